Background: an optimization exercise with open tools, aiming at small area. Do not read the settings as production practice.
Where RTL was checked, it was by simulation tests only, not by an equivalence proof against the original.
The runs stand in the order in which they began. Some may have run side by side, so a run need not build on the results above it, and the first need not be the original design.
The series may have gaps, and a smaller design here may also do less where the tests do not look.
The RTL of runs 1, 2, 6 to 11, 16, 22 to 25, 32 and 33 was laid out without a check of its function.
Power and IR drop assume default switching activity.

[config.mk]
export PLATFORM = sky130hd
export DESIGN_NAME = ALU
export DESIGN_NICKNAME = ALU
export VERILOG_FILES = /design/flow/design.v
export SDC_FILE = /design/flow/constraint.sdc
export NUM_CORES = 4
export LEC_CHECK = 0
export CAP_MARGIN = 20
export CORE_MARGIN = 2
export CORE_UTILIZATION = 40
export SLEW_MARGIN = 20
[constraint.sdc]
create_clock -name core_clock -period 6.0 [get_ports {clk}]
set_input_delay 1.2000 -clock core_clock [delete_from_list [all_inputs] [get_ports {clk}]]
set_output_delay 1.2000 -clock core_clock [all_outputs]
set_load 0.01 [all_outputs]
[design.v]
module ALU #(parameter w = 8) (
    clk, rst, CE, IN_valid, MODE, CMD, OPA, OPB, Cin,
    ERR, RES, OF, COUT, G, L, E);
    input clk;
    input rst;
    input CE;
    input [1:0] IN_valid;
    input MODE;
    input [3:0] CMD;
    input [w-1:0] OPA;
    input [w-1:0] OPB;
    input Cin;
    output reg ERR;
    output reg OF;
    output reg COUT;
    output reg G;
    output reg L;
    output reg E;
    output reg [2*w:0] RES;
reg [1:0] IN_valid_t;
reg [3:0] CMD_t;
reg MODE_t, Cin_t;
reg [w-1:0] OPA_t, OPB_t;
reg ERR_t, OF_t, COUT_t, G_t, L_t, E_t;
reg [2*w:0] RES_t, RES_m;
reg signed [w-1:0] sOPA, sOPB;
reg signed [2*w:0] sRES;
reg [$clog2(w)-1:0] shift_amount;
always @(posedge clk or posedge rst) begin  
    if(rst) begin
        OPA_t <= 0;
        OPB_t <= 0;
        Cin_t <= 0;
        IN_valid_t <= 0;
        MODE_t <= 0;
        CMD_t <= 0; end
     else if(CE) begin
        OPA_t <= OPA;
        OPB_t <= OPB;
        Cin_t <= Cin;
        IN_valid_t <= IN_valid;
        MODE_t <= MODE;
        CMD_t <= CMD; end   
end
always @(*) begin
    ERR_t = 0;    
    sOPA = 0;
    sOPB = 0;
    sRES = 0;
    shift_amount = 0;
    OF_t = 0;
    COUT_t = 0;
    G_t = 0;
    L_t = 0;
    E_t = 0;
    RES_t = 0;
    if(MODE_t) begin
        case(CMD_t)
            4'b0000: begin 
                        if(IN_valid_t == 2'b11) begin
                            RES_t = OPA_t + OPB_t;
                            COUT_t = RES_t[w]; end
                        else ERR_t = 1; end
            4'b0001: begin 
                        if(IN_valid_t == 2'b11) begin
                            RES_t = OPA_t - OPB_t;
                            OF_t = (OPA_t < OPB_t) ? 1 : 0; end
                        else ERR_t = 1; end
            4'b0010: begin 
                        if(IN_valid_t == 2'b11) begin
                            RES_t = OPA_t + OPB_t + Cin_t;
                            COUT_t = RES_t[w]; end
                        else ERR_t = 1; end
            4'b0011: begin 
                        if(IN_valid_t == 2'b11) begin
                            RES_t = OPA_t - OPB_t - Cin_t;
                            OF_t = (OPA_t < (OPB_t + Cin_t)); end
                        else ERR_t = 1; end
            4'b0100: begin 
                        if(IN_valid_t[0] == 1'b1) begin
                            RES_t = OPA_t + 1'b1;
                            COUT_t = RES_t[w]; end
                        else ERR_t = 1; end
            4'b0101: begin 
                        if(IN_valid_t[0] == 1'b1) begin
                            RES_t = OPA_t - 1'b1;
                            OF_t = RES_t[w]; end
                        else ERR_t = 1; end
            4'b0110: begin 
                        if(IN_valid_t[1] == 1'b1) begin
                            RES_t = OPB_t + 1'b1;
                            COUT_t = RES_t[w]; end
                        else ERR_t = 1; end
            4'b0111: begin 
                        if(IN_valid_t[1] == 1'b1) begin
                            RES_t = OPB_t - 1'b1;
                            OF_t = RES_t[w]; end
                        else ERR_t = 1; end
            4'b1000: begin 
                        if(IN_valid_t == 2'b11) begin
                            E_t = (OPA_t == OPB_t) ? 1 : 0;
                            L_t = (OPA_t < OPB_t) ? 1 : 0;
                            G_t = (OPA_t > OPB_t) ? 1 : 0; end
                        else ERR_t = 1; end
            4'b1001: begin 
                        if(IN_valid_t == 2'b11) begin
                            RES_t = (OPA_t + 1) * (OPB_t + 1); end
                        else ERR_t = 1; end
            4'b1010: begin 
                        if(IN_valid_t == 2'b11) begin
                            RES_t = (OPA_t << 1) * OPB_t; end
                        else ERR_t = 1; end
            4'b1011: begin
                        if(IN_valid_t == 2'b11) begin
                            sOPA = $signed(OPA_t);
                            sOPB = $signed(OPB_t);
                            sRES = sOPA + sOPB;
                            RES_t = sRES;
                            OF_t = ((sOPA[w-1] == sOPB[w-1]) && (sRES[w-1] != sOPA[w-1]));
                            E_t = (sOPA == sOPB) ? 1 : 0;
                            L_t = (sOPA < sOPB) ? 1 : 0;
                            G_t = (sOPA > sOPB) ? 1 : 0; end
                        else ERR_t = 1; end
            4'b1100: begin
                        if(IN_valid_t == 2'b11) begin
                            sOPA = $signed(OPA_t);
                            sOPB = $signed(OPB_t);
                            sRES = sOPA - sOPB;
                            RES_t = sRES;
                            OF_t = ((sOPA[w-1] != sOPB[w-1]) && (sRES[w-1] != sOPA[w-1]));
                            E_t = (sOPA == sOPB) ? 1 : 0;
                            L_t = (sOPA < sOPB) ? 1 : 0;
                            G_t = (sOPA > sOPB) ? 1 : 0; end
                        else ERR_t = 1; end
            default: begin
                        RES_t = 0;
                        COUT_t = 1'b0;
                        OF_t = 1'b0;
                        G_t = 1'b0;
                        E_t = 1'b0;
                        L_t = 1'b0;
                        ERR_t = 1'b1; end
             endcase
             end
    else begin 
        case(CMD_t)
          4'b0000: begin
                      if(IN_valid_t == 2'b11) begin
                          RES_t = OPA_t & OPB_t; end
                      else ERR_t = 1; end
          4'b0001: begin
                      if(IN_valid_t == 2'b11) begin
                          RES_t = ~(OPA_t & OPB_t);
                          RES_t[2*w-1 : 8] = 0; end
                      else ERR_t = 1; end
          4'b0010: begin
                      if(IN_valid_t == 2'b11) begin
                          RES_t = OPA_t | OPB_t; end
                      else ERR_t = 1; end
          4'b0011: begin
                      if(IN_valid_t == 2'b11) begin
                          RES_t = ~(OPA_t | OPB_t);
                          RES_t[2*w-1 : 8] = 0; end
                      else ERR_t = 1; end
          4'b0100: begin
                      if(IN_valid_t == 2'b11) begin
                          RES_t = OPA_t ^ OPB_t; end
                      else ERR_t = 1; end
          4'b0101: begin
                      if(IN_valid_t == 2'b11) begin
                          RES_t = ~(OPA_t ^ OPB_t);
                          RES_t[2*w-1 : 8] = 0; end
                      else ERR_t = 1; end
          4'b0110: begin
                      if(IN_valid_t[0] == 1'b1) begin
                          RES_t = ~OPA_t;
                          RES_t[2*w-1 : 8] = 0; end
                      else ERR_t = 1; end
          4'b0111: begin
                      if(IN_valid_t[1] == 1'b1) begin
                          RES_t = ~OPB_t;
                          RES_t[2*w-1 : 8] = 0; end
                      else ERR_t = 1; end
          4'b1000: begin
                      if(IN_valid_t[0] == 1'b1) begin
                          RES_t = OPA_t >> 1; end
                      else ERR_t = 1; end
          4'b1001: begin
                      if(IN_valid_t[0] == 1'b1) begin
                          RES_t = OPA_t << 1; end
                      else ERR_t = 1; end
          4'b1010: begin
                      if(IN_valid_t[1] == 1'b1) begin
                          RES_t = OPB_t >> 1; end
                      else ERR_t = 1; end
          4'b1011: begin
                      if(IN_valid_t[1] == 1'b1) begin
                          RES_t = OPB_t << 1; end
                      else ERR_t = 1; end
          4'b1100: begin 
                      if(IN_valid_t == 2'b11) begin
                          if( |(OPB_t[(w-1) : ($clog2(w)+1)]))
                               ERR_t = 1;
                          else begin
                               shift_amount = OPB_t[$clog2(w)-1:0];
                               RES_t = {1'b0, ((OPA_t << shift_amount) | OPA_t >> (w - shift_amount))}; end end
                      else  ERR_t = 1; end
          4'b1101: begin 
                      if(IN_valid_t == 2'b11) begin
                          if( |(OPB_t[(w-1) : ($clog2(w)+1)]))
                               ERR_t = 1;
                          else begin
                               shift_amount = OPB_t[$clog2(w)-1:0];
                               RES_t = {1'b0, ((OPA_t >> shift_amount) | OPA_t << (w - shift_amount))}; end end
                      else  ERR_t = 1; end
          default: begin
                        RES_t = 0;
                        ERR_t = 1'b1; end
             endcase
             end
end
always @(posedge clk or posedge rst) begin
    if (rst) begin
        RES  <= 0;
        COUT <= 0;
        OF   <= 0;
        G    <= 0;
        L    <= 0;
        E    <= 0;
        ERR  <= 0;
        RES_m <= 0;
    end 
    else if (CE) begin
        if ((CMD_t == 4'b1001 || CMD_t == 4'b1010) && MODE_t == 1) begin
            RES_m <= RES_t;
            RES <= RES_m;
        end
        else
            RES <= RES_t;
            COUT <= COUT_t;
            OF   <= OF_t;
            G    <= G_t;
            L    <= L_t;
            E    <= E_t;
            ERR  <= ERR_t;
  end
end
endmodule
[run.sh]
#!/bin/bash
# synth_recipe.tcl (not shown) runs the flow's synth.tcl, then flattens the netlist and writes it again
# the make line also repeats each setting of config.mk as NAME=value (left out here)
make -C /OpenROAD-flow-scripts/flow DESIGN_CONFIG=/design/flow/config.mk WORK_HOME=/design/flow/orfs CLKGATE_MAP_FILE= SYNTH_SCRIPT=/design/flow/synth_recipe.tcl finish
==> results by group, run 1 <==
Run status
  – Outcome: no timing/DRC/antenna violations

Clock network
  – Htree depth: 3
  – Clk slew on worst S/H paths: 0.07 ns
  – Root Buffer: clkbuf_16
  – CTS Hold Bufs: 0
  – CTS tree: built
  – Inserted Clock Buffers: 9
  – Post-CTS Repair Setup Buffers: 0
  – Deepest clock path buffer count: 2
  – Sink Count: 64
  – Post_cts resized: 0
  – Worst-Skew Late Latency: 0.35 ns

Timing
  – Final setup vio count: 0
  – Max frequency: 175.4 MHz
  – Post-layout minimum cycle time: 5.701 ns
  – Worst hold slack: 0.4796 ns
  – Setup ws final: 0.2995 ns
  – Max-slew violations: 0
  – Setup Skew: 0.01087 ns
  – Period Utilization, post-route: 95.01%
  – Hold Fails Final Rpt: 0
  – Slew HR: 23.70%
  – Worst slew pin tran: 1.129 ns

Floorplanning
  – Die X-Extent: 175.3 um
  – Die ar.: 30740 sq um
  – Die span in y: 175.3 um
  – Starting Density: 40.79%
  – Rows: 62
  – I/O pin cnt: 50
  – Core area: 28780 sq um

Power and ir drop
  – Maximum VDD drop: 0.2133 mV
  – Leak pwr: 0.006056 uW
  – Pwr dens: 298.9 nW/um^2

Worst setup path
  – Worst setup path class: flop to flop
  – Nature of the critical path startpoint: flop
  – Required time of the critical path: 6.23 ns
  – Crit-path max FO: 8
  – Critical Path End Type: flop
  – Arrival time worst endpoint: 5.93 ns

Final layout
  – Commonest non-fill, non-tap cell in the layout: nor2_1
  – Most frequent cells in the layout: nor2_1, nand2_1, inv_1, ha_1
  – ANT cells: 0
  – Multi-input logic area: 9229 sq um
  – Final core occ: 46.50%
  – Reg area: 1602 sq um
  – Syn-to-layout area delta: 13.98%
  – Nets@finish: 1805
  – Finished Layout Cells: 1964
  – Layout cells sized above 1: 9.367%
  – Post-route cell area: 13380 sq um
  – Fillers: 2877

Global route
  – Vias in the first global route: 11608
  – Met1 Resource Use GR: 41.51%
  – First-pass GRT wire length: 71.75 mm
  – GRT Residual Overflow: 0
  – Antenna violations before repair: 0
  – Met2 usage: 46.46%
  – Largest net degree at the start of global routing: 65
  – Top Usage Layer GRT: met2
  – M3 GR Usage: 7.511%
  – All-Layer GR Usage: 30.95%

Synth
  – Seq cells post-synth: 64
  – Yosys cell types: 82
  – Avg Cell Area, Syn: 7.739 sq um
  – Synthesized instance count: 1517
  – Synthesized area: 11740 sq um
  – Number of flops mapped to enable cells by yosys: 0
  – Ys Warns: 1
  – Synth Net Count: 1747
  – Synth area leader: fa_1
  – Primary FF master, synth: dfrtp_1
  – Register area share after synthesis: 13.64%
  – Ys async rst share: 100.0%
  – Synth top area share: 14.84%
  – Most area-consuming cells after synthesis: fa_1, dfrtp_1, ha_1, nor2_1, xnor2_1

Flow run
  – Maxcap violations: 0

Drt
  – Wire per inst: 23.96 um
  – Post-route DRC: 0
  – DRT iter0 DRCs: 1527
  – Total number of vias: 11838
  – Post-DRT Antenna Nets: 0
  – Final wirelength: 47.06 mm
  – DR vias/cell: 6.027
  – Pre-antenna DRT Iters: 6

Place
  – PortBufs: 49
  – DPL Wire Length: 36.91 mm
  – Placed inst area: 13010 sq um
  – GPL Wtd Cong: 1.054
  – Cell count after placement: 1948
  – Pre-CTS setup slack: 0.2115 ns

Min path
  – Hold crit path type: flop to flop
-- per-layer routing --
layer  vias up  wire length [um]
li1       5386                 -
met1      5794             20070
met2       549             20020
met3       109              4267
met4         0              2709
met5         -                 0
-- final timing paths --
| kind | startpoint | end | slack (ns) | depth (start not counted) |
|---|---|---|---|---|
| max | OPB_t[0] | RES[14] | 0.30 | 20 |
| min | RES_m[3] | RES_m[3] | 0.48 | 2 |
| max reg2reg | OPB_t[0] | RES[14] | 0.30 | 20 |
| min reg2reg | RES_m[3] | RES_m[3] | 0.48 | 2 |
| max in group asynchronous | rst | OPA_t[4] | 3.98 | 3 |
| min in group asynchronous | rst | RES[1] | 1.44 | 3 |
-- cells in the mapped netlist (29+ instances only) --
cell type and instances:
nor2_1 169, nand2_1 150, inv_1 146, ha_1 116
o21ai_0 89, fa_1 87, clkbuf_1 66, xnor2_1 66
a21oi_1 64, dfrtp_1 64, nand3_1 43, nor3_1 37
a22oi_1 30, nand2b_1 29
-- power breakdown --
group	leakage (uW)	total (uW)	switching, uW	internal, uW
registers	0.000829	528	47.5	480
clock network	0.000169	663	243	420
logic	0.00506	2810	1760	1050
total	0.00606	4000	2050	1950
-- cell type report --
cell class / count / share of cell area, %
Clock buffer: 10 / 1.786
Timing Repair Buffer: 134 / 8.396
Tap cell: 384 / 3.590
Sequential cell: 64 / 11.97
Clock inverter: 6 / 0.8602
Multi-Input combinational cell: 1208 / 68.97
Inverter: 158 / 4.432
-- state kept, by name, indices dropped and copies added (netlist names), 2 cells and up --
| register | count |
|---|---|
| OPB_t | 8 |
| IN_valid_t | 2 |
| RES | 17 |
| RES_m | 17 |
| OPA_t | 8 |
| CMD_t | 4 |
-- cells by family after synthesis --
kind of cell	Yosys count	synth area share (%)
AOI/OAI and AO/OA	357	20.35
xor gates and xnor gates	83	6.309
adders and majority gates	203	27.20
buffers and inverters	245	7.993
DFF	64	13.64
muxes	33	3.133
and+or+nand+nor	532	21.38
-- stage by stage --
step,total power [uW],setup TNS [ns]
3_5_place_dp,3281,0
4_1_cts,3955,0
5_1_grt,4307,-0.003780
3_3_place_gp,3254,0
6_report,4000,0
2_1_floorplan,2291,0
-- critical path, cell delays in order (launching register included) --
cell      delay (ns)
dfrtp_1         0.47
ha_1            0.21
nand3_1         0.10
xnor2_1         0.39
buf_4           0.25
nor2_1          0.07
fa_1            0.53
fa_1            0.44
fa_1            0.55
inv_1           0.06
fa_1            0.55
inv_1           0.05
ha_1            0.34
and3_1          0.18
a22o_1          0.28
nor2_1          0.15
xnor2_1         0.12
a22oi_1         0.15
o221ai_1        0.18
and2_1          0.26
a221o_1         0.26
==> inputs of run 2 (changes only) <==
==> design.v (replaced) <==
module ALU #(parameter w = 8) (
    clk, rst, CE, IN_valid, MODE, CMD, OPA, OPB, Cin,
    ERR, RES, OF, COUT, G, L, E);
    input clk;
    input rst;
    input CE;
    input [1:0] IN_valid;
    input MODE;
    input [3:0] CMD;
    input [7:0] OPA;
    input [7:0] OPB;
    input Cin;
    output reg ERR;
    output reg OF;
    output reg COUT;
    output reg G;
    output reg L;
    output reg E;
    output reg [16:0] RES;
reg need_a, need_b, bad_cmd;
always @(*) begin
    need_a = 1'b1; need_b = 1'b1; bad_cmd = 1'b0;
    if (MODE) begin
        case (CMD)
            4'b0100, 4'b0101: need_b = 1'b0;
            4'b0110, 4'b0111: need_a = 1'b0;
            4'b1101, 4'b1110, 4'b1111: bad_cmd = 1'b1;
            default: ;
        endcase
    end else begin
        case (CMD)
            4'b0110, 4'b1000, 4'b1001: need_b = 1'b0;
            4'b0111, 4'b1010, 4'b1011: need_a = 1'b0;
            4'b1100, 4'b1101: bad_cmd = |OPB[7:4];
            4'b1110, 4'b1111: bad_cmd = 1'b1;
            default: ;
        endcase
    end
end
wire err_in = bad_cmd | (need_a & ~IN_valid[0]) | (need_b & ~IN_valid[1]);
reg [7:0] A, B;
reg Cin_t, MODE_t;
reg [3:0] CMD_t;
reg err_t;
always @(posedge clk) begin
    if (CE) begin
        A <= OPA;
        B <= OPB;
        Cin_t <= Cin;
        MODE_t <= MODE;
        CMD_t <= CMD;
    end
end
always @(posedge clk or posedge rst) begin
    if (rst)
        err_t <= 1'b1;
    else if (CE)
        err_t <= err_in;
end
wire ok = ~err_t;
wire m1 = MODE_t & ok;
wire m0 = ~MODE_t & ok;
wire [15:0] c1 = m1 ? (16'd1 << CMD_t) : 16'd0;
wire [15:0] c0 = m0 ? (16'd1 << CMD_t) : 16'd0;
wire op_add  = c1[0];
wire op_sub  = c1[1];
wire op_addc = c1[2];
wire op_subc = c1[3];
wire op_inca = c1[4];
wire op_deca = c1[5];
wire op_incb = c1[6];
wire op_decb = c1[7];
wire op_cmp  = c1[8];
wire op_mul1 = c1[9];
wire op_mul2 = c1[10];
wire op_sadd = c1[11];
wire op_ssub = c1[12];
wire op_shra = c0[8];
wire op_shla = c0[9];
wire op_shrb = c0[10];
wire op_shlb = c0[11];
wire op_rotl = c0[12];
wire op_rotr = c0[13];
wire mulop = MODE_t & (CMD_t == 4'b1001 || CMD_t == 4'b1010);
wire arith = op_add | op_sub | op_addc | op_subc | op_inca | op_deca |
             op_incb | op_decb | op_sadd | op_ssub;
wire sgn = op_sadd | op_ssub;
wire [2:0] rs = op_rotr ? (3'd0 - B[2:0]) : B[2:0];
wire [2:0] sa = op_shla ? 3'd1 : op_shra ? 3'd7 : rs;
wire dec_en = op_rotl | op_rotr | op_shla | op_shra;
wire [7:0] onehot = dec_en ? (8'd1 << sa) : 8'd0;
wire selA = op_mul1 | dec_en;
wire [8:0] Aq = ({9{selA}} & {1'b0, A}) | ({9{op_mul2}} & {A, 1'b0}) |
                {1'b0, op_shrb, 5'b0, op_shlb, 1'b0};
wire [7:0] Bq = ({8{op_mul1 | op_mul2 | op_shrb | op_shlb}} & B) | onehot;
wire xa = op_add | op_sub | op_addc | op_subc | op_inca | op_deca | op_mul1 | sgn;
wire [7:0] X = ({8{xa}} & A) | {8{op_decb}};
wire yb  = op_add | op_addc | op_incb | op_decb | op_mul1 | op_sadd;
wire ynb = op_sub | op_subc | op_ssub;
wire [7:0] Y = ({8{yb}} & B) | ({8{ynb}} & ~B) | {8{op_deca}};
wire ci = op_sub | op_ssub | op_inca | op_incb | op_mul1 |
          (op_addc & Cin_t) | (op_subc & ~Cin_t);
wire [7:0] pp [0:8];
genvar gi;
generate for (gi = 0; gi < 9; gi = gi + 1) begin : g_pp
    assign pp[gi] = {8{Aq[gi]}} & Bq;
end endgenerate
wire [16:0] P;
wire s1;
wire c2;
assign s1 = pp[0][7] ^ pp[1][6];
assign c2 = pp[0][7] & pp[1][6];
wire s3;
wire c4;
assign s3 = pp[0][4] ^ pp[1][3];
assign c4 = pp[0][4] & pp[1][3];
wire s5;
wire c6;
assign s5 = pp[0][5] ^ pp[1][4] ^ pp[2][3];
assign c6 = (pp[0][5] & pp[1][4]) | (pp[0][5] & pp[2][3]) | (pp[1][4] & pp[2][3]);
wire s7;
wire c8;
assign s7 = pp[3][2] ^ pp[4][1];
assign c8 = pp[3][2] & pp[4][1];
wire s9;
wire c10;
assign s9 = pp[0][6] ^ pp[1][5] ^ pp[2][4];
assign c10 = (pp[0][6] & pp[1][5]) | (pp[0][6] & pp[2][4]) | (pp[1][5] & pp[2][4]);
wire s11;
wire c12;
assign s11 = pp[3][3] ^ pp[4][2] ^ pp[5][1];
assign c12 = (pp[3][3] & pp[4][2]) | (pp[3][3] & pp[5][1]) | (pp[4][2] & pp[5][1]);
wire s13;
wire c14;
assign s13 = pp[6][0] ^ X[6];
assign c14 = pp[6][0] & X[6];
wire s15;
wire c16;
assign s15 = pp[2][5] ^ pp[3][4] ^ pp[4][3];
assign c16 = (pp[2][5] & pp[3][4]) | (pp[2][5] & pp[4][3]) | (pp[3][4] & pp[4][3]);
wire s17;
wire c18;
assign s17 = pp[5][2] ^ pp[6][1] ^ pp[7][0];
assign c18 = (pp[5][2] & pp[6][1]) | (pp[5][2] & pp[7][0]) | (pp[6][1] & pp[7][0]);
wire s19;
wire c20;
assign s19 = X[7] ^ Y[7] ^ s1;
assign c20 = (X[7] & Y[7]) | (X[7] & s1) | (Y[7] & s1);
wire s21;
wire c22;
assign s21 = pp[1][7] ^ pp[2][6] ^ pp[3][5];
assign c22 = (pp[1][7] & pp[2][6]) | (pp[1][7] & pp[3][5]) | (pp[2][6] & pp[3][5]);
wire s23;
wire c24;
assign s23 = pp[4][4] ^ pp[5][3] ^ pp[6][2];
assign c24 = (pp[4][4] & pp[5][3]) | (pp[4][4] & pp[6][2]) | (pp[5][3] & pp[6][2]);
wire s25;
wire c26;
assign s25 = pp[7][1] ^ pp[8][0] ^ c2;
assign c26 = (pp[7][1] & pp[8][0]) | (pp[7][1] & c2) | (pp[8][0] & c2);
wire s27;
wire c28;
assign s27 = pp[2][7] ^ pp[3][6] ^ pp[4][5];
assign c28 = (pp[2][7] & pp[3][6]) | (pp[2][7] & pp[4][5]) | (pp[3][6] & pp[4][5]);
wire s29;
wire c30;
assign s29 = pp[5][4] ^ pp[6][3] ^ pp[7][2];
assign c30 = (pp[5][4] & pp[6][3]) | (pp[5][4] & pp[7][2]) | (pp[6][3] & pp[7][2]);
wire s31;
wire c32;
assign s31 = pp[3][7] ^ pp[4][6] ^ pp[5][5];
assign c32 = (pp[3][7] & pp[4][6]) | (pp[3][7] & pp[5][5]) | (pp[4][6] & pp[5][5]);
wire s33;
wire c34;
assign s33 = pp[0][2] ^ pp[1][1];
assign c34 = pp[0][2] & pp[1][1];
wire s35;
wire c36;
assign s35 = pp[0][3] ^ pp[1][2] ^ pp[2][1];
assign c36 = (pp[0][3] & pp[1][2]) | (pp[0][3] & pp[2][1]) | (pp[1][2] & pp[2][1]);
wire s37;
wire c38;
assign s37 = pp[3][0] ^ X[3];
assign c38 = pp[3][0] & X[3];
wire s39;
wire c40;
assign s39 = pp[2][2] ^ pp[3][1] ^ pp[4][0];
assign c40 = (pp[2][2] & pp[3][1]) | (pp[2][2] & pp[4][0]) | (pp[3][1] & pp[4][0]);
wire s41;
wire c42;
assign s41 = X[4] ^ Y[4] ^ s3;
assign c42 = (X[4] & Y[4]) | (X[4] & s3) | (Y[4] & s3);
wire s43;
wire c44;
assign s43 = pp[5][0] ^ X[5] ^ Y[5];
assign c44 = (pp[5][0] & X[5]) | (pp[5][0] & Y[5]) | (X[5] & Y[5]);
wire s45;
wire c46;
assign s45 = s5 ^ s7 ^ c4;
assign c46 = (s5 & s7) | (s5 & c4) | (s7 & c4);
wire s47;
wire c48;
assign s47 = Y[6] ^ s9 ^ s11;
assign c48 = (Y[6] & s9) | (Y[6] & s11) | (s9 & s11);
wire s49;
wire c50;
assign s49 = s13 ^ c6 ^ c8;
assign c50 = (s13 & c6) | (s13 & c8) | (c6 & c8);
wire s51;
wire c52;
assign s51 = s15 ^ s17 ^ s19;
assign c52 = (s15 & s17) | (s15 & s19) | (s17 & s19);
wire s53;
wire c54;
assign s53 = c10 ^ c12 ^ c14;
assign c54 = (c10 & c12) | (c10 & c14) | (c12 & c14);
wire s55;
wire c56;
assign s55 = s21 ^ s23 ^ s25;
assign c56 = (s21 & s23) | (s21 & s25) | (s23 & s25);
wire s57;
wire c58;
assign s57 = c16 ^ c18 ^ c20;
assign c58 = (c16 & c18) | (c16 & c20) | (c18 & c20);
wire s59;
wire c60;
assign s59 = pp[8][1] ^ s27 ^ s29;
assign c60 = (pp[8][1] & s27) | (pp[8][1] & s29) | (s27 & s29);
wire s61;
wire c62;
assign s61 = c22 ^ c24 ^ c26;
assign c62 = (c22 & c24) | (c22 & c26) | (c24 & c26);
wire s63;
wire c64;
assign s63 = pp[6][4] ^ pp[7][3] ^ pp[8][2];
assign c64 = (pp[6][4] & pp[7][3]) | (pp[6][4] & pp[8][2]) | (pp[7][3] & pp[8][2]);
wire s65;
wire c66;
assign s65 = s31 ^ c28 ^ c30;
assign c66 = (s31 & c28) | (s31 & c30) | (c28 & c30);
wire s67;
wire c68;
assign s67 = pp[4][7] ^ pp[5][6] ^ pp[6][5];
assign c68 = (pp[4][7] & pp[5][6]) | (pp[4][7] & pp[6][5]) | (pp[5][6] & pp[6][5]);
wire s69;
wire c70;
assign s69 = pp[7][4] ^ pp[8][3] ^ c32;
assign c70 = (pp[7][4] & pp[8][3]) | (pp[7][4] & c32) | (pp[8][3] & c32);
wire s71;
wire c72;
assign s71 = pp[5][7] ^ pp[6][6] ^ pp[7][5];
assign c72 = (pp[5][7] & pp[6][6]) | (pp[5][7] & pp[7][5]) | (pp[6][6] & pp[7][5]);
wire s73;
wire c74;
assign s73 = pp[0][0] ^ X[0];
assign c74 = pp[0][0] & X[0];
wire s75;
wire c76;
assign s75 = pp[0][1] ^ pp[1][0] ^ X[1];
assign c76 = (pp[0][1] & pp[1][0]) | (pp[0][1] & X[1]) | (pp[1][0] & X[1]);
wire s77;
wire c78;
assign s77 = pp[2][0] ^ X[2] ^ Y[2];
assign c78 = (pp[2][0] & X[2]) | (pp[2][0] & Y[2]) | (X[2] & Y[2]);
wire s79;
wire c80;
assign s79 = Y[3] ^ s35 ^ s37;
assign c80 = (Y[3] & s35) | (Y[3] & s37) | (s35 & s37);
wire s81;
wire c82;
assign s81 = s39 ^ s41 ^ c36;
assign c82 = (s39 & s41) | (s39 & c36) | (s41 & c36);
wire s83;
wire c84;
assign s83 = s43 ^ s45 ^ c40;
assign c84 = (s43 & s45) | (s43 & c40) | (s45 & c40);
wire s85;
wire c86;
assign s85 = s47 ^ s49 ^ c44;
assign c86 = (s47 & s49) | (s47 & c44) | (s49 & c44);
wire s87;
wire c88;
assign s87 = s51 ^ s53 ^ c48;
assign c88 = (s51 & s53) | (s51 & c48) | (s53 & c48);
wire s89;
wire c90;
assign s89 = s55 ^ s57 ^ c52;
assign c90 = (s55 & s57) | (s55 & c52) | (s57 & c52);
wire s91;
wire c92;
assign s91 = s59 ^ s61 ^ c56;
assign c92 = (s59 & s61) | (s59 & c56) | (s61 & c56);
wire s93;
wire c94;
assign s93 = s63 ^ s65 ^ c60;
assign c94 = (s63 & s65) | (s63 & c60) | (s65 & c60);
wire s95;
wire c96;
assign s95 = s67 ^ s69 ^ c64;
assign c96 = (s67 & s69) | (s67 & c64) | (s69 & c64);
wire s97;
wire c98;
assign s97 = pp[8][4] ^ s71 ^ c68;
assign c98 = (pp[8][4] & s71) | (pp[8][4] & c68) | (s71 & c68);
wire s99;
wire c100;
assign s99 = pp[6][7] ^ pp[7][6] ^ pp[8][5];
assign c100 = (pp[6][7] & pp[7][6]) | (pp[6][7] & pp[8][5]) | (pp[7][6] & pp[8][5]);
wire s101;
wire c102;
assign s101 = Y[0] ^ ci;
assign c102 = Y[0] & ci;
wire s103;
wire c104;
assign s103 = Y[1] ^ s75 ^ c74;
assign c104 = (Y[1] & s75) | (Y[1] & c74) | (s75 & c74);
wire s105;
wire c106;
assign s105 = s33 ^ s77 ^ c76;
assign c106 = (s33 & s77) | (s33 & c76) | (s77 & c76);
wire s107;
wire c108;
assign s107 = c34 ^ s79 ^ c78;
assign c108 = (c34 & s79) | (c34 & c78) | (s79 & c78);
wire s109;
wire c110;
assign s109 = c38 ^ s81 ^ c80;
assign c110 = (c38 & s81) | (c38 & c80) | (s81 & c80);
wire s111;
wire c112;
assign s111 = c42 ^ s83 ^ c82;
assign c112 = (c42 & s83) | (c42 & c82) | (s83 & c82);
wire s113;
wire c114;
assign s113 = c46 ^ s85 ^ c84;
assign c114 = (c46 & s85) | (c46 & c84) | (s85 & c84);
wire s115;
wire c116;
assign s115 = c50 ^ s87 ^ c86;
assign c116 = (c50 & s87) | (c50 & c86) | (s87 & c86);
wire s117;
wire c118;
assign s117 = c54 ^ s89 ^ c88;
assign c118 = (c54 & s89) | (c54 & c88) | (s89 & c88);
wire s119;
wire c120;
assign s119 = c58 ^ s91 ^ c90;
assign c120 = (c58 & s91) | (c58 & c90) | (s91 & c90);
wire s121;
wire c122;
assign s121 = c62 ^ s93 ^ c92;
assign c122 = (c62 & s93) | (c62 & c92) | (s93 & c92);
wire s123;
wire c124;
assign s123 = c66 ^ s95 ^ c94;
assign c124 = (c66 & s95) | (c66 & c94) | (s95 & c94);
wire s125;
wire c126;
assign s125 = c70 ^ s97 ^ c96;
assign c126 = (c70 & s97) | (c70 & c96) | (s97 & c96);
wire s127;
wire c128;
assign s127 = c72 ^ s99 ^ c98;
assign c128 = (c72 & s99) | (c72 & c98) | (s99 & c98);
wire s129;
wire c130;
assign s129 = pp[7][7] ^ pp[8][6] ^ c100;
assign c130 = (pp[7][7] & pp[8][6]) | (pp[7][7] & c100) | (pp[8][6] & c100);
wire s131;
wire c132;
assign s131 = s73 ^ s101;
assign c132 = s73 & s101;
wire s133;
wire c134;
assign s133 = s103 ^ c102 ^ c132;
assign c134 = (s103 & c102) | (s103 & c132) | (c102 & c132);
wire s135;
wire c136;
assign s135 = s105 ^ c104 ^ c134;
assign c136 = (s105 & c104) | (s105 & c134) | (c104 & c134);
wire s137;
wire c138;
assign s137 = s107 ^ c106 ^ c136;
assign c138 = (s107 & c106) | (s107 & c136) | (c106 & c136);
wire s139;
wire c140;
assign s139 = s109 ^ c108 ^ c138;
assign c140 = (s109 & c108) | (s109 & c138) | (c108 & c138);
wire s141;
wire c142;
assign s141 = s111 ^ c110 ^ c140;
assign c142 = (s111 & c110) | (s111 & c140) | (c110 & c140);
wire s143;
wire c144;
assign s143 = s113 ^ c112 ^ c142;
assign c144 = (s113 & c112) | (s113 & c142) | (c112 & c142);
wire s145;
wire c146;
assign s145 = s115 ^ c114 ^ c144;
assign c146 = (s115 & c114) | (s115 & c144) | (c114 & c144);
wire s147;
wire c148;
assign s147 = s117 ^ c116 ^ c146;
assign c148 = (s117 & c116) | (s117 & c146) | (c116 & c146);
wire s149;
wire c150;
assign s149 = s119 ^ c118 ^ c148;
assign c150 = (s119 & c118) | (s119 & c148) | (c118 & c148);
wire s151;
wire c152;
assign s151 = s121 ^ c120 ^ c150;
assign c152 = (s121 & c120) | (s121 & c150) | (c120 & c150);
wire s153;
wire c154;
assign s153 = s123 ^ c122 ^ c152;
assign c154 = (s123 & c122) | (s123 & c152) | (c122 & c152);
wire s155;
wire c156;
assign s155 = s125 ^ c124 ^ c154;
assign c156 = (s125 & c124) | (s125 & c154) | (c124 & c154);
wire s157;
wire c158;
assign s157 = s127 ^ c126 ^ c156;
assign c158 = (s127 & c126) | (s127 & c156) | (c126 & c156);
wire s159;
wire c160;
assign s159 = s129 ^ c128 ^ c158;
assign c160 = (s129 & c128) | (s129 & c158) | (c128 & c158);
wire s161;
wire c162;
assign s161 = pp[8][7] ^ c130 ^ c160;
assign c162 = (pp[8][7] & c130) | (pp[8][7] & c160) | (c130 & c160);
assign P = {c162, s161, s159, s157, s155, s153, s151, s149, s147, s145, s143, s141, s139, s137, s135, s133, s131};
reg [3:0] tt;
always @(*) begin
    tt = 4'b0000;
    if (m0)
        case (CMD_t)
            4'b0000: tt = 4'b1000;
            4'b0001: tt = 4'b0111;
            4'b0010: tt = 4'b1110;
            4'b0011: tt = 4'b0001;
            4'b0100: tt = 4'b0110;
            4'b0101: tt = 4'b1001;
            4'b0110: tt = 4'b0011;
            4'b0111: tt = 4'b0101;
            default: tt = 4'b0000;
        endcase
end
wire inv16 = m0 & (CMD_t == 4'b0001 || CMD_t == 4'b0011 || CMD_t == 4'b0101 ||
                   CMD_t == 4'b0110 || CMD_t == 4'b0111);
wire lo_en = arith | op_shla | op_shlb | op_rotl | op_rotr;
wire hi_en = op_shra | op_shrb | op_rotl | op_rotr;
wire en8   = arith | op_shla | op_shlb;
wire subk  = op_sub | op_subc | op_deca | op_decb;
wire k8    = subk | (op_sadd & (A[7] ^ B[7])) | (op_ssub & ~(A[7] ^ B[7]));
reg [7:0] lo;
integer i;
always @(*)
    for (i = 0; i < 8; i = i + 1)
        lo[i] = (lo_en & P[i]) | (hi_en & P[i+8]) | tt[{A[i], B[i]}];
wire r8 = (en8 & P[8]) ^ k8;
wire U  = arith & (k8 ? ~P[8] : (sgn & A[7]));
wire [16:0] R = {U | inv16, {7{U}}, r8, lo};
wire y7 = op_ssub ? ~B[7] : B[7];
wire cout_n = (op_add | op_addc | op_inca | op_incb) & P[8];
wire of_n = ((op_sub | op_deca | op_decb) & ~P[8]) |
            (op_subc & ~P[8] & ~(Cin_t & (&B))) |
            (sgn & (A[7] == y7) & (P[7] != A[7]));
wire cmp_en = op_cmp | sgn;
wire [7:0] ca = {A[7] ^ sgn, A[6:0]};
wire [7:0] cb = {B[7] ^ sgn, B[6:0]};
wire e_n = cmp_en & (ca == cb);
wire l_n = cmp_en & (ca < cb);
wire g_n = cmp_en & (ca > cb);
reg [16:0] RES_m;
always @(posedge clk or posedge rst) begin
    if (rst) begin
        RES <= 0; RES_m <= 0;
        COUT <= 0; OF <= 0; G <= 0; L <= 0; E <= 0; ERR <= 0;
    end else if (CE) begin
        if (mulop) begin
            RES_m <= P;
            RES <= RES_m;
        end else
            RES <= R;
        COUT <= cout_n;
        OF <= of_n;
        G <= g_n;
        L <= l_n;
        E <= e_n;
        ERR <= err_t;
    end
end
endmodule
==> run 2 against run 1 <==
  * Highest routed layer unchanged
  * Via count decreased by 51%
  * Largest cell class unchanged
  * Non-clock buffer count increased by 46
  * Die area decreased by 44%
  * Final area decreased by 35%
  * Final cell count decreased by 45%
  * Critical endpoint is now RES[7]
  * Now fails the layout checks on negative setup slack
  * Global-route usage decreased by 6.4 points
  * Clock power decreased by 16%
  * Critical path depth increased by 8
  * First-iteration DRC count decreased by 74%
  * Utilization increased by 8.1 points
==> results by group, run 2 <==
Timing
  – Max-slew violations: 0 (unchanged)
  – Final setup vio count: 28 (was 0)
  – RSZ-0062 raised after global routing: yes
  – Setup ws final: -2.362 ns (was 0.2995 ns)
  – Hold Fails Final Rpt: 0 (unchanged)
  – Post-layout minimum cycle time: 8.362 ns (was 5.701 ns)
  – Max frequency: 119.6 MHz (was 175.4 MHz)
  – Setup Skew: 0.007024 ns (was 0.01087 ns)
  – Period Utilization, post-route: 139.4% (was 95.01%)
  – Worst slew pin tran: 0.9291 ns (was 1.129 ns)
  – Slew HR: 36.46% (was 23.70%)

Drt
  – Pre-antenna DRT Iters: 5 (was 6)
  – Total number of vias: 5781 (was 11838)
  – Post-route DRC: 0 (unchanged)
  – DRT iter0 DRCs: 395 (was 1527)
  – Post-DRT Antenna Nets: 0 (unchanged)
  – Wire per inst: 19.02 um (was 23.96 um)
  – Final wirelength: 20.41 mm (was 47.06 mm)
  – DR vias/cell: 5.388 (was 6.027)

Synth
  – Combinational family with the most area after synthesis: adder cells (unchanged)
  – Synth area leader: fa_1 (unchanged)
  – Synthesized area: 6528 sq um (was 11740 sq um)
  – Synth Net Count: 822 (was 1747)
  – Post-Synth Simple-Gate Area: 17.10% (was 21.38%)
  – Yosys cell types: 65 (was 82)
  – Synthesized instance count: 701 (was 1517)
  – Compound-Gate Fraction of Synth Area: 17.44% (was 20.35%)
  – Most area-consuming cells after synthesis: fa_1, dfrtp_1, edfxtp_1, inv_1, nand2_1 (was fa_1, dfrtp_1, ha_1, nor2_1, xnor2_1)
  – Most frequent cell after synthesis: inv_1 (was nor2_1)
  – Primary FF master, synth: dfrtp_1 (unchanged)
  – Number of flops mapped to enable cells by yosys: 22 (was 0)
  – Synth Area in XOR/XNOR: 0.4025% (was 6.309%)
  – Synth top area share: 22.08% (was 14.84%)
  – Ys async rst share: 61.19% (was 100.0%)
  – Register area share after synthesis: 27.08% (was 13.64%)
  – Avg Cell Area, Syn: 9.312 sq um (was 7.739 sq um)
  – Top cells by count, synth: inv_1, nand2_1, fa_1 (was nor2_1, nand2_1, inv_1)
  – Seq cells post-synth: 67 (was 64)
  – Multiplexer area fraction after synthesis: 3.776% (was 3.133%)
  – Adder-Cell Fraction of Synth Area: 26.30% (was 27.20%)
  – Ys Warns: 1 (unchanged)

Power and ir drop
  – Internal: 1052 uW (was 1949 uW)
  – Pwr dens: 173.5 nW/um^2 (was 298.9 nW/um^2)
  – Maximum VDD drop: 0.2983 mV (was 0.2133 mV)
  – Switching share of power: 30.36% (was 51.29%)
  – Clock group share of total power: 36.8% (was 16.6%)
  – Combinational power share: 27.0% (was 70.2%)
  – Power consumption: 1510 uW (was 4000 uW)
  – Psw: 458.5 uW (was 2052 uW)
  – Leak pwr: 0.003694 uW (was 0.006056 uW)
  – Sequential Power Share: 36.2% (was 13.2%)

Final layout
  – ANT cells: 0 (unchanged)
  – Commonest non-fill, non-tap cell in the layout: buf_4 (was nor2_1)
  – Layout cells sized above 1: 26.49% (was 9.367%)
  – Regs by FF count: RES: 17 flops, RES_m: 17 flops (unchanged)
  – Most frequent cells in the layout: buf_4, inv_1, nand2_1, nor2_1, fa_1 (was nor2_1, nand2_1, inv_1, ha_1)
  – Final core occ: 54.61% (was 46.50%)
  – Multi-input logic area: 4504 sq um (was 9229 sq um)
  – Nets@finish: 973 (was 1805)
  – Syn-to-layout area delta: 33.39% (was 13.98%)
  – Fillers: 1440 (was 2877)
  – Reg area: 1768 sq um (was 1602 sq um)

Clock network
  – Root Buffer: clkbuf_16 (unchanged)
  – Worst-Skew Late Latency: 0.34 ns (was 0.35 ns)
  – Sink Count: 67 (was 64)
  – Inserted Clock Buffers: 9 (unchanged)
  – Clk slew on worst S/H paths: 0.06 ns (was 0.07 ns)
  – CTS tree: built (unchanged)
  – CTS Hold Bufs: 0 (unchanged)
  – Deepest clock path buffer count: 2 (unchanged)
  – Htree depth: 3 (unchanged)

Floorplanning
  – Starting Density: 40.94% (was 40.79%)
  – Core area: 15940 sq um (was 28780 sq um)
  – I/O pin cnt: 50 (unchanged)
  – Rows: 46 (was 62)
  – Die ar.: 17360 sq um (was 30740 sq um)
  – Die span in y: 131.7 um (was 175.3 um)
  – Die X-Extent: 131.7 um (was 175.3 um)

Worst setup path
  – Largest stage delay, worst path: 0.56 ns (was 0.55 ns)
  – Arrival time worst endpoint: 8.58 ns (was 5.93 ns)
  – Critical Path End Type: flop (unchanged)
  – Reg2Reg Depth: 28 (was 20)
  – Nature of the critical path startpoint: flop (unchanged)
  – Worst setup path class: flop to flop (unchanged)
  – Crit-path max FO: 6 (was 8)
  – Crit path top cell by count: fa_2 (was fa_1)
  – Required time of the critical path: 6.22 ns (was 6.23 ns)
  – Slowest stage cell, crit path: or4_4 (was fa_1)

Global route
  – Antenna violations before repair: 0 (unchanged)
  – Largest net degree at the start of global routing: 42 (was 65)
  – All-Layer GR Usage: 24.50% (was 30.95%)
  – GRT Residual Overflow: 0 (unchanged)
  – Vias in the first global route: 6003 (was 11608)
  – First-pass GRT wire length: 32.92 mm (was 71.75 mm)

Run status
  – Failing Checks: negative setup slack
  – Outcome: failed layout checks (was no timing/DRC/antenna violations)

Min path
  – Cells on Worst Hold Path: 2 (unchanged)
  – Hold crit path type: flop to flop (unchanged)

Place
  – GPL Wtd Cong: 0.9562 (was 1.054)
  – DPL Wire Length: 16.23 mm (was 36.91 mm)
  – PortBufs: 49 (unchanged)

Flow run
  – Maxcap violations: 0 (unchanged)
-- run 2: cell types whose count changed in the layout (fill, tap and decap cells not counted), moves of 23 or more --
cell and change:
buf_4 +40, fa_1 -30, nor2_1 -107, a22oi_1 -23, nor3_1 -29, a21oi_1 -32, inv_1 -61, nand3_1 -37
dfrtp_1 -24, nand2_1 -76, xnor2_1 -65, ha_1 -94, o21ai_0 -65
-- run 2: path summary, 6_finish.rpt --
kind	startpoint	endpoint	slack (ns)
setup / recovery	MODE_t	RES[7]	-2.36
hold / removal	RES_m[2]	RES_m[2]	0.48
setup reg to reg	MODE_t	RES[7]	-2.36
hold reg to reg	RES_m[2]	RES_m[2]	0.48
max in group asynchronous	rst	err_t	4.33
min in group asynchronous	rst	RES_m[9]	1.29
-- run 2: cell type report --
| cell class | instances | area share, % |
|---|---|---|
| Tap cell | 216 | 3.104 |
| Multi-Input combinational cell | 502 | 51.73 |
| Clock buffer | 10 | 2.874 |
| Inverter | 92 | 4.009 |
| Timing Repair Buffer | 180 | 17.17 |
| Sequential cell | 67 | 20.30 |
| Clock inverter | 6 | 0.8047 |
-- run 2: what timing repair did --
| action | CTS | global route |
|---|---|---|
| setup endpoints to repair | 28 | 29 |
| buffers inserted | 4 | 8 |
| gates resized for setup | 14 | 25 |
| pin swaps | 14 | 24 |
| cloned | 0 | 0 |
-- run 2: cell families after synthesis --
kind of cell	Yosys count
simple gates	235
fa+ha+maj	94
buf+inv	132
xor+xnor	3
compound gates	156
flops	67
mux	14
-- run 2: power groups by stage --
stage	clock network [uW]	logic, uW	registers [uW]
2_1_floorplan	0	211	551
3_3_place_gp	0	381	553
3_5_place_dp	0	387	555
4_1_cts	570	395	547
5_1_grt	593	443	552
6_report	556	407	547
-- run 2: layer usage --
layer  wire, um  track usage [%]  vias to the layer above  share of wire [%]
met1       9246            33.85                     2840                 45
met4        515            7.548                        0                2.5
met3       1164            4.037                       34                5.7
met2       9485            39.76                      200                 46
li1           -                -                     2707                  -
met5          0                0                        -                  0
-- run 2: per-stage QoR --
stage,setup slack (ns),hold slack [ns],std cells,area [sq um],TNS [ns]
2_1_floorplan,-2.418,0.4463,701,6664,-21.02
3_3_place_gp,-2.375,0.4626,1046,8129,-22.57
3_5_place_dp,-2.492,0.4654,1047,8149,-24.55
4_1_cts,-2.346,0.4803,1067,8552,-23.18
5_1_grt,-2.593,0.5052,1073,8707,-29.37
6_report,-2.362,0.4755,1073,8707,-24.15
-- run 2: worst max-delay path: cells and delay by family, from the launching register on --
family                     cells  cell delay (ns)
adders and majority gates     17             5.94
and+or+nand+nor                3             0.91
AOI/OAI and AO/OA              4             0.76
DFF                            1             0.41
buffers and inverters          4             0.22
==> inputs of run 3 (changes only) <==
==> design.v (replaced) <==
module ALU #(parameter w = 8) (
    clk, rst, CE, IN_valid, MODE, CMD, OPA, OPB, Cin,
    ERR, RES, OF, COUT, G, L, E);
    input clk;
    input rst;
    input CE;
    input [1:0] IN_valid;
    input MODE;
    input [3:0] CMD;
    input [7:0] OPA;
    input [7:0] OPB;
    input Cin;
    output reg ERR;
    output reg OF;
    output reg COUT;
    output reg G;
    output reg L;
    output reg E;
    output reg [16:0] RES;
wire sgn_in = (CMD[3:2] == 2'b11) | (CMD[1:0] == 2'b11);   
wire [7:0] ca = {OPA[7] ^ sgn_in, OPA[6:0]};
wire [7:0] cb = {OPB[7] ^ sgn_in, OPB[6:0]};
wire [1:0] cmp_code = (ca == cb) ? 2'b11 : (ca < cb) ? 2'b01 : 2'b10;
wire [2:0] rot_amt = CMD[0] ? (3'd0 - OPB[2:0]) : OPB[2:0];
reg need_a, need_b, bad;
reg rows_i, aq1_i, aq2_i, ci_i, swap;
reg [3:0] s_i;
reg [1:0] bsel;        
reg [7:0] bconst;
reg azero;
always @(*) begin
    need_a = 1'b1; need_b = 1'b1; bad = 1'b0;
    rows_i = 1'b0; aq1_i = 1'b0; aq2_i = 1'b0; ci_i = 1'b0;
    s_i = 4'b0000; swap = 1'b0; bsel = 2'd0; bconst = 8'h00; azero = 1'b0;
    if (MODE) begin
        case (CMD)
            4'b0000: begin rows_i = 1'b1; end
            4'b0001: begin rows_i = 1'b1; ci_i = 1'b1; s_i = 4'b1000; bsel = 2'd1; end
            4'b0010: begin rows_i = 1'b1; ci_i = Cin; end
            4'b0011: begin rows_i = 1'b1; ci_i = ~Cin; bsel = 2'd1;
                           s_i = {3'b100, Cin & (&OPB)}; end
            4'b0100: begin rows_i = 1'b1; ci_i = 1'b1; bsel = 2'd3; need_b = 1'b0; end
            4'b0101: begin rows_i = 1'b1; s_i = 4'b1000; bsel = 2'd2; bconst = 8'hFF;
                           need_b = 1'b0; end
            4'b0110: begin rows_i = 1'b1; ci_i = 1'b1; bsel = 2'd3; swap = 1'b1;
                           need_a = 1'b0; end
            4'b0111: begin rows_i = 1'b1; s_i = 4'b1000; bsel = 2'd2; bconst = 8'hFF;
                           swap = 1'b1; need_a = 1'b0; end
            4'b1000: begin rows_i = 1'b1; s_i = {2'b01, cmp_code}; bsel = 2'd3;
                           azero = 1'b1; end
            4'b1001: begin rows_i = 1'b1; aq1_i = 1'b1; ci_i = 1'b1; end
            4'b1010: begin aq2_i = 1'b1; end
            4'b1011: begin rows_i = 1'b1; s_i = {2'b01, cmp_code}; end
            4'b1100: begin rows_i = 1'b1; ci_i = 1'b1; s_i = {2'b01, cmp_code};
                           bsel = 2'd1; end
            default: bad = 1'b1;
        endcase
    end else begin
        case (CMD)
            4'b0000: s_i = 4'b1000;
            4'b0001: s_i = 4'b0111;
            4'b0010: s_i = 4'b1110;
            4'b0011: s_i = 4'b0001;
            4'b0100: s_i = 4'b0110;
            4'b0101: s_i = 4'b1001;
            4'b0110: begin s_i = 4'b0011; need_b = 1'b0; end
            4'b0111: begin s_i = 4'b0011; swap = 1'b1; need_a = 1'b0; end
            4'b1000: begin aq1_i = 1'b1; s_i = 4'b0001; bsel = 2'd2; bconst = 8'h80;
                           need_b = 1'b0; end
            4'b1001: begin aq1_i = 1'b1; s_i = 4'b0110; bsel = 2'd2; bconst = 8'h02;
                           need_b = 1'b0; end
            4'b1010: begin aq1_i = 1'b1; s_i = 4'b0001; bsel = 2'd2; bconst = 8'h80;
                           swap = 1'b1; need_a = 1'b0; end
            4'b1011: begin aq1_i = 1'b1; s_i = 4'b0110; bsel = 2'd2; bconst = 8'h02;
                           swap = 1'b1; need_a = 1'b0; end
            4'b1100, 4'b1101: begin
                           aq1_i = 1'b1; s_i = 4'b0011; bsel = 2'd2;
                           bconst = 8'd1 << rot_amt; bad = |OPB[7:4]; end
            default: bad = 1'b1;
        endcase
    end
end
wire err_in = bad | (need_a & ~IN_valid[0]) | (need_b & ~IN_valid[1]);
wire mul_in = MODE & (CMD == 4'b1001 || CMD == 4'b1010);
wire [7:0] a_in = (err_in | azero) ? 8'h00 : swap ? OPB : OPA;
wire [7:0] b_in = bsel == 2'd0 ? OPB : bsel == 2'd1 ? ~OPB :
                  bsel == 2'd2 ? bconst : 8'h00;
wire [7:0] code_in = err_in ? {2'b00, mul_in, 1'b0, mul_in, 3'b000} :
                     {rows_i, aq1_i, aq2_i, ci_i, s_i};
reg [7:0] A, B;
reg rows, aq1, aq2, ci;
reg [3:0] s;
always @(posedge clk) begin
    if (CE) begin
        A <= a_in;
        B <= b_in;
    end
end
always @(posedge clk or posedge rst) begin
    if (rst)
        {rows, aq1, aq2, ci, s} <= 8'h00;
    else if (CE)
        {rows, aq1, aq2, ci, s} <= code_in;
end
wire [8:0] Aq = ({9{aq1}} & {1'b0, A}) | ({9{aq2}} & {A, 1'b0});
wire [7:0] X = {8{rows}} & A;
wire [7:0] Y = {8{rows}} & B;
wire [7:0] pp [0:8];
genvar gi;
generate for (gi = 0; gi < 9; gi = gi + 1) begin : g_pp
    assign pp[gi] = {8{Aq[gi]}} & B;
end endgenerate
wire [16:0] P;
wire s1;
wire c2;
alu_ha us1 (pp[0][7], pp[1][6], s1, c2);
wire s3;
wire c4;
alu_ha us3 (pp[0][4], pp[1][3], s3, c4);
wire s5;
wire c6;
alu_fa us5 (pp[0][5], pp[1][4], pp[2][3], s5, c6);
wire s7;
wire c8;
alu_ha us7 (pp[3][2], pp[4][1], s7, c8);
wire s9;
wire c10;
alu_fa us9 (pp[0][6], pp[1][5], pp[2][4], s9, c10);
wire s11;
wire c12;
alu_fa us11 (pp[3][3], pp[4][2], pp[5][1], s11, c12);
wire s13;
wire c14;
alu_ha us13 (pp[6][0], X[6], s13, c14);
wire s15;
wire c16;
alu_fa us15 (pp[2][5], pp[3][4], pp[4][3], s15, c16);
wire s17;
wire c18;
alu_fa us17 (pp[5][2], pp[6][1], pp[7][0], s17, c18);
wire s19;
wire c20;
alu_fa us19 (X[7], Y[7], s1, s19, c20);
wire s21;
wire c22;
alu_fa us21 (pp[1][7], pp[2][6], pp[3][5], s21, c22);
wire s23;
wire c24;
alu_fa us23 (pp[4][4], pp[5][3], pp[6][2], s23, c24);
wire s25;
wire c26;
alu_fa us25 (pp[7][1], pp[8][0], c2, s25, c26);
wire s27;
wire c28;
alu_fa us27 (pp[2][7], pp[3][6], pp[4][5], s27, c28);
wire s29;
wire c30;
alu_fa us29 (pp[5][4], pp[6][3], pp[7][2], s29, c30);
wire s31;
wire c32;
alu_fa us31 (pp[3][7], pp[4][6], pp[5][5], s31, c32);
wire s33;
wire c34;
alu_ha us33 (pp[0][2], pp[1][1], s33, c34);
wire s35;
wire c36;
alu_fa us35 (pp[0][3], pp[1][2], pp[2][1], s35, c36);
wire s37;
wire c38;
alu_ha us37 (pp[3][0], X[3], s37, c38);
wire s39;
wire c40;
alu_fa us39 (pp[2][2], pp[3][1], pp[4][0], s39, c40);
wire s41;
wire c42;
alu_fa us41 (X[4], Y[4], s3, s41, c42);
wire s43;
wire c44;
alu_fa us43 (pp[5][0], X[5], Y[5], s43, c44);
wire s45;
wire c46;
alu_fa us45 (s5, s7, c4, s45, c46);
wire s47;
wire c48;
alu_fa us47 (Y[6], s9, s11, s47, c48);
wire s49;
wire c50;
alu_fa us49 (s13, c6, c8, s49, c50);
wire s51;
wire c52;
alu_fa us51 (s15, s17, s19, s51, c52);
wire s53;
wire c54;
alu_fa us53 (c10, c12, c14, s53, c54);
wire s55;
wire c56;
alu_fa us55 (s21, s23, s25, s55, c56);
wire s57;
wire c58;
alu_fa us57 (c16, c18, c20, s57, c58);
wire s59;
wire c60;
alu_fa us59 (pp[8][1], s27, s29, s59, c60);
wire s61;
wire c62;
alu_fa us61 (c22, c24, c26, s61, c62);
wire s63;
wire c64;
alu_fa us63 (pp[6][4], pp[7][3], pp[8][2], s63, c64);
wire s65;
wire c66;
alu_fa us65 (s31, c28, c30, s65, c66);
wire s67;
wire c68;
alu_fa us67 (pp[4][7], pp[5][6], pp[6][5], s67, c68);
wire s69;
wire c70;
alu_fa us69 (pp[7][4], pp[8][3], c32, s69, c70);
wire s71;
wire c72;
alu_fa us71 (pp[5][7], pp[6][6], pp[7][5], s71, c72);
wire s73;
wire c74;
alu_ha us73 (pp[0][0], X[0], s73, c74);
wire s75;
wire c76;
alu_fa us75 (pp[0][1], pp[1][0], X[1], s75, c76);
wire s77;
wire c78;
alu_fa us77 (pp[2][0], X[2], Y[2], s77, c78);
wire s79;
wire c80;
alu_fa us79 (Y[3], s35, s37, s79, c80);
wire s81;
wire c82;
alu_fa us81 (s39, s41, c36, s81, c82);
wire s83;
wire c84;
alu_fa us83 (s43, s45, c40, s83, c84);
wire s85;
wire c86;
alu_fa us85 (s47, s49, c44, s85, c86);
wire s87;
wire c88;
alu_fa us87 (s51, s53, c48, s87, c88);
wire s89;
wire c90;
alu_fa us89 (s55, s57, c52, s89, c90);
wire s91;
wire c92;
alu_fa us91 (s59, s61, c56, s91, c92);
wire s93;
wire c94;
alu_fa us93 (s63, s65, c60, s93, c94);
wire s95;
wire c96;
alu_fa us95 (s67, s69, c64, s95, c96);
wire s97;
wire c98;
alu_fa us97 (pp[8][4], s71, c68, s97, c98);
wire s99;
wire c100;
alu_fa us99 (pp[6][7], pp[7][6], pp[8][5], s99, c100);
wire s101;
wire c102;
alu_ha us101 (Y[0], ci, s101, c102);
wire s103;
wire c104;
alu_fa us103 (Y[1], s75, c74, s103, c104);
wire s105;
wire c106;
alu_fa us105 (s33, s77, c76, s105, c106);
wire s107;
wire c108;
alu_fa us107 (c34, s79, c78, s107, c108);
wire s109;
wire c110;
alu_fa us109 (c38, s81, c80, s109, c110);
wire s111;
wire c112;
alu_fa us111 (c42, s83, c82, s111, c112);
wire s113;
wire c114;
alu_fa us113 (c46, s85, c84, s113, c114);
wire s115;
wire c116;
alu_fa us115 (c50, s87, c86, s115, c116);
wire s117;
wire c118;
alu_fa us117 (c54, s89, c88, s117, c118);
wire s119;
wire c120;
alu_fa us119 (c58, s91, c90, s119, c120);
wire s121;
wire c122;
alu_fa us121 (c62, s93, c92, s121, c122);
wire s123;
wire c124;
alu_fa us123 (c66, s95, c94, s123, c124);
wire s125;
wire c126;
alu_fa us125 (c70, s97, c96, s125, c126);
wire s127;
wire c128;
alu_fa us127 (c72, s99, c98, s127, c128);
wire s129;
wire c130;
alu_fa us129 (pp[7][7], pp[8][6], c100, s129, c130);
wire [16:0] row0 = {1'b0, pp[8][7], s129, s127, s125, s123, s121, s119, s117, s115, s113, s111, s109, s107, s105, s103, s73};
wire [16:0] row1 = {1'b0, c130, c128, c126, c124, c122, c120, c118, c116, c114, c112, c110, c108, c106, c104, c102, s101};
wire [16:0] psum = row0 + row1;
assign P = {psum[16], psum[15], psum[14], psum[13], psum[12], psum[11], psum[10], psum[9], psum[8], psum[7], psum[6], psum[5], psum[4], psum[3], psum[2], psum[1], psum[0]};
wire arith = rows & ~aq1;
wire shrot = aq1 & ~rows;
wire lgc   = ~rows & ~aq1 & ~aq2;
wire mulop = aq2 | (rows & aq1);
wire lo_en = arith | (shrot & s[1]);
wire hi_en = shrot & s[0];
wire en8   = arith | (shrot & s[2]);
wire [3:0] tt = {4{lgc}} & s;
wire inv16 = lgc & s[0];
wire k8 = arith & (s[3] | (s[2] & (A[7] ^ B[7])));
wire U  = arith & (k8 ? ~P[8] : (s[2] & A[7]));
reg [7:0] lo;
integer i;
always @(*)
    for (i = 0; i < 8; i = i + 1)
        lo[i] = (lo_en & P[i]) | (hi_en & P[i+8]) | tt[{A[i], B[i]}];
wire r8 = (en8 & P[8]) ^ k8;
wire [16:0] R = {U | inv16, {7{U}}, r8, lo};
wire cout_n = arith & ~s[3] & ~s[2] & P[8];
wire of_n = arith & ((s[3] & ~s[0] & ~P[8]) |
                     (s[2] & (A[7] == B[7]) & (P[7] != A[7])));
wire cmp = arith & s[2];
wire e_n = cmp & s[1] & s[0];
wire l_n = cmp & ~s[1] & s[0];
wire g_n = cmp & s[1] & ~s[0];
wire err_n = (lgc & (s == 4'b0000)) | (aq2 & s[3]);
reg [16:0] RES_m;
always @(posedge clk or posedge rst) begin
    if (rst) begin
        RES <= 0; RES_m <= 0;
        COUT <= 0; OF <= 0; G <= 0; L <= 0; E <= 0; ERR <= 0;
    end else if (CE) begin
        if (mulop) begin
            RES_m <= P;
            RES <= RES_m;
        end else
            RES <= R;
        COUT <= cout_n;
        OF <= of_n;
        G <= g_n;
        L <= l_n;
        E <= e_n;
        ERR <= err_n;
    end
end
endmodule
module alu_fa (a, b, c, s, co);
    input a, b, c;
    output s, co;
    assign s = a ^ b ^ c;
    assign co = (a & b) | (a & c) | (b & c);
endmodule
module alu_ha (a, b, s, co);
    input a, b;
    output s, co;
    assign s = a ^ b;
    assign co = a & b;
endmodule
--- a/config.mk
+++ b/config.mk
@@ -5,7 +5,9 @@
 export SDC_FILE = /design/flow/constraint.sdc
 export NUM_CORES = 4
 export LEC_CHECK = 0
+export ABC_AREA = 1
 export CAP_MARGIN = 20
 export CORE_MARGIN = 2
 export CORE_UTILIZATION = 40
 export SLEW_MARGIN = 20
+export SYNTH_HIERARCHICAL = 1
==> run 3 against run 2 <==
  * Worst hold slack gained 0.0012 ns
  * Clock power increased by 4.0%
  * Largest power group is now combinational logic
  * Now clean on timing, DRC and antenna
  * Largest cell class unchanged
  * Final area shrank 8.9%
  * Sequential share of layout area grew 0.89 points
  * Critical endpoint is now RES[11]
  * Clock skew up 0.0077 ns
==> results by group, run 3 <==
Timing
  – Hold Fails Final Rpt: 0 (unchanged)
  – Final setup vio count: 0 (was 28)
  – Setup ws final: 0.9870 ns (was -2.362 ns)
  – RSZ-0062 raised after global routing: no (was yes)
  – Max frequency: 199.5 MHz (was 119.6 MHz)
  – Post-layout minimum cycle time: 5.013 ns (was 8.362 ns)
  – Worst slew pin tran: 0.8264 ns (was 0.9291 ns)
  – Max-slew violations: 0 (unchanged)
  – Setup Skew: 0.01477 ns (was 0.007024 ns)
  – Slew HR: 44.91% (was 36.46%)
  – Period Utilization, post-route: 83.55% (was 139.4%)
  – Worst hold slack: 0.4768 ns (was 0.4755 ns)
  – Fin Setup TNS: 0 ns (was -24.15 ns)

Clock network
  – Worst-Skew Late Latency: 0.35 ns (was 0.34 ns)
  – CTS tree: built (unchanged)
  – Htree depth: 3 (unchanged)
  – Post_cts resized: 0 (was 14)
  – Deepest clock path buffer count: 2 (unchanged)
  – Post-CTS Repair Setup Buffers: 0 (was 4)
  – Sink Count: 64 (was 67)
  – Inserted Clock Buffers: 9 (unchanged)
  – Clk slew on worst S/H paths: 0.06 ns (about the same)
  – CTS Hold Bufs: 0 (unchanged)
  – Root Buffer: clkbuf_16 (unchanged)

Worst setup path
  – Arrival time worst endpoint: 5.23 ns (was 8.58 ns)
  – Nature of the critical path startpoint: flop (unchanged)
  – Crit-path max FO: 13 (was 6)
  – Largest stage delay, worst path: 0.59 ns (was 0.56 ns)
  – Worst-path cell chain: inv_1, o21ai_0, inv_1, nor2_1, ha_1, fa_1, fa_1, fa_1, fa_1, ha_1, nand2_1, nor2_1, nand2_1, nand2_1, nand2_1, nand3b_1, nand2_1, nand3_1, nand2_1
  – Reg2Reg Depth: 19 (was 28)
  – Crit path top cell by count: nand2_1 (was fa_2)
  – Worst setup path class: flop to flop (unchanged)
  – Slowest stage cell, crit path: fa_1 (was or4_4)
  – Required time of the critical path: 6.22 ns (about the same)
  – Critical Path End Type: flop (unchanged)

Drt
  – DRT iter0 DRCs: 456 (was 395)
  – Final wirelength: 19.30 mm (was 20.41 mm)
  – Total number of vias: 6385 (was 5781)
  – DR vias/cell: 5.080 (was 5.388)
  – Wire per inst: 15.35 um (was 19.02 um)
  – Post-route DRC: 0 (unchanged)
  – Post-DRT Antenna Nets: 0 (unchanged)
  – Pre-antenna DRT Iters: 7 (was 5)

Synth
  – Avg Cell Area, Syn: 6.998 sq um (was 9.312 sq um)
  – Synth Net Count: 1112 (was 822)
  – Yosys cell types: 42 (was 65)
  – Ys Warns: 7 (was 1)
  – Primary FF master, synth: dfrtp_1 (unchanged)
  – Seq cells post-synth: 64 (was 67)
  – Top cells by count, synth: nand2_1, inv_1, nor2_1 (was inv_1, nand2_1, fa_1)
  – Synth area leader: dfrtp_1 (was fa_1)
  – Number of flops mapped to enable cells by yosys: 16 (was 22)
  – Most area-consuming cells after synthesis: dfrtp_1, fa_1, nand2_1, inv_1, nor2_1 (was fa_1, dfrtp_1, edfxtp_1, inv_1, nand2_1)
  – Synthesized area: 6942 sq um (was 6528 sq um)
  – Register area share after synthesis: 24.22% (was 27.08%)
  – Synthesized instance count: 992 (was 701)
  – Ys async rst share: 75.00% (was 61.19%)
  – Synth top area share: 17.30% (was 22.08%)
  – Most frequent cell after synthesis: nand2_1 (was inv_1)

Place
  – Pre-CTS setup slack: 1.002 ns (was -2.492 ns)
  – PortBufs: 49 (unchanged)
  – GPL Wtd Cong: 0.9305 (was 0.9562)
  – DPL Wire Length: 15.19 mm (was 16.23 mm)

Flow run
  – Maxcap violations: 0 (unchanged)

Final layout
  – ANT cells: 0 (unchanged)
  – Syn-to-layout area delta: 14.31% (was 33.39%)
  – Regs by FF count: RES: 17 flops, RES_m: 17 flops (unchanged)
  – Layout cells sized above 1: 4.651% (was 26.49%)
  – Commonest non-fill, non-tap cell in the layout: nand2_1 (was buf_4)
  – Most frequent cells in the layout: nand2_1, inv_1, nor2_1, nand3_1, fa_1 (was buf_4, inv_1, nand2_1, nor2_1, fa_1)
  – Nets@finish: 1147 (was 973)
  – Final core occ: 46.36% (was 54.61%)
  – Fillers: 1778 (was 1440)

Floorplanning
  – Core area: 17120 sq um (was 15940 sq um)
  – I/O pin cnt: 50 (unchanged)
  – Rows: 48 (was 46)
  – Die X-Extent: 135.7 um (was 131.7 um)
  – Die span in y: 135.7 um (was 131.7 um)
  – Starting Density: 40.56% (was 40.94%)
  – Die ar.: 18420 sq um (was 17360 sq um)

Power and ir drop
  – Leak pwr: 0.004223 uW (was 0.003694 uW)
  – Power consumption: 2110 uW (was 1510 uW)
  – Maximum VDD drop: 0.1572 mV (was 0.2983 mV)
  – Pwr dens: 265.9 nW/um^2 (was 173.5 nW/um^2)

Global route
  – GRT Residual Overflow: 0 (unchanged)
  – Antenna violations before repair: 0 (unchanged)
  – First-pass GRT wire length: 32.02 mm (was 32.92 mm)
  – All-Layer GR Usage: 22.35% (was 24.50%)
  – Vias in the first global route: 6317 (was 6003)
  – Largest net degree at the start of global routing: 49 (was 42)

Min path
  – Cells on Worst Hold Path: 2 (unchanged)
  – Hold crit path type: flop to flop (unchanged)

Run status
  – Outcome: no timing/DRC/antenna violations (was failed layout checks)
==> run 3: changes by cell type in the layout (fill, tap and decap cells not counted), moves of 9 or more <==
cell and change:
nand2_1 +230, buf_4 -123, nor2_1 +73, nand3_1 +61, inv_1 +50, o21ai_0 +23, nand2b_1 -17, a221oi_1 -16
fa_2 -15, o211ai_1 +15, ha_1 +14, or2_1 -10, a21o_1 -9
==> run 3: worst max-delay path: cells and delay by family, from the launching register on <==
| family | cells | cell delay, ns |
|---|---|---|
| AOI/OAI and AO/OA | 1 | 0.16 |
| buffers and inverters | 2 | 0.54 |
| and+or+nand+nor | 10 | 1.16 |
| DFF | 1 | 0.39 |
| adders and majority gates | 6 | 2.66 |
==> run 3: cells by family (layout without fill, tap and decap cells) <==
family	count (synthesis)	after routing	share of synthesized area [%]
adder cells (fa/ha/maj)	93	93	23.04
multiplexers	1	1	0.1442
XOR/XNOR	3	3	0.3786
AO/OA/AOI/OAI	111	111	9.607
AND/OR/NAND/NOR	550	550	33.13
flip-flops	64	64	24.22
buffers and inverters	170	210	9.481
==> run 3: area by class of cell <==
| type | instances | area (sq um) | share of cell area, % |
|---|---|---|---|
| well taps | 225 | 281.5 | 3.548 |
| clock buffers | 9 | 225.2 | 2.838 |
| flip-flops and latches | 64 | 1682 | 21.19 |
| clock inverters | 7 | 101.3 | 1.277 |
| multi-input cells | 758 | 4602 | 57.99 |
| inverters | 143 | 538.0 | 6.780 |
| repair buffers | 51 | 505.5 | 6.370 |
==> run 3: final timing paths <==
path / slack (ns) / startpoint / to
worst max-delay path: 0.99 / aq1 / RES[11]
worst min-delay path: 0.48 / RES[1] / RES[1]
worst max register to register: 0.99 / aq1 / RES[11]
worst min register to register: 0.48 / RES[1] / RES[1]
max in group asynchronous: 4.20 / rst / RES_m[7]
min in group asynchronous: 1.31 / rst / RES[6]
==> run 3: layer usage <==
metal  track usage [%]  wire (um)  vias to the layer above
li1                  -          -                     3199
met1             29.31       8526                     2966
met2             38.10       9304                      190
met3             3.143       1017                       30
met4             7.234        450                        0
met5                 0          0                        -
==> run 3: power breakdown <==
part / internal [uW] / switching, uW
sequential: 533 / 50.5
combinational: 352 / 596
clock: 368 / 210
total: 1250 / 857
==> run 3: modules after synthesis (local to each module, per instance) <==
module  cells  area, sq um  times used
alu_fa      1        20.02          57
alu_ha      1        12.51           8
ALU       927         5700           1
==> run 3: per-stage QoR <==
step,instance area (sq um),instances
floorplan,6942,992
global placement,7607,1241
detailed placement,7607,1241
CTS,7934,1257
global route,7935,1257
finish,7935,1257
==> inputs of run 4 (changes only) <==
--- a/config.mk
+++ b/config.mk
@@ -5,7 +5,6 @@
 export SDC_FILE = /design/flow/constraint.sdc
 export NUM_CORES = 4
 export LEC_CHECK = 0
-export ABC_AREA = 1
 export CAP_MARGIN = 20
 export CORE_MARGIN = 2
 export CORE_UTILIZATION = 40
==> run 4 against run 3 <==
  * Wire length shrank 6.4%
  * Power down 4.9%
  * Global-route usage decreased by 1.4 points
  * Largest cell class unchanged
  * Largest power group unchanged
  * Synthesized area down 3.6%
  * Setup slack got worse by 0.57 ns
  * Critical path type unchanged
  * Combinational power shrank 13%
  * Via count decreased by 15%
  * Synthesized cell count down 29%
  * Worst hold slack improved by 0.0073 ns
  * Clock skew shrank 0.0089 ns
  * Flip-flop and latch count is the same
  * Critical endpoint is now RES[8]
  * Still clean
==> results by group, run 4 <==
Synth
  – Yosys cell types: 73 (was 42)
  – Synth Net Count: 823 (was 1112)
  – Synth area leader: dfrtp_1 (unchanged)
  – Synthesized instance count: 703 (was 992)
  – Compound-Gate Fraction of Synth Area: 20.71% (was 9.607%)
  – Avg Cell Area, Syn: 9.524 sq um (was 6.998 sq um)
  – Seq cells post-synth: 64 (unchanged)
  – Most frequent cell after synthesis: nor2b_1 (was nand2_1)
  – Ys async rst share: 75.00% (unchanged)
  – Ys Warns: 7 (unchanged)
  – Synthesized area: 6695 sq um (was 6942 sq um)
  – Combinational family with the most area after synthesis: adder cells (was simple AND/OR/NAND/NOR gates)
  – Multiplexer area fraction after synthesis: 4.709% (was 0.1442%)
  – Primary FF master, synth: dfrtp_1 (unchanged)
  – Register area share after synthesis: 25.12% (was 24.22%)
  – Synth Area in XOR/XNOR: 3.140% (was 0.3785%)
  – Adder-Cell Fraction of Synth Area: 23.88% (was 23.04%)
  – Top cells by count, synth: nor2b_1, a21oi_1, fa_1 (was nand2_1, inv_1, nor2_1)
  – Post-Synth Simple-Gate Area: 18.54% (was 33.13%)
  – Synth top area share: 17.94% (was 17.30%)
  – Number of flops mapped to enable cells by yosys: 16 (unchanged)
  – Most area-consuming cells after synthesis: dfrtp_1, fa_1, edfxtp_1, ha_1, nor2b_1 (was dfrtp_1, fa_1, nand2_1, inv_1, nor2_1)

Global route
  – Largest net degree at the start of global routing: 49 (unchanged)
  – All-Layer GR Usage: 20.95% (was 22.35%)
  – GRT Residual Overflow: 0 (unchanged)
  – First-pass GRT wire length: 29.73 mm (was 32.02 mm)
  – Vias in the first global route: 5615 (was 6317)
  – Antenna violations before repair: 0 (unchanged)

Timing
  – Worst hold slack: 0.4841 ns (was 0.4768 ns)
  – Slew HR: 32.83% (was 44.91%)
  – Max frequency: 179.0 MHz (was 199.5 MHz)
  – Final setup vio count: 0 (unchanged)
  – Hold Fails Final Rpt: 0 (unchanged)
  – Period Utilization, post-route: 93.09% (was 83.55%)
  – Max-slew violations: 0 (unchanged)
  – Setup Skew: 0.005920 ns (was 0.01477 ns)
  – Worst slew pin tran: 1.004 ns (was 0.8264 ns)
  – Fin Setup TNS: 0 ns (unchanged)
  – Post-layout minimum cycle time: 5.585 ns (was 5.013 ns)
  – RSZ-0062 raised after global routing: no (unchanged)

Final layout
  – Final core occ: 46.49% (was 46.36%)
  – Commonest non-fill, non-tap cell in the layout: nor2b_1 (was nand2_1)
  – Most frequent cells in the layout: nor2b_1, a21oi_1, fa_1, nor2_1 (was nand2_1, inv_1, nor2_1, nand3_1, fa_1)
  – Layout cells sized above 1: 9.078% (was 4.651%)
  – Reg area: 1682 sq um (unchanged)
  – Multi-input logic area: 4772 sq um (was 4602 sq um)
  – Finished Layout Cells: 947 (was 1257)
  – ANT cells: 0 (unchanged)
  – Syn-to-layout area delta: 14.33% (was 14.31%)
  – Fillers: 1597 (was 1778)
  – Regs by FF count: RES: 17 flops, RES_m: 17 flops (unchanged)
  – Nets@finish: 842 (was 1147)

Place
  – PortBufs: 49 (unchanged)
  – GPL Wtd Cong: 0.8992 (was 0.9305)
  – Cell count after placement: 931 (was 1241)
  – DPL Wire Length: 14.09 mm (was 15.19 mm)

Clock network
  – Clk slew on worst S/H paths: 0.05 ns (was 0.06 ns)
  – Worst-Skew Late Latency: 0.33 ns (was 0.35 ns)
  – Post-CTS Repair Setup Buffers: 0 (unchanged)
  – Deepest clock path buffer count: 2 (unchanged)
  – Sink Count: 64 (unchanged)
  – Inserted Clock Buffers: 9 (unchanged)
  – CTS tree: built (unchanged)
  – Htree depth: 3 (unchanged)
  – Root Buffer: clkbuf_16 (unchanged)

Drt
  – Final wirelength: 18.07 mm (was 19.30 mm)
  – DRT iter0 DRCs: 286 (was 456)
  – DR vias/cell: 5.713 (was 5.080)
  – Pre-antenna DRT Iters: 6 (was 7)
  – Wire per inst: 19.08 um (was 15.35 um)
  – Post-route DRC: 0 (unchanged)
  – Post-DRT Antenna Nets: 0 (unchanged)
  – Total number of vias: 5410 (was 6385)

Floorplanning
  – I/O pin cnt: 50 (unchanged)
  – Die ar.: 17790 sq um (was 18420 sq um)
  – Rows: 47 (was 48)
  – Core area: 16470 sq um (was 17120 sq um)
  – Starting Density: 40.66% (was 40.56%)
  – Die X-Extent: 133.4 um (was 135.7 um)
  – Die span in y: 133.4 um (was 135.7 um)

Power and ir drop
  – Pwr dens: 262.2 nW/um^2 (was 265.9 nW/um^2)
  – Leak pwr: 0.003298 uW (was 0.004223 uW)
  – Maximum VDD drop: 0.1671 mV (was 0.1572 mV)

Worst setup path
  – Required time of the critical path: 6.27 ns (was 6.22 ns)
  – Arrival time worst endpoint: 5.86 ns (was 5.23 ns)
  – Nature of the critical path startpoint: flop (unchanged)
  – Crit-path max FO: 20 (was 13)
  – Worst setup path class: flop to flop (unchanged)
  – Critical Path End Type: flop (unchanged)

Run status
  – Outcome: no timing/DRC/antenna violations (unchanged)

Min path
  – Hold crit path type: flop to flop (unchanged)

Flow run
  – Maxcap violations: 0 (unchanged)
run 4: critical path: stages (launching register included):
cell and delay (ns):
dfrtp_1 0.66, a22oi_1 0.76, nor2b_1 0.13, fa_1 0.56, fa_1 0.45, fa_1 0.59
fa_1 0.42, ha_1 0.52, o21ai_0 0.22, a22oi_1 0.48, nand3_1 0.14, mux2_4 0.28
o2111ai_1 0.10, o221a_2 0.20
run 4: timing repair:
| item | 4_1_cts | 5_1_grt |
|---|---|---|
| endpoints found under the hold margin | 0 | 0 |
| setup endpoints to repair | 0 | 3 |
| resized for setup | 0 | 4 |
| hold buffers | 0 | 0 |
run 4: area by class of cell:
cell class              count  share of cell area (%)
repair buffers             55                   6.930
clock inverters             6                   1.193
clock buffers              10                   3.122
inverters                  17                  0.8500
flip-flops and latches     64                   21.97
multi-input cells         575                   62.34
well taps                 220                   3.596
run 4: path summary, 6_finish.rpt:
kind                       cells past startpoint      from  slack, ns   endpoint
setup / recovery                              13       aq2       0.41     RES[8]
hold / removal                                 2  RES_m[9]       0.48   RES_m[9]
setup reg to reg                              13       aq2       0.41     RES[8]
hold reg to reg                                2  RES_m[9]       0.48   RES_m[9]
max in group asynchronous                      2       rst       4.20  RES_m[15]
min in group asynchronous                      2       rst       1.32       s[1]
run 4: per-stage QoR:
step	power [uW]	setup slack (ns)	cell area (sq um)
finish	2007	0.4147	7655
global route	2145	0.02985	7655
CTS	2027	0.3574	7634
detailed placement	1454	0.3705	7303
global placement	1430	0.4488	7303
floorplan	1186	1.099	6695
run 4: cells by family after synthesis:
| kind of cell | Yosys count |
|---|---|
| and+or+nand+nor | 235 |
| AOI/OAI and AO/OA | 203 |
| adders and majority gates | 93 |
| buffers and inverters | 64 |
| DFF | 64 |
| xor gates and xnor gates | 24 |
| muxes | 20 |
run 4: modules after synthesis (local to each module, per instance):
module | area [sq um] | flip-flops and latches
alu_ha | 12.51 | 0
alu_fa | 20.02 | 0
ALU | 5454 | 64
run 4: metal layers:
metal	vias up	wire [um]	track usage (%)
met1	2648	8039	27.49
met5	-	0	0
li1	2581	-	-
met3	26	684	2.740
met2	155	8975	36.43
met4	0	367	5.910
run 4: where the power goes:
part / internal [uW] / switching [uW]
Sequential: 532 / 87.2
Clock: 376 / 189
Combinational: 355 / 467
==> inputs of run 5 (changes only) <==
--- a/config.mk
+++ b/config.mk
@@ -7,6 +7,7 @@
 export LEC_CHECK = 0
 export CAP_MARGIN = 20
 export CORE_MARGIN = 2
-export CORE_UTILIZATION = 40
+export CORE_UTILIZATION = 60
+export CTS_BUF_LIST = sky130_fd_sc_hd__clkbuf_4
 export SLEW_MARGIN = 20
 export SYNTH_HIERARCHICAL = 1
==> run 5 against run 4 <==
  * Critical path depth did not move
  * Clock power shrank 49%
  * First-iteration DRC count increased by 54%
  * Final area is 4.3% lower
  * Synthesized area stayed put
  * Wire length fell by 4.7%
  * Count of clock-buffer cells in the layout decreased by 1
==> results by group, run 5 <==
Worst setup path
  – R2r startpoint: aq2 (unchanged)
  – Reg2Reg Depth: 13 (unchanged)
  – Crit-path max FO: 20 (unchanged)
  – End point of the critical path: RES[8] (unchanged)
  – CP Depth: 13 (unchanged)
  – R2R Path End: RES[8] (unchanged)
  – Arrival time worst endpoint: 6.10 ns (was 5.86 ns)
  – Crit path top cell by count: fa_1 (unchanged)
  – Critical Path End Type: flop (unchanged)
  – Required time of the critical path: 6.37 ns (was 6.27 ns)
  – Crit path buf inv count: 0 (unchanged)
  – Nature of the critical path startpoint: flop (unchanged)
  – R2R setup slack: 0.27 ns (was 0.41 ns)
  – CP startpoint: aq2 (unchanged)
  – Largest stage delay, worst path: 0.82 ns (was 0.76 ns)
  – Worst-path cell chain: a22oi_1, nor2b_1, fa_1, fa_1, fa_1, fa_1, ha_1, o21ai_0, a22oi_1, nand3_1, mux2_4, o2111ai_1, o221a_2 (unchanged)
  – Worst setup path class: flop to flop (unchanged)
  – Slowest stage cell, crit path: a22oi_1 (unchanged)
  – Crit-path leading delay family: adder cells (unchanged)

Final layout
  – Layout cells sized above 1: 8.138% (was 9.078%)
  – Final core occ: 67.58% (was 46.49%)
  – Nets@finish: 840 (was 842)
  – Syn-to-layout area delta: 9.419% (was 14.33%)
  – ANT cells: 0 (unchanged)
  – Most frequent cells in the layout: nor2b_1, a21oi_1, fa_1, nor2_1 (unchanged)
  – Regs by FF count: RES: 17 flops, RES_m: 17 flops (unchanged)
  – Commonest non-fill, non-tap cell in the layout: nor2b_1 (unchanged)
  – Fillers: 896 (was 1597)

Synth
  – Primary FF master, synth: dfrtp_1 (unchanged)
  – Adder-Cell Fraction of Synth Area: 23.88% (unchanged)
  – Most area-consuming cells after synthesis: dfrtp_1, fa_1, edfxtp_1, ha_1, nor2b_1 (unchanged)
  – Avg Cell Area, Syn: 9.524 sq um (unchanged)
  – Synth Area in XOR/XNOR: 3.140% (unchanged)
  – Ys Warns: 7 (unchanged)
  – Synthesized instance count: 703 (unchanged)
  – Combinational family with the most area after synthesis: adder cells (unchanged)
  – Synth area leader: dfrtp_1 (unchanged)
  – Multiplexer area fraction after synthesis: 4.709% (unchanged)
  – Synth Net Count: 823 (unchanged)
  – Most frequent cell after synthesis: nor2b_1 (unchanged)
  – Register area share after synthesis: 25.12% (unchanged)
  – Post-Synth Simple-Gate Area: 18.54% (unchanged)
  – Yosys cell types: 73 (unchanged)
  – Ys async rst share: 75.00% (unchanged)
  – Compound-Gate Fraction of Synth Area: 20.71% (unchanged)
  – Synth top area share: 17.94% (unchanged)
  – Seq cells post-synth: 64 (unchanged)
  – Synthesized area: 6695 sq um (unchanged)
  – Top cells by count, synth: nor2b_1, a21oi_1, fa_1 (unchanged)
  – Number of flops mapped to enable cells by yosys: 16 (unchanged)

Global route
  – Largest net degree at the start of global routing: 49 (unchanged)
  – First-pass GRT wire length: 28.17 mm (was 29.73 mm)
  – GRT Residual Overflow: 0 (unchanged)
  – All-Layer GR Usage: 30.74% (was 20.95%)
  – Vias in the first global route: 5579 (was 5615)
  – Antenna violations before repair: 0 (unchanged)

Timing
  – Setup Skew: 0.01624 ns (was 0.005920 ns)
  – Worst hold slack: 0.4931 ns (was 0.4841 ns)
  – Hold Fails Final Rpt: 0 (unchanged)
  – Period Utilization, post-route: 95.53% (was 93.09%)
  – Fin Setup TNS: 0 ns (unchanged)
  – Final setup vio count: 0 (unchanged)
  – Worst slew pin tran: 0.9317 ns (was 1.004 ns)
  – Max frequency: 174.5 MHz (was 179.0 MHz)
  – Setup ws final: 0.2682 ns (was 0.4147 ns)
  – Slew HR: 37.79% (was 32.83%)
  – Post-layout minimum cycle time: 5.732 ns (was 5.585 ns)
  – RSZ-0062 raised after global routing: no (unchanged)
  – Max-slew violations: 0 (unchanged)

Clock network
  – Post_cts resized: 0 (unchanged)
  – CTS tree: built (unchanged)
  – Deepest clock path buffer count: 2 (unchanged)
  – CTS Hold Bufs: 0 (unchanged)
  – Post-CTS Repair Setup Buffers: 0 (unchanged)
  – Inserted Clock Buffers: 9 (unchanged)
  – Root Buffer: clkbuf_4 (was clkbuf_16)
  – Clk slew on worst S/H paths: 0.11 ns (was 0.05 ns)
  – Worst-Skew Late Latency: 0.43 ns (was 0.33 ns)
  – Sink Count: 64 (unchanged)
  – Htree depth: 3 (unchanged)

Power and ir drop
  – Maximum VDD drop: 0.1320 mV (was 0.1671 mV)
  – Switching share of power: 41.60% (was 37.04%)
  – Sequential Power Share: 35.8% (was 30.8%)
  – Internal: 1010 uW (was 1264 uW)
  – Power consumption: 1730 uW (was 2007 uW)
  – Leak pwr: 0.003198 uW (was 0.003298 uW)
  – Psw: 719.6 uW (was 743.6 uW)
  – Pwr dens: 236.1 nW/um^2 (was 262.2 nW/um^2)
  – Clock group share of total power: 16.8% (was 28.2%)
  – Combinational power share: 47.4% (was 41.0%)

Run status
  – Outcome: no timing/DRC/antenna violations (unchanged)

Floorplanning
  – I/O pin cnt: 50 (unchanged)
  – Core area: 10840 sq um (was 16470 sq um)
  – Die X-Extent: 109.6 um (was 133.4 um)
  – Die span in y: 109.6 um (was 133.4 um)
  – Rows: 38 (was 47)
  – Starting Density: 61.76% (was 40.66%)
  – Die ar.: 12020 sq um (was 17790 sq um)

Flow run
  – Maxcap violations: 0 (unchanged)

Place
  – Pre-CTS setup slack: 0.4043 ns (was 0.3705 ns)
  – PortBufs: 49 (unchanged)
  – GPL Wtd Cong: 0.9313 (was 0.8992)
  – DPL Wire Length: 13.20 mm (was 14.09 mm)

Drt
  – DRT iter0 DRCs: 440 (was 286)
  – Post-DRT Antenna Nets: 0 (unchanged)
  – Final wirelength: 17.22 mm (was 18.07 mm)
  – DR vias/cell: 6.401 (was 5.713)
  – Wire per inst: 19.91 um (was 19.08 um)
  – Post-route DRC: 0 (unchanged)
  – Pre-antenna DRT Iters: 5 (was 6)
  – Total number of vias: 5537 (was 5410)

Min path
  – Hold crit path type: flop to flop (unchanged)
[run 5: logic make-up (layout without fill, tap and decap cells)]
group	Yosys count	count (layout)
fa+ha+maj	93	93
simple gates	235	235
mux	20	20
xor+xnor	24	24
compound gates	203	203
buf+inv	64	86
flops	64	64
[run 5: tightest hold or removal path, stage by stage, from the launching register on]
cell and delay (ns):
dfrtp_1 0.36, nand2_1 0.05, o21ai_0 0.06
[run 5: how the worst min path moves through the flow]
stage,cells after the start,startpoint,slack [ns],end
finish,2,RES_m[3],0.49,RES_m[3]
global route,1,RES[0],0.52,RES[0]
CTS,2,RES_m[3],0.50,RES_m[3]
detailed placement,2,RES_m[3],0.47,RES_m[3]
global placement,2,RES_m[5],0.47,RES_m[5]
floorplan,2,RES_m[5],0.44,RES_m[5]
[run 5: final cells by class]
class	count	area [sq um]	share of cell area, %
sequential	64	1682	22.95
tap	140	175.2	2.391
clock inverter	7	70.07	0.9564
timing repair buffer	53	515.5	7.037
inverter	17	63.81	0.8710
clock buffer	9	67.56	0.9223
multi-input combinational	575	4752	64.87
[run 5: metal layers]
metal	vias up	share of wire, %	global-route usage, %
li1	2581	-	-
met2	203	49	51.85
met1	2715	43	39.78
met5	-	0	0
met4	0	2.9	11.57
met3	38	5.2	5.157
[run 5: through the flow]
step / cell area (sq um) / std cells
finish: 7326 / 865
global placement: 7188 / 849
global route: 7326 / 865
floorplan: 6695 / 703
CTS: 7326 / 865
detailed placement: 7188 / 849
[run 5: per-module statistics from Yosys, one instance, submodules excluded]
module,copies in the design,flip-flops and latches
ALU,1,64
alu_fa,57,0
alu_ha,8,0
[run 5: power by group through the flow]
stage               clock network, uW  logic [uW]  registers (uW)
floorplan                           0         597             588
global placement                    0         795             622
detailed placement                  0         814             627
CTS                               297         816             617
global route                      318         907             629
finish                            290         821             619
==> inputs of run 6 (changes only) <==
--- a/design.v
+++ b/design.v
@@ -306,10 +306,124 @@
 wire s129;
 wire c130;
 alu_fa us129 (pp[7][7], pp[8][6], c100, s129, c130);
-wire [16:0] row0 = {1'b0, pp[8][7], s129, s127, s125, s123, s121, s119, s117, s115, s113, s111, s109, s107, s105, s103, s73};
-wire [16:0] row1 = {1'b0, c130, c128, c126, c124, c122, c120, c118, c116, c114, c112, c110, c108, c106, c104, c102, s101};
-wire [16:0] psum = row0 + row1;
-assign P = {psum[16], psum[15], psum[14], psum[13], psum[12], psum[11], psum[10], psum[9], psum[8], psum[7], psum[6], psum[5], psum[4], psum[3], psum[2], psum[1], psum[0]};
+wire s131;
+wire c132;
+alu_ha us131 (s73, s101, s131, c132);
+wire s133;
+wire c134;
+wire p135;
+wire g136;
+alu_ha up135 (s103, c102, p135, g136);
+alu_aoi uc134 (p135, c132, g136, c134);
+alu_xr us133 (p135, c132, s133);
+wire s137;
+wire c138;
+wire p139;
+wire g140;
+alu_xn up139 (s105, c104, p139);
+alu_nd ug140 (s105, c104, g140);
+alu_oai uc138 (p139, c134, g140, c138);
+alu_xr us137 (p139, c134, s137);
+wire s141;
+wire c142;
+wire p143;
+wire g144;
+alu_ha up143 (s107, c106, p143, g144);
+alu_aoi uc142 (p143, c138, g144, c142);
+alu_xr us141 (p143, c138, s141);
+wire s145;
+wire c146;
+wire p147;
+wire g148;
+alu_xn up147 (s109, c108, p147);
+alu_nd ug148 (s109, c108, g148);
+alu_oai uc146 (p147, c142, g148, c146);
+alu_xr us145 (p147, c142, s145);
+wire s149;
+wire c150;
+wire p151;
+wire g152;
+alu_ha up151 (s111, c110, p151, g152);
+alu_aoi uc150 (p151, c146, g152, c150);
+alu_xr us149 (p151, c146, s149);
+wire s153;
+wire c154;
+wire p155;
+wire g156;
+alu_xn up155 (s113, c112, p155);
+alu_nd ug156 (s113, c112, g156);
+alu_oai uc154 (p155, c150, g156, c154);
+alu_xr us153 (p155, c150, s153);
+wire s157;
+wire c158;
+wire p159;
+wire g160;
+alu_ha up159 (s115, c114, p159, g160);
+alu_aoi uc158 (p159, c154, g160, c158);
+alu_xr us157 (p159, c154, s157);
+wire s161;
+wire c162;
+wire p163;
+wire g164;
+alu_xn up163 (s117, c116, p163);
+alu_nd ug164 (s117, c116, g164);
+alu_oai uc162 (p163, c158, g164, c162);
+alu_xr us161 (p163, c158, s161);
+wire s165;
+wire c166;
+wire p167;
+wire g168;
+alu_ha up167 (s119, c118, p167, g168);
+alu_aoi uc166 (p167, c162, g168, c166);
+alu_xr us165 (p167, c162, s165);
+wire s169;
+wire c170;
+wire p171;
+wire g172;
+alu_xn up171 (s121, c120, p171);
+alu_nd ug172 (s121, c120, g172);
+alu_oai uc170 (p171, c166, g172, c170);
+alu_xr us169 (p171, c166, s169);
+wire s173;
+wire c174;
+wire p175;
+wire g176;
+alu_ha up175 (s123, c122, p175, g176);
+alu_aoi uc174 (p175, c170, g176, c174);
+alu_xr us173 (p175, c170, s173);
+wire s177;
+wire c178;
+wire p179;
+wire g180;
+alu_xn up179 (s125, c124, p179);
+alu_nd ug180 (s125, c124, g180);
+alu_oai uc178 (p179, c174, g180, c178);
+alu_xr us177 (p179, c174, s177);
+wire s181;
+wire c182;
+wire p183;
+wire g184;
+alu_ha up183 (s127, c126, p183, g184);
+alu_aoi uc182 (p183, c178, g184, c182);
+alu_xr us181 (p183, c178, s181);
+wire s185;
+wire c186;
+wire p187;
+wire g188;
+alu_xn up187 (s129, c128, p187);
+alu_nd ug188 (s129, c128, g188);
+alu_oai uc186 (p187, c182, g188, c186);
+alu_xr us185 (p187, c182, s185);
+wire s189;
+wire c190;
+wire p191;
+wire g192;
+alu_ha up191 (pp[8][7], c130, p191, g192);
+alu_aoi uc190 (p191, c186, g192, c190);
+alu_xr us189 (p191, c186, s189);
+wire s193;
+assign s193 = ~c190;
+assign P = {s193, s189, s185, s181, s177, s173, s169, s165, s161, s157, s153, s149, s145, s141, s137, s133, s131};
 wire arith = rows & ~aq1;
 wire shrot = aq1 & ~rows;
 wire lgc   = ~rows & ~aq1 & ~aq2;
@@ -368,3 +482,33 @@
     assign s = a ^ b;
     assign co = a & b;
 endmodule
+module alu_nd (a, b, y);
+    input a, b;
+    output y;
+    assign y = ~(a & b);
+endmodule
+module alu_xn (a, b, y);
+    input a, b;
+    output y;
+    assign y = ~(a ^ b);
+endmodule
+module alu_xr (a, b, y);
+    input a, b;
+    output y;
+    assign y = a ^ b;
+endmodule
+module alu_anb (a, bn, y);
+    input a, bn;
+    output y;
+    assign y = a & ~bn;
+endmodule
+module alu_aoi (p, c, g, y);
+    input p, c, g;
+    output y;
+    assign y = ~((p & c) | g);
+endmodule
+module alu_oai (pn, cn, gn, y);
+    input pn, cn, gn;
+    output y;
+    assign y = ~((pn | cn) & gn);
+endmodule
--- a/config.mk
+++ b/config.mk
@@ -8,6 +8,6 @@
 export CAP_MARGIN = 20
 export CORE_MARGIN = 2
 export CORE_UTILIZATION = 60
-export CTS_BUF_LIST = sky130_fd_sc_hd__clkbuf_4
+export CTS_BUF_LIST = sky130_fd_sc_hd__clkbuf_4 sky130_fd_sc_hd__clkbuf_8
 export SLEW_MARGIN = 20
 export SYNTH_HIERARCHICAL = 1
==> run 6 against run 5 <==
  * Still clean
  * Clock power is 26% higher
  * Non-clock buffer count grew 21
  * Global-route usage rose by 1.6 points
  * Combinational power down 38%
  * Clock skew down 0.0022 ns
  * Flip-flop and latch count unchanged
  * Synthesized area fell by 5.2%
  * Final cell count is 1.6% lower
  * Power fell by 15%
  * Fmax is essentially flat
  * Die area shrank 5.0%
  * Setup slack got worse by 0.0018 ns
==> results by group, run 6 <==
Run status
  – Outcome: no timing/DRC/antenna violations (unchanged)

Worst setup path
  – Critical Path End Type: flop (unchanged)
  – Worst-path cell chain: a22oi_2, buf_4, nor2b_1, ha_1, fa_1, fa_1, fa_1, fa_1, ha_1, a21oi_2, o21ai_1, a21oi_2, o21ai_2, a21oi_2, o21ai_2, a21oi_2, o21ai_2, xor2_1, a21oi_1, o21ai_0, a21o_1, o221ai_1, o21ai_0 (was a22oi_1, nor2b_1, fa_1, fa_1, fa_1, fa_1, ha_1, o21ai_0, a22oi_1, nand3_1, mux2_4, o2111ai_1, o221a_2)
  – Largest stage delay, worst path: 0.57 ns (was 0.82 ns)
  – Crit path buf inv count: 1 (was 0)
  – Crit-path max FO: 7 (was 20)
  – Slowest stage cell, crit path: fa_1 (was a22oi_1)
  – Nature of the critical path startpoint: flop (unchanged)
  – R2r startpoint: A[0] (was aq2)
  – Reg2Reg Depth: 23 (was 13)
  – Worst setup path class: flop to flop (unchanged)
  – Required time of the critical path: 6.21 ns (was 6.37 ns)
  – CP Depth: 23 (was 13)
  – Arrival time worst endpoint: 5.95 ns (was 6.10 ns)
  – Crit-path leading delay family: adder cells (unchanged)
  – R2R Path End: RES[7] (was RES[8])
  – R2R setup slack: 0.27 ns (about the same)

Clock network
  – CTS tree: built (unchanged)
  – Root Buffer: clkbuf_8 (was clkbuf_4)
  – CTS Hold Bufs: 0 (unchanged)
  – Worst-Skew Late Latency: 0.35 ns (was 0.43 ns)
  – Deepest clock path buffer count: 2 (unchanged)
  – Sink Count: 64 (unchanged)
  – Clk slew on worst S/H paths: 0.08 ns (was 0.11 ns)
  – Inserted Clock Buffers: 9 (unchanged)
  – Htree depth: 3 (unchanged)

Power and ir drop
  – Power consumption: 1470 uW (was 1730 uW)
  – Sequential Power Share: 40.6% (was 35.8%)
  – Leak pwr: 0.003192 uW (was 0.003198 uW)
  – Switching share of power: 36.20% (was 41.60%)
  – Combinational power share: 34.7% (was 47.4%)
  – Maximum VDD drop: 0.1280 mV (was 0.1320 mV)
  – Internal: 937.6 uW (was 1010 uW)
  – Pwr dens: 203.2 nW/um^2 (was 236.1 nW/um^2)
  – Psw: 532.0 uW (was 719.6 uW)
  – Clock group share of total power: 24.8% (was 16.8%)

Drt
  – Total number of vias: 5304 (was 5537)
  – Final wirelength: 17.41 mm (was 17.22 mm)
  – DR vias/cell: 6.233 (was 6.401)
  – Post-route DRC: 0 (unchanged)
  – Post-DRT Antenna Nets: 0 (unchanged)
  – Pre-antenna DRT Iters: 5 (unchanged)
  – Wire per inst: 20.46 um (was 19.91 um)
  – DRT iter0 DRCs: 312 (was 440)

Timing
  – Post-layout minimum cycle time: 5.734 ns (was 5.732 ns)
  – Slew HR: 34.20% (was 37.79%)
  – Final setup vio count: 0 (unchanged)
  – Setup ws final: 0.2664 ns (was 0.2682 ns)
  – Max frequency: 174.4 MHz (was 174.5 MHz)
  – Worst slew pin tran: 0.9870 ns (was 0.9317 ns)
  – Hold Fails Final Rpt: 0 (unchanged)
  – Max-slew violations: 0 (unchanged)
  – Worst hold slack: 0.5115 ns (was 0.4931 ns)
  – Setup Skew: 0.01403 ns (was 0.01624 ns)
  – Period Utilization, post-route: 95.56% (was 95.53%)
  – Fin Setup TNS: 0 ns (unchanged)

Final layout
  – Most frequent cells in the layout: nor2b_1, nor2_1, fa_1, a21oi_1, clkdlybuf4s50_1 (was nor2b_1, a21oi_1, fa_1, nor2_1)
  – Regs by FF count: RES: 17 flops, RES_m: 17 flops (unchanged)
  – Layout cells sized above 1: 12.31% (was 8.138%)
  – ANT cells: 0 (unchanged)
  – Commonest non-fill, non-tap cell in the layout: nor2b_1 (unchanged)
  – Syn-to-layout area delta: 13.98% (was 9.419%)
  – Nets@finish: 820 (was 840)
  – Finished Layout Cells: 851 (was 865)
  – Fillers: 828 (was 896)

Global route
  – First-pass GRT wire length: 28.19 mm (was 28.17 mm)
  – Top Usage Layer GRT: met2 (unchanged)
  – All-Layer GR Usage: 32.32% (was 30.74%)
  – Met1 Resource Use GR: 43.72% (was 39.78%)
  – Met2 usage: 52.78% (was 51.85%)
  – GRT Residual Overflow: 0 (unchanged)
  – Antenna violations before repair: 0 (unchanged)
  – Largest net degree at the start of global routing: 52 (was 49)
  – M3 GR Usage: 6.201% (was 5.157%)
  – Vias in the first global route: 5415 (was 5579)

Floorplanning
  – Starting Density: 61.74% (was 61.76%)
  – Core area: 10280 sq um (was 10840 sq um)
  – I/O pin cnt: 50 (unchanged)
  – Die ar.: 11410 sq um (was 12020 sq um)
  – Die X-Extent: 106.8 um (was 109.6 um)
  – Rows: 37 (was 38)
  – Die span in y: 106.8 um (was 109.6 um)

Synth
  – Number of flops mapped to enable cells by yosys: 16 (unchanged)
  – Seq cells post-synth: 64 (unchanged)
  – Synth area leader: dfrtp_1 (unchanged)
  – Primary FF master, synth: dfrtp_1 (unchanged)
  – Register area share after synthesis: 26.50% (was 25.12%)
  – Yosys cell types: 58 (was 73)
  – Avg Cell Area, Syn: 9.470 sq um (was 9.524 sq um)
  – Synthesized instance count: 670 (was 703)
  – Top cells by count, synth: nor2b_1, fa_1, nor2_1 (was nor2b_1, a21oi_1, fa_1)
  – Synth Net Count: 780 (was 823)
  – Ys Warns: 7 (unchanged)
  – Most area-consuming cells after synthesis: dfrtp_1, fa_1, edfxtp_1, nor2b_1, ha_1 (was dfrtp_1, fa_1, edfxtp_1, ha_1, nor2b_1)
  – Most frequent cell after synthesis: nor2b_1 (unchanged)
  – Synth top area share: 18.93% (was 17.94%)
  – Ys async rst share: 75.00% (unchanged)
  – Synthesized area: 6345 sq um (was 6695 sq um)

Min path
  – Worst Hold End: RES_m[16] (was RES_m[3])
  – Hold Path Origin: RES_m[16] (was RES_m[3])
  – Hold crit path type: flop to flop (unchanged)
  – Cells on Worst Hold Path: 2 (unchanged)

Place
  – PortBufs: 49 (unchanged)
  – GPL Wtd Cong: 0.9730 (was 0.9313)
  – Cell count after placement: 831 (was 849)
  – DPL Wire Length: 13.16 mm (was 13.20 mm)
  – Pre-CTS setup slack: 0.08437 ns (was 0.4043 ns)

Flow run
  – Maxcap violations: 0 (unchanged)
[run 6: worst reg2reg max path: cells and delay by family, from the launching register on]
family	cells	cell delay, ns
fa+ha+maj	6	2.56
compound gates	14	2.10
flops	1	0.50
buf+inv	1	0.19
xor+xnor	1	0.19
simple gates	1	0.06
[run 6: what timing repair did]
action,in CTS,in global routing
setup endpoints to repair,0,2
setup buffers,0,4
gates resized for setup,0,9
[run 6: worst max-delay path by stage]
stage | start | endpoint | slack [ns]
after floorplan | aq1 | RES[7] | 0.31
after global placement | aq1 | RES[7] | 0.20
after detailed placement | aq1 | RES[7] | 0.08
after CTS | aq1 | RES[7] | 0.04
after global routing | A[0] | RES[7] | -0.05
final | A[0] | RES[7] | 0.27
[run 6: layer usage]
| metal | wire (um) | vias to the layer above |
|---|---|---|
| met2 | 8545 | 193 |
| met3 | 1061 | 38 |
| met5 | 0 | - |
| met1 | 7337 | 2628 |
| li1 | - | 2445 |
| met4 | 467 | 0 |
[run 6: power by group through the flow]
stage                     Combinational [uW]  Clock (uW)  Sequential (uW)
after CTS                                499         369              593
final                                    509         364              596
after floorplan                          334           0              575
after global routing                     556         389              604
after global placement                   479           0              599
after detailed placement                 497           0              601
[run 6: cell families (layout without fill, tap and decap cells)]
| kind of cell | count (synthesis) | count (layout) | share of synthesized area [%] |
|---|---|---|---|
| buffers and inverters | 68 | 113 | 4.398 |
| AO/OA/AOI/OAI | 170 | 170 | 17.27 |
| XOR/XNOR | 26 | 26 | 3.589 |
| multiplexers | 27 | 27 | 6.172 |
| flip-flops | 64 | 64 | 26.50 |
| adder cells (fa/ha/maj) | 83 | 83 | 23.11 |
| AND/OR/NAND/NOR | 232 | 232 | 18.95 |
[run 6: layout make-up]
type,instances,area (sq um),share of cell area [%]
clock buffers,11,151.4,2.093
clock inverters,5,38.79,0.5363
inverters,23,87.58,1.211
multi-input cells,538,4428,61.23
flip-flops and latches,64,1683,23.27
well taps,136,170.2,2.353
repair buffers,74,673.1,9.308
[run 6: metrics by stage]
step	util [%]	instance area, sq um
floorplan	-	6345
global placement	67.77	6965
detailed placement	67.77	6965
CTS	69.63	7156
global route	70.37	7232
finish	70.37	7232
[run 6: per-module statistics from Yosys (local to each module, per instance)]
module	times used	cell area, sq um	cells	flip-flops and latches
alu_aoi	8	8.758	1	0
ALU	1	4667	552	64
alu_nd	7	3.754	1	0
alu_xn	7	8.758	1	0
alu_ha	17	12.51	1	0
alu_fa	57	20.02	1	0
alu_oai	7	5.005	1	0
alu_xr	15	8.758	1	0
==> inputs of run 7 (changes only) <==
--- a/design.v
+++ b/design.v
@@ -451,14 +451,19 @@
 wire g_n = cmp & s[1] & ~s[0];
 wire err_n = (lgc & (s == 4'b0000)) | (aq2 & s[3]);
 reg [16:0] RES_m;
+reg m_ok;
+always @(posedge clk) begin
+    if (CE & mulop)
+        RES_m <= P;
+end
 always @(posedge clk or posedge rst) begin
     if (rst) begin
-        RES <= 0; RES_m <= 0;
+        RES <= 0; m_ok <= 0;
         COUT <= 0; OF <= 0; G <= 0; L <= 0; E <= 0; ERR <= 0;
     end else if (CE) begin
         if (mulop) begin
-            RES_m <= P;
-            RES <= RES_m;
+            RES <= m_ok ? RES_m : 17'd0;
+            m_ok <= 1'b1;
         end else
             RES <= R;
         COUT <= cout_n;
==> run 7 against run 6 <==
  * Setup slack improved by 0.068 ns
  * Non-clock buffer count rose by 3
  * Combinational power rose by 38%
  * Power rose by 14%
  * Synthesized area rose by 0.97%
  * Via count fell by 1.5%
  * First-iteration DRC count rose by 21%
  * Wire length fell by 1.9%
  * Final cell count fell by 4.2%
  * Critical path type unchanged
  * Highest routed layer unchanged
==> results by group, run 7 <==
Synth
  – Synthesized area: 6406 sq um (was 6345 sq um)
  – Avg Cell Area, Syn: 10.09 sq um (was 9.470 sq um)
  – Seq cells post-synth: 65 (was 64)
  – Most area-consuming cells after synthesis: fa_1, edfxtp_1, dfrtp_1, nor2b_1, ha_1 (was dfrtp_1, fa_1, edfxtp_1, nor2b_1, ha_1)
  – Synth Net Count: 745 (was 780)
  – Ys async rst share: 49.23% (was 75.00%)
  – Primary FF master, synth: edfxtp_1 (was dfrtp_1)
  – Ys Warns: 7 (unchanged)
  – Synth area leader: fa_1 (was dfrtp_1)
  – Synth top area share: 17.81% (was 18.93%)
  – Most frequent cell after synthesis: nor2b_1 (unchanged)
  – Register area share after synthesis: 27.97% (was 26.50%)
  – Number of flops mapped to enable cells by yosys: 33 (was 16)
  – Top cells by count, synth: nor2b_1, fa_1, a21oi_1 (was nor2b_1, fa_1, nor2_1)
  – Synthesized instance count: 635 (was 670)
  – Yosys cell types: 69 (was 58)

Worst setup path
  – Crit path buf inv count: 1 (unchanged)
  – Reg2Reg Depth: 22 (was 23)
  – Required time of the critical path: 6.26 ns (was 6.21 ns)
  – Slowest stage cell, crit path: fa_1 (unchanged)
  – R2r startpoint: A[1] (was A[0])
  – Arrival time worst endpoint: 5.92 ns (was 5.95 ns)
  – R2R Path End: RES[7] (unchanged)
  – Critical Path End Type: flop (unchanged)
  – R2R setup slack: 0.33 ns (was 0.27 ns)
  – Crit-path leading delay family: adder cells (unchanged)
  – Nature of the critical path startpoint: flop (unchanged)
  – Worst setup path class: flop to flop (unchanged)
  – Largest stage delay, worst path: 0.58 ns (was 0.57 ns)
  – Worst-path cell chain: a22oi_2, buf_4, nor2b_1, ha_1, fa_1, fa_1, fa_1, fa_1, ha_1, a21oi_2, o21ai_1, a21oi_2, o21ai_2, a21oi_2, o21ai_2, a21oi_2, o21ai_2, xor2_1, a21oi_1, o2111ai_1, a21oi_1, a211oi_1 (was a22oi_2, buf_4, nor2b_1, ha_1, fa_1, fa_1, fa_1, fa_1, ha_1, a21oi_2, o21ai_1, a21oi_2, o21ai_2, a21oi_2, o21ai_2, a21oi_2, o21ai_2, xor2_1, a21oi_1, o21ai_0, a21o_1, o221ai_1, o21ai_0)
  – Crit-path max FO: 7 (unchanged)

Drt
  – Post-DRT Antenna Nets: 0 (unchanged)
  – Top Metal Used: met4 (unchanged)
  – DRT iter0 DRCs: 376 (was 312)
  – DR vias/cell: 6.407 (was 6.233)
  – Post-route DRC: 0 (unchanged)
  – Metal-1 WL: 7.002 mm (was 7.337 mm)
  – WL met3: 1.176 mm (was 1.061 mm)
  – DR WL met2: 8.505 mm (was 8.545 mm)
  – Final wirelength: 17.08 mm (was 17.41 mm)
  – Total number of vias: 5222 (was 5304)
  – Pre-antenna DRT Iters: 5 (unchanged)
  – Wire per inst: 20.95 um (was 20.46 um)

Place
  – GPL Wtd Cong: 0.9219 (was 0.9730)
  – DPL Wire Length: 13.02 mm (was 13.16 mm)
  – PortBufs: 49 (unchanged)
  – Cell count after placement: 798 (was 831)

Flow run
  – Maxcap violations: 0 (unchanged)

Floorplanning
  – Starting Density: 62.05% (was 61.74%)
  – Die X-Extent: 107.3 um (was 106.8 um)
  – Die span in y: 107.3 um (was 106.8 um)
  – Die ar.: 11520 sq um (was 11410 sq um)
  – Core area: 10320 sq um (was 10280 sq um)
  – I/O pin cnt: 50 (unchanged)
  – Rows: 37 (unchanged)

Timing
  – Period Utilization, post-route: 94.43% (was 95.56%)
  – Slew HR: 27.96% (was 34.20%)
  – Worst slew pin tran: 1.078 ns (was 0.9870 ns)
  – Fin Setup TNS: 0 ns (unchanged)
  – Post-layout minimum cycle time: 5.666 ns (was 5.734 ns)
  – Setup Skew: 0.01410 ns (was 0.01403 ns)
  – Final setup vio count: 0 (unchanged)
  – Worst hold slack: 0.4910 ns (was 0.5115 ns)
  – Max frequency: 176.5 MHz (was 174.4 MHz)
  – Hold Fails Final Rpt: 0 (unchanged)
  – Max-slew violations: 0 (unchanged)

Final layout
  – Finished Layout Cells: 815 (was 851)
  – Layout cells sized above 1: 12.37% (was 12.31%)
  – Syn-to-layout area delta: 13.48% (was 13.98%)
  – ANT cells: 0 (unchanged)
  – Regs by FF count: RES: 17 flops, RES_m: 17 flops (unchanged)
  – Fillers: 787 (was 828)
  – Nets@finish: 784 (was 820)
  – Commonest non-fill, non-tap cell in the layout: nor2b_1 (unchanged)
  – Most frequent cells in the layout: nor2b_1, fa_1, a21oi_1, clkdlybuf4s50_1, nand2_1 (was nor2b_1, nor2_1, fa_1, a21oi_1, clkdlybuf4s50_1)

Clock network
  – Deepest clock path buffer count: 2 (unchanged)
  – Htree depth: 3 (unchanged)
  – Worst-Skew Late Latency: 0.35 ns (about the same)
  – Sink Count: 65 (was 64)
  – Inserted Clock Buffers: 9 (unchanged)
  – Root Buffer: clkbuf_8 (unchanged)
  – CTS tree: built (unchanged)
  – Clk slew on worst S/H paths: 0.09 ns (was 0.08 ns)
  – CTS Hold Bufs: 0 (unchanged)

Min path
  – Hold crit path type: flop to flop (unchanged)
  – Cells on Worst Hold Path: 2 (unchanged)
  – Worst Hold End: G (was RES_m[16])
  – Hold Path Origin: G (was RES_m[16])

Power and ir drop
  – Maximum VDD drop: 0.1245 mV (was 0.1280 mV)
  – Leak pwr: 0.003089 uW (was 0.003192 uW)
  – Pwr dens: 229.8 nW/um^2 (was 203.2 nW/um^2)

Global route
  – GRT Residual Overflow: 0 (unchanged)
  – First-pass GRT wire length: 27.43 mm (was 28.19 mm)
  – Antenna violations before repair: 0 (unchanged)
  – Largest net degree at the start of global routing: 54 (was 52)
  – Vias in the first global route: 5151 (was 5415)
  – All-Layer GR Usage: 31.17% (was 32.32%)

Run status
  – Outcome: no timing/DRC/antenna violations (unchanged)
-- run 7: cell count changes in the layout (fill, tap and decap cells not counted), sizes merged, moves of 5 or more --
cell | before | now
o211ai | 2 | 7
o21a | 10 | 0
mux2 | 17 | 1
o21ai | 33 | 19
a21oi | 63 | 57
a221o | 0 | 7
nor2 | 57 | 33
dfrtp | 48 | 32
a211oi | 11 | 3
nand2b | 3 | 8
edfxtp | 16 | 33
-- run 7: repair_timing --
action	CTS	global route
endpoints found under the setup margin	0	1
buffers inserted	0	1
gates resized for setup	0	6
-- run 7: how the worst max path moves through the flow --
stage               startpoint  endpoint  slack (ns)  cells after the start
finish                    A[1]    RES[7]        0.33                     22
global route               aq2    RES[7]      -0.001                     24
CTS                        aq2    RES[7]        0.15                     23
detailed placement         aq2    RES[7]        0.18                     23
global placement           aq2    RES[7]        0.32                     23
floorplan                  aq1    RES[7]        0.33                     24
-- run 7: cell type report --
cell class,instances,area (sq um),share of cell area [%]
sequential,65,1792,24.65
clock buffer,9,123.9,1.704
multi-input combinational,501,4333,59.60
tap,136,170.2,2.341
inverter,20,75.07,1.033
clock inverter,7,80.08,1.102
timing repair buffer,77,695.7,9.570
-- run 7: power breakdown --
group	switching, uW	internal (uW)
registers	45.6	531
clock network	192	199
logic	409	293
total	647	1020
-- run 7: cell families (layout without fill, tap and decap cells) --
kind of cell	Yosys count	after routing	synth area share [%]
simple gates	222	222	18.91
fa+ha+maj	83	83	22.89
mux	10	10	3.144
buf+inv	69	113	4.785
xor+xnor	30	30	4.102
compound gates	156	156	18.20
flops	65	65	27.97
-- run 7: through the flow --
step	area (sq um)	total power, uW	setup slack (ns)	utilization, %
CTS	7237	1663	0.1510	70.10
floorplan	6406	1029	0.3331	-
global placement	7033	1251	0.3176	68.13
global route	7269	1756	-0.001354	70.42
finish	7269	1670	0.3341	70.42
detailed placement	7033	1273	0.1837	68.13
-- run 7: worst min-delay path, delay by kind of cell (launching register included) --
| family | cells | cell delay (ns) |
|---|---|---|
| flops | 1 | 0.36 |
| simple gates | 1 | 0.05 |
| compound gates | 1 | 0.05 |
-- run 7: Yosys stat by module (local to each module, per instance) --
module   flip-flops and latches  cells inside  copies in the design  cell area, sq um
ALU                          65           517                     1              4728
alu_aoi                       0             1                     8             8.758
alu_fa                        0             1                    57             20.02
alu_ha                        0             1                    17             12.51
alu_nd                        0             1                     7             3.754
alu_oai                       0             1                     7             5.005
alu_xn                        0             1                     7             8.758
alu_xr                        0             1                    15             8.758
-- run 7: routing by layer --
metal  track usage, %  up-vias
li1                 -     2364
met1            42.00     2584
met2            53.21      246
met3            4.298       28
met4            8.700        0
met5                0        -
==> inputs of run 8 (changes only) <==
--- a/design.v
+++ b/design.v
@@ -451,19 +451,14 @@
 wire g_n = cmp & s[1] & ~s[0];
 wire err_n = (lgc & (s == 4'b0000)) | (aq2 & s[3]);
 reg [16:0] RES_m;
-reg m_ok;
-always @(posedge clk) begin
-    if (CE & mulop)
-        RES_m <= P;
-end
 always @(posedge clk or posedge rst) begin
     if (rst) begin
-        RES <= 0; m_ok <= 0;
+        RES <= 0; RES_m <= 0;
         COUT <= 0; OF <= 0; G <= 0; L <= 0; E <= 0; ERR <= 0;
     end else if (CE) begin
         if (mulop) begin
-            RES <= m_ok ? RES_m : 17'd0;
-            m_ok <= 1'b1;
+            RES_m <= P;
+            RES <= RES_m;
         end else
             RES <= R;
         COUT <= cout_n;
--- a/config.mk
+++ b/config.mk
@@ -9,5 +9,6 @@
 export CORE_MARGIN = 2
 export CORE_UTILIZATION = 60
 export CTS_BUF_LIST = sky130_fd_sc_hd__clkbuf_4 sky130_fd_sc_hd__clkbuf_8
+export GPL_TIMING_DRIVEN = 0
 export SLEW_MARGIN = 20
 export SYNTH_HIERARCHICAL = 1
==> run 8 against run 7 <==
  * Still clean on timing, DRC and antenna
  * Clock power down 3%
  * Synthesized cell count up 5.5%
  * Count of clock-buffer cells in the layout up 1
  * Critical path depth up 1
  * Wire length up 2.9%
  * Fmax down 2.6%
  * Final cell count up 8.8%
  * Sequential share of layout area down 2.1 points
  * Highest routed layer unchanged
==> results by group, run 8 <==
Clock network
  – Htree depth: 3 (unchanged)
  – Deepest clock path buffer count: 2 (unchanged)
  – CTS Hold Bufs: 0 (unchanged)
  – Worst-Skew Late Latency: 0.36 ns (was 0.35 ns)
  – Sink Count: 64 (was 65)
  – Root Buffer: clkbuf_8 (unchanged)
  – Inserted Clock Buffers: 9 (unchanged)
  – Clk slew on worst S/H paths: 0.07 ns (was 0.09 ns)
  – CTS tree: built (unchanged)

Drt
  – Wire per inst: 19.81 um (was 20.95 um)
  – DRT iter0 DRCs: 479 (was 376)
  – Pre-antenna DRT Iters: 5 (unchanged)
  – Final wirelength: 17.57 mm (was 17.08 mm)
  – Metal-1 WL: 7.378 mm (was 7.002 mm)
  – DR WL met2: 8.603 mm (was 8.505 mm)
  – DR vias/cell: 6.283 (was 6.407)
  – Total number of vias: 5573 (was 5222)
  – Post-DRT Antenna Nets: 0 (unchanged)
  – Top Metal Used: met4 (unchanged)
  – Post-route DRC: 0 (unchanged)
  – WL met3: 1.063 mm (was 1.176 mm)

Timing
  – Max frequency: 171.9 MHz (was 176.5 MHz)
  – Setup Skew: 0.01651 ns (was 0.01410 ns)
  – Period Utilization, post-route: 96.96% (was 94.43%)
  – Post-layout minimum cycle time: 5.818 ns (was 5.666 ns)
  – Worst hold slack: 0.5055 ns (was 0.4910 ns)
  – Slew HR: 44.80% (was 27.96%)
  – Max-slew violations: 0 (unchanged)
  – Worst slew pin tran: 0.8280 ns (was 1.078 ns)
  – Hold Fails Final Rpt: 0 (unchanged)
  – Final setup vio count: 0 (unchanged)

Worst setup path
  – Crit-path max FO: 7 (unchanged)
  – Required time of the critical path: 6.22 ns (was 6.26 ns)
  – R2r startpoint: aq1 (was A[1])
  – Arrival time worst endpoint: 6.03 ns (was 5.92 ns)
  – Nature of the critical path startpoint: flop (unchanged)
  – Worst setup path class: flop to flop (unchanged)
  – CP startpoint: aq1 (was A[1])
  – Critical Path End Type: flop (unchanged)

Global route
  – Antenna violations before repair: 0 (unchanged)
  – All-Layer GR Usage: 32.75% (was 31.17%)
  – Largest net degree at the start of global routing: 33 (was 54)
  – GRT Residual Overflow: 0 (unchanged)
  – Vias in the first global route: 5675 (was 5151)
  – First-pass GRT wire length: 29.17 mm (was 27.43 mm)

Final layout
  – Post-route cell area: 7465 sq um (was 7269 sq um)
  – Layout cells sized above 1: 14.11% (was 12.37%)
  – Commonest non-fill, non-tap cell in the layout: nor2b_1 (unchanged)
  – Nets@finish: 856 (was 784)
  – ANT cells: 0 (unchanged)
  – Syn-to-layout area delta: 17.65% (was 13.48%)
  – Most frequent cells in the layout: nor2b_1, nor2_1, fa_1, a21oi_1, clkdlybuf4s50_1 (was nor2b_1, fa_1, a21oi_1, clkdlybuf4s50_1, nand2_1)
  – Fillers: 793 (was 787)
  – Regs by FF count: RES: 17 flops, RES_m: 17 flops (unchanged)

Flow run
  – Maxcap violations: 0 (unchanged)

Synth
  – Seq cells post-synth: 64 (was 65)
  – Most area-consuming cells after synthesis: dfrtp_1, fa_1, edfxtp_1, nor2b_1, ha_1 (was fa_1, edfxtp_1, dfrtp_1, nor2b_1, ha_1)
  – Yosys cell types: 58 (was 69)
  – Most frequent cell after synthesis: nor2b_1 (unchanged)
  – Synth Net Count: 780 (was 745)
  – Synth top area share: 18.93% (was 17.81%)
  – Number of flops mapped to enable cells by yosys: 16 (was 33)
  – Avg Cell Area, Syn: 9.470 sq um (was 10.09 sq um)
  – Primary FF master, synth: dfrtp_1 (was edfxtp_1)
  – Synthesized instance count: 670 (was 635)
  – Top cells by count, synth: nor2b_1, fa_1, nor2_1 (was nor2b_1, fa_1, a21oi_1)
  – Register area share after synthesis: 26.50% (was 27.97%)
  – Synthesized area: 6345 sq um (was 6406 sq um)
  – Ys async rst share: 75.00% (was 49.23%)
  – Ys Warns: 7 (unchanged)
  – Synth area leader: dfrtp_1 (was fa_1)

Min path
  – Hold Path Origin: RES_m[16] (was G)
  – Hold crit path type: flop to flop (unchanged)

Floorplanning
  – Core area: 10280 sq um (was 10320 sq um)
  – I/O pin cnt: 50 (unchanged)
  – Die ar.: 11410 sq um (was 11520 sq um)
  – Die X-Extent: 106.8 um (was 107.3 um)
  – Starting Density: 61.74% (was 62.05%)
  – Rows: 37 (unchanged)
  – Die span in y: 106.8 um (was 107.3 um)

Place
  – PortBufs: 47 (was 49)
  – Placed inst area: 7005 sq um (was 7033 sq um)
  – GPL Wtd Cong: 0.9745 (was 0.9219)
  – DPL Wire Length: 13.24 mm (was 13.02 mm)

Power and ir drop
  – Leak pwr: 0.003273 uW (was 0.003089 uW)
  – Pwr dens: 201.3 nW/um^2 (was 229.8 nW/um^2)
  – Maximum VDD drop: 0.1872 mV (was 0.1245 mV)

Run status
  – Outcome: no timing/DRC/antenna violations (unchanged)
[run 8: changes by cell type after synthesis, sizes merged, moves of 6 or more]
cell,delta
a221o,-7
edfxtp,-17
dfrtp,+16
nor2,+24
a21oi,+6
o21a,+10
mux2,+16
o21ai,+14
a211oi,+8
[run 8: layout make-up]
| type | instances | area (sq um) | share of cell area [%] |
|---|---|---|---|
| inverter | 23 | 86.33 | 1.157 |
| timing repair buffer | 75 | 693.2 | 9.286 |
| clock inverter | 6 | 66.31 | 0.8884 |
| tap | 136 | 170.2 | 2.280 |
| clock buffer | 10 | 137.6 | 1.844 |
| sequential | 64 | 1684 | 22.56 |
| multi-input combinational | 538 | 4468 | 59.86 |
| buffer | 35 | 158.9 | 2.129 |
[run 8: final timing paths]
kind                              to  slack [ns]  cells after the start
setup / recovery              RES[7]        0.18                     23
hold / removal             RES_m[16]        0.51                      2
setup reg to reg              RES[7]        0.18                     23
hold reg to reg            RES_m[16]        0.51                      2
max in group asynchronous     RES[4]        4.37                      3
min in group asynchronous     RES[9]        1.14                      2
[run 8: critical path, cell delays in order, from the launching register on]
cell	delay [ns]
dfrtp_2	0.48
a22oi_2	0.28
buf_4	0.18
nor2b_1	0.05
ha_1	0.29
fa_1	0.47
fa_1	0.53
fa_1	0.57
fa_1	0.47
ha_4	0.28
a21oi_2	0.17
o21ai_2	0.11
a21oi_2	0.20
o21ai_2	0.11
a21oi_2	0.21
o21ai_2	0.11
a21oi_2	0.19
o21ai_2	0.11
xor2_2	0.17
a21oi_1	0.13
o21ai_0	0.12
a21o_1	0.19
o221ai_2	0.15
o21ai_0	0.12
[run 8: power breakdown]
group	total, uW	internal, uW	switching (uW)	leakage, uW
clock	382	205	178	0.000103
sequential	593	525	68.4	0.000774
combinational	528	245	283	0.00240
total	1500	974	529	0.00327
[run 8: per-module statistics from Yosys, one instance, submodules excluded]
module,times used,flops+latches,cells
alu_xn,7,0,1
alu_fa,57,0,1
ALU,1,64,552
alu_xr,15,0,1
alu_oai,7,0,1
alu_ha,17,0,1
alu_aoi,8,0,1
alu_nd,7,0,1
[run 8: metal layers]
layer | up-vias | global-route usage, %
li1 | 2518 | -
met1 | 2756 | 44.02
met2 | 252 | 54.37
met3 | 47 | 4.620
met4 | 0 | 12.06
met5 | - | 0
[run 8: kinds of logic (layout without fill, tap and decap cells)]
family / after synthesis / in the layout / synth area share (%)
multiplexers: 27 / 27 / 6.172
AND/OR/NAND/NOR: 232 / 232 / 18.95
AO/OA/AOI/OAI: 170 / 170 / 17.27
XOR/XNOR: 26 / 26 / 3.589
adder cells (fa/ha/maj): 83 / 83 / 23.11
buffers and inverters: 68 / 149 / 4.398
flip-flops: 64 / 64 / 26.50
[run 8: what timing repair did]
item / 4_1_cts / 5_1_grt
pin swaps: 4 / 15
endpoints found under the setup margin: 15 / 1
gates resized for setup: 12 / 10
setup buffers: 14 / 13
[run 8: stage by stage]
step	setup WS [ns]	utilization, %	power, uW	setup TNS [ns]	std cells
floorplan	0.3134	-	909.0	0	670
global placement	-0.6285	67.97	1076	-1.136	853
detailed placement	-0.6859	68.16	1093	-1.703	854
CTS	0.02830	71.44	1485	0	879
global route	-0.07211	72.63	1579	-0.07211	887
finish	0.1823	72.63	1503	0	887
==> inputs of run 9 (changes only) <==
==> config.mk (replaced) <==
export PLATFORM = sky130hd
export DESIGN_NAME = ALU
export DESIGN_NICKNAME = ALU
export VERILOG_FILES = /design/flow/design.v
export SDC_FILE = /design/flow/constraint.sdc
export NUM_CORES = 4
export LEC_CHECK = 0
export CAP_MARGIN = 0
export CORE_MARGIN = 2
export CORE_UTILIZATION = 70
export CTS_BUF_LIST = sky130_fd_sc_hd__clkbuf_4 sky130_fd_sc_hd__clkbuf_8
export SLEW_MARGIN = 0
export SYNTH_HIERARCHICAL = 1
==> run 9 against run 8 <==
  * Combinational power down 2%
  * Non-clock buffer count down 35
  * Clock skew up 0.0031 ns
  * Utilization up 9.7 points
  * Flip-flop and latch count unchanged
  * Worst hold slack better by 0.0088 ns
  * Synthesized area unchanged
  * Fmax up 1.4%
  * Count of clock-buffer cells in the layout unchanged
  * Critical path type unchanged
  * Largest power group unchanged
==> results by group, run 9 <==
Worst setup path
  – Arrival time worst endpoint: 5.95 ns (was 6.03 ns)
  – Crit-path max FO: 9 (was 7)
  – R2R Path End: RES[7] (unchanged)
  – CP startpoint: aq1 (unchanged)
  – End point of the critical path: RES[7] (unchanged)
  – Critical Path End Type: flop (unchanged)
  – R2R setup slack: 0.27 ns (was 0.18 ns)
  – Nature of the critical path startpoint: flop (unchanged)
  – Reg2Reg Depth: 23 (unchanged)
  – R2r startpoint: aq1 (unchanged)
  – Worst setup path class: flop to flop (unchanged)
  – Required time of the critical path: 6.21 ns (was 6.22 ns)

Drt
  – Post-DRT Antenna Nets: 0 (unchanged)
  – Pre-antenna DRT Iters: 5 (unchanged)
  – DRT iter0 DRCs: 389 (was 479)
  – DR vias/cell: 6.666 (was 6.283)
  – Post-route DRC: 0 (unchanged)
  – Total number of vias: 5493 (was 5573)
  – Final wirelength: 17.80 mm (was 17.57 mm)
  – Wire per inst: 21.61 um (was 19.81 um)

Timing
  – Hold Fails Final Rpt: 0 (unchanged)
  – Max frequency: 174.4 MHz (was 171.9 MHz)
  – Post-layout minimum cycle time: 5.735 ns (was 5.818 ns)
  – Worst slew pin tran: 1.160 ns (was 0.8280 ns)
  – Fin Setup TNS: 0 ns (unchanged)
  – Max-slew violations: 0 (unchanged)
  – RSZ-0062 raised after global routing: no
  – Final setup vio count: 0 (unchanged)
  – Period Utilization, post-route: 95.58% (was 96.96%)
  – Slew HR: 22.43% (was 44.80%)
  – Setup Skew: 0.01956 ns (was 0.01651 ns)

Clock network
  – Worst-Skew Late Latency: 0.36 ns (about the same)
  – CTS Hold Bufs: 0 (unchanged)
  – Deepest clock path buffer count: 2 (unchanged)
  – Sink Count: 64 (unchanged)
  – Clk slew on worst S/H paths: 0.08 ns (was 0.07 ns)
  – CTS tree: built (unchanged)
  – Root Buffer: clkbuf_8 (unchanged)
  – Inserted Clock Buffers: 9 (unchanged)
  – Htree depth: 3 (unchanged)

Power and ir drop
  – Power consumption: 1504 uW (was 1503 uW)
  – Pwr dens: 208.5 nW/um^2 (was 201.3 nW/um^2)
  – Leak pwr: 0.003203 uW (was 0.003273 uW)
  – Maximum VDD drop: 0.1419 mV (was 0.1872 mV)

Synth
  – Synthesized area: 6345 sq um (unchanged)
  – Primary FF master, synth: dfrtp_1 (unchanged)
  – Number of flops mapped to enable cells by yosys: 16 (unchanged)
  – Top cells by count, synth: nor2b_1, fa_1, nor2_1 (unchanged)
  – Ys async rst share: 75.00% (unchanged)
  – Yosys cell types: 58 (unchanged)
  – Seq cells post-synth: 64 (unchanged)
  – Synthesized instance count: 670 (unchanged)
  – Synth top area share: 18.93% (unchanged)
  – Most area-consuming cells after synthesis: dfrtp_1, fa_1, edfxtp_1, nor2b_1, ha_1 (unchanged)
  – Ys Warns: 7 (unchanged)
  – Most frequent cell after synthesis: nor2b_1 (unchanged)
  – Synth Net Count: 780 (unchanged)
  – Synth area leader: dfrtp_1 (unchanged)
  – Register area share after synthesis: 26.50% (unchanged)
  – Avg Cell Area, Syn: 9.470 sq um (unchanged)

Final layout
  – Regs by FF count: RES: 17 flops, RES_m: 17 flops (unchanged)
  – Nets@finish: 821 (was 856)
  – ANT cells: 0 (unchanged)
  – Multi-input logic area: 4428 sq um (was 4468 sq um)
  – Fillers: 539 (was 793)
  – Commonest non-fill, non-tap cell in the layout: nor2b_1 (unchanged)
  – Reg area: 1683 sq um (was 1684 sq um)
  – Finished Layout Cells: 824 (was 887)
  – Most frequent cells in the layout: nor2b_1, nor2_1, fa_1, a21oi_1, clkdlybuf4s50_1 (unchanged)
  – Layout cells sized above 1: 12.57% (was 14.11%)
  – Syn-to-layout area delta: 13.74% (was 17.65%)

Run status
  – Outcome: no timing/DRC/antenna violations (unchanged)

Place
  – Cell count after placement: 803 (was 854)
  – DPL Wire Length: 13.19 mm (was 13.24 mm)
  – GPL Wtd Cong: 0.9149 (was 0.9745)
  – PortBufs: 49 (was 47)

Floorplanning
  – Die X-Extent: 99.21 um (was 106.8 um)
  – Starting Density: 72.40% (was 61.74%)
  – Die ar.: 9842 sq um (was 11410 sq um)
  – Rows: 34 (was 37)
  – I/O pin cnt: 50 (unchanged)
  – Core area: 8763 sq um (was 10280 sq um)
  – Die span in y: 99.21 um (was 106.8 um)

Global route
  – First-pass GRT wire length: 29.24 mm (was 29.17 mm)
  – Antenna violations before repair: 0 (unchanged)
  – Largest net degree at the start of global routing: 49 (was 33)
  – All-Layer GR Usage: 38.06% (was 32.75%)
  – Vias in the first global route: 5669 (was 5675)
  – GRT Residual Overflow: 0 (unchanged)

Min path
  – Cells on Worst Hold Path: 1 (was 2)
  – Hold crit path type: flop to flop (unchanged)

Flow run
  – Maxcap violations: 0 (unchanged)
## run 9: cell counts after synthesis
Identical to the previous run, type by type.
## run 9: worst min path at each step
stage	startpoint	to	slack, ns
6_report	RES_m[8]	RES_m[8]	0.51
5_1_grt	RES_m[8]	RES_m[8]	0.53
4_1_cts	RES_m[8]	RES_m[8]	0.52
3_5_place_dp	RES_m[8]	RES_m[8]	0.50
3_3_place_gp	L	L	0.48
2_1_floorplan	RES_m[16]	RES_m[16]	0.45
## run 9: metrics by stage
stage               hold slack [ns]  utilization (%)  worst slack [ns]  area [sq um]
global placement             0.4801            79.08            0.2236          6930
CTS                          0.5155            81.50           0.07390          7142
global route                 0.5343            82.35          0.006301          7217
finish                       0.5143            82.35            0.2654          7217
detailed placement           0.4976            79.08         -0.005447          6930
floorplan                    0.4504                -            0.3134          6345
## run 9: cell families (layout without fill, tap and decap cells)
kind of cell    count (synthesis)  in the layout  synth area share (%)
simple gates                  232            232                 18.95
fa+ha+maj                      83             83                 23.11
mux                            27             27                 6.172
compound gates                170            170                 17.27
flops                          64             64                 26.50
buf+inv                        68            114                 4.398
xor+xnor                       26             26                 3.589
## run 9: area by class of cell
class                           instances  share of cell area [%]
Clock buffer                           10                   1.907
Clock inverter                          6                  0.9189
Inverter                               23                   1.196
Multi-Input combinational cell        538                   61.36
Sequential cell                        64                   23.32
Tap cell                              108                   1.872
Timing Repair Buffer                   75                   9.431
## run 9: critical path, cell delays in order (launching register included)
cell and delay (ns):
dfrtp_2 0.49, a22oi_2 0.28, nor2b_1 0.10, fa_1 0.50, fa_1 0.60, fa_1 0.45, fa_1 0.49, ha_1 0.35
a21oi_2 0.08, o21ai_2 0.22, a21oi_2 0.10, o21ai_2 0.21, a21oi_2 0.10, o21ai_2 0.24, a21oi_2 0.11, o21ai_2 0.20
a21oi_2 0.09, o21ai_1 0.26, xor2_1 0.13, a21oi_1 0.13, o21ai_0 0.09, a21o_1 0.17, o221ai_1 0.12, o21ai_0 0.10
## run 9: modules after synthesis (local to each module, per instance), a selection
module / cell area (sq um) / copies in the design / flip-flops and latches
alu_aoi: 8.758 / 8 / 0
alu_ha: 12.51 / 17 / 0
ALU: 4667 / 1 / 64
alu_xr: 8.758 / 15 / 0
alu_nd: 3.754 / 7 / 0
alu_fa: 20.02 / 57 / 0
alu_oai: 5.005 / 7 / 0
## run 9: what timing repair did
item                                    in CTS  in global routing
setup buffers                                0                  5
hold endpoints to repair                     0                  0
pin swaps                                    0                  4
gates resized for setup                      2                  9
endpoints found under the setup margin       1                  2
## run 9: report_power, final
part / internal, uW / switching (uW) / leakage, uW / total (uW)
logic: 237 / 282 / 0.00232 / 519
registers: 524 / 69.8 / 0.000775 / 594
clock network: 205 / 186 / 0.000107 / 391
## run 9: layer usage
metal,GRT usage (%),vias up,share of wire [%]
met5,0,-,0
met4,18.44,0,5.0
li1,-,2447,-
met3,6.817,81,7.4
met2,62.68,287,49
met1,49.07,2678,39
==> inputs of run 10 (changes only) <==
--- a/design.v
+++ b/design.v
@@ -106,83 +106,94 @@
 wire [7:0] X = {8{rows}} & A;
 wire [7:0] Y = {8{rows}} & B;
 wire [7:0] pp [0:8];
+wire [7:0] ppn [0:8];
 genvar gi;
 generate for (gi = 0; gi < 9; gi = gi + 1) begin : g_pp
     assign pp[gi] = {8{Aq[gi]}} & B;
+    assign ppn[gi] = ~({8{Aq[gi]}} & B);
 end endgenerate
+wire [7:0] Xn = ~X;
+wire [7:0] Yn = ~Y;
+wire cin = ~ci;
 wire [16:0] P;
 wire s1;
 wire c2;
-alu_ha us1 (pp[0][7], pp[1][6], s1, c2);
+alu_xn us1 (ppn[0][7], ppn[1][6], s1);
+alu_or uc2 (ppn[0][7], ppn[1][6], c2);
 wire s3;
 wire c4;
-alu_ha us3 (pp[0][4], pp[1][3], s3, c4);
+alu_xn us3 (ppn[0][4], ppn[1][3], s3);
+alu_or uc4 (ppn[0][4], ppn[1][3], c4);
 wire s5;
 wire c6;
-alu_fa us5 (pp[0][5], pp[1][4], pp[2][3], s5, c6);
+alu_fa us5 (ppn[0][5], ppn[1][4], ppn[2][3], s5, c6);
 wire s7;
 wire c8;
-alu_ha us7 (pp[3][2], pp[4][1], s7, c8);
+alu_xn us7 (ppn[3][2], ppn[4][1], s7);
+alu_or uc8 (ppn[3][2], ppn[4][1], c8);
 wire s9;
 wire c10;
-alu_fa us9 (pp[0][6], pp[1][5], pp[2][4], s9, c10);
+alu_fa us9 (ppn[0][6], ppn[1][5], ppn[2][4], s9, c10);
 wire s11;
 wire c12;
-alu_fa us11 (pp[3][3], pp[4][2], pp[5][1], s11, c12);
+alu_fa us11 (ppn[3][3], ppn[4][2], ppn[5][1], s11, c12);
 wire s13;
 wire c14;
-alu_ha us13 (pp[6][0], X[6], s13, c14);
+alu_xn us13 (ppn[6][0], Xn[6], s13);
+alu_or uc14 (ppn[6][0], Xn[6], c14);
 wire s15;
 wire c16;
-alu_fa us15 (pp[2][5], pp[3][4], pp[4][3], s15, c16);
+alu_fa us15 (ppn[2][5], ppn[3][4], ppn[4][3], s15, c16);
 wire s17;
 wire c18;
-alu_fa us17 (pp[5][2], pp[6][1], pp[7][0], s17, c18);
+alu_fa us17 (ppn[5][2], ppn[6][1], ppn[7][0], s17, c18);
 wire s19;
 wire c20;
-alu_fa us19 (X[7], Y[7], s1, s19, c20);
+alu_fa us19 (Xn[7], Yn[7], s1, s19, c20);
 wire s21;
 wire c22;
-alu_fa us21 (pp[1][7], pp[2][6], pp[3][5], s21, c22);
+alu_fa us21 (ppn[1][7], ppn[2][6], ppn[3][5], s21, c22);
 wire s23;
 wire c24;
-alu_fa us23 (pp[4][4], pp[5][3], pp[6][2], s23, c24);
+alu_fa us23 (ppn[4][4], ppn[5][3], ppn[6][2], s23, c24);
 wire s25;
 wire c26;
-alu_fa us25 (pp[7][1], pp[8][0], c2, s25, c26);
+alu_fa us25 (ppn[7][1], ppn[8][0], c2, s25, c26);
 wire s27;
 wire c28;
-alu_fa us27 (pp[2][7], pp[3][6], pp[4][5], s27, c28);
+alu_fa us27 (ppn[2][7], ppn[3][6], ppn[4][5], s27, c28);
 wire s29;
 wire c30;
-alu_fa us29 (pp[5][4], pp[6][3], pp[7][2], s29, c30);
+alu_fa us29 (ppn[5][4], ppn[6][3], ppn[7][2], s29, c30);
 wire s31;
 wire c32;
-alu_fa us31 (pp[3][7], pp[4][6], pp[5][5], s31, c32);
+alu_fa us31 (ppn[3][7], ppn[4][6], ppn[5][5], s31, c32);
 wire s33;
 wire c34;
-alu_ha us33 (pp[0][2], pp[1][1], s33, c34);
+alu_xn us33 (ppn[0][2], ppn[1][1], s33);
+alu_or uc34 (ppn[0][2], ppn[1][1], c34);
 wire s35;
 wire c36;
-alu_fa us35 (pp[0][3], pp[1][2], pp[2][1], s35, c36);
+alu_fa us35 (ppn[0][3], ppn[1][2], ppn[2][1], s35, c36);
 wire s37;
 wire c38;
-alu_ha us37 (pp[3][0], X[3], s37, c38);
+alu_xn us37 (ppn[3][0], Xn[3], s37);
+alu_or uc38 (ppn[3][0], Xn[3], c38);
 wire s39;
 wire c40;
-alu_fa us39 (pp[2][2], pp[3][1], pp[4][0], s39, c40);
+alu_fa us39 (ppn[2][2], ppn[3][1], ppn[4][0], s39, c40);
 wire s41;
 wire c42;
-alu_fa us41 (X[4], Y[4], s3, s41, c42);
+alu_fa us41 (Xn[4], Yn[4], s3, s41, c42);
 wire s43;
 wire c44;
-alu_fa us43 (pp[5][0], X[5], Y[5], s43, c44);
+alu_fa us43 (ppn[5][0], Xn[5], Yn[5], s43, c44);
 wire s45;
 wire c46;
 alu_fa us45 (s5, s7, c4, s45, c46);
 wire s47;
 wire c48;
-alu_fa us47 (Y[6], s9, s11, s47, c48);
+alu_fa us47 (Yn[6], s9, s11, s47, c48);
 wire s49;
 wire c50;
 alu_fa us49 (s13, c6, c8, s49, c50);
@@ -200,37 +211,38 @@
 alu_fa us57 (c16, c18, c20, s57, c58);
 wire s59;
 wire c60;
-alu_fa us59 (pp[8][1], s27, s29, s59, c60);
+alu_fa us59 (ppn[8][1], s27, s29, s59, c60);
 wire s61;
 wire c62;
 alu_fa us61 (c22, c24, c26, s61, c62);
 wire s63;
 wire c64;
-alu_fa us63 (pp[6][4], pp[7][3], pp[8][2], s63, c64);
+alu_fa us63 (ppn[6][4], ppn[7][3], ppn[8][2], s63, c64);
 wire s65;
 wire c66;
 alu_fa us65 (s31, c28, c30, s65, c66);
 wire s67;
 wire c68;
-alu_fa us67 (pp[4][7], pp[5][6], pp[6][5], s67, c68);
+alu_fa us67 (ppn[4][7], ppn[5][6], ppn[6][5], s67, c68);
 wire s69;
 wire c70;
-alu_fa us69 (pp[7][4], pp[8][3], c32, s69, c70);
+alu_fa us69 (ppn[7][4], ppn[8][3], c32, s69, c70);
 wire s71;
 wire c72;
-alu_fa us71 (pp[5][7], pp[6][6], pp[7][5], s71, c72);
+alu_fa us71 (ppn[5][7], ppn[6][6], ppn[7][5], s71, c72);
 wire s73;
 wire c74;
-alu_ha us73 (pp[0][0], X[0], s73, c74);
+alu_xn us73 (ppn[0][0], Xn[0], s73);
+alu_or uc74 (ppn[0][0], Xn[0], c74);
 wire s75;
 wire c76;
-alu_fa us75 (pp[0][1], pp[1][0], X[1], s75, c76);
+alu_fa us75 (ppn[0][1], ppn[1][0], Xn[1], s75, c76);
 wire s77;
 wire c78;
-alu_fa us77 (pp[2][0], X[2], Y[2], s77, c78);
+alu_fa us77 (ppn[2][0], Xn[2], Yn[2], s77, c78);
 wire s79;
 wire c80;
-alu_fa us79 (Y[3], s35, s37, s79, c80);
+alu_fa us79 (Yn[3], s35, s37, s79, c80);
 wire s81;
 wire c82;
 alu_fa us81 (s39, s41, c36, s81, c82);
@@ -257,16 +269,17 @@
 alu_fa us95 (s67, s69, c64, s95, c96);
 wire s97;
 wire c98;
-alu_fa us97 (pp[8][4], s71, c68, s97, c98);
+alu_fa us97 (ppn[8][4], s71, c68, s97, c98);
 wire s99;
 wire c100;
-alu_fa us99 (pp[6][7], pp[7][6], pp[8][5], s99, c100);
+alu_fa us99 (ppn[6][7], ppn[7][6], ppn[8][5], s99, c100);
 wire s101;
 wire c102;
-alu_ha us101 (Y[0], ci, s101, c102);
+alu_xn us101 (Yn[0], cin, s101);
+alu_or uc102 (Yn[0], cin, c102);
 wire s103;
 wire c104;
-alu_fa us103 (Y[1], s75, c74, s103, c104);
+alu_fa us103 (Yn[1], s75, c74, s103, c104);
 wire s105;
 wire c106;
 alu_fa us105 (s33, s77, c76, s105, c106);
@@ -305,30 +318,33 @@
 alu_fa us127 (c72, s99, c98, s127, c128);
 wire s129;
 wire c130;
-alu_fa us129 (pp[7][7], pp[8][6], c100, s129, c130);
+alu_fa us129 (ppn[7][7], ppn[8][6], c100, s129, c130);
 wire s131;
-wire c132;
-alu_ha us131 (s73, s101, s131, c132);
+wire g132;
+alu_xr us131 (s73, s101, s131);
+alu_nr ug132 (s73, s101, g132);
 wire s133;
 wire c134;
 wire p135;
 wire g136;
-alu_ha up135 (s103, c102, p135, g136);
-alu_aoi uc134 (p135, c132, g136, c134);
-alu_xr us133 (p135, c132, s133);
+alu_xr up135 (s103, c102, p135);
+alu_nr ug136 (s103, c102, g136);
+alu_aoi uc134 (p135, g132, g136, c134);
+alu_xr us133 (p135, g132, s133);
 wire s137;
 wire c138;
 wire p139;
 wire g140;
 alu_xn up139 (s105, c104, p139);
-alu_nd ug140 (s105, c104, g140);
+alu_or ug140 (s105, c104, g140);
 alu_oai uc138 (p139, c134, g140, c138);
 alu_xr us137 (p139, c134, s137);
 wire s141;
 wire c142;
 wire p143;
 wire g144;
-alu_ha up143 (s107, c106, p143, g144);
+alu_xr up143 (s107, c106, p143);
+alu_nr ug144 (s107, c106, g144);
 alu_aoi uc142 (p143, c138, g144, c142);
 alu_xr us141 (p143, c138, s141);
 wire s145;
@@ -336,14 +352,15 @@
 wire p147;
 wire g148;
 alu_xn up147 (s109, c108, p147);
-alu_nd ug148 (s109, c108, g148);
+alu_or ug148 (s109, c108, g148);
 alu_oai uc146 (p147, c142, g148, c146);
 alu_xr us145 (p147, c142, s145);
 wire s149;
 wire c150;
 wire p151;
 wire g152;
-alu_ha up151 (s111, c110, p151, g152);
+alu_xr up151 (s111, c110, p151);
+alu_nr ug152 (s111, c110, g152);
 alu_aoi uc150 (p151, c146, g152, c150);
 alu_xr us149 (p151, c146, s149);
 wire s153;
@@ -351,14 +368,15 @@
 wire p155;
 wire g156;
 alu_xn up155 (s113, c112, p155);
-alu_nd ug156 (s113, c112, g156);
+alu_or ug156 (s113, c112, g156);
 alu_oai uc154 (p155, c150, g156, c154);
 alu_xr us153 (p155, c150, s153);
 wire s157;
 wire c158;
 wire p159;
 wire g160;
-alu_ha up159 (s115, c114, p159, g160);
+alu_xr up159 (s115, c114, p159);
+alu_nr ug160 (s115, c114, g160);
 alu_aoi uc158 (p159, c154, g160, c158);
 alu_xr us157 (p159, c154, s157);
 wire s161;
@@ -366,14 +384,15 @@
 wire p163;
 wire g164;
 alu_xn up163 (s117, c116, p163);
-alu_nd ug164 (s117, c116, g164);
+alu_or ug164 (s117, c116, g164);
 alu_oai uc162 (p163, c158, g164, c162);
 alu_xr us161 (p163, c158, s161);
 wire s165;
 wire c166;
 wire p167;
 wire g168;
-alu_ha up167 (s119, c118, p167, g168);
+alu_xr up167 (s119, c118, p167);
+alu_nr ug168 (s119, c118, g168);
 alu_aoi uc166 (p167, c162, g168, c166);
 alu_xr us165 (p167, c162, s165);
 wire s169;
@@ -381,14 +400,15 @@
 wire p171;
 wire g172;
 alu_xn up171 (s121, c120, p171);
-alu_nd ug172 (s121, c120, g172);
+alu_or ug172 (s121, c120, g172);
 alu_oai uc170 (p171, c166, g172, c170);
 alu_xr us169 (p171, c166, s169);
 wire s173;
 wire c174;
 wire p175;
 wire g176;
-alu_ha up175 (s123, c122, p175, g176);
+alu_xr up175 (s123, c122, p175);
+alu_nr ug176 (s123, c122, g176);
 alu_aoi uc174 (p175, c170, g176, c174);
 alu_xr us173 (p175, c170, s173);
 wire s177;
@@ -396,14 +416,15 @@
 wire p179;
 wire g180;
 alu_xn up179 (s125, c124, p179);
-alu_nd ug180 (s125, c124, g180);
+alu_or ug180 (s125, c124, g180);
 alu_oai uc178 (p179, c174, g180, c178);
 alu_xr us177 (p179, c174, s177);
 wire s181;
 wire c182;
 wire p183;
 wire g184;
-alu_ha up183 (s127, c126, p183, g184);
+alu_xr up183 (s127, c126, p183);
+alu_nr ug184 (s127, c126, g184);
 alu_aoi uc182 (p183, c178, g184, c182);
 alu_xr us181 (p183, c178, s181);
 wire s185;
@@ -411,14 +432,15 @@
 wire p187;
 wire g188;
 alu_xn up187 (s129, c128, p187);
-alu_nd ug188 (s129, c128, g188);
+alu_or ug188 (s129, c128, g188);
 alu_oai uc186 (p187, c182, g188, c186);
 alu_xr us185 (p187, c182, s185);
 wire s189;
 wire c190;
 wire p191;
 wire g192;
-alu_ha up191 (pp[8][7], c130, p191, g192);
+alu_xr up191 (ppn[8][7], c130, p191);
+alu_nr ug192 (ppn[8][7], c130, g192);
 alu_aoi uc190 (p191, c186, g192, c190);
 alu_xr us189 (p191, c186, s189);
 wire s193;
@@ -502,6 +524,21 @@
     output y;
     assign y = a & ~bn;
 endmodule
+module alu_nr (a, b, y);
+    input a, b;
+    output y;
+    assign y = ~(a | b);
+endmodule
+module alu_or (a, b, y);
+    input a, b;
+    output y;
+    assign y = a | b;
+endmodule
+module alu_onb (a, bn, y);
+    input a, bn;
+    output y;
+    assign y = a | ~bn;
+endmodule
 module alu_aoi (p, c, g, y);
     input p, c, g;
     output y;
==> config.mk (replaced) <==
export PLATFORM = sky130hd
export DESIGN_NAME = ALU
export DESIGN_NICKNAME = ALU
export VERILOG_FILES = /design/flow/design.v
export SDC_FILE = /design/flow/constraint.sdc
export NUM_CORES = 4
export LEC_CHECK = 0
export ABC_AREA = 1
export CAP_MARGIN = 20
export CORE_MARGIN = 2
export CORE_UTILIZATION = 60
export CTS_BUF_LIST = sky130_fd_sc_hd__clkbuf_4 sky130_fd_sc_hd__clkbuf_8
export SLEW_MARGIN = 20
export SYNTH_HIERARCHICAL = 1
==> run 10 against run 9 <==
  * Still clean on timing, DRC and antenna
  * First-iteration DRC count is 25% higher
  * Clock skew is 0.0049 ns lower
  * Global-route usage is 8.0 points lower
  * Critical path depth is 6 higher
  * Sequential power is 3% lower
  * Die area is 23% higher
  * Final area is 6.5% higher
  * Fmax is 2.4% higher
  * Final cell count is 46% higher
  * Combinational power is 13% higher
  * Synthesized area is 5.9% higher
  * Highest routed layer unchanged
==> results by group, run 10 <==
Floorplanning
  – I/O pin cnt: 50 (unchanged)
  – Die ar.: 12060 sq um (was 9842 sq um)
  – Starting Density: 61.69% (was 72.40%)
  – Die span in y: 109.8 um (was 99.21 um)
  – Core area: 10890 sq um (was 8763 sq um)
  – Die X-Extent: 109.8 um (was 99.21 um)
  – Rows: 38 (was 34)

Clock network
  – Root Buffer: clkbuf_8 (unchanged)
  – Deepest clock path buffer count: 2 (unchanged)
  – Inserted Clock Buffers: 9 (unchanged)
  – Worst-Skew Late Latency: 0.36 ns (about the same)
  – Htree depth: 3 (unchanged)
  – Clk slew on worst S/H paths: 0.09 ns (was 0.08 ns)
  – Sink Count: 64 (unchanged)
  – CTS tree: built (unchanged)
  – CTS Hold Bufs: 0 (unchanged)

Synth
  – Synth Net Count: 1102 (was 780)
  – Primary FF master, synth: dfrtp_1 (unchanged)
  – Ys Warns: 7 (unchanged)
  – Seq cells post-synth: 64 (unchanged)
  – Avg Cell Area, Syn: 6.657 sq um (was 9.470 sq um)
  – Top cells by count, synth: nand2_1, inv_1, nand3_1 (was nor2b_1, fa_1, nor2_1)
  – Register area share after synthesis: 25.04% (was 26.50%)
  – Synth top area share: 21.80% (was 18.93%)
  – Yosys cell types: 39 (was 58)
  – Synthesized area: 6716 sq um (was 6345 sq um)
  – Synth area leader: nand2_1 (was dfrtp_1)
  – Synthesized instance count: 1009 (was 670)
  – Ys async rst share: 75.00% (unchanged)
  – Most frequent cell after synthesis: nand2_1 (was nor2b_1)
  – Number of flops mapped to enable cells by yosys: 16 (unchanged)
  – Most area-consuming cells after synthesis: nand2_1, dfrtp_1, fa_1, inv_1, edfxtp_1 (was dfrtp_1, fa_1, edfxtp_1, nor2b_1, ha_1)

Global route
  – All-Layer GR Usage: 30.11% (was 38.06%)
  – GRT Residual Overflow: 0 (unchanged)
  – First-pass GRT wire length: 28.27 mm (was 29.24 mm)
  – Vias in the first global route: 5933 (was 5669)
  – Largest net degree at the start of global routing: 49 (unchanged)
  – Antenna violations before repair: 0 (unchanged)

Timing
  – Worst hold slack: 0.4839 ns (was 0.5143 ns)
  – Setup ws final: 0.4004 ns (was 0.2654 ns)
  – Fin Setup TNS: 0 ns (unchanged)
  – Period Utilization, post-route: 93.33% (was 95.58%)
  – Max frequency: 178.6 MHz (was 174.4 MHz)
  – Slew HR: 38.42% (was 22.43%)
  – Hold Fails Final Rpt: 0 (unchanged)
  – Final setup vio count: 0 (unchanged)
  – Setup Skew: 0.01467 ns (was 0.01956 ns)
  – Worst slew pin tran: 0.9215 ns (was 1.160 ns)
  – Max-slew violations: 0 (unchanged)
  – RSZ-0062 raised after global routing: no (unchanged)
  – Post-layout minimum cycle time: 5.600 ns (was 5.735 ns)

Final layout
  – Commonest non-fill, non-tap cell in the layout: nand2_1 (was nor2b_1)
  – ANT cells: 0 (unchanged)
  – Layout cells sized above 1: 7.613% (was 12.57%)
  – Regs by FF count: RES: 17 flops, RES_m: 17 flops (unchanged)
  – Most frequent cells in the layout: nand2_1, inv_1, nand3_1, fa_1, nor2_1 (was nor2b_1, nor2_1, fa_1, a21oi_1, clkdlybuf4s50_1)
  – Finished Layout Cells: 1204 (was 824)
  – Nets@finish: 1152 (was 821)
  – Syn-to-layout area delta: 14.40% (was 13.74%)

Drt
  – Post-DRT Antenna Nets: 0 (unchanged)
  – DR vias/cell: 5.365 (was 6.666)
  – Top Metal Used: met4 (unchanged)
  – Total number of vias: 6460 (was 5493)
  – Final wirelength: 16.83 mm (was 17.80 mm)
  – Metal-1 WL: 7.358 mm (was 6.947 mm)
  – DRT iter0 DRCs: 487 (was 389)
  – Post-route DRC: 0 (unchanged)
  – DR WL met2: 7.885 mm (was 8.651 mm)
  – WL met3: 1.265 mm (was 1.320 mm)
  – Wire per inst: 13.98 um (was 21.61 um)
  – Pre-antenna DRT Iters: 7 (was 5)

Place
  – PortBufs: 49 (unchanged)
  – GPL Wtd Cong: 0.9621 (was 0.9149)
  – DPL Wire Length: 13.55 mm (was 13.19 mm)
  – Pre-CTS setup slack: 0.06234 ns (was -0.005447 ns)
  – Cell count after placement: 1186 (was 803)

Worst setup path
  – Arrival time worst endpoint: 5.84 ns (was 5.95 ns)
  – Slowest stage cell, crit path: fa_1 (unchanged)
  – Largest stage delay, worst path: 0.61 ns (was 0.60 ns)
  – Critical Path End Type: flop (unchanged)
  – Nature of the critical path startpoint: flop (unchanged)
  – Crit-path max FO: 10 (was 9)
  – Required time of the critical path: 6.24 ns (was 6.21 ns)
  – Worst setup path class: flop to flop (unchanged)
  – Crit path top cell by count: nand2_1 (was a21oi_2)

Power and ir drop
  – Maximum VDD drop: 0.1612 mV (was 0.1419 mV)
  – Combinational power share: 36.8% (was 34.5%)
  – Psw: 604.3 uW (was 538.0 uW)
  – Leak pwr: 0.003943 uW (was 0.003203 uW)
  – Internal: 981.7 uW (was 966.5 uW)
  – Power consumption: 1586 uW (was 1504 uW)
  – Pwr dens: 206.4 nW/um^2 (was 208.5 nW/um^2)
  – Clock group share of total power: 26.7% (was 26.0%)
  – Sequential Power Share: 36.5% (was 39.5%)
  – Switching share of power: 38.10% (was 35.76%)

Min path
  – Hold crit path type: flop to flop (unchanged)

Flow run
  – Maxcap violations: 0 (unchanged)

Run status
  – Outcome: no timing/DRC/antenna violations (unchanged)
[run 10: cell count changes in the layout (fill, tap and decap cells not counted), moves of 30 or more]
| cell | change |
|---|---|
| nand2_1 | +348 |
| inv_1 | +157 |
| nor2b_1 | -62 |
| a21oi_1 | -31 |
| o21ai_0 | +30 |
| nand3_1 | +51 |
[run 10: power groups by stage]
stage	logic, uW	clock network [uW]	registers (uW)
final	584	424	579
after CTS	577	427	578
after global routing	671	445	589
after detailed placement	575	0	586
after floorplan	396	0	570
after global placement	562	0	585
[run 10: area by class of cell]
type / instances / area [sq um]
inverter: 186 / 699.4
multi-input combinational: 730 / 4269
fill: 972 / 3204
clock inverter: 7 / 100.1
timing repair buffer: 68 / 633.1
tap: 140 / 175.2
clock buffer: 9 / 123.9
sequential: 64 / 1683
[run 10: kinds of logic after synthesis]
group | count (synthesis) | share of synthesized area, %
simple gates | 535 | 32.36
buf+inv | 215 | 12.28
compound gates | 121 | 10.36
fa+ha+maj | 66 | 18.67
flops | 64 | 25.04
mux | 7 | 1.174
xor+xnor | 1 | 0.1304
[run 10: final timing paths]
path | start | to | slack [ns] | cells past startpoint
min in group asynchronous | rst | RES[10] | 1.30 | 2
setup / recovery | aq1 | RES[7] | 0.40 | 29
setup reg to reg | aq1 | RES[7] | 0.40 | 29
hold reg to reg | RES[0] | RES[0] | 0.48 | 2
max in group asynchronous | rst | aq2 | 4.17 | 2
hold / removal | RES[0] | RES[0] | 0.48 | 2
[run 10: routing by layer]
layer,global-route usage (%),vias to the layer above
li1,-,3208
met2,49.96,272
met5,0,-
met1,41.34,2950
met3,4.801,30
met4,7.324,0
[run 10: repair_timing]
item	CTS	global route
endpoints found under the setup margin	0	6
setup buffers	0	2
gates resized for setup	0	13
[run 10: per-module statistics from Yosys, one instance, submodules excluded, a selection]
module   copies in the design  cells  flip-flops and latches  area [sq um]
alu_nr                      9      1                       0         3.754
alu_oai                     7      1                       0         5.005
alu_aoi                     8      1                       0         8.758
alu_xr                     24      5                       0         18.77
alu_xn                     15      5                       0         18.77
ALU                         1    688                      64          4536
alu_fa                     57      1                       0         20.02
[run 10: critical path: cells and delay by family (launching register included)]
| kind | cells | cell delay (ns) |
|---|---|---|
| buffers and inverters | 5 | 0.47 |
| AO/OA/AOI/OAI | 11 | 1.82 |
| adder cells (fa/ha/maj) | 4 | 2.12 |
| flip-flops | 1 | 0.41 |
| AND/OR/NAND/NOR | 9 | 0.66 |
[run 10: stage by stage]
step,utilization [%],cell area [sq um]
floorplan,-,6716
global placement,67.81,7383
detailed placement,67.81,7383
CTS,69.87,7607
global route,70.57,7684
finish,70.57,7684
==> inputs of run 11 (changes only) <==
--- a/config.mk
+++ b/config.mk
@@ -5,7 +5,6 @@
 export SDC_FILE = /design/flow/constraint.sdc
 export NUM_CORES = 4
 export LEC_CHECK = 0
-export ABC_AREA = 1
 export CAP_MARGIN = 20
 export CORE_MARGIN = 2
 export CORE_UTILIZATION = 60
==> run 11 against run 10 <==
  * Synthesized cell count shrank 34%
  * Die area decreased by 5.9%
  * Clock power increased by 6.4%
  * Clock skew down 0.0040 ns
  * Largest cell class unchanged
  * Largest power group unchanged
  * Fmax fell by 0.34%
  * Critical endpoint unchanged
==> results by group, run 11 <==
Drt
  – DR vias/cell: 6.325 (was 5.365)
  – DR WL met2: 8.062 mm (was 7.885 mm)
  – Wire per inst: 19.86 um (was 13.98 um)
  – Metal-1 WL: 6.486 mm (was 7.358 mm)
  – Pre-antenna DRT Iters: 7 (unchanged)
  – WL met3: 1.216 mm (was 1.265 mm)
  – Total number of vias: 5288 (was 6460)
  – Post-DRT Antenna Nets: 0 (unchanged)
  – DRT iter0 DRCs: 435 (was 487)
  – Post-route DRC: 0 (unchanged)
  – Final wirelength: 16.61 mm (was 16.83 mm)
  – Top Metal Used: met4 (unchanged)

Clock network
  – Inserted Clock Buffers: 9 (unchanged)
  – Post-CTS Repair Setup Buffers: 0 (unchanged)
  – Htree depth: 3 (unchanged)
  – Deepest clock path buffer count: 2 (unchanged)
  – Post_cts resized: 0 (unchanged)
  – Root Buffer: clkbuf_8 (unchanged)
  – Clk slew on worst S/H paths: 0.07 ns (was 0.09 ns)
  – CTS tree: built (unchanged)
  – Worst-Skew Late Latency: 0.35 ns (was 0.36 ns)
  – Sink Count: 64 (unchanged)
  – CTS Hold Bufs: 0 (unchanged)

Final layout
  – Commonest non-fill, non-tap cell in the layout: nand2_1 (unchanged)
  – Most frequent cells in the layout: nand2_1, fa_1, clkdlybuf4s50_1, dfrtp_1, nor2_1 (was nand2_1, inv_1, nand3_1, fa_1, nor2_1)
  – Syn-to-layout area delta: 12.93% (was 14.40%)
  – Layout cells sized above 1: 11.14% (was 7.613%)
  – Final core occ: 69.31% (was 70.57%)
  – ANT cells: 0 (unchanged)
  – Multi-input logic area: 4334 sq um (was 4269 sq um)
  – Reg area: 1683 sq um (unchanged)
  – Regs by FF count: RES: 17 flops, RES_m: 17 flops (unchanged)
  – Nets@finish: 788 (was 1152)
  – Fillers: 831 (was 972)

Min path
  – Hold crit path type: flop to flop (unchanged)

Place
  – PortBufs: 49 (unchanged)
  – GPL Wtd Cong: 0.9520 (was 0.9621)
  – DPL Wire Length: 12.73 mm (was 13.55 mm)

Worst setup path
  – Required time of the critical path: 6.24 ns (about the same)
  – Worst setup path class: flop to flop (unchanged)
  – Arrival time worst endpoint: 5.85 ns (was 5.84 ns)
  – Crit-path max FO: 4 (was 10)
  – Nature of the critical path startpoint: flop (unchanged)
  – Critical Path End Type: flop (unchanged)
  – R2R setup slack: 0.38 ns (was 0.40 ns)

Power and ir drop
  – Maximum VDD drop: 0.1183 mV (was 0.1612 mV)
  – Pwr dens: 254.4 nW/um^2 (was 206.4 nW/um^2)
  – Leak pwr: 0.002492 uW (was 0.003943 uW)

Floorplanning
  – Die X-Extent: 106.5 um (was 109.8 um)
  – Die ar.: 11350 sq um (was 12060 sq um)
  – Core area: 10280 sq um (was 10890 sq um)
  – I/O pin cnt: 50 (unchanged)
  – Starting Density: 61.37% (was 61.69%)
  – Rows: 37 (was 38)
  – Die span in y: 106.5 um (was 109.8 um)

Synth
  – Seq cells post-synth: 64 (unchanged)
  – Synthesized instance count: 664 (was 1009)
  – Ys Warns: 7 (unchanged)
  – Primary FF master, synth: dfrtp_1 (unchanged)
  – Register area share after synthesis: 26.66% (was 25.04%)
  – Most area-consuming cells after synthesis: dfrtp_1, fa_1, edfxtp_1, nand2_1, xor2_1 (was nand2_1, dfrtp_1, fa_1, inv_1, edfxtp_1)
  – Yosys cell types: 72 (was 39)
  – Synth Net Count: 757 (was 1102)
  – Avg Cell Area, Syn: 9.499 sq um (was 6.657 sq um)
  – Synth top area share: 19.04% (was 21.80%)
  – Ys async rst share: 75.00% (unchanged)
  – Number of flops mapped to enable cells by yosys: 16 (unchanged)
  – Most frequent cell after synthesis: nand2_1 (unchanged)
  – Top cells by count, synth: nand2_1, fa_1, dfrtp_1 (was nand2_1, inv_1, nand3_1)
  – Synthesized area: 6307 sq um (was 6716 sq um)
  – Synth area leader: dfrtp_1 (was nand2_1)

Timing
  – RSZ-0062 raised after global routing: no (unchanged)
  – Max-slew violations: 0 (unchanged)
  – Setup Skew: 0.01063 ns (was 0.01467 ns)
  – Hold Fails Final Rpt: 0 (unchanged)
  – Slew HR: 44.32% (was 38.42%)
  – Fin Setup TNS: 0 ns (unchanged)
  – Period Utilization, post-route: 93.64% (was 93.33%)
  – Max frequency: 178.0 MHz (was 178.6 MHz)
  – Post-layout minimum cycle time: 5.618 ns (was 5.600 ns)
  – Worst slew pin tran: 0.8326 ns (was 0.9215 ns)
  – Final setup vio count: 0 (unchanged)

Global route
  – Vias in the first global route: 5338 (was 5933)
  – All-Layer GR Usage: 31.26% (was 30.11%)
  – Largest net degree at the start of global routing: 49 (unchanged)
  – Antenna violations before repair: 0 (unchanged)
  – First-pass GRT wire length: 27.21 mm (was 28.27 mm)
  – GRT Residual Overflow: 0 (unchanged)

Flow run
  – Maxcap violations: 0 (unchanged)

Run status
  – Outcome: no timing/DRC/antenna violations (unchanged)
run 11: cell count changes after synthesis, moves of 16 or more:
cell,change
xnor2_1,+17
xor2_1,+26
mux2i_1,+16
nand3_1,-54
nand2_1,-269
o21ai_0,-40
inv_1,-163
run 11: cells by family (layout without fill, tap and decap cells):
family	after synthesis	after routing	synth area share (%)
buffers and inverters	67	103	4.622
flip-flops	64	64	26.66
multiplexers	41	41	8.431
AND/OR/NAND/NOR	227	227	16.60
adder cells (fa/ha/maj)	66	66	19.88
XOR/XNOR	44	44	6.110
AO/OA/AOI/OAI	155	155	17.70
run 11: worst paths after layout:
kind / startpoint / to / depth (start not counted)
max: A[1] / RES[7] / 22
min: RES_m[7] / RES_m[7] / 1
max reg2reg: A[1] / RES[7] / 22
min reg2reg: RES_m[7] / RES_m[7] / 1
max in group asynchronous: rst / aq1 / 2
min in group asynchronous: rst / RES[15] / 2
run 11: critical path, stage by stage (launching register included):
cell and delay [ns]:
edfxtp_1 0.50, a22o_1 0.28, nand2_1 0.09, fa_1 0.44, fa_1 0.57, fa_1 0.44, fa_1 0.56, xor2_1 0.26
a21oi_2 0.11, o21ai_1 0.23, a21oi_2 0.10, o21ai_1 0.25, a21oi_2 0.12, o21ai_1 0.25, a21oi_2 0.11, o21ai_1 0.26
a21oi_2 0.10, o21ai_1 0.24, xor2_1 0.12, a22oi_1 0.15, nand2_1 0.07, a21oi_1 0.15, o2bb2ai_1 0.08
run 11: through the flow:
step | cell area (sq um) | setup slack (ns) | instances | power (uW) | hold slack (ns)
2_1_floorplan | 6307 | 0.4113 | 664 | 1094 | 0.4423
3_3_place_gp | 6878 | 0.4879 | 820 | 1328 | 0.4669
3_5_place_dp | 6878 | 0.3725 | 820 | 1357 | 0.4763
4_1_cts | 7121 | 0.3334 | 836 | 1807 | 0.4919
5_1_grt | 7123 | 0.02273 | 836 | 1911 | 0.5056
6_report | 7123 | 0.3815 | 836 | 1812 | 0.4878
run 11: per-module statistics from Yosys, one instance, submodules excluded:
module	cells inside	flip-flops and latches
ALU	529	64
alu_or	1	0
alu_aoi	1	0
alu_fa	1	0
alu_xr	1	0
alu_oai	1	0
alu_nr	1	0
alu_xn	1	0
run 11: power by group:
group / total, uW / internal [uW] / switching, uW
logic: 757 / 324 / 433
registers: 604 / 530 / 74.4
clock network: 451 / 277 / 175
run 11: final cells by class:
cell class,instances,share of cell area [%]
Multi-Input combinational cell,533,60.85
Sequential cell,64,23.63
Inverter,21,1.124
Clock inverter,7,1.669
Clock buffer,9,1.739
Timing Repair Buffer,66,8.607
Tap cell,136,2.389
run 11: per-layer routing:
metal / up-vias / global-route usage (%)
li1: 2385 / -
met3: 65 / 4.537
met2: 280 / 49.95
met5: - / 0
met1: 2558 / 41.75
met4: 0 / 16.05
==> inputs of run 12 (changes only) <==
--- a/design.v
+++ b/design.v
@@ -22,37 +22,36 @@
 wire [7:0] cb = {OPB[7] ^ sgn_in, OPB[6:0]};
 wire [1:0] cmp_code = (ca == cb) ? 2'b11 : (ca < cb) ? 2'b01 : 2'b10;
 wire [2:0] rot_amt = CMD[0] ? (3'd0 - OPB[2:0]) : OPB[2:0];
+wire [7:0] rot_hot = 8'd1 << rot_amt;
 reg need_a, need_b, bad;
-reg rows_i, aq1_i, aq2_i, ci_i, swap;
+reg rows_i, aq1_i, aq2_i, ci_i;
 reg [3:0] s_i;
-reg [1:0] bsel;        
-reg [7:0] bconst;
-reg azero;
+reg sela, selb, invb, rot;
+reg [7:0] ka, kb;
 always @(*) begin
     need_a = 1'b1; need_b = 1'b1; bad = 1'b0;
-    rows_i = 1'b0; aq1_i = 1'b0; aq2_i = 1'b0; ci_i = 1'b0;
-    s_i = 4'b0000; swap = 1'b0; bsel = 2'd0; bconst = 8'h00; azero = 1'b0;
+    rows_i = 1'b0; aq1_i = 1'b0; aq2_i = 1'b0; ci_i = 1'b0; s_i = 4'b0000;
+    sela = 1'b1; selb = 1'b1; invb = 1'b0; rot = 1'b0; ka = 8'h00; kb = 8'h00;
     if (MODE) begin
         case (CMD)
-            4'b0000: begin rows_i = 1'b1; end
-            4'b0001: begin rows_i = 1'b1; ci_i = 1'b1; s_i = 4'b1000; bsel = 2'd1; end
+            4'b0000: rows_i = 1'b1;
+            4'b0001: begin rows_i = 1'b1; ci_i = 1'b1; s_i = 4'b1000; invb = 1'b1; end
             4'b0010: begin rows_i = 1'b1; ci_i = Cin; end
-            4'b0011: begin rows_i = 1'b1; ci_i = ~Cin; bsel = 2'd1;
+            4'b0011: begin rows_i = 1'b1; ci_i = ~Cin; invb = 1'b1;
                            s_i = {3'b100, Cin & (&OPB)}; end
-            4'b0100: begin rows_i = 1'b1; ci_i = 1'b1; bsel = 2'd3; need_b = 1'b0; end
-            4'b0101: begin rows_i = 1'b1; s_i = 4'b1000; bsel = 2'd2; bconst = 8'hFF;
+            4'b0100: begin rows_i = 1'b1; ci_i = 1'b1; selb = 1'b0; need_b = 1'b0; end
+            4'b0101: begin rows_i = 1'b1; s_i = 4'b1000; selb = 1'b0; kb = 8'hFF;
                            need_b = 1'b0; end
-            4'b0110: begin rows_i = 1'b1; ci_i = 1'b1; bsel = 2'd3; swap = 1'b1;
+            4'b0110: begin rows_i = 1'b1; ci_i = 1'b1; sela = 1'b0; need_a = 1'b0; end
+            4'b0111: begin rows_i = 1'b1; s_i = 4'b1000; sela = 1'b0; ka = 8'hFF;
                            need_a = 1'b0; end
-            4'b0111: begin rows_i = 1'b1; s_i = 4'b1000; bsel = 2'd2; bconst = 8'hFF;
-                           swap = 1'b1; need_a = 1'b0; end
-            4'b1000: begin rows_i = 1'b1; s_i = {2'b01, cmp_code}; bsel = 2'd3;
-                           azero = 1'b1; end
+            4'b1000: begin rows_i = 1'b1; s_i = {2'b01, cmp_code}; sela = 1'b0;
+                           selb = 1'b0; end
             4'b1001: begin rows_i = 1'b1; aq1_i = 1'b1; ci_i = 1'b1; end
-            4'b1010: begin aq2_i = 1'b1; end
+            4'b1010: aq2_i = 1'b1;
             4'b1011: begin rows_i = 1'b1; s_i = {2'b01, cmp_code}; end
             4'b1100: begin rows_i = 1'b1; ci_i = 1'b1; s_i = {2'b01, cmp_code};
-                           bsel = 2'd1; end
+                           invb = 1'b1; end
             default: bad = 1'b1;
         endcase
     end else begin
@@ -64,27 +63,26 @@
             4'b0100: s_i = 4'b0110;
             4'b0101: s_i = 4'b1001;
             4'b0110: begin s_i = 4'b0011; need_b = 1'b0; end
-            4'b0111: begin s_i = 4'b0011; swap = 1'b1; need_a = 1'b0; end
-            4'b1000: begin aq1_i = 1'b1; s_i = 4'b0001; bsel = 2'd2; bconst = 8'h80;
+            4'b0111: begin s_i = 4'b0101; need_a = 1'b0; end
+            4'b1000: begin aq1_i = 1'b1; s_i = 4'b0001; selb = 1'b0; kb = 8'h80;
                            need_b = 1'b0; end
-            4'b1001: begin aq1_i = 1'b1; s_i = 4'b0110; bsel = 2'd2; bconst = 8'h02;
+            4'b1001: begin aq1_i = 1'b1; s_i = 4'b0110; selb = 1'b0; kb = 8'h02;
                            need_b = 1'b0; end
-            4'b1010: begin aq1_i = 1'b1; s_i = 4'b0001; bsel = 2'd2; bconst = 8'h80;
-                           swap = 1'b1; need_a = 1'b0; end
-            4'b1011: begin aq1_i = 1'b1; s_i = 4'b0110; bsel = 2'd2; bconst = 8'h02;
-                           swap = 1'b1; need_a = 1'b0; end
+            4'b1010: begin aq1_i = 1'b1; s_i = 4'b0001; sela = 1'b0; ka = 8'h80;
+                           need_a = 1'b0; end
+            4'b1011: begin aq1_i = 1'b1; s_i = 4'b0110; sela = 1'b0; ka = 8'h02;
+                           need_a = 1'b0; end
             4'b1100, 4'b1101: begin
-                           aq1_i = 1'b1; s_i = 4'b0011; bsel = 2'd2;
-                           bconst = 8'd1 << rot_amt; bad = |OPB[7:4]; end
+                           aq1_i = 1'b1; s_i = 4'b0011; selb = 1'b0; rot = 1'b1;
+                           bad = |OPB[7:4]; end
             default: bad = 1'b1;
         endcase
     end
 end
 wire err_in = bad | (need_a & ~IN_valid[0]) | (need_b & ~IN_valid[1]);
 wire mul_in = MODE & (CMD == 4'b1001 || CMD == 4'b1010);
-wire [7:0] a_in = (err_in | azero) ? 8'h00 : swap ? OPB : OPA;
-wire [7:0] b_in = bsel == 2'd0 ? OPB : bsel == 2'd1 ? ~OPB :
-                  bsel == 2'd2 ? bconst : 8'h00;
+wire [7:0] a_in = err_in ? 8'h00 : ({8{sela}} & OPA) | ka;
+wire [7:0] b_in = ({8{selb}} & (OPB ^ {8{invb}})) | kb | ({8{rot}} & rot_hot);
 wire [7:0] code_in = err_in ? {2'b00, mul_in, 1'b0, mul_in, 3'b000} :
                      {rows_i, aq1_i, aq2_i, ci_i, s_i};
 reg [7:0] A, B;
==> run 12 against run 11 <==
  * Sequential power shrank 4.0%
  * Final cell count grew 1.6%
  * Sequential share of layout area grew 0.66 points
  * Via count shrank 0.17%
  * Setup slack lost 0.018 ns
  * Register-to-register slack lost 0.02 ns
  * Wire length shrank 2.5%
  * Largest power group is now sequential cells
  * Highest routed layer unchanged
  * Power shrank 24%
==> results by group, run 12 <==
Place
  – Pre-CTS setup slack: 0.2240 ns (was 0.3725 ns)
  – PortBufs: 49 (unchanged)
  – GPL Wtd Cong: 0.9742 (was 0.9520)
  – DPL Wire Length: 12.50 mm (was 12.73 mm)

Min path
  – Hold Path Origin: RES_m[4] (was RES_m[7])
  – Hold crit path type: flop to flop (unchanged)
  – Worst Hold End: RES_m[4] (was RES_m[7])
  – Cells on Worst Hold Path: 2 (was 1)

Final layout
  – Regs by FF count: RES: 17 flops, RES_m: 17 flops (unchanged)
  – Nets@finish: 804 (was 788)
  – Most frequent cells in the layout: nand2_1, fa_1, clkdlybuf4s50_1, dfrtp_1, nor2_1 (unchanged)
  – Commonest non-fill, non-tap cell in the layout: nand2_1 (unchanged)
  – Layout cells sized above 1: 9.218% (was 11.14%)
  – Final core occ: 70.58% (was 69.31%)
  – ANT cells: 0 (unchanged)
  – Syn-to-layout area delta: 13.36% (was 12.93%)

Power and ir drop
  – Maximum VDD drop: 0.1023 mV (was 0.1183 mV)
  – Switching share of power: 36.61% (was 37.64%)
  – Psw: 503.9 uW (was 682.1 uW)
  – Leak pwr: 0.002320 uW (was 0.002492 uW)
  – Clock group share of total power: 24.9% (about the same)
  – Combinational power share: 32.9% (was 41.7%)
  – Sequential Power Share: 42.1% (was 33.3%)
  – Internal: 872.5 uW (was 1130 uW)
  – Pwr dens: 198.6 nW/um^2 (was 254.4 nW/um^2)

Synth
  – Avg Cell Area, Syn: 9.003 sq um (was 9.499 sq um)
  – Post-Synth Simple-Gate Area: 18.97% (was 16.60%)
  – Multiplexer area fraction after synthesis: 3.131% (was 8.431%)
  – Synthesized instance count: 679 (was 664)
  – Synth Area in XOR/XNOR: 7.307% (was 6.110%)
  – Top cells by count, synth: nand2_1, fa_1, dfrtp_1 (unchanged)
  – Synthesized area: 6113 sq um (was 6307 sq um)
  – Ys Warns: 7 (unchanged)
  – Synth area leader: dfrtp_1 (unchanged)
  – Synth top area share: 19.65% (was 19.04%)
  – Ys async rst share: 75.00% (unchanged)
  – Register area share after synthesis: 27.51% (was 26.66%)
  – Seq cells post-synth: 64 (unchanged)
  – Number of flops mapped to enable cells by yosys: 16 (unchanged)
  – Primary FF master, synth: dfrtp_1 (unchanged)
  – Yosys cell types: 62 (was 72)
  – Compound-Gate Fraction of Synth Area: 18.19% (was 17.69%)
  – Adder-Cell Fraction of Synth Area: 20.51% (was 19.88%)
  – Most frequent cell after synthesis: nand2_1 (unchanged)
  – Most area-consuming cells after synthesis: dfrtp_1, fa_1, nand2_1, edfxtp_1, xor2_1 (was dfrtp_1, fa_1, edfxtp_1, nand2_1, xor2_1)
  – Combinational family with the most area after synthesis: adder cells (unchanged)
  – Synth Net Count: 772 (was 757)

Drt
  – DRT iter0 DRCs: 362 (was 435)
  – Post-route DRC: 0 (unchanged)
  – Total number of vias: 5279 (was 5288)
  – Post-DRT Antenna Nets: 0 (unchanged)
  – Pre-antenna DRT Iters: 5 (was 7)
  – Final wirelength: 16.19 mm (was 16.61 mm)
  – DR vias/cell: 6.218 (was 6.325)
  – Wire per inst: 19.07 um (was 19.86 um)

Clock network
  – Worst-Skew Late Latency: 0.36 ns (was 0.35 ns)
  – Deepest clock path buffer count: 2 (unchanged)
  – CTS Hold Bufs: 0 (unchanged)
  – Inserted Clock Buffers: 9 (unchanged)
  – CTS tree: built (unchanged)
  – Clk slew on worst S/H paths: 0.07 ns (about the same)
  – Root Buffer: clkbuf_8 (unchanged)
  – Sink Count: 64 (unchanged)
  – Htree depth: 3 (unchanged)

Timing
  – Hold Fails Final Rpt: 0 (unchanged)
  – Period Utilization, post-route: 93.94% (was 93.64%)
  – Fin Setup TNS: 0 ns (unchanged)
  – Slew HR: 27.27% (was 44.32%)
  – Setup Skew: 0.007446 ns (was 0.01063 ns)
  – Setup ws final: 0.3637 ns (was 0.3815 ns)
  – Max frequency: 177.4 MHz (was 178.0 MHz)
  – Final setup vio count: 0 (unchanged)
  – Worst slew pin tran: 1.081 ns (was 0.8326 ns)
  – RSZ-0062 raised after global routing: no (unchanged)
  – Post-layout minimum cycle time: 5.636 ns (was 5.618 ns)
  – Max-slew violations: 0 (unchanged)

Global route
  – First-pass GRT wire length: 26.09 mm (was 27.21 mm)
  – Antenna violations before repair: 0 (unchanged)
  – Vias in the first global route: 5297 (was 5338)
  – All-Layer GR Usage: 30.37% (was 31.26%)
  – GRT Residual Overflow: 0 (unchanged)
  – Largest net degree at the start of global routing: 49 (unchanged)

Worst setup path
  – R2R Path End: RES[7] (unchanged)
  – Crit-path max FO: 12 (was 4)
  – Nature of the critical path startpoint: flop (unchanged)
  – Critical Path End Type: flop (unchanged)
  – R2r startpoint: aq2 (was A[1])
  – Worst setup path class: flop to flop (unchanged)
  – Arrival time worst endpoint: 5.92 ns (was 5.85 ns)
  – Reg2Reg Depth: 22 (unchanged)
  – Required time of the critical path: 6.28 ns (was 6.24 ns)
  – R2R setup slack: 0.36 ns (was 0.38 ns)

Floorplanning
  – Rows: 36 (was 37)
  – I/O pin cnt: 50 (unchanged)
  – Core area: 9819 sq um (was 10280 sq um)
  – Starting Density: 62.26% (was 61.37%)
  – Die X-Extent: 104.9 um (was 106.5 um)
  – Die ar.: 11010 sq um (was 11350 sq um)
  – Die span in y: 104.9 um (was 106.5 um)

Flow run
  – Maxcap violations: 0 (unchanged)

Run status
  – Outcome: no timing/DRC/antenna violations (unchanged)
-- run 12: timing repair --
action | in CTS | in global routing
endpoints found under the setup margin | 0 | 2
setup buffers | 0 | 0
resized for setup | 0 | 3
-- run 12: routing by layer --
layer  routed length, um  global-route usage, %
met1                6260                  37.06
met2                8129                  51.67
met3                1192                  5.989
met4                 608                  14.57
met5                   0                      0
-- run 12: worst max-delay path by stage --
stage	slack, ns	cells past startpoint	end	start
after floorplan	0.41	24	RES[7]	aq1
after global placement	0.38	22	RES[7]	aq2
after detailed placement	0.22	22	RES[7]	aq2
after CTS	0.16	22	RES[7]	aq2
after global routing	0.007	22	RES[7]	aq2
final	0.36	22	RES[7]	aq2
-- run 12: per-stage QoR --
stage                     hold WS, ns  cell area (sq um)  cells  power, uW
after floorplan                0.4468               6113    679      871.2
after global placement         0.4598               6716    832       1016
after detailed placement       0.4634               6716    832       1036
after CTS                      0.4810               6897    848       1374
after global routing           0.5126               6930    849       1457
final                          0.4793               6930    849       1376
-- run 12: modules after synthesis (local to each module, per instance) --
module | flip-flops and latches | copies in the design | cells inside
ALU | 64 | 1 | 544
alu_aoi | 0 | 8 | 1
alu_fa | 0 | 57 | 1
alu_nr | 0 | 9 | 1
alu_oai | 0 | 7 | 1
alu_or | 0 | 15 | 1
alu_xn | 0 | 15 | 1
alu_xr | 0 | 24 | 1
-- run 12: cell type report --
class                   instances  area [sq um]
clock buffers                  10         137.6
clock inverters                 6         42.54
fillers                       822          2889
inverters                      19         71.32
multi-input cells             548          4177
flip-flops and latches         64          1683
well taps                     133         166.4
repair buffers                 69         653.1
-- run 12: power groups by stage --
stage	sequential (uW)	combinational [uW]	clock, uW
after floorplan	565	306	0
after global placement	585	432	0
after detailed placement	587	448	0
after CTS	578	450	346
after global routing	590	501	367
final	580	453	343
-- run 12: worst max-delay path: stages (launching register included) --
cell and delay (ns):
dfrtp_2 0.49, a22o_1 0.24, nand2_1 0.09, fa_1 0.46, fa_1 0.58, fa_1 0.46
fa_1 0.56, xor2_1 0.26, a21oi_2 0.11, o21ai_1 0.26, a21oi_2 0.12, o21ai_2 0.21
a21oi_2 0.10, o21ai_2 0.22, a21oi_2 0.10, o21ai_1 0.24, a21oi_2 0.10, o21ai_1 0.24
xor2_1 0.22, a22oi_1 0.10, o211ai_1 0.21, a21oi_1 0.07, nor2_1 0.14
-- run 12: logic make-up after synthesis --
group	after synthesis
xor gates and xnor gates	51
adders and majority gates	66
DFF	64
AOI/OAI and AO/OA	161
muxes	9
and+or+nand+nor	261
buffers and inverters	67
==> inputs of run 13 (changes only) <==
==> flow/run.sh (new file) <==
#!/bin/bash
# Layout flow: the standard layout (standard.sh, all ORFS steps from
# synthesis to finish) with one change: the buffers that the flow puts on
# every input and output port are buf_1 cells, not the resizer's default
# choice. The full output of the run goes to standard.log in this folder;
# ORFS keeps each step's own log under orfs/logs/.
set -euo pipefail
bash standard.sh "BUFFER_PORTS_ARGS=-buffer_cell sky130_fd_sc_hd__buf_1" finish > standard.log 2>&1
==> standard.sh (new file) <==
#!/bin/bash
# synth_recipe.tcl (not shown) runs the flow's synth.tcl, then flattens the netlist and writes it again
# the make line also repeats each setting of config.mk as NAME=value (left out here)
make -C /OpenROAD-flow-scripts/flow DESIGN_CONFIG=/design/flow/config.mk WORK_HOME=/design/flow/orfs CLKGATE_MAP_FILE= SYNTH_SCRIPT=/design/flow/synth_recipe.tcl "${@:-finish}"
removed: run.sh
==> run 13 against run 12 <==
  * Still clean on timing, DRC and antenna
  * Wire length decreased by 0.23%
  * Final cell count increased by 0.35%
  * Utilization decreased by 2.1 points
  * Clock power increased by 39%
  * Setup slack got worse by 0.0026 ns
  * Critical path type unchanged
  * Largest cell class unchanged
==> results by group, run 13 <==
Run status
  – Outcome: no timing/DRC/antenna violations (unchanged)

Worst setup path
  – Worst-path cell chain: a22o_1, nand2_1, fa_1, fa_1, fa_1, fa_1, xor2_2, a21oi_2, o21ai_1, a21oi_2, o21ai_1, a21oi_2, o21ai_2, a21oi_2, o21ai_1, a21oi_2, o21ai_1, xor2_1, a22oi_1, o211ai_1, a21oi_1, nor2_1 (was a22o_1, nand2_1, fa_1, fa_1, fa_1, fa_1, xor2_1, a21oi_2, o21ai_1, a21oi_2, o21ai_2, a21oi_2, o21ai_2, a21oi_2, o21ai_1, a21oi_2, o21ai_1, xor2_1, a22oi_1, o211ai_1, a21oi_1, nor2_1)
  – Required time of the critical path: 6.28 ns (about the same)
  – Crit path top cell by count: a21oi_2 (unchanged)
  – Largest stage delay, worst path: 0.59 ns (was 0.58 ns)
  – Nature of the critical path startpoint: flop (unchanged)
  – Critical Path End Type: flop (unchanged)
  – Crit-path max FO: 12 (unchanged)
  – Arrival time worst endpoint: 5.92 ns (about the same)
  – Slowest stage cell, crit path: fa_1 (unchanged)
  – Worst setup path class: flop to flop (unchanged)

Floorplanning
  – I/O pin cnt: 50 (unchanged)
  – Rows: 36 (unchanged)
  – Die X-Extent: 104.9 um (unchanged)
  – Die ar.: 11010 sq um (unchanged)
  – Core area: 9819 sq um (unchanged)
  – Die span in y: 104.9 um (unchanged)
  – Starting Density: 62.26% (unchanged)

Flow run
  – Maxcap violations: 0 (unchanged)

Global route
  – Vias in the first global route: 5235 (was 5297)
  – Antenna violations before repair: 0 (unchanged)
  – First-pass GRT wire length: 26.66 mm (was 26.09 mm)
  – All-Layer GR Usage: 30.83% (was 30.37%)
  – GRT Residual Overflow: 0 (unchanged)
  – Largest net degree at the start of global routing: 49 (unchanged)

Timing
  – Hold Fails Final Rpt: 0 (unchanged)
  – Fin Setup TNS: 0 ns (unchanged)
  – Max-slew violations: 0 (unchanged)
  – Final setup vio count: 0 (unchanged)
  – Period Utilization, post-route: 93.98% (was 93.94%)
  – Setup Skew: 0.01177 ns (was 0.007446 ns)
  – Max frequency: 177.3 MHz (was 177.4 MHz)
  – Post-layout minimum cycle time: 5.639 ns (was 5.636 ns)
  – Worst hold slack: 0.4829 ns (was 0.4793 ns)
  – Worst slew pin tran: 1.213 ns (was 1.081 ns)
  – Slew HR: 18.51% (was 27.27%)

Synth
  – Number of flops mapped to enable cells by yosys: 16 (unchanged)
  – Synthesized area: 6113 sq um (unchanged)
  – Most area-consuming cells after synthesis: dfrtp_1, fa_1, nand2_1, edfxtp_1, xor2_1 (unchanged)
  – Seq cells post-synth: 64 (unchanged)
  – Synth Net Count: 772 (unchanged)
  – Most frequent cell after synthesis: nand2_1 (unchanged)
  – Synth top area share: 19.65% (unchanged)
  – Primary FF master, synth: dfrtp_1 (unchanged)
  – Ys async rst share: 75.00% (unchanged)
  – Top cells by count, synth: nand2_1, fa_1, dfrtp_1 (unchanged)
  – Synth area leader: dfrtp_1 (unchanged)
  – Yosys cell types: 62 (unchanged)
  – Register area share after synthesis: 27.51% (unchanged)
  – Synthesized instance count: 679 (unchanged)
  – Avg Cell Area, Syn: 9.003 sq um (unchanged)
  – Ys Warns: 7 (unchanged)

Min path
  – Hold crit path type: flop to flop (unchanged)

Place
  – PortBufs: 49 (unchanged)
  – GPL Wtd Cong: 0.9368 (was 0.9742)
  – DPL Wire Length: 12.15 mm (was 12.50 mm)

Clock network
  – CTS tree: built (unchanged)
  – Root Buffer: clkbuf_8 (unchanged)
  – Htree depth: 3 (unchanged)
  – Sink Count: 64 (unchanged)
  – Inserted Clock Buffers: 9 (unchanged)
  – CTS Hold Bufs: 0 (unchanged)
  – Deepest clock path buffer count: 2 (unchanged)
  – Clk slew on worst S/H paths: 0.07 ns (about the same)
  – Worst-Skew Late Latency: 0.35 ns (was 0.36 ns)

Final layout
  – Fillers: 819 (was 822)
  – Syn-to-layout area delta: 9.947% (was 13.36%)
  – Nets@finish: 807 (was 804)
  – Commonest non-fill, non-tap cell in the layout: nand2_1 (unchanged)
  – Reg area: 1683 sq um (unchanged)
  – Most frequent cells in the layout: nand2_1, fa_1, buf_1, dfrtp_1, nor2_1 (was nand2_1, fa_1, clkdlybuf4s50_1, dfrtp_1, nor2_1)
  – ANT cells: 0 (unchanged)
  – Multi-input logic area: 4188 sq um (was 4177 sq um)
  – Layout cells sized above 1: 10.01% (was 9.218%)
  – Regs by FF count: RES: 17 flops, RES_m: 17 flops (unchanged)

Drt
  – Final wirelength: 16.15 mm (was 16.19 mm)
  – Wire per inst: 18.96 um (was 19.07 um)
  – DR vias/cell: 6.170 (was 6.218)
  – Post-route DRC: 0 (unchanged)
  – DRT iter0 DRCs: 414 (was 362)
  – Total number of vias: 5257 (was 5279)
  – Pre-antenna DRT Iters: 5 (unchanged)
  – Post-DRT Antenna Nets: 0 (unchanged)

Power and ir drop
  – Pwr dens: 220.4 nW/um^2 (was 198.6 nW/um^2)
  – Maximum VDD drop: 0.1381 mV (was 0.1023 mV)
  – Leak pwr: 0.002240 uW (was 0.002320 uW)
run 13: cell counts after synthesis:
No cell type changed its count.
run 13: through the flow:
| stage | power (uW) | cells | util, % | worst slack [ns] | instance area (sq um) |
|---|---|---|---|---|---|
| after global placement | 982.7 | 830 | 65.14 | 0.3880 | 6396 |
| after global routing | 1557 | 852 | 68.45 | -0.008156 | 6721 |
| final | 1481 | 852 | 68.45 | 0.3611 | 6721 |
| after detailed placement | 999.2 | 830 | 65.14 | 0.1912 | 6396 |
| after floorplan | 871.2 | 679 | - | 0.4144 | 6113 |
| after CTS | 1472 | 846 | 67.72 | 0.1598 | 6650 |
run 13: report_power, final:
| group | switching, uW | leakage, uW | internal (uW) |
|---|---|---|---|
| Combinational | 256 | 0.00133 | 164 |
| Sequential | 65.6 | 0.000787 | 518 |
| Clock | 180 | 0.000126 | 298 |
| Total | 501 | 0.00224 | 980 |
run 13: worst paths after layout:
kind / start / end / slack, ns / cells past startpoint
max: aq2 / RES[7] / 0.36 / 22
min: RES_m[5] / RES_m[5] / 0.48 / 2
max reg2reg: aq2 / RES[7] / 0.36 / 22
min reg2reg: RES_m[5] / RES_m[5] / 0.48 / 2
max in group asynchronous: rst / aq2 / 4.50 / 2
min in group asynchronous: rst / RES[13] / 0.95 / 2
run 13: cells by family after synthesis:
group	synth area share (%)
simple gates	18.97
fa+ha+maj	20.51
flops	27.51
xor+xnor	7.307
compound gates	18.20
mux	3.131
buf+inv	4.380
run 13: critical path: cells and delay by family (launching register included):
kind | cells | cell delay [ns]
xor gates and xnor gates | 2 | 0.42
and+or+nand+nor | 2 | 0.23
adders and majority gates | 4 | 2.08
AOI/OAI and AO/OA | 14 | 2.32
DFF | 1 | 0.50
run 13: what timing repair did:
action,in CTS,in global routing
hold endpoints to repair,0,0
setup endpoints to repair,0,3
setup buffers,0,6
resized for setup,0,6
run 13: per-layer routing:
metal	vias up	share of wire [%]	track usage (%)
li1	2422	-	-
met1	2546	41	40.35
met2	252	49	50.79
met3	37	6.6	4.616
met4	0	3.9	14.00
met5	-	0	0
run 13: per-module statistics from Yosys, one instance, submodules excluded:
module	flops+latches	cell area (sq um)	cells	copies in the design
alu_xn	0	8.758	1	15
alu_xr	0	8.758	1	24
alu_fa	0	20.02	1	57
ALU	64	4398	544	1
alu_nr	0	3.754	1	9
alu_aoi	0	8.758	1	8
alu_or	0	6.256	1	15
alu_oai	0	5.005	1	7
run 13: cell type report:
type	count	area share (%)
timing repair buffer	72	5.324
tap	133	2.476
clock inverter	5	1.526
sequential	64	25.04
clock buffer	11	2.252
inverter	19	1.080
multi-input combinational	548	62.30
==> inputs of run 14 (changes only) <==
==> flow/run.sh (replaced) <==
#!/bin/bash
# Layout flow: the standard layout (standard.sh, all ORFS steps from
# synthesis to finish) with two changes: the buffers that the flow puts on
# every input and output port are buf_1 cells, not the resizer's default
# choice, clock tree synthesis adds no dummy loads to balance the tree, and after
# global routing the resizer downsizes cells on paths with slack to spare
# (RECOVER_POWER).
# The full output of the run goes to standard.log in this folder; ORFS keeps
# each step's own log under orfs/logs/.
set -euo pipefail
bash standard.sh \
  "BUFFER_PORTS_ARGS=-buffer_cell sky130_fd_sc_hd__buf_1" \
  "CTS_ARGS=-sink_clustering_enable -repair_clock_nets -buf_list {sky130_fd_sc_hd__clkbuf_4 sky130_fd_sc_hd__clkbuf_8} -dont_use_dummy_load" \
  "RECOVER_POWER=100" \
  finish > standard.log 2>&1
==> run 14 against run 13 <==
  * The layout now fails its checks (max-capacitance violations, max-slew violations)
  * Die area stayed put
  * Worst hold slack worse by 0.0056 ns
  * Global-route usage is 0.27 points lower
  * First-iteration DRC count is 9.7% lower
  * Register-to-register slack hardly changed
  * Critical path depth is 1 lower
==> results by group, run 14 <==
Global route
  – GRT Residual Overflow: 0 (unchanged)
  – All-Layer GR Usage: 30.55% (was 30.83%)
  – First-pass GRT wire length: 26.44 mm (was 26.66 mm)
  – Vias in the first global route: 5198 (was 5235)
  – Antenna violations before repair: 0 (unchanged)
  – Largest net degree at the start of global routing: 49 (unchanged)

Worst setup path
  – Required time of the critical path: 6.27 ns (was 6.28 ns)
  – Crit-path max FO: 8 (was 12)
  – Arrival time worst endpoint: 5.91 ns (was 5.92 ns)
  – R2R setup slack: 0.35 ns (was 0.36 ns)
  – Nature of the critical path startpoint: flop (unchanged)
  – Worst setup path class: flop to flop (unchanged)
  – Reg2Reg Depth: 21 (was 22)
  – R2r startpoint: A[4] (was aq2)
  – R2R Path End: RES[7] (unchanged)
  – Critical Path End Type: flop (unchanged)

Floorplanning
  – Rows: 36 (unchanged)
  – Starting Density: 62.26% (unchanged)
  – Core area: 9819 sq um (unchanged)
  – Die span in y: 104.9 um (unchanged)
  – I/O pin cnt: 50 (unchanged)
  – Die X-Extent: 104.9 um (unchanged)
  – Die ar.: 11010 sq um (unchanged)

Power and ir drop
  – Psw: 471.3 uW (was 501.2 uW)
  – Combinational power share: 32.6% (was 28.3%)
  – Internal: 815.6 uW (was 980.0 uW)
  – Maximum VDD drop: 0.09217 mV (was 0.1381 mV)
  – Clock group share of total power: 22.0% (was 32.3%)
  – Leak pwr: 0.002170 uW (was 0.002240 uW)
  – Power consumption: 1287 uW (was 1481 uW)
  – Switching share of power: 36.63% (was 33.84%)
  – Pwr dens: 195.5 nW/um^2 (was 220.4 nW/um^2)
  – Sequential Power Share: 45.4% (was 39.4%)

Final layout
  – Regs by FF count: RES: 17 flops, RES_m: 17 flops (unchanged)
  – Most frequent cells in the layout: nand2_1, fa_1, buf_1, dfrtp_1, nor2_1 (unchanged)
  – Post-route cell area: 6584 sq um (was 6721 sq um)
  – Finished Layout Cells: 844 (was 852)
  – Nets@finish: 806 (was 807)
  – ANT cells: 0 (unchanged)
  – Syn-to-layout area delta: 7.695% (was 9.947%)
  – Commonest non-fill, non-tap cell in the layout: nand2_1 (unchanged)
  – Layout cells sized above 1: 9.001% (was 10.01%)

Place
  – PortBufs: 49 (unchanged)
  – Pre-CTS setup slack: 0.1912 ns (unchanged)
  – DPL Wire Length: 12.15 mm (unchanged)
  – Cell count after placement: 830 (unchanged)
  – Placed inst area: 6396 sq um (unchanged)
  – GPL Wtd Cong: 0.9368 (unchanged)

Synth
  – Register area share after synthesis: 27.51% (unchanged)
  – Ys async rst share: 75.00% (unchanged)
  – Primary FF master, synth: dfrtp_1 (unchanged)
  – Yosys cell types: 62 (unchanged)
  – Most area-consuming cells after synthesis: dfrtp_1, fa_1, nand2_1, edfxtp_1, xor2_1 (unchanged)
  – Most frequent cell after synthesis: nand2_1 (unchanged)
  – Top cells by count, synth: nand2_1, fa_1, dfrtp_1 (unchanged)
  – Synth top area share: 19.65% (unchanged)
  – Synthesized instance count: 679 (unchanged)
  – Ys Warns: 7 (unchanged)
  – Synth area leader: dfrtp_1 (unchanged)
  – Avg Cell Area, Syn: 9.003 sq um (unchanged)
  – Synthesized area: 6113 sq um (unchanged)
  – Synth Net Count: 772 (unchanged)
  – Seq cells post-synth: 64 (unchanged)
  – Number of flops mapped to enable cells by yosys: 16 (unchanged)

Clock network
  – Inserted Clock Buffers: 9 (unchanged)
  – Htree depth: 3 (unchanged)
  – Worst-Skew Late Latency: 0.35 ns (about the same)
  – CTS tree: built (unchanged)
  – Root Buffer: clkbuf_8 (unchanged)
  – Clk slew on worst S/H paths: 0.06 ns (was 0.07 ns)
  – Sink Count: 64 (unchanged)
  – CTS Hold Bufs: 0 (unchanged)
  – Deepest clock path buffer count: 2 (unchanged)

Timing
  – Max-slew violations: 49 (was 0)
  – Setup ws final: 0.3539 ns (was 0.3611 ns)
  – Post-layout minimum cycle time: 5.646 ns (was 5.639 ns)
  – Max frequency: 177.1 MHz (was 177.3 MHz)
  – Period Utilization, post-route: 94.10% (was 93.98%)
  – Setup Skew: 0.01789 ns (was 0.01177 ns)
  – Hold Fails Final Rpt: 0 (unchanged)
  – Final setup vio count: 0 (unchanged)
  – Slew HR: -38.82% (was 18.51%)
  – Worst slew pin tran: 2.071 ns (was 1.213 ns)

Run status
  – Failing Checks: max-capacitance violations, max-slew violations
  – Outcome: failed layout checks (was no timing/DRC/antenna violations)

Drt
  – DRT iter0 DRCs: 374 (was 414)
  – DR vias/cell: 6.187 (was 6.170)
  – Total number of vias: 5222 (was 5257)
  – Pre-antenna DRT Iters: 5 (unchanged)
  – Final wirelength: 16.03 mm (was 16.15 mm)
  – Wire per inst: 18.99 um (was 18.96 um)
  – Post-DRT Antenna Nets: 0 (unchanged)
  – Post-route DRC: 0 (unchanged)

Flow run
  – Maxcap violations: 1 (was 0)

Min path
  – Cells on Worst Hold Path: 2 (unchanged)
  – Hold crit path type: flop to flop (unchanged)
  – Worst Hold End: RES_m[9] (was RES_m[5])
  – Hold Path Origin: RES_m[9] (was RES_m[5])
run 14: cell types whose count changed in the layout (fill, tap and decap cells not counted):
cell | previous run | this run
bufinv_16 | 3 | 0
clkbuf_8 | 11 | 9
clkinv_2 | 2 | 0
buf_4 | 23 | 22
clkinvlp_2 | 0 | 1
clkinvlp_4 | 1 | 0
run 14: timing repair:
action,CTS,global route
endpoints found under the setup margin,0,3
buffers inserted,0,5
gates resized for setup,0,6
run 14: cells by family (layout without fill, tap and decap cells):
family,count (synthesis),after routing,synth area share [%]
AOI/OAI and AO/OA,161,161,18.20
xor gates and xnor gates,51,51,7.307
adders and majority gates,66,66,20.51
buffers and inverters,67,99,4.380
DFF,64,64,27.51
muxes,9,9,3.131
and+or+nand+nor,261,261,18.97
run 14: metrics by stage:
stage	hold slack, ns	setup TNS (ns)	util (%)
after detailed placement	0.4641	0	65.14
after floorplan	0.4468	0	-
after global routing	0.5028	-0.01998	67.05
final	0.4773	0	67.05
after global placement	0.4598	0	65.14
after CTS	0.4786	0	66.40
run 14: metal layers:
metal / GRT usage [%] / share of wire [%] / vias up / wire, um
li1: - / - / 2411 / -
met1: 39.84 / 41 / 2532 / 6573
met4: 13.62 / 3.9 / 0 / 621
met5: 0 / 0 / - / 0
met2: 50.23 / 49 / 238 / 7879
met3: 5.115 / 5.9 / 41 / 952
run 14: cell type report:
cell class,instances,area (sq um)
timing repair buffer,71,350.3
clock buffer,9,123.9
fill,840,3236
inverter,19,72.57
tap,133,166.4
multi-input combinational,548,4188
sequential,64,1683
run 14: worst max path at each step:
| stage | start | to | slack (ns) | depth (start not counted) |
|---|---|---|---|---|
| after global routing | aq2 | RES[7] | -0.02 | 22 |
| after CTS | aq2 | RES[7] | 0.16 | 24 |
| after detailed placement | aq2 | RES[7] | 0.19 | 24 |
| final | A[4] | RES[7] | 0.35 | 21 |
| after floorplan | aq1 | RES[7] | 0.41 | 24 |
| after global placement | aq2 | RES[7] | 0.39 | 22 |
run 14: critical path, stage by stage, from the launching register on:
cell and delay, ns:
edfxtp_1 0.49, a22o_1 0.39, nand2_1 0.13, fa_1 0.55
fa_1 0.44, fa_1 0.59, fa_1 0.46, xnor2_1 0.17
o21ai_1 0.25, a21oi_2 0.12, o21ai_1 0.24, a21oi_2 0.11
o21ai_2 0.22, a21oi_2 0.09, o21ai_1 0.24, a21oi_2 0.10
o21ai_1 0.25, xor2_1 0.22, a22oi_1 0.09, o211ai_1 0.23
a21oi_1 0.06, nor2_1 0.14
run 14: power by group through the flow:
stage | registers [uW] | clock network (uW) | logic, uW
after global routing | 594 | 302 | 468
after global placement | 589 | 0 | 394
after detailed placement | 593 | 0 | 406
final | 585 | 283 | 419
after floorplan | 565 | 0 | 306
after CTS | 585 | 286 | 408
run 14: modules after synthesis (local to each module, per instance):
module	flops+latches	area [sq um]	copies in the design	cells
alu_fa	0	20.02	57	1
alu_oai	0	5.005	7	1
alu_xr	0	8.758	24	1
alu_aoi	0	8.758	8	1
alu_or	0	6.256	15	1
ALU	64	4398	1	544
alu_xn	0	8.758	15	1
alu_nr	0	3.754	9	1
==> inputs of run 15 (changes only) <==
==> flow/run.sh (replaced) <==
#!/bin/bash
# Layout flow: the standard layout (standard.sh, all ORFS steps from
# synthesis to finish) with two changes: the buffers that the flow puts on
# every input and output port are buf_1 cells, not the resizer's default
# choice, and clock tree synthesis adds no dummy loads to balance the tree.
# The full output of the run goes to standard.log in this folder; ORFS keeps
# each step's own log under orfs/logs/.
set -euo pipefail
bash standard.sh \
  "BUFFER_PORTS_ARGS=-buffer_cell sky130_fd_sc_hd__buf_1" \
  "CTS_ARGS=-sink_clustering_enable -repair_clock_nets -buf_list {sky130_fd_sc_hd__clkbuf_4 sky130_fd_sc_hd__clkbuf_8} -dont_use_dummy_load" \
  finish > standard.log 2>&1
==> run 15 against run 14 <==
  * Synthesized area stayed put
  * Count of clock-buffer cells in the layout unchanged
  * Wire length is essentially flat
  * Clock skew is essentially flat
  * Fmax barely moved
  * Sequential power about the same
  * Via count grew 0.17%
  * Setup slack about the same
  * Utilization stayed put
  * Power barely moved
  * Non-clock buffer count unchanged
  * Global-route usage stayed put
  * Now clean on timing, DRC and antenna
==> results by group, run 15 <==
Floorplanning
  – Die X-Extent: 104.9 um (unchanged)
  – I/O pin cnt: 50 (unchanged)
  – Die span in y: 104.9 um (unchanged)
  – Core area: 9819 sq um (unchanged)
  – Rows: 36 (unchanged)
  – Die ar.: 11010 sq um (unchanged)
  – Starting Density: 62.26% (unchanged)

Synth
  – Synth area leader: dfrtp_1 (unchanged)
  – Number of flops mapped to enable cells by yosys: 16 (unchanged)
  – Ys Warns: 7 (unchanged)
  – Synthesized instance count: 679 (unchanged)
  – Most frequent cell after synthesis: nand2_1 (unchanged)
  – Avg Cell Area, Syn: 9.003 sq um (unchanged)
  – Top cells by count, synth: nand2_1, fa_1, dfrtp_1 (unchanged)
  – Synth Net Count: 772 (unchanged)
  – Yosys cell types: 62 (unchanged)
  – Most area-consuming cells after synthesis: dfrtp_1, fa_1, nand2_1, edfxtp_1, xor2_1 (unchanged)
  – Primary FF master, synth: dfrtp_1 (unchanged)
  – Register area share after synthesis: 27.51% (unchanged)
  – Seq cells post-synth: 64 (unchanged)
  – Synth top area share: 19.65% (unchanged)
  – Synthesized area: 6113 sq um (unchanged)
  – Ys async rst share: 75.00% (unchanged)

Worst setup path
  – Slowest stage cell, crit path: fa_1 (unchanged)
  – Worst setup path class: flop to flop (unchanged)
  – CP startpoint: A[4] (unchanged)
  – Crit-path max FO: 8 (unchanged)
  – R2R setup slack: 0.35 ns (about the same)
  – Critical Path End Type: flop (unchanged)
  – Arrival time worst endpoint: 5.91 ns (about the same)
  – R2R Path End: RES[7] (unchanged)
  – Largest stage delay, worst path: 0.59 ns (about the same)
  – Worst-path cell chain: a22o_1, nand2_1, fa_1, fa_1, fa_1, fa_1, xnor2_1, o21ai_1, a21oi_2, o21ai_1, a21oi_2, o21ai_2, a21oi_2, o21ai_1, a21oi_2, o21ai_1, xor2_1, a22oi_1, o211ai_1, a21oi_1, nor2_1 (unchanged)
  – R2r startpoint: A[4] (unchanged)
  – Required time of the critical path: 6.27 ns (about the same)
  – Reg2Reg Depth: 21 (unchanged)
  – Nature of the critical path startpoint: flop (unchanged)

Min path
  – Worst Hold End: RES_m[9] (unchanged)
  – Hold crit path type: flop to flop (unchanged)
  – Cells on Worst Hold Path: 2 (unchanged)
  – Hold Path Origin: RES_m[9] (unchanged)

Global route
  – Met1 Resource Use GR: 39.84% (unchanged)
  – M3 GR Usage: 5.115% (unchanged)
  – Vias in the first global route: 5198 (unchanged)
  – All-Layer GR Usage: 30.55% (unchanged)
  – Top Usage Layer GRT: met2 (unchanged)
  – Largest net degree at the start of global routing: 49 (unchanged)
  – Met2 usage: 50.23% (unchanged)
  – GRT Residual Overflow: 0 (unchanged)
  – Antenna violations before repair: 0 (unchanged)
  – First-pass GRT wire length: 26.44 mm (unchanged)

Drt
  – Final wirelength: 16.04 mm (was 16.03 mm)
  – Pre-antenna DRT Iters: 5 (unchanged)
  – Total number of vias: 5231 (was 5222)
  – DR vias/cell: 6.198 (was 6.187)
  – DRT iter0 DRCs: 374 (unchanged)
  – Post-DRT Antenna Nets: 0 (unchanged)
  – Wire per inst: 19.01 um (was 18.99 um)
  – Post-route DRC: 0 (unchanged)

Clock network
  – Htree depth: 3 (unchanged)
  – CTS Hold Bufs: 0 (unchanged)
  – CTS tree: built (unchanged)
  – Root Buffer: clkbuf_8 (unchanged)
  – Clk slew on worst S/H paths: 0.06 ns (about the same)
  – Sink Count: 64 (unchanged)
  – Deepest clock path buffer count: 2 (unchanged)
  – Inserted Clock Buffers: 9 (unchanged)
  – Worst-Skew Late Latency: 0.35 ns (about the same)

Timing
  – Max frequency: 177.1 MHz (about the same)
  – Worst slew pin tran: 1.163 ns (was 2.071 ns)
  – Max-slew violations: 0 (was 49)
  – Setup Skew: 0.01789 ns (about the same)
  – Fin Setup TNS: 0 ns (unchanged)
  – Worst hold slack: 0.4773 ns (unchanged)
  – Period Utilization, post-route: 94.10% (about the same)
  – Slew HR: 21.84% (was -38.82%)
  – Post-layout minimum cycle time: 5.646 ns (about the same)
  – Setup ws final: 0.3540 ns (was 0.3539 ns)
  – Final setup vio count: 0 (unchanged)
  – Hold Fails Final Rpt: 0 (unchanged)

Final layout
  – Regs by FF count: RES: 17 flops, RES_m: 17 flops (unchanged)
  – Layout cells sized above 1: 9.001% (unchanged)
  – ANT cells: 0 (unchanged)
  – Finished Layout Cells: 844 (unchanged)
  – Fillers: 840 (unchanged)
  – Most frequent cells in the layout: nand2_1, fa_1, buf_1, dfrtp_1, nor2_1 (unchanged)
  – Commonest non-fill, non-tap cell in the layout: nand2_1 (unchanged)
  – Reg area: 1683 sq um (unchanged)
  – Nets@finish: 806 (unchanged)
  – Multi-input logic area: 4188 sq um (unchanged)
  – Syn-to-layout area delta: 7.695% (unchanged)

Power and ir drop
  – Maximum VDD drop: 0.09213 mV (was 0.09217 mV)
  – Leak pwr: 0.002174 uW (was 0.002170 uW)
  – Pwr dens: 195.5 nW/um^2 (about the same)

Place
  – GPL Wtd Cong: 0.9368 (unchanged)
  – PortBufs: 49 (unchanged)
  – DPL Wire Length: 12.15 mm (unchanged)
  – Cell count after placement: 830 (unchanged)
  – Pre-CTS setup slack: 0.1912 ns (unchanged)

Flow run
  – Maxcap violations: 0 (was 1)

Run status
  – Outcome: no timing/DRC/antenna violations (was failed layout checks)
run 15: cell counts after synthesis:
No cell type changed its count.
run 15: repair_timing:
action | 4_1_cts | 5_1_grt
resized for setup | 0 | 6
endpoints found under the setup margin | 0 | 3
setup buffers | 0 | 5
run 15: Yosys stat by module (local to each module, per instance):
| module | times used | cells | flip-flops and latches | area, sq um |
|---|---|---|---|---|
| alu_xr | 24 | 1 | 0 | 8.758 |
| ALU | 1 | 544 | 64 | 4398 |
| alu_or | 15 | 1 | 0 | 6.256 |
| alu_fa | 57 | 1 | 0 | 20.02 |
| alu_oai | 7 | 1 | 0 | 5.005 |
| alu_xn | 15 | 1 | 0 | 8.758 |
| alu_aoi | 8 | 1 | 0 | 8.758 |
| alu_nr | 9 | 1 | 0 | 3.754 |
run 15: worst max-delay path by stage:
stage	slack, ns	end	cells past startpoint
3_3_place_gp	0.39	RES[7]	22
2_1_floorplan	0.41	RES[7]	24
3_5_place_dp	0.19	RES[7]	24
4_1_cts	0.16	RES[7]	24
5_1_grt	-0.02	RES[7]	22
6_report	0.35	RES[7]	21
run 15: where the power goes:
part / internal (uW) / switching, uW / leakage [uW]
registers: 519 / 65.9 / 0.000787
logic: 163 / 256 / 0.00132
clock network: 134 / 149 / 0.0000647
run 15: kinds of logic after synthesis:
kind of cell,synth area share (%)
flops,27.51
compound gates,18.20
fa+ha+maj,20.51
buf+inv,4.380
simple gates,18.97
xor+xnor,7.307
mux,3.131
run 15: layer usage:
layer,vias up,wire (um)
li1,2411,-
met1,2538,6604
met2,241,7868
met3,41,949
met4,0,620
met5,-,0
run 15: critical path: cells and delay by family, from the launching register on:
| kind | cells | cell delay, ns |
|---|---|---|
| compound gates | 13 | 2.39 |
| xor+xnor | 2 | 0.39 |
| flops | 1 | 0.49 |
| fa+ha+maj | 4 | 2.04 |
| simple gates | 2 | 0.27 |
run 15: layout make-up:
class                           count  share of cell area, %
Inverter                           19                  1.102
Sequential cell                    64                  25.56
Clock buffer                        9                  1.881
Multi-Input combinational cell    548                  63.61
Timing Repair Buffer               71                  5.321
Tap cell                          133                  2.528
run 15: stage by stage:
stage	utilization (%)	instance area [sq um]	total power, uW
3_3_place_gp	65.14	6396	982.7
2_1_floorplan	-	6113	871.2
5_1_grt	67.05	6584	1364
3_5_place_dp	65.14	6396	999.2
4_1_cts	66.40	6520	1279
6_report	67.05	6584	1287
==> inputs of run 16 (changes only) <==
--- a/design.v
+++ b/design.v
@@ -471,14 +471,19 @@
 wire g_n = cmp & s[1] & ~s[0];
 wire err_n = (lgc & (s == 4'b0000)) | (aq2 & s[3]);
 reg [16:0] RES_m;
+reg m_ok;
+always @(posedge clk) begin
+    if (CE & mulop)
+        RES_m <= P;
+end
 always @(posedge clk or posedge rst) begin
     if (rst) begin
-        RES <= 0; RES_m <= 0;
+        RES <= 0; m_ok <= 0;
         COUT <= 0; OF <= 0; G <= 0; L <= 0; E <= 0; ERR <= 0;
     end else if (CE) begin
         if (mulop) begin
-            RES_m <= P;
-            RES <= RES_m;
+            RES <= m_ok ? RES_m : 17'd0;
+            m_ok <= 1'b1;
         end else
             RES <= R;
         COUT <= cout_n;
==> run 16 against run 15 <==
  * Synthesized area increased by 2.0%
  * Clock power down 2%
  * Utilization decreased by 1.1 points
  * Largest power group unchanged
==> results by group, run 16 <==
Worst setup path
  – Required time of the critical path: 6.18 ns (was 6.27 ns)
  – Worst-path cell chain: a22o_1, buf_4, nand2_1, xnor2_1, fa_1, fa_1, fa_1, fa_1, xor2_1, a21oi_2, o21ai_2, a21oi_2, o21ai_2, a21oi_2, o21ai_1, a21oi_2, xor2_1, a22oi_1, nor3_1, a221oi_1, a2bb2oi_1, a21oi_1 (was a22o_1, nand2_1, fa_1, fa_1, fa_1, fa_1, xnor2_1, o21ai_1, a21oi_2, o21ai_1, a21oi_2, o21ai_2, a21oi_2, o21ai_1, a21oi_2, o21ai_1, xor2_1, a22oi_1, o211ai_1, a21oi_1, nor2_1)
  – Nature of the critical path startpoint: flop (unchanged)
  – R2R Path End: RES[6] (was RES[7])
  – Arrival time worst endpoint: 5.76 ns (was 5.91 ns)
  – Critical Path End Type: flop (unchanged)
  – Worst setup path class: flop to flop (unchanged)
  – Slowest stage cell, crit path: fa_1 (unchanged)
  – R2r startpoint: A[1] (was A[4])
  – Crit-path max FO: 7 (was 8)
  – Reg2Reg Depth: 22 (was 21)
  – R2R setup slack: 0.42 ns (was 0.35 ns)
  – Largest stage delay, worst path: 0.56 ns (was 0.59 ns)

Synth
  – Yosys cell types: 68 (was 62)
  – Synth Net Count: 752 (was 772)
  – Avg Cell Area, Syn: 9.461 sq um (was 9.003 sq um)
  – Top cells by count, synth: nand2_1, fa_1, nor2_1 (was nand2_1, fa_1, dfrtp_1)
  – Synthesized area: 6235 sq um (was 6113 sq um)
  – Ys async rst share: 49.23% (was 75.00%)
  – Synth area leader: fa_1 (was dfrtp_1)
  – Most frequent cell after synthesis: nand2_1 (unchanged)
  – Synth top area share: 18.30% (was 19.65%)
  – Seq cells post-synth: 65 (was 64)
  – Synthesized instance count: 659 (was 679)
  – Ys Warns: 7 (unchanged)
  – Most area-consuming cells after synthesis: fa_1, edfxtp_1, dfrtp_1, nand2_1, xor2_1 (was dfrtp_1, fa_1, nand2_1, edfxtp_1, xor2_1)
  – Number of flops mapped to enable cells by yosys: 33 (was 16)
  – Register area share after synthesis: 28.74% (was 27.51%)
  – Primary FF master, synth: edfxtp_1 (was dfrtp_1)

Global route
  – GRT Residual Overflow: 0 (unchanged)
  – Largest net degree at the start of global routing: 69 (was 49)
  – M3 GR Usage: 5.702% (was 5.115%)
  – Met2 usage: 50.88% (was 50.23%)
  – Met1 Resource Use GR: 41.50% (was 39.84%)
  – All-Layer GR Usage: 30.54% (was 30.55%)
  – Top Usage Layer GRT: met2 (unchanged)
  – Antenna violations before repair: 0 (unchanged)
  – Vias in the first global route: 5098 (was 5198)
  – First-pass GRT wire length: 26.60 mm (was 26.44 mm)

Floorplanning
  – Rows: 37 (was 36)
  – Core area: 10180 sq um (was 9819 sq um)
  – Die span in y: 105.9 um (was 104.9 um)
  – Die ar.: 11220 sq um (was 11010 sq um)
  – Starting Density: 61.22% (was 62.26%)
  – Die X-Extent: 105.9 um (was 104.9 um)
  – I/O pin cnt: 50 (unchanged)

Timing
  – Max-slew violations: 0 (unchanged)
  – Hold Fails Final Rpt: 0 (unchanged)
  – Fin Setup TNS: 0 ns (unchanged)
  – RSZ-0062 raised after global routing: no
  – Worst slew pin tran: 1.006 ns (was 1.163 ns)
  – Final setup vio count: 0 (unchanged)
  – Period Utilization, post-route: 93.03% (was 94.10%)
  – Setup Skew: 0.02720 ns (was 0.01789 ns)
  – Max frequency: 179.1 MHz (was 177.1 MHz)
  – Post-layout minimum cycle time: 5.582 ns (was 5.646 ns)
  – Slew HR: 32.93% (was 21.84%)

Clock network
  – Worst-Skew Late Latency: 0.34 ns (was 0.35 ns)
  – Deepest clock path buffer count: 2 (unchanged)
  – CTS tree: built (unchanged)
  – Root Buffer: clkbuf_8 (unchanged)
  – Inserted Clock Buffers: 9 (unchanged)
  – Sink Count: 65 (was 64)
  – Htree depth: 3 (unchanged)
  – Clk slew on worst S/H paths: 0.08 ns (was 0.06 ns)

Final layout
  – Finished Layout Cells: 833 (was 844)
  – Most frequent cells in the layout: nand2_1, fa_1, buf_1, nor2_1, a21oi_1 (was nand2_1, fa_1, buf_1, dfrtp_1, nor2_1)
  – Syn-to-layout area delta: 7.807% (was 7.695%)
  – ANT cells: 0 (unchanged)
  – Nets@finish: 792 (was 806)
  – Reg area: 1793 sq um (was 1683 sq um)
  – Layout cells sized above 1: 10.04% (was 9.001%)
  – Commonest non-fill, non-tap cell in the layout: nand2_1 (unchanged)
  – Fillers: 896 (was 840)
  – Regs by FF count: RES: 17 flops, RES_m: 17 flops (unchanged)
  – Multi-input logic area: 4160 sq um (was 4188 sq um)

Drt
  – Post-DRT Antenna Nets: 0 (unchanged)
  – Final wirelength: 16.00 mm (was 16.04 mm)
  – Post-route DRC: 0 (unchanged)
  – DR vias/cell: 6.194 (was 6.198)
  – Wire per inst: 19.20 um (was 19.01 um)
  – DRT iter0 DRCs: 453 (was 374)
  – Pre-antenna DRT Iters: 8 (was 5)
  – Total number of vias: 5160 (was 5231)

Min path
  – Hold crit path type: flop to flop (unchanged)
  – Hold Path Origin: RES_m[9] (unchanged)
  – Worst Hold End: RES[9] (was RES_m[9])
  – Cells on Worst Hold Path: 2 (unchanged)

Run status
  – Outcome: no timing/DRC/antenna violations (unchanged)

Power and ir drop
  – Leak pwr: 0.002091 uW (was 0.002174 uW)
  – Pwr dens: 184.9 nW/um^2 (was 195.5 nW/um^2)
  – Maximum VDD drop: 0.08895 mV (was 0.09213 mV)

Flow run
  – Maxcap violations: 0 (unchanged)

Place
  – Cell count after placement: 824 (was 830)
  – GPL Wtd Cong: 0.9380 (was 0.9368)
  – DPL Wire Length: 12.35 mm (was 12.15 mm)
  – PortBufs: 49 (unchanged)
## run 16: timing repair
item | CTS | global route
gates resized for setup | 0 | 7
setup endpoints to repair | 0 | 3
buffers inserted | 0 | 0
hold buffers | 0 | 0
## run 16: critical path: cells and delay by family (launching register included)
| kind | cells | cell delay, ns |
|---|---|---|
| AO/OA/AOI/OAI | 12 | 2.06 |
| adder cells (fa/ha/maj) | 4 | 2.01 |
| XOR/XNOR | 3 | 0.60 |
| flip-flops | 1 | 0.45 |
| buffers and inverters | 1 | 0.17 |
| AND/OR/NAND/NOR | 2 | 0.16 |
## run 16: how the worst max path moves through the flow
| stage | startpoint | to | slack [ns] | cells past startpoint |
|---|---|---|---|---|
| finish | A[1] | RES[6] | 0.42 | 22 |
| CTS | A[1] | RES[6] | 0.17 | 22 |
| global route | A[1] | RES[6] | 0.01 | 22 |
| detailed placement | A[1] | RES[6] | 0.18 | 22 |
| floorplan | aq1 | RES[7] | 0.31 | 24 |
| global placement | A[1] | RES[6] | 0.43 | 22 |
## run 16: per-stage QoR
stage / setup WS (ns) / hold WS [ns] / cell area [sq um] / util, % / total power, uW
after floorplan: 0.3101 / 0.4695 / 6235 / - / 845.5
after global placement: 0.4287 / 0.4928 / 6568 / 64.48 / 958.8
after detailed placement: 0.1837 / 0.4989 / 6568 / 64.48 / 969.3
after CTS: 0.1720 / 0.4791 / 6691 / 65.70 / 1247
after global routing: 0.009691 / 0.5278 / 6721 / 66.00 / 1319
final: 0.4180 / 0.4819 / 6721 / 66.00 / 1243
## run 16: modules after synthesis, one instance, submodules excluded
module	cell area [sq um]	flops+latches
ALU	4519	65
alu_fa	20.02	0
alu_aoi	8.758	0
alu_xn	8.758	0
alu_xr	8.758	0
alu_or	6.256	0
alu_oai	5.005	0
alu_nr	3.754	0
## run 16: per-layer routing
metal / vias up / wire length (um)
met2: 197 / 7962
met4: 0 / 291
met5: - / 0
li1: 2388 / -
met1: 2554 / 6689
met3: 21 / 1054
## run 16: kinds of logic (layout without fill, tap and decap cells)
logic type               Yosys count  in the layout  synth area share, %
AND/OR/NAND/NOR                  238            238                17.90
multiplexers                      12             12                3.592
XOR/XNOR                          52             52                7.305
AO/OA/AOI/OAI                    155            155                17.36
buffers and inverters             71            109                4.997
adder cells (fa/ha/maj)           66             66                20.11
flip-flops                        65             65                28.74
## run 16: area by class of cell
type	instances	area share (%)
Inverter	25	1.396
Timing Repair Buffer	75	5.659
Multi-Input combinational cell	523	61.89
Clock buffer	9	1.843
Sequential cell	65	26.68
Tap cell	136	2.532
## run 16: power breakdown
part	internal, uW	total (uW)	switching (uW)
combinational	161	415	254
sequential	512	551	39.6
clock	133	276	143
==> inputs of run 17 (changes only) <==
--- a/design.v
+++ b/design.v
@@ -471,19 +471,14 @@
 wire g_n = cmp & s[1] & ~s[0];
 wire err_n = (lgc & (s == 4'b0000)) | (aq2 & s[3]);
 reg [16:0] RES_m;
-reg m_ok;
-always @(posedge clk) begin
-    if (CE & mulop)
-        RES_m <= P;
-end
 always @(posedge clk or posedge rst) begin
     if (rst) begin
-        RES <= 0; m_ok <= 0;
+        RES <= 0; RES_m <= 0;
         COUT <= 0; OF <= 0; G <= 0; L <= 0; E <= 0; ERR <= 0;
     end else if (CE) begin
         if (mulop) begin
-            RES <= m_ok ? RES_m : 17'd0;
-            m_ok <= 1'b1;
+            RES_m <= P;
+            RES <= RES_m;
         end else
             RES <= R;
         COUT <= cout_n;
--- a/config.mk
+++ b/config.mk
@@ -7,7 +7,7 @@
 export LEC_CHECK = 0
 export CAP_MARGIN = 20
 export CORE_MARGIN = 2
-export CORE_UTILIZATION = 60
+export CORE_UTILIZATION = 75
 export CTS_BUF_LIST = sky130_fd_sc_hd__clkbuf_4 sky130_fd_sc_hd__clkbuf_8
 export SLEW_MARGIN = 20
 export SYNTH_HIERARCHICAL = 1
==> run 17 against run 16 <==
  * Still clean on timing, DRC and antenna
  * Setup slack got worse by 0.035 ns
  * Final cell count fell by 3.1%
  * Clock power rose by 2%
  * Sequential share of layout area fell by 0.74 points
  * Global-route usage rose by 8.9 points
  * Power rose by 3.7%
  * Largest power group unchanged
==> results by group, run 17 <==
Worst setup path
  – Worst setup path class: flop to flop (unchanged)
  – Largest stage delay, worst path: 0.59 ns (was 0.56 ns)
  – End point of the critical path: RES[7] (was RES[6])
  – Slowest stage cell, crit path: fa_1 (unchanged)
  – R2R setup slack: 0.38 ns (was 0.42 ns)
  – Crit-path max FO: 9 (was 7)
  – Arrival time worst endpoint: 5.87 ns (was 5.76 ns)
  – Critical Path End Type: flop (unchanged)
  – Nature of the critical path startpoint: flop (unchanged)
  – Crit path top cell by count: a21oi_2
  – Reg2Reg Depth: 24 (was 22)
  – CP startpoint: aq1 (was A[1])
  – Worst-path cell chain: and2_1, buf_4, nand2_1, fa_1, fa_1, fa_1, xor2_1, a21oi_2, o21ai_1, a21oi_2, o21ai_2, a21oi_2, o21ai_2, a21oi_2, o21ai_2, a21oi_2, o21ai_1, a21oi_2, o21ai_1, xor2_1, a22oi_1, o211ai_1, a21oi_1, nor2_1 (was a22o_1, buf_4, nand2_1, xnor2_1, fa_1, fa_1, fa_1, fa_1, xor2_1, a21oi_2, o21ai_2, a21oi_2, o21ai_2, a21oi_2, o21ai_1, a21oi_2, xor2_1, a22oi_1, nor3_1, a221oi_1, a2bb2oi_1, a21oi_1)
  – R2R Path End: RES[7] (was RES[6])
  – Required time of the critical path: 6.26 ns (was 6.18 ns)
  – R2r startpoint: aq1 (was A[1])

Synth
  – Combinational family with the most area after synthesis: adder cells (unchanged)
  – Multiplexer area fraction after synthesis: 3.131% (was 3.592%)
  – Yosys cell types: 62 (was 68)
  – Top cells by count, synth: nand2_1, fa_1, dfrtp_1 (was nand2_1, fa_1, nor2_1)
  – Ys Warns: 7 (unchanged)
  – Synth area leader: dfrtp_1 (was fa_1)
  – Primary FF master, synth: dfrtp_1 (was edfxtp_1)
  – Number of flops mapped to enable cells by yosys: 16 (was 33)
  – Most area-consuming cells after synthesis: dfrtp_1, fa_1, nand2_1, edfxtp_1, xor2_1 (was fa_1, edfxtp_1, dfrtp_1, nand2_1, xor2_1)
  – Synth Area in XOR/XNOR: 7.307% (was 7.305%)
  – Ys async rst share: 75.00% (was 49.23%)
  – Most frequent cell after synthesis: nand2_1 (unchanged)
  – Seq cells post-synth: 64 (was 65)
  – Synthesized instance count: 679 (was 659)
  – Synth top area share: 19.65% (was 18.30%)
  – Avg Cell Area, Syn: 9.003 sq um (was 9.461 sq um)
  – Compound-Gate Fraction of Synth Area: 18.19% (was 17.36%)
  – Adder-Cell Fraction of Synth Area: 20.51% (was 20.11%)
  – Synth Net Count: 772 (was 752)
  – Register area share after synthesis: 27.51% (was 28.74%)
  – Post-Synth Simple-Gate Area: 18.97% (was 17.90%)
  – Synthesized area: 6113 sq um (was 6235 sq um)

Place
  – PortBufs: 49 (unchanged)
  – DPL Wire Length: 12.39 mm (was 12.35 mm)
  – GPL Wtd Cong: 0.9248 (was 0.9380)

Clock network
  – Inserted Clock Buffers: 9 (unchanged)
  – Worst-Skew Late Latency: 0.34 ns (about the same)
  – CTS Hold Bufs: 0 (unchanged)
  – Htree depth: 3 (unchanged)
  – Clk slew on worst S/H paths: 0.08 ns (about the same)
  – Root Buffer: clkbuf_8 (unchanged)
  – Sink Count: 64 (was 65)
  – CTS tree: built (unchanged)
  – Deepest clock path buffer count: 2 (unchanged)
  – Post-CTS Repair Setup Buffers: 0 (unchanged)

Timing
  – Setup Skew: 0.01721 ns (was 0.02720 ns)
  – Max frequency: 178.0 MHz (was 179.1 MHz)
  – RSZ-0062 raised after global routing: no (unchanged)
  – Max-slew violations: 0 (unchanged)
  – Period Utilization, post-route: 93.61% (was 93.03%)
  – Post-layout minimum cycle time: 5.617 ns (was 5.582 ns)
  – Slew HR: 29.30% (was 32.93%)
  – Hold Fails Final Rpt: 0 (unchanged)
  – Worst slew pin tran: 1.052 ns (was 1.006 ns)
  – Fin Setup TNS: 0 ns (unchanged)
  – Final setup vio count: 0 (unchanged)
  – Worst hold slack: 0.4866 ns (was 0.4819 ns)

Global route
  – Antenna violations before repair: 0 (unchanged)
  – Vias in the first global route: 5365 (was 5098)
  – GRT Residual Overflow: 0 (unchanged)
  – Largest net degree at the start of global routing: 49 (was 69)
  – All-Layer GR Usage: 39.47% (was 30.54%)
  – First-pass GRT wire length: 26.63 mm (was 26.60 mm)

Floorplanning
  – Die ar.: 8890 sq um (was 11220 sq um)
  – Rows: 32 (was 37)
  – Starting Density: 78.30% (was 61.22%)
  – Die span in y: 94.29 um (was 105.9 um)
  – Core area: 7807 sq um (was 10180 sq um)
  – I/O pin cnt: 50 (unchanged)
  – Die X-Extent: 94.29 um (was 105.9 um)

Final layout
  – Layout cells sized above 1: 7.943% (was 10.04%)
  – Commonest non-fill, non-tap cell in the layout: nand2_1 (unchanged)
  – Syn-to-layout area delta: 6.119% (was 7.807%)
  – Reg area: 1683 sq um (was 1793 sq um)
  – Multi-input logic area: 4175 sq um (was 4160 sq um)
  – Regs by FF count: RES: 17 flops, RES_m: 17 flops (unchanged)
  – ANT cells: 0 (unchanged)
  – Most frequent cells in the layout: nand2_1, fa_1, buf_1, dfrtp_1, nor2_1 (was nand2_1, fa_1, buf_1, nor2_1, a21oi_1)
  – Fillers: 476 (was 896)
  – Nets@finish: 800 (was 792)

Drt
  – Total number of vias: 5498 (was 5160)
  – DR WL met2: 7.969 mm (was 7.962 mm)
  – DR vias/cell: 6.813 (was 6.194)
  – Metal-1 WL: 6.031 mm (was 6.689 mm)
  – Pre-antenna DRT Iters: 5 (was 8)
  – Final wirelength: 16.51 mm (was 16.00 mm)
  – DRT iter0 DRCs: 564 (was 453)
  – WL met3: 1.840 mm (was 1.054 mm)
  – Wire per inst: 20.46 um (was 19.20 um)
  – Post-route DRC: 0 (unchanged)
  – Post-DRT Antenna Nets: 0 (unchanged)
  – Top Metal Used: met4 (unchanged)

Power and ir drop
  – Maximum VDD drop: 0.1254 mV (was 0.08895 mV)
  – Leak pwr: 0.002141 uW (was 0.002091 uW)
  – Pwr dens: 198.7 nW/um^2 (was 184.9 nW/um^2)

Run status
  – Outcome: no timing/DRC/antenna violations (unchanged)

Flow run
  – Maxcap violations: 0 (unchanged)

Min path
  – Hold crit path type: flop to flop (unchanged)
[run 17: metrics by stage]
stage	power, uW	setup slack [ns]	utilization (%)	area, sq um	std cells
3_3_place_gp	970.8	0.4622	81.33	6350	798
4_1_cts	1276	0.1500	82.92	6474	807
5_1_grt	1359	0.05593	83.09	6487	807
3_5_place_dp	1001	0.1855	81.33	6350	798
2_1_floorplan	871.2	0.4144	-	6113	679
6_report	1289	0.3833	83.09	6487	807
[run 17: logic make-up after synthesis]
group | after synthesis
AND/OR/NAND/NOR | 261
AO/OA/AOI/OAI | 161
buffers and inverters | 67
adder cells (fa/ha/maj) | 66
flip-flops | 64
XOR/XNOR | 51
multiplexers | 9
[run 17: worst min path at each step]
stage / start / endpoint / slack [ns] / depth (start not counted)
3_5_place_dp: RES_m[12] / RES_m[12] / 0.47 / 2
6_report: L / L / 0.49 / 2
5_1_grt: RES_m[7] / RES_m[7] / 0.51 / 2
4_1_cts: RES_m[12] / RES_m[12] / 0.48 / 2
2_1_floorplan: RES_m[0] / RES_m[0] / 0.45 / 2
3_3_place_gp: RES_m[6] / RES_m[6] / 0.46 / 2
[run 17: critical path, delay by kind of cell, from the launching register on]
kind | cells | cell delay, ns
AO/OA/AOI/OAI | 15 | 2.39
buffers and inverters | 1 | 0.17
flip-flops | 1 | 0.47
adder cells (fa/ha/maj) | 3 | 1.59
AND/OR/NAND/NOR | 3 | 0.41
XOR/XNOR | 2 | 0.48
[run 17: layer usage]
metal	GRT usage [%]	vias to the layer above
met5	0	-
met4	16.30	0
met3	10.75	77
met2	64.58	427
met1	49.73	2585
li1	-	2409
[run 17: final cells by class]
class,count,share of cell area [%]
Tap cell,102,1.967
Sequential cell,64,25.94
Inverter,19,1.119
Multi-Input combinational cell,548,64.36
Timing Repair Buffer,65,4.706
Clock buffer,9,1.909
[run 17: what timing repair did]
action / in CTS / in global routing
setup endpoints to repair: 0 / 3
hold endpoints to repair: 0 / 0
gates resized for setup: 0 / 4
[run 17: power by group]
part / switching [uW] / internal [uW]
Sequential: 66.3 / 519
Clock: 147 / 134
Combinational: 265 / 159
[run 17: per-module statistics from Yosys, one instance, submodules excluded]
module,cells inside,flip-flops and latches,copies in the design,cell area (sq um)
ALU,544,64,1,4398
alu_fa,1,0,57,20.02
alu_aoi,1,0,8,8.758
alu_xn,1,0,15,8.758
alu_xr,1,0,24,8.758
alu_or,1,0,15,6.256
alu_oai,1,0,7,5.005
alu_nr,1,0,9,3.754
==> inputs of run 18 (changes only) <==
==> flow/run.sh (replaced) <==
#!/bin/bash
# Layout flow: the standard layout (standard.sh: ORFS from synthesis to
# finish) with these changes:
#  - synthesis maps the logic with an area-oriented ABC script (deepsyn, then
#    area mapping) instead of ORFS's delay-oriented one. Only the final abc
#    call of ORFS's synthesis is changed: its -script argument is replaced.
#    Everything else, registers included, is the standard synthesis
#    (synth_recipe.tcl).
#  - the buffers that the flow puts on every input and output port are buf_1
#    cells, not the resizer's default choice;
#  - clock tree synthesis adds no dummy loads to balance the tree.
# The full output of the run goes to standard.log in this folder; ORFS keeps
# each step's own log under orfs/logs/.
set -euo pipefail
W=$(pwd)
printf '%s\n' '&get -n' '&st' '&deepsyn -T 10' '&put' 'dch' 'map -a' 'topo' 'stime -c' > "$W/abc_area_deep.script"
cat > "$W/own_synth.tcl" <<EOT
proc abc {args} {
  set i [lsearch -exact \$args -script]
  if {\$i >= 0} { lset args [expr {\$i + 1}] {$W/abc_area_deep.script} }
  yosys abc {*}\$args
}
source {$W/synth_recipe.tcl}
EOT
bash standard.sh \
  "SYNTH_SCRIPT=$W/own_synth.tcl" \
  "BUFFER_PORTS_ARGS=-buffer_cell sky130_fd_sc_hd__buf_1" \
  "CTS_ARGS=-sink_clustering_enable -repair_clock_nets -buf_list {sky130_fd_sc_hd__clkbuf_4 sky130_fd_sc_hd__clkbuf_8} -dont_use_dummy_load" \
  finish > standard.log 2>&1
--- a/config.mk
+++ b/config.mk
@@ -7,7 +7,7 @@
 export LEC_CHECK = 0
 export CAP_MARGIN = 20
 export CORE_MARGIN = 2
-export CORE_UTILIZATION = 75
+export CORE_UTILIZATION = 60
 export CTS_BUF_LIST = sky130_fd_sc_hd__clkbuf_4 sky130_fd_sc_hd__clkbuf_8
 export SLEW_MARGIN = 20
 export SYNTH_HIERARCHICAL = 1
==> run 18 against run 17 <==
  * Still clean
  * Synthesized area is 8.0% lower
  * Clock power is 4% lower
  * Power is 45% higher
  * Global-route usage is 6.4 points lower
  * Final cell count is 7.8% higher
  * First-iteration DRC count is 43% lower
  * Flip-flop and latch count stayed put
  * Final area is 2.1% lower
  * Worst hold slack worse by 0.0078 ns
  * Wire length is 4.9% lower
  * Die area is 14% higher
  * Critical path type unchanged
  * Critical endpoint is now RES[6]
  * Highest routed layer unchanged
==> results by group, run 18 <==
Timing
  – Hold Fails Final Rpt: 0 (unchanged)
  – Final setup vio count: 0 (unchanged)
  – Period Utilization, post-route: 94.14% (was 93.61%)
  – Fin Setup TNS: 0 ns (unchanged)
  – Worst slew pin tran: 0.9799 ns (was 1.052 ns)
  – Post-layout minimum cycle time: 5.648 ns (was 5.617 ns)
  – Max frequency: 177.0 MHz (was 178.0 MHz)
  – RSZ-0062 raised after global routing: no (unchanged)
  – Setup Skew: 0.03475 ns (was 0.01721 ns)
  – Slew HR: 34.58% (was 29.30%)
  – Max-slew violations: 0 (unchanged)

Drt
  – DRT iter0 DRCs: 321 (was 564)
  – Post-DRT Antenna Nets: 0 (unchanged)
  – Final wirelength: 15.71 mm (was 16.51 mm)
  – Pre-antenna DRT Iters: 5 (unchanged)
  – DR vias/cell: 6.094 (was 6.813)
  – Wire per inst: 18.06 um (was 20.46 um)
  – Total number of vias: 5302 (was 5498)
  – Post-route DRC: 0 (unchanged)

Floorplanning
  – I/O pin cnt: 50 (unchanged)
  – Core area: 9153 sq um (was 7807 sq um)
  – Rows: 35 (was 32)
  – Die span in y: 100.8 um (was 94.29 um)
  – Starting Density: 61.48% (was 78.30%)
  – Die X-Extent: 100.8 um (was 94.29 um)
  – Die ar.: 10170 sq um (was 8890 sq um)

Clock network
  – Htree depth: 3 (unchanged)
  – Root Buffer: clkbuf_8 (unchanged)
  – CTS tree: built (unchanged)
  – Sink Count: 64 (unchanged)
  – Post_cts resized: 3 (was 0)
  – Deepest clock path buffer count: 2 (unchanged)
  – Inserted Clock Buffers: 9 (unchanged)
  – CTS Hold Bufs: 0 (unchanged)
  – Clk slew on worst S/H paths: 0.06 ns (was 0.08 ns)
  – Worst-Skew Late Latency: 0.34 ns (about the same)
  – Post-CTS Repair Setup Buffers: 0 (unchanged)

Place
  – DPL Wire Length: 12.73 mm (was 12.39 mm)
  – PortBufs: 49 (unchanged)
  – GPL Wtd Cong: 1.069 (was 0.9248)

Synth
  – Primary FF master, synth: dfrtp_1 (unchanged)
  – Avg Cell Area, Syn: 8.385 sq um (was 9.003 sq um)
  – Synth Net Count: 764 (was 772)
  – Synthesized area: 5627 sq um (was 6113 sq um)
  – Synth top area share: 21.35% (was 19.65%)
  – Register area share after synthesis: 29.89% (was 27.51%)
  – Most frequent cell after synthesis: nand2_1 (unchanged)
  – Yosys cell types: 32 (was 62)
  – Synthesized instance count: 671 (was 679)
  – Synth area leader: dfrtp_1 (unchanged)
  – Ys async rst share: 75.00% (unchanged)
  – Number of flops mapped to enable cells by yosys: 16 (unchanged)
  – Ys Warns: 7 (unchanged)
  – Top cells by count, synth: nand2_1, nor2_1, clkinv_1 (was nand2_1, fa_1, dfrtp_1)
  – Seq cells post-synth: 64 (unchanged)
  – Most area-consuming cells after synthesis: dfrtp_1, fa_1, nand2_1, edfxtp_1, nor2_1 (was dfrtp_1, fa_1, nand2_1, edfxtp_1, xor2_1)

Run status
  – Outcome: no timing/DRC/antenna violations (unchanged)

Worst setup path
  – Worst setup path class: flop to flop (unchanged)
  – Crit-path max FO: 6 (was 9)
  – Arrival time worst endpoint: 5.91 ns (was 5.87 ns)
  – Nature of the critical path startpoint: flop (unchanged)
  – Critical Path End Type: flop (unchanged)
  – Required time of the critical path: 6.26 ns (about the same)

Final layout
  – Commonest non-fill, non-tap cell in the layout: nand2_1 (unchanged)
  – Regs by FF count: RES: 17 flops, RES_m: 17 flops (unchanged)
  – Syn-to-layout area delta: 12.88% (was 6.119%)
  – ANT cells: 0 (unchanged)
  – Most frequent cells in the layout: nand2_1, nor2_1, clkinv_1, fa_1, a21oi_1 (was nand2_1, fa_1, buf_1, dfrtp_1, nor2_1)
  – Nets@finish: 854 (was 800)
  – Layout cells sized above 1: 8.827% (was 7.943%)
  – Fillers: 738 (was 476)

Power and ir drop
  – Clock group share of total power: 14.4% (was 21.8%)
  – Combinational power share: 52.3% (was 32.9%)
  – Switching share of power: 44.32% (was 37.06%)
  – Internal: 1044 uW (was 811.5 uW)
  – Pwr dens: 295.2 nW/um^2 (was 198.7 nW/um^2)
  – Power consumption: 1875 uW (was 1289 uW)
  – Maximum VDD drop: 0.1723 mV (was 0.1254 mV)
  – Sequential Power Share: 33.3% (was 45.4%)
  – Leak pwr: 0.002213 uW (was 0.002141 uW)
  – Psw: 831.1 uW (was 477.8 uW)

Global route
  – First-pass GRT wire length: 26.10 mm (was 26.63 mm)
  – GRT Residual Overflow: 0 (unchanged)
  – Antenna violations before repair: 0 (unchanged)
  – All-Layer GR Usage: 33.11% (was 39.47%)
  – Vias in the first global route: 5319 (was 5365)
  – Largest net degree at the start of global routing: 49 (unchanged)

Min path
  – Hold crit path type: flop to flop (unchanged)

Flow run
  – Maxcap violations: 0 (unchanged)
[run 18: changes by cell type in the layout (fill, tap and decap cells not counted), sizes merged, moves of 9 or more]
cell    change
a21oi      +12
nor2       +38
xnor2       -9
o22ai       +9
buf        +15
inv        -16
clkinv     +60
o21ai      +10
nand3      +14
[run 18: kinds of logic after synthesis]
family	after synthesis	synth area share (%)
XOR/XNOR	40	6.226
multiplexers	1	0.1779
adder cells (fa/ha/maj)	66	22.28
buffers and inverters	64	4.270
flip-flops	64	29.89
AO/OA/AOI/OAI	161	17.19
AND/OR/NAND/NOR	275	19.97
[run 18: worst paths after layout]
path	startpoint	to	slack, ns	cells after the start
setup / recovery	aq2	RES[6]	0.35	22
hold / removal	E	E	0.48	2
setup reg to reg	aq2	RES[6]	0.35	22
hold reg to reg	E	E	0.48	2
max in group asynchronous	rst	aq2	4.30	2
min in group asynchronous	rst	RES[14]	1.06	2
[run 18: through the flow]
| stage | area (sq um) | hold slack (ns) | setup WS, ns | util [%] | std cells |
|---|---|---|---|---|---|
| after floorplan | 5643 | 0.4427 | 0.09197 | - | 671 |
| after global placement | 6193 | 0.4595 | 0.09326 | 67.67 | 861 |
| after detailed placement | 6193 | 0.4635 | -0.1028 | 67.67 | 861 |
| after CTS | 6324 | 0.4835 | 0.03725 | 69.09 | 870 |
| after global routing | 6351 | 0.4892 | 0.01380 | 69.39 | 870 |
| final | 6351 | 0.4787 | 0.3517 | 69.39 | 870 |
[run 18: modules after synthesis (local to each module, per instance)]
module	copies in the design	flops+latches	area, sq um
alu_xn	15	0	8.758
alu_oai	7	0	5.005
alu_xr	24	0	8.758
alu_or	15	0	6.256
alu_aoi	8	0	5.005
alu_fa	57	0	20.02
ALU	1	64	3941
alu_nr	9	0	3.754
[run 18: power by group through the flow]
stage          Sequential [uW]  Combinational (uW)  Clock, uW
2_1_floorplan              638                 622          0
3_3_place_gp               625                 927          0
3_5_place_dp               631                 963          0
4_1_cts                    622                 968        272
5_1_grt                    636                1090        289
6_report                   624                 981        270
[run 18: worst max-delay path, cell delays in order (launching register included)]
cell        delay [ns]
dfrtp_1           0.42
clkinvlp_4        0.21
o22ai_2           0.20
nand2_1           0.11
fa_1              0.51
fa_1              0.58
fa_1              0.45
fa_1              0.50
xor2_1            0.17
a21oi_1           0.22
o21ai_1           0.14
a21oi_1           0.21
o21ai_1           0.13
a21oi_1           0.21
o21ai_1           0.14
a21oi_2           0.19
o21ai_1           0.13
a21oi_1           0.21
xor2_1            0.44
a31oi_1           0.14
o21ai_0           0.10
a21oi_1           0.08
nor2_1            0.09
[run 18: cell type report]
type / count / area (sq um) / share of cell area, %
clock buffers: 9 / 123.9 / 1.950
inverters: 64 / 245.2 / 3.861
multi-input cells: 543 / 3752 / 59.08
flip-flops and latches: 64 / 1682 / 26.48
well taps: 111 / 138.9 / 2.187
repair buffers: 79 / 409.1 / 6.442
[run 18: routing by layer]
| layer | wire, um | global-route usage, % | vias up |
|---|---|---|---|
| met5 | 0 | 0 | - |
| met4 | 549 | 12.33 | 0 |
| met3 | 1236 | 6.449 | 50 |
| met2 | 7514 | 54.31 | 260 |
| met1 | 6411 | 43.86 | 2528 |
| li1 | - | - | 2464 |
==> inputs of run 19 (changes only) <==
--- a/config.mk
+++ b/config.mk
@@ -9,5 +9,6 @@
 export CORE_MARGIN = 2
 export CORE_UTILIZATION = 60
 export CTS_BUF_LIST = sky130_fd_sc_hd__clkbuf_4 sky130_fd_sc_hd__clkbuf_8
+export GPL_TIMING_DRIVEN = 0
 export SLEW_MARGIN = 20
 export SYNTH_HIERARCHICAL = 1
==> run 19 against run 18 <==
  * Final cell count down 2.0%
  * Die area stayed put
  * Setup slack lost 0.10 ns
  * Clock skew down 0.0094 ns
  * Worst hold slack barely moved
  * First-iteration DRC count grew 2.5%
  * Wire length shrank 1.5%
  * Sequential share of layout area increased by 0.056 points
  * Synthesized area stayed put
  * Critical path depth is the same
  * Critical path type unchanged
  * Critical endpoint is now RES[7]
  * Highest routed layer unchanged
==> results by group, run 19 <==
Min path
  – Hold crit path type: flop to flop (unchanged)
  – Worst Hold End: RES_m[14] (was E)
  – Hold Path Origin: RES_m[14] (was E)
  – Cells on Worst Hold Path: 2 (unchanged)

Global route
  – M3 GR Usage: 8.252% (was 6.449%)
  – Met2 usage: 50.00% (was 54.31%)
  – Vias in the first global route: 5056 (was 5319)
  – Met1 Resource Use GR: 40.91% (was 43.86%)
  – Top Usage Layer GRT: met2 (unchanged)
  – All-Layer GR Usage: 31.35% (was 33.11%)
  – GRT Residual Overflow: 0 (unchanged)
  – First-pass GRT wire length: 24.61 mm (was 26.10 mm)
  – Largest net degree at the start of global routing: 37 (was 49)
  – Antenna violations before repair: 0 (unchanged)

Floorplanning
  – Starting Density: 61.48% (unchanged)
  – Die ar.: 10170 sq um (unchanged)
  – Core area: 9153 sq um (unchanged)
  – Rows: 35 (unchanged)
  – I/O pin cnt: 50 (unchanged)
  – Die span in y: 100.8 um (unchanged)
  – Die X-Extent: 100.8 um (unchanged)

Clock network
  – CTS tree: built (unchanged)
  – Root Buffer: clkbuf_8 (unchanged)
  – Inserted Clock Buffers: 9 (unchanged)
  – Worst-Skew Late Latency: 0.34 ns (about the same)
  – Clk slew on worst S/H paths: 0.07 ns (was 0.06 ns)
  – Deepest clock path buffer count: 2 (unchanged)
  – Sink Count: 64 (unchanged)
  – CTS Hold Bufs: 0 (unchanged)
  – Htree depth: 3 (unchanged)

Drt
  – DRT iter0 DRCs: 329 (was 321)
  – Pre-antenna DRT Iters: 5 (unchanged)
  – Post-DRT Antenna Nets: 0 (unchanged)
  – Wire per inst: 18.14 um (was 18.06 um)
  – DR vias/cell: 6.216 (was 6.094)
  – Total number of vias: 5302 (unchanged)
  – Final wirelength: 15.47 mm (was 15.71 mm)
  – Post-route DRC: 0 (unchanged)

Synth
  – Synth Net Count: 764 (unchanged)
  – Register area share after synthesis: 29.89% (unchanged)
  – Most area-consuming cells after synthesis: dfrtp_1, fa_1, nand2_1, edfxtp_1, nor2_1 (unchanged)
  – Primary FF master, synth: dfrtp_1 (unchanged)
  – Avg Cell Area, Syn: 8.385 sq um (unchanged)
  – Synth top area share: 21.35% (unchanged)
  – Synth area leader: dfrtp_1 (unchanged)
  – Most frequent cell after synthesis: nand2_1 (unchanged)
  – Number of flops mapped to enable cells by yosys: 16 (unchanged)
  – Synthesized instance count: 671 (unchanged)
  – Seq cells post-synth: 64 (unchanged)
  – Synthesized area: 5627 sq um (unchanged)
  – Ys Warns: 7 (unchanged)
  – Top cells by count, synth: nand2_1, nor2_1, clkinv_1 (unchanged)
  – Yosys cell types: 32 (unchanged)
  – Ys async rst share: 75.00% (unchanged)

Power and ir drop
  – Switching share of power: 44.95% (was 44.32%)
  – Clock group share of total power: 14.4% (about the same)
  – Power consumption: 1878 uW (was 1875 uW)
  – Internal: 1034 uW (was 1044 uW)
  – Leak pwr: 0.002163 uW (was 0.002213 uW)
  – Maximum VDD drop: 0.1488 mV (was 0.1723 mV)
  – Combinational power share: 51.5% (was 52.3%)
  – Pwr dens: 296.1 nW/um^2 (was 295.2 nW/um^2)
  – Psw: 844.1 uW (was 831.1 uW)
  – Sequential Power Share: 34.1% (was 33.3%)

Timing
  – Max-slew violations: 0 (unchanged)
  – Period Utilization, post-route: 95.85% (was 94.14%)
  – Worst slew pin tran: 0.8152 ns (was 0.9799 ns)
  – Fin Setup TNS: 0 ns (unchanged)
  – Slew HR: 45.65% (was 34.58%)
  – Setup Skew: 0.02532 ns (was 0.03475 ns)
  – Final setup vio count: 0 (unchanged)
  – Post-layout minimum cycle time: 5.751 ns (was 5.648 ns)
  – Hold Fails Final Rpt: 0 (unchanged)
  – Setup ws final: 0.2492 ns (was 0.3517 ns)
  – Max frequency: 173.9 MHz (was 177.0 MHz)

Final layout
  – Layout cells sized above 1: 8.491% (was 8.827%)
  – Syn-to-layout area delta: 12.72% (was 12.88%)
  – Regs by FF count: RES: 17 flops, RES_m: 17 flops (unchanged)
  – ANT cells: 0 (unchanged)
  – Nets@finish: 837 (was 854)
  – Most frequent cells in the layout: nand2_1, nor2_1, clkinv_1, fa_1, a21oi_1 (unchanged)
  – Commonest non-fill, non-tap cell in the layout: nand2_1 (unchanged)

Worst setup path
  – Arrival time worst endpoint: 5.98 ns (was 5.91 ns)
  – R2r startpoint: A[3] (was aq2)
  – Required time of the critical path: 6.23 ns (was 6.26 ns)
  – Worst setup path class: flop to flop (unchanged)
  – Reg2Reg Depth: 22 (unchanged)
  – Crit-path max FO: 4 (was 6)
  – R2R setup slack: 0.25 ns (was 0.35 ns)
  – Critical Path End Type: flop (unchanged)
  – Nature of the critical path startpoint: flop (unchanged)
  – R2R Path End: RES[7] (was RES[6])

Place
  – GPL Wtd Cong: 0.9804 (was 1.069)
  – PortBufs: 49 (unchanged)
  – DPL Wire Length: 11.68 mm (was 12.73 mm)
  – Pre-CTS setup slack: -0.9190 ns (was -0.1028 ns)

Run status
  – Outcome: no timing/DRC/antenna violations (unchanged)

Flow run
  – Maxcap violations: 0 (unchanged)
-- run 19: cell types whose count changed in the layout (fill, tap and decap cells not counted), sizes merged --
cell / change
buf: -17
clkinvlp: -1
inv: +1
-- run 19: logic make-up after synthesis --
kind of cell	share of synthesized area, %
buffers and inverters	4.270
flip-flops	29.89
AND/OR/NAND/NOR	19.97
XOR/XNOR	6.226
multiplexers	0.1779
AO/OA/AOI/OAI	17.19
adder cells (fa/ha/maj)	22.28
-- run 19: power by group through the flow --
stage | combinational [uW] | clock [uW] | sequential [uW]
floorplan | 622 | 0 | 638
global placement | 855 | 0 | 642
detailed placement | 887 | 0 | 648
CTS | 907 | 273 | 639
global route | 1060 | 291 | 653
finish | 967 | 271 | 640
-- run 19: metal layers --
metal | part of all wire (%) | wire (um)
met5 | 0 | 0
met4 | 3.4 | 531
met3 | 8.6 | 1337
met2 | 47 | 7245
met1 | 41 | 6356
-- run 19: critical path, stage by stage, from the launching register on --
cell	delay, ns
edfxtp_1	0.46
clkinv_1	0.25
o22ai_4	0.30
nand2_1	0.12
fa_1	0.58
fa_1	0.46
fa_1	0.59
fa_1	0.48
xnor2_2	0.22
o21ai_2	0.10
a21oi_2	0.21
o21ai_2	0.13
a21oi_2	0.20
o21ai_1	0.13
a21oi_1	0.24
o21ai_2	0.09
a21oi_1	0.21
o21ai_1	0.14
xor2_1	0.18
clkinv_1	0.12
o22ai_1	0.10
a211oi_1	0.26
nor2_1	0.06
-- run 19: what timing repair did --
| action | CTS | global route |
|---|---|---|
| endpoints found under the hold margin | 0 | 0 |
| pin swaps | 2 | 4 |
| setup endpoints to repair | 10 | 8 |
| buffers inserted | 5 | 7 |
| resized for setup | 16 | 15 |
-- run 19: cell type report --
type	instances	area (sq um)
tap	111	138.9
clock buffer	9	123.9
inverter	64	250.2
fill	761	2810
timing repair buffer	62	307.8
sequential	64	1683
multi-input combinational	543	3839
-- run 19: through the flow --
step                      util [%]  cells  area, sq um  hold slack, ns
after floorplan                  -    671         5643          0.4427
after global placement       65.18    831         5966          0.4616
after detailed placement     65.51    832         5996          0.4612
after CTS                    67.92    846         6216          0.4793
after global routing         69.30    853         6342          0.5105
final                        69.30    853         6342          0.4788
-- run 19: worst max-delay path by stage --
stage | start | slack [ns] | depth (start not counted) | end
6_report | A[3] | 0.25 | 22 | RES[7]
5_1_grt | A[1] | -0.09 | 25 | RES[7]
4_1_cts | aq2 | 0.004 | 22 | RES[7]
3_5_place_dp | aq1 | -0.92 | 22 | RES[7]
3_3_place_gp | CE | -0.98 | 6 | RES[2]
2_1_floorplan | aq1 | 0.09 | 23 | RES[7]
-- run 19: modules after synthesis, one instance, submodules excluded, a selection --
module | times used | area (sq um)
ALU | 1 | 3941
alu_fa | 57 | 20.02
alu_xr | 24 | 8.758
alu_or | 15 | 6.256
alu_oai | 7 | 5.005
alu_aoi | 8 | 5.005
alu_nr | 9 | 3.754
==> inputs of run 20 (changes only) <==
--- a/flow/run.sh
+++ b/flow/run.sh
@@ -8,7 +8,8 @@
 #    (synth_recipe.tcl).
 #  - the buffers that the flow puts on every input and output port are buf_1
 #    cells, not the resizer's default choice;
-#  - clock tree synthesis adds no dummy loads to balance the tree.
+#  - clock tree synthesis adds no dummy loads to balance the tree and
+#    clusters up to 32 flip-flops (within 100 um) per leaf buffer.
 # The full output of the run goes to standard.log in this folder; ORFS keeps
 # each step's own log under orfs/logs/.
 set -euo pipefail
@@ -25,5 +26,5 @@
 bash standard.sh \
   "SYNTH_SCRIPT=$W/own_synth.tcl" \
   "BUFFER_PORTS_ARGS=-buffer_cell sky130_fd_sc_hd__buf_1" \
-  "CTS_ARGS=-sink_clustering_enable -repair_clock_nets -buf_list {sky130_fd_sc_hd__clkbuf_4 sky130_fd_sc_hd__clkbuf_8} -dont_use_dummy_load" \
+  "CTS_ARGS=-sink_clustering_enable -repair_clock_nets -buf_list {sky130_fd_sc_hd__clkbuf_4 sky130_fd_sc_hd__clkbuf_8} -dont_use_dummy_load -sink_clustering_size 32 -sink_clustering_max_diameter 100" \
   finish > standard.log 2>&1
--- a/config.mk
+++ b/config.mk
@@ -9,6 +9,5 @@
 export CORE_MARGIN = 2
 export CORE_UTILIZATION = 60
 export CTS_BUF_LIST = sky130_fd_sc_hd__clkbuf_4 sky130_fd_sc_hd__clkbuf_8
-export GPL_TIMING_DRIVEN = 0
 export SLEW_MARGIN = 20
 export SYNTH_HIERARCHICAL = 1
==> run 20 against run 19 <==
  * Die area unchanged
  * Critical path type unchanged
  * Power decreased by 0.16%
  * Critical path depth unchanged
  * Wire length increased by 1.6%
  * First-iteration DRC count decreased by 2.4%
  * Clock power about the same
  * Highest routed layer unchanged
  * Via count unchanged
  * Sequential power decreased by 3%
  * Global-route usage increased by 1.8 points
  * Utilization increased by 0.096 points
  * Final area increased by 0.14%
  * Non-clock buffer count increased by 17
==> results by group, run 20 <==
Worst setup path
  – R2r startpoint: aq2 (was A[3])
  – Critical Path End Type: flop (unchanged)
  – Worst-path cell chain: clkinvlp_4, o22ai_2, nand2_1, fa_1, fa_1, fa_1, fa_1, xor2_1, a21oi_1, o21ai_1, a21oi_1, o21ai_1, a21oi_1, o21ai_1, a21oi_2, o21ai_1, a21oi_1, xor2_1, a31oi_1, o21ai_0, a21oi_1, nor2_1 (was clkinv_1, o22ai_4, nand2_1, fa_1, fa_1, fa_1, fa_1, xnor2_2, o21ai_2, a21oi_2, o21ai_2, a21oi_2, o21ai_1, a21oi_1, o21ai_2, a21oi_1, o21ai_1, xor2_1, clkinv_1, o22ai_1, a211oi_1, nor2_1)
  – Worst setup path class: flop to flop (unchanged)
  – Nature of the critical path startpoint: flop (unchanged)
  – Largest stage delay, worst path: 0.58 ns (was 0.59 ns)
  – Required time of the critical path: 6.26 ns (was 6.23 ns)
  – Crit-path max FO: 6 (was 4)
  – Crit path buf inv count: 1 (was 2)
  – Crit-path leading delay family: compound AO/OA/AOI/OAI gates (unchanged)
  – Reg2Reg Depth: 22 (unchanged)
  – Arrival time worst endpoint: 5.91 ns (was 5.98 ns)
  – R2R Path End: RES[6] (was RES[7])
  – Crit path top cell by count: a21oi_1 (was fa_1)
  – Slowest stage cell, crit path: fa_1 (unchanged)
  – R2R setup slack: 0.35 ns (was 0.25 ns)

Synth
  – Primary FF master, synth: dfrtp_1 (unchanged)
  – Most frequent cell after synthesis: nand2_1 (unchanged)
  – Ys Warns: 7 (unchanged)
  – Synth area leader: dfrtp_1 (unchanged)
  – Synthesized instance count: 671 (unchanged)
  – Ys async rst share: 75.00% (unchanged)
  – Most area-consuming cells after synthesis: dfrtp_1, fa_1, nand2_1, edfxtp_1, nor2_1 (unchanged)
  – Yosys cell types: 32 (unchanged)
  – Number of flops mapped to enable cells by yosys: 16 (unchanged)
  – Top cells by count, synth: nand2_1, nor2_1, clkinv_1 (unchanged)
  – Register area share after synthesis: 29.89% (unchanged)
  – Synth Net Count: 764 (unchanged)
  – Synth top area share: 21.35% (unchanged)
  – Synthesized area: 5627 sq um (unchanged)
  – Seq cells post-synth: 64 (unchanged)
  – Avg Cell Area, Syn: 8.385 sq um (unchanged)

Global route
  – Antenna violations before repair: 0 (unchanged)
  – GRT Residual Overflow: 0 (unchanged)
  – Largest net degree at the start of global routing: 49 (was 37)
  – First-pass GRT wire length: 26.10 mm (was 24.61 mm)
  – Vias in the first global route: 5319 (was 5056)
  – All-Layer GR Usage: 33.11% (was 31.35%)

Power and ir drop
  – Internal: 1044 uW (was 1034 uW)
  – Clock group share of total power: 14.4% (about the same)
  – Switching share of power: 44.32% (was 44.95%)
  – Sequential Power Share: 33.3% (was 34.1%)
  – Combinational power share: 52.3% (was 51.5%)
  – Maximum VDD drop: 0.1723 mV (was 0.1488 mV)
  – Pwr dens: 295.2 nW/um^2 (was 296.1 nW/um^2)
  – Power consumption: 1875 uW (was 1878 uW)
  – Psw: 831.1 uW (was 844.1 uW)
  – Leak pwr: 0.002213 uW (was 0.002163 uW)

Flow run
  – Maxcap violations: 0 (unchanged)

Floorplanning
  – I/O pin cnt: 50 (unchanged)
  – Rows: 35 (unchanged)
  – Die span in y: 100.8 um (unchanged)
  – Starting Density: 61.48% (unchanged)
  – Core area: 9153 sq um (unchanged)
  – Die X-Extent: 100.8 um (unchanged)
  – Die ar.: 10170 sq um (unchanged)

Final layout
  – Final core occ: 69.39% (was 69.30%)
  – Nets@finish: 854 (was 837)
  – Layout cells sized above 1: 8.827% (was 8.491%)
  – Syn-to-layout area delta: 12.88% (was 12.72%)
  – Most frequent cells in the layout: nand2_1, nor2_1, clkinv_1, fa_1, a21oi_1 (unchanged)
  – Fillers: 738 (was 761)
  – Post-route cell area: 6351 sq um (was 6342 sq um)
  – Regs by FF count: RES: 17 flops, RES_m: 17 flops (unchanged)
  – ANT cells: 0 (unchanged)
  – Commonest non-fill, non-tap cell in the layout: nand2_1 (unchanged)

Min path
  – Cells on Worst Hold Path: 2 (unchanged)
  – Hold crit path type: flop to flop (unchanged)
  – Worst Hold End: E (was RES_m[14])
  – Hold Path Origin: E (was RES_m[14])

Drt
  – Post-DRT Antenna Nets: 0 (unchanged)
  – DR vias/cell: 6.094 (was 6.216)
  – Post-route DRC: 0 (unchanged)
  – DR WL met2: 7.514 mm (was 7.245 mm)
  – Metal-1 WL: 6.411 mm (was 6.356 mm)
  – Top Metal Used: met4 (unchanged)
  – WL met3: 1.236 mm (was 1.337 mm)
  – Final wirelength: 15.71 mm (was 15.47 mm)
  – Total number of vias: 5302 (unchanged)
  – DRT iter0 DRCs: 321 (was 329)
  – Wire per inst: 18.06 um (was 18.14 um)
  – Pre-antenna DRT Iters: 5 (unchanged)

Clock network
  – Worst-Skew Late Latency: 0.34 ns (about the same)
  – CTS tree: built (unchanged)
  – Clk slew on worst S/H paths: 0.06 ns (was 0.07 ns)
  – Htree depth: 3 (unchanged)
  – Sink Count: 64 (unchanged)
  – Post_cts resized: 3 (was 16)
  – Root Buffer: clkbuf_8 (unchanged)
  – Post-CTS Repair Setup Buffers: 0 (was 5)
  – Deepest clock path buffer count: 2 (unchanged)
  – CTS Hold Bufs: 0 (unchanged)
  – Inserted Clock Buffers: 9 (unchanged)

Timing
  – Setup Skew: 0.03475 ns (was 0.02532 ns)
  – Max-slew violations: 0 (unchanged)
  – Worst slew pin tran: 0.9799 ns (was 0.8152 ns)
  – RSZ-0062 raised after global routing: no
  – Max frequency: 177.0 MHz (was 173.9 MHz)
  – Final setup vio count: 0 (unchanged)
  – Slew HR: 34.58% (was 45.65%)
  – Period Utilization, post-route: 94.14% (was 95.85%)
  – Post-layout minimum cycle time: 5.648 ns (was 5.751 ns)
  – Hold Fails Final Rpt: 0 (unchanged)

Place
  – Placed inst area: 6193 sq um (was 5996 sq um)
  – PortBufs: 49 (unchanged)
  – DPL Wire Length: 12.73 mm (was 11.68 mm)
  – GPL Wtd Cong: 1.069 (was 0.9804)

Run status
  – Outcome: no timing/DRC/antenna violations (unchanged)
-- run 20: cell counts after synthesis --
Identical to the previous run, type by type.
-- run 20: cell families (layout without fill, tap and decap cells) --
kind of cell	Yosys count	count (layout)	synth area share, %
AND/OR/NAND/NOR	275	275	19.97
AO/OA/AOI/OAI	161	161	17.19
adder cells (fa/ha/maj)	66	66	22.28
flip-flops	64	64	29.89
buffers and inverters	64	152	4.270
XOR/XNOR	40	40	6.226
multiplexers	1	1	0.1779
-- run 20: cell type report --
cell class	instances	area, sq um	area share, %
multi-input cells	543	3752	59.08
flip-flops and latches	64	1682	26.48
repair buffers	79	409.1	6.442
inverters	64	245.2	3.861
well taps	111	138.9	2.187
clock buffers	9	123.9	1.950
-- run 20: worst reg2reg max path, stage by stage (launching register included) --
cell        delay, ns
dfrtp_1          0.42
clkinvlp_4       0.21
o22ai_2          0.20
nand2_1          0.11
fa_1             0.51
fa_1             0.58
fa_1             0.45
fa_1             0.50
xor2_1           0.17
a21oi_1          0.22
o21ai_1          0.14
a21oi_1          0.21
o21ai_1          0.13
a21oi_1          0.21
o21ai_1          0.14
a21oi_2          0.19
o21ai_1          0.13
a21oi_1          0.21
xor2_1           0.44
a31oi_1          0.15
o21ai_0          0.10
a21oi_1          0.08
nor2_1           0.09
-- run 20: per-stage QoR --
step           hold slack (ns)  setup WS, ns  std cells  TNS (ns)
6_report                0.4787        0.3517        870         0
5_1_grt                 0.4892       0.01380        870         0
4_1_cts                 0.4835       0.03725        870         0
3_5_place_dp            0.4635       -0.1028        861   -0.1028
3_3_place_gp            0.4595       0.09326        861         0
2_1_floorplan           0.4427       0.09197        671         0
-- run 20: how the worst max path moves through the flow --
| stage | endpoint | start | depth (start not counted) | slack (ns) |
|---|---|---|---|---|
| 2_1_floorplan | RES[7] | aq1 | 23 | 0.09 |
| 3_3_place_gp | RES[7] | aq2 | 22 | 0.09 |
| 3_5_place_dp | RES[7] | aq2 | 25 | -0.10 |
| 4_1_cts | RES[7] | aq2 | 23 | 0.04 |
| 5_1_grt | RES[7] | aq2 | 25 | 0.01 |
| 6_report | RES[6] | aq2 | 22 | 0.35 |
-- run 20: layer usage --
layer / up-vias / GRT usage, %
met5: - / 0
met4: 0 / 12.33
met3: 50 / 6.449
met2: 260 / 54.31
met1: 2528 / 43.86
li1: 2464 / -
-- run 20: power groups by stage --
stage	Sequential (uW)	Combinational (uW)	Clock (uW)
after detailed placement	631	963	0
after global placement	625	927	0
after global routing	636	1090	289
final	624	981	270
after CTS	622	968	272
after floorplan	638	622	0
-- run 20: Yosys stat by module (local to each module, per instance) --
module / times used / cells
alu_xn: 15 / 1
alu_xr: 24 / 1
ALU: 1 / 536
alu_fa: 57 / 1
alu_oai: 7 / 1
alu_aoi: 8 / 1
alu_nr: 9 / 1
alu_or: 15 / 1
==> inputs of run 21 (changes only) <==
--- a/flow/run.sh
+++ b/flow/run.sh
@@ -9,7 +9,7 @@
 #  - the buffers that the flow puts on every input and output port are buf_1
 #    cells, not the resizer's default choice;
 #  - clock tree synthesis adds no dummy loads to balance the tree and
-#    clusters up to 32 flip-flops (within 100 um) per leaf buffer.
+#    clusters up to 16 flip-flops (within 100 um) per leaf buffer.
 # The full output of the run goes to standard.log in this folder; ORFS keeps
 # each step's own log under orfs/logs/.
 set -euo pipefail
@@ -26,5 +26,5 @@
 bash standard.sh \
   "SYNTH_SCRIPT=$W/own_synth.tcl" \
   "BUFFER_PORTS_ARGS=-buffer_cell sky130_fd_sc_hd__buf_1" \
-  "CTS_ARGS=-sink_clustering_enable -repair_clock_nets -buf_list {sky130_fd_sc_hd__clkbuf_4 sky130_fd_sc_hd__clkbuf_8} -dont_use_dummy_load -sink_clustering_size 32 -sink_clustering_max_diameter 100" \
+  "CTS_ARGS=-sink_clustering_enable -repair_clock_nets -buf_list {sky130_fd_sc_hd__clkbuf_4 sky130_fd_sc_hd__clkbuf_8} -dont_use_dummy_load -sink_clustering_size 16 -sink_clustering_max_diameter 100" \
   finish > standard.log 2>&1
==> run 21 against run 20 <==
  * Synthesized cell count unchanged
  * Critical path depth unchanged
  * Via count unchanged
  * Flip-flop and latch count unchanged
  * Global-route usage unchanged
  * Combinational power about the same
  * Utilization unchanged
  * Worst hold slack unchanged
  * Clock power about the same
==> results by group, run 21 <==
Timing
  – Setup Skew: 0.03475 ns (unchanged)
  – Period Utilization, post-route: 94.14% (unchanged)
  – Post-layout minimum cycle time: 5.648 ns (unchanged)
  – Max frequency: 177.0 MHz (unchanged)
  – RSZ-0062 raised after global routing: no (unchanged)
  – Fin Setup TNS: 0 ns (unchanged)
  – Final setup vio count: 0 (unchanged)
  – Worst slew pin tran: 0.9799 ns (unchanged)
  – Max-slew violations: 0 (unchanged)
  – Slew HR: 34.58% (unchanged)
  – Setup ws final: 0.3517 ns (unchanged)
  – Hold Fails Final Rpt: 0 (unchanged)

Power and ir drop
  – Psw: 831.1 uW (unchanged)
  – Maximum VDD drop: 0.1723 mV (unchanged)
  – Clock group share of total power: 14.4% (about the same)
  – Power consumption: 1875 uW (unchanged)
  – Leak pwr: 0.002213 uW (unchanged)
  – Switching share of power: 44.32% (unchanged)
  – Sequential Power Share: 33.3% (about the same)
  – Combinational power share: 52.3% (about the same)
  – Internal: 1044 uW (unchanged)
  – Pwr dens: 295.2 nW/um^2 (unchanged)

Synth
  – Synth area leader: dfrtp_1 (unchanged)
  – Most area-consuming cells after synthesis: dfrtp_1, fa_1, nand2_1, edfxtp_1, nor2_1 (unchanged)
  – Top cells by count, synth: nand2_1, nor2_1, clkinv_1 (unchanged)
  – Register area share after synthesis: 29.89% (unchanged)
  – Primary FF master, synth: dfrtp_1 (unchanged)
  – Seq cells post-synth: 64 (unchanged)
  – Most frequent cell after synthesis: nand2_1 (unchanged)
  – Synthesized area: 5627 sq um (unchanged)
  – Yosys cell types: 32 (unchanged)
  – Number of flops mapped to enable cells by yosys: 16 (unchanged)
  – Ys async rst share: 75.00% (unchanged)
  – Synth top area share: 21.35% (unchanged)
  – Synth Net Count: 764 (unchanged)
  – Ys Warns: 7 (unchanged)
  – Avg Cell Area, Syn: 8.385 sq um (unchanged)
  – Synthesized instance count: 671 (unchanged)

Place
  – PortBufs: 49 (unchanged)
  – Pre-CTS setup slack: -0.1028 ns (unchanged)
  – GPL Wtd Cong: 1.069 (unchanged)
  – DPL Wire Length: 12.73 mm (unchanged)
  – Placed inst area: 6193 sq um (unchanged)

Floorplanning
  – Rows: 35 (unchanged)
  – I/O pin cnt: 50 (unchanged)
  – Die span in y: 100.8 um (unchanged)
  – Die X-Extent: 100.8 um (unchanged)
  – Core area: 9153 sq um (unchanged)
  – Starting Density: 61.48% (unchanged)
  – Die ar.: 10170 sq um (unchanged)

Drt
  – Wire per inst: 18.06 um (unchanged)
  – Pre-antenna DRT Iters: 5 (unchanged)
  – Total number of vias: 5302 (unchanged)
  – DRT iter0 DRCs: 321 (unchanged)
  – Final wirelength: 15.71 mm (unchanged)
  – Post-route DRC: 0 (unchanged)
  – Post-DRT Antenna Nets: 0 (unchanged)
  – DR vias/cell: 6.094 (unchanged)

Clock network
  – Deepest clock path buffer count: 2 (unchanged)
  – Root Buffer: clkbuf_8 (unchanged)
  – CTS tree: built (unchanged)
  – CTS Hold Bufs: 0 (unchanged)
  – Inserted Clock Buffers: 9 (unchanged)
  – Clk slew on worst S/H paths: 0.06 ns (about the same)
  – Worst-Skew Late Latency: 0.34 ns (about the same)
  – Sink Count: 64 (unchanged)
  – Htree depth: 3 (unchanged)

Final layout
  – Syn-to-layout area delta: 12.88% (unchanged)
  – Layout cells sized above 1: 8.827% (unchanged)
  – Final core occ: 69.39% (unchanged)
  – Most frequent cells in the layout: nand2_1, nor2_1, clkinv_1, fa_1, a21oi_1 (unchanged)
  – Nets@finish: 854 (unchanged)
  – Commonest non-fill, non-tap cell in the layout: nand2_1 (unchanged)
  – Post-route cell area: 6351 sq um (unchanged)
  – Regs by FF count: RES: 17 flops, RES_m: 17 flops (unchanged)
  – ANT cells: 0 (unchanged)

Worst setup path
  – Slowest stage cell, crit path: fa_1 (unchanged)
  – Reg2Reg Depth: 22 (unchanged)
  – Crit-path max FO: 6 (unchanged)
  – Critical Path End Type: flop (unchanged)
  – CP startpoint: aq2 (unchanged)
  – End point of the critical path: RES[6] (unchanged)
  – R2R Path End: RES[6] (unchanged)
  – R2r startpoint: aq2 (unchanged)
  – R2R setup slack: 0.35 ns (about the same)
  – Largest stage delay, worst path: 0.58 ns (about the same)
  – Required time of the critical path: 6.26 ns (about the same)
  – Nature of the critical path startpoint: flop (unchanged)
  – Worst-path cell chain: clkinvlp_4, o22ai_2, nand2_1, fa_1, fa_1, fa_1, fa_1, xor2_1, a21oi_1, o21ai_1, a21oi_1, o21ai_1, a21oi_1, o21ai_1, a21oi_2, o21ai_1, a21oi_1, xor2_1, a31oi_1, o21ai_0, a21oi_1, nor2_1 (unchanged)
  – Worst setup path class: flop to flop (unchanged)
  – Crit path top cell by count: a21oi_1 (unchanged)
  – Arrival time worst endpoint: 5.91 ns (about the same)

Flow run
  – Maxcap violations: 0 (unchanged)

Global route
  – GRT Residual Overflow: 0 (unchanged)
  – Vias in the first global route: 5319 (unchanged)
  – First-pass GRT wire length: 26.10 mm (unchanged)
  – All-Layer GR Usage: 33.11% (unchanged)
  – Antenna violations before repair: 0 (unchanged)
  – Largest net degree at the start of global routing: 49 (unchanged)

Min path
  – Hold crit path type: flop to flop (unchanged)

Run status
  – Outcome: no timing/DRC/antenna violations (unchanged)
==> run 21: power by group through the flow <==
stage                     clock network, uW  registers, uW  logic [uW]
after CTS                               272            622         968
final                                   270            624         981
after global placement                    0            625         927
after global routing                    289            636        1090
after floorplan                           0            638         622
after detailed placement                  0            631         963
==> run 21: layout make-up <==
cell class	count	area, sq um
clock buffer	9	123.9
fill	738	2801
inverter	64	245.2
multi-input combinational	543	3752
sequential	64	1682
tap	111	138.9
timing repair buffer	79	409.1
==> run 21: cell families after synthesis <==
kind of cell / after synthesis / share of synthesized area (%)
and+or+nand+nor: 275 / 19.97
AOI/OAI and AO/OA: 161 / 17.19
adders and majority gates: 66 / 22.28
buffers and inverters: 64 / 4.270
DFF: 64 / 29.89
xor gates and xnor gates: 40 / 6.226
muxes: 1 / 0.1779
==> run 21: layer usage <==
layer | vias to the layer above | share of wire [%] | track usage [%] | wire length [um]
met4 | 0 | 3.5 | 12.33 | 549
li1 | 2464 | - | - | -
met1 | 2528 | 41 | 43.86 | 6411
met3 | 50 | 7.9 | 6.449 | 1236
met2 | 260 | 48 | 54.31 | 7514
met5 | - | 0 | 0 | 0
==> run 21: through the flow <==
stage,std cells,hold slack [ns]
after floorplan,671,0.4427
after detailed placement,861,0.4635
after CTS,870,0.4835
after global routing,870,0.4892
final,870,0.4787
after global placement,861,0.4595
==> run 21: worst min path at each step <==
stage	from	end	slack, ns	cells after the start
2_1_floorplan	RES_m[10]	RES_m[10]	0.44	2
3_3_place_gp	RES_m[11]	RES_m[11]	0.46	2
3_5_place_dp	RES_m[9]	RES_m[9]	0.46	2
4_1_cts	RES_m[9]	RES_m[9]	0.48	2
5_1_grt	RES_m[12]	RES_m[12]	0.49	2
6_report	E	E	0.48	2
==> run 21: what timing repair did <==
item | CTS | global route
resized for setup | 3 | 9
setup buffers | 0 | 0
setup endpoints to repair | 1 | 6
==> run 21: per-module statistics from Yosys, one instance, submodules excluded <==
module   flops+latches  times used
ALU                 64           1
alu_fa               0          57
alu_xn               0          15
alu_xr               0          24
alu_or               0          15
alu_aoi              0           8
alu_oai              0           7
alu_nr               0           9
==> run 21: worst max-delay path: cells and delay by family (launching register included) <==
| family | cells | cell delay [ns] |
|---|---|---|
| simple gates | 2 | 0.20 |
| xor+xnor | 2 | 0.61 |
| flops | 1 | 0.42 |
| compound gates | 13 | 2.10 |
| fa+ha+maj | 4 | 2.04 |
| buf+inv | 1 | 0.21 |
==> inputs of run 22 (changes only) <==
--- a/design.v
+++ b/design.v
@@ -328,7 +328,7 @@
 alu_xr up135 (s103, c102, p135);
 alu_nr ug136 (s103, c102, g136);
 alu_aoi uc134 (p135, g132, g136, c134);
-alu_xr us133 (p135, g132, s133);
+assign s133 = (p135 ^ g132);
 wire s137;
 wire c138;
 wire p139;
@@ -336,7 +336,7 @@
 alu_xn up139 (s105, c104, p139);
 alu_or ug140 (s105, c104, g140);
 alu_oai uc138 (p139, c134, g140, c138);
-alu_xr us137 (p139, c134, s137);
+assign s137 = (p139 ^ c134);
 wire s141;
 wire c142;
 wire p143;
@@ -344,7 +344,7 @@
 alu_xr up143 (s107, c106, p143);
 alu_nr ug144 (s107, c106, g144);
 alu_aoi uc142 (p143, c138, g144, c142);
-alu_xr us141 (p143, c138, s141);
+assign s141 = (p143 ^ c138);
 wire s145;
 wire c146;
 wire p147;
@@ -352,7 +352,7 @@
 alu_xn up147 (s109, c108, p147);
 alu_or ug148 (s109, c108, g148);
 alu_oai uc146 (p147, c142, g148, c146);
-alu_xr us145 (p147, c142, s145);
+assign s145 = (p147 ^ c142);
 wire s149;
 wire c150;
 wire p151;
@@ -360,7 +360,7 @@
 alu_xr up151 (s111, c110, p151);
 alu_nr ug152 (s111, c110, g152);
 alu_aoi uc150 (p151, c146, g152, c150);
-alu_xr us149 (p151, c146, s149);
+assign s149 = (p151 ^ c146);
 wire s153;
 wire c154;
 wire p155;
@@ -368,7 +368,7 @@
 alu_xn up155 (s113, c112, p155);
 alu_or ug156 (s113, c112, g156);
 alu_oai uc154 (p155, c150, g156, c154);
-alu_xr us153 (p155, c150, s153);
+assign s153 = (p155 ^ c150);
 wire s157;
 wire c158;
 wire p159;
@@ -376,7 +376,7 @@
 alu_xr up159 (s115, c114, p159);
 alu_nr ug160 (s115, c114, g160);
 alu_aoi uc158 (p159, c154, g160, c158);
-alu_xr us157 (p159, c154, s157);
+assign s157 = (p159 ^ c154);
 wire s161;
 wire c162;
 wire p163;
@@ -384,7 +384,7 @@
 alu_xn up163 (s117, c116, p163);
 alu_or ug164 (s117, c116, g164);
 alu_oai uc162 (p163, c158, g164, c162);
-alu_xr us161 (p163, c158, s161);
+assign s161 = (p163 ^ c158);
 wire s165;
 wire c166;
 wire p167;
@@ -392,7 +392,7 @@
 alu_xr up167 (s119, c118, p167);
 alu_nr ug168 (s119, c118, g168);
 alu_aoi uc166 (p167, c162, g168, c166);
-alu_xr us165 (p167, c162, s165);
+assign s165 = (p167 ^ c162);
 wire s169;
 wire c170;
 wire p171;
@@ -400,7 +400,7 @@
 alu_xn up171 (s121, c120, p171);
 alu_or ug172 (s121, c120, g172);
 alu_oai uc170 (p171, c166, g172, c170);
-alu_xr us169 (p171, c166, s169);
+assign s169 = (p171 ^ c166);
 wire s173;
 wire c174;
 wire p175;
@@ -408,7 +408,7 @@
 alu_xr up175 (s123, c122, p175);
 alu_nr ug176 (s123, c122, g176);
 alu_aoi uc174 (p175, c170, g176, c174);
-alu_xr us173 (p175, c170, s173);
+assign s173 = (p175 ^ c170);
 wire s177;
 wire c178;
 wire p179;
@@ -416,7 +416,7 @@
 alu_xn up179 (s125, c124, p179);
 alu_or ug180 (s125, c124, g180);
 alu_oai uc178 (p179, c174, g180, c178);
-alu_xr us177 (p179, c174, s177);
+assign s177 = (p179 ^ c174);
 wire s181;
 wire c182;
 wire p183;
@@ -424,7 +424,7 @@
 alu_xr up183 (s127, c126, p183);
 alu_nr ug184 (s127, c126, g184);
 alu_aoi uc182 (p183, c178, g184, c182);
-alu_xr us181 (p183, c178, s181);
+assign s181 = (p183 ^ c178);
 wire s185;
 wire c186;
 wire p187;
@@ -432,7 +432,7 @@
 alu_xn up187 (s129, c128, p187);
 alu_or ug188 (s129, c128, g188);
 alu_oai uc186 (p187, c182, g188, c186);
-alu_xr us185 (p187, c182, s185);
+assign s185 = (p187 ^ c182);
 wire s189;
 wire c190;
 wire p191;
@@ -440,7 +440,7 @@
 alu_xr up191 (ppn[8][7], c130, p191);
 alu_nr ug192 (ppn[8][7], c130, g192);
 alu_aoi uc190 (p191, c186, g192, c190);
-alu_xr us189 (p191, c186, s189);
+assign s189 = (p191 ^ c186);
 wire s193;
 assign s193 = ~c190;
 assign P = {s193, s189, s185, s181, s177, s173, s169, s165, s161, s157, s153, s149, s145, s141, s137, s133, s131};
==> flow/run.sh (replaced) <==
#!/bin/bash
# Layout flow: the standard layout (standard.sh: ORFS from synthesis to
# finish) with these changes:
#  - synthesis maps the logic with an area-oriented ABC script (deepsyn, then
#    area mapping) instead of ORFS's delay-oriented one. Only the final abc
#    call of ORFS's synthesis is changed: its -script argument is replaced.
#    Everything else, registers included, is the standard synthesis
#    (synth_recipe.tcl).
#  - the buffers that the flow puts on every input and output port are buf_1
#    cells, not the resizer's default choice;
#  - clock tree synthesis adds no dummy loads to balance the tree.
# The full output of the run goes to standard.log in this folder; ORFS keeps
# each step's own log under orfs/logs/.
set -euo pipefail
W=$(pwd)
printf '%s\n' '&get -n' '&st' '&deepsyn -T 30' '&put' 'dch' 'map -a' 'topo' 'stime -c' > "$W/abc_area_deep.script"
cat > "$W/own_synth.tcl" <<EOT
proc abc {args} {
  set i [lsearch -exact \$args -script]
  if {\$i >= 0} { lset args [expr {\$i + 1}] {$W/abc_area_deep.script} }
  yosys abc {*}\$args
}
source {$W/synth_recipe.tcl}
EOT
bash standard.sh \
  "SYNTH_SCRIPT=$W/own_synth.tcl" \
  "BUFFER_PORTS_ARGS=-buffer_cell sky130_fd_sc_hd__buf_1" \
  "CTS_ARGS=-sink_clustering_enable -repair_clock_nets -buf_list {sky130_fd_sc_hd__clkbuf_4 sky130_fd_sc_hd__clkbuf_8} -dont_use_dummy_load" \
  finish > standard.log 2>&1
==> run 22 against run 21 <==
  * Count of clock-buffer cells in the layout is the same
  * Register-to-register slack gained 0.04 ns
  * Sequential share of layout area shrank 0.052 points
  * Power shrank 5.2%
  * Clock power is essentially flat
  * Clock skew shrank 0.0082 ns
  * Global-route usage shrank 0.68 points
  * Non-clock buffer count grew 5
  * Utilization grew 0.14 points
  * Die area shrank 0.33%
==> results by group, run 22 <==
Synth
  – Register area share after synthesis: 29.99% (was 29.89%)
  – Ys Warns: 7 (unchanged)
  – Synthesized instance count: 664 (was 671)
  – Ys async rst share: 75.00% (unchanged)
  – Post-Synth Simple-Gate Area: 20.44% (was 19.97%)
  – Most frequent cell after synthesis: nand2_1 (unchanged)
  – Synth Net Count: 757 (was 764)
  – Adder-Cell Fraction of Synth Area: 22.36% (was 22.28%)
  – Yosys cell types: 32 (unchanged)
  – Synth Area in XOR/XNOR: 5.935% (was 6.226%)
  – Top cells by count, synth: nand2_1, clkinv_1, fa_1 (was nand2_1, nor2_1, clkinv_1)
  – Multiplexer area fraction after synthesis: 0% (was 0.1779%)
  – Seq cells post-synth: 64 (unchanged)
  – Combinational family with the most area after synthesis: adder cells (unchanged)
  – Most area-consuming cells after synthesis: dfrtp_1, fa_1, nand2_1, edfxtp_1, o21ai_0 (was dfrtp_1, fa_1, nand2_1, edfxtp_1, nor2_1)
  – Synthesized area: 5608 sq um (was 5627 sq um)
  – Avg Cell Area, Syn: 8.446 sq um (was 8.385 sq um)
  – Number of flops mapped to enable cells by yosys: 16 (unchanged)
  – Synth top area share: 21.42% (was 21.35%)
  – Compound-Gate Fraction of Synth Area: 17.07% (was 17.19%)
  – Primary FF master, synth: dfrtp_1 (unchanged)
  – Synth area leader: dfrtp_1 (unchanged)

Clock network
  – Post-CTS Repair Setup Buffers: 0 (unchanged)
  – Htree depth: 3 (unchanged)
  – Root Buffer: clkbuf_8 (unchanged)
  – Sink Count: 64 (unchanged)
  – Clk slew on worst S/H paths: 0.08 ns (was 0.06 ns)
  – Deepest clock path buffer count: 2 (unchanged)
  – CTS tree: built (unchanged)
  – Inserted Clock Buffers: 9 (unchanged)
  – Worst-Skew Late Latency: 0.34 ns (about the same)

Drt
  – Total number of vias: 5282 (was 5302)
  – Pre-antenna DRT Iters: 6 (was 5)
  – Final wirelength: 15.55 mm (was 15.71 mm)
  – DR vias/cell: 6.085 (was 6.094)
  – DRT iter0 DRCs: 314 (was 321)
  – Wire per inst: 17.92 um (was 18.06 um)
  – Post-route DRC: 0 (unchanged)
  – Post-DRT Antenna Nets: 0 (unchanged)

Run status
  – Outcome: no timing/DRC/antenna violations (unchanged)

Min path
  – Hold Path Origin: RES_m[9] (was E)
  – Cells on Worst Hold Path: 2 (unchanged)
  – Hold crit path type: flop to flop (unchanged)
  – Worst Hold End: RES_m[9] (was E)

Final layout
  – Syn-to-layout area delta: 13.48% (was 12.88%)
  – Finished Layout Cells: 868 (was 870)
  – Layout cells sized above 1: 10.04% (was 8.827%)
  – Regs by FF count: RES: 17 flops, RES_m: 17 flops (unchanged)
  – Commonest non-fill, non-tap cell in the layout: nand2_1 (unchanged)
  – Post-route cell area: 6364 sq um (was 6351 sq um)
  – Fillers: 755 (was 738)
  – ANT cells: 0 (unchanged)
  – Most frequent cells in the layout: nand2_1, clkinv_1, fa_1, nor2_1, buf_1 (was nand2_1, nor2_1, clkinv_1, fa_1, a21oi_1)
  – Nets@finish: 852 (was 854)

Floorplanning
  – Die ar.: 10140 sq um (was 10170 sq um)
  – Rows: 35 (unchanged)
  – Core area: 9153 sq um (unchanged)
  – Die X-Extent: 100.7 um (was 100.8 um)
  – I/O pin cnt: 50 (unchanged)
  – Starting Density: 61.27% (was 61.48%)
  – Die span in y: 100.7 um (was 100.8 um)

Worst setup path
  – R2r startpoint: aq1 (was aq2)
  – Reg2Reg Depth: 22 (unchanged)
  – Worst setup path class: flop to flop (unchanged)
  – CP startpoint: aq1 (was aq2)
  – Nature of the critical path startpoint: flop (unchanged)
  – R2R Path End: RES[7] (was RES[6])
  – R2R setup slack: 0.39 ns (was 0.35 ns)
  – Critical Path End Type: flop (unchanged)
  – Arrival time worst endpoint: 5.81 ns (was 5.91 ns)
  – Required time of the critical path: 6.20 ns (was 6.26 ns)
  – Crit-path max FO: 6 (unchanged)

Place
  – PortBufs: 49 (unchanged)
  – Cell count after placement: 859 (was 861)
  – DPL Wire Length: 12.66 mm (was 12.73 mm)
  – GPL Wtd Cong: 0.9806 (was 1.069)
  – Placed inst area: 6196 sq um (was 6193 sq um)

Timing
  – Setup Skew: 0.02652 ns (was 0.03475 ns)
  – Final setup vio count: 0 (unchanged)
  – Worst slew pin tran: 0.9580 ns (was 0.9799 ns)
  – Max-slew violations: 0 (unchanged)
  – Max frequency: 178.4 MHz (was 177.0 MHz)
  – Slew HR: 35.64% (was 34.58%)
  – Post-layout minimum cycle time: 5.607 ns (was 5.648 ns)
  – Hold Fails Final Rpt: 0 (unchanged)
  – Period Utilization, post-route: 93.44% (was 94.14%)

Power and ir drop
  – Maximum VDD drop: 0.1316 mV (was 0.1723 mV)
  – Pwr dens: 279.3 nW/um^2 (was 295.2 nW/um^2)
  – Leak pwr: 0.002213 uW (about the same)

Flow run
  – Maxcap violations: 0 (unchanged)

Global route
  – First-pass GRT wire length: 25.27 mm (was 26.10 mm)
  – Antenna violations before repair: 0 (unchanged)
  – GRT Residual Overflow: 0 (unchanged)
  – Vias in the first global route: 5152 (was 5319)
  – Largest net degree at the start of global routing: 49 (unchanged)
  – All-Layer GR Usage: 32.43% (was 33.11%)
==> run 22: changes by cell type after synthesis, sizes merged, moves of 3 or more <==
| cell | change |
|---|---|
| a21oi | -21 |
| a221oi | +4 |
| a22oi | +4 |
| nand2 | +18 |
| nand3 | +3 |
| nor2 | -21 |
| o211ai | +4 |
| o21ai | +10 |
| o22ai | -3 |
| o32ai | -3 |
| xnor2 | +4 |
| xor2 | -6 |
==> run 22: cells by family (layout without fill, tap and decap cells) <==
kind of cell / Yosys count / in the layout
adder cells (fa/ha/maj): 66 / 66
AO/OA/AOI/OAI: 155 / 155
flip-flops: 64 / 64
AND/OR/NAND/NOR: 278 / 278
XOR/XNOR: 38 / 38
buffers and inverters: 63 / 156
==> run 22: critical path, stage by stage (launching register included) <==
cell and delay [ns]:
dfrtp_1 0.36, clkinv_1 0.19, o22ai_2 0.28, nand2_1 0.10, fa_1 0.51, fa_1 0.60, fa_1 0.47, fa_1 0.50
xor2_1 0.18, a21oi_2 0.20, o21ai_2 0.10, a21oi_2 0.18, o21ai_1 0.12, a21oi_1 0.21, o21ai_1 0.13, a21oi_1 0.22
o21ai_1 0.14, a21oi_2 0.18, o21ai_1 0.12, xnor2_1 0.26, o21ai_0 0.14, a221oi_1 0.25, nor2_1 0.06
==> run 22: metal layers <==
metal | vias up | share of wire, % | global-route usage [%] | wire [um]
met2 | 300 | 48 | 53.95 | 7416
met4 | 0 | 3.3 | 11.06 | 518
met5 | - | 0 | 0 | 0
met3 | 41 | 8.6 | 6.935 | 1345
met1 | 2482 | 40 | 42.28 | 6271
li1 | 2459 | - | - | -
==> run 22: how the worst max path moves through the flow <==
stage | cells past startpoint | end | slack (ns)
after floorplan | 22 | RES[7] | 0.06
after global placement | 22 | RES[7] | 0.13
after detailed placement | 22 | RES[7] | -0.06
after CTS | 22 | RES[7] | 0.07
after global routing | 24 | RES[7] | -0.02
final | 22 | RES[7] | 0.39
==> run 22: repair_timing <==
| action | in CTS | in global routing |
|---|---|---|
| pin swaps | 0 | 1 |
| endpoints found under the setup margin | 1 | 8 |
| resized for setup | 3 | 12 |
| hold buffers | 0 | 0 |
==> run 22: area by class of cell <==
| type | count | area [sq um] | share of cell area (%) |
|---|---|---|---|
| Tap cell | 111 | 138.9 | 2.182 |
| Multi-Input combinational cell | 537 | 3736 | 58.71 |
| Sequential cell | 64 | 1682 | 26.43 |
| Clock buffer | 9 | 123.9 | 1.947 |
| Timing Repair Buffer | 84 | 446.7 | 7.019 |
| Inverter | 63 | 236.5 | 3.716 |
==> run 22: metrics by stage <==
step	hold slack (ns)	utilization [%]	setup WS (ns)	total power (uW)	setup TNS, ns
3_3_place_gp	0.4584	67.70	0.1304	1453	0
3_5_place_dp	0.4632	67.70	-0.05857	1492	-0.05857
6_report	0.4800	69.53	0.3935	1778	0
5_1_grt	0.5067	69.53	-0.02214	1911	-0.02214
4_1_cts	0.4809	69.19	0.07425	1759	0
2_1_floorplan	0.4427	-	0.06167	1184	0
==> run 22: where the power goes <==
part / total [uW] / leakage (uW) / internal (uW) / switching, uW
Clock: 267 / 0.0000647 / 133 / 134
Sequential: 616 / 0.000764 / 545 / 71.0
Combinational: 894 / 0.00138 / 336 / 558
Total: 1780 / 0.00221 / 1010 / 763
==> run 22: modules after synthesis (local to each module, per instance) <==
module,area [sq um],times used,cells
ALU,4054,1,544
alu_aoi,5.005,8,1
alu_fa,20.02,57,1
alu_nr,3.754,9,1
alu_oai,5.005,7,1
alu_or,6.256,15,1
alu_xn,8.758,15,1
alu_xr,8.758,9,1
==> inputs of run 23 (changes only) <==
--- a/flow/run.sh
+++ b/flow/run.sh
@@ -25,5 +25,5 @@
 bash standard.sh \
   "SYNTH_SCRIPT=$W/own_synth.tcl" \
   "BUFFER_PORTS_ARGS=-buffer_cell sky130_fd_sc_hd__buf_1" \
-  "CTS_ARGS=-sink_clustering_enable -repair_clock_nets -buf_list {sky130_fd_sc_hd__clkbuf_4 sky130_fd_sc_hd__clkbuf_8} -dont_use_dummy_load" \
+  "CTS_ARGS=-sink_clustering_enable -repair_clock_nets -buf_list {sky130_fd_sc_hd__clkbuf_4} -dont_use_dummy_load" \
   finish > standard.log 2>&1
--- a/config.mk
+++ b/config.mk
@@ -8,6 +8,6 @@
 export CAP_MARGIN = 20
 export CORE_MARGIN = 2
 export CORE_UTILIZATION = 60
-export CTS_BUF_LIST = sky130_fd_sc_hd__clkbuf_4 sky130_fd_sc_hd__clkbuf_8
+export CTS_BUF_LIST = sky130_fd_sc_hd__clkbuf_4
 export SLEW_MARGIN = 20
 export SYNTH_HIERARCHICAL = 1
==> run 23 against run 22 <==
  * Sequential power is essentially flat
  * Wire length shrank 0.20%
  * Global-route usage shrank 0.074 points
  * Count of clock-buffer cells in the layout is the same
  * Clock skew grew 0.012 ns
  * Worst hold slack gained 0.0075 ns
  * Final area shrank 0.88%
  * Die area is the same
  * Non-clock buffer count is the same
  * Largest cell class unchanged
==> results by group, run 23 <==
Run status
  – Outcome: no timing/DRC/antenna violations (unchanged)

Synth
  – Most area-consuming cells after synthesis: dfrtp_1, fa_1, nand2_1, edfxtp_1, o21ai_0 (unchanged)
  – Synth Area in XOR/XNOR: 5.935% (unchanged)
  – Primary FF master, synth: dfrtp_1 (unchanged)
  – Synth Net Count: 757 (unchanged)
  – Synth area leader: dfrtp_1 (unchanged)
  – Synth top area share: 21.42% (unchanged)
  – Combinational family with the most area after synthesis: adder cells (unchanged)
  – Avg Cell Area, Syn: 8.446 sq um (unchanged)
  – Register area share after synthesis: 29.99% (unchanged)
  – Post-Synth Simple-Gate Area: 20.44% (unchanged)
  – Top cells by count, synth: nand2_1, clkinv_1, fa_1 (unchanged)
  – Adder-Cell Fraction of Synth Area: 22.36% (unchanged)
  – Yosys cell types: 32 (unchanged)
  – Seq cells post-synth: 64 (unchanged)
  – Number of flops mapped to enable cells by yosys: 16 (unchanged)
  – Ys Warns: 7 (unchanged)
  – Synthesized area: 5608 sq um (unchanged)
  – Compound-Gate Fraction of Synth Area: 17.07% (unchanged)
  – Ys async rst share: 75.00% (unchanged)
  – Most frequent cell after synthesis: nand2_1 (unchanged)
  – Multiplexer area fraction after synthesis: 0% (unchanged)
  – Synthesized instance count: 664 (unchanged)

Worst setup path
  – End point of the critical path: RES[7] (unchanged)
  – Required time of the critical path: 6.25 ns (was 6.20 ns)
  – R2r startpoint: aq1 (unchanged)
  – Worst setup path class: flop to flop (unchanged)
  – R2R setup slack: 0.40 ns (was 0.39 ns)
  – Crit-path max FO: 6 (unchanged)
  – Critical Path End Type: flop (unchanged)
  – Reg2Reg Depth: 22 (unchanged)
  – Arrival time worst endpoint: 5.86 ns (was 5.81 ns)
  – Nature of the critical path startpoint: flop (unchanged)
  – CP startpoint: aq1 (unchanged)
  – R2R Path End: RES[7] (unchanged)

Final layout
  – Layout cells sized above 1: 10.04% (unchanged)
  – Commonest non-fill, non-tap cell in the layout: nand2_1 (unchanged)
  – Most frequent cells in the layout: nand2_1, clkinv_1, fa_1, nor2_1, buf_1 (unchanged)
  – Post-route cell area: 6307 sq um (was 6364 sq um)
  – Syn-to-layout area delta: 12.47% (was 13.48%)
  – Regs by FF count: RES: 17 flops, RES_m: 17 flops (unchanged)
  – Nets@finish: 852 (unchanged)
  – Final core occ: 68.91% (was 69.53%)
  – ANT cells: 0 (unchanged)

Timing
  – Worst slew pin tran: 0.9538 ns (was 0.9580 ns)
  – Max-slew violations: 0 (unchanged)
  – Final setup vio count: 0 (unchanged)
  – Setup Skew: 0.03851 ns (was 0.02652 ns)
  – Post-layout minimum cycle time: 5.601 ns (was 5.607 ns)
  – Period Utilization, post-route: 93.34% (was 93.44%)
  – Hold Fails Final Rpt: 0 (unchanged)
  – Max frequency: 178.6 MHz (was 178.4 MHz)
  – Slew HR: 35.93% (was 35.64%)

Clock network
  – Htree depth: 3 (unchanged)
  – Inserted Clock Buffers: 9 (unchanged)
  – CTS tree: built (unchanged)
  – Deepest clock path buffer count: 2 (unchanged)
  – Sink Count: 64 (unchanged)
  – Worst-Skew Late Latency: 0.40 ns (was 0.34 ns)
  – Root Buffer: clkbuf_4 (was clkbuf_8)
  – CTS Hold Bufs: 0 (unchanged)
  – Clk slew on worst S/H paths: 0.08 ns (about the same)

Power and ir drop
  – Maximum VDD drop: 0.1339 mV (was 0.1316 mV)
  – Leak pwr: 0.002190 uW (was 0.002213 uW)
  – Pwr dens: 270.4 nW/um^2 (was 279.3 nW/um^2)

Global route
  – Antenna violations before repair: 0 (unchanged)
  – First-pass GRT wire length: 25.23 mm (was 25.27 mm)
  – Vias in the first global route: 5142 (was 5152)
  – GRT Residual Overflow: 0 (unchanged)
  – Largest net degree at the start of global routing: 49 (unchanged)
  – All-Layer GR Usage: 32.36% (was 32.43%)

Place
  – Placed inst area: 6196 sq um (unchanged)
  – DPL Wire Length: 12.66 mm (unchanged)
  – GPL Wtd Cong: 0.9806 (unchanged)
  – PortBufs: 49 (unchanged)

Drt
  – Post-route DRC: 0 (unchanged)
  – Final wirelength: 15.52 mm (was 15.55 mm)
  – DRT iter0 DRCs: 314 (unchanged)
  – Total number of vias: 5256 (was 5282)
  – Post-DRT Antenna Nets: 0 (unchanged)
  – Pre-antenna DRT Iters: 7 (was 6)
  – Wire per inst: 17.88 um (was 17.92 um)
  – DR vias/cell: 6.055 (was 6.085)

Flow run
  – Maxcap violations: 0 (unchanged)

Floorplanning
  – Core area: 9153 sq um (unchanged)
  – I/O pin cnt: 50 (unchanged)
  – Die span in y: 100.7 um (unchanged)
  – Rows: 35 (unchanged)
  – Die X-Extent: 100.7 um (unchanged)
  – Die ar.: 10140 sq um (unchanged)
  – Starting Density: 61.27% (unchanged)

Min path
  – Hold crit path type: flop to flop (unchanged)
-- run 23: cell counts after synthesis --
No cell type changed its count.
-- run 23: report_power, final --
group          leakage [uW]  switching (uW)  internal [uW]
registers          0.000764            70.7            544
logic               0.00138             559            336
clock network     0.0000414             126           69.7
-- run 23: through the flow --
step           setup TNS [ns]  total power (uW)  worst slack, ns  hold slack, ns  instances
5_1_grt              -0.02755              1837         -0.02755          0.5083        868
3_3_place_gp                0              1453           0.1304          0.4584        859
3_5_place_dp         -0.05857              1492         -0.05857          0.4632        859
4_1_cts                     0              1685          0.06825          0.4778        868
6_report                    0              1706           0.3994          0.4875        868
2_1_floorplan               0              1184          0.06167          0.4427        664
-- run 23: repair_timing --
action | in CTS | in global routing
pin swaps | 0 | 1
setup buffers | 0 | 0
resized for setup | 3 | 12
cloned | 0 | 0
endpoints found under the setup margin | 1 | 7
-- run 23: kinds of logic (layout without fill, tap and decap cells) --
| family | Yosys count | count (layout) |
|---|---|---|
| buf+inv | 63 | 156 |
| compound gates | 155 | 155 |
| fa+ha+maj | 66 | 66 |
| simple gates | 278 | 278 |
| xor+xnor | 38 | 38 |
| flops | 64 | 64 |
-- run 23: worst max-delay path, cell delays in order, from the launching register on --
cell and delay [ns]:
dfrtp_1 0.37, clkinv_1 0.19, o22ai_2 0.28, nand2_1 0.10, fa_1 0.51, fa_1 0.60
fa_1 0.47, fa_1 0.55, xor2_1 0.22, a21oi_2 0.11, o21ai_2 0.19, a21oi_2 0.09
o21ai_1 0.19, a21oi_1 0.12, o21ai_1 0.20, a21oi_1 0.12, o21ai_1 0.22, a21oi_2 0.10
o21ai_1 0.21, xnor2_1 0.20, o21ai_0 0.14, a221oi_1 0.23, nor2_1 0.06
-- run 23: final cells by class --
cell class,count,area [sq um]
flip-flops and latches,64,1682
multi-input cells,537,3736
repair buffers,84,446.7
clock buffers,9,67.56
well taps,111,138.9
inverters,63,236.5
fillers,762,2845
-- run 23: per-layer routing --
| metal | GRT usage [%] | part of all wire (%) |
|---|---|---|
| met5 | 0 | 0 |
| met4 | 9.905 | 2.9 |
| met3 | 7.212 | 8.2 |
| met2 | 54.05 | 48 |
| met1 | 42.28 | 41 |
-- run 23: how the worst min path moves through the flow --
stage	from	to	cells past startpoint
floorplan	RES_m[10]	RES_m[10]	2
global placement	RES_m[10]	RES_m[10]	2
detailed placement	RES_m[2]	RES_m[2]	2
CTS	RES_m[11]	RES[11]	2
global route	RES_m[11]	RES[11]	2
finish	RES_m[0]	RES_m[0]	2
-- run 23: Yosys stat by module (local to each module, per instance) --
module / times used / flip-flops and latches / cells inside / area, sq um
ALU: 1 / 64 / 544 / 4054
alu_fa: 57 / 0 / 1 / 20.02
alu_xn: 15 / 0 / 1 / 8.758
alu_aoi: 8 / 0 / 1 / 5.005
alu_oai: 7 / 0 / 1 / 5.005
alu_xr: 9 / 0 / 1 / 8.758
alu_or: 15 / 0 / 1 / 6.256
alu_nr: 9 / 0 / 1 / 3.754
==> inputs of run 24 (changes only) <==
--- a/flow/run.sh
+++ b/flow/run.sh
@@ -13,7 +13,7 @@
 # each step's own log under orfs/logs/.
 set -euo pipefail
 W=$(pwd)
-printf '%s\n' '&get -n' '&st' '&deepsyn -T 30' '&put' 'dch' 'map -a' 'topo' 'stime -c' > "$W/abc_area_deep.script"
+printf '%s\n' '&get -n' '&st' '&deepsyn -T 10' '&put' 'dch' 'map -a' 'topo' 'stime -c' > "$W/abc_area_deep.script"
 cat > "$W/own_synth.tcl" <<EOT
 proc abc {args} {
   set i [lsearch -exact \$args -script]
@@ -25,5 +25,5 @@
 bash standard.sh \
   "SYNTH_SCRIPT=$W/own_synth.tcl" \
   "BUFFER_PORTS_ARGS=-buffer_cell sky130_fd_sc_hd__buf_1" \
-  "CTS_ARGS=-sink_clustering_enable -repair_clock_nets -buf_list {sky130_fd_sc_hd__clkbuf_4} -dont_use_dummy_load" \
+  "CTS_ARGS=-sink_clustering_enable -repair_clock_nets -root_buf sky130_fd_sc_hd__clkbuf_8 -buf_list {sky130_fd_sc_hd__clkbuf_4} -dont_use_dummy_load" \
   finish > standard.log 2>&1
--- a/config.mk
+++ b/config.mk
@@ -8,6 +8,6 @@
 export CAP_MARGIN = 20
 export CORE_MARGIN = 2
 export CORE_UTILIZATION = 60
-export CTS_BUF_LIST = sky130_fd_sc_hd__clkbuf_4
+export CTS_BUF_LIST = sky130_fd_sc_hd__clkbuf_4 sky130_fd_sc_hd__clkbuf_8
 export SLEW_MARGIN = 20
 export SYNTH_HIERARCHICAL = 1
==> run 24 against run 23 <==
  * Critical path depth did not move
  * Combinational power about the same
  * Power up 4.2%
  * Flip-flop and latch count unchanged
  * Fmax fell by 0.11%
  * Final cell count stayed put
  * First-iteration DRC count did not move
  * Sequential share of layout area is 0.24 points lower
  * Highest routed layer unchanged
==> results by group, run 24 <==
Run status
  – Outcome: no timing/DRC/antenna violations (unchanged)

Synth
  – Synth Net Count: 757 (unchanged)
  – Synth top area share: 21.42% (unchanged)
  – Register area share after synthesis: 29.99% (unchanged)
  – Seq cells post-synth: 64 (unchanged)
  – Ys Warns: 7 (unchanged)
  – Synthesized instance count: 664 (unchanged)
  – Primary FF master, synth: dfrtp_1 (unchanged)
  – Synthesized area: 5608 sq um (unchanged)
  – Most frequent cell after synthesis: nand2_1 (unchanged)
  – Most area-consuming cells after synthesis: dfrtp_1, fa_1, nand2_1, edfxtp_1, o21ai_0 (unchanged)
  – Avg Cell Area, Syn: 8.446 sq um (unchanged)
  – Yosys cell types: 32 (unchanged)
  – Ys async rst share: 75.00% (unchanged)
  – Top cells by count, synth: nand2_1, clkinv_1, fa_1 (unchanged)
  – Synth area leader: dfrtp_1 (unchanged)
  – Number of flops mapped to enable cells by yosys: 16 (unchanged)

Timing
  – Final setup vio count: 0 (unchanged)
  – Worst slew pin tran: 0.9580 ns (was 0.9538 ns)
  – Period Utilization, post-route: 93.44% (was 93.34%)
  – Slew HR: 35.64% (was 35.93%)
  – Hold Fails Final Rpt: 0 (unchanged)
  – Max-slew violations: 0 (unchanged)
  – Setup Skew: 0.02652 ns (was 0.03851 ns)
  – Max frequency: 178.4 MHz (was 178.6 MHz)
  – Post-layout minimum cycle time: 5.607 ns (was 5.601 ns)

Final layout
  – Reg area: 1682 sq um (unchanged)
  – ANT cells: 0 (unchanged)
  – Fillers: 755 (was 762)
  – Most frequent cells in the layout: nand2_1, clkinv_1, fa_1, nor2_1, buf_1 (unchanged)
  – Nets@finish: 852 (unchanged)
  – Commonest non-fill, non-tap cell in the layout: nand2_1 (unchanged)
  – Regs by FF count: RES: 17 flops, RES_m: 17 flops (unchanged)
  – Multi-input logic area: 3736 sq um (unchanged)
  – Final core occ: 69.53% (was 68.91%)
  – Syn-to-layout area delta: 13.48% (was 12.47%)
  – Layout cells sized above 1: 10.04% (unchanged)

Drt
  – Pre-antenna DRT Iters: 6 (was 7)
  – Post-route DRC: 0 (unchanged)
  – Total number of vias: 5282 (was 5256)
  – DRT iter0 DRCs: 314 (unchanged)
  – Final wirelength: 15.55 mm (was 15.52 mm)
  – Wire per inst: 17.92 um (was 17.88 um)
  – DR vias/cell: 6.085 (was 6.055)
  – Post-DRT Antenna Nets: 0 (unchanged)

Power and ir drop
  – Internal: 1014 uW (was 949.5 uW)
  – Psw: 763.3 uW (was 756.3 uW)
  – Leak pwr: 0.002213 uW (was 0.002190 uW)
  – Pwr dens: 279.3 nW/um^2 (was 270.4 nW/um^2)
  – Switching share of power: 42.94% (was 44.34%)
  – Power consumption: 1778 uW (was 1706 uW)
  – Sequential Power Share: 34.7% (was 36.0%)
  – Maximum VDD drop: 0.1316 mV (was 0.1339 mV)
  – Combinational power share: 50.3% (was 52.5%)
  – Clock group share of total power: 15.0% (was 11.5%)

Clock network
  – Sink Count: 64 (unchanged)
  – Worst-Skew Late Latency: 0.34 ns (was 0.40 ns)
  – CTS tree: built (unchanged)
  – Htree depth: 3 (unchanged)
  – Deepest clock path buffer count: 2 (unchanged)
  – Clk slew on worst S/H paths: 0.08 ns (about the same)
  – CTS Hold Bufs: 0 (unchanged)
  – Inserted Clock Buffers: 9 (unchanged)
  – Root Buffer: clkbuf_8 (was clkbuf_4)
  – Post-CTS Repair Setup Buffers: 0 (unchanged)

Worst setup path
  – Crit-path max FO: 6 (unchanged)
  – Nature of the critical path startpoint: flop (unchanged)
  – Crit path buf inv count: 1 (unchanged)
  – Crit-path leading delay family: compound AO/OA/AOI/OAI gates (unchanged)
  – Slowest stage cell, crit path: fa_1 (unchanged)
  – Largest stage delay, worst path: 0.60 ns (about the same)
  – Worst setup path class: flop to flop (unchanged)
  – Critical Path End Type: flop (unchanged)
  – Required time of the critical path: 6.20 ns (was 6.25 ns)
  – Arrival time worst endpoint: 5.81 ns (was 5.86 ns)
  – Worst-path cell chain: clkinv_1, o22ai_2, nand2_1, fa_1, fa_1, fa_1, fa_1, xor2_1, a21oi_2, o21ai_2, a21oi_2, o21ai_1, a21oi_1, o21ai_1, a21oi_1, o21ai_1, a21oi_2, o21ai_1, xnor2_1, o21ai_0, a221oi_1, nor2_1 (unchanged)

Floorplanning
  – I/O pin cnt: 50 (unchanged)
  – Die span in y: 100.7 um (unchanged)
  – Starting Density: 61.27% (unchanged)
  – Die ar.: 10140 sq um (unchanged)
  – Core area: 9153 sq um (unchanged)
  – Die X-Extent: 100.7 um (unchanged)
  – Rows: 35 (unchanged)

Global route
  – Vias in the first global route: 5152 (was 5142)
  – GRT Residual Overflow: 0 (unchanged)
  – First-pass GRT wire length: 25.27 mm (was 25.23 mm)
  – All-Layer GR Usage: 32.43% (was 32.36%)
  – Antenna violations before repair: 0 (unchanged)
  – Largest net degree at the start of global routing: 49 (unchanged)

Place
  – PortBufs: 49 (unchanged)
  – DPL Wire Length: 12.66 mm (unchanged)
  – GPL Wtd Cong: 0.9806 (unchanged)

Min path
  – Hold crit path type: flop to flop (unchanged)

Flow run
  – Maxcap violations: 0 (unchanged)
-- run 24: cell families (layout without fill, tap and decap cells) --
logic type / after synthesis / after routing / share of synthesized area (%)
buffers and inverters: 63 / 156 / 4.217
and+or+nand+nor: 278 / 278 / 20.44
adders and majority gates: 66 / 66 / 22.36
AOI/OAI and AO/OA: 155 / 155 / 17.07
DFF: 64 / 64 / 29.99
xor gates and xnor gates: 38 / 38 / 5.935
-- run 24: Yosys stat by module, one instance, submodules excluded --
module	flops+latches	copies in the design	area, sq um	cells inside
ALU	64	1	4054	544
alu_fa	0	57	20.02	1
alu_xn	0	15	8.758	1
alu_xr	0	9	8.758	1
alu_or	0	15	6.256	1
alu_aoi	0	8	5.005	1
alu_oai	0	7	5.005	1
alu_nr	0	9	3.754	1
-- run 24: final timing paths --
check                          from  endpoint  slack, ns  cells past startpoint
setup / recovery                aq1    RES[7]       0.39                     22
hold / removal             RES_m[9]  RES_m[9]       0.48                      2
setup reg to reg                aq1    RES[7]       0.39                     22
hold reg to reg            RES_m[9]  RES_m[9]       0.48                      2
max in group asynchronous       rst      rows       4.33                      2
min in group asynchronous       rst   RES[12]       1.05                      2
-- run 24: final cells by class --
class	count	share of cell area, %
clock buffers	9	1.947
inverters	63	3.716
well taps	111	2.182
flip-flops and latches	64	26.43
repair buffers	84	7.019
multi-input cells	537	58.71
-- run 24: through the flow --
| step | setup TNS, ns | instances | area (sq um) | setup slack [ns] | hold slack (ns) |
|---|---|---|---|---|---|
| floorplan | 0 | 664 | 5608 | 0.06167 | 0.4427 |
| global placement | 0 | 859 | 6196 | 0.1304 | 0.4584 |
| detailed placement | -0.05857 | 859 | 6196 | -0.05857 | 0.4632 |
| CTS | 0 | 868 | 6332 | 0.07425 | 0.4809 |
| global route | -0.02214 | 868 | 6364 | -0.02214 | 0.5067 |
| finish | 0 | 868 | 6364 | 0.3935 | 0.4800 |
-- run 24: power by group through the flow --
stage	Combinational (uW)	Sequential, uW	Clock, uW
final	894	616	267
after global routing	994	626	291
after CTS	873	615	271
after detailed placement	869	623	0
after global placement	836	617	0
after floorplan	559	626	0
-- run 24: routing by layer --
layer / part of all wire [%] / up-vias / GRT usage [%]
met5: 0 / - / 0
met2: 48 / 300 / 53.95
met3: 8.6 / 41 / 6.935
met4: 3.3 / 0 / 11.06
li1: - / 2459 / -
met1: 40 / 2482 / 42.28
-- run 24: worst register-to-register path, cell delays in order, from the launching register on --
cell      delay [ns]
dfrtp_1         0.36
clkinv_1        0.19
o22ai_2         0.28
nand2_1         0.10
fa_1            0.51
fa_1            0.61
fa_1            0.47
fa_1            0.50
xor2_1          0.18
a21oi_2         0.20
o21ai_2         0.10
a21oi_2         0.18
o21ai_1         0.12
a21oi_1         0.21
o21ai_1         0.13
a21oi_1         0.22
o21ai_1         0.14
a21oi_2         0.18
o21ai_1         0.12
xnor2_1         0.26
o21ai_0         0.14
a221oi_1        0.25
nor2_1          0.06
-- run 24: what timing repair did --
action	4_1_cts	5_1_grt
gates resized for setup	3	12
pin swaps	0	1
endpoints found under the setup margin	1	8
==> inputs of run 25 (changes only) <==
--- a/flow/run.sh
+++ b/flow/run.sh
@@ -25,5 +25,5 @@
 bash standard.sh \
   "SYNTH_SCRIPT=$W/own_synth.tcl" \
   "BUFFER_PORTS_ARGS=-buffer_cell sky130_fd_sc_hd__buf_1" \
-  "CTS_ARGS=-sink_clustering_enable -repair_clock_nets -root_buf sky130_fd_sc_hd__clkbuf_8 -buf_list {sky130_fd_sc_hd__clkbuf_4} -dont_use_dummy_load" \
+  "CTS_ARGS=-sink_clustering_enable -repair_clock_nets -buf_list {sky130_fd_sc_hd__clkbuf_4 sky130_fd_sc_hd__clkbuf_8} -dont_use_dummy_load" \
   finish > standard.log 2>&1
--- a/config.mk
+++ b/config.mk
@@ -7,7 +7,7 @@
 export LEC_CHECK = 0
 export CAP_MARGIN = 20
 export CORE_MARGIN = 2
-export CORE_UTILIZATION = 60
+export CORE_UTILIZATION = 66
 export CTS_BUF_LIST = sky130_fd_sc_hd__clkbuf_4 sky130_fd_sc_hd__clkbuf_8
 export SLEW_MARGIN = 20
 export SYNTH_HIERARCHICAL = 1
==> run 25 against run 24 <==
  * Combinational power grew 6.4%
  * Synthesized area stayed put
  * Flip-flop and latch count is the same
  * Register-to-register slack lost 0.06 ns
  * Fmax is 1.1% lower
  * Sequential share of layout area shrank 0.43 points
==> results by group, run 25 <==
Drt
  – DR vias/cell: 6.469 (was 6.085)
  – Post-DRT Antenna Nets: 0 (unchanged)
  – WL met3: 1.648 mm (was 1.345 mm)
  – Wire per inst: 19.61 um (was 17.92 um)
  – Post-route DRC: 0 (unchanged)
  – DR WL met2: 8.207 mm (was 7.416 mm)
  – Final wirelength: 17.10 mm (was 15.55 mm)
  – DRT iter0 DRCs: 573 (was 314)
  – Top Metal Used: met4 (unchanged)
  – Pre-antenna DRT Iters: 7 (was 6)
  – Total number of vias: 5641 (was 5282)
  – Metal-1 WL: 6.483 mm (was 6.271 mm)

Worst setup path
  – Crit path buf inv count: 3 (was 1)
  – Reg2Reg Depth: 21 (was 22)
  – Crit path top cell by count: fa_1
  – Nature of the critical path startpoint: flop (unchanged)
  – Slowest stage cell, crit path: fa_1 (unchanged)
  – CP Depth: 21 (was 22)
  – Critical Path End Type: flop (unchanged)
  – Required time of the critical path: 6.28 ns (was 6.20 ns)
  – Arrival time worst endpoint: 5.94 ns (was 5.81 ns)
  – Worst-path cell chain: clkinv_1, buf_4, o22ai_2, buf_4, nand2_1, fa_1, fa_1, fa_1, fa_1, xor2_2, a21oi_2, o21ai_1, a21oi_1, o21ai_1, a21oi_1, o21ai_1, a21oi_1, xor2_1, a22oi_1, a31oi_1, a221o_2 (was clkinv_1, o22ai_2, nand2_1, fa_1, fa_1, fa_1, fa_1, xor2_1, a21oi_2, o21ai_2, a21oi_2, o21ai_1, a21oi_1, o21ai_1, a21oi_1, o21ai_1, a21oi_2, o21ai_1, xnor2_1, o21ai_0, a221oi_1, nor2_1)
  – Largest stage delay, worst path: 0.58 ns (was 0.60 ns)
  – Crit-path max FO: 5 (was 6)
  – Crit-path leading delay family: adder cells (was compound AO/OA/AOI/OAI gates)
  – Worst setup path class: flop to flop (unchanged)

Power and ir drop
  – Maximum VDD drop: 0.1794 mV (was 0.1316 mV)
  – Leak pwr: 0.002278 uW (was 0.002213 uW)
  – Power consumption: 1849 uW (was 1778 uW)
  – Pwr dens: 285.8 nW/um^2 (was 279.3 nW/um^2)

Synth
  – Synth top area share: 21.42% (unchanged)
  – Synthesized instance count: 664 (unchanged)
  – Register area share after synthesis: 29.99% (unchanged)
  – Ys async rst share: 75.00% (unchanged)
  – Avg Cell Area, Syn: 8.446 sq um (unchanged)
  – Synthesized area: 5608 sq um (unchanged)
  – Ys Warns: 7 (unchanged)
  – Number of flops mapped to enable cells by yosys: 16 (unchanged)
  – Top cells by count, synth: nand2_1, clkinv_1, fa_1 (unchanged)
  – Most area-consuming cells after synthesis: dfrtp_1, fa_1, nand2_1, edfxtp_1, o21ai_0 (unchanged)
  – Seq cells post-synth: 64 (unchanged)
  – Synth area leader: dfrtp_1 (unchanged)
  – Yosys cell types: 32 (unchanged)
  – Synth Net Count: 757 (unchanged)
  – Most frequent cell after synthesis: nand2_1 (unchanged)
  – Primary FF master, synth: dfrtp_1 (unchanged)

Clock network
  – Sink Count: 64 (unchanged)
  – Htree depth: 3 (unchanged)
  – Inserted Clock Buffers: 9 (unchanged)
  – CTS tree: built (unchanged)
  – Clk slew on worst S/H paths: 0.07 ns (was 0.08 ns)
  – Deepest clock path buffer count: 2 (unchanged)
  – Worst-Skew Late Latency: 0.35 ns (was 0.34 ns)
  – Root Buffer: clkbuf_8 (unchanged)

Min path
  – Hold crit path type: flop to flop (unchanged)
  – Cells on Worst Hold Path: 2 (unchanged)

Final layout
  – Layout cells sized above 1: 11.47% (was 10.04%)
  – ANT cells: 0 (unchanged)
  – Regs by FF count: RES: 17 flops, RES_m: 17 flops (unchanged)
  – Commonest non-fill, non-tap cell in the layout: nand2_1 (unchanged)
  – Syn-to-layout area delta: 15.37% (was 13.48%)
  – Most frequent cells in the layout: nand2_1, clkinv_1, fa_1, nor2_1, buf_1 (unchanged)
  – Nets@finish: 862 (was 852)

Timing
  – Post-layout minimum cycle time: 5.666 ns (was 5.607 ns)
  – Worst slew pin tran: 0.9788 ns (was 0.9580 ns)
  – Final setup vio count: 0 (unchanged)
  – Worst hold slack: 0.4814 ns (was 0.4800 ns)
  – Hold Fails Final Rpt: 0 (unchanged)
  – RSZ-0062 raised after global routing: no
  – Period Utilization, post-route: 94.44% (was 93.44%)
  – Max frequency: 176.5 MHz (was 178.4 MHz)
  – Setup Skew: 0.02997 ns (was 0.02652 ns)
  – Max-slew violations: 0 (unchanged)
  – Slew HR: 34.25% (was 35.64%)

Floorplanning
  – Die span in y: 96.18 um (was 100.7 um)
  – Rows: 33 (was 35)
  – Starting Density: 68.25% (was 61.27%)
  – Core area: 8217 sq um (was 9153 sq um)
  – Die ar.: 9251 sq um (was 10140 sq um)
  – Die X-Extent: 96.18 um (was 100.7 um)
  – I/O pin cnt: 50 (unchanged)

Run status
  – Outcome: no timing/DRC/antenna violations (unchanged)

Global route
  – Antenna violations before repair: 0 (unchanged)
  – Vias in the first global route: 5525 (was 5152)
  – All-Layer GR Usage: 38.97% (was 32.43%)
  – First-pass GRT wire length: 26.99 mm (was 25.27 mm)
  – GRT Residual Overflow: 0 (unchanged)
  – Largest net degree at the start of global routing: 49 (unchanged)

Flow run
  – Maxcap violations: 0 (unchanged)

Place
  – GPL Wtd Cong: 1.007 (was 0.9806)
  – PortBufs: 49 (unchanged)
  – DPL Wire Length: 13.21 mm (was 12.66 mm)
[run 25: worst reg2reg max path, delay by kind of cell, from the launching register on]
family	cells	cell delay, ns
fa+ha+maj	4	2.08
compound gates	11	2.03
xor+xnor	2	0.55
buf+inv	3	0.54
flops	1	0.34
simple gates	1	0.08
[run 25: logic make-up after synthesis]
kind of cell | after synthesis | share of synthesized area, %
buf+inv | 63 | 4.217
compound gates | 155 | 17.07
flops | 64 | 29.99
simple gates | 278 | 20.44
fa+ha+maj | 66 | 22.36
xor+xnor | 38 | 5.935
[run 25: layout make-up]
class	instances	area, sq um
fill	553	1747
clock buffer	9	123.9
inverter	63	236.5
tap	105	131.4
multi-input combinational	537	3755
sequential	64	1682
timing repair buffer	94	541.8
[run 25: what timing repair did]
action,in CTS,in global routing
pin swaps,0,2
setup endpoints to repair,2,5
resized for setup,3,14
buffers inserted,0,1
hold buffers,0,0
[run 25: power by group]
group | total [uW] | leakage (uW) | switching [uW] | internal (uW)
sequential | 624 | 0.000764 | 78.6 | 545
clock | 274 | 0.0000647 | 141 | 133
combinational | 951 | 0.00145 | 600 | 352
[run 25: per-module statistics from Yosys (local to each module, per instance), excerpt]
module | cells | flops+latches | times used | cell area (sq um)
alu_or | 1 | 0 | 15 | 6.256
alu_xr | 1 | 0 | 9 | 8.758
ALU | 544 | 64 | 1 | 4054
alu_oai | 1 | 0 | 7 | 5.005
alu_fa | 1 | 0 | 57 | 20.02
alu_nr | 1 | 0 | 9 | 3.754
[run 25: path summary, 6_finish.rpt]
path                       from   endpoint  slack [ns]
min in group asynchronous   rst    RES[11]        0.86
setup / recovery            aq1     RES[6]        0.33
setup reg to reg            aq1     RES[6]        0.33
max in group asynchronous   rst  RES_m[15]        4.59
hold reg to reg               G          G        0.48
hold / removal                G          G        0.48
[run 25: through the flow]
stage / cell area (sq um) / TNS [ns] / util [%] / std cells / setup WS (ns)
CTS: 6372 / 0 / 77.55 / 870 / 0.03208
global placement: 6248 / 0 / 76.05 / 861 / 0.1307
global route: 6470 / 0 / 78.74 / 872 / 0.02261
detailed placement: 6248 / -0.3007 / 76.05 / 861 / -0.1791
finish: 6470 / 0 / 78.74 / 872 / 0.3335
floorplan: 5608 / 0 / - / 664 / 0.06167
[run 25: per-layer routing]
metal / global-route usage, % / up-vias
li1: - / 2482
met1: 48.88 / 2651
met2: 64.41 / 436
met3: 9.084 / 72
met4: 17.14 / 0
met5: 0 / -
==> inputs of run 26 (changes only) <==
--- a/design.v
+++ b/design.v
@@ -328,7 +328,7 @@
 alu_xr up135 (s103, c102, p135);
 alu_nr ug136 (s103, c102, g136);
 alu_aoi uc134 (p135, g132, g136, c134);
-assign s133 = (p135 ^ g132);
+alu_xr us133 (p135, g132, s133);
 wire s137;
 wire c138;
 wire p139;
@@ -336,7 +336,7 @@
 alu_xn up139 (s105, c104, p139);
 alu_or ug140 (s105, c104, g140);
 alu_oai uc138 (p139, c134, g140, c138);
-assign s137 = (p139 ^ c134);
+alu_xr us137 (p139, c134, s137);
 wire s141;
 wire c142;
 wire p143;
@@ -344,7 +344,7 @@
 alu_xr up143 (s107, c106, p143);
 alu_nr ug144 (s107, c106, g144);
 alu_aoi uc142 (p143, c138, g144, c142);
-assign s141 = (p143 ^ c138);
+alu_xr us141 (p143, c138, s141);
 wire s145;
 wire c146;
 wire p147;
@@ -352,7 +352,7 @@
 alu_xn up147 (s109, c108, p147);
 alu_or ug148 (s109, c108, g148);
 alu_oai uc146 (p147, c142, g148, c146);
-assign s145 = (p147 ^ c142);
+alu_xr us145 (p147, c142, s145);
 wire s149;
 wire c150;
 wire p151;
@@ -360,7 +360,7 @@
 alu_xr up151 (s111, c110, p151);
 alu_nr ug152 (s111, c110, g152);
 alu_aoi uc150 (p151, c146, g152, c150);
-assign s149 = (p151 ^ c146);
+alu_xr us149 (p151, c146, s149);
 wire s153;
 wire c154;
 wire p155;
@@ -368,7 +368,7 @@
 alu_xn up155 (s113, c112, p155);
 alu_or ug156 (s113, c112, g156);
 alu_oai uc154 (p155, c150, g156, c154);
-assign s153 = (p155 ^ c150);
+alu_xr us153 (p155, c150, s153);
 wire s157;
 wire c158;
 wire p159;
@@ -376,7 +376,7 @@
 alu_xr up159 (s115, c114, p159);
 alu_nr ug160 (s115, c114, g160);
 alu_aoi uc158 (p159, c154, g160, c158);
-assign s157 = (p159 ^ c154);
+alu_xr us157 (p159, c154, s157);
 wire s161;
 wire c162;
 wire p163;
@@ -384,7 +384,7 @@
 alu_xn up163 (s117, c116, p163);
 alu_or ug164 (s117, c116, g164);
 alu_oai uc162 (p163, c158, g164, c162);
-assign s161 = (p163 ^ c158);
+alu_xr us161 (p163, c158, s161);
 wire s165;
 wire c166;
 wire p167;
@@ -392,7 +392,7 @@
 alu_xr up167 (s119, c118, p167);
 alu_nr ug168 (s119, c118, g168);
 alu_aoi uc166 (p167, c162, g168, c166);
-assign s165 = (p167 ^ c162);
+alu_xr us165 (p167, c162, s165);
 wire s169;
 wire c170;
 wire p171;
@@ -400,7 +400,7 @@
 alu_xn up171 (s121, c120, p171);
 alu_or ug172 (s121, c120, g172);
 alu_oai uc170 (p171, c166, g172, c170);
-assign s169 = (p171 ^ c166);
+alu_xr us169 (p171, c166, s169);
 wire s173;
 wire c174;
 wire p175;
@@ -408,7 +408,7 @@
 alu_xr up175 (s123, c122, p175);
 alu_nr ug176 (s123, c122, g176);
 alu_aoi uc174 (p175, c170, g176, c174);
-assign s173 = (p175 ^ c170);
+alu_xr us173 (p175, c170, s173);
 wire s177;
 wire c178;
 wire p179;
@@ -416,7 +416,7 @@
 alu_xn up179 (s125, c124, p179);
 alu_or ug180 (s125, c124, g180);
 alu_oai uc178 (p179, c174, g180, c178);
-assign s177 = (p179 ^ c174);
+alu_xr us177 (p179, c174, s177);
 wire s181;
 wire c182;
 wire p183;
@@ -424,7 +424,7 @@
 alu_xr up183 (s127, c126, p183);
 alu_nr ug184 (s127, c126, g184);
 alu_aoi uc182 (p183, c178, g184, c182);
-assign s181 = (p183 ^ c178);
+alu_xr us181 (p183, c178, s181);
 wire s185;
 wire c186;
 wire p187;
@@ -432,7 +432,7 @@
 alu_xn up187 (s129, c128, p187);
 alu_or ug188 (s129, c128, g188);
 alu_oai uc186 (p187, c182, g188, c186);
-assign s185 = (p187 ^ c182);
+alu_xr us185 (p187, c182, s185);
 wire s189;
 wire c190;
 wire p191;
@@ -440,7 +440,7 @@
 alu_xr up191 (ppn[8][7], c130, p191);
 alu_nr ug192 (ppn[8][7], c130, g192);
 alu_aoi uc190 (p191, c186, g192, c190);
-assign s189 = (p191 ^ c186);
+alu_xr us189 (p191, c186, s189);
 wire s193;
 assign s193 = ~c190;
 assign P = {s193, s189, s185, s181, s177, s173, s169, s165, s161, s157, s153, s149, s145, s141, s137, s133, s131};
@@ -459,7 +459,9 @@
 integer i;
 always @(*)
     for (i = 0; i < 8; i = i + 1)
-        lo[i] = (lo_en & P[i]) | (hi_en & P[i+8]) | tt[{A[i], B[i]}];
+        lo[i] = (lo_en & P[i]) | (hi_en & P[i+8]) |
+                (tt[3] & A[i] & B[i]) | (tt[2] & A[i] & ~B[i]) |
+                (tt[1] & ~A[i] & B[i]) | (tt[0] & ~A[i] & ~B[i]);
 wire r8 = (en8 & P[8]) ^ k8;
 wire [16:0] R = {U | inv16, {7{U}}, r8, lo};
 wire cout_n = arith & ~s[3] & ~s[2] & P[8];
--- a/config.mk
+++ b/config.mk
@@ -7,7 +7,7 @@
 export LEC_CHECK = 0
 export CAP_MARGIN = 20
 export CORE_MARGIN = 2
-export CORE_UTILIZATION = 66
+export CORE_UTILIZATION = 60
 export CTS_BUF_LIST = sky130_fd_sc_hd__clkbuf_4 sky130_fd_sc_hd__clkbuf_8
 export SLEW_MARGIN = 20
 export SYNTH_HIERARCHICAL = 1
==> run 26 against run 25 <==
  * Final area is 1.7% lower
  * Global-route usage is 6.9 points lower
  * Count of clock-buffer cells in the layout unchanged
  * Critical endpoint is now RES[7]
  * Still clean on timing, DRC and antenna
  * Largest power group is now sequential cells
  * First-iteration DRC count is 46% lower
==> results by group, run 26 <==
Global route
  – GRT Residual Overflow: 0 (unchanged)
  – Antenna violations before repair: 0 (unchanged)
  – Largest net degree at the start of global routing: 49 (unchanged)
  – First-pass GRT wire length: 24.89 mm (was 26.99 mm)
  – Vias in the first global route: 5133 (was 5525)
  – All-Layer GR Usage: 32.02% (was 38.97%)

Timing
  – Setup ws final: 0.2968 ns (was 0.3335 ns)
  – Final setup vio count: 0 (unchanged)
  – Slew HR: 36.20% (was 34.25%)
  – Period Utilization, post-route: 95.05% (was 94.44%)
  – Setup Skew: 0.02728 ns (was 0.02997 ns)
  – Post-layout minimum cycle time: 5.703 ns (was 5.666 ns)
  – Worst hold slack: 0.4921 ns (was 0.4814 ns)
  – Max-slew violations: 0 (unchanged)
  – Worst slew pin tran: 0.9557 ns (was 0.9788 ns)
  – Max frequency: 175.3 MHz (was 176.5 MHz)
  – Hold Fails Final Rpt: 0 (unchanged)

Floorplanning
  – I/O pin cnt: 50 (unchanged)
  – Starting Density: 61.35% (was 68.25%)
  – Core area: 9153 sq um (was 8217 sq um)
  – Die span in y: 100.7 um (was 96.18 um)
  – Die X-Extent: 100.7 um (was 96.18 um)
  – Die ar.: 10150 sq um (was 9251 sq um)
  – Rows: 35 (was 33)

Worst setup path
  – Arrival time worst endpoint: 5.91 ns (was 5.94 ns)
  – Required time of the critical path: 6.20 ns (was 6.28 ns)
  – Nature of the critical path startpoint: flop (unchanged)
  – R2R Path End: RES[7] (was RES[6])
  – Crit-path max FO: 6 (was 5)
  – R2R setup slack: 0.30 ns (was 0.33 ns)
  – R2r startpoint: aq1 (unchanged)
  – Worst setup path class: flop to flop (unchanged)
  – Reg2Reg Depth: 24 (was 21)
  – Critical Path End Type: flop (unchanged)

Clock network
  – Clk slew on worst S/H paths: 0.08 ns (was 0.07 ns)
  – Inserted Clock Buffers: 9 (unchanged)
  – Root Buffer: clkbuf_8 (unchanged)
  – Deepest clock path buffer count: 2 (unchanged)
  – Htree depth: 3 (unchanged)
  – Worst-Skew Late Latency: 0.35 ns (about the same)
  – Sink Count: 64 (unchanged)
  – CTS tree: built (unchanged)
  – CTS Hold Bufs: 0 (unchanged)

Synth
  – Synthesized area: 5615 sq um (was 5608 sq um)
  – Synth top area share: 21.39% (was 21.42%)
  – Synth Net Count: 756 (was 757)
  – Most area-consuming cells after synthesis: dfrtp_1, fa_1, nand2_1, edfxtp_1, a21oi_1 (was dfrtp_1, fa_1, nand2_1, edfxtp_1, o21ai_0)
  – Top cells by count, synth: nand2_1, nor2_1, clkinv_1 (was nand2_1, clkinv_1, fa_1)
  – Yosys cell types: 35 (was 32)
  – Number of flops mapped to enable cells by yosys: 16 (unchanged)
  – Most frequent cell after synthesis: nand2_1 (unchanged)
  – Synthesized instance count: 663 (was 664)
  – Seq cells post-synth: 64 (unchanged)
  – Ys async rst share: 75.00% (unchanged)
  – Register area share after synthesis: 29.95% (was 29.99%)
  – Primary FF master, synth: dfrtp_1 (unchanged)
  – Synth area leader: dfrtp_1 (unchanged)
  – Ys Warns: 7 (unchanged)
  – Avg Cell Area, Syn: 8.470 sq um (was 8.446 sq um)

Drt
  – DRT iter0 DRCs: 312 (was 573)
  – Post-route DRC: 0 (unchanged)
  – Final wirelength: 15.40 mm (was 17.10 mm)
  – Wire per inst: 17.74 um (was 19.61 um)
  – Pre-antenna DRT Iters: 6 (was 7)
  – DR vias/cell: 5.998 (was 6.469)
  – Total number of vias: 5206 (was 5641)
  – Post-DRT Antenna Nets: 0 (unchanged)

Final layout
  – ANT cells: 0 (unchanged)
  – Regs by FF count: RES: 17 flops, RES_m: 17 flops (unchanged)
  – Most frequent cells in the layout: nand2_1, nor2_1, clkinv_1, fa_1, a21oi_1 (was nand2_1, clkinv_1, fa_1, nor2_1, buf_1)
  – Finished Layout Cells: 868 (was 872)
  – Syn-to-layout area delta: 13.28% (was 15.37%)
  – Commonest non-fill, non-tap cell in the layout: nand2_1 (unchanged)
  – Post-route cell area: 6361 sq um (was 6470 sq um)
  – Nets@finish: 852 (was 862)
  – Layout cells sized above 1: 9.115% (was 11.47%)

Place
  – PortBufs: 49 (unchanged)
  – Cell count after placement: 859 (was 861)
  – Placed inst area: 6217 sq um (was 6248 sq um)
  – Pre-CTS setup slack: -0.06067 ns (was -0.1791 ns)
  – DPL Wire Length: 12.44 mm (was 13.21 mm)
  – GPL Wtd Cong: 0.9796 (was 1.007)

Min path
  – Worst Hold End: RES_m[14] (was G)
  – Hold crit path type: flop to flop (unchanged)
  – Hold Path Origin: RES_m[14] (was G)
  – Cells on Worst Hold Path: 2 (unchanged)

Power and ir drop
  – Maximum VDD drop: 0.09813 mV (was 0.1794 mV)
  – Leak pwr: 0.002115 uW (was 0.002278 uW)
  – Power consumption: 1387 uW (was 1849 uW)
  – Pwr dens: 218.1 nW/um^2 (was 285.8 nW/um^2)

Flow run
  – Maxcap violations: 0 (unchanged)

Run status
  – Outcome: no timing/DRC/antenna violations (unchanged)
run 26: cell count changes in the layout (fill, tap and decap cells not counted), moves of 4 or more:
cell | previous run | this run
a21oi_1 | 30 | 56
nand2_1 | 166 | 141
nor2_1 | 54 | 71
o21ai_0 | 43 | 28
buf_4 | 44 | 36
xor2_1 | 18 | 25
a221oi_1 | 6 | 0
a22oi_1 | 18 | 13
o311ai_0 | 0 | 5
a31oi_1 | 9 | 5
nand3_1 | 22 | 18
o211ai_1 | 10 | 6
o221ai_1 | 1 | 5
o22ai_1 | 14 | 18
run 26: modules after synthesis, one instance, submodules excluded:
module,times used,cells inside
alu_fa,57,1
ALU,1,528
alu_aoi,8,1
alu_xn,15,1
alu_nr,9,1
alu_or,15,1
alu_xr,24,1
alu_oai,7,1
run 26: kinds of logic after synthesis:
| logic type | Yosys count | synth area share [%] |
|---|---|---|
| AO/OA/AOI/OAI | 162 | 17.47 |
| buffers and inverters | 66 | 4.412 |
| multiplexers | 1 | 0.1783 |
| adder cells (fa/ha/maj) | 66 | 22.33 |
| XOR/XNOR | 40 | 6.239 |
| AND/OR/NAND/NOR | 264 | 19.43 |
| flip-flops | 64 | 29.95 |
run 26: what timing repair did:
action	in CTS	in global routing
pin swaps	0	0
endpoints found under the setup margin	1	6
setup buffers	0	0
gates resized for setup	1	9
run 26: worst max-delay path, cell delays in order (launching register included):
cell and delay, ns:
dfrtp_1 0.35, clkinv_1 0.18, o22ai_1 0.28, buf_4 0.17, buf_4 0.13, nand2_1 0.07
fa_1 0.47, fa_1 0.50, fa_1 0.59, fa_1 0.45, or2_2 0.28, o21ai_1 0.16
a21oi_2 0.11, o21ai_1 0.25, a21oi_2 0.11, o21ai_1 0.20, a21oi_1 0.13, o21ai_1 0.21
a21oi_1 0.12, o21ai_1 0.22, xor2_1 0.13, a31oi_1 0.16, o21ai_0 0.11, a31oi_1 0.15
nor2_1 0.05
run 26: area by class of cell:
type	instances	area, sq um
fill	755	2791
inverter	66	247.7
tap	111	138.9
multi-input combinational	533	3715
timing repair buffer	85	454.2
clock buffer	9	123.9
sequential	64	1682
run 26: worst max path at each step:
| stage | startpoint | slack [ns] | to |
|---|---|---|---|
| after floorplan | aq1 | 0.001 | RES[7] |
| after global placement | aq1 | 0.12 | RES[7] |
| after detailed placement | aq1 | -0.06 | RES[7] |
| after CTS | aq1 | 0.03 | RES[7] |
| after global routing | aq1 | -0.03 | RES[7] |
| final | aq1 | 0.30 | RES[7] |
run 26: layer usage:
| layer | part of all wire (%) | up-vias | wire, um | GRT usage [%] |
|---|---|---|---|---|
| met1 | 42 | 2462 | 6413 | 42.31 |
| met2 | 48 | 239 | 7440 | 52.26 |
| li1 | - | 2461 | - | - |
| met4 | 3.2 | 0 | 500 | 11.91 |
| met3 | 6.8 | 44 | 1046 | 6.657 |
| met5 | 0 | - | 0 | 0 |
run 26: power breakdown:
group / switching (uW) / internal, uW
clock network: 139 / 133
logic: 325 / 192
registers: 64.0 / 534
run 26: per-stage QoR:
step                      setup TNS (ns)  util (%)
final                                  0     69.50
after global routing            -0.03292     69.50
after CTS                              0     69.28
after detailed placement        -0.06067     67.93
after global placement                 0     67.93
after floorplan                        0         -
==> inputs of run 27 (changes only) <==
==> run.sh (new file) <==
#!/bin/bash
# synth_recipe.tcl (not shown) runs the flow's synth.tcl, then flattens the netlist and writes it again
# the make line also repeats each setting of config.mk as NAME=value (left out here)
make -C /OpenROAD-flow-scripts/flow DESIGN_CONFIG=/design/flow/config.mk WORK_HOME=/design/flow/orfs CLKGATE_MAP_FILE= SYNTH_SCRIPT=/design/flow/synth_recipe.tcl finish
removed: flow/run.sh
removed: standard.sh
==> run 27 against run 26 <==
  * Synthesized area up 9.1%
  * Largest power group unchanged
  * Flip-flop and latch count stayed put
  * Fmax is 2.1% higher
  * Utilization grew 1.7 points
  * Critical path depth shrank 2
  * Final area rose by 10%
  * Wire length rose by 4.5%
  * Worst hold slack lost 0.011 ns
  * Highest routed layer unchanged
  * Non-clock buffer count shrank 14
==> results by group, run 27 <==
Timing
  – Worst hold slack: 0.4810 ns (was 0.4921 ns)
  – Slew HR: 36.20% (about the same)
  – Max frequency: 179.0 MHz (was 175.3 MHz)
  – Setup ws final: 0.4119 ns (was 0.2968 ns)
  – Worst slew pin tran: 0.9540 ns (was 0.9557 ns)
  – Setup Skew: 0.009737 ns (was 0.02728 ns)
  – Fin Setup TNS: 0 ns (unchanged)
  – Max-slew violations: 0 (unchanged)
  – Final setup vio count: 0 (unchanged)
  – Post-layout minimum cycle time: 5.588 ns (was 5.703 ns)
  – RSZ-0062 raised after global routing: no
  – Hold Fails Final Rpt: 0 (unchanged)
  – Period Utilization, post-route: 93.14% (was 95.05%)

Global route
  – All-Layer GR Usage: 31.02% (was 32.02%)
  – Antenna violations before repair: 0 (unchanged)
  – GRT Residual Overflow: 0 (unchanged)
  – Largest net degree at the start of global routing: 51 (was 49)
  – Vias in the first global route: 5344 (was 5133)
  – First-pass GRT wire length: 26.85 mm (was 24.89 mm)

Synth
  – Number of flops mapped to enable cells by yosys: 16 (unchanged)
  – Synth top area share: 19.60% (was 21.39%)
  – Seq cells post-synth: 64 (unchanged)
  – Synthesized instance count: 685 (was 663)
  – Post-Synth Simple-Gate Area: 19.91% (was 19.43%)
  – Ys async rst share: 75.00% (unchanged)
  – Combinational family with the most area after synthesis: adder cells (unchanged)
  – Synth area leader: dfrtp_1 (unchanged)
  – Most area-consuming cells after synthesis: dfrtp_1, fa_1, nand2_1, edfxtp_1, xor2_1 (was dfrtp_1, fa_1, nand2_1, edfxtp_1, a21oi_1)
  – Adder-Cell Fraction of Synth Area: 20.46% (was 22.33%)
  – Register area share after synthesis: 27.45% (was 29.95%)
  – Primary FF master, synth: dfrtp_1 (unchanged)
  – Avg Cell Area, Syn: 8.945 sq um (was 8.470 sq um)
  – Top cells by count, synth: nand2_1, fa_1, dfrtp_1 (was nand2_1, nor2_1, clkinv_1)
  – Compound-Gate Fraction of Synth Area: 17.85% (was 17.47%)
  – Multiplexer area fraction after synthesis: 2.941% (was 0.1783%)
  – Most frequent cell after synthesis: nand2_1 (unchanged)
  – Synth Net Count: 778 (was 756)
  – Ys Warns: 7 (unchanged)
  – Synthesized area: 6127 sq um (was 5615 sq um)
  – Synth Area in XOR/XNOR: 7.147% (was 6.239%)
  – Yosys cell types: 61 (was 35)

Drt
  – Top Metal Used: met4 (unchanged)
  – Wire per inst: 18.69 um (was 17.74 um)
  – Metal-1 WL: 6.447 mm (was 6.413 mm)
  – Post-DRT Antenna Nets: 0 (unchanged)
  – Total number of vias: 5363 (was 5206)
  – Pre-antenna DRT Iters: 5 (was 6)
  – DR WL met2: 7.872 mm (was 7.440 mm)
  – Post-route DRC: 0 (unchanged)
  – DR vias/cell: 6.229 (was 5.998)
  – WL met3: 1.344 mm (was 1.046 mm)
  – DRT iter0 DRCs: 330 (was 312)
  – Final wirelength: 16.09 mm (was 15.40 mm)

Final layout
  – Nets@finish: 816 (was 852)
  – Layout cells sized above 1: 9.341% (was 9.115%)
  – Syn-to-layout area delta: 14.64% (was 13.28%)
  – Regs by FF count: RES: 17 flops, RES_m: 17 flops (unchanged)
  – Commonest non-fill, non-tap cell in the layout: nand2_1 (unchanged)
  – Fillers: 795 (was 755)
  – Most frequent cells in the layout: nand2_1, fa_1, clkdlybuf4s50_1, dfrtp_1, a21oi_1 (was nand2_1, nor2_1, clkinv_1, fa_1, a21oi_1)
  – Final core occ: 71.21% (was 69.50%)
  – ANT cells: 0 (unchanged)

Clock network
  – Inserted Clock Buffers: 9 (unchanged)
  – Root Buffer: clkbuf_8 (unchanged)
  – Sink Count: 64 (unchanged)
  – Htree depth: 3 (unchanged)
  – Clk slew on worst S/H paths: 0.07 ns (was 0.08 ns)
  – CTS tree: built (unchanged)
  – Worst-Skew Late Latency: 0.35 ns (about the same)
  – Deepest clock path buffer count: 2 (unchanged)

Power and ir drop
  – Sequential Power Share: 39.6% (was 43.1%)
  – Maximum VDD drop: 0.1377 mV (was 0.09813 mV)
  – Psw: 487.6 uW (was 528.0 uW)
  – Internal: 931.0 uW (was 859.3 uW)
  – Clock group share of total power: 29.4% (was 19.6%)
  – Combinational power share: 31.0% (was 37.3%)
  – Switching share of power: 34.37% (was 38.06%)
  – Leak pwr: 0.002389 uW (was 0.002115 uW)
  – Pwr dens: 202.0 nW/um^2 (was 218.1 nW/um^2)

Worst setup path
  – Crit-path max FO: 7 (was 6)
  – Worst setup path class: flop to flop (unchanged)
  – Nature of the critical path startpoint: flop (unchanged)
  – Arrival time worst endpoint: 5.79 ns (was 5.91 ns)
  – Required time of the critical path: 6.21 ns (was 6.20 ns)
  – Critical Path End Type: flop (unchanged)

Floorplanning
  – Die X-Extent: 105.1 um (was 100.7 um)
  – Rows: 36 (was 35)
  – I/O pin cnt: 50 (unchanged)
  – Die span in y: 105.1 um (was 100.7 um)
  – Die ar.: 11040 sq um (was 10150 sq um)
  – Starting Density: 62.11% (was 61.35%)
  – Core area: 9864 sq um (was 9153 sq um)

Place
  – PortBufs: 49 (unchanged)
  – Pre-CTS setup slack: 0.2042 ns (was -0.06067 ns)
  – DPL Wire Length: 12.56 mm (was 12.44 mm)
  – GPL Wtd Cong: 0.9529 (was 0.9796)

Min path
  – Hold crit path type: flop to flop (unchanged)

Run status
  – Outcome: no timing/DRC/antenna violations (unchanged)

Flow run
  – Maxcap violations: 0 (unchanged)
==> run 27: cell families after synthesis <==
kind of cell,Yosys count
buffers and inverters,66
adders and majority gates,66
and+or+nand+nor,277
DFF,64
xor gates and xnor gates,50
muxes,8
AOI/OAI and AO/OA,154
==> run 27: path summary, 6_finish.rpt <==
path | startpoint | end | slack (ns) | depth (start not counted)
min reg2reg | RES_m[1] | RES_m[1] | 0.48 | 2
min | RES_m[1] | RES_m[1] | 0.48 | 2
max in group asynchronous | rst | aq1 | 4.13 | 2
max | A[1] | RES[7] | 0.41 | 22
min in group asynchronous | rst | RES_m[11] | 1.31 | 2
max reg2reg | A[1] | RES[7] | 0.41 | 22
==> run 27: Yosys stat by module, one instance, submodules excluded <==
module	cell area [sq um]	copies in the design	cells inside
alu_xr	8.758	24	1
alu_aoi	8.758	8	1
alu_nr	3.754	9	1
alu_oai	5.005	7	1
alu_fa	20.02	57	1
ALU	4412	1	550
alu_or	6.256	15	1
alu_xn	8.758	15	1
==> run 27: timing repair <==
item / 4_1_cts / 5_1_grt
hold buffers: 0 / 0
setup buffers: 0 / 0
gates resized for setup: 0 / 7
setup endpoints to repair: 0 / 3
==> run 27: metal layers <==
metal,global-route usage (%),up-vias
met3,6.987,44
met5,0,-
met4,10.86,0
met1,40.13,2586
li1,-,2457
met2,51.53,276
==> run 27: layout make-up <==
class / instances / area, sq um / share of cell area, %
multi-input combinational: 555 / 4215 / 60.01
sequential: 64 / 1683 / 23.96
timing repair buffer: 71 / 650.6 / 9.263
tap: 133 / 166.4 / 2.369
clock buffer: 9 / 123.9 / 1.763
clock inverter: 7 / 101.3 / 1.443
inverter: 22 / 83.83 / 1.193
==> run 27: power by group through the flow <==
stage / sequential (uW) / combinational [uW] / clock (uW)
after floorplan: 552 / 291 / 0
after global placement: 567 / 418 / 0
after detailed placement: 570 / 431 / 0
after CTS: 561 / 433 / 419
after global routing: 569 / 486 / 437
final: 562 / 439 / 417
==> run 27: critical path: stages, from the launching register on <==
cell and delay, ns:
edfxtp_1 0.45, a22o_1 0.28, buf_4 0.17, nand2_1 0.10, xnor2_1 0.14, fa_1 0.45
fa_1 0.48, fa_1 0.53, fa_1 0.59, xor2_2 0.23, a21oi_2 0.11, o21ai_2 0.20
a21oi_2 0.09, o21ai_2 0.19, a21oi_2 0.09, o21ai_1 0.24, a21oi_2 0.10, o21ai_1 0.26
xor2_1 0.15, a22oi_1 0.19, nor2_1 0.07, a211oi_1 0.22, o221ai_1 0.12
==> run 27: stage by stage <==
stage / instances / total power, uW / cell area, sq um
global placement: 845 / 985.1 / 6766
global route: 861 / 1492 / 7024
detailed placement: 845 / 1001 / 6766
finish: 861 / 1419 / 7024
floorplan: 685 / 842.6 / 6127
CTS: 861 / 1413 / 6992
==> inputs of run 28 (changes only) <==
==> flow/run.sh (new file) <==
#!/bin/bash
# Layout flow: the standard layout (standard.sh: ORFS from synthesis to
# finish) with these changes:
#  - synthesis maps the logic with an area-oriented ABC script (deepsyn, then
#    area mapping) instead of ORFS's delay-oriented one. Only the final abc
#    call of ORFS's synthesis is changed: its -script argument is replaced.
#    Everything else, registers included, is the standard synthesis
#    (synth_recipe.tcl).
#  - the buffers that the flow puts on every input and output port are buf_1
#    cells, not the resizer's default choice;
#  - clock tree synthesis adds no dummy loads to balance the tree.
# The full output of the run goes to standard.log in this folder; ORFS keeps
# each step's own log under orfs/logs/.
set -euo pipefail
W=$(pwd)
printf '%s\n' '&get -n' '&st' '&deepsyn -T 10' '&put' 'dch' 'map -a' 'topo' 'stime -c' > "$W/abc_area_deep.script"
cat > "$W/own_synth.tcl" <<EOT
proc abc {args} {
  set i [lsearch -exact \$args -script]
  if {\$i >= 0} { lset args [expr {\$i + 1}] {$W/abc_area_deep.script} }
  yosys abc {*}\$args
}
source {$W/synth_recipe.tcl}
EOT
bash standard.sh \
  "SYNTH_SCRIPT=$W/own_synth.tcl" \
  "BUFFER_PORTS_ARGS=-buffer_cell sky130_fd_sc_hd__buf_1" \
  "CTS_ARGS=-sink_clustering_enable -repair_clock_nets -buf_list {sky130_fd_sc_hd__clkbuf_4 sky130_fd_sc_hd__clkbuf_8} -dont_use_dummy_load" \
  finish > standard.log 2>&1
==> standard.sh (new file) <==
#!/bin/bash
# synth_recipe.tcl (not shown) runs the flow's synth.tcl, then flattens the netlist and writes it again
# the make line also repeats each setting of config.mk as NAME=value (left out here)
make -C /OpenROAD-flow-scripts/flow DESIGN_CONFIG=/design/flow/config.mk WORK_HOME=/design/flow/orfs CLKGATE_MAP_FILE= SYNTH_SCRIPT=/design/flow/synth_recipe.tcl "${@:-finish}"
--- a/config.mk
+++ b/config.mk
@@ -9,5 +9,7 @@
 export CORE_MARGIN = 2
 export CORE_UTILIZATION = 60
 export CTS_BUF_LIST = sky130_fd_sc_hd__clkbuf_4 sky130_fd_sc_hd__clkbuf_8
+export GPL_ROUTABILITY_DRIVEN = 1
+export PLACE_DENSITY = 0.75
 export SLEW_MARGIN = 20
 export SYNTH_HIERARCHICAL = 1
removed: run.sh
==> run 28 against run 27 <==
  * Fmax shrank 0.71%
  * Clock power decreased by 35%
  * Flip-flop and latch count stayed put
  * Non-clock buffer count grew 13
  * Largest power group unchanged
  * Via count decreased by 2.0%
==> results by group, run 28 <==
Drt
  – Post-route DRC: 0 (unchanged)
  – Wire per inst: 17.69 um (was 18.69 um)
  – Pre-antenna DRT Iters: 5 (unchanged)
  – Final wirelength: 15.34 mm (was 16.09 mm)
  – DRT iter0 DRCs: 287 (was 330)
  – Post-DRT Antenna Nets: 0 (unchanged)
  – Total number of vias: 5258 (was 5363)
  – DR vias/cell: 6.065 (was 6.229)

Timing
  – Slew HR: 37.94% (was 36.20%)
  – Worst hold slack: 0.4884 ns (was 0.4810 ns)
  – Setup ws final: 0.3716 ns (was 0.4119 ns)
  – Period Utilization, post-route: 93.81% (was 93.14%)
  – Max-slew violations: 0 (unchanged)
  – Hold Fails Final Rpt: 0 (unchanged)
  – Worst slew pin tran: 0.9212 ns (was 0.9540 ns)
  – Max frequency: 177.7 MHz (was 179.0 MHz)
  – Final setup vio count: 0 (unchanged)
  – Post-layout minimum cycle time: 5.628 ns (was 5.588 ns)
  – Setup Skew: 0.03271 ns (was 0.009737 ns)

Min path
  – Worst Hold End: RES_m[15] (was RES_m[1])
  – Hold crit path type: flop to flop (unchanged)
  – Hold Path Origin: RES_m[15] (was RES_m[1])
  – Cells on Worst Hold Path: 2 (unchanged)

Power and ir drop
  – Maximum VDD drop: 0.1020 mV (was 0.1377 mV)
  – Psw: 528.3 uW (was 487.6 uW)
  – Combinational power share: 37.6% (was 31.0%)
  – Sequential Power Share: 42.8% (was 39.6%)
  – Pwr dens: 218.6 nW/um^2 (was 202.0 nW/um^2)
  – Leak pwr: 0.002113 uW (was 0.002389 uW)
  – Internal: 861.1 uW (was 931.0 uW)
  – Clock group share of total power: 19.5% (was 29.4%)
  – Switching share of power: 38.02% (was 34.37%)

Place
  – Placed inst area: 6210 sq um (was 6766 sq um)
  – DPL Wire Length: 12.33 mm (was 12.56 mm)
  – PortBufs: 49 (unchanged)
  – Pre-CTS setup slack: 0.05595 ns (was 0.2042 ns)
  – Cell count after placement: 858 (was 845)
  – GPL Wtd Cong: 0.9359 (was 0.9529)

Global route
  – All-Layer GR Usage: 32.54% (was 31.02%)
  – GRT Residual Overflow: 0 (unchanged)
  – Vias in the first global route: 5211 (was 5344)
  – Antenna violations before repair: 0 (unchanged)
  – Largest net degree at the start of global routing: 49 (was 51)
  – First-pass GRT wire length: 25.47 mm (was 26.85 mm)

Final layout
  – Fillers: 784 (was 795)
  – Layout cells sized above 1: 9.259% (was 9.341%)
  – Finished Layout Cells: 867 (was 861)
  – Nets@finish: 851 (was 816)
  – Multi-input logic area: 3717 sq um (was 4215 sq um)
  – Final core occ: 69.46% (was 71.21%)
  – Commonest non-fill, non-tap cell in the layout: nand2_1 (unchanged)
  – ANT cells: 0 (unchanged)
  – Most frequent cells in the layout: nand2_1, nor2_1, clkinv_1, fa_1, a21oi_1 (was nand2_1, fa_1, clkdlybuf4s50_1, dfrtp_1, a21oi_1)
  – Reg area: 1682 sq um (was 1683 sq um)
  – Syn-to-layout area delta: 13.21% (was 14.64%)
  – Regs by FF count: RES: 17 flops, RES_m: 17 flops (unchanged)
  – Post-route cell area: 6357 sq um (was 7024 sq um)

Synth
  – Compound-Gate Fraction of Synth Area: 17.47% (was 17.85%)
  – Synth top area share: 21.39% (was 19.60%)
  – Number of flops mapped to enable cells by yosys: 16 (unchanged)
  – Primary FF master, synth: dfrtp_1 (unchanged)
  – Ys Warns: 7 (unchanged)
  – Avg Cell Area, Syn: 8.470 sq um (was 8.945 sq um)
  – Most area-consuming cells after synthesis: dfrtp_1, fa_1, nand2_1, edfxtp_1, a21oi_1 (was dfrtp_1, fa_1, nand2_1, edfxtp_1, xor2_1)
  – Post-Synth Simple-Gate Area: 19.43% (was 19.91%)
  – Synth area leader: dfrtp_1 (unchanged)
  – Yosys cell types: 35 (was 61)
  – Ys async rst share: 75.00% (unchanged)
  – Synth Net Count: 756 (was 778)
  – Synth Area in XOR/XNOR: 6.239% (was 7.147%)
  – Adder-Cell Fraction of Synth Area: 22.33% (was 20.46%)
  – Synthesized area: 5615 sq um (was 6127 sq um)
  – Register area share after synthesis: 29.95% (was 27.45%)
  – Synthesized instance count: 663 (was 685)
  – Top cells by count, synth: nand2_1, nor2_1, clkinv_1 (was nand2_1, fa_1, dfrtp_1)
  – Multiplexer area fraction after synthesis: 0.1783% (was 2.941%)
  – Combinational family with the most area after synthesis: adder cells (unchanged)
  – Most frequent cell after synthesis: nand2_1 (unchanged)
  – Seq cells post-synth: 64 (unchanged)

Worst setup path
  – Crit-path max FO: 5 (was 7)
  – Reg2Reg Depth: 21 (was 22)
  – R2R Path End: RES[6] (was RES[7])
  – Required time of the critical path: 6.21 ns (about the same)
  – Critical Path End Type: flop (unchanged)
  – Worst setup path class: flop to flop (unchanged)
  – Arrival time worst endpoint: 5.83 ns (was 5.79 ns)
  – R2R setup slack: 0.37 ns (was 0.41 ns)
  – R2r startpoint: A[4] (was A[1])
  – Nature of the critical path startpoint: flop (unchanged)

Clock network
  – Deepest clock path buffer count: 2 (unchanged)
  – Inserted Clock Buffers: 9 (unchanged)
  – Sink Count: 64 (unchanged)
  – Htree depth: 3 (unchanged)
  – Post-CTS Repair Setup Buffers: 0 (unchanged)
  – Worst-Skew Late Latency: 0.35 ns (about the same)
  – Root Buffer: clkbuf_8 (unchanged)
  – CTS tree: built (unchanged)
  – Clk slew on worst S/H paths: 0.08 ns (was 0.07 ns)

Floorplanning
  – Die ar.: 10150 sq um (was 11040 sq um)
  – Rows: 35 (was 36)
  – Die X-Extent: 100.7 um (was 105.1 um)
  – Core area: 9153 sq um (was 9864 sq um)
  – Die span in y: 100.7 um (was 105.1 um)
  – Starting Density: 61.35% (was 62.11%)
  – I/O pin cnt: 50 (unchanged)

Run status
  – Outcome: no timing/DRC/antenna violations (unchanged)

Flow run
  – Maxcap violations: 0 (unchanged)
==> run 28: changes by cell type after synthesis, moves of 9 or more <==
cell / previous run / this run
nand2_1: 168 / 141
o22ai_1: 10 / 21
or2_1: 15 / 0
or2_2: 2 / 15
clkbuf_1: 34 / 0
o21ai_0: 10 / 34
inv_1: 21 / 0
a22o_1: 9 / 0
a221o_1: 9 / 0
nor2_1: 37 / 72
a21oi_1: 38 / 58
clkinv_1: 1 / 66
==> run 28: per-module statistics from Yosys, one instance, submodules excluded <==
module | flops+latches | cell area, sq um | cells inside | times used
ALU | 64 | 3930 | 528 | 1
alu_aoi | 0 | 5.005 | 1 | 8
alu_fa | 0 | 20.02 | 1 | 57
alu_nr | 0 | 3.754 | 1 | 9
alu_oai | 0 | 5.005 | 1 | 7
alu_or | 0 | 6.256 | 1 | 15
alu_xn | 0 | 8.758 | 1 | 15
alu_xr | 0 | 8.758 | 1 | 24
==> run 28: worst max-delay path by stage <==
stage | start | to | cells past startpoint
finish | A[4] | RES[6] | 21
global placement | aq1 | RES[7] | 23
CTS | aq1 | RES[7] | 25
floorplan | aq1 | RES[7] | 23
global route | aq1 | RES[7] | 22
detailed placement | aq1 | RES[7] | 23
==> run 28: critical path, cell delays in order, from the launching register on <==
cell and delay (ns):
edfxtp_1 0.40, clkinv_1 0.17, o22ai_1 0.36, buf_4 0.21
nand2_1 0.07, fa_1 0.46, fa_1 0.52, fa_1 0.53
fa_1 0.56, xor2_1 0.28, a21oi_2 0.12, o21ai_2 0.21
a21oi_2 0.10, o21ai_1 0.21, a21oi_2 0.10, o21ai_1 0.21
a21oi_1 0.13, xor2_1 0.23, a31oi_1 0.21, o21ai_0 0.15
a21oi_1 0.20, nor2_1 0.06
==> run 28: per-stage QoR <==
| step | TNS (ns) | total power [uW] |
|---|---|---|
| 2_1_floorplan | 0 | 931.6 |
| 3_3_place_gp | 0 | 1095 |
| 3_5_place_dp | 0 | 1118 |
| 4_1_cts | 0 | 1389 |
| 5_1_grt | -0.01110 | 1484 |
| 6_report | 0 | 1389 |
==> run 28: cell families after synthesis <==
kind of cell    after synthesis
simple gates                264
compound gates              162
buf+inv                      66
fa+ha+maj                    66
flops                        64
xor+xnor                     40
mux                           1
==> run 28: layout make-up <==
| type | instances | area share (%) |
|---|---|---|
| Sequential cell | 64 | 26.45 |
| Clock buffer | 9 | 1.948 |
| Tap cell | 111 | 2.185 |
| Timing Repair Buffer | 84 | 7.026 |
| Inverter | 66 | 3.917 |
| Multi-Input combinational cell | 533 | 58.47 |
==> run 28: routing by layer <==
metal | wire length [um] | part of all wire, % | global-route usage (%)
met5 | 0 | 0 | 0
met4 | 313 | 2.0 | 11.70
met3 | 963 | 6.3 | 4.785
met2 | 7529 | 49 | 53.13
met1 | 6530 | 43 | 44.54
==> run 28: repair_timing <==
item	4_1_cts	5_1_grt
hold buffers	0	0
setup endpoints to repair	0	8
gates resized for setup	0	11
==> run 28: power groups by stage <==
stage | Clock, uW | Combinational (uW) | Sequential, uW
6_report | 271 | 523 | 595
5_1_grt | 291 | 585 | 607
4_1_cts | 277 | 516 | 596
3_5_place_dp | 0 | 513 | 604
3_3_place_gp | 0 | 495 | 601
2_1_floorplan | 0 | 327 | 604
==> inputs of run 29 (changes only) <==
--- a/config.mk
+++ b/config.mk
@@ -9,7 +9,7 @@
 export CORE_MARGIN = 2
 export CORE_UTILIZATION = 60
 export CTS_BUF_LIST = sky130_fd_sc_hd__clkbuf_4 sky130_fd_sc_hd__clkbuf_8
-export GPL_ROUTABILITY_DRIVEN = 1
-export PLACE_DENSITY = 0.75
+export GPL_ROUTABILITY_DRIVEN = 0
+export PLACE_DENSITY = 0.85
 export SLEW_MARGIN = 20
 export SYNTH_HIERARCHICAL = 1
==> run 29 against run 28 <==
  * Final cell count fell by 0.23%
  * Final area barely moved
  * Setup slack improved by 0.020 ns
  * Wire length rose by 1.5%
  * Via count rose by 3.5%
  * Utilization barely moved
  * Non-clock buffer count fell by 2
  * Synthesized area did not move
  * Register-to-register slack improved by 0.02 ns
  * Synthesized cell count did not move
  * Count of clock-buffer cells in the layout did not move
==> results by group, run 29 <==
Timing
  – Max frequency: 178.3 MHz (was 177.7 MHz)
  – Period Utilization, post-route: 93.47% (was 93.81%)
  – Final setup vio count: 0 (unchanged)
  – Worst slew pin tran: 1.005 ns (was 0.9212 ns)
  – Hold Fails Final Rpt: 0 (unchanged)
  – Post-layout minimum cycle time: 5.608 ns (was 5.628 ns)
  – Max-slew violations: 0 (unchanged)
  – Setup Skew: 0.02883 ns (was 0.03271 ns)
  – Slew HR: 32.38% (was 37.94%)

Worst setup path
  – Critical Path End Type: flop (unchanged)
  – Crit path top cell by count: fa_1 (unchanged)
  – Nature of the critical path startpoint: flop (unchanged)
  – Crit-path max FO: 7 (was 5)
  – Worst setup path class: flop to flop (unchanged)
  – Crit path buf inv count: 3 (was 2)
  – Slowest stage cell, crit path: fa_1 (unchanged)
  – Worst-path cell chain: clkinv_1, buf_4, o22ai_1, buf_4, nand2_1, fa_1, fa_1, fa_1, fa_1, xor2_2, a21oi_2, o21ai_2, a21oi_2, o21ai_1, a21oi_1, o21ai_1, a21oi_2, o21ai_1, xor2_1, a31oi_1, o21ai_0, a31oi_1, nor2_1 (was clkinv_1, o22ai_1, buf_4, nand2_1, fa_1, fa_1, fa_1, fa_1, xor2_1, a21oi_2, o21ai_2, a21oi_2, o21ai_1, a21oi_2, o21ai_1, a21oi_1, xor2_1, a31oi_1, o21ai_0, a21oi_1, nor2_1)
  – Arrival time worst endpoint: 5.83 ns (about the same)
  – Largest stage delay, worst path: 0.60 ns (was 0.56 ns)
  – Crit-path leading delay family: adder cells (unchanged)
  – Required time of the critical path: 6.23 ns (was 6.21 ns)

Drt
  – Post-route DRC: 0 (unchanged)
  – DRT iter0 DRCs: 413 (was 287)
  – Final wirelength: 15.56 mm (was 15.34 mm)
  – Total number of vias: 5442 (was 5258)
  – DR vias/cell: 6.291 (was 6.065)
  – Pre-antenna DRT Iters: 6 (was 5)
  – Wire per inst: 17.99 um (was 17.69 um)
  – Post-DRT Antenna Nets: 0 (unchanged)

Synth
  – Top cells by count, synth: nand2_1, nor2_1, clkinv_1 (unchanged)
  – Primary FF master, synth: dfrtp_1 (unchanged)
  – Seq cells post-synth: 64 (unchanged)
  – Synth Net Count: 756 (unchanged)
  – Synthesized instance count: 663 (unchanged)
  – Synth top area share: 21.39% (unchanged)
  – Synth area leader: dfrtp_1 (unchanged)
  – Number of flops mapped to enable cells by yosys: 16 (unchanged)
  – Register area share after synthesis: 29.95% (unchanged)
  – Ys async rst share: 75.00% (unchanged)
  – Avg Cell Area, Syn: 8.470 sq um (unchanged)
  – Most area-consuming cells after synthesis: dfrtp_1, fa_1, nand2_1, edfxtp_1, a21oi_1 (unchanged)
  – Ys Warns: 7 (unchanged)
  – Yosys cell types: 35 (unchanged)
  – Most frequent cell after synthesis: nand2_1 (unchanged)
  – Synthesized area: 5615 sq um (unchanged)

Global route
  – GRT Residual Overflow: 0 (unchanged)
  – Antenna violations before repair: 0 (unchanged)
  – Largest net degree at the start of global routing: 49 (unchanged)
  – Vias in the first global route: 5437 (was 5211)
  – All-Layer GR Usage: 32.41% (was 32.54%)
  – First-pass GRT wire length: 25.77 mm (was 25.47 mm)

Final layout
  – Layout cells sized above 1: 9.284% (was 9.259%)
  – Finished Layout Cells: 865 (was 867)
  – Commonest non-fill, non-tap cell in the layout: nand2_1 (unchanged)
  – Most frequent cells in the layout: nand2_1, nor2_1, clkinv_1, fa_1, a21oi_1 (unchanged)
  – Nets@finish: 849 (was 851)
  – ANT cells: 0 (unchanged)
  – Syn-to-layout area delta: 13.19% (was 13.21%)
  – Regs by FF count: RES: 17 flops, RES_m: 17 flops (unchanged)
  – Post-route cell area: 6356 sq um (was 6357 sq um)

Floorplanning
  – Rows: 35 (unchanged)
  – Core area: 9153 sq um (unchanged)
  – I/O pin cnt: 50 (unchanged)
  – Die X-Extent: 100.7 um (unchanged)
  – Starting Density: 61.35% (unchanged)
  – Die ar.: 10150 sq um (unchanged)
  – Die span in y: 100.7 um (unchanged)

Clock network
  – Deepest clock path buffer count: 2 (unchanged)
  – Clk slew on worst S/H paths: 0.08 ns (about the same)
  – Root Buffer: clkbuf_8 (unchanged)
  – CTS tree: built (unchanged)
  – Inserted Clock Buffers: 9 (unchanged)
  – Htree depth: 3 (unchanged)
  – Sink Count: 64 (unchanged)
  – Worst-Skew Late Latency: 0.35 ns (about the same)

Run status
  – Outcome: no timing/DRC/antenna violations (unchanged)

Power and ir drop
  – Maximum VDD drop: 0.1112 mV (was 0.1020 mV)
  – Combinational power share: 37.9% (was 37.6%)
  – Psw: 540.0 uW (was 528.3 uW)
  – Sequential Power Share: 42.5% (was 42.8%)
  – Switching share of power: 38.44% (was 38.02%)
  – Pwr dens: 221.0 nW/um^2 (was 218.6 nW/um^2)
  – Clock group share of total power: 19.6% (was 19.5%)
  – Internal: 864.7 uW (was 861.1 uW)
  – Leak pwr: 0.002108 uW (was 0.002113 uW)

Place
  – Cell count after placement: 856 (was 858)
  – PortBufs: 49 (unchanged)
  – Placed inst area: 6195 sq um (was 6210 sq um)
  – DPL Wire Length: 12.17 mm (was 12.33 mm)

Flow run
  – Maxcap violations: 0 (unchanged)

Min path
  – Hold crit path type: flop to flop (unchanged)
==> run 29: cell counts after synthesis <==
No cell type changed its count.
==> run 29: layout make-up <==
cell class | instances | area [sq um]
fillers | 727 | 2796
flip-flops and latches | 64 | 1682
multi-input cells | 533 | 3732
clock buffers | 9 | 123.9
inverters | 66 | 247.7
repair buffers | 82 | 431.7
well taps | 111 | 138.9
==> run 29: Yosys stat by module, one instance, submodules excluded, excerpt <==
module / cells / copies in the design / flops+latches / cell area (sq um)
alu_oai: 1 / 7 / 0 / 5.005
alu_xr: 1 / 24 / 0 / 8.758
alu_aoi: 1 / 8 / 0 / 5.005
alu_xn: 1 / 15 / 0 / 8.758
alu_nr: 1 / 9 / 0 / 3.754
alu_fa: 1 / 57 / 0 / 20.02
alu_or: 1 / 15 / 0 / 6.256
==> run 29: layer usage <==
layer / wire length [um] / global-route usage, % / vias to the layer above
met4: 500 / 13.70 / 0
met3: 1476 / 6.033 / 55
met1: 5823 / 40.49 / 2566
met5: 0 / 0 / -
met2: 7760 / 55.28 / 365
li1: - / - / 2456
==> run 29: power by group through the flow <==
stage	clock network (uW)	registers [uW]	logic (uW)
floorplan	0	604	327
global placement	0	599	484
detailed placement	0	604	509
CTS	279	596	514
global route	291	607	590
finish	275	598	532
==> run 29: final timing paths <==
kind	slack (ns)	startpoint	to	depth (start not counted)
max	0.39	aq1	RES[7]	23
min	0.48	RES_m[10]	RES[10]	2
max reg2reg	0.39	aq1	RES[7]	23
min reg2reg	0.48	RES_m[10]	RES[10]	2
max in group asynchronous	4.33	rst	aq1	2
min in group asynchronous	1.05	rst	RES[13]	2
==> run 29: cells by family after synthesis <==
logic type | Yosys count | synth area share [%]
compound gates | 162 | 17.47
xor+xnor | 40 | 6.239
fa+ha+maj | 66 | 22.33
buf+inv | 66 | 4.412
flops | 64 | 29.95
mux | 1 | 0.1783
simple gates | 264 | 19.43
==> run 29: metrics by stage <==
step | TNS, ns | worst slack (ns) | power [uW] | utilization, % | hold slack, ns
2_1_floorplan | 0 | 0.001311 | 931.6 | - | 0.4427
3_3_place_gp | 0 | 0.02249 | 1083 | 67.68 | 0.4632
3_5_place_dp | -0.2511 | -0.1860 | 1113 | 67.68 | 0.4619
4_1_cts | 0 | 0.03123 | 1388 | 69.04 | 0.4754
5_1_grt | -0.04703 | -0.04703 | 1489 | 69.45 | 0.5127
6_report | 0 | 0.3917 | 1405 | 69.45 | 0.4791
==> run 29: timing repair <==
item / 4_1_cts / 5_1_grt
resized for setup: 2 / 12
setup endpoints to repair: 2 / 6
buffers inserted: 0 / 0
hold buffers: 0 / 0
==> run 29: worst reg2reg max path, delay by kind of cell, from the launching register on <==
kind                     cells  cell delay (ns)
adder cells (fa/ha/maj)      4             2.14
AO/OA/AOI/OAI               12             1.98
buffers and inverters        3             0.59
flip-flops                   1             0.34
XOR/XNOR                     2             0.34
AND/OR/NAND/NOR              2             0.13
==> inputs of run 30 (changes only) <==
--- a/design.v
+++ b/design.v
@@ -83,10 +83,10 @@
 wire mul_in = MODE & (CMD == 4'b1001 || CMD == 4'b1010);
 wire [7:0] a_in = err_in ? 8'h00 : ({8{sela}} & OPA) | ka;
 wire [7:0] b_in = ({8{selb}} & (OPB ^ {8{invb}})) | kb | ({8{rot}} & rot_hot);
-wire [7:0] code_in = err_in ? {2'b00, mul_in, 1'b0, mul_in, 3'b000} :
-                     {rows_i, aq1_i, aq2_i, ci_i, s_i};
+wire [7:0] code_in = err_in ? {1'b0, mul_in, mul_in, 1'b0, mul_in, 3'b000} :
+                     {rows_i, aq1_i | aq2_i, aq2_i, ci_i, s_i};
 reg [7:0] A, B;
-reg rows, aq1, aq2, ci;
+reg rows, aq, m2, ci;
 reg [3:0] s;
 always @(posedge clk) begin
     if (CE) begin
@@ -96,17 +96,17 @@
 end
 always @(posedge clk or posedge rst) begin
     if (rst)
-        {rows, aq1, aq2, ci, s} <= 8'h00;
+        {rows, aq, m2, ci, s} <= 8'h00;
     else if (CE)
-        {rows, aq1, aq2, ci, s} <= code_in;
+        {rows, aq, m2, ci, s} <= code_in;
 end
-wire [8:0] Aq = ({9{aq1}} & {1'b0, A}) | ({9{aq2}} & {A, 1'b0});
+wire [7:0] Aq = {8{aq}} & A;
 wire [7:0] X = {8{rows}} & A;
 wire [7:0] Y = {8{rows}} & B;
-wire [7:0] pp [0:8];
-wire [7:0] ppn [0:8];
+wire [7:0] pp [0:7];
+wire [7:0] ppn [0:7];
 genvar gi;
-generate for (gi = 0; gi < 9; gi = gi + 1) begin : g_pp
+generate for (gi = 0; gi < 8; gi = gi + 1) begin : g_pp
     assign pp[gi] = {8{Aq[gi]}} & B;
     assign ppn[gi] = ~({8{Aq[gi]}} & B);
 end endgenerate
@@ -156,16 +156,19 @@
 alu_fa us23 (ppn[4][4], ppn[5][3], ppn[6][2], s23, c24);
 wire s25;
 wire c26;
-alu_fa us25 (ppn[7][1], ppn[8][0], c2, s25, c26);
+alu_xn us25 (ppn[7][1], c2, s25);
+alu_or uc26 (ppn[7][1], c2, c26);
 wire s27;
 wire c28;
 alu_fa us27 (ppn[2][7], ppn[3][6], ppn[4][5], s27, c28);
 wire s29;
 wire c30;
-alu_fa us29 (ppn[5][4], ppn[6][3], ppn[7][2], s29, c30);
+alu_xn us29 (ppn[5][4], ppn[6][3], s29);
+alu_or uc30 (ppn[5][4], ppn[6][3], c30);
 wire s31;
 wire c32;
-alu_fa us31 (ppn[3][7], ppn[4][6], ppn[5][5], s31, c32);
+alu_xn us31 (ppn[3][7], ppn[4][6], s31);
+alu_or uc32 (ppn[3][7], ppn[4][6], c32);
 wire s33;
 wire c34;
 alu_xn us33 (ppn[0][2], ppn[1][1], s33);
@@ -209,13 +212,13 @@
 alu_fa us57 (c16, c18, c20, s57, c58);
 wire s59;
 wire c60;
-alu_fa us59 (ppn[8][1], s27, s29, s59, c60);
+alu_fa us59 (ppn[7][2], s27, s29, s59, c60);
 wire s61;
 wire c62;
 alu_fa us61 (c22, c24, c26, s61, c62);
 wire s63;
 wire c64;
-alu_fa us63 (ppn[6][4], ppn[7][3], ppn[8][2], s63, c64);
+alu_fa us63 (ppn[5][5], ppn[6][4], ppn[7][3], s63, c64);
 wire s65;
 wire c66;
 alu_fa us65 (s31, c28, c30, s65, c66);
@@ -224,10 +227,12 @@
 alu_fa us67 (ppn[4][7], ppn[5][6], ppn[6][5], s67, c68);
 wire s69;
 wire c70;
-alu_fa us69 (ppn[7][4], ppn[8][3], c32, s69, c70);
+alu_xn us69 (ppn[7][4], c32, s69);
+alu_or uc70 (ppn[7][4], c32, c70);
 wire s71;
 wire c72;
-alu_fa us71 (ppn[5][7], ppn[6][6], ppn[7][5], s71, c72);
+alu_xn us71 (ppn[5][7], ppn[6][6], s71);
+alu_or uc72 (ppn[5][7], ppn[6][6], c72);
 wire s73;
 wire c74;
 alu_xn us73 (ppn[0][0], Xn[0], s73);
@@ -267,10 +272,11 @@
 alu_fa us95 (s67, s69, c64, s95, c96);
 wire s97;
 wire c98;
-alu_fa us97 (ppn[8][4], s71, c68, s97, c98);
+alu_fa us97 (ppn[7][5], s71, c68, s97, c98);
 wire s99;
 wire c100;
-alu_fa us99 (ppn[6][7], ppn[7][6], ppn[8][5], s99, c100);
+alu_xn us99 (ppn[6][7], ppn[7][6], s99);
+alu_or uc100 (ppn[6][7], ppn[7][6], c100);
 wire s101;
 wire c102;
 alu_xn us101 (Yn[0], cin, s101);
@@ -316,7 +322,8 @@
 alu_fa us127 (c72, s99, c98, s127, c128);
 wire s129;
 wire c130;
-alu_fa us129 (ppn[7][7], ppn[8][6], c100, s129, c130);
+alu_xn us129 (ppn[7][7], c100, s129);
+alu_or uc130 (ppn[7][7], c100, c130);
 wire s131;
 wire g132;
 alu_xr us131 (s73, s101, s131);
@@ -435,19 +442,15 @@
 alu_xr us185 (p187, c182, s185);
 wire s189;
 wire c190;
-wire p191;
-wire g192;
-alu_xr up191 (ppn[8][7], c130, p191);
-alu_nr ug192 (ppn[8][7], c130, g192);
-alu_aoi uc190 (p191, c186, g192, c190);
-alu_xr us189 (p191, c186, s189);
-wire s193;
-assign s193 = ~c190;
-assign P = {s193, s189, s185, s181, s177, s173, s169, s165, s161, s157, s153, s149, s145, s141, s137, s133, s131};
-wire arith = rows & ~aq1;
-wire shrot = aq1 & ~rows;
-wire lgc   = ~rows & ~aq1 & ~aq2;
-wire mulop = aq2 | (rows & aq1);
+alu_onb uc190 (c130, c186, c190);
+alu_xn us189 (c130, c186, s189);
+wire s191;
+assign s191 = ~c190;
+assign P = {s191, s189, s185, s181, s177, s173, s169, s165, s161, s157, s153, s149, s145, s141, s137, s133, s131};
+wire arith = rows & ~aq;
+wire shrot = aq & ~rows & ~m2;
+wire lgc   = ~rows & ~aq;
+wire mulop = m2 | (rows & aq);
 wire lo_en = arith | (shrot & s[1]);
 wire hi_en = shrot & s[0];
 wire en8   = arith | (shrot & s[2]);
@@ -471,7 +474,7 @@
 wire e_n = cmp & s[1] & s[0];
 wire l_n = cmp & ~s[1] & s[0];
 wire g_n = cmp & s[1] & ~s[0];
-wire err_n = (lgc & (s == 4'b0000)) | (aq2 & s[3]);
+wire err_n = (lgc & (s == 4'b0000)) | (m2 & s[3]);
 reg [16:0] RES_m;
 always @(posedge clk or posedge rst) begin
     if (rst) begin
@@ -479,7 +482,7 @@
         COUT <= 0; OF <= 0; G <= 0; L <= 0; E <= 0; ERR <= 0;
     end else if (CE) begin
         if (mulop) begin
-            RES_m <= P;
+            RES_m <= m2 ? {P[15:0], 1'b0} : P;
             RES <= RES_m;
         end else
             RES <= R;
--- a/config.mk
+++ b/config.mk
@@ -9,7 +9,5 @@
 export CORE_MARGIN = 2
 export CORE_UTILIZATION = 60
 export CTS_BUF_LIST = sky130_fd_sc_hd__clkbuf_4 sky130_fd_sc_hd__clkbuf_8
-export GPL_ROUTABILITY_DRIVEN = 0
-export PLACE_DENSITY = 0.85
 export SLEW_MARGIN = 20
 export SYNTH_HIERARCHICAL = 1
==> run 30 against run 29 <==
  * Still clean
  * Sequential share of layout area grew 0.74 points
  * Non-clock buffer count fell by 14
  * Die area decreased by 0.76%
  * Global-route usage decreased by 0.38 points
  * Worst hold slack improved by 0.014 ns
  * Register-to-register slack worse by 0.03 ns
  * Via count is 4.5% lower
  * Setup slack worse by 0.030 ns
  * Synthesized area fell by 0.80%
  * Clock power is 2% higher
  * Wire length down 2.9%
  * Power up 7.2%
  * Critical endpoint is now RES_m[16]
  * Largest power group unchanged
==> results by group, run 30 <==
Timing
  – Post-layout minimum cycle time: 5.638 ns (was 5.608 ns)
  – Worst hold slack: 0.4931 ns (was 0.4791 ns)
  – Period Utilization, post-route: 93.97% (was 93.47%)
  – Worst slew pin tran: 0.9671 ns (was 1.005 ns)
  – Final setup vio count: 0 (unchanged)
  – Setup Skew: 0.03503 ns (was 0.02883 ns)
  – RSZ-0062 raised after global routing: no
  – Hold Fails Final Rpt: 0 (unchanged)
  – Slew HR: 35.43% (was 32.38%)
  – Max frequency: 177.4 MHz (was 178.3 MHz)
  – Max-slew violations: 0 (unchanged)

Power and ir drop
  – Combinational power share: 40.3% (was 37.9%)
  – Psw: 603.6 uW (was 540.0 uW)
  – Maximum VDD drop: 0.1736 mV (was 0.1112 mV)
  – Leak pwr: 0.002075 uW (was 0.002108 uW)
  – Sequential Power Share: 41.2% (was 42.5%)
  – Switching share of power: 40.08% (was 38.44%)
  – Clock group share of total power: 18.6% (was 19.6%)
  – Pwr dens: 243.6 nW/um^2 (was 221.0 nW/um^2)
  – Power consumption: 1506 uW (was 1405 uW)
  – Internal: 902.5 uW (was 864.7 uW)

Final layout
  – Post-route cell area: 6183 sq um (was 6356 sq um)
  – Regs by FF count: RES: 17 flops, RES_m: 17 flops (unchanged)
  – Syn-to-layout area delta: 11.01% (was 13.19%)
  – Final core occ: 67.88% (was 69.45%)
  – Multi-input logic area: 3654 sq um (was 3732 sq um)
  – Commonest non-fill, non-tap cell in the layout: nand2_1 (unchanged)
  – ANT cells: 0 (unchanged)
  – Reg area: 1682 sq um (unchanged)
  – Nets@finish: 840 (was 849)
  – Layout cells sized above 1: 7.979% (was 9.284%)
  – Fillers: 781 (was 727)
  – Most frequent cells in the layout: nand2_1, nor2_1, clkinv_1, fa_1, buf_1 (was nand2_1, nor2_1, clkinv_1, fa_1, a21oi_1)

Clock network
  – CTS tree: built (unchanged)
  – Deepest clock path buffer count: 2 (unchanged)
  – CTS Hold Bufs: 0 (unchanged)
  – Post-CTS Repair Setup Buffers: 0 (unchanged)
  – Inserted Clock Buffers: 9 (unchanged)
  – Root Buffer: clkbuf_8 (unchanged)
  – Htree depth: 3 (unchanged)
  – Sink Count: 64 (unchanged)
  – Clk slew on worst S/H paths: 0.09 ns (was 0.08 ns)
  – Worst-Skew Late Latency: 0.35 ns (about the same)

Worst setup path
  – R2r startpoint: aq (was aq1)
  – R2R setup slack: 0.36 ns (was 0.39 ns)
  – Arrival time worst endpoint: 5.87 ns (was 5.83 ns)
  – Crit-path max FO: 5 (was 7)
  – Reg2Reg Depth: 21 (was 23)
  – Critical Path End Type: flop (unchanged)
  – Crit-path leading delay family: adder cells (unchanged)
  – R2R Path End: RES_m[16] (was RES[7])
  – End point of the critical path: RES_m[16] (was RES[7])
  – CP startpoint: aq (was aq1)
  – Nature of the critical path startpoint: flop (unchanged)
  – Slowest stage cell, crit path: fa_1 (unchanged)
  – Crit path buf inv count: 4 (was 3)
  – Largest stage delay, worst path: 0.56 ns (was 0.60 ns)
  – Worst setup path class: flop to flop (unchanged)
  – CP Depth: 21 (was 23)
  – Worst-path cell chain: clkinv_1, buf_4, nor2_1, buf_4, nand2_1, fa_1, fa_1, fa_1, fa_1, xor2_1, a21oi_2, o21ai_1, a21oi_1, o21ai_1, a21oi_1, o21ai_1, a21oi_1, o21ai_1, xnor2_1, clkinv_1, o221ai_1 (was clkinv_1, buf_4, o22ai_1, buf_4, nand2_1, fa_1, fa_1, fa_1, fa_1, xor2_2, a21oi_2, o21ai_2, a21oi_2, o21ai_1, a21oi_1, o21ai_1, a21oi_2, o21ai_1, xor2_1, a31oi_1, o21ai_0, a31oi_1, nor2_1)
  – Required time of the critical path: 6.23 ns (about the same)

Synth
  – Seq cells post-synth: 64 (unchanged)
  – Ys Warns: 7 (unchanged)
  – Most frequent cell after synthesis: nand2_1 (unchanged)
  – Top cells by count, synth: nand2_1, nor2_1, clkinv_1 (unchanged)
  – Avg Cell Area, Syn: 8.252 sq um (was 8.470 sq um)
  – Synth Net Count: 761 (was 756)
  – Ys async rst share: 75.00% (unchanged)
  – Synthesized area: 5570 sq um (was 5615 sq um)
  – Synth area leader: dfrtp_1 (unchanged)
  – Primary FF master, synth: dfrtp_1 (unchanged)
  – Number of flops mapped to enable cells by yosys: 16 (unchanged)
  – Yosys cell types: 31 (was 35)
  – Synthesized instance count: 675 (was 663)
  – Most area-consuming cells after synthesis: dfrtp_1, fa_1, edfxtp_1, nand2_1, nor2_1 (was dfrtp_1, fa_1, nand2_1, edfxtp_1, a21oi_1)
  – Register area share after synthesis: 30.19% (was 29.95%)
  – Synth top area share: 21.56% (was 21.39%)

Floorplanning
  – Die X-Extent: 100.4 um (was 100.7 um)
  – Die ar.: 10070 sq um (was 10150 sq um)
  – Core area: 9109 sq um (was 9153 sq um)
  – Die span in y: 100.4 um (was 100.7 um)
  – I/O pin cnt: 50 (unchanged)
  – Rows: 35 (unchanged)
  – Starting Density: 61.15% (was 61.35%)

Drt
  – Top Metal Used: met4 (unchanged)
  – DRT iter0 DRCs: 437 (was 413)
  – Wire per inst: 17.50 um (was 17.99 um)
  – WL met3: 1.046 mm (was 1.476 mm)
  – Post-route DRC: 0 (unchanged)
  – Total number of vias: 5199 (was 5442)
  – Metal-1 WL: 6.594 mm (was 5.823 mm)
  – DR WL met2: 7.019 mm (was 7.760 mm)
  – DR vias/cell: 6.024 (was 6.291)
  – Post-DRT Antenna Nets: 0 (unchanged)
  – Pre-antenna DRT Iters: 5 (was 6)
  – Final wirelength: 15.10 mm (was 15.56 mm)

Run status
  – Outcome: no timing/DRC/antenna violations (unchanged)

Global route
  – GRT Residual Overflow: 0 (unchanged)
  – Antenna violations before repair: 0 (unchanged)
  – Largest net degree at the start of global routing: 49 (unchanged)
  – All-Layer GR Usage: 32.03% (was 32.41%)
  – Vias in the first global route: 5056 (was 5437)
  – First-pass GRT wire length: 24.91 mm (was 25.77 mm)

Flow run
  – Maxcap violations: 0 (unchanged)

Place
  – PortBufs: 49 (unchanged)
  – DPL Wire Length: 12.10 mm (was 12.17 mm)
  – GPL Wtd Cong: 0.9954
  – Placed inst area: 6036 sq um (was 6195 sq um)

Min path
  – Hold crit path type: flop to flop (unchanged)
[run 30: cell families after synthesis]
family | after synthesis | share of synthesized area [%]
buffers and inverters | 69 | 4.650
adder cells (fa/ha/maj) | 59 | 19.99
XOR/XNOR | 45 | 7.075
AO/OA/AOI/OAI | 162 | 17.66
flip-flops | 64 | 30.19
AND/OR/NAND/NOR | 276 | 20.44
[run 30: per-layer routing]
layer  GRT usage, %  vias to the layer above
li1               -                     2456
met1          43.56                     2496
met2          50.34                      215
met3          7.660                       32
met4          11.70                        0
met5              0                        -
[run 30: final cells by class]
type                            count  area share, %
Timing Repair Buffer               68          5.281
Tap cell                          111          2.246
Sequential cell                    64          27.20
Clock buffer                        9          2.003
Multi-Input combinational cell    542          59.09
Inverter                           69          4.189
[run 30: stage by stage]
step	TNS [ns]	worst slack [ns]	cells
after CTS	0	0.09023	863
final	0	0.3619	863
after detailed placement	-0.3009	-0.1422	854
after floorplan	0	0.2022	675
after global placement	0	0.1633	854
after global routing	0	0.03143	863
[run 30: modules after synthesis, one instance, submodules excluded]
module   area (sq um)  copies in the design  flip-flops and latches
ALU              3930                     1                      64
alu_nr          3.754                     8                       0
alu_or          6.256                    22                       0
alu_fa          20.02                    50                       0
alu_oai         5.005                     7                       0
alu_xn          8.758                    23                       0
alu_xr          8.758                    22                       0
alu_onb         7.507                     1                       0
alu_aoi         5.005                     7                       0
[run 30: worst reg2reg max path: cells and delay by family, from the launching register on]
family,cells,cell delay (ns)
fa+ha+maj,4,2.08
compound gates,9,1.62
buf+inv,4,0.71
xor+xnor,2,0.45
simple gates,2,0.38
flops,1,0.34
[run 30: worst min-delay path by stage]
stage,start,to,cells past startpoint
floorplan,RES_m[16],RES_m[16],2
global placement,L,L,2
detailed placement,E,E,2
CTS,E,E,2
global route,RES_m[1],RES_m[1],2
finish,E,E,2
[run 30: repair_timing]
action,CTS,global route
endpoints found under the hold margin,0,0
endpoints found under the setup margin,4,5
resized for setup,3,8
[run 30: power by group through the flow]
stage | Combinational, uW | Sequential (uW) | Clock, uW
global route | 684 | 633 | 304
floorplan | 398 | 628 | 0
detailed placement | 594 | 628 | 0
CTS | 596 | 620 | 284
finish | 606 | 620 | 280
global placement | 578 | 625 | 0
==> inputs of run 31 (changes only) <==
==> run.sh (new file) <==
#!/bin/bash
# synth_recipe.tcl (not shown) runs the flow's synth.tcl, then flattens the netlist and writes it again
# the make line also repeats each setting of config.mk as NAME=value (left out here)
make -C /OpenROAD-flow-scripts/flow DESIGN_CONFIG=/design/flow/config.mk WORK_HOME=/design/flow/orfs CLKGATE_MAP_FILE= SYNTH_SCRIPT=/design/flow/synth_recipe.tcl finish
removed: flow/run.sh
removed: standard.sh
==> run 31 against run 30 <==
  * Register-to-register slack better by 0.05 ns
  * Largest cell class unchanged
  * Still clean
  * Final area up 12%
  * Utilization rose by 0.19 points
  * Critical path depth grew 1
  * Die area grew 10%
  * Synthesized cell count rose by 0.59%
==> results by group, run 31 <==
Synth
  – Compound-Gate Fraction of Synth Area: 18.48% (was 17.65%)
  – Ys Warns: 7 (unchanged)
  – Combinational family with the most area after synthesis: compound AO/OA/AOI/OAI gates (was simple AND/OR/NAND/NOR gates)
  – Avg Cell Area, Syn: 9.083 sq um (was 8.252 sq um)
  – Synthesized area: 6167 sq um (was 5570 sq um)
  – Most frequent cell after synthesis: nand2_1 (unchanged)
  – Post-Synth Simple-Gate Area: 17.87% (was 20.44%)
  – Yosys cell types: 67 (was 31)
  – Ys async rst share: 75.00% (unchanged)
  – Synth top area share: 19.48% (was 21.56%)
  – Synth area leader: dfrtp_1 (unchanged)
  – Primary FF master, synth: dfrtp_1 (unchanged)
  – Most area-consuming cells after synthesis: dfrtp_1, fa_1, edfxtp_1, nand2_1, xnor2_1 (was dfrtp_1, fa_1, edfxtp_1, nand2_1, nor2_1)
  – Synth Net Count: 765 (was 761)
  – Synth Area in XOR/XNOR: 8.095% (was 7.075%)
  – Seq cells post-synth: 64 (unchanged)
  – Register area share after synthesis: 27.27% (was 30.19%)
  – Top cells by count, synth: nand2_1, fa_1, dfrtp_1 (was nand2_1, nor2_1, clkinv_1)
  – Adder-Cell Fraction of Synth Area: 18.06% (was 19.99%)
  – Synthesized instance count: 679 (was 675)
  – Number of flops mapped to enable cells by yosys: 16 (unchanged)
  – Multiplexer area fraction after synthesis: 5.518% (was 0%)

Clock network
  – CTS Hold Bufs: 0 (unchanged)
  – CTS tree: built (unchanged)
  – Htree depth: 3 (unchanged)
  – Deepest clock path buffer count: 2 (unchanged)
  – Root Buffer: clkbuf_8 (unchanged)
  – Worst-Skew Late Latency: 0.35 ns (about the same)
  – Clk slew on worst S/H paths: 0.08 ns (was 0.09 ns)
  – Inserted Clock Buffers: 9 (unchanged)
  – Sink Count: 64 (unchanged)

Drt
  – Post-DRT Antenna Nets: 0 (unchanged)
  – Final wirelength: 16.07 mm (was 15.10 mm)
  – Wire per inst: 19.16 um (was 17.50 um)
  – DR vias/cell: 6.229 (was 6.024)
  – Post-route DRC: 0 (unchanged)
  – Pre-antenna DRT Iters: 5 (unchanged)
  – DRT iter0 DRCs: 426 (was 437)
  – Total number of vias: 5226 (was 5199)

Final layout
  – Layout cells sized above 1: 8.108% (was 7.979%)
  – ANT cells: 0 (unchanged)
  – Fillers: 837 (was 781)
  – Final core occ: 68.07% (was 67.88%)
  – Syn-to-layout area delta: 11.91% (was 11.01%)
  – Most frequent cells in the layout: nand2_1, fa_1, clkdlybuf4s50_1, dfrtp_1, a21oi_1 (was nand2_1, nor2_1, clkinv_1, fa_1, buf_1)
  – Post-route cell area: 6902 sq um (was 6183 sq um)
  – Nets@finish: 784 (was 840)
  – Commonest non-fill, non-tap cell in the layout: nand2_1 (unchanged)
  – Regs by FF count: RES: 17 flops, RES_m: 17 flops (unchanged)

Power and ir drop
  – Maximum VDD drop: 0.1097 mV (was 0.1736 mV)
  – Leak pwr: 0.002242 uW (was 0.002075 uW)
  – Pwr dens: 204.2 nW/um^2 (was 243.6 nW/um^2)

Worst setup path
  – Critical Path End Type: flop (unchanged)
  – Worst setup path class: flop to flop (unchanged)
  – Largest stage delay, worst path: 0.58 ns (was 0.56 ns)
  – Arrival time worst endpoint: 5.82 ns (was 5.87 ns)
  – Crit path top cell by count: o21ai_1
  – Crit-path max FO: 12 (was 5)
  – Slowest stage cell, crit path: fa_1 (unchanged)
  – Worst-path cell chain: buf_4, and2_1, nand2_1, fa_1, fa_1, fa_1, fa_1, xnor2_1, o21ai_1, a21oi_2, o21ai_1, a21oi_2, o21ai_1, a21oi_2, o21ai_1, a21oi_2, o21ai_1, xnor2_1, nand2_1, nand3_1, a221oi_1, o2bb2ai_1 (was clkinv_1, buf_4, nor2_1, buf_4, nand2_1, fa_1, fa_1, fa_1, fa_1, xor2_1, a21oi_2, o21ai_1, a21oi_1, o21ai_1, a21oi_1, o21ai_1, a21oi_1, o21ai_1, xnor2_1, clkinv_1, o221ai_1)
  – Required time of the critical path: 6.23 ns (about the same)
  – Nature of the critical path startpoint: flop (unchanged)

Place
  – GPL Wtd Cong: 0.9138 (was 0.9954)
  – Placed inst area: 6698 sq um (was 6036 sq um)
  – DPL Wire Length: 12.40 mm (was 12.10 mm)
  – Pre-CTS setup slack: 0.3575 ns (was -0.1422 ns)
  – PortBufs: 49 (unchanged)

Global route
  – All-Layer GR Usage: 30.45% (was 32.03%)
  – Antenna violations before repair: 0 (unchanged)
  – Vias in the first global route: 5319 (was 5056)
  – Largest net degree at the start of global routing: 49 (unchanged)
  – GRT Residual Overflow: 0 (unchanged)
  – First-pass GRT wire length: 26.52 mm (was 24.91 mm)

Floorplanning
  – Core area: 10140 sq um (was 9109 sq um)
  – Die X-Extent: 105.4 um (was 100.4 um)
  – Starting Density: 60.83% (was 61.15%)
  – Die ar.: 11110 sq um (was 10070 sq um)
  – I/O pin cnt: 50 (unchanged)
  – Die span in y: 105.4 um (was 100.4 um)
  – Rows: 37 (was 35)

Timing
  – Final setup vio count: 0 (unchanged)
  – Setup ws final: 0.4137 ns (was 0.3619 ns)
  – Fin Setup TNS: 0 ns (unchanged)
  – Period Utilization, post-route: 93.11% (was 93.97%)
  – Slew HR: 29.34% (was 35.43%)
  – Max-slew violations: 0 (unchanged)
  – RSZ-0062 raised after global routing: no (unchanged)
  – Worst slew pin tran: 1.060 ns (was 0.9671 ns)
  – Hold Fails Final Rpt: 0 (unchanged)
  – Post-layout minimum cycle time: 5.586 ns (was 5.638 ns)
  – Setup Skew: 0.01059 ns (was 0.03503 ns)
  – Max frequency: 179.0 MHz (was 177.4 MHz)

Min path
  – Hold crit path type: flop to flop (unchanged)

Flow run
  – Maxcap violations: 0 (unchanged)

Run status
  – Outcome: no timing/DRC/antenna violations (unchanged)
[run 31: cell count changes after synthesis, moves of 13 or more]
cell      change
a21oi_1      +14
buf_2        +13
clkbuf_1     +35
clkinv_1     -69
inv_1        +18
mux2i_1      +16
nor2_1       -69
o21ai_0      -40
o21ai_1      +31
o22ai_1      -25
or2_1        +24
or2_2        -22
[run 31: kinds of logic after synthesis]
group | after synthesis
fa+ha+maj | 59
buf+inv | 71
xor+xnor | 57
mux | 25
compound gates | 170
flops | 64
simple gates | 233
[run 31: cell type report]
cell class              instances  area [sq um]  area share [%]
clock buffers                   9         123.9           1.795
flip-flops and latches         64          1682           24.37
well taps                     136         170.2           2.466
clock inverters                 7         76.32           1.106
multi-input cells             544          4204           60.91
repair buffers                 60         573.1           8.303
inverters                      19         72.57           1.051
[run 31: path summary, 6_finish.rpt]
check,from,endpoint,slack [ns],cells past startpoint
worst max-delay path,aq,RES[7],0.41,22
worst min-delay path,RES_m[9],RES_m[9],0.50,2
worst max register to register,aq,RES[7],0.41,22
worst min register to register,RES_m[9],RES_m[9],0.50,2
max in group asynchronous,rst,RES[3],4.23,2
min in group asynchronous,rst,RES_m[13],1.29,2
[run 31: power by group]
part | switching [uW] | internal [uW]
sequential | 59.7 | 513
combinational | 263 | 193
clock | 185 | 196
total | 507 | 902
[run 31: modules after synthesis, one instance, submodules excluded, excerpt]
module	flops+latches	cell area [sq um]	cells inside	times used
alu_xn	0	8.758	1	23
alu_xr	0	8.758	1	22
alu_oai	0	5.005	1	7
alu_or	0	6.256	1	22
alu_onb	0	6.256	1	1
alu_aoi	0	8.758	1	7
ALU	64	4502	539	1
[run 31: critical path: cells and delay by family (launching register included)]
family                     cells  cell delay [ns]
and+or+nand+nor                4             0.59
DFF                            1             0.38
buffers and inverters          1             0.19
xor gates and xnor gates       2             0.32
AOI/OAI and AO/OA             11             1.95
adders and majority gates      4             2.05
[run 31: stage by stage]
stage	total power, uW	hold slack [ns]	cells
floorplan	877.3	0.4503	679
global placement	1016	0.4691	823
detailed placement	1033	0.4771	823
CTS	1414	0.4958	839
global route	1493	0.5171	839
finish	1409	0.4960	839
[run 31: what timing repair did]
action,in CTS,in global routing
setup endpoints to repair,0,1
resized for setup,0,2
setup buffers,0,0
endpoints found under the hold margin,0,0
[run 31: layer usage]
layer	vias to the layer above	routed length, um	part of all wire [%]	GRT usage, %
li1	2409	-	-	-
met1	2569	6867	43	41.05
met2	215	7758	48	49.86
met3	33	1005	6.3	4.762
met4	0	443	2.8	11.33
met5	-	0	0	0
==> inputs of run 32 (changes only) <==
--- a/design.v
+++ b/design.v
@@ -81,9 +81,9 @@
 end
 wire err_in = bad | (need_a & ~IN_valid[0]) | (need_b & ~IN_valid[1]);
 wire mul_in = MODE & (CMD == 4'b1001 || CMD == 4'b1010);
-wire [7:0] a_in = err_in ? 8'h00 : ({8{sela}} & OPA) | ka;
+wire [7:0] a_in = ({8{sela}} & OPA) | ka;
 wire [7:0] b_in = ({8{selb}} & (OPB ^ {8{invb}})) | kb | ({8{rot}} & rot_hot);
-wire [7:0] code_in = err_in ? {1'b0, mul_in, mul_in, 1'b0, mul_in, 3'b000} :
+wire [7:0] code_in = err_in ? {2'b00, mul_in, 1'b0, mul_in, 3'b000} :
                      {rows_i, aq1_i | aq2_i, aq2_i, ci_i, s_i};
 reg [7:0] A, B;
 reg rows, aq, m2, ci;
==> flow/run.sh (new file) <==
#!/bin/bash
# Layout flow: the standard layout (standard.sh: ORFS from synthesis to
# finish) with these changes:
#  - synthesis maps the logic with an area-oriented ABC script (deepsyn, then
#    area mapping) instead of ORFS's delay-oriented one. Only the final abc
#    call of ORFS's synthesis is changed: its -script argument is replaced.
#    Everything else, registers included, is the standard synthesis
#    (synth_recipe.tcl).
#  - the buffers that the flow puts on every input and output port are buf_1
#    cells, not the resizer's default choice;
#  - clock tree synthesis adds no dummy loads to balance the tree.
# The full output of the run goes to standard.log in this folder; ORFS keeps
# each step's own log under orfs/logs/.
set -euo pipefail
W=$(pwd)
printf '%s\n' '&get -n' '&st' '&deepsyn -T 10' '&put' 'dch' 'map -a' 'topo' 'stime -c' > "$W/abc_area_deep.script"
cat > "$W/own_synth.tcl" <<EOT
proc abc {args} {
  set i [lsearch -exact \$args -script]
  if {\$i >= 0} { lset args [expr {\$i + 1}] {$W/abc_area_deep.script} }
  yosys abc {*}\$args
}
source {$W/synth_recipe.tcl}
EOT
bash standard.sh \
  "SYNTH_SCRIPT=$W/own_synth.tcl" \
  "BUFFER_PORTS_ARGS=-buffer_cell sky130_fd_sc_hd__buf_1" \
  "CTS_ARGS=-sink_clustering_enable -repair_clock_nets -buf_list {sky130_fd_sc_hd__clkbuf_4 sky130_fd_sc_hd__clkbuf_8} -dont_use_dummy_load" \
  finish > standard.log 2>&1
==> standard.sh (new file) <==
#!/bin/bash
# synth_recipe.tcl (not shown) runs the flow's synth.tcl, then flattens the netlist and writes it again
# the make line also repeats each setting of config.mk as NAME=value (left out here)
make -C /OpenROAD-flow-scripts/flow DESIGN_CONFIG=/design/flow/config.mk WORK_HOME=/design/flow/orfs CLKGATE_MAP_FILE= SYNTH_SCRIPT=/design/flow/synth_recipe.tcl "${@:-finish}"
removed: run.sh
==> run 32 against run 31 <==
  * Clock power fell by 27%
  * Utilization rose by 0.53 points
  * Final area fell by 9.0%
  * Setup slack got worse by 0.044 ns
  * Non-clock buffer count rose by 17
  * Critical endpoint unchanged
  * Synthesized area fell by 9.3%
  * Largest cell class unchanged
  * Highest routed layer unchanged
  * Wire length fell by 7.1%
  * Still clean
  * Fmax fell by 0.78%
==> results by group, run 32 <==
Run status
  – Outcome: no timing/DRC/antenna violations (unchanged)

Clock network
  – Sink Count: 64 (unchanged)
  – Root Buffer: clkbuf_8 (unchanged)
  – CTS Hold Bufs: 0 (unchanged)
  – Inserted Clock Buffers: 9 (unchanged)
  – Worst-Skew Late Latency: 0.35 ns (about the same)
  – CTS tree: built (unchanged)
  – Deepest clock path buffer count: 2 (unchanged)
  – Htree depth: 3 (unchanged)
  – Clk slew on worst S/H paths: 0.06 ns (was 0.08 ns)

Place
  – Placed inst area: 6127 sq um (was 6698 sq um)
  – GPL Wtd Cong: 0.9699 (was 0.9138)
  – PortBufs: 49 (unchanged)
  – DPL Wire Length: 12.00 mm (was 12.40 mm)

Power and ir drop
  – Clock group share of total power: 22.4% (was 27.0%)
  – Power consumption: 1236 uW (was 1409 uW)
  – Switching share of power: 35.49% (was 35.99%)
  – Maximum VDD drop: 0.1000 mV (was 0.1097 mV)
  – Sequential Power Share: 46.3% (was 40.6%)
  – Psw: 438.6 uW (was 507.1 uW)
  – Pwr dens: 196.9 nW/um^2 (was 204.2 nW/um^2)
  – Leak pwr: 0.002052 uW (was 0.002242 uW)
  – Internal: 797.4 uW (was 902.1 uW)
  – Combinational power share: 31.3% (was 32.4%)

Worst setup path
  – Reg2Reg Depth: 23 (was 22)
  – Crit-path max FO: 5 (was 12)
  – Critical Path End Type: flop (unchanged)
  – Worst setup path class: flop to flop (unchanged)
  – Arrival time worst endpoint: 5.90 ns (was 5.82 ns)
  – R2R Path End: RES[7] (unchanged)
  – R2r startpoint: aq (unchanged)
  – Required time of the critical path: 6.27 ns (was 6.23 ns)
  – R2R setup slack: 0.37 ns (was 0.41 ns)
  – Nature of the critical path startpoint: flop (unchanged)

Drt
  – Total number of vias: 5191 (was 5226)
  – Final wirelength: 14.93 mm (was 16.07 mm)
  – Post-route DRC: 0 (unchanged)
  – Post-DRT Antenna Nets: 0 (unchanged)
  – Wire per inst: 17.18 um (was 19.16 um)
  – Pre-antenna DRT Iters: 5 (unchanged)
  – DR vias/cell: 5.974 (was 6.229)
  – DRT iter0 DRCs: 359 (was 426)

Global route
  – All-Layer GR Usage: 31.23% (was 30.45%)
  – GRT Residual Overflow: 0 (unchanged)
  – Antenna violations before repair: 0 (unchanged)
  – Largest net degree at the start of global routing: 49 (unchanged)
  – Vias in the first global route: 4887 (was 5319)
  – First-pass GRT wire length: 24.39 mm (was 26.52 mm)

Min path
  – Cells on Worst Hold Path: 2 (unchanged)
  – Worst Hold End: RES_m[0] (was RES_m[9])
  – Hold Path Origin: RES_m[0] (was RES_m[9])
  – Hold crit path type: flop to flop (unchanged)

Final layout
  – Post-route cell area: 6279 sq um (was 6902 sq um)
  – Syn-to-layout area delta: 12.26% (was 11.91%)
  – ANT cells: 0 (unchanged)
  – Commonest non-fill, non-tap cell in the layout: nand2_1 (unchanged)
  – Regs by FF count: RES: 17 flops, RES_m: 17 flops (unchanged)
  – Layout cells sized above 1: 9.103% (was 8.108%)
  – Nets@finish: 846 (was 784)
  – Fillers: 788 (was 837)
  – Final core occ: 68.60% (was 68.07%)
  – Most frequent cells in the layout: nand2_1, nor2_1, clkinv_1, fa_1 (was nand2_1, fa_1, clkdlybuf4s50_1, dfrtp_1, a21oi_1)

Synth
  – Yosys cell types: 29 (was 67)
  – Compound-Gate Fraction of Synth Area: 16.96% (was 18.48%)
  – Most area-consuming cells after synthesis: dfrtp_1, fa_1, nand2_1, edfxtp_1, nor2_1 (was dfrtp_1, fa_1, edfxtp_1, nand2_1, xnor2_1)
  – Synth Area in XOR/XNOR: 7.047% (was 8.095%)
  – Ys Warns: 7 (unchanged)
  – Post-Synth Simple-Gate Area: 20.65% (was 17.87%)
  – Top cells by count, synth: nand2_1, nor2_1, clkinv_1 (was nand2_1, fa_1, dfrtp_1)
  – Synth Net Count: 758 (was 765)
  – Avg Cell Area, Syn: 8.323 sq um (was 9.083 sq um)
  – Combinational family with the most area after synthesis: simple AND/OR/NAND/NOR gates (was compound AO/OA/AOI/OAI gates)
  – Synth top area share: 21.48% (was 19.48%)
  – Multiplexer area fraction after synthesis: 0% (was 5.518%)
  – Number of flops mapped to enable cells by yosys: 16 (unchanged)
  – Ys async rst share: 75.00% (unchanged)
  – Seq cells post-synth: 64 (unchanged)
  – Synthesized instance count: 672 (was 679)
  – Primary FF master, synth: dfrtp_1 (unchanged)
  – Synth area leader: dfrtp_1 (unchanged)
  – Adder-Cell Fraction of Synth Area: 19.91% (was 18.06%)
  – Register area share after synthesis: 30.07% (was 27.27%)
  – Most frequent cell after synthesis: nand2_1 (unchanged)
  – Synthesized area: 5593 sq um (was 6167 sq um)

Floorplanning
  – Starting Density: 61.11% (was 60.83%)
  – Core area: 9153 sq um (was 10140 sq um)
  – Die X-Extent: 100.5 um (was 105.4 um)
  – Rows: 35 (was 37)
  – Die span in y: 100.5 um (was 105.4 um)
  – Die ar.: 10110 sq um (was 11110 sq um)
  – I/O pin cnt: 50 (unchanged)

Timing
  – Setup Skew: 0.02760 ns (was 0.01059 ns)
  – Hold Fails Final Rpt: 0 (unchanged)
  – Period Utilization, post-route: 93.84% (was 93.11%)
  – Max frequency: 177.6 MHz (was 179.0 MHz)
  – Fin Setup TNS: 0 ns (unchanged)
  – Slew HR: 36.61% (was 29.34%)
  – Final setup vio count: 0 (unchanged)
  – Worst slew pin tran: 0.9409 ns (was 1.060 ns)
  – Post-layout minimum cycle time: 5.630 ns (was 5.586 ns)
  – Max-slew violations: 0 (unchanged)

Flow run
  – Maxcap violations: 0 (unchanged)
run 32: cell count changes after synthesis, sizes merged, moves of 10 or more:
cell	before	now
o21ai	42	31
nor2	27	86
buf	17	0
o221ai	8	23
a21oi	52	33
clkbuf	35	0
clkinv	0	80
inv	19	0
o22ai	9	19
mux2i	16	0
run 32: layout make-up:
type	instances	area [sq um]	area share, %
Multi-Input combinational cell	528	3638	57.95
Sequential cell	64	1682	26.78
Timing Repair Buffer	77	395.4	6.297
Inverter	80	300.3	4.783
Tap cell	111	138.9	2.212
Clock buffer	9	123.9	1.973
run 32: modules after synthesis, one instance, submodules excluded:
module   times used  flip-flops and latches  area (sq um)  cells inside
ALU               1                      64          3953           531
alu_fa           50                       0         20.02             1
alu_xn           23                       0         8.758             1
alu_xr           22                       0         8.758             1
alu_onb           1                       0         7.507             2
alu_or           22                       0         6.256             1
alu_aoi           7                       0         5.005             1
alu_oai           7                       0         5.005             1
alu_nr            8                       0         3.754             1
run 32: how the worst max path moves through the flow:
stage,from,endpoint,slack [ns],cells after the start
3_3_place_gp,aq,RES[7],0.18,25
2_1_floorplan,aq,RES[7],0.12,23
4_1_cts,aq,RES[7],0.04,25
5_1_grt,aq,RES[7],-0.03,23
3_5_place_dp,aq,RES[7],-0.02,23
6_report,aq,RES[7],0.37,23
run 32: cells by family (layout without fill, tap and decap cells):
| family | after synthesis | after routing |
|---|---|---|
| adders and majority gates | 59 | 59 |
| buffers and inverters | 80 | 166 |
| AOI/OAI and AO/OA | 147 | 147 |
| xor gates and xnor gates | 45 | 45 |
| and+or+nand+nor | 277 | 277 |
| DFF | 64 | 64 |
run 32: layer usage:
layer / vias to the layer above / share of wire [%] / routed length [um] / global-route usage, %
li1: 2472 / - / - / -
met1: 2433 / 44 / 6525 / 43.40
met2: 246 / 46 / 6824 / 48.53
met3: 40 / 7.8 / 1161 / 8.183
met4: 0 / 2.8 / 418 / 9.168
met5: - / 0 / 0 / 0
run 32: what timing repair did:
action | in CTS | in global routing
setup buffers | 0 | 0
endpoints found under the setup margin | 1 | 6
resized for setup | 1 | 13
run 32: worst max-delay path, stage by stage, from the launching register on:
cell and delay (ns):
dfrtp_1 0.35, clkinv_1 0.19, buf_4 0.22, nor2_2 0.19
nand2_1 0.11, fa_1 0.59, fa_1 0.46, fa_1 0.57
fa_1 0.44, xnor2_1 0.23, o21ai_1 0.13, a21oi_1 0.22
o21ai_1 0.14, a21oi_1 0.21, o21ai_1 0.13, a21oi_1 0.22
o21ai_1 0.16, a21oi_2 0.22, o21ai_2 0.11, xnor2_2 0.25
clkinv_1 0.12, o22ai_1 0.17, a211oi_1 0.07, nor2_1 0.09
run 32: per-stage QoR:
stage               setup slack, ns  hold WS (ns)  std cells
floorplan                    0.1217        0.4540        672
global placement             0.1778        0.4703        860
detailed placement         -0.01818        0.4749        860
CTS                         0.03732        0.4894        869
global route               -0.03291        0.5208        869
finish                       0.3696        0.4860        869
run 32: power by group through the flow:
stage / clock, uW / combinational (uW) / sequential, uW
floorplan: 0 / 243 / 580
global placement: 0 / 374 / 578
detailed placement: 0 / 380 / 580
CTS: 281 / 382 / 573
global route: 301 / 435 / 582
finish: 277 / 387 / 572
==> inputs of run 33 (changes only) <==
--- a/design.v
+++ b/design.v
@@ -10,12 +10,12 @@
     input [7:0] OPA;
     input [7:0] OPB;
     input Cin;
-    output reg ERR;
+    output ERR;
     output reg OF;
-    output reg COUT;
-    output reg G;
-    output reg L;
-    output reg E;
+    output COUT;
+    output G;
+    output L;
+    output E;
     output reg [16:0] RES;
 wire sgn_in = (CMD[3:2] == 2'b11) | (CMD[1:0] == 2'b11);   
 wire [7:0] ca = {OPA[7] ^ sgn_in, OPA[6:0]};
@@ -471,27 +471,28 @@
 wire of_n = arith & ((s[3] & ~s[0] & ~P[8]) |
                      (s[2] & (A[7] == B[7]) & (P[7] != A[7])));
 wire cmp = arith & s[2];
-wire e_n = cmp & s[1] & s[0];
-wire l_n = cmp & ~s[1] & s[0];
-wire g_n = cmp & s[1] & ~s[0];
 wire err_n = (lgc & (s == 4'b0000)) | (m2 & s[3]);
+reg fx;
+reg [1:0] fy;
+assign E = fx & fy[1] & fy[0];
+assign L = fx & ~fy[1] & fy[0];
+assign G = fx & fy[1] & ~fy[0];
+assign COUT = ~fx & fy[1];
+assign ERR = ~fx & fy[0];
 reg [16:0] RES_m;
 always @(posedge clk or posedge rst) begin
     if (rst) begin
         RES <= 0; RES_m <= 0;
-        COUT <= 0; OF <= 0; G <= 0; L <= 0; E <= 0; ERR <= 0;
+        OF <= 0; fx <= 0; fy <= 2'b00;
     end else if (CE) begin
         if (mulop) begin
             RES_m <= m2 ? {P[15:0], 1'b0} : P;
             RES <= RES_m;
         end else
             RES <= R;
-        COUT <= cout_n;
         OF <= of_n;
-        G <= g_n;
-        L <= l_n;
-        E <= e_n;
-        ERR <= err_n;
+        fx <= cmp;
+        fy <= cmp ? s[1:0] : {cout_n, err_n};
     end
 end
 endmodule
==> run 33 against run 32 <==
  * Global-route usage rose by 1.7 points
  * Synthesized cell count rose by 0.30%
  * Utilization fell by 0.52 points
  * Critical endpoint is now RES_m[16]
  * Largest power group unchanged
==> results by group, run 33 <==
Synth
  – Most area-consuming cells after synthesis: dfrtp_1, fa_1, edfxtp_1, nand2_1, clkinv_1 (was dfrtp_1, fa_1, nand2_1, edfxtp_1, nor2_1)
  – Primary FF master, synth: dfrtp_1 (unchanged)
  – Top cells by count, synth: nand2_1, clkinv_1, nor2_1 (was nand2_1, nor2_1, clkinv_1)
  – Compound-Gate Fraction of Synth Area: 18.69% (was 16.96%)
  – Register area share after synthesis: 29.51% (was 30.07%)
  – Synth Net Count: 760 (was 758)
  – Synth top area share: 20.82% (was 21.48%)
  – Seq cells post-synth: 62 (was 64)
  – Synthesized area: 5529 sq um (was 5593 sq um)
  – Synth Area in XOR/XNOR: 7.287% (was 7.047%)
  – Synthesized instance count: 674 (was 672)
  – Most frequent cell after synthesis: nand2_1 (unchanged)
  – Ys async rst share: 74.19% (was 75.00%)
  – Multiplexer area fraction after synthesis: 0% (unchanged)
  – Ys Warns: 7 (unchanged)
  – Synth area leader: dfrtp_1 (unchanged)
  – Combinational family with the most area after synthesis: adder cells (was simple AND/OR/NAND/NOR gates)
  – Number of flops mapped to enable cells by yosys: 16 (unchanged)
  – Yosys cell types: 28 (was 29)
  – Avg Cell Area, Syn: 8.203 sq um (was 8.323 sq um)
  – Adder-Cell Fraction of Synth Area: 20.14% (was 19.91%)
  – Post-Synth Simple-Gate Area: 18.53% (was 20.65%)

Drt
  – Metal-1 WL: 6.415 mm (was 6.525 mm)
  – WL met3: 1.219 mm (was 1.161 mm)
  – DR WL met2: 7.122 mm (was 6.824 mm)
  – Final wirelength: 15.22 mm (was 14.93 mm)
  – DRT iter0 DRCs: 395 (was 359)
  – DR vias/cell: 6.009 (was 5.974)
  – Top Metal Used: met4 (unchanged)
  – Post-route DRC: 0 (unchanged)
  – Post-DRT Antenna Nets: 0 (unchanged)
  – Wire per inst: 17.48 um (was 17.18 um)
  – Pre-antenna DRT Iters: 5 (unchanged)
  – Total number of vias: 5234 (was 5191)

Floorplanning
  – Die ar.: 9999 sq um (was 10110 sq um)
  – Starting Density: 60.70% (was 61.11%)
  – Core area: 9109 sq um (was 9153 sq um)
  – Die span in y: 100.0 um (was 100.5 um)
  – Rows: 35 (unchanged)
  – Die X-Extent: 100.0 um (was 100.5 um)
  – I/O pin cnt: 50 (unchanged)

Clock network
  – Post-CTS Repair Setup Buffers: 0 (unchanged)
  – Clk slew on worst S/H paths: 0.08 ns (was 0.06 ns)
  – Inserted Clock Buffers: 9 (unchanged)
  – Worst-Skew Late Latency: 0.35 ns (about the same)
  – Root Buffer: clkbuf_8 (unchanged)
  – Htree depth: 3 (unchanged)
  – CTS tree: built (unchanged)
  – Deepest clock path buffer count: 2 (unchanged)
  – Sink Count: 62 (was 64)

Worst setup path
  – Worst-path cell chain: clkinv_1, buf_4, nor2_2, buf_4, nand2_1, fa_1, fa_1, fa_1, fa_1, xor2_1, a21oi_2, o21ai_0, a21oi_1, o21ai_1, a21oi_1, o21ai_1, a21oi_1, o21ai_1, xnor2_1, clkinv_1, o221ai_1 (was clkinv_1, buf_4, nor2_2, nand2_1, fa_1, fa_1, fa_1, fa_1, xnor2_1, o21ai_1, a21oi_1, o21ai_1, a21oi_1, o21ai_1, a21oi_1, o21ai_1, a21oi_2, o21ai_2, xnor2_2, clkinv_1, o22ai_1, a211oi_1, nor2_1)
  – Slowest stage cell, crit path: fa_1 (unchanged)
  – Nature of the critical path startpoint: flop (unchanged)
  – Required time of the critical path: 6.22 ns (was 6.27 ns)
  – Worst setup path class: flop to flop (unchanged)
  – Crit path top cell by count: fa_1
  – Critical Path End Type: flop (unchanged)
  – Largest stage delay, worst path: 0.55 ns (was 0.59 ns)
  – Arrival time worst endpoint: 5.73 ns (was 5.90 ns)
  – Crit-path max FO: 8 (was 5)

Final layout
  – Fillers: 773 (was 788)
  – ANT cells: 0 (unchanged)
  – Final core occ: 68.08% (was 68.60%)
  – Syn-to-layout area delta: 12.15% (was 12.26%)
  – Multi-input logic area: 3588 sq um (was 3638 sq um)
  – Layout cells sized above 1: 8.816% (was 9.103%)
  – Most frequent cells in the layout: nand2_1, clkinv_1, nor2_1, a21oi_1, fa_1 (was nand2_1, nor2_1, clkinv_1, fa_1)
  – Reg area: 1632 sq um (was 1682 sq um)
  – Post-route cell area: 6201 sq um (was 6279 sq um)
  – Nets@finish: 848 (was 846)
  – Regs by FF count: RES: 17 flops, RES_m: 17 flops (unchanged)
  – Commonest non-fill, non-tap cell in the layout: nand2_1 (unchanged)

Timing
  – Max frequency: 181.6 MHz (was 177.6 MHz)
  – Final setup vio count: 0 (unchanged)
  – Period Utilization, post-route: 91.79% (was 93.84%)
  – Slew HR: 32.35% (was 36.61%)
  – RSZ-0062 raised after global routing: no
  – Fin Setup TNS: 0 ns (unchanged)
  – Setup Skew: 0.03234 ns (was 0.02760 ns)
  – Max-slew violations: 0 (unchanged)
  – Post-layout minimum cycle time: 5.507 ns (was 5.630 ns)
  – Hold Fails Final Rpt: 0 (unchanged)
  – Worst slew pin tran: 1.004 ns (was 0.9409 ns)

Flow run
  – Maxcap violations: 0 (unchanged)

Place
  – PortBufs: 49 (unchanged)
  – Placed inst area: 6063 sq um (was 6127 sq um)
  – DPL Wire Length: 12.38 mm (was 12.00 mm)
  – GPL Wtd Cong: 0.9935 (was 0.9699)

Power and ir drop
  – Leak pwr: 0.002020 uW (was 0.002052 uW)
  – Pwr dens: 220.5 nW/um^2 (was 196.9 nW/um^2)
  – Maximum VDD drop: 0.1146 mV (was 0.1000 mV)

Global route
  – GRT Residual Overflow: 0 (unchanged)
  – Largest net degree at the start of global routing: 47 (was 49)
  – First-pass GRT wire length: 25.54 mm (was 24.39 mm)
  – Vias in the first global route: 5163 (was 4887)
  – All-Layer GR Usage: 32.93% (was 31.23%)
  – Antenna violations before repair: 0 (unchanged)

Run status
  – Outcome: no timing/DRC/antenna violations (unchanged)

Min path
  – Hold crit path type: flop to flop (unchanged)
==> run 33: per-module statistics from Yosys (local to each module, per instance) <==
| module | cells | times used | area (sq um) | flops+latches |
|---|---|---|---|---|
| alu_xn | 1 | 23 | 8.758 | 0 |
| alu_nr | 1 | 8 | 3.754 | 0 |
| alu_oai | 1 | 7 | 5.005 | 0 |
| alu_xr | 1 | 22 | 8.758 | 0 |
| alu_onb | 2 | 1 | 7.507 | 0 |
| ALU | 533 | 1 | 3889 | 62 |
| alu_fa | 1 | 50 | 20.02 | 0 |
| alu_aoi | 1 | 7 | 5.005 | 0 |
| alu_or | 1 | 22 | 6.256 | 0 |
==> run 33: cell families (layout without fill, tap and decap cells) <==
kind of cell    after synthesis  in the layout
xor+xnor                     46             46
buf+inv                      86            172
fa+ha+maj                    59             59
simple gates                248            248
flops                        62             62
compound gates              173            173
==> run 33: worst max-delay path, delay by kind of cell (launching register included) <==
kind,cells,cell delay (ns)
adders and majority gates,4,2.05
DFF,1,0.36
xor gates and xnor gates,2,0.44
and+or+nand+nor,2,0.26
AOI/OAI and AO/OA,9,1.58
buffers and inverters,4,0.69
==> run 33: through the flow <==
step,hold WS [ns],worst slack (ns),cells,power [uW]
floorplan,0.4540,0.2033,674,904.6
global route,0.5275,0.01720,871,1452
CTS,0.4969,0.04368,871,1361
global placement,0.4753,0.2174,862,1070
detailed placement,0.4869,0.05747,862,1087
finish,0.4997,0.4929,871,1367
==> run 33: final timing paths <==
path | to | slack, ns | depth (start not counted) | from
max in group asynchronous | rows | 4.33 | 2 | rst
min | RES_m[13] | 0.50 | 2 | RES_m[13]
min in group asynchronous | RES[12] | 1.04 | 2 | rst
max reg2reg | RES_m[16] | 0.49 | 21 | aq
max | RES_m[16] | 0.49 | 21 | aq
min reg2reg | RES_m[13] | 0.50 | 2 | RES_m[13]
==> run 33: repair_timing <==
action                     CTS  global route
hold buffers                 0             0
setup endpoints to repair    0             7
resized for setup            0            11
hold endpoints to repair     0             0
==> run 33: routing by layer <==
layer / vias to the layer above / GRT usage, %
met1: 2473 / 46.59
met5: - / 0
met3: 42 / 5.084
met4: 0 / 10.22
met2: 264 / 52.96
li1: 2455 / -
==> run 33: power by group <==
part / internal (uW) / switching (uW)
Clock: 133 / 146
Combinational: 188 / 324
Sequential: 514 / 61.6
Total: 835 / 532
==> run 33: final cells by class <==
type | count | area share, %
Multi-Input combinational cell | 526 | 57.87
Sequential cell | 62 | 26.31
Timing Repair Buffer | 77 | 6.376
Clock buffer | 9 | 1.998
Tap cell | 111 | 2.240
Inverter | 86 | 5.206

-- separate check: timing with driven ports --
The flow's constraints put no driver on any port. The routed layouts listed below were extracted and timed again, unchanged, in two steps. Step 1 sets driving cells, clkbuf_16 on the clock port and buf_2 on the other inputs (assumed; they add their load-dependent delay and slew). Step 2 also shifts input and output timing later by t, the mid clock arrival at the registers, as if the neighbouring blocks saw the same clock. a / b / c = ideal / step 1 / step 2; a / b = the first two.
run	shift t [ns]	slack for setup (ns)	worst slew at a driven data input, ns	pins driven straight from the clock port
run 1	0.394	0.299 / 0.299 / 0.299	0.05	1
run 2	0.381	-2.362 / -2.362 / -2.362	0.03	1
run 3	0.383	0.987 / 0.987 / 0.987	0.03	1
run 4	0.363	0.415 / 0.415 / 0.415	0.03	1
run 5	0.450	0.268 / 0.268 / 0.268	0.03	1
run 6	0.379	0.266 / 0.266 / 0.266	0.04	1
run 7	0.376	0.334 / 0.334 / 0.334	0.03	1
run 8	0.379	0.182 / 0.182 / 0.182	0.04	1
run 9	0.385	0.265 / 0.265 / 0.265	0.04	1
run 10	0.383	0.400 / 0.400 / 0.400	0.03	1
run 11	0.381	0.382 / 0.382 / 0.382	0.04	1
run 12	0.390	0.364 / 0.364 / 0.364	0.04	1
run 13	0.380	0.361 / 0.361 / 0.361	0.03	1
run 14	0.373	0.354 / 0.354 / 0.354	0.03	1
run 15	0.373	0.354 / 0.354 / 0.354	0.03	1
run 16	0.361	0.418 / 0.418 / 0.418	0.04	1
run 17	0.369	0.383 / 0.383 / 0.383	0.03	1
run 18	0.357	0.352 / 0.352 / 0.352	0.03	1
run 19	0.360	0.249 / 0.249 / 0.249	0.04	1
run 20	0.357	0.352 / 0.352 / 0.352	0.03	1
run 21	0.357	0.352 / 0.352 / 0.352	0.03	1
run 22	0.361	0.393 / 0.393 / 0.393	0.04	1
run 23	0.415	0.399 / 0.399 / 0.399	0.04	1
run 24	0.361	0.393 / 0.393 / 0.393	0.04	1
run 25	0.364	0.334 / 0.334 / 0.334	0.04	1
run 26	0.367	0.297 / 0.297 / 0.297	0.03	1
run 27	0.378	0.412 / 0.412 / 0.412	0.04	1
run 28	0.369	0.372 / 0.372 / 0.372	0.03	1
run 29	0.368	0.392 / 0.392 / 0.392	0.03	1
run 30	0.363	0.362 / 0.362 / 0.362	0.03	1
run 31	0.379	0.414 / 0.414 / 0.414	0.03	1
run 32	0.366	0.370 / 0.370 / 0.370	0.04	1
run 33	0.366	0.493 / 0.493 / 0.493	0.03	1
